Context: an optimization exercise on an open-source flow, tuned for small area and a short achievable clock period. The choices shown serve that exercise and are no tape-out recipe. Where RTL was checked, it was by simulation tests only, not by an equivalence proof against the original. Runs are listed by start time; runs that overlapped did not see each other's results, and the first one shown may already differ from the original design. Not every run is shown, and edits may drop behaviour that the tests do not exercise. Only the layout flow was run in runs 4 to 7 and 14 to 17; the RTL was not checked for function there. The clock port is modelled as an ideal driver; clocking choices that lean on that would not hold on a real chip. Power is estimated from default activity; no workload was simulated.

## flow/design.v

```verilog
`timescale 1ns / 1ps
module basic_pe_array_ws (clk, reset, a_vec, b_vec, c_vec);
parameter size=8, row=8, col=8;
input wire clk,reset;                                                
input wire [row*size-1:0] a_vec;                             
input wire [row*col*size-1:0] b_vec;                 
output wire [col*(row)*(2*size+1)-1:0] c_vec;                      
wire [size-1:0] wa [1:row*col];        
wire [2*size:0] wc [1:col*row];
wire [size-1:0] b [1:row*col];
genvar j;
generate
    for (j =1; j <= row; j=j+1) begin                 
        assign wa[col*(j-1)+1] = a_vec[size*(row-j+1)-1:size*(row-j)];
    end
endgenerate
genvar k;
generate
    for (k =1; k <= (row)*col; k=k+1) begin      
        if(k%col != 0) begin                        
            assign c_vec[(2*size+1)*(col*(row)-k+1)-1:(2*size+1)*(col*(row)-k)] = wc[k];
        end
        else if (k%col == 0) begin
            assign c_vec[(2*size+1)*(col*(row)-k+1)-1:(2*size+1)*(col*(row)-k)] = wc[k];
        end
    end
endgenerate
genvar n;
generate
    for (n =1; n <= row*col; n=n+1) begin
        assign b[n] = b_vec[size*(row*col-n+1)-1:size*(row*col-n)];
    end
endgenerate
genvar i;
generate 
    for (i=1; i<=row*col; i=i+1) begin: sa
        if (i < col) begin
            pe_ws pe (.clk(clk), .reset(reset), .in_a(wa[i]), .in_b(b[i]), .in_c(0), .out_a(wa[i+1]), .out_c(wc[i]));
        end    
        else if (i == col) begin
            pe_ws pe (.clk(clk), .reset(reset), .in_a(wa[i]), .in_b(b[i]), .in_c(0), .out_a(), .out_c(wc[i]));
        end        
        else if (i > col && (i)%col != 0) begin
            pe_ws pe (.clk(clk), .reset(reset), .in_a(wa[i]), .in_b(b[i]), .in_c(wc[i-row]), .out_a(wa[i+1]), .out_c(wc[i]));
        end
        else if(i%col ==0)begin
            pe_ws pe (.clk(clk), .reset(reset), .in_a(wa[i]), .in_b(b[i]), .in_c(wc[i-row]), .out_a(), .out_c(wc[i]));
        end
    end
endgenerate
endmodule
module pe_ws(clk,reset,in_a,in_b,in_c,out_a,out_c);  
parameter size=8;                  
input wire reset,clk;                    
input wire [size-1:0] in_a,in_b;    
input wire [2*size:0] in_c;  
output wire [2*size:0] out_c;        
output wire [size-1:0] out_a;  
reg [2*size:0] reg_c;
reg [size-1:0] reg_a, reg_b;
 always @(posedge clk)begin           
    if(reset) begin                      
      reg_a <= 0;
      reg_b <= 0;
      reg_c <= 0;
    end
    else begin                           
      reg_a <= in_a;
      reg_b <= in_b;
      reg_c <= in_c;
    end
 end
    assign out_a = reg_a;
    assign out_c = reg_a*reg_b + reg_c;
endmodule
```

## flow/run.sh

```bash
#!/bin/bash
# synth_recipe.tcl (not shown) runs the flow's synth.tcl, then flattens the netlist and writes it again
# the make line also repeats each setting of config.mk as NAME=value (left out here)
make -C /OpenROAD-flow-scripts/flow DESIGN_CONFIG=/design/flow/config.mk WORK_HOME=/design/flow/orfs CLKGATE_MAP_FILE= SYNTH_SCRIPT=/design/flow/synth_recipe.tcl finish
```

## flow/config.mk

```make
export PLATFORM = sky130hd
export DESIGN_NAME = basic_pe_array_ws
export DESIGN_NICKNAME = basic_pe_array_ws
export VERILOG_FILES = /design/flow/design.v
export SDC_FILE = /design/flow/constraint.sdc
export NUM_CORES = 4
export LEC_CHECK = 0
export CAP_MARGIN = 20
export CORE_MARGIN = 2
export CORE_UTILIZATION = 40
export SLEW_MARGIN = 20
```

## flow/constraint.sdc

```tcl
create_clock -name core_clock -period 9.0 [get_ports {clk}]
set_input_delay 1.8000 -clock core_clock [delete_from_list [all_inputs] [get_ports {clk}]]
set_output_delay 1.8000 -clock core_clock [all_outputs]
set_load 0.01 [all_outputs]
```

==> results.py, run 1 <==
metrics = {
    "timing": {
        "finClkSkew_ns": 0.04660,
        "hold_viol_final": 0,
        "period_minus_slack_ns": 8.764,
        "setup_viol": 0,
        "worst-slew-pin-transition_ns": 1.346,
        "grt_setup_unrepaired": "yes",
        "slew_headroom": 0.1030,
        "report.final.slew_viol_count": 0,
        "post-route-period-util": 0.9737,
        "timing.fmax_mhz": 114.1,
        "setup_slack_ns": 0.2363,
    },
    "detailed_routing": {
        "wl_met1_um": 322100,
        "num_vias": 170888,
        "drt-pass1-iter-count": 6,
        "routedWlPerCell_um": 21.91,
        "drc": 0,
        "wl_met3_um": 47980,
        "dr_wl_met2_um": 327700,
        "top_layer": "met5",
        "finalWirelength_um": 743600,
        "ant_nets": 0,
        "drt_iter0_drc": 9700,
        "post_drt_via_cell_ratio": 5.035,
    },
    "place": {
        "dp_cells": 33042,
        "globalplace.congestion": 0.9655,
        "dp_slack_ns": 0.7639,
        "portBuffers": 1657,
        "place.detailed.hpwl_um": 631800,
    },
    "yosys": {
        "syn_inst": 24261,
        "ys_ff_latch": 1968,
        "synth.top_cell.area_share": 0.2135,
        "yosysSeqAreaShare": 0.1780,
        "synth_area_um2": 221300,
        "synth_edf_count": 0,
        "syn_avg_cell_area_um2": 9.121,
        "yosys-top-cells-count": "and2_1, inv_1, ha_1",
        "yosys_warnings": 2,
        "synth_cell_types": 83,
        "synth_area_leader_cell": "fa_1",
        "async_flop_share": 0,
        "yosysMostFrequentCell": "and2_1",
        "synth_ff_type": "dfxtp_1",
        "synth_area_leaders": "fa_1, ha_1, dfxtp_1",
    },
    "hold_path": {
        "hold_class": "flop to flop",
        "whs_path_depth": 2,
    },
    "global_route": {
        "grtUsageTotal": 0.2608,
        "grt_pass1_wl_um": 1102000,
        "grt_pass1_vias": 171660,
        "grt_antenna_before_repair": 206,
        "overflow": 0,
        "grt_max_degree": 190,
    },
    "layout": {
        "drive_above_1_share": 0.04870,
        "instances_no_fill": 33941,
        "fin_nets": 32254,
        "area_growth_pct": 17.31,
    },
    "worst_setup_path": {
        "end_kind": "primary output",
        "ff2ff_path_depth": 24,
        "crit_arrival_ns": 6.96,
        "path_max_fanout": 8,
        "crit_type": "flop to primary output",
        "worst_ep_required_time_ns": 7.20,
        "start_kind": "flop",
    },
    "clocking": {
        "root_buffer": "clkbuf_16",
        "cts_made_buffers": 273,
        "clk_pin_slew_worst_paths_ns": 0.06,
        "cts_tree": "built",
        "cts.sinks": 1968,
        "clock_latency_ns": 0.97,
        "clockBufferDepth": 4,
        "cts-htree-levels": 5,
        "cts_hold_buf": 0,
    },
    "pwr": {
        "p_leak_nw": 136.5,
        "seq_power_share": 0.357,
        "p_switching_w": 0.008545,
        "switching_share": 0.3146,
        "pwr-share-clk": 0.431,
        "comb_power_share": 0.212,
        "internal_power_w": 0.01862,
        "power.density_nw_per_um2": 104.6,
        "vdd_drop_max_v": 0.0001406,
    },
    "floorplan": {
        "die_h_um": 747.8,
        "die_w_um": 747.8,
        "ioPinCount": 1666,
        "initial_utilization": 0.4009,
        "rows": 273,
        "die_area_um2": 559200,
        "core_um2": 552000,
    },
    "run_status": {
        "status": "timing/DRC/antenna clean",
    },
    "flow_run": {
        "maxCapViolCount": 0,
    },
}
## worst paths after layout
kind	from	end	slack [ns]
max	flop	c_vec[692]	0.24
min	sa[47].genblk1.genblk1.genblk1.pe.reg_c[16]	sa[55].genblk1.genblk1.genblk1.pe.reg_c[16]	0.52
min reg2reg	sa[47].genblk1.genblk1.genblk1.pe.reg_c[16]	sa[55].genblk1.genblk1.genblk1.pe.reg_c[16]	0.52
max reg2reg	sa[10].genblk1.genblk1.genblk1.pe.reg_a[5]	sa[18].genblk1.genblk1.genblk1.pe.reg_c[14]	2.49
## cells by family (layout without fill, tap and decap cells)
group / count (synthesis) / after routing / synth area share
xor+xnor: 1526 / 1526 / 0.06040
mux: 37 / 37 / 0.001809
compound gates: 3140 / 3140 / 0.09090
simple gates: 8135 / 8135 / 0.2064
other cells: 1 / 381 / 0.00001695
flops: 1968 / 1968 / 0.1780
buf+inv: 3848 / 5861 / 0.06541
fa+ha+maj: 5606 / 5606 / 0.3970
## state kept, by name, summed over array words and instances, names as in the netlist
register	cells
sa.genblk1.genblk1.genblk1.genblk1.pe.reg_c	118
sa.genblk1.genblk1.pe.reg_a	8
sa.genblk1.genblk1.genblk1.pe.reg_c	826
sa.genblk1.genblk1.genblk1.genblk1.pe.reg_a	56
sa.genblk1.pe.reg_a	56
sa.genblk1.genblk1.genblk1.pe.reg_b	392
sa.genblk1.pe.reg_b	56
sa.genblk1.genblk1.pe.reg_b	8
sa.genblk1.genblk1.genblk1.genblk1.pe.reg_b	56
sa.genblk1.genblk1.genblk1.pe.reg_a	392
## power groups by stage
stage	clock, W	sequential (W)	combinational, W
CTS	0.0120	0.00968	0.00573
finish	0.0117	0.00970	0.00577
floorplan	0	0.00953	0.00293
detailed placement	0	0.00986	0.00567
global placement	0	0.00986	0.00566
global route	0.0123	0.00974	0.00618
## critical path, stage by stage (launching register included)
cell and delay [ns]:
dfxtp_1 0.52, nand2_1 0.13, fa_1 0.51, fa_1 0.50, inv_1 0.05, fa_1 0.48
inv_1 0.06, fa_1 0.48, inv_1 0.04, ha_1 0.33, a21oi_1 0.10, o21ai_0 0.33
a21oi_1 0.14, xnor2_1 0.14, ha_1 0.36, inv_1 0.13, o41ai_4 0.48, xor2_1 0.54
clkdlybuf4s50_1 0.67
## cell type report
type | count | area (µm²)
clock inverter | 134 | 1785
tap | 7287 | 9117
sequential | 1968 | 39840
antenna | 373 | 933.4
inverter | 3589 | 13480
timing repair buffer | 1786 | 17800
multi-input combinational | 18452 | 168900
fill | 53086 | 292400
clock buffer | 352 | 7711
## what timing repair did
action / CTS / global route
resized for setup: 145 / 615
setup buffers: 1 / 38
endpoints found under the setup margin: 83 / 221
pin swaps: 6 / 64
## cell usage in the layout, fill, tap and decap left out, drive strengths merged, types with 24 or more instances in the layout
master / Yosys / routed
a211oi: 96 / 96
a21o: 590 / 590
a21oi: 1057 / 1057
a31o: 30 / 30
a31oi: 126 / 126
a41oi: 45 / 45
and2: 4078 / 4078
and3: 85 / 85
buf: 10 / 131
bufinv: 0 / 32
clkbuf: 249 / 363
clkdlybuf4s50: 0 / 1548
clkinv: 0 / 69
dfxtp: 1968 / 1968
diode: 0 / 373
dlymetal6s2s: 0 / 81
fa: 2360 / 2360
ha: 3246 / 3246
inv: 3589 / 3607
nand2: 1267 / 1267
nand2b: 80 / 80
nand3: 182 / 182
nand4: 43 / 43
nor2: 675 / 675
nor2b: 1420 / 1420
nor3: 184 / 184
o211ai: 26 / 26
o21a: 143 / 143
o21ai: 517 / 517
o21bai: 212 / 212
o31ai: 40 / 40
o41a: 24 / 24
or2: 32 / 32
or3: 26 / 26
xnor2: 1035 / 1035
xor2: 491 / 491
## layer usage
metal | GRT usage | up-vias
met2 | 0.4031 | 4388
met1 | 0.3426 | 83754
met3 | 0.05089 | 1081
met5 | 0 | -
met4 | 0.1435 | 56
li1 | - | 81609
## per-stage QoR
| step | setup TNS [ns] | hold WS [ns] | cell area, µm² | utilization | power, W |
|---|---|---|---|---|---|
| after global routing | -0.3099 | 0.5346 | 259400 | 0.4700 | 0.02826 |
| after detailed placement | 0 | 0.5046 | 246900 | 0.4473 | 0.01553 |
| after CTS | 0 | 0.5125 | 256900 | 0.4653 | 0.02742 |
| final | 0 | 0.5195 | 259600 | 0.4703 | 0.02717 |
| after global placement | 0 | 0.4938 | 246900 | 0.4473 | 0.01552 |
| after floorplan | 0 | 0.4802 | 221300 | - | 0.01246 |
==> run 2: changes to the inputs <==
==> flow/design.v (replaced) <==
module basic_pe_array_ws (clk, reset, a_vec, b_vec, c_vec);
parameter size=8, row=8, col=8;
input wire clk, reset;
input wire [row*size-1:0] a_vec;
input wire [row*col*size-1:0] b_vec;
output wire [col*row*(2*size+1)-1:0] c_vec;
wire [2*size:0] cw [0:row*col-1];
wire [size-1:0] aw [0:row*col-1];    
genvar r, c;
generate
  for (r = 0; r < row; r = r + 1) begin : gr
    reg [size-1:0] ah [0:col-2];
    always @(posedge clk) begin : sh
      integer i;
      for (i = 0; i < col-1; i = i + 1)
        if (reset) ah[i] <= 0;
        else ah[i] <= aw[row*r+i];
    end
    for (c = 0; c < col; c = c + 1) begin : gc
      wire [size-1:0] bw = b_vec[size*(row*col-1-(row*r+c)) +: size];
      if (c == 0) begin : ga
        assign aw[row*r+c] = a_vec[size*(row-1-r) +: size];
      end else begin : ga
        assign aw[row*r+c] = ah[c-1];
      end
      if (c == 0 && r == 0) begin : pe
        pe_ws_az u (.clk(clk), .reset(reset), .a(aw[row*r+c]), .b(bw), .s({(2*size+1){1'b0}}), .c(cw[row*r+c]));
      end else if (c == 0) begin : pe
        pe_ws_as u (.clk(clk), .reset(reset), .a(aw[row*r+c]), .b(bw), .s(cw[row*(r-1)+c]), .c(cw[row*r+c]));
      end else if (r == 0) begin : pe
        pe_ws_rz u (.clk(clk), .reset(reset), .a(aw[row*r+c]), .b(bw), .s({(2*size+1){1'b0}}), .c(cw[row*r+c]));
      end else begin : pe
        pe_ws_rs u (.clk(clk), .reset(reset), .a(aw[row*r+c]), .b(bw), .s(cw[row*(r-1)+c]), .c(cw[row*r+c]));
      end
      assign c_vec[(2*size+1)*(row*col-1-(row*r+c)) +: 2*size+1] = cw[row*r+c];
    end
  end
endgenerate
endmodule
module pe_ws_rz (clk, reset, a, b, s, c);
input wire clk, reset;
input wire [7:0] a, b;
input wire [16:0] s;
output wire [16:0] c;
  wire pp0_0 = a[0] & b[0];
  wire pp0_1 = a[0] & b[1];
  wire pp0_2 = a[0] & b[2];
  wire pp0_3 = a[0] & b[3];
  wire pp0_4 = a[0] & b[4];
  wire pp0_5 = a[0] & b[5];
  wire pp0_6 = a[0] & b[6];
  wire pp0_7 = a[0] & b[7];
  wire pp1_0 = a[1] & b[0];
  wire pp1_1 = a[1] & b[1];
  wire pp1_2 = a[1] & b[2];
  wire pp1_3 = a[1] & b[3];
  wire pp1_4 = a[1] & b[4];
  wire pp1_5 = a[1] & b[5];
  wire pp1_6 = a[1] & b[6];
  wire pp1_7 = a[1] & b[7];
  wire pp2_0 = a[2] & b[0];
  wire pp2_1 = a[2] & b[1];
  wire pp2_2 = a[2] & b[2];
  wire pp2_3 = a[2] & b[3];
  wire pp2_4 = a[2] & b[4];
  wire pp2_5 = a[2] & b[5];
  wire pp2_6 = a[2] & b[6];
  wire pp2_7 = a[2] & b[7];
  wire pp3_0 = a[3] & b[0];
  wire pp3_1 = a[3] & b[1];
  wire pp3_2 = a[3] & b[2];
  wire pp3_3 = a[3] & b[3];
  wire pp3_4 = a[3] & b[4];
  wire pp3_5 = a[3] & b[5];
  wire pp3_6 = a[3] & b[6];
  wire pp3_7 = a[3] & b[7];
  wire pp4_0 = a[4] & b[0];
  wire pp4_1 = a[4] & b[1];
  wire pp4_2 = a[4] & b[2];
  wire pp4_3 = a[4] & b[3];
  wire pp4_4 = a[4] & b[4];
  wire pp4_5 = a[4] & b[5];
  wire pp4_6 = a[4] & b[6];
  wire pp4_7 = a[4] & b[7];
  wire pp5_0 = a[5] & b[0];
  wire pp5_1 = a[5] & b[1];
  wire pp5_2 = a[5] & b[2];
  wire pp5_3 = a[5] & b[3];
  wire pp5_4 = a[5] & b[4];
  wire pp5_5 = a[5] & b[5];
  wire pp5_6 = a[5] & b[6];
  wire pp5_7 = a[5] & b[7];
  wire pp6_0 = a[6] & b[0];
  wire pp6_1 = a[6] & b[1];
  wire pp6_2 = a[6] & b[2];
  wire pp6_3 = a[6] & b[3];
  wire pp6_4 = a[6] & b[4];
  wire pp6_5 = a[6] & b[5];
  wire pp6_6 = a[6] & b[6];
  wire pp6_7 = a[6] & b[7];
  wire pp7_0 = a[7] & b[0];
  wire pp7_1 = a[7] & b[1];
  wire pp7_2 = a[7] & b[2];
  wire pp7_3 = a[7] & b[3];
  wire pp7_4 = a[7] & b[4];
  wire pp7_5 = a[7] & b[5];
  wire pp7_6 = a[7] & b[6];
  wire pp7_7 = a[7] & b[7];
  wire w1, w2;
  ha_ws h3 (.a(pp0_6), .b(pp1_5), .s(w1), .co(w2));
  wire w4, w5;
  fa_ws f6 (.a(pp0_7), .b(pp1_6), .ci(pp2_5), .s(w4), .co(w5));
  wire w7, w8;
  ha_ws h9 (.a(pp3_4), .b(pp4_3), .s(w7), .co(w8));
  wire w10, w11;
  fa_ws f12 (.a(pp1_7), .b(pp2_6), .ci(pp3_5), .s(w10), .co(w11));
  wire w13, w14;
  ha_ws h15 (.a(pp4_4), .b(pp5_3), .s(w13), .co(w14));
  wire w16, w17;
  fa_ws f18 (.a(pp2_7), .b(pp3_6), .ci(pp4_5), .s(w16), .co(w17));
  wire w19, w20;
  ha_ws h21 (.a(pp0_4), .b(pp1_3), .s(w19), .co(w20));
  wire w22, w23;
  fa_ws f24 (.a(pp0_5), .b(pp1_4), .ci(pp2_3), .s(w22), .co(w23));
  wire w25, w26;
  ha_ws h27 (.a(pp3_2), .b(pp4_1), .s(w25), .co(w26));
  wire w28, w29;
  fa_ws f30 (.a(pp2_4), .b(pp3_3), .ci(pp4_2), .s(w28), .co(w29));
  wire w31, w32;
  fa_ws f33 (.a(pp5_1), .b(pp6_0), .ci(w1), .s(w31), .co(w32));
  wire w34, w35;
  fa_ws f36 (.a(pp5_2), .b(pp6_1), .ci(pp7_0), .s(w34), .co(w35));
  wire w37, w38;
  fa_ws f39 (.a(w2), .b(w7), .ci(w34), .s(w37), .co(w38));
  wire w40, w41;
  fa_ws f42 (.a(pp6_2), .b(pp7_1), .ci(w8), .s(w40), .co(w41));
  wire w43, w44;
  fa_ws f45 (.a(w13), .b(w5), .ci(w10), .s(w43), .co(w44));
  wire w46, w47;
  fa_ws f48 (.a(pp5_4), .b(pp6_3), .ci(pp7_2), .s(w46), .co(w47));
  wire w49, w50;
  fa_ws f51 (.a(w14), .b(w11), .ci(w16), .s(w49), .co(w50));
  wire w52, w53;
  fa_ws f54 (.a(pp3_7), .b(pp4_6), .ci(pp5_5), .s(w52), .co(w53));
  wire w55, w56;
  fa_ws f57 (.a(pp6_4), .b(pp7_3), .ci(w17), .s(w55), .co(w56));
  wire w58, w59;
  fa_ws f60 (.a(pp4_7), .b(pp5_6), .ci(pp6_5), .s(w58), .co(w59));
  wire w61, w62;
  ha_ws h63 (.a(pp0_3), .b(pp1_2), .s(w61), .co(w62));
  wire w64, w65;
  fa_ws f66 (.a(pp2_2), .b(pp3_1), .ci(pp4_0), .s(w64), .co(w65));
  wire w67, w68;
  fa_ws f69 (.a(pp5_0), .b(w20), .ci(w25), .s(w67), .co(w68));
  wire w70, w71;
  fa_ws f72 (.a(w26), .b(w23), .ci(w28), .s(w70), .co(w71));
  wire w73, w74;
  fa_ws f75 (.a(w29), .b(w4), .ci(w32), .s(w73), .co(w74));
  wire w76, w77;
  fa_ws f78 (.a(w35), .b(w40), .ci(w38), .s(w76), .co(w77));
  wire w79, w80;
  fa_ws f81 (.a(w46), .b(w41), .ci(w44), .s(w79), .co(w80));
  wire w82, w83;
  fa_ws f84 (.a(w47), .b(w52), .ci(w50), .s(w82), .co(w83));
  wire w85, w86;
  fa_ws f87 (.a(pp7_4), .b(w53), .ci(w58), .s(w85), .co(w86));
  wire w88, w89;
  fa_ws f90 (.a(pp5_7), .b(pp6_6), .ci(pp7_5), .s(w88), .co(w89));
  wire w91, w92;
  ha_ws h93 (.a(pp0_2), .b(pp1_1), .s(w91), .co(w92));
  wire w94, w95;
  fa_ws f96 (.a(pp2_1), .b(pp3_0), .ci(w61), .s(w94), .co(w95));
  wire w97, w98;
  fa_ws f99 (.a(w62), .b(w19), .ci(w64), .s(w97), .co(w98));
  wire w100, w101;
  fa_ws f102 (.a(w65), .b(w22), .ci(w67), .s(w100), .co(w101));
  wire w103, w104;
  fa_ws f105 (.a(w68), .b(w31), .ci(w70), .s(w103), .co(w104));
  wire w106, w107;
  fa_ws f108 (.a(w71), .b(w37), .ci(w73), .s(w106), .co(w107));
  wire w109, w110;
  fa_ws f111 (.a(w43), .b(w74), .ci(w76), .s(w109), .co(w110));
  wire w112, w113;
  fa_ws f114 (.a(w49), .b(w77), .ci(w79), .s(w112), .co(w113));
  wire w115, w116;
  fa_ws f117 (.a(w55), .b(w80), .ci(w82), .s(w115), .co(w116));
  wire w118, w119;
  fa_ws f120 (.a(w56), .b(w85), .ci(w83), .s(w118), .co(w119));
  wire w121, w122;
  fa_ws f123 (.a(w59), .b(w88), .ci(w86), .s(w121), .co(w122));
  wire w124, w125;
  fa_ws f126 (.a(pp6_7), .b(pp7_6), .ci(w89), .s(w124), .co(w125));
  wire w127, w128;
  ha_ws h129 (.a(pp0_1), .b(pp1_0), .s(w127), .co(w128));
  wire w130, w131;
  fa_ws f132 (.a(pp2_0), .b(w128), .ci(w91), .s(w130), .co(w131));
  wire w133, w134;
  fa_ws f135 (.a(w92), .b(w131), .ci(w94), .s(w133), .co(w134));
  wire w136, w137;
  fa_ws f138 (.a(w95), .b(w97), .ci(w134), .s(w136), .co(w137));
  wire w139, w140;
  ha_ws h141 (.a(w101), .b(w103), .s(w139), .co(w140));
  wire w142, w143;
  ha_ws h144 (.a(w124), .b(w122), .s(w142), .co(w143));
  reg [14:0] r0;
  wire [14:0] d0 = {pp7_7, w142, w121, w116, w113, w110, w107, w104, w139, w98, w136, w133, w130, w127, pp0_0};
  always @(posedge clk) begin
    if (reset) r0 <= 0;
    else r0 <= d0;
  end
  wire [16:0] q0 = {2'b0, r0};
  reg [14:5] r1;
  wire [14:5] d1 = {w125, 1'b0, w119, w118, w115, w112, w109, w106, 1'b0, w100};
  always @(posedge clk) begin
    if (reset) r1 <= 0;
    else r1 <= d1;
  end
  wire [16:0] q1 = {2'b0, r1, 5'b0};
  reg [14:5] r2;
  wire [14:5] d2 = {w143, 1'b0, 1'b0, 1'b0, 1'b0, 1'b0, 1'b0, w140, 1'b0, w137};
  always @(posedge clk) begin
    if (reset) r2 <= 0;
    else r2 <= d2;
  end
  wire [16:0] q2 = {2'b0, r2, 5'b0};
  assign c = q0 + q1 + q2;
endmodule
module pe_ws_rs (clk, reset, a, b, s, c);
input wire clk, reset;
input wire [7:0] a, b;
input wire [16:0] s;
output wire [16:0] c;
  wire pp0_0 = a[0] & b[0];
  wire pp0_1 = a[0] & b[1];
  wire pp0_2 = a[0] & b[2];
  wire pp0_3 = a[0] & b[3];
  wire pp0_4 = a[0] & b[4];
  wire pp0_5 = a[0] & b[5];
  wire pp0_6 = a[0] & b[6];
  wire pp0_7 = a[0] & b[7];
  wire pp1_0 = a[1] & b[0];
  wire pp1_1 = a[1] & b[1];
  wire pp1_2 = a[1] & b[2];
  wire pp1_3 = a[1] & b[3];
  wire pp1_4 = a[1] & b[4];
  wire pp1_5 = a[1] & b[5];
  wire pp1_6 = a[1] & b[6];
  wire pp1_7 = a[1] & b[7];
  wire pp2_0 = a[2] & b[0];
  wire pp2_1 = a[2] & b[1];
  wire pp2_2 = a[2] & b[2];
  wire pp2_3 = a[2] & b[3];
  wire pp2_4 = a[2] & b[4];
  wire pp2_5 = a[2] & b[5];
  wire pp2_6 = a[2] & b[6];
  wire pp2_7 = a[2] & b[7];
  wire pp3_0 = a[3] & b[0];
  wire pp3_1 = a[3] & b[1];
  wire pp3_2 = a[3] & b[2];
  wire pp3_3 = a[3] & b[3];
  wire pp3_4 = a[3] & b[4];
  wire pp3_5 = a[3] & b[5];
  wire pp3_6 = a[3] & b[6];
  wire pp3_7 = a[3] & b[7];
  wire pp4_0 = a[4] & b[0];
  wire pp4_1 = a[4] & b[1];
  wire pp4_2 = a[4] & b[2];
  wire pp4_3 = a[4] & b[3];
  wire pp4_4 = a[4] & b[4];
  wire pp4_5 = a[4] & b[5];
  wire pp4_6 = a[4] & b[6];
  wire pp4_7 = a[4] & b[7];
  wire pp5_0 = a[5] & b[0];
  wire pp5_1 = a[5] & b[1];
  wire pp5_2 = a[5] & b[2];
  wire pp5_3 = a[5] & b[3];
  wire pp5_4 = a[5] & b[4];
  wire pp5_5 = a[5] & b[5];
  wire pp5_6 = a[5] & b[6];
  wire pp5_7 = a[5] & b[7];
  wire pp6_0 = a[6] & b[0];
  wire pp6_1 = a[6] & b[1];
  wire pp6_2 = a[6] & b[2];
  wire pp6_3 = a[6] & b[3];
  wire pp6_4 = a[6] & b[4];
  wire pp6_5 = a[6] & b[5];
  wire pp6_6 = a[6] & b[6];
  wire pp6_7 = a[6] & b[7];
  wire pp7_0 = a[7] & b[0];
  wire pp7_1 = a[7] & b[1];
  wire pp7_2 = a[7] & b[2];
  wire pp7_3 = a[7] & b[3];
  wire pp7_4 = a[7] & b[4];
  wire pp7_5 = a[7] & b[5];
  wire pp7_6 = a[7] & b[6];
  wire pp7_7 = a[7] & b[7];
  wire w1, w2;
  ha_ws h3 (.a(s[5]), .b(pp0_5), .s(w1), .co(w2));
  wire w4, w5;
  fa_ws f6 (.a(s[6]), .b(pp0_6), .ci(pp1_5), .s(w4), .co(w5));
  wire w7, w8;
  ha_ws h9 (.a(pp2_4), .b(pp3_3), .s(w7), .co(w8));
  wire w10, w11;
  fa_ws f12 (.a(s[7]), .b(pp0_7), .ci(pp1_6), .s(w10), .co(w11));
  wire w13, w14;
  fa_ws f15 (.a(pp2_5), .b(pp3_4), .ci(pp4_3), .s(w13), .co(w14));
  wire w16, w17;
  ha_ws h18 (.a(pp5_2), .b(pp6_1), .s(w16), .co(w17));
  wire w19, w20;
  fa_ws f21 (.a(s[8]), .b(pp1_7), .ci(pp2_6), .s(w19), .co(w20));
  wire w22, w23;
  fa_ws f24 (.a(pp3_5), .b(pp4_4), .ci(pp5_3), .s(w22), .co(w23));
  wire w25, w26;
  ha_ws h27 (.a(pp6_2), .b(pp7_1), .s(w25), .co(w26));
  wire w28, w29;
  fa_ws f30 (.a(s[9]), .b(pp2_7), .ci(pp3_6), .s(w28), .co(w29));
  wire w31, w32;
  fa_ws f33 (.a(pp4_5), .b(pp5_4), .ci(pp6_3), .s(w31), .co(w32));
  wire w34, w35;
  fa_ws f36 (.a(s[10]), .b(pp3_7), .ci(pp4_6), .s(w34), .co(w35));
  wire w37, w38;
  ha_ws h39 (.a(s[3]), .b(pp0_3), .s(w37), .co(w38));
  wire w40, w41;
  fa_ws f42 (.a(s[4]), .b(pp0_4), .ci(pp1_3), .s(w40), .co(w41));
  wire w43, w44;
  ha_ws h45 (.a(pp2_2), .b(pp3_1), .s(w43), .co(w44));
  wire w46, w47;
  fa_ws f48 (.a(pp1_4), .b(pp2_3), .ci(pp3_2), .s(w46), .co(w47));
  wire w49, w50;
  fa_ws f51 (.a(pp4_1), .b(pp5_0), .ci(w1), .s(w49), .co(w50));
  wire w52, w53;
  fa_ws f54 (.a(pp4_2), .b(pp5_1), .ci(pp6_0), .s(w52), .co(w53));
  wire w55, w56;
  fa_ws f57 (.a(w2), .b(w7), .ci(w4), .s(w55), .co(w56));
  wire w58, w59;
  fa_ws f60 (.a(pp7_0), .b(w8), .ci(w16), .s(w58), .co(w59));
  wire w61, w62;
  fa_ws f63 (.a(w5), .b(w10), .ci(w13), .s(w61), .co(w62));
  wire w64, w65;
  fa_ws f66 (.a(w17), .b(w25), .ci(w11), .s(w64), .co(w65));
  wire w67, w68;
  fa_ws f69 (.a(w14), .b(w19), .ci(w22), .s(w67), .co(w68));
  wire w70, w71;
  fa_ws f72 (.a(pp7_2), .b(w26), .ci(w20), .s(w70), .co(w71));
  wire w73, w74;
  fa_ws f75 (.a(w23), .b(w28), .ci(w31), .s(w73), .co(w74));
  wire w76, w77;
  fa_ws f78 (.a(pp5_5), .b(pp6_4), .ci(pp7_3), .s(w76), .co(w77));
  wire w79, w80;
  fa_ws f81 (.a(w29), .b(w32), .ci(w34), .s(w79), .co(w80));
  wire w82, w83;
  fa_ws f84 (.a(s[11]), .b(pp4_7), .ci(pp5_6), .s(w82), .co(w83));
  wire w85, w86;
  fa_ws f87 (.a(pp6_5), .b(pp7_4), .ci(w35), .s(w85), .co(w86));
  wire w88, w89;
  fa_ws f90 (.a(s[12]), .b(pp5_7), .ci(pp6_6), .s(w88), .co(w89));
  wire w91, w92;
  ha_ws h93 (.a(s[2]), .b(pp0_2), .s(w91), .co(w92));
  wire w94, w95;
  fa_ws f96 (.a(pp1_2), .b(pp2_1), .ci(pp3_0), .s(w94), .co(w95));
  wire w97, w98;
  fa_ws f99 (.a(pp4_0), .b(w38), .ci(w43), .s(w97), .co(w98));
  wire w100, w101;
  fa_ws f102 (.a(w44), .b(w41), .ci(w46), .s(w100), .co(w101));
  wire w103, w104;
  fa_ws f105 (.a(w47), .b(w52), .ci(w50), .s(w103), .co(w104));
  wire w106, w107;
  fa_ws f108 (.a(w53), .b(w58), .ci(w56), .s(w106), .co(w107));
  wire w109, w110;
  fa_ws f111 (.a(w59), .b(w62), .ci(w64), .s(w109), .co(w110));
  wire w112, w113;
  fa_ws f114 (.a(w65), .b(w68), .ci(w70), .s(w112), .co(w113));
  wire w115, w116;
  fa_ws f117 (.a(w76), .b(w71), .ci(w74), .s(w115), .co(w116));
  wire w118, w119;
  fa_ws f120 (.a(w77), .b(w82), .ci(w80), .s(w118), .co(w119));
  wire w121, w122;
  fa_ws f123 (.a(pp7_5), .b(w83), .ci(w88), .s(w121), .co(w122));
  wire w124, w125;
  fa_ws f126 (.a(s[13]), .b(pp6_7), .ci(pp7_6), .s(w124), .co(w125));
  wire w127, w128;
  ha_ws h129 (.a(s[1]), .b(pp0_1), .s(w127), .co(w128));
  wire w130, w131;
  fa_ws f132 (.a(pp1_1), .b(pp2_0), .ci(w91), .s(w130), .co(w131));
  wire w133, w134;
  fa_ws f135 (.a(w92), .b(w37), .ci(w94), .s(w133), .co(w134));
  wire w136, w137;
  fa_ws f138 (.a(w95), .b(w40), .ci(w97), .s(w136), .co(w137));
  wire w139, w140;
  fa_ws f141 (.a(w98), .b(w49), .ci(w100), .s(w139), .co(w140));
  wire w142, w143;
  fa_ws f144 (.a(w101), .b(w55), .ci(w103), .s(w142), .co(w143));
  wire w145, w146;
  fa_ws f147 (.a(w61), .b(w104), .ci(w106), .s(w145), .co(w146));
  wire w148, w149;
  fa_ws f150 (.a(w67), .b(w107), .ci(w109), .s(w148), .co(w149));
  wire w151, w152;
  fa_ws f153 (.a(w73), .b(w110), .ci(w112), .s(w151), .co(w152));
  wire w154, w155;
  fa_ws f156 (.a(w79), .b(w113), .ci(w115), .s(w154), .co(w155));
  wire w157, w158;
  fa_ws f159 (.a(w85), .b(w116), .ci(w118), .s(w157), .co(w158));
  wire w160, w161;
  fa_ws f162 (.a(w86), .b(w121), .ci(w119), .s(w160), .co(w161));
  wire w163, w164;
  fa_ws f165 (.a(w89), .b(w124), .ci(w122), .s(w163), .co(w164));
  wire w166, w167;
  fa_ws f168 (.a(s[14]), .b(pp7_7), .ci(w125), .s(w166), .co(w167));
  wire w169, w170;
  ha_ws h171 (.a(s[0]), .b(pp0_0), .s(w169), .co(w170));
  wire w172, w173;
  fa_ws f174 (.a(pp1_0), .b(w170), .ci(w127), .s(w172), .co(w173));
  wire w175, w176;
  fa_ws f177 (.a(w128), .b(w173), .ci(w130), .s(w175), .co(w176));
  wire w178, w179;
  fa_ws f180 (.a(w131), .b(w133), .ci(w176), .s(w178), .co(w179));
  wire w181, w182;
  ha_ws h183 (.a(w137), .b(w139), .s(w181), .co(w182));
  wire w184, w185;
  ha_ws h186 (.a(w166), .b(w164), .s(w184), .co(w185));
  reg [16:0] r0;
  wire [16:0] d0 = {s[16], s[15], w184, w163, w158, w155, w152, w149, w146, w143, w140, w181, w134, w178, w175, w172, w169};
  always @(posedge clk) begin
    if (reset) r0 <= 0;
    else r0 <= d0;
  end
  wire [16:0] q0 = {r0};
  reg [15:4] r1;
  wire [15:4] d1 = {w167, 1'b0, w161, w160, w157, w154, w151, w148, w145, w142, 1'b0, w136};
  always @(posedge clk) begin
    if (reset) r1 <= 0;
    else r1 <= d1;
  end
  wire [16:0] q1 = {1'b0, r1, 4'b0};
  reg [15:4] r2;
  wire [15:4] d2 = {w185, 1'b0, 1'b0, 1'b0, 1'b0, 1'b0, 1'b0, 1'b0, 1'b0, w182, 1'b0, w179};
  always @(posedge clk) begin
    if (reset) r2 <= 0;
    else r2 <= d2;
  end
  wire [16:0] q2 = {1'b0, r2, 4'b0};
  assign c = q0 + q1 + q2;
endmodule
module pe_ws_az (clk, reset, a, b, s, c);
input wire clk, reset;
input wire [7:0] a, b;
input wire [16:0] s;
output wire [16:0] c;
  wire pp0_0 = a[0] & b[0];
  wire pp0_1 = a[0] & b[1];
  wire pp0_2 = a[0] & b[2];
  wire pp0_3 = a[0] & b[3];
  wire pp0_4 = a[0] & b[4];
  wire pp0_5 = a[0] & b[5];
  wire pp0_6 = a[0] & b[6];
  wire pp0_7 = a[0] & b[7];
  wire pp1_0 = a[1] & b[0];
  wire pp1_1 = a[1] & b[1];
  wire pp1_2 = a[1] & b[2];
  wire pp1_3 = a[1] & b[3];
  wire pp1_4 = a[1] & b[4];
  wire pp1_5 = a[1] & b[5];
  wire pp1_6 = a[1] & b[6];
  wire pp1_7 = a[1] & b[7];
  wire pp2_0 = a[2] & b[0];
  wire pp2_1 = a[2] & b[1];
  wire pp2_2 = a[2] & b[2];
  wire pp2_3 = a[2] & b[3];
  wire pp2_4 = a[2] & b[4];
  wire pp2_5 = a[2] & b[5];
  wire pp2_6 = a[2] & b[6];
  wire pp2_7 = a[2] & b[7];
  wire pp3_0 = a[3] & b[0];
  wire pp3_1 = a[3] & b[1];
  wire pp3_2 = a[3] & b[2];
  wire pp3_3 = a[3] & b[3];
  wire pp3_4 = a[3] & b[4];
  wire pp3_5 = a[3] & b[5];
  wire pp3_6 = a[3] & b[6];
  wire pp3_7 = a[3] & b[7];
  wire pp4_0 = a[4] & b[0];
  wire pp4_1 = a[4] & b[1];
  wire pp4_2 = a[4] & b[2];
  wire pp4_3 = a[4] & b[3];
  wire pp4_4 = a[4] & b[4];
  wire pp4_5 = a[4] & b[5];
  wire pp4_6 = a[4] & b[6];
  wire pp4_7 = a[4] & b[7];
  wire pp5_0 = a[5] & b[0];
  wire pp5_1 = a[5] & b[1];
  wire pp5_2 = a[5] & b[2];
  wire pp5_3 = a[5] & b[3];
  wire pp5_4 = a[5] & b[4];
  wire pp5_5 = a[5] & b[5];
  wire pp5_6 = a[5] & b[6];
  wire pp5_7 = a[5] & b[7];
  wire pp6_0 = a[6] & b[0];
  wire pp6_1 = a[6] & b[1];
  wire pp6_2 = a[6] & b[2];
  wire pp6_3 = a[6] & b[3];
  wire pp6_4 = a[6] & b[4];
  wire pp6_5 = a[6] & b[5];
  wire pp6_6 = a[6] & b[6];
  wire pp6_7 = a[6] & b[7];
  wire pp7_0 = a[7] & b[0];
  wire pp7_1 = a[7] & b[1];
  wire pp7_2 = a[7] & b[2];
  wire pp7_3 = a[7] & b[3];
  wire pp7_4 = a[7] & b[4];
  wire pp7_5 = a[7] & b[5];
  wire pp7_6 = a[7] & b[6];
  wire pp7_7 = a[7] & b[7];
  wire w1, w2;
  ha_ws h3 (.a(pp0_6), .b(pp1_5), .s(w1), .co(w2));
  wire w4, w5;
  fa_ws f6 (.a(pp0_7), .b(pp1_6), .ci(pp2_5), .s(w4), .co(w5));
  wire w7, w8;
  ha_ws h9 (.a(pp3_4), .b(pp4_3), .s(w7), .co(w8));
  wire w10, w11;
  fa_ws f12 (.a(pp1_7), .b(pp2_6), .ci(pp3_5), .s(w10), .co(w11));
  wire w13, w14;
  ha_ws h15 (.a(pp4_4), .b(pp5_3), .s(w13), .co(w14));
  wire w16, w17;
  fa_ws f18 (.a(pp2_7), .b(pp3_6), .ci(pp4_5), .s(w16), .co(w17));
  wire w19, w20;
  ha_ws h21 (.a(pp0_4), .b(pp1_3), .s(w19), .co(w20));
  wire w22, w23;
  fa_ws f24 (.a(pp0_5), .b(pp1_4), .ci(pp2_3), .s(w22), .co(w23));
  wire w25, w26;
  ha_ws h27 (.a(pp3_2), .b(pp4_1), .s(w25), .co(w26));
  wire w28, w29;
  fa_ws f30 (.a(pp2_4), .b(pp3_3), .ci(pp4_2), .s(w28), .co(w29));
  wire w31, w32;
  fa_ws f33 (.a(pp5_1), .b(pp6_0), .ci(w1), .s(w31), .co(w32));
  wire w34, w35;
  fa_ws f36 (.a(pp5_2), .b(pp6_1), .ci(pp7_0), .s(w34), .co(w35));
  wire w37, w38;
  fa_ws f39 (.a(w2), .b(w7), .ci(w34), .s(w37), .co(w38));
  wire w40, w41;
  fa_ws f42 (.a(pp6_2), .b(pp7_1), .ci(w8), .s(w40), .co(w41));
  wire w43, w44;
  fa_ws f45 (.a(w13), .b(w5), .ci(w10), .s(w43), .co(w44));
  wire w46, w47;
  fa_ws f48 (.a(pp5_4), .b(pp6_3), .ci(pp7_2), .s(w46), .co(w47));
  wire w49, w50;
  fa_ws f51 (.a(w14), .b(w11), .ci(w16), .s(w49), .co(w50));
  wire w52, w53;
  fa_ws f54 (.a(pp3_7), .b(pp4_6), .ci(pp5_5), .s(w52), .co(w53));
  wire w55, w56;
  fa_ws f57 (.a(pp6_4), .b(pp7_3), .ci(w17), .s(w55), .co(w56));
  wire w58, w59;
  fa_ws f60 (.a(pp4_7), .b(pp5_6), .ci(pp6_5), .s(w58), .co(w59));
  wire w61, w62;
  ha_ws h63 (.a(pp0_3), .b(pp1_2), .s(w61), .co(w62));
  wire w64, w65;
  fa_ws f66 (.a(pp2_2), .b(pp3_1), .ci(pp4_0), .s(w64), .co(w65));
  wire w67, w68;
  fa_ws f69 (.a(pp5_0), .b(w20), .ci(w25), .s(w67), .co(w68));
  wire w70, w71;
  fa_ws f72 (.a(w26), .b(w23), .ci(w28), .s(w70), .co(w71));
  wire w73, w74;
  fa_ws f75 (.a(w29), .b(w4), .ci(w32), .s(w73), .co(w74));
  wire w76, w77;
  fa_ws f78 (.a(w35), .b(w40), .ci(w38), .s(w76), .co(w77));
  wire w79, w80;
  fa_ws f81 (.a(w46), .b(w41), .ci(w44), .s(w79), .co(w80));
  wire w82, w83;
  fa_ws f84 (.a(w47), .b(w52), .ci(w50), .s(w82), .co(w83));
  wire w85, w86;
  fa_ws f87 (.a(pp7_4), .b(w53), .ci(w58), .s(w85), .co(w86));
  wire w88, w89;
  fa_ws f90 (.a(pp5_7), .b(pp6_6), .ci(pp7_5), .s(w88), .co(w89));
  wire w91, w92;
  ha_ws h93 (.a(pp0_2), .b(pp1_1), .s(w91), .co(w92));
  wire w94, w95;
  fa_ws f96 (.a(pp2_1), .b(pp3_0), .ci(w61), .s(w94), .co(w95));
  wire w97, w98;
  fa_ws f99 (.a(w62), .b(w19), .ci(w64), .s(w97), .co(w98));
  wire w100, w101;
  fa_ws f102 (.a(w65), .b(w22), .ci(w67), .s(w100), .co(w101));
  wire w103, w104;
  fa_ws f105 (.a(w68), .b(w31), .ci(w70), .s(w103), .co(w104));
  wire w106, w107;
  fa_ws f108 (.a(w71), .b(w37), .ci(w73), .s(w106), .co(w107));
  wire w109, w110;
  fa_ws f111 (.a(w43), .b(w74), .ci(w76), .s(w109), .co(w110));
  wire w112, w113;
  fa_ws f114 (.a(w49), .b(w77), .ci(w79), .s(w112), .co(w113));
  wire w115, w116;
  fa_ws f117 (.a(w55), .b(w80), .ci(w82), .s(w115), .co(w116));
  wire w118, w119;
  fa_ws f120 (.a(w56), .b(w85), .ci(w83), .s(w118), .co(w119));
  wire w121, w122;
  fa_ws f123 (.a(w59), .b(w88), .ci(w86), .s(w121), .co(w122));
  wire w124, w125;
  fa_ws f126 (.a(pp6_7), .b(pp7_6), .ci(w89), .s(w124), .co(w125));
  wire w127, w128;
  ha_ws h129 (.a(pp0_1), .b(pp1_0), .s(w127), .co(w128));
  wire w130, w131;
  fa_ws f132 (.a(pp2_0), .b(w128), .ci(w91), .s(w130), .co(w131));
  wire w133, w134;
  fa_ws f135 (.a(w92), .b(w131), .ci(w94), .s(w133), .co(w134));
  wire w136, w137;
  fa_ws f138 (.a(w95), .b(w97), .ci(w134), .s(w136), .co(w137));
  wire w139, w140;
  ha_ws h141 (.a(w101), .b(w103), .s(w139), .co(w140));
  wire w142, w143;
  ha_ws h144 (.a(w124), .b(w122), .s(w142), .co(w143));
  reg [14:0] r0;
  wire [14:0] d0 = {pp7_7, w142, w121, w116, w113, w110, w107, w104, w139, w98, w136, w133, w130, w127, pp0_0};
  always @(posedge clk) begin
    if (reset) r0 <= 0;
    else r0 <= d0;
  end
  wire [16:0] q0 = {2'b0, r0};
  reg [14:5] r1;
  wire [14:5] d1 = {w125, 1'b0, w119, w118, w115, w112, w109, w106, 1'b0, w100};
  always @(posedge clk) begin
    if (reset) r1 <= 0;
    else r1 <= d1;
  end
  wire [16:0] q1 = {2'b0, r1, 5'b0};
  reg [14:5] r2;
  wire [14:5] d2 = {w143, 1'b0, 1'b0, 1'b0, 1'b0, 1'b0, 1'b0, w140, 1'b0, w137};
  always @(posedge clk) begin
    if (reset) r2 <= 0;
    else r2 <= d2;
  end
  wire [16:0] q2 = {2'b0, r2, 5'b0};
  assign c = q0 + q1 + q2;
endmodule
module pe_ws_as (clk, reset, a, b, s, c);
input wire clk, reset;
input wire [7:0] a, b;
input wire [16:0] s;
output wire [16:0] c;
  wire pp0_0 = a[0] & b[0];
  wire pp0_1 = a[0] & b[1];
  wire pp0_2 = a[0] & b[2];
  wire pp0_3 = a[0] & b[3];
  wire pp0_4 = a[0] & b[4];
  wire pp0_5 = a[0] & b[5];
  wire pp0_6 = a[0] & b[6];
  wire pp0_7 = a[0] & b[7];
  wire pp1_0 = a[1] & b[0];
  wire pp1_1 = a[1] & b[1];
  wire pp1_2 = a[1] & b[2];
  wire pp1_3 = a[1] & b[3];
  wire pp1_4 = a[1] & b[4];
  wire pp1_5 = a[1] & b[5];
  wire pp1_6 = a[1] & b[6];
  wire pp1_7 = a[1] & b[7];
  wire pp2_0 = a[2] & b[0];
  wire pp2_1 = a[2] & b[1];
  wire pp2_2 = a[2] & b[2];
  wire pp2_3 = a[2] & b[3];
  wire pp2_4 = a[2] & b[4];
  wire pp2_5 = a[2] & b[5];
  wire pp2_6 = a[2] & b[6];
  wire pp2_7 = a[2] & b[7];
  wire pp3_0 = a[3] & b[0];
  wire pp3_1 = a[3] & b[1];
  wire pp3_2 = a[3] & b[2];
  wire pp3_3 = a[3] & b[3];
  wire pp3_4 = a[3] & b[4];
  wire pp3_5 = a[3] & b[5];
  wire pp3_6 = a[3] & b[6];
  wire pp3_7 = a[3] & b[7];
  wire pp4_0 = a[4] & b[0];
  wire pp4_1 = a[4] & b[1];
  wire pp4_2 = a[4] & b[2];
  wire pp4_3 = a[4] & b[3];
  wire pp4_4 = a[4] & b[4];
  wire pp4_5 = a[4] & b[5];
  wire pp4_6 = a[4] & b[6];
  wire pp4_7 = a[4] & b[7];
  wire pp5_0 = a[5] & b[0];
  wire pp5_1 = a[5] & b[1];
  wire pp5_2 = a[5] & b[2];
  wire pp5_3 = a[5] & b[3];
  wire pp5_4 = a[5] & b[4];
  wire pp5_5 = a[5] & b[5];
  wire pp5_6 = a[5] & b[6];
  wire pp5_7 = a[5] & b[7];
  wire pp6_0 = a[6] & b[0];
  wire pp6_1 = a[6] & b[1];
  wire pp6_2 = a[6] & b[2];
  wire pp6_3 = a[6] & b[3];
  wire pp6_4 = a[6] & b[4];
  wire pp6_5 = a[6] & b[5];
  wire pp6_6 = a[6] & b[6];
  wire pp6_7 = a[6] & b[7];
  wire pp7_0 = a[7] & b[0];
  wire pp7_1 = a[7] & b[1];
  wire pp7_2 = a[7] & b[2];
  wire pp7_3 = a[7] & b[3];
  wire pp7_4 = a[7] & b[4];
  wire pp7_5 = a[7] & b[5];
  wire pp7_6 = a[7] & b[6];
  wire pp7_7 = a[7] & b[7];
  wire w1, w2;
  ha_ws h3 (.a(s[5]), .b(pp0_5), .s(w1), .co(w2));
  wire w4, w5;
  fa_ws f6 (.a(s[6]), .b(pp0_6), .ci(pp1_5), .s(w4), .co(w5));
  wire w7, w8;
  ha_ws h9 (.a(pp2_4), .b(pp3_3), .s(w7), .co(w8));
  wire w10, w11;
  fa_ws f12 (.a(s[7]), .b(pp0_7), .ci(pp1_6), .s(w10), .co(w11));
  wire w13, w14;
  fa_ws f15 (.a(pp2_5), .b(pp3_4), .ci(pp4_3), .s(w13), .co(w14));
  wire w16, w17;
  ha_ws h18 (.a(pp5_2), .b(pp6_1), .s(w16), .co(w17));
  wire w19, w20;
  fa_ws f21 (.a(s[8]), .b(pp1_7), .ci(pp2_6), .s(w19), .co(w20));
  wire w22, w23;
  fa_ws f24 (.a(pp3_5), .b(pp4_4), .ci(pp5_3), .s(w22), .co(w23));
  wire w25, w26;
  ha_ws h27 (.a(pp6_2), .b(pp7_1), .s(w25), .co(w26));
  wire w28, w29;
  fa_ws f30 (.a(s[9]), .b(pp2_7), .ci(pp3_6), .s(w28), .co(w29));
  wire w31, w32;
  fa_ws f33 (.a(pp4_5), .b(pp5_4), .ci(pp6_3), .s(w31), .co(w32));
  wire w34, w35;
  fa_ws f36 (.a(s[10]), .b(pp3_7), .ci(pp4_6), .s(w34), .co(w35));
  wire w37, w38;
  ha_ws h39 (.a(s[3]), .b(pp0_3), .s(w37), .co(w38));
  wire w40, w41;
  fa_ws f42 (.a(s[4]), .b(pp0_4), .ci(pp1_3), .s(w40), .co(w41));
  wire w43, w44;
  ha_ws h45 (.a(pp2_2), .b(pp3_1), .s(w43), .co(w44));
  wire w46, w47;
  fa_ws f48 (.a(pp1_4), .b(pp2_3), .ci(pp3_2), .s(w46), .co(w47));
  wire w49, w50;
  fa_ws f51 (.a(pp4_1), .b(pp5_0), .ci(w1), .s(w49), .co(w50));
  wire w52, w53;
  fa_ws f54 (.a(pp4_2), .b(pp5_1), .ci(pp6_0), .s(w52), .co(w53));
  wire w55, w56;
  fa_ws f57 (.a(w2), .b(w7), .ci(w4), .s(w55), .co(w56));
  wire w58, w59;
  fa_ws f60 (.a(pp7_0), .b(w8), .ci(w16), .s(w58), .co(w59));
  wire w61, w62;
  fa_ws f63 (.a(w5), .b(w10), .ci(w13), .s(w61), .co(w62));
  wire w64, w65;
  fa_ws f66 (.a(w17), .b(w25), .ci(w11), .s(w64), .co(w65));
  wire w67, w68;
  fa_ws f69 (.a(w14), .b(w19), .ci(w22), .s(w67), .co(w68));
  wire w70, w71;
  fa_ws f72 (.a(pp7_2), .b(w26), .ci(w20), .s(w70), .co(w71));
  wire w73, w74;
  fa_ws f75 (.a(w23), .b(w28), .ci(w31), .s(w73), .co(w74));
  wire w76, w77;
  fa_ws f78 (.a(pp5_5), .b(pp6_4), .ci(pp7_3), .s(w76), .co(w77));
  wire w79, w80;
  fa_ws f81 (.a(w29), .b(w32), .ci(w34), .s(w79), .co(w80));
  wire w82, w83;
  fa_ws f84 (.a(s[11]), .b(pp4_7), .ci(pp5_6), .s(w82), .co(w83));
  wire w85, w86;
  fa_ws f87 (.a(pp6_5), .b(pp7_4), .ci(w35), .s(w85), .co(w86));
  wire w88, w89;
  fa_ws f90 (.a(s[12]), .b(pp5_7), .ci(pp6_6), .s(w88), .co(w89));
  wire w91, w92;
  ha_ws h93 (.a(s[2]), .b(pp0_2), .s(w91), .co(w92));
  wire w94, w95;
  fa_ws f96 (.a(pp1_2), .b(pp2_1), .ci(pp3_0), .s(w94), .co(w95));
  wire w97, w98;
  fa_ws f99 (.a(pp4_0), .b(w38), .ci(w43), .s(w97), .co(w98));
  wire w100, w101;
  fa_ws f102 (.a(w44), .b(w41), .ci(w46), .s(w100), .co(w101));
  wire w103, w104;
  fa_ws f105 (.a(w47), .b(w52), .ci(w50), .s(w103), .co(w104));
  wire w106, w107;
  fa_ws f108 (.a(w53), .b(w58), .ci(w56), .s(w106), .co(w107));
  wire w109, w110;
  fa_ws f111 (.a(w59), .b(w62), .ci(w64), .s(w109), .co(w110));
  wire w112, w113;
  fa_ws f114 (.a(w65), .b(w68), .ci(w70), .s(w112), .co(w113));
  wire w115, w116;
  fa_ws f117 (.a(w76), .b(w71), .ci(w74), .s(w115), .co(w116));
  wire w118, w119;
  fa_ws f120 (.a(w77), .b(w82), .ci(w80), .s(w118), .co(w119));
  wire w121, w122;
  fa_ws f123 (.a(pp7_5), .b(w83), .ci(w88), .s(w121), .co(w122));
  wire w124, w125;
  fa_ws f126 (.a(s[13]), .b(pp6_7), .ci(pp7_6), .s(w124), .co(w125));
  wire w127, w128;
  ha_ws h129 (.a(s[1]), .b(pp0_1), .s(w127), .co(w128));
  wire w130, w131;
  fa_ws f132 (.a(pp1_1), .b(pp2_0), .ci(w91), .s(w130), .co(w131));
  wire w133, w134;
  fa_ws f135 (.a(w92), .b(w37), .ci(w94), .s(w133), .co(w134));
  wire w136, w137;
  fa_ws f138 (.a(w95), .b(w40), .ci(w97), .s(w136), .co(w137));
  wire w139, w140;
  fa_ws f141 (.a(w98), .b(w49), .ci(w100), .s(w139), .co(w140));
  wire w142, w143;
  fa_ws f144 (.a(w101), .b(w55), .ci(w103), .s(w142), .co(w143));
  wire w145, w146;
  fa_ws f147 (.a(w61), .b(w104), .ci(w106), .s(w145), .co(w146));
  wire w148, w149;
  fa_ws f150 (.a(w67), .b(w107), .ci(w109), .s(w148), .co(w149));
  wire w151, w152;
  fa_ws f153 (.a(w73), .b(w110), .ci(w112), .s(w151), .co(w152));
  wire w154, w155;
  fa_ws f156 (.a(w79), .b(w113), .ci(w115), .s(w154), .co(w155));
  wire w157, w158;
  fa_ws f159 (.a(w85), .b(w116), .ci(w118), .s(w157), .co(w158));
  wire w160, w161;
  fa_ws f162 (.a(w86), .b(w121), .ci(w119), .s(w160), .co(w161));
  wire w163, w164;
  fa_ws f165 (.a(w89), .b(w124), .ci(w122), .s(w163), .co(w164));
  wire w166, w167;
  fa_ws f168 (.a(s[14]), .b(pp7_7), .ci(w125), .s(w166), .co(w167));
  wire w169, w170;
  ha_ws h171 (.a(s[0]), .b(pp0_0), .s(w169), .co(w170));
  wire w172, w173;
  fa_ws f174 (.a(pp1_0), .b(w170), .ci(w127), .s(w172), .co(w173));
  wire w175, w176;
  fa_ws f177 (.a(w128), .b(w173), .ci(w130), .s(w175), .co(w176));
  wire w178, w179;
  fa_ws f180 (.a(w131), .b(w133), .ci(w176), .s(w178), .co(w179));
  wire w181, w182;
  ha_ws h183 (.a(w137), .b(w139), .s(w181), .co(w182));
  wire w184, w185;
  ha_ws h186 (.a(w166), .b(w164), .s(w184), .co(w185));
  reg [16:0] r0;
  wire [16:0] d0 = {s[16], s[15], w184, w163, w158, w155, w152, w149, w146, w143, w140, w181, w134, w178, w175, w172, w169};
  always @(posedge clk) begin
    if (reset) r0 <= 0;
    else r0 <= d0;
  end
  wire [16:0] q0 = {r0};
  reg [15:4] r1;
  wire [15:4] d1 = {w167, 1'b0, w161, w160, w157, w154, w151, w148, w145, w142, 1'b0, w136};
  always @(posedge clk) begin
    if (reset) r1 <= 0;
    else r1 <= d1;
  end
  wire [16:0] q1 = {1'b0, r1, 4'b0};
  reg [15:4] r2;
  wire [15:4] d2 = {w185, 1'b0, 1'b0, 1'b0, 1'b0, 1'b0, 1'b0, 1'b0, 1'b0, w182, 1'b0, w179};
  always @(posedge clk) begin
    if (reset) r2 <= 0;
    else r2 <= d2;
  end
  wire [16:0] q2 = {1'b0, r2, 4'b0};
  assign c = q0 + q1 + q2;
endmodule
module fa_ws (a, b, ci, s, co);
input wire a, b, ci;
output wire s, co;
assign s = a ^ b ^ ci;
assign co = (a & b) | (ci & (a ^ b));
endmodule
module ha_ws (a, b, s, co);
input wire a, b;
output wire s, co;
assign s = a ^ b;
assign co = a & b;
endmodule
--- a/flow/config.mk
+++ b/flow/config.mk
@@ -10,2 +10,4 @@
 export CORE_UTILIZATION = 40
 export SLEW_MARGIN = 20
+export SYNTH_HIERARCHICAL = 1
+export SYNTH_MINIMUM_KEEP_SIZE = 0
==> results.py, run 2 <==
metrics = {
    "clocking": {
        "clock_latency_ns": 0.98,
        "cts_tree": "built",
        "cts_hold_buf": 0,
        "cts.sinks": 2336,
        "cts-htree-levels": 5,
        "root_buffer": "clkbuf_16",
        "cts.repair.resized": 0,
        "cts_made_buffers": 302,
        "clk_pin_slew_worst_paths_ns": 0.05,
        "cts_setup_buffers": 0,
        "clockBufferDepth": 4,
    },
    "place": {
        "portBuffers": 1665,
        "globalplace.congestion": 0.9169,
        "place.detailed.hpwl_um": 532500,
    },
    "timing": {
        "period_minus_slack_ns": 6.066,
        "post-route-period-util": 0.6740,
        "holdWs_ns": 0.5547,
        "report.final.slew_viol_count": 0,
        "fin_setup_tns_ns": 0,
        "worst-slew-pin-transition_ns": 1.225,
        "setup_viol": 0,
        "hold_viol_final": 0,
        "slew_headroom": 0.1822,
        "grt_setup_unrepaired": "no",
        "timing.fmax_mhz": 164.9,
        "finClkSkew_ns": 0.06207,
    },
    "flow_run": {
        "maxCapViolCount": 0,
    },
    "detailed_routing": {
        "drt_iter0_drc": 6496,
        "wl_met1_um": 260500,
        "drt-pass1-iter-count": 5,
        "num_vias": 131872,
        "top_layer": "met5",
        "routedWlPerCell_um": 23.91,
        "post_drt_via_cell_ratio": 4.985,
        "finalWirelength_um": 632600,
        "dr_wl_met2_um": 286700,
        "ant_nets": 0,
        "wl_met3_um": 38920,
        "drc": 0,
    },
    "worst_setup_path": {
        "path_max_fanout": 4,
        "cp_top_family": "compound AO/OA/AOI/OAI gates",
        "worstSetupEndpoint": "c_vec[607]",
        "crit_type": "flop to primary output",
        "crit_arrival_ns": 4.27,
        "cpPeakStageDelay_ns": 1.02,
        "cpMaxStageDelayCell": "o311ai_2",
        "end_kind": "primary output",
        "worst_ep_required_time_ns": 7.20,
        "crit_buf_inv": 1,
        "r2r_end": "gr[4].gc[4].genblk2.genblk1.pe.u.r0[14]",
        "ff2ff_path_depth": 11,
        "r2r_setup_slack_ns": 4.51,
        "crit_path_start": "gr[3].gc[4].genblk2.genblk1.pe.u.r0[6]",
        "start_kind": "flop",
        "rr_startpoint": "gr[3].gc[4].genblk2.genblk1.pe.u.r0[6]",
        "crit_path_cell_trace": "fa_1, ha_1, nand4_1, a21boi_0, o21a_1, o311ai_2, clkdlybuf4s50_1",
        "worst-path-stages": 7,
    },
    "layout": {
        "largest_register_ffs": 938,
        "final_cell_mix": "and2_1, fa_1, dfxtp_1, nor2b_1, ha_1",
        "area_growth_pct": 16.21,
        "fin_nets": 25133,
        "regMostFlops": "gr.gc.genblk2.genblk1.pe.u.r0",
        "top_regs": "gr.gc.genblk2.genblk1.pe.u.r0 x938, gr.gc.genblk2.genblk1.pe.u.r1 x546, gr.ah x448",
        "final_common_cell": "and2_1",
        "drive_above_1_share": 0.05300,
        "fillCellCount": 46760,
    },
    "floorplan": {
        "die_h_um": 715.4,
        "die_w_um": 715.4,
        "core_um2": 504500,
        "rows": 261,
        "initial_utilization": 0.4012,
        "ioPinCount": 1666,
        "die_area_um2": 511800,
    },
    "pwr": {
        "power.density_nw_per_um2": 166.0,
        "total_power_w": 0.03904,
        "p_leak_nw": 112.5,
        "vdd_drop_max_v": 0.0002144,
    },
    "yosys": {
        "syn_avg_cell_area_um2": 11.25,
        "synth_area_um2": 202400,
        "yosys_warnings": 27,
        "syn_inst": 17987,
    },
    "global_route": {
        "grt_antenna_before_repair": 178,
        "overflow": 0,
        "grtUsageTotal": 0.2465,
        "grt_max_degree": 193,
        "grt_pass1_vias": 142435,
        "grt_pass1_wl_um": 940700,
    },
    "hold_path": {
        "hold_class": "flop to flop",
    },
    "run_status": {
        "status": "timing/DRC/antenna clean",
    },
}
-- run 2: cell types whose count changed in the layout (fill, tap and decap cells not counted), moves of 304 or more --
cell,before,now
dfxtp_2,327,0
a21oi_1,1003,436
o21ai_0,471,56
dfxtp_1,1631,2336
nor2b_1,1417,2189
inv_1,3588,453
fa_1,2360,3352
a21o_1,590,29
ha_1,3234,1752
xnor2_1,971,373
nor2_1,669,342
nand2_1,1263,190
diode_2,373,69
xor2_1,463,156
-- run 2: area by class of cell --
class	instances	area, µm²	share of cell area
antenna	69	172.7	0.0007340
timing repair buffer	1707	17170	0.07300
multi-input combinational	14651	150500	0.6399
tap	6706	8391	0.03567
sequential	2336	46760	0.1988
inverter	453	1700	0.007228
clock inverter	148	2110	0.008967
clock buffer	386	8399	0.03570
-- run 2: where the power goes --
| part | internal, W | switching (W) | leakage (nW) |
|---|---|---|---|
| clock network | 0.00779 | 0.00513 | 5.11 |
| registers | 0.0113 | 0.000509 | 19.0 |
| logic | 0.00650 | 0.00782 | 88.4 |
-- run 2: routing by layer --
layer  vias up  global-route usage
met2      2953              0.3943
met5         -                   0
met3      1070             0.05511
met1     66808              0.3047
li1      60943                   -
met4        98              0.1484
-- run 2: tightest hold or removal path: cells and delay by family (launching register included) --
family / cells / cell delay (ns)
flip-flops: 1 / 0.38
AND/OR/NAND/NOR: 2 / 0.14
-- run 2: metrics by stage --
step / instances / util / setup WS [ns] / instance area [µm²]
floorplan: 17987 / - / 4.977 / 202400
global placement: 25853 / 0.4451 / 3.536 / 224600
detailed placement: 25853 / 0.4451 / 3.503 / 224600
CTS: 26387 / 0.4659 / 2.429 / 235100
global route: 26434 / 0.4662 / 2.681 / 235200
finish: 26456 / 0.4663 / 2.934 / 235200
-- run 2: worst min path at each step --
stage / startpoint / endpoint / slack, ns / cells after the start
2_1_floorplan: gr[0].ah[6][0] / gr[0].gc[7].genblk2.genblk1.pe.u.r0[0] / 0.46 / 2
3_3_place_gp: gr[0].ah[6][7] / gr[0].gc[7].genblk2.genblk1.pe.u.r0[14] / 0.56 / 2
3_5_place_dp: gr[0].ah[6][7] / gr[0].gc[7].genblk2.genblk1.pe.u.r0[14] / 0.55 / 2
4_1_cts: gr[0].ah[6][7] / gr[0].gc[7].genblk2.genblk1.pe.u.r0[14] / 0.56 / 2
5_1_grt: gr[0].ah[6][7] / gr[0].gc[7].genblk2.genblk1.pe.u.r0[14] / 0.58 / 2
6_report: gr[0].ah[6][7] / gr[0].gc[7].genblk2.genblk1.pe.u.r0[14] / 0.55 / 2
==> run 3: changes to the inputs <==
==> flow/design.v (replaced) <==
module basic_pe_array_ws (clk, reset, a_vec, b_vec, c_vec);
parameter size=8, row=8, col=8;
input wire clk, reset;
input wire [row*size-1:0] a_vec;
input wire [row*col*size-1:0] b_vec;
output wire [col*row*(2*size+1)-1:0] c_vec;
wire [2*size:0] cw [0:row*col-1];
wire [2*size:0] cnw [0:row*col-1];
wire [size-1:0] aw [0:row*col-1];    
genvar r, c;
generate
  for (r = 0; r < row; r = r + 1) begin : gr
    reg [size-1:0] ah [0:col-2];
    always @(posedge clk) begin : sh
      integer i;
      for (i = 0; i < col-1; i = i + 1)
        if (reset) ah[i] <= 0;
        else ah[i] <= aw[row*r+i];
    end
    for (c = 0; c < col; c = c + 1) begin : gc
      wire [size-1:0] bw = b_vec[size*(row*col-1-(row*r+c)) +: size];
      if (c == 0) begin : ga
        assign aw[row*r+c] = a_vec[size*(row-1-r) +: size];
      end else begin : ga
        assign aw[row*r+c] = ah[c-1];
      end
      if (c == 0 && r == 0) begin : pe
        pe_ws_az u (.clk(clk), .reset(reset), .a(aw[row*r+c]), .b(bw), .s({(2*size+1){1'b0}}), .sn({(2*size+1){1'b1}}), .c(cw[row*r+c]), .cn(cnw[row*r+c]));
      end else if (c == 0) begin : pe
        pe_ws_as u (.clk(clk), .reset(reset), .a(aw[row*r+c]), .b(bw), .s(cw[row*(r-1)+c]), .sn(cnw[row*(r-1)+c]), .c(cw[row*r+c]), .cn(cnw[row*r+c]));
      end else if (r == 0) begin : pe
        pe_ws_rz u (.clk(clk), .reset(reset), .a(aw[row*r+c]), .b(bw), .s({(2*size+1){1'b0}}), .sn({(2*size+1){1'b1}}), .c(cw[row*r+c]), .cn(cnw[row*r+c]));
      end else begin : pe
        pe_ws_rs u (.clk(clk), .reset(reset), .a(aw[row*r+c]), .b(bw), .s(cw[row*(r-1)+c]), .sn(cnw[row*(r-1)+c]), .c(cw[row*r+c]), .cn(cnw[row*r+c]));
      end
      assign c_vec[(2*size+1)*(row*col-1-(row*r+c)) +: 2*size+1] = cw[row*r+c];
    end
  end
endgenerate
endmodule
module pe_ws_rz (clk, reset, a, b, s, sn, c, cn);
input wire clk, reset;
input wire [7:0] a, b;
input wire [16:0] s, sn;    
output wire [16:0] c, cn;
  wire pp0_0 = ~(a[0] & b[0]);
  wire pp0_1 = ~(a[0] & b[1]);
  wire pp0_2 = ~(a[0] & b[2]);
  wire pp0_3 = ~(a[0] & b[3]);
  wire pp0_4 = ~(a[0] & b[4]);
  wire pp0_5 = ~(a[0] & b[5]);
  wire pp0_6 = ~(a[0] & b[6]);
  wire pp0_7 = ~(a[0] & b[7]);
  wire pp1_0 = ~(a[1] & b[0]);
  wire pp1_1 = ~(a[1] & b[1]);
  wire pp1_2 = ~(a[1] & b[2]);
  wire pp1_3 = ~(a[1] & b[3]);
  wire pp1_4 = ~(a[1] & b[4]);
  wire pp1_5 = ~(a[1] & b[5]);
  wire pp1_6 = ~(a[1] & b[6]);
  wire pp1_7 = ~(a[1] & b[7]);
  wire pp2_0 = ~(a[2] & b[0]);
  wire pp2_1 = ~(a[2] & b[1]);
  wire pp2_2 = ~(a[2] & b[2]);
  wire pp2_3 = ~(a[2] & b[3]);
  wire pp2_4 = ~(a[2] & b[4]);
  wire pp2_5 = ~(a[2] & b[5]);
  wire pp2_6 = ~(a[2] & b[6]);
  wire pp2_7 = ~(a[2] & b[7]);
  wire pp3_0 = ~(a[3] & b[0]);
  wire pp3_1 = ~(a[3] & b[1]);
  wire pp3_2 = ~(a[3] & b[2]);
  wire pp3_3 = ~(a[3] & b[3]);
  wire pp3_4 = ~(a[3] & b[4]);
  wire pp3_5 = ~(a[3] & b[5]);
  wire pp3_6 = ~(a[3] & b[6]);
  wire pp3_7 = ~(a[3] & b[7]);
  wire pp4_0 = ~(a[4] & b[0]);
  wire pp4_1 = ~(a[4] & b[1]);
  wire pp4_2 = ~(a[4] & b[2]);
  wire pp4_3 = ~(a[4] & b[3]);
  wire pp4_4 = ~(a[4] & b[4]);
  wire pp4_5 = ~(a[4] & b[5]);
  wire pp4_6 = ~(a[4] & b[6]);
  wire pp4_7 = ~(a[4] & b[7]);
  wire pp5_0 = ~(a[5] & b[0]);
  wire pp5_1 = ~(a[5] & b[1]);
  wire pp5_2 = ~(a[5] & b[2]);
  wire pp5_3 = ~(a[5] & b[3]);
  wire pp5_4 = ~(a[5] & b[4]);
  wire pp5_5 = ~(a[5] & b[5]);
  wire pp5_6 = ~(a[5] & b[6]);
  wire pp5_7 = ~(a[5] & b[7]);
  wire pp6_0 = ~(a[6] & b[0]);
  wire pp6_1 = ~(a[6] & b[1]);
  wire pp6_2 = ~(a[6] & b[2]);
  wire pp6_3 = ~(a[6] & b[3]);
  wire pp6_4 = ~(a[6] & b[4]);
  wire pp6_5 = ~(a[6] & b[5]);
  wire pp6_6 = ~(a[6] & b[6]);
  wire pp6_7 = ~(a[6] & b[7]);
  wire pp7_0 = ~(a[7] & b[0]);
  wire pp7_1 = ~(a[7] & b[1]);
  wire pp7_2 = ~(a[7] & b[2]);
  wire pp7_3 = ~(a[7] & b[3]);
  wire pp7_4 = ~(a[7] & b[4]);
  wire pp7_5 = ~(a[7] & b[5]);
  wire pp7_6 = ~(a[7] & b[6]);
  wire pp7_7 = ~(a[7] & b[7]);
  wire w1, w2;
  fa_ws h3 (.a(pp0_6), .b(pp1_5), .ci(1'b1), .s(w1), .co(w2));
  wire w4, w5;
  fa_ws f6 (.a(pp0_7), .b(pp1_6), .ci(pp2_5), .s(w4), .co(w5));
  wire w7, w8;
  fa_ws h9 (.a(pp3_4), .b(pp4_3), .ci(1'b1), .s(w7), .co(w8));
  wire w10, w11;
  fa_ws f12 (.a(pp1_7), .b(pp2_6), .ci(pp3_5), .s(w10), .co(w11));
  wire w13, w14;
  fa_ws h15 (.a(pp4_4), .b(pp5_3), .ci(1'b1), .s(w13), .co(w14));
  wire w16, w17;
  fa_ws f18 (.a(pp2_7), .b(pp3_6), .ci(pp4_5), .s(w16), .co(w17));
  wire w19, w20;
  fa_ws h21 (.a(pp0_4), .b(pp1_3), .ci(1'b1), .s(w19), .co(w20));
  wire w22, w23;
  fa_ws f24 (.a(pp0_5), .b(pp1_4), .ci(pp2_3), .s(w22), .co(w23));
  wire w25, w26;
  fa_ws h27 (.a(pp3_2), .b(pp4_1), .ci(1'b1), .s(w25), .co(w26));
  wire w28, w29;
  fa_ws f30 (.a(pp2_4), .b(pp3_3), .ci(pp4_2), .s(w28), .co(w29));
  wire w31, w32;
  fa_ws f33 (.a(pp5_1), .b(pp6_0), .ci(w1), .s(w31), .co(w32));
  wire w34, w35;
  fa_ws f36 (.a(pp5_2), .b(pp6_1), .ci(pp7_0), .s(w34), .co(w35));
  wire w37, w38;
  fa_ws f39 (.a(w2), .b(w7), .ci(w34), .s(w37), .co(w38));
  wire w40, w41;
  fa_ws f42 (.a(pp6_2), .b(pp7_1), .ci(w8), .s(w40), .co(w41));
  wire w43, w44;
  fa_ws f45 (.a(w13), .b(w5), .ci(w10), .s(w43), .co(w44));
  wire w46, w47;
  fa_ws f48 (.a(pp5_4), .b(pp6_3), .ci(pp7_2), .s(w46), .co(w47));
  wire w49, w50;
  fa_ws f51 (.a(w14), .b(w11), .ci(w16), .s(w49), .co(w50));
  wire w52, w53;
  fa_ws f54 (.a(pp3_7), .b(pp4_6), .ci(pp5_5), .s(w52), .co(w53));
  wire w55, w56;
  fa_ws f57 (.a(pp6_4), .b(pp7_3), .ci(w17), .s(w55), .co(w56));
  wire w58, w59;
  fa_ws f60 (.a(pp4_7), .b(pp5_6), .ci(pp6_5), .s(w58), .co(w59));
  wire w61, w62;
  fa_ws h63 (.a(pp0_3), .b(pp1_2), .ci(1'b1), .s(w61), .co(w62));
  wire w64, w65;
  fa_ws f66 (.a(pp2_2), .b(pp3_1), .ci(pp4_0), .s(w64), .co(w65));
  wire w67, w68;
  fa_ws f69 (.a(pp5_0), .b(w20), .ci(w25), .s(w67), .co(w68));
  wire w70, w71;
  fa_ws f72 (.a(w26), .b(w23), .ci(w28), .s(w70), .co(w71));
  wire w73, w74;
  fa_ws f75 (.a(w29), .b(w4), .ci(w32), .s(w73), .co(w74));
  wire w76, w77;
  fa_ws f78 (.a(w35), .b(w40), .ci(w38), .s(w76), .co(w77));
  wire w79, w80;
  fa_ws f81 (.a(w46), .b(w41), .ci(w44), .s(w79), .co(w80));
  wire w82, w83;
  fa_ws f84 (.a(w47), .b(w52), .ci(w50), .s(w82), .co(w83));
  wire w85, w86;
  fa_ws f87 (.a(pp7_4), .b(w53), .ci(w58), .s(w85), .co(w86));
  wire w88, w89;
  fa_ws f90 (.a(pp5_7), .b(pp6_6), .ci(pp7_5), .s(w88), .co(w89));
  wire w91, w92;
  fa_ws h93 (.a(pp0_2), .b(pp1_1), .ci(1'b1), .s(w91), .co(w92));
  wire w94, w95;
  fa_ws f96 (.a(pp2_1), .b(pp3_0), .ci(w61), .s(w94), .co(w95));
  wire w97, w98;
  fa_ws f99 (.a(w62), .b(w19), .ci(w64), .s(w97), .co(w98));
  wire w100, w101;
  fa_ws f102 (.a(w65), .b(w22), .ci(w67), .s(w100), .co(w101));
  wire w103, w104;
  fa_ws f105 (.a(w68), .b(w31), .ci(w70), .s(w103), .co(w104));
  wire w106, w107;
  fa_ws f108 (.a(w71), .b(w37), .ci(w73), .s(w106), .co(w107));
  wire w109, w110;
  fa_ws f111 (.a(w43), .b(w74), .ci(w76), .s(w109), .co(w110));
  wire w112, w113;
  fa_ws f114 (.a(w49), .b(w77), .ci(w79), .s(w112), .co(w113));
  wire w115, w116;
  fa_ws f117 (.a(w55), .b(w80), .ci(w82), .s(w115), .co(w116));
  wire w118, w119;
  fa_ws f120 (.a(w56), .b(w85), .ci(w83), .s(w118), .co(w119));
  wire w121, w122;
  fa_ws f123 (.a(w59), .b(w88), .ci(w86), .s(w121), .co(w122));
  wire w124, w125;
  fa_ws f126 (.a(pp6_7), .b(pp7_6), .ci(w89), .s(w124), .co(w125));
  wire [16:0] x0 = {1'b0, 1'b0, ~pp7_7, ~w124, ~w121, ~w116, ~w113, ~w110, ~w107, ~w104, ~w101, ~w98, ~w95, ~w92, ~pp2_0, ~pp0_1, ~pp0_0};
  wire [16:0] x1 = {1'b0, 1'b0, ~w125, ~w122, ~w119, ~w118, ~w115, ~w112, ~w109, ~w106, ~w103, ~w100, ~w97, ~w94, ~w91, ~pp1_0, 1'b0};
  wire [16:0] x2 = {1'b0, 1'b0, 1'b0, 1'b0, 1'b0, 1'b0, 1'b0, 1'b0, 1'b0, 1'b0, 1'b0, 1'b0, 1'b0, 1'b0, 1'b0, 1'b0, 1'b0};
  wire [16:0] sum = x0 + x1 + x2;
  reg [16:0] cr;
  always @(posedge clk) begin
    if (reset) cr <= 0;
    else cr <= sum;
  end
  assign c = cr;
  assign cn = ~cr;
endmodule
module pe_ws_rs (clk, reset, a, b, s, sn, c, cn);
input wire clk, reset;
input wire [7:0] a, b;
input wire [16:0] s, sn;    
output wire [16:0] c, cn;
  wire pp0_0 = ~(a[0] & b[0]);
  wire pp0_1 = ~(a[0] & b[1]);
  wire pp0_2 = ~(a[0] & b[2]);
  wire pp0_3 = ~(a[0] & b[3]);
  wire pp0_4 = ~(a[0] & b[4]);
  wire pp0_5 = ~(a[0] & b[5]);
  wire pp0_6 = ~(a[0] & b[6]);
  wire pp0_7 = ~(a[0] & b[7]);
  wire pp1_0 = ~(a[1] & b[0]);
  wire pp1_1 = ~(a[1] & b[1]);
  wire pp1_2 = ~(a[1] & b[2]);
  wire pp1_3 = ~(a[1] & b[3]);
  wire pp1_4 = ~(a[1] & b[4]);
  wire pp1_5 = ~(a[1] & b[5]);
  wire pp1_6 = ~(a[1] & b[6]);
  wire pp1_7 = ~(a[1] & b[7]);
  wire pp2_0 = ~(a[2] & b[0]);
  wire pp2_1 = ~(a[2] & b[1]);
  wire pp2_2 = ~(a[2] & b[2]);
  wire pp2_3 = ~(a[2] & b[3]);
  wire pp2_4 = ~(a[2] & b[4]);
  wire pp2_5 = ~(a[2] & b[5]);
  wire pp2_6 = ~(a[2] & b[6]);
  wire pp2_7 = ~(a[2] & b[7]);
  wire pp3_0 = ~(a[3] & b[0]);
  wire pp3_1 = ~(a[3] & b[1]);
  wire pp3_2 = ~(a[3] & b[2]);
  wire pp3_3 = ~(a[3] & b[3]);
  wire pp3_4 = ~(a[3] & b[4]);
  wire pp3_5 = ~(a[3] & b[5]);
  wire pp3_6 = ~(a[3] & b[6]);
  wire pp3_7 = ~(a[3] & b[7]);
  wire pp4_0 = ~(a[4] & b[0]);
  wire pp4_1 = ~(a[4] & b[1]);
  wire pp4_2 = ~(a[4] & b[2]);
  wire pp4_3 = ~(a[4] & b[3]);
  wire pp4_4 = ~(a[4] & b[4]);
  wire pp4_5 = ~(a[4] & b[5]);
  wire pp4_6 = ~(a[4] & b[6]);
  wire pp4_7 = ~(a[4] & b[7]);
  wire pp5_0 = ~(a[5] & b[0]);
  wire pp5_1 = ~(a[5] & b[1]);
  wire pp5_2 = ~(a[5] & b[2]);
  wire pp5_3 = ~(a[5] & b[3]);
  wire pp5_4 = ~(a[5] & b[4]);
  wire pp5_5 = ~(a[5] & b[5]);
  wire pp5_6 = ~(a[5] & b[6]);
  wire pp5_7 = ~(a[5] & b[7]);
  wire pp6_0 = ~(a[6] & b[0]);
  wire pp6_1 = ~(a[6] & b[1]);
  wire pp6_2 = ~(a[6] & b[2]);
  wire pp6_3 = ~(a[6] & b[3]);
  wire pp6_4 = ~(a[6] & b[4]);
  wire pp6_5 = ~(a[6] & b[5]);
  wire pp6_6 = ~(a[6] & b[6]);
  wire pp6_7 = ~(a[6] & b[7]);
  wire pp7_0 = ~(a[7] & b[0]);
  wire pp7_1 = ~(a[7] & b[1]);
  wire pp7_2 = ~(a[7] & b[2]);
  wire pp7_3 = ~(a[7] & b[3]);
  wire pp7_4 = ~(a[7] & b[4]);
  wire pp7_5 = ~(a[7] & b[5]);
  wire pp7_6 = ~(a[7] & b[6]);
  wire pp7_7 = ~(a[7] & b[7]);
  wire w1, w2;
  fa_ws h3 (.a(sn[5]), .b(pp0_5), .ci(1'b1), .s(w1), .co(w2));
  wire w4, w5;
  fa_ws f6 (.a(sn[6]), .b(pp0_6), .ci(pp1_5), .s(w4), .co(w5));
  wire w7, w8;
  fa_ws h9 (.a(pp2_4), .b(pp3_3), .ci(1'b1), .s(w7), .co(w8));
  wire w10, w11;
  fa_ws f12 (.a(sn[7]), .b(pp0_7), .ci(pp1_6), .s(w10), .co(w11));
  wire w13, w14;
  fa_ws f15 (.a(pp2_5), .b(pp3_4), .ci(pp4_3), .s(w13), .co(w14));
  wire w16, w17;
  fa_ws h18 (.a(pp5_2), .b(pp6_1), .ci(1'b1), .s(w16), .co(w17));
  wire w19, w20;
  fa_ws f21 (.a(sn[8]), .b(pp1_7), .ci(pp2_6), .s(w19), .co(w20));
  wire w22, w23;
  fa_ws f24 (.a(pp3_5), .b(pp4_4), .ci(pp5_3), .s(w22), .co(w23));
  wire w25, w26;
  fa_ws h27 (.a(pp6_2), .b(pp7_1), .ci(1'b1), .s(w25), .co(w26));
  wire w28, w29;
  fa_ws f30 (.a(sn[9]), .b(pp2_7), .ci(pp3_6), .s(w28), .co(w29));
  wire w31, w32;
  fa_ws f33 (.a(pp4_5), .b(pp5_4), .ci(pp6_3), .s(w31), .co(w32));
  wire w34, w35;
  fa_ws f36 (.a(sn[10]), .b(pp3_7), .ci(pp4_6), .s(w34), .co(w35));
  wire w37, w38;
  fa_ws h39 (.a(sn[3]), .b(pp0_3), .ci(1'b1), .s(w37), .co(w38));
  wire w40, w41;
  fa_ws f42 (.a(sn[4]), .b(pp0_4), .ci(pp1_3), .s(w40), .co(w41));
  wire w43, w44;
  fa_ws h45 (.a(pp2_2), .b(pp3_1), .ci(1'b1), .s(w43), .co(w44));
  wire w46, w47;
  fa_ws f48 (.a(pp1_4), .b(pp2_3), .ci(pp3_2), .s(w46), .co(w47));
  wire w49, w50;
  fa_ws f51 (.a(pp4_1), .b(pp5_0), .ci(w1), .s(w49), .co(w50));
  wire w52, w53;
  fa_ws f54 (.a(pp4_2), .b(pp5_1), .ci(pp6_0), .s(w52), .co(w53));
  wire w55, w56;
  fa_ws f57 (.a(w2), .b(w7), .ci(w4), .s(w55), .co(w56));
  wire w58, w59;
  fa_ws f60 (.a(pp7_0), .b(w8), .ci(w16), .s(w58), .co(w59));
  wire w61, w62;
  fa_ws f63 (.a(w5), .b(w10), .ci(w13), .s(w61), .co(w62));
  wire w64, w65;
  fa_ws f66 (.a(w17), .b(w25), .ci(w11), .s(w64), .co(w65));
  wire w67, w68;
  fa_ws f69 (.a(w14), .b(w19), .ci(w22), .s(w67), .co(w68));
  wire w70, w71;
  fa_ws f72 (.a(pp7_2), .b(w26), .ci(w20), .s(w70), .co(w71));
  wire w73, w74;
  fa_ws f75 (.a(w23), .b(w28), .ci(w31), .s(w73), .co(w74));
  wire w76, w77;
  fa_ws f78 (.a(pp5_5), .b(pp6_4), .ci(pp7_3), .s(w76), .co(w77));
  wire w79, w80;
  fa_ws f81 (.a(w29), .b(w32), .ci(w34), .s(w79), .co(w80));
  wire w82, w83;
  fa_ws f84 (.a(sn[11]), .b(pp4_7), .ci(pp5_6), .s(w82), .co(w83));
  wire w85, w86;
  fa_ws f87 (.a(pp6_5), .b(pp7_4), .ci(w35), .s(w85), .co(w86));
  wire w88, w89;
  fa_ws f90 (.a(sn[12]), .b(pp5_7), .ci(pp6_6), .s(w88), .co(w89));
  wire w91, w92;
  fa_ws h93 (.a(sn[2]), .b(pp0_2), .ci(1'b1), .s(w91), .co(w92));
  wire w94, w95;
  fa_ws f96 (.a(pp1_2), .b(pp2_1), .ci(pp3_0), .s(w94), .co(w95));
  wire w97, w98;
  fa_ws f99 (.a(pp4_0), .b(w38), .ci(w43), .s(w97), .co(w98));
  wire w100, w101;
  fa_ws f102 (.a(w44), .b(w41), .ci(w46), .s(w100), .co(w101));
  wire w103, w104;
  fa_ws f105 (.a(w47), .b(w52), .ci(w50), .s(w103), .co(w104));
  wire w106, w107;
  fa_ws f108 (.a(w53), .b(w58), .ci(w56), .s(w106), .co(w107));
  wire w109, w110;
  fa_ws f111 (.a(w59), .b(w62), .ci(w64), .s(w109), .co(w110));
  wire w112, w113;
  fa_ws f114 (.a(w65), .b(w68), .ci(w70), .s(w112), .co(w113));
  wire w115, w116;
  fa_ws f117 (.a(w76), .b(w71), .ci(w74), .s(w115), .co(w116));
  wire w118, w119;
  fa_ws f120 (.a(w77), .b(w82), .ci(w80), .s(w118), .co(w119));
  wire w121, w122;
  fa_ws f123 (.a(pp7_5), .b(w83), .ci(w88), .s(w121), .co(w122));
  wire w124, w125;
  fa_ws f126 (.a(sn[13]), .b(pp6_7), .ci(pp7_6), .s(w124), .co(w125));
  wire w127, w128;
  fa_ws h129 (.a(sn[1]), .b(pp0_1), .ci(1'b1), .s(w127), .co(w128));
  wire w130, w131;
  fa_ws f132 (.a(pp1_1), .b(pp2_0), .ci(w91), .s(w130), .co(w131));
  wire w133, w134;
  fa_ws f135 (.a(w92), .b(w37), .ci(w94), .s(w133), .co(w134));
  wire w136, w137;
  fa_ws f138 (.a(w95), .b(w40), .ci(w97), .s(w136), .co(w137));
  wire w139, w140;
  fa_ws f141 (.a(w98), .b(w49), .ci(w100), .s(w139), .co(w140));
  wire w142, w143;
  fa_ws f144 (.a(w101), .b(w55), .ci(w103), .s(w142), .co(w143));
  wire w145, w146;
  fa_ws f147 (.a(w61), .b(w104), .ci(w106), .s(w145), .co(w146));
  wire w148, w149;
  fa_ws f150 (.a(w67), .b(w107), .ci(w109), .s(w148), .co(w149));
  wire w151, w152;
  fa_ws f153 (.a(w73), .b(w110), .ci(w112), .s(w151), .co(w152));
  wire w154, w155;
  fa_ws f156 (.a(w79), .b(w113), .ci(w115), .s(w154), .co(w155));
  wire w157, w158;
  fa_ws f159 (.a(w85), .b(w116), .ci(w118), .s(w157), .co(w158));
  wire w160, w161;
  fa_ws f162 (.a(w86), .b(w121), .ci(w119), .s(w160), .co(w161));
  wire w163, w164;
  fa_ws f165 (.a(w89), .b(w124), .ci(w122), .s(w163), .co(w164));
  wire w166, w167;
  fa_ws f168 (.a(sn[14]), .b(pp7_7), .ci(w125), .s(w166), .co(w167));
  wire [16:0] x0 = {~sn[16], ~sn[15], ~w166, ~w163, ~w158, ~w155, ~w152, ~w149, ~w146, ~w143, ~w140, ~w137, ~w134, ~w131, ~w128, ~pp1_0, ~sn[0]};
  wire [16:0] x1 = {1'b0, ~w167, ~w164, ~w161, ~w160, ~w157, ~w154, ~w151, ~w148, ~w145, ~w142, ~w139, ~w136, ~w133, ~w130, ~w127, ~pp0_0};
  wire [16:0] x2 = {1'b0, 1'b0, 1'b0, 1'b0, 1'b0, 1'b0, 1'b0, 1'b0, 1'b0, 1'b0, 1'b0, 1'b0, 1'b0, 1'b0, 1'b0, 1'b0, 1'b0};
  wire [16:0] sum = x0 + x1 + x2;
  reg [16:0] cr;
  always @(posedge clk) begin
    if (reset) cr <= 0;
    else cr <= sum;
  end
  assign c = cr;
  assign cn = ~cr;
endmodule
module pe_ws_az (clk, reset, a, b, s, sn, c, cn);
input wire clk, reset;
input wire [7:0] a, b;
input wire [16:0] s, sn;    
output wire [16:0] c, cn;
  wire pp0_0 = ~(a[0] & b[0]);
  wire pp0_1 = ~(a[0] & b[1]);
  wire pp0_2 = ~(a[0] & b[2]);
  wire pp0_3 = ~(a[0] & b[3]);
  wire pp0_4 = ~(a[0] & b[4]);
  wire pp0_5 = ~(a[0] & b[5]);
  wire pp0_6 = ~(a[0] & b[6]);
  wire pp0_7 = ~(a[0] & b[7]);
  wire pp1_0 = ~(a[1] & b[0]);
  wire pp1_1 = ~(a[1] & b[1]);
  wire pp1_2 = ~(a[1] & b[2]);
  wire pp1_3 = ~(a[1] & b[3]);
  wire pp1_4 = ~(a[1] & b[4]);
  wire pp1_5 = ~(a[1] & b[5]);
  wire pp1_6 = ~(a[1] & b[6]);
  wire pp1_7 = ~(a[1] & b[7]);
  wire pp2_0 = ~(a[2] & b[0]);
  wire pp2_1 = ~(a[2] & b[1]);
  wire pp2_2 = ~(a[2] & b[2]);
  wire pp2_3 = ~(a[2] & b[3]);
  wire pp2_4 = ~(a[2] & b[4]);
  wire pp2_5 = ~(a[2] & b[5]);
  wire pp2_6 = ~(a[2] & b[6]);
  wire pp2_7 = ~(a[2] & b[7]);
  wire pp3_0 = ~(a[3] & b[0]);
  wire pp3_1 = ~(a[3] & b[1]);
  wire pp3_2 = ~(a[3] & b[2]);
  wire pp3_3 = ~(a[3] & b[3]);
  wire pp3_4 = ~(a[3] & b[4]);
  wire pp3_5 = ~(a[3] & b[5]);
  wire pp3_6 = ~(a[3] & b[6]);
  wire pp3_7 = ~(a[3] & b[7]);
  wire pp4_0 = ~(a[4] & b[0]);
  wire pp4_1 = ~(a[4] & b[1]);
  wire pp4_2 = ~(a[4] & b[2]);
  wire pp4_3 = ~(a[4] & b[3]);
  wire pp4_4 = ~(a[4] & b[4]);
  wire pp4_5 = ~(a[4] & b[5]);
  wire pp4_6 = ~(a[4] & b[6]);
  wire pp4_7 = ~(a[4] & b[7]);
  wire pp5_0 = ~(a[5] & b[0]);
  wire pp5_1 = ~(a[5] & b[1]);
  wire pp5_2 = ~(a[5] & b[2]);
  wire pp5_3 = ~(a[5] & b[3]);
  wire pp5_4 = ~(a[5] & b[4]);
  wire pp5_5 = ~(a[5] & b[5]);
  wire pp5_6 = ~(a[5] & b[6]);
  wire pp5_7 = ~(a[5] & b[7]);
  wire pp6_0 = ~(a[6] & b[0]);
  wire pp6_1 = ~(a[6] & b[1]);
  wire pp6_2 = ~(a[6] & b[2]);
  wire pp6_3 = ~(a[6] & b[3]);
  wire pp6_4 = ~(a[6] & b[4]);
  wire pp6_5 = ~(a[6] & b[5]);
  wire pp6_6 = ~(a[6] & b[6]);
  wire pp6_7 = ~(a[6] & b[7]);
  wire pp7_0 = ~(a[7] & b[0]);
  wire pp7_1 = ~(a[7] & b[1]);
  wire pp7_2 = ~(a[7] & b[2]);
  wire pp7_3 = ~(a[7] & b[3]);
  wire pp7_4 = ~(a[7] & b[4]);
  wire pp7_5 = ~(a[7] & b[5]);
  wire pp7_6 = ~(a[7] & b[6]);
  wire pp7_7 = ~(a[7] & b[7]);
  wire w1, w2;
  fa_ws h3 (.a(pp0_6), .b(pp1_5), .ci(1'b1), .s(w1), .co(w2));
  wire w4, w5;
  fa_ws f6 (.a(pp0_7), .b(pp1_6), .ci(pp2_5), .s(w4), .co(w5));
  wire w7, w8;
  fa_ws h9 (.a(pp3_4), .b(pp4_3), .ci(1'b1), .s(w7), .co(w8));
  wire w10, w11;
  fa_ws f12 (.a(pp1_7), .b(pp2_6), .ci(pp3_5), .s(w10), .co(w11));
  wire w13, w14;
  fa_ws h15 (.a(pp4_4), .b(pp5_3), .ci(1'b1), .s(w13), .co(w14));
  wire w16, w17;
  fa_ws f18 (.a(pp2_7), .b(pp3_6), .ci(pp4_5), .s(w16), .co(w17));
  wire w19, w20;
  fa_ws h21 (.a(pp0_4), .b(pp1_3), .ci(1'b1), .s(w19), .co(w20));
  wire w22, w23;
  fa_ws f24 (.a(pp0_5), .b(pp1_4), .ci(pp2_3), .s(w22), .co(w23));
  wire w25, w26;
  fa_ws h27 (.a(pp3_2), .b(pp4_1), .ci(1'b1), .s(w25), .co(w26));
  wire w28, w29;
  fa_ws f30 (.a(pp2_4), .b(pp3_3), .ci(pp4_2), .s(w28), .co(w29));
  wire w31, w32;
  fa_ws f33 (.a(pp5_1), .b(pp6_0), .ci(w1), .s(w31), .co(w32));
  wire w34, w35;
  fa_ws f36 (.a(pp5_2), .b(pp6_1), .ci(pp7_0), .s(w34), .co(w35));
  wire w37, w38;
  fa_ws f39 (.a(w2), .b(w7), .ci(w34), .s(w37), .co(w38));
  wire w40, w41;
  fa_ws f42 (.a(pp6_2), .b(pp7_1), .ci(w8), .s(w40), .co(w41));
  wire w43, w44;
  fa_ws f45 (.a(w13), .b(w5), .ci(w10), .s(w43), .co(w44));
  wire w46, w47;
  fa_ws f48 (.a(pp5_4), .b(pp6_3), .ci(pp7_2), .s(w46), .co(w47));
  wire w49, w50;
  fa_ws f51 (.a(w14), .b(w11), .ci(w16), .s(w49), .co(w50));
  wire w52, w53;
  fa_ws f54 (.a(pp3_7), .b(pp4_6), .ci(pp5_5), .s(w52), .co(w53));
  wire w55, w56;
  fa_ws f57 (.a(pp6_4), .b(pp7_3), .ci(w17), .s(w55), .co(w56));
  wire w58, w59;
  fa_ws f60 (.a(pp4_7), .b(pp5_6), .ci(pp6_5), .s(w58), .co(w59));
  wire w61, w62;
  fa_ws h63 (.a(pp0_3), .b(pp1_2), .ci(1'b1), .s(w61), .co(w62));
  wire w64, w65;
  fa_ws f66 (.a(pp2_2), .b(pp3_1), .ci(pp4_0), .s(w64), .co(w65));
  wire w67, w68;
  fa_ws f69 (.a(pp5_0), .b(w20), .ci(w25), .s(w67), .co(w68));
  wire w70, w71;
  fa_ws f72 (.a(w26), .b(w23), .ci(w28), .s(w70), .co(w71));
  wire w73, w74;
  fa_ws f75 (.a(w29), .b(w4), .ci(w32), .s(w73), .co(w74));
  wire w76, w77;
  fa_ws f78 (.a(w35), .b(w40), .ci(w38), .s(w76), .co(w77));
  wire w79, w80;
  fa_ws f81 (.a(w46), .b(w41), .ci(w44), .s(w79), .co(w80));
  wire w82, w83;
  fa_ws f84 (.a(w47), .b(w52), .ci(w50), .s(w82), .co(w83));
  wire w85, w86;
  fa_ws f87 (.a(pp7_4), .b(w53), .ci(w58), .s(w85), .co(w86));
  wire w88, w89;
  fa_ws f90 (.a(pp5_7), .b(pp6_6), .ci(pp7_5), .s(w88), .co(w89));
  wire w91, w92;
  fa_ws h93 (.a(pp0_2), .b(pp1_1), .ci(1'b1), .s(w91), .co(w92));
  wire w94, w95;
  fa_ws f96 (.a(pp2_1), .b(pp3_0), .ci(w61), .s(w94), .co(w95));
  wire w97, w98;
  fa_ws f99 (.a(w62), .b(w19), .ci(w64), .s(w97), .co(w98));
  wire w100, w101;
  fa_ws f102 (.a(w65), .b(w22), .ci(w67), .s(w100), .co(w101));
  wire w103, w104;
  fa_ws f105 (.a(w68), .b(w31), .ci(w70), .s(w103), .co(w104));
  wire w106, w107;
  fa_ws f108 (.a(w71), .b(w37), .ci(w73), .s(w106), .co(w107));
  wire w109, w110;
  fa_ws f111 (.a(w43), .b(w74), .ci(w76), .s(w109), .co(w110));
  wire w112, w113;
  fa_ws f114 (.a(w49), .b(w77), .ci(w79), .s(w112), .co(w113));
  wire w115, w116;
  fa_ws f117 (.a(w55), .b(w80), .ci(w82), .s(w115), .co(w116));
  wire w118, w119;
  fa_ws f120 (.a(w56), .b(w85), .ci(w83), .s(w118), .co(w119));
  wire w121, w122;
  fa_ws f123 (.a(w59), .b(w88), .ci(w86), .s(w121), .co(w122));
  wire w124, w125;
  fa_ws f126 (.a(pp6_7), .b(pp7_6), .ci(w89), .s(w124), .co(w125));
  wire [16:0] x0 = {1'b0, 1'b0, ~pp7_7, ~w124, ~w121, ~w116, ~w113, ~w110, ~w107, ~w104, ~w101, ~w98, ~w95, ~w92, ~pp2_0, ~pp0_1, ~pp0_0};
  wire [16:0] x1 = {1'b0, 1'b0, ~w125, ~w122, ~w119, ~w118, ~w115, ~w112, ~w109, ~w106, ~w103, ~w100, ~w97, ~w94, ~w91, ~pp1_0, 1'b0};
  wire [16:0] x2 = {1'b0, 1'b0, 1'b0, 1'b0, 1'b0, 1'b0, 1'b0, 1'b0, 1'b0, 1'b0, 1'b0, 1'b0, 1'b0, 1'b0, 1'b0, 1'b0, 1'b0};
  wire [16:0] sum = x0 + x1 + x2;
  reg [16:0] cr;
  always @(posedge clk) begin
    if (reset) cr <= 0;
    else cr <= sum;
  end
  assign c = cr;
  assign cn = ~cr;
endmodule
module pe_ws_as (clk, reset, a, b, s, sn, c, cn);
input wire clk, reset;
input wire [7:0] a, b;
input wire [16:0] s, sn;    
output wire [16:0] c, cn;
  wire pp0_0 = ~(a[0] & b[0]);
  wire pp0_1 = ~(a[0] & b[1]);
  wire pp0_2 = ~(a[0] & b[2]);
  wire pp0_3 = ~(a[0] & b[3]);
  wire pp0_4 = ~(a[0] & b[4]);
  wire pp0_5 = ~(a[0] & b[5]);
  wire pp0_6 = ~(a[0] & b[6]);
  wire pp0_7 = ~(a[0] & b[7]);
  wire pp1_0 = ~(a[1] & b[0]);
  wire pp1_1 = ~(a[1] & b[1]);
  wire pp1_2 = ~(a[1] & b[2]);
  wire pp1_3 = ~(a[1] & b[3]);
  wire pp1_4 = ~(a[1] & b[4]);
  wire pp1_5 = ~(a[1] & b[5]);
  wire pp1_6 = ~(a[1] & b[6]);
  wire pp1_7 = ~(a[1] & b[7]);
  wire pp2_0 = ~(a[2] & b[0]);
  wire pp2_1 = ~(a[2] & b[1]);
  wire pp2_2 = ~(a[2] & b[2]);
  wire pp2_3 = ~(a[2] & b[3]);
  wire pp2_4 = ~(a[2] & b[4]);
  wire pp2_5 = ~(a[2] & b[5]);
  wire pp2_6 = ~(a[2] & b[6]);
  wire pp2_7 = ~(a[2] & b[7]);
  wire pp3_0 = ~(a[3] & b[0]);
  wire pp3_1 = ~(a[3] & b[1]);
  wire pp3_2 = ~(a[3] & b[2]);
  wire pp3_3 = ~(a[3] & b[3]);
  wire pp3_4 = ~(a[3] & b[4]);
  wire pp3_5 = ~(a[3] & b[5]);
  wire pp3_6 = ~(a[3] & b[6]);
  wire pp3_7 = ~(a[3] & b[7]);
  wire pp4_0 = ~(a[4] & b[0]);
  wire pp4_1 = ~(a[4] & b[1]);
  wire pp4_2 = ~(a[4] & b[2]);
  wire pp4_3 = ~(a[4] & b[3]);
  wire pp4_4 = ~(a[4] & b[4]);
  wire pp4_5 = ~(a[4] & b[5]);
  wire pp4_6 = ~(a[4] & b[6]);
  wire pp4_7 = ~(a[4] & b[7]);
  wire pp5_0 = ~(a[5] & b[0]);
  wire pp5_1 = ~(a[5] & b[1]);
  wire pp5_2 = ~(a[5] & b[2]);
  wire pp5_3 = ~(a[5] & b[3]);
  wire pp5_4 = ~(a[5] & b[4]);
  wire pp5_5 = ~(a[5] & b[5]);
  wire pp5_6 = ~(a[5] & b[6]);
  wire pp5_7 = ~(a[5] & b[7]);
  wire pp6_0 = ~(a[6] & b[0]);
  wire pp6_1 = ~(a[6] & b[1]);
  wire pp6_2 = ~(a[6] & b[2]);
  wire pp6_3 = ~(a[6] & b[3]);
  wire pp6_4 = ~(a[6] & b[4]);
  wire pp6_5 = ~(a[6] & b[5]);
  wire pp6_6 = ~(a[6] & b[6]);
  wire pp6_7 = ~(a[6] & b[7]);
  wire pp7_0 = ~(a[7] & b[0]);
  wire pp7_1 = ~(a[7] & b[1]);
  wire pp7_2 = ~(a[7] & b[2]);
  wire pp7_3 = ~(a[7] & b[3]);
  wire pp7_4 = ~(a[7] & b[4]);
  wire pp7_5 = ~(a[7] & b[5]);
  wire pp7_6 = ~(a[7] & b[6]);
  wire pp7_7 = ~(a[7] & b[7]);
  wire w1, w2;
  fa_ws h3 (.a(sn[5]), .b(pp0_5), .ci(1'b1), .s(w1), .co(w2));
  wire w4, w5;
  fa_ws f6 (.a(sn[6]), .b(pp0_6), .ci(pp1_5), .s(w4), .co(w5));
  wire w7, w8;
  fa_ws h9 (.a(pp2_4), .b(pp3_3), .ci(1'b1), .s(w7), .co(w8));
  wire w10, w11;
  fa_ws f12 (.a(sn[7]), .b(pp0_7), .ci(pp1_6), .s(w10), .co(w11));
  wire w13, w14;
  fa_ws f15 (.a(pp2_5), .b(pp3_4), .ci(pp4_3), .s(w13), .co(w14));
  wire w16, w17;
  fa_ws h18 (.a(pp5_2), .b(pp6_1), .ci(1'b1), .s(w16), .co(w17));
  wire w19, w20;
  fa_ws f21 (.a(sn[8]), .b(pp1_7), .ci(pp2_6), .s(w19), .co(w20));
  wire w22, w23;
  fa_ws f24 (.a(pp3_5), .b(pp4_4), .ci(pp5_3), .s(w22), .co(w23));
  wire w25, w26;
  fa_ws h27 (.a(pp6_2), .b(pp7_1), .ci(1'b1), .s(w25), .co(w26));
  wire w28, w29;
  fa_ws f30 (.a(sn[9]), .b(pp2_7), .ci(pp3_6), .s(w28), .co(w29));
  wire w31, w32;
  fa_ws f33 (.a(pp4_5), .b(pp5_4), .ci(pp6_3), .s(w31), .co(w32));
  wire w34, w35;
  fa_ws f36 (.a(sn[10]), .b(pp3_7), .ci(pp4_6), .s(w34), .co(w35));
  wire w37, w38;
  fa_ws h39 (.a(sn[3]), .b(pp0_3), .ci(1'b1), .s(w37), .co(w38));
  wire w40, w41;
  fa_ws f42 (.a(sn[4]), .b(pp0_4), .ci(pp1_3), .s(w40), .co(w41));
  wire w43, w44;
  fa_ws h45 (.a(pp2_2), .b(pp3_1), .ci(1'b1), .s(w43), .co(w44));
  wire w46, w47;
  fa_ws f48 (.a(pp1_4), .b(pp2_3), .ci(pp3_2), .s(w46), .co(w47));
  wire w49, w50;
  fa_ws f51 (.a(pp4_1), .b(pp5_0), .ci(w1), .s(w49), .co(w50));
  wire w52, w53;
  fa_ws f54 (.a(pp4_2), .b(pp5_1), .ci(pp6_0), .s(w52), .co(w53));
  wire w55, w56;
  fa_ws f57 (.a(w2), .b(w7), .ci(w4), .s(w55), .co(w56));
  wire w58, w59;
  fa_ws f60 (.a(pp7_0), .b(w8), .ci(w16), .s(w58), .co(w59));
  wire w61, w62;
  fa_ws f63 (.a(w5), .b(w10), .ci(w13), .s(w61), .co(w62));
  wire w64, w65;
  fa_ws f66 (.a(w17), .b(w25), .ci(w11), .s(w64), .co(w65));
  wire w67, w68;
  fa_ws f69 (.a(w14), .b(w19), .ci(w22), .s(w67), .co(w68));
  wire w70, w71;
  fa_ws f72 (.a(pp7_2), .b(w26), .ci(w20), .s(w70), .co(w71));
  wire w73, w74;
  fa_ws f75 (.a(w23), .b(w28), .ci(w31), .s(w73), .co(w74));
  wire w76, w77;
  fa_ws f78 (.a(pp5_5), .b(pp6_4), .ci(pp7_3), .s(w76), .co(w77));
  wire w79, w80;
  fa_ws f81 (.a(w29), .b(w32), .ci(w34), .s(w79), .co(w80));
  wire w82, w83;
  fa_ws f84 (.a(sn[11]), .b(pp4_7), .ci(pp5_6), .s(w82), .co(w83));
  wire w85, w86;
  fa_ws f87 (.a(pp6_5), .b(pp7_4), .ci(w35), .s(w85), .co(w86));
  wire w88, w89;
  fa_ws f90 (.a(sn[12]), .b(pp5_7), .ci(pp6_6), .s(w88), .co(w89));
  wire w91, w92;
  fa_ws h93 (.a(sn[2]), .b(pp0_2), .ci(1'b1), .s(w91), .co(w92));
  wire w94, w95;
  fa_ws f96 (.a(pp1_2), .b(pp2_1), .ci(pp3_0), .s(w94), .co(w95));
  wire w97, w98;
  fa_ws f99 (.a(pp4_0), .b(w38), .ci(w43), .s(w97), .co(w98));
  wire w100, w101;
  fa_ws f102 (.a(w44), .b(w41), .ci(w46), .s(w100), .co(w101));
  wire w103, w104;
  fa_ws f105 (.a(w47), .b(w52), .ci(w50), .s(w103), .co(w104));
  wire w106, w107;
  fa_ws f108 (.a(w53), .b(w58), .ci(w56), .s(w106), .co(w107));
  wire w109, w110;
  fa_ws f111 (.a(w59), .b(w62), .ci(w64), .s(w109), .co(w110));
  wire w112, w113;
  fa_ws f114 (.a(w65), .b(w68), .ci(w70), .s(w112), .co(w113));
  wire w115, w116;
  fa_ws f117 (.a(w76), .b(w71), .ci(w74), .s(w115), .co(w116));
  wire w118, w119;
  fa_ws f120 (.a(w77), .b(w82), .ci(w80), .s(w118), .co(w119));
  wire w121, w122;
  fa_ws f123 (.a(pp7_5), .b(w83), .ci(w88), .s(w121), .co(w122));
  wire w124, w125;
  fa_ws f126 (.a(sn[13]), .b(pp6_7), .ci(pp7_6), .s(w124), .co(w125));
  wire w127, w128;
  fa_ws h129 (.a(sn[1]), .b(pp0_1), .ci(1'b1), .s(w127), .co(w128));
  wire w130, w131;
  fa_ws f132 (.a(pp1_1), .b(pp2_0), .ci(w91), .s(w130), .co(w131));
  wire w133, w134;
  fa_ws f135 (.a(w92), .b(w37), .ci(w94), .s(w133), .co(w134));
  wire w136, w137;
  fa_ws f138 (.a(w95), .b(w40), .ci(w97), .s(w136), .co(w137));
  wire w139, w140;
  fa_ws f141 (.a(w98), .b(w49), .ci(w100), .s(w139), .co(w140));
  wire w142, w143;
  fa_ws f144 (.a(w101), .b(w55), .ci(w103), .s(w142), .co(w143));
  wire w145, w146;
  fa_ws f147 (.a(w61), .b(w104), .ci(w106), .s(w145), .co(w146));
  wire w148, w149;
  fa_ws f150 (.a(w67), .b(w107), .ci(w109), .s(w148), .co(w149));
  wire w151, w152;
  fa_ws f153 (.a(w73), .b(w110), .ci(w112), .s(w151), .co(w152));
  wire w154, w155;
  fa_ws f156 (.a(w79), .b(w113), .ci(w115), .s(w154), .co(w155));
  wire w157, w158;
  fa_ws f159 (.a(w85), .b(w116), .ci(w118), .s(w157), .co(w158));
  wire w160, w161;
  fa_ws f162 (.a(w86), .b(w121), .ci(w119), .s(w160), .co(w161));
  wire w163, w164;
  fa_ws f165 (.a(w89), .b(w124), .ci(w122), .s(w163), .co(w164));
  wire w166, w167;
  fa_ws f168 (.a(sn[14]), .b(pp7_7), .ci(w125), .s(w166), .co(w167));
  wire [16:0] x0 = {~sn[16], ~sn[15], ~w166, ~w163, ~w158, ~w155, ~w152, ~w149, ~w146, ~w143, ~w140, ~w137, ~w134, ~w131, ~w128, ~pp1_0, ~sn[0]};
  wire [16:0] x1 = {1'b0, ~w167, ~w164, ~w161, ~w160, ~w157, ~w154, ~w151, ~w148, ~w145, ~w142, ~w139, ~w136, ~w133, ~w130, ~w127, ~pp0_0};
  wire [16:0] x2 = {1'b0, 1'b0, 1'b0, 1'b0, 1'b0, 1'b0, 1'b0, 1'b0, 1'b0, 1'b0, 1'b0, 1'b0, 1'b0, 1'b0, 1'b0, 1'b0, 1'b0};
  wire [16:0] sum = x0 + x1 + x2;
  reg [16:0] cr;
  always @(posedge clk) begin
    if (reset) cr <= 0;
    else cr <= sum;
  end
  assign c = cr;
  assign cn = ~cr;
endmodule
module fa_ws (a, b, ci, s, co);
input wire a, b, ci;
output wire s, co;
assign s = a ^ b ^ ci;
assign co = (a & b) | (ci & (a ^ b));
endmodule
module ha_ws (a, b, s, co);
input wire a, b;
output wire s, co;
assign s = a ^ b;
assign co = a & b;
endmodule
module han_ws (a, b, s, co);
input wire a, b;
output wire s, co;
assign s = ~(a ^ b);
assign co = a | b;
endmodule
--- a/flow/config.mk
+++ b/flow/config.mk
@@ -8,5 +8,6 @@
 export CAP_MARGIN = 20
 export CORE_MARGIN = 2
-export CORE_UTILIZATION = 40
+export CORE_UTILIZATION = 60
+export SETUP_SLACK_MARGIN = 4.5
 export SLEW_MARGIN = 20
 export SYNTH_HIERARCHICAL = 1
==> results.py, run 3 <==
metrics = {
    "run_status": {
        "status": "timing/DRC/antenna clean",
    },
    "clocking": {
        "clk_pin_slew_worst_paths_ns": 0.06,
        "cts_tree": "built",
        "cts_made_buffers": 195,
        "root_buffer": "clkbuf_16",
        "cts.sinks": 1528,
        "clockBufferDepth": 4,
        "clock_latency_ns": 0.95,
        "cts-htree-levels": 4,
    },
    "worst_setup_path": {
        "start_kind": "input pin",
        "ff2ff_path_depth": 12,
        "cpPeakStageDelay_ns": 0.56,
        "r2r_end": "gr[6].gc[6].genblk2.genblk1.pe.u.cr[13]",
        "crit_top_cell": "fa_1",
        "crit_path_start": "b_vec[77]",
        "cpMaxStageDelayCell": "fa_1",
        "crit_path_cell_trace": "buf_12, nand2_4, fa_1, fa_2, fa_1, fa_1, inv_2, ha_4, a21oi_4, o21ai_2, a221o_1, a21oi_2, mux2_4",
        "crit_arrival_ns": 5.43,
        "rr_startpoint": "gr[6].ah[5][0]",
        "r2r_setup_slack_ns": 4.67,
        "worst_ep_required_time_ns": 9.80,
        "crit_type": "input pin to flop",
        "path_max_fanout": 5,
        "end_kind": "flop",
        "worstSetupEndpoint": "gr[6].gc[6].genblk2.genblk1.pe.u.cr[13]",
    },
    "global_route": {
        "grt_pass1_vias": 162281,
        "grt_max_degree": 215,
        "overflow": 0,
        "grt_pass1_wl_um": 970500,
        "grtUsageTotal": 0.3959,
        "grt_antenna_before_repair": 182,
    },
    "detailed_routing": {
        "drt-pass1-iter-count": 8,
        "drt_iter0_drc": 11644,
        "finalWirelength_um": 643300,
        "drc": 0,
        "num_vias": 156438,
        "routedWlPerCell_um": 23.35,
        "ant_nets": 0,
        "post_drt_via_cell_ratio": 5.679,
    },
    "timing": {
        "post-route-period-util": 0.5145,
        "finClkSkew_ns": 0.03940,
        "holdWs_ns": 0.6038,
        "grt_setup_unrepaired": "yes",
        "setup_viol": 0,
        "worst-slew-pin-transition_ns": 1.156,
        "report.final.slew_viol_count": 0,
        "period_minus_slack_ns": 4.630,
        "hold_viol_final": 0,
        "fin_setup_tns_ns": 0,
        "slew_headroom": 0.2295,
        "timing.fmax_mhz": 216.0,
    },
    "floorplan": {
        "die_h_um": 567.5,
        "core_um2": 315500,
        "ioPinCount": 1666,
        "rows": 206,
        "die_area_um2": 322100,
        "die_w_um": 567.5,
        "initial_utilization": 0.6039,
    },
    "pwr": {
        "p_switching_w": 0.02837,
        "seq_power_share": 0.155,
        "vdd_drop_max_v": 0.0004244,
        "total_power_w": 0.06056,
        "p_leak_nw": 88.74,
        "internal_power_w": 0.03219,
        "power.density_nw_per_um2": 258.1,
        "switching_share": 0.4684,
        "pwr-share-clk": 0.144,
        "comb_power_share": 0.700,
    },
    "layout": {
        "area_growth_pct": 23.14,
        "drive_above_1_share": 0.1995,
        "instances_no_fill": 27547,
        "final_cell_mix": "nand2_1, inv_1, fa_1, dfxtp_1, nor2_1",
        "final_common_cell": "nand2_1",
        "regMostFlops": "gr.gc.genblk2.genblk1.pe.u.cr",
        "largest_register_ffs": 945,
        "fin_nets": 28236,
        "top_regs": "gr.gc.genblk2.genblk1.pe.u.cr x945, gr.ah x448, gr.gc.genblk2.pe.u.cr x119",
        "final_util": 0.7437,
    },
    "yosys": {
        "synth_area_um2": 190500,
        "syn_inst": 21702,
        "syn_avg_cell_area_um2": 8.779,
        "yosys_warnings": 27,
    },
    "place": {
        "place.detailed.hpwl_um": 533900,
        "globalplace.congestion": 1.015,
        "dp_cells": 26842,
        "portBuffers": 1657,
    },
    "hold_path": {
        "hold_class": "flop to flop",
    },
    "flow_run": {
        "maxCapViolCount": 0,
    },
}
-- run 3: per-stage QoR --
step / instance area [µm²] / worst slack (ns)
after global routing: 234500 / 4.322
final: 234600 / 4.370
after CTS: 226500 / 4.449
after detailed placement: 220100 / 2.718
after global placement: 220100 / 2.736
after floorplan: 207700 / 3.685
-- run 3: layer usage --
metal | vias to the layer above | GRT usage | share of wire
met5 | - | 0 | 0.00095
met2 | 6784 | 0.6054 | 0.44
met3 | 1810 | 0.1331 | 0.11
li1 | 69496 | - | -
met1 | 78254 | 0.4627 | 0.36
met4 | 94 | 0.2964 | 0.091
-- run 3: power groups by stage --
stage	Combinational, W	Sequential, W	Clock [W]
2_1_floorplan	0.0281	0.00932	0
3_3_place_gp	0.0370	0.00949	0
3_5_place_dp	0.0375	0.00950	0
4_1_cts	0.0385	0.00937	0.00886
5_1_grt	0.0460	0.00946	0.00910
6_report	0.0424	0.00941	0.00875
-- run 3: repair_timing --
item | 4_1_cts | 5_1_grt
cloned | 0 | 0
pin swaps | 60 | 697
gates resized for setup | 3054 | 1825
hold buffers | 0 | 0
buffers inserted | 21 | 214
setup endpoints to repair | 620 | 333
-- run 3: worst min path at each step --
stage / startpoint / end / slack, ns / cells after the start
6_report: gr[0].ah[2][6] / gr[0].ah[3][6] / 0.60 / 1
5_1_grt: gr[0].ah[2][6] / gr[0].ah[3][6] / 0.62 / 1
4_1_cts: gr[0].ah[5][0] / gr[0].gc[6].genblk2.genblk1.pe.u.cr[0] / 0.58 / 2
3_5_place_dp: gr[0].ah[5][0] / gr[0].gc[6].genblk2.genblk1.pe.u.cr[0] / 0.58 / 2
3_3_place_gp: gr[0].ah[5][0] / gr[0].gc[6].genblk2.genblk1.pe.u.cr[0] / 0.58 / 2
2_1_floorplan: gr[0].ah[0][2] / gr[0].ah[1][2] / 0.44 / 1
-- run 3: final cells by class --
cell class	instances	area [µm²]
timing repair buffer	1911	18410
antenna	114	285.3
multi-input combinational	16433	161700
inverter	3045	11430
tap	4160	5205
fill	23332	80870
clock buffer	244	5421
clock inverter	112	1593
sequential	1528	30590
-- run 3: worst max-delay path: cells and delay by family --
family                   cells  cell delay (ns)
adder cells (fa/ha/maj)      5             2.25
AO/OA/AOI/OAI                4             0.86
multiplexers                 1             0.30
buffers and inverters        2             0.14
AND/OR/NAND/NOR              1             0.06
==> run 4: changes to the inputs <==
--- a/flow/design.v
+++ b/flow/design.v
@@ -194,13 +194,24 @@
   wire [16:0] x0 = {1'b0, 1'b0, ~pp7_7, ~w124, ~w121, ~w116, ~w113, ~w110, ~w107, ~w104, ~w101, ~w98, ~w95, ~w92, ~pp2_0, ~pp0_1, ~pp0_0};
   wire [16:0] x1 = {1'b0, 1'b0, ~w125, ~w122, ~w119, ~w118, ~w115, ~w112, ~w109, ~w106, ~w103, ~w100, ~w97, ~w94, ~w91, ~pp1_0, 1'b0};
-  wire [16:0] x2 = {1'b0, 1'b0, 1'b0, 1'b0, 1'b0, 1'b0, 1'b0, 1'b0, 1'b0, 1'b0, 1'b0, 1'b0, 1'b0, 1'b0, 1'b0, 1'b0, 1'b0};
-  wire [16:0] sum = x0 + x1 + x2;
-  reg [16:0] cr;
+  wire [9:0] lo = x0[8:0] + x1[8:0];
+  reg [9:0] lr;
   always @(posedge clk) begin
-    if (reset) cr <= 0;
-    else cr <= sum;
+    if (reset) lr <= 0;
+    else lr <= lo;
   end
-  assign c = cr;
-  assign cn = ~cr;
+  reg [14:9] hr0;
+  always @(posedge clk) begin
+    if (reset) hr0 <= 0;
+    else hr0 <= x0[14:9];
+  end
+  wire [16:9] h0 = {2'b0, hr0};
+  reg [14:9] hr1;
+  always @(posedge clk) begin
+    if (reset) hr1 <= 0;
+    else hr1 <= x1[14:9];
+  end
+  wire [16:9] h1 = {2'b0, hr1};
+  assign c = {h0 + h1 + lr[9], lr[8:0]};
+  assign cn = ~c;
 endmodule
 module pe_ws_rs (clk, reset, a, b, s, sn, c, cn);
@@ -387,13 +398,24 @@
   wire [16:0] x0 = {~sn[16], ~sn[15], ~w166, ~w163, ~w158, ~w155, ~w152, ~w149, ~w146, ~w143, ~w140, ~w137, ~w134, ~w131, ~w128, ~pp1_0, ~sn[0]};
   wire [16:0] x1 = {1'b0, ~w167, ~w164, ~w161, ~w160, ~w157, ~w154, ~w151, ~w148, ~w145, ~w142, ~w139, ~w136, ~w133, ~w130, ~w127, ~pp0_0};
-  wire [16:0] x2 = {1'b0, 1'b0, 1'b0, 1'b0, 1'b0, 1'b0, 1'b0, 1'b0, 1'b0, 1'b0, 1'b0, 1'b0, 1'b0, 1'b0, 1'b0, 1'b0, 1'b0};
-  wire [16:0] sum = x0 + x1 + x2;
-  reg [16:0] cr;
+  wire [9:0] lo = x0[8:0] + x1[8:0];
+  reg [9:0] lr;
+  always @(posedge clk) begin
+    if (reset) lr <= 0;
+    else lr <= lo;
+  end
+  reg [16:9] hr0;
+  always @(posedge clk) begin
+    if (reset) hr0 <= 0;
+    else hr0 <= x0[16:9];
+  end
+  wire [16:9] h0 = {hr0};
+  reg [15:9] hr1;
   always @(posedge clk) begin
-    if (reset) cr <= 0;
-    else cr <= sum;
+    if (reset) hr1 <= 0;
+    else hr1 <= x1[15:9];
   end
-  assign c = cr;
-  assign cn = ~cr;
+  wire [16:9] h1 = {1'b0, hr1};
+  assign c = {h0 + h1 + lr[9], lr[8:0]};
+  assign cn = ~c;
 endmodule
 module pe_ws_az (clk, reset, a, b, s, sn, c, cn);
@@ -552,13 +574,24 @@
   wire [16:0] x0 = {1'b0, 1'b0, ~pp7_7, ~w124, ~w121, ~w116, ~w113, ~w110, ~w107, ~w104, ~w101, ~w98, ~w95, ~w92, ~pp2_0, ~pp0_1, ~pp0_0};
   wire [16:0] x1 = {1'b0, 1'b0, ~w125, ~w122, ~w119, ~w118, ~w115, ~w112, ~w109, ~w106, ~w103, ~w100, ~w97, ~w94, ~w91, ~pp1_0, 1'b0};
-  wire [16:0] x2 = {1'b0, 1'b0, 1'b0, 1'b0, 1'b0, 1'b0, 1'b0, 1'b0, 1'b0, 1'b0, 1'b0, 1'b0, 1'b0, 1'b0, 1'b0, 1'b0, 1'b0};
-  wire [16:0] sum = x0 + x1 + x2;
-  reg [16:0] cr;
+  wire [9:0] lo = x0[8:0] + x1[8:0];
+  reg [9:0] lr;
   always @(posedge clk) begin
-    if (reset) cr <= 0;
-    else cr <= sum;
+    if (reset) lr <= 0;
+    else lr <= lo;
   end
-  assign c = cr;
-  assign cn = ~cr;
+  reg [14:9] hr0;
+  always @(posedge clk) begin
+    if (reset) hr0 <= 0;
+    else hr0 <= x0[14:9];
+  end
+  wire [16:9] h0 = {2'b0, hr0};
+  reg [14:9] hr1;
+  always @(posedge clk) begin
+    if (reset) hr1 <= 0;
+    else hr1 <= x1[14:9];
+  end
+  wire [16:9] h1 = {2'b0, hr1};
+  assign c = {h0 + h1 + lr[9], lr[8:0]};
+  assign cn = ~c;
 endmodule
 module pe_ws_as (clk, reset, a, b, s, sn, c, cn);
@@ -745,13 +778,24 @@
   wire [16:0] x0 = {~sn[16], ~sn[15], ~w166, ~w163, ~w158, ~w155, ~w152, ~w149, ~w146, ~w143, ~w140, ~w137, ~w134, ~w131, ~w128, ~pp1_0, ~sn[0]};
   wire [16:0] x1 = {1'b0, ~w167, ~w164, ~w161, ~w160, ~w157, ~w154, ~w151, ~w148, ~w145, ~w142, ~w139, ~w136, ~w133, ~w130, ~w127, ~pp0_0};
-  wire [16:0] x2 = {1'b0, 1'b0, 1'b0, 1'b0, 1'b0, 1'b0, 1'b0, 1'b0, 1'b0, 1'b0, 1'b0, 1'b0, 1'b0, 1'b0, 1'b0, 1'b0, 1'b0};
-  wire [16:0] sum = x0 + x1 + x2;
-  reg [16:0] cr;
+  wire [9:0] lo = x0[8:0] + x1[8:0];
+  reg [9:0] lr;
+  always @(posedge clk) begin
+    if (reset) lr <= 0;
+    else lr <= lo;
+  end
+  reg [16:9] hr0;
+  always @(posedge clk) begin
+    if (reset) hr0 <= 0;
+    else hr0 <= x0[16:9];
+  end
+  wire [16:9] h0 = {hr0};
+  reg [15:9] hr1;
   always @(posedge clk) begin
-    if (reset) cr <= 0;
-    else cr <= sum;
+    if (reset) hr1 <= 0;
+    else hr1 <= x1[15:9];
   end
-  assign c = cr;
-  assign cn = ~cr;
+  wire [16:9] h1 = {1'b0, hr1};
+  assign c = {h0 + h1 + lr[9], lr[8:0]};
+  assign cn = ~c;
 endmodule
 module fa_ws (a, b, ci, s, co);
==> results.py, run 4 <==
metrics = {
    "run_status": {
        "status": "timing/DRC/antenna clean",
    },
    "pwr": {
        "internal_power_w": 0.02984,
        "power.density_nw_per_um2": 219.7,
        "p_switching_w": 0.02060,
        "p_leak_nw": 86.06,
        "seq_power_share": 0.235,
        "pwr-share-clk": 0.211,
        "vdd_drop_max_v": 0.0002337,
        "switching_share": 0.4084,
        "comb_power_share": 0.554,
    },
    "worst_setup_path": {
        "end_kind": "flop",
        "cpMaxStageDelayCell": "fa_2",
        "crit_top_cell": "buf_4",
        "crit_buf_inv": 27,
        "r2r_setup_slack_ns": 4.14,
        "rr_startpoint": "gr[5].gc[7].genblk2.genblk1.pe.u.lr[9]",
        "path_max_fanout": 2,
        "start_kind": "flop",
        "worst_ep_required_time_ns": 9.82,
        "r2r_end": "gr[6].gc[7].genblk2.genblk1.pe.u.hr0[15]",
        "cp_top_family": "buffers and inverters",
        "cpPeakStageDelay_ns": 0.36,
        "ff2ff_path_depth": 35,
        "crit_arrival_ns": 5.68,
        "crit_type": "flop to flop",
    },
    "timing": {
        "fin_setup_tns_ns": 0,
        "hold_viol_final": 0,
        "worst-slew-pin-transition_ns": 1.073,
        "period_minus_slack_ns": 4.857,
        "grt_setup_unrepaired": "yes",
        "holdWs_ns": 0.5503,
        "report.final.slew_viol_count": 0,
        "post-route-period-util": 0.5397,
        "slew_headroom": 0.2846,
        "setup_viol": 0,
        "finClkSkew_ns": 0.04330,
        "timing.fmax_mhz": 205.9,
    },
    "floorplan": {
        "die_area_um2": 327300,
        "rows": 208,
        "die_w_um": 572.1,
        "initial_utilization": 0.6030,
        "ioPinCount": 1666,
        "die_h_um": 572.1,
        "core_um2": 321100,
    },
    "detailed_routing": {
        "finalWirelength_um": 597100,
        "drt-pass1-iter-count": 6,
        "drc": 0,
        "num_vias": 142565,
        "drt_iter0_drc": 9632,
        "ant_nets": 0,
        "post_drt_via_cell_ratio": 5.381,
        "routedWlPerCell_um": 22.54,
    },
    "clocking": {
        "clk_pin_slew_worst_paths_ns": 0.06,
        "cts_tree": "built",
        "cts.sinks": 2024,
        "clock_latency_ns": 0.96,
        "cts_made_buffers": 241,
        "cts-htree-levels": 4,
        "clockBufferDepth": 4,
        "root_buffer": "clkbuf_16",
    },
    "layout": {
        "fin_nets": 27000,
        "final_common_cell": "nand2_1",
        "drive_above_1_share": 0.1432,
        "regMostFlops": "gr.gc.genblk2.genblk1.pe.u.lr",
        "fillCellCount": 24779,
        "final_cell_mix": "nand2_1, fa_1, inv_1, dfxtp_1, nor2_1",
        "largest_register_ffs": 560,
        "area_growth_pct": 18.54,
        "top_regs": "gr.gc.genblk2.genblk1.pe.u.lr x560, gr.ah x448, gr.gc.genblk2.genblk1.pe.u.hr0 x434",
    },
    "global_route": {
        "grt_pass1_wl_um": 889300,
        "grt_pass1_vias": 147393,
        "grt_max_degree": 168,
        "overflow": 0,
        "grtUsageTotal": 0.3639,
        "grt_antenna_before_repair": 291,
    },
    "place": {
        "place.detailed.hpwl_um": 487800,
        "globalplace.congestion": 0.9779,
        "portBuffers": 1657,
    },
    "hold_path": {
        "whs_path_depth": 2,
        "hold_class": "flop to flop",
        "hold_path.startpoint": "gr[0].ah[6][0]",
        "hold-path-endpoint": "gr[0].gc[7].genblk2.genblk1.pe.u.lr[0]",
    },
    "yosys": {
        "yosys_warnings": 27,
        "syn_avg_cell_area_um2": 9.344,
        "synth_area_um2": 193700,
        "syn_inst": 20727,
    },
    "flow_run": {
        "maxCapViolCount": 0,
    },
}
==> run 4: final cells by class <==
cell class	count	area [µm²]	area share
multi-input combinational	15006	144700	0.6302
sequential	2024	40720	0.1774
timing repair buffer	2088	20600	0.08975
inverter	2453	9214	0.04014
clock buffer	326	6970	0.03036
tap	4305	5386	0.02346
clock inverter	114	1549	0.006747
antenna	179	447.9	0.001951
==> run 4: worst max-delay path by stage <==
stage / from / endpoint / slack [ns] / cells past startpoint
finish: gr[5].gc[7].genblk2.genblk1.pe.u.lr[9] / gr[6].gc[7].genblk2.genblk1.pe.u.hr0[15] / 4.14 / 35
global route: gr[5].gc[7].genblk2.genblk1.pe.u.lr[9] / gr[6].gc[7].genblk2.genblk1.pe.u.hr0[15] / 4.04 / 35
CTS: gr[2].gc[3].genblk2.genblk1.pe.u.lr[9] / c_vec[763] / 4.16 / 9
detailed placement: a_vec[48] / gr[1].gc[0].genblk2.pe.u.lr[8] / 3.35 / 12
global placement: a_vec[24] / gr[4].gc[0].genblk2.pe.u.lr[8] / 3.40 / 12
floorplan: b_vec[509] / gr[0].gc[0].pe.u.lr[8] / 4.22 / 12
==> run 4: per-layer routing <==
layer,global-route usage,vias up,routed length (µm)
li1,-,64221,-
met1,0.4327,71467,220200
met2,0.5509,5270,263700
met3,0.1336,1463,65380
met4,0.2495,144,46900
met5,0,-,923
==> run 4: what timing repair did <==
action / CTS / global route
pin swaps: 397 / 373
setup endpoints to repair: 482 / 474
buffers inserted: 266 / 140
gates resized for setup: 2302 / 991
hold buffers: 0 / 0
==> run 4: per-stage QoR <==
step / utilization / cell area [µm²] / worst slack [ns] / std cells / power [W]
2_1_floorplan: - / 202700 / 4.220 / 21175 / 0.03100
3_5_place_dp: 0.6630 / 212900 / 3.354 / 25470 / 0.03911
3_3_place_gp: 0.6630 / 212900 / 3.404 / 25470 / 0.03859
6_report: 0.7148 / 229600 / 4.143 / 26495 / 0.05045
4_1_cts: 0.7018 / 225400 / 4.163 / 26176 / 0.05012
5_1_grt: 0.7145 / 229500 / 4.037 / 26449 / 0.05420
==> run 4: power groups by stage <==
stage	Combinational (W)	Clock, W	Sequential (W)
global placement	0.0267	0	0.0119
CTS	0.0276	0.0108	0.0118
floorplan	0.0199	0	0.0111
detailed placement	0.0272	0	0.0119
finish	0.0280	0.0106	0.0119
global route	0.0311	0.0111	0.0119
==> run 4: worst min-delay path, delay by kind of cell (launching register included) <==
| kind | cells | cell delay [ns] |
|---|---|---|
| flops | 1 | 0.38 |
| simple gates | 2 | 0.14 |
==> run 5: changes to the inputs <==
--- a/flow/design.v
+++ b/flow/design.v
@@ -109,21 +109,26 @@
   wire pp7_7 = ~(a[7] & b[7]);
   wire w1, w2;
-  fa_ws h3 (.a(pp0_6), .b(pp1_5), .ci(1'b1), .s(w1), .co(w2));
+  xnor_ws h3 (.a(pp0_6), .b(pp1_5), .y(w1));
+  or_ws o3 (.a(pp0_6), .b(pp1_5), .y(w2));
   wire w4, w5;
   fa_ws f6 (.a(pp0_7), .b(pp1_6), .ci(pp2_5), .s(w4), .co(w5));
   wire w7, w8;
-  fa_ws h9 (.a(pp3_4), .b(pp4_3), .ci(1'b1), .s(w7), .co(w8));
+  xnor_ws h9 (.a(pp3_4), .b(pp4_3), .y(w7));
+  or_ws o9 (.a(pp3_4), .b(pp4_3), .y(w8));
   wire w10, w11;
   fa_ws f12 (.a(pp1_7), .b(pp2_6), .ci(pp3_5), .s(w10), .co(w11));
   wire w13, w14;
-  fa_ws h15 (.a(pp4_4), .b(pp5_3), .ci(1'b1), .s(w13), .co(w14));
+  xnor_ws h15 (.a(pp4_4), .b(pp5_3), .y(w13));
+  or_ws o15 (.a(pp4_4), .b(pp5_3), .y(w14));
   wire w16, w17;
   fa_ws f18 (.a(pp2_7), .b(pp3_6), .ci(pp4_5), .s(w16), .co(w17));
   wire w19, w20;
-  fa_ws h21 (.a(pp0_4), .b(pp1_3), .ci(1'b1), .s(w19), .co(w20));
+  xnor_ws h21 (.a(pp0_4), .b(pp1_3), .y(w19));
+  or_ws o21 (.a(pp0_4), .b(pp1_3), .y(w20));
   wire w22, w23;
   fa_ws f24 (.a(pp0_5), .b(pp1_4), .ci(pp2_3), .s(w22), .co(w23));
   wire w25, w26;
-  fa_ws h27 (.a(pp3_2), .b(pp4_1), .ci(1'b1), .s(w25), .co(w26));
+  xnor_ws h27 (.a(pp3_2), .b(pp4_1), .y(w25));
+  or_ws o27 (.a(pp3_2), .b(pp4_1), .y(w26));
   wire w28, w29;
   fa_ws f30 (.a(pp2_4), .b(pp3_3), .ci(pp4_2), .s(w28), .co(w29));
@@ -149,5 +154,6 @@
   fa_ws f60 (.a(pp4_7), .b(pp5_6), .ci(pp6_5), .s(w58), .co(w59));
   wire w61, w62;
-  fa_ws h63 (.a(pp0_3), .b(pp1_2), .ci(1'b1), .s(w61), .co(w62));
+  xnor_ws h63 (.a(pp0_3), .b(pp1_2), .y(w61));
+  or_ws o63 (.a(pp0_3), .b(pp1_2), .y(w62));
   wire w64, w65;
   fa_ws f66 (.a(pp2_2), .b(pp3_1), .ci(pp4_0), .s(w64), .co(w65));
@@ -169,5 +175,6 @@
   fa_ws f90 (.a(pp5_7), .b(pp6_6), .ci(pp7_5), .s(w88), .co(w89));
   wire w91, w92;
-  fa_ws h93 (.a(pp0_2), .b(pp1_1), .ci(1'b1), .s(w91), .co(w92));
+  xnor_ws h93 (.a(pp0_2), .b(pp1_1), .y(w91));
+  or_ws o93 (.a(pp0_2), .b(pp1_1), .y(w92));
   wire w94, w95;
   fa_ws f96 (.a(pp2_1), .b(pp3_0), .ci(w61), .s(w94), .co(w95));
@@ -192,26 +199,15 @@
   wire w124, w125;
   fa_ws f126 (.a(pp6_7), .b(pp7_6), .ci(w89), .s(w124), .co(w125));
-  wire [16:0] x0 = {1'b0, 1'b0, ~pp7_7, ~w124, ~w121, ~w116, ~w113, ~w110, ~w107, ~w104, ~w101, ~w98, ~w95, ~w92, ~pp2_0, ~pp0_1, ~pp0_0};
-  wire [16:0] x1 = {1'b0, 1'b0, ~w125, ~w122, ~w119, ~w118, ~w115, ~w112, ~w109, ~w106, ~w103, ~w100, ~w97, ~w94, ~w91, ~pp1_0, 1'b0};
-  wire [9:0] lo = x0[8:0] + x1[8:0];
-  reg [9:0] lr;
+  wire [16:0] n0 = {1'b1, 1'b1, pp7_7, w124, w121, w116, w113, w110, w107, w104, w101, w98, w95, w92, pp2_0, pp0_1, pp0_0};
+  wire [16:0] n1 = {1'b1, 1'b1, w125, w122, w119, w118, w115, w112, w109, w106, w103, w100, w97, w94, w91, pp1_0, 1'b1};
+  wire [16:0] sumn = n0 + n1 + 1'b1;
+  wire [16:0] sum = ~sumn;
+  reg [16:0] cr;
   always @(posedge clk) begin
-    if (reset) lr <= 0;
-    else lr <= lo;
+    if (reset) cr <= 0;
+    else cr <= sum;
   end
-  reg [14:9] hr0;
-  always @(posedge clk) begin
-    if (reset) hr0 <= 0;
-    else hr0 <= x0[14:9];
-  end
-  wire [16:9] h0 = {2'b0, hr0};
-  reg [14:9] hr1;
-  always @(posedge clk) begin
-    if (reset) hr1 <= 0;
-    else hr1 <= x1[14:9];
-  end
-  wire [16:9] h1 = {2'b0, hr1};
-  assign c = {h0 + h1 + lr[9], lr[8:0]};
-  assign cn = ~c;
+  assign c = cr;
+  assign cn = ~cr;
 endmodule
 module pe_ws_rs (clk, reset, a, b, s, sn, c, cn);
@@ -285,9 +281,11 @@
   wire pp7_7 = ~(a[7] & b[7]);
   wire w1, w2;
-  fa_ws h3 (.a(sn[5]), .b(pp0_5), .ci(1'b1), .s(w1), .co(w2));
+  xnor_ws h3 (.a(sn[5]), .b(pp0_5), .y(w1));
+  or_ws o3 (.a(sn[5]), .b(pp0_5), .y(w2));
   wire w4, w5;
   fa_ws f6 (.a(sn[6]), .b(pp0_6), .ci(pp1_5), .s(w4), .co(w5));
   wire w7, w8;
-  fa_ws h9 (.a(pp2_4), .b(pp3_3), .ci(1'b1), .s(w7), .co(w8));
+  xnor_ws h9 (.a(pp2_4), .b(pp3_3), .y(w7));
+  or_ws o9 (.a(pp2_4), .b(pp3_3), .y(w8));
   wire w10, w11;
   fa_ws f12 (.a(sn[7]), .b(pp0_7), .ci(pp1_6), .s(w10), .co(w11));
@@ -295,5 +293,6 @@
   fa_ws f15 (.a(pp2_5), .b(pp3_4), .ci(pp4_3), .s(w13), .co(w14));
   wire w16, w17;
-  fa_ws h18 (.a(pp5_2), .b(pp6_1), .ci(1'b1), .s(w16), .co(w17));
+  xnor_ws h18 (.a(pp5_2), .b(pp6_1), .y(w16));
+  or_ws o18 (.a(pp5_2), .b(pp6_1), .y(w17));
   wire w19, w20;
   fa_ws f21 (.a(sn[8]), .b(pp1_7), .ci(pp2_6), .s(w19), .co(w20));
@@ -301,5 +300,6 @@
   fa_ws f24 (.a(pp3_5), .b(pp4_4), .ci(pp5_3), .s(w22), .co(w23));
   wire w25, w26;
-  fa_ws h27 (.a(pp6_2), .b(pp7_1), .ci(1'b1), .s(w25), .co(w26));
+  xnor_ws h27 (.a(pp6_2), .b(pp7_1), .y(w25));
+  or_ws o27 (.a(pp6_2), .b(pp7_1), .y(w26));
   wire w28, w29;
   fa_ws f30 (.a(sn[9]), .b(pp2_7), .ci(pp3_6), .s(w28), .co(w29));
@@ -309,9 +309,11 @@
   fa_ws f36 (.a(sn[10]), .b(pp3_7), .ci(pp4_6), .s(w34), .co(w35));
   wire w37, w38;
-  fa_ws h39 (.a(sn[3]), .b(pp0_3), .ci(1'b1), .s(w37), .co(w38));
+  xnor_ws h39 (.a(sn[3]), .b(pp0_3), .y(w37));
+  or_ws o39 (.a(sn[3]), .b(pp0_3), .y(w38));
   wire w40, w41;
   fa_ws f42 (.a(sn[4]), .b(pp0_4), .ci(pp1_3), .s(w40), .co(w41));
   wire w43, w44;
-  fa_ws h45 (.a(pp2_2), .b(pp3_1), .ci(1'b1), .s(w43), .co(w44));
+  xnor_ws h45 (.a(pp2_2), .b(pp3_1), .y(w43));
+  or_ws o45 (.a(pp2_2), .b(pp3_1), .y(w44));
   wire w46, w47;
   fa_ws f48 (.a(pp1_4), .b(pp2_3), .ci(pp3_2), .s(w46), .co(w47));
@@ -345,5 +347,6 @@
   fa_ws f90 (.a(sn[12]), .b(pp5_7), .ci(pp6_6), .s(w88), .co(w89));
   wire w91, w92;
-  fa_ws h93 (.a(sn[2]), .b(pp0_2), .ci(1'b1), .s(w91), .co(w92));
+  xnor_ws h93 (.a(sn[2]), .b(pp0_2), .y(w91));
+  or_ws o93 (.a(sn[2]), .b(pp0_2), .y(w92));
   wire w94, w95;
   fa_ws f96 (.a(pp1_2), .b(pp2_1), .ci(pp3_0), .s(w94), .co(w95));
@@ -369,5 +372,6 @@
   fa_ws f126 (.a(sn[13]), .b(pp6_7), .ci(pp7_6), .s(w124), .co(w125));
   wire w127, w128;
-  fa_ws h129 (.a(sn[1]), .b(pp0_1), .ci(1'b1), .s(w127), .co(w128));
+  xnor_ws h129 (.a(sn[1]), .b(pp0_1), .y(w127));
+  or_ws o129 (.a(sn[1]), .b(pp0_1), .y(w128));
   wire w130, w131;
   fa_ws f132 (.a(pp1_1), .b(pp2_0), .ci(w91), .s(w130), .co(w131));
@@ -396,26 +400,15 @@
   wire w166, w167;
   fa_ws f168 (.a(sn[14]), .b(pp7_7), .ci(w125), .s(w166), .co(w167));
-  wire [16:0] x0 = {~sn[16], ~sn[15], ~w166, ~w163, ~w158, ~w155, ~w152, ~w149, ~w146, ~w143, ~w140, ~w137, ~w134, ~w131, ~w128, ~pp1_0, ~sn[0]};
-  wire [16:0] x1 = {1'b0, ~w167, ~w164, ~w161, ~w160, ~w157, ~w154, ~w151, ~w148, ~w145, ~w142, ~w139, ~w136, ~w133, ~w130, ~w127, ~pp0_0};
-  wire [9:0] lo = x0[8:0] + x1[8:0];
-  reg [9:0] lr;
-  always @(posedge clk) begin
-    if (reset) lr <= 0;
-    else lr <= lo;
-  end
-  reg [16:9] hr0;
-  always @(posedge clk) begin
-    if (reset) hr0 <= 0;
-    else hr0 <= x0[16:9];
-  end
-  wire [16:9] h0 = {hr0};
-  reg [15:9] hr1;
+  wire [16:0] n0 = {sn[16], sn[15], w166, w163, w158, w155, w152, w149, w146, w143, w140, w137, w134, w131, w128, pp1_0, sn[0]};
+  wire [16:0] n1 = {1'b1, w167, w164, w161, w160, w157, w154, w151, w148, w145, w142, w139, w136, w133, w130, w127, pp0_0};
+  wire [16:0] sumn = n0 + n1 + 1'b1;
+  wire [16:0] sum = ~sumn;
+  reg [16:0] cr;
   always @(posedge clk) begin
-    if (reset) hr1 <= 0;
-    else hr1 <= x1[15:9];
+    if (reset) cr <= 0;
+    else cr <= sum;
   end
-  wire [16:9] h1 = {1'b0, hr1};
-  assign c = {h0 + h1 + lr[9], lr[8:0]};
-  assign cn = ~c;
+  assign c = cr;
+  assign cn = ~cr;
 endmodule
 module pe_ws_az (clk, reset, a, b, s, sn, c, cn);
@@ -489,21 +482,26 @@
   wire pp7_7 = ~(a[7] & b[7]);
   wire w1, w2;
-  fa_ws h3 (.a(pp0_6), .b(pp1_5), .ci(1'b1), .s(w1), .co(w2));
+  xnor_ws h3 (.a(pp0_6), .b(pp1_5), .y(w1));
+  or_ws o3 (.a(pp0_6), .b(pp1_5), .y(w2));
   wire w4, w5;
   fa_ws f6 (.a(pp0_7), .b(pp1_6), .ci(pp2_5), .s(w4), .co(w5));
   wire w7, w8;
-  fa_ws h9 (.a(pp3_4), .b(pp4_3), .ci(1'b1), .s(w7), .co(w8));
+  xnor_ws h9 (.a(pp3_4), .b(pp4_3), .y(w7));
+  or_ws o9 (.a(pp3_4), .b(pp4_3), .y(w8));
   wire w10, w11;
   fa_ws f12 (.a(pp1_7), .b(pp2_6), .ci(pp3_5), .s(w10), .co(w11));
   wire w13, w14;
-  fa_ws h15 (.a(pp4_4), .b(pp5_3), .ci(1'b1), .s(w13), .co(w14));
+  xnor_ws h15 (.a(pp4_4), .b(pp5_3), .y(w13));
+  or_ws o15 (.a(pp4_4), .b(pp5_3), .y(w14));
   wire w16, w17;
   fa_ws f18 (.a(pp2_7), .b(pp3_6), .ci(pp4_5), .s(w16), .co(w17));
   wire w19, w20;
-  fa_ws h21 (.a(pp0_4), .b(pp1_3), .ci(1'b1), .s(w19), .co(w20));
+  xnor_ws h21 (.a(pp0_4), .b(pp1_3), .y(w19));
+  or_ws o21 (.a(pp0_4), .b(pp1_3), .y(w20));
   wire w22, w23;
   fa_ws f24 (.a(pp0_5), .b(pp1_4), .ci(pp2_3), .s(w22), .co(w23));
   wire w25, w26;
-  fa_ws h27 (.a(pp3_2), .b(pp4_1), .ci(1'b1), .s(w25), .co(w26));
+  xnor_ws h27 (.a(pp3_2), .b(pp4_1), .y(w25));
+  or_ws o27 (.a(pp3_2), .b(pp4_1), .y(w26));
   wire w28, w29;
   fa_ws f30 (.a(pp2_4), .b(pp3_3), .ci(pp4_2), .s(w28), .co(w29));
@@ -529,5 +527,6 @@
   fa_ws f60 (.a(pp4_7), .b(pp5_6), .ci(pp6_5), .s(w58), .co(w59));
   wire w61, w62;
-  fa_ws h63 (.a(pp0_3), .b(pp1_2), .ci(1'b1), .s(w61), .co(w62));
+  xnor_ws h63 (.a(pp0_3), .b(pp1_2), .y(w61));
+  or_ws o63 (.a(pp0_3), .b(pp1_2), .y(w62));
   wire w64, w65;
   fa_ws f66 (.a(pp2_2), .b(pp3_1), .ci(pp4_0), .s(w64), .co(w65));
@@ -549,5 +548,6 @@
   fa_ws f90 (.a(pp5_7), .b(pp6_6), .ci(pp7_5), .s(w88), .co(w89));
   wire w91, w92;
-  fa_ws h93 (.a(pp0_2), .b(pp1_1), .ci(1'b1), .s(w91), .co(w92));
+  xnor_ws h93 (.a(pp0_2), .b(pp1_1), .y(w91));
+  or_ws o93 (.a(pp0_2), .b(pp1_1), .y(w92));
   wire w94, w95;
   fa_ws f96 (.a(pp2_1), .b(pp3_0), .ci(w61), .s(w94), .co(w95));
@@ -572,26 +572,15 @@
   wire w124, w125;
   fa_ws f126 (.a(pp6_7), .b(pp7_6), .ci(w89), .s(w124), .co(w125));
-  wire [16:0] x0 = {1'b0, 1'b0, ~pp7_7, ~w124, ~w121, ~w116, ~w113, ~w110, ~w107, ~w104, ~w101, ~w98, ~w95, ~w92, ~pp2_0, ~pp0_1, ~pp0_0};
-  wire [16:0] x1 = {1'b0, 1'b0, ~w125, ~w122, ~w119, ~w118, ~w115, ~w112, ~w109, ~w106, ~w103, ~w100, ~w97, ~w94, ~w91, ~pp1_0, 1'b0};
-  wire [9:0] lo = x0[8:0] + x1[8:0];
-  reg [9:0] lr;
-  always @(posedge clk) begin
-    if (reset) lr <= 0;
-    else lr <= lo;
-  end
-  reg [14:9] hr0;
+  wire [16:0] n0 = {1'b1, 1'b1, pp7_7, w124, w121, w116, w113, w110, w107, w104, w101, w98, w95, w92, pp2_0, pp0_1, pp0_0};
+  wire [16:0] n1 = {1'b1, 1'b1, w125, w122, w119, w118, w115, w112, w109, w106, w103, w100, w97, w94, w91, pp1_0, 1'b1};
+  wire [16:0] sumn = n0 + n1 + 1'b1;
+  wire [16:0] sum = ~sumn;
+  reg [16:0] cr;
   always @(posedge clk) begin
-    if (reset) hr0 <= 0;
-    else hr0 <= x0[14:9];
+    if (reset) cr <= 0;
+    else cr <= sum;
   end
-  wire [16:9] h0 = {2'b0, hr0};
-  reg [14:9] hr1;
-  always @(posedge clk) begin
-    if (reset) hr1 <= 0;
-    else hr1 <= x1[14:9];
-  end
-  wire [16:9] h1 = {2'b0, hr1};
-  assign c = {h0 + h1 + lr[9], lr[8:0]};
-  assign cn = ~c;
+  assign c = cr;
+  assign cn = ~cr;
 endmodule
 module pe_ws_as (clk, reset, a, b, s, sn, c, cn);
@@ -665,9 +654,11 @@
   wire pp7_7 = ~(a[7] & b[7]);
   wire w1, w2;
-  fa_ws h3 (.a(sn[5]), .b(pp0_5), .ci(1'b1), .s(w1), .co(w2));
+  xnor_ws h3 (.a(sn[5]), .b(pp0_5), .y(w1));
+  or_ws o3 (.a(sn[5]), .b(pp0_5), .y(w2));
   wire w4, w5;
   fa_ws f6 (.a(sn[6]), .b(pp0_6), .ci(pp1_5), .s(w4), .co(w5));
   wire w7, w8;
-  fa_ws h9 (.a(pp2_4), .b(pp3_3), .ci(1'b1), .s(w7), .co(w8));
+  xnor_ws h9 (.a(pp2_4), .b(pp3_3), .y(w7));
+  or_ws o9 (.a(pp2_4), .b(pp3_3), .y(w8));
   wire w10, w11;
   fa_ws f12 (.a(sn[7]), .b(pp0_7), .ci(pp1_6), .s(w10), .co(w11));
@@ -675,5 +666,6 @@
   fa_ws f15 (.a(pp2_5), .b(pp3_4), .ci(pp4_3), .s(w13), .co(w14));
   wire w16, w17;
-  fa_ws h18 (.a(pp5_2), .b(pp6_1), .ci(1'b1), .s(w16), .co(w17));
+  xnor_ws h18 (.a(pp5_2), .b(pp6_1), .y(w16));
+  or_ws o18 (.a(pp5_2), .b(pp6_1), .y(w17));
   wire w19, w20;
   fa_ws f21 (.a(sn[8]), .b(pp1_7), .ci(pp2_6), .s(w19), .co(w20));
@@ -681,5 +673,6 @@
   fa_ws f24 (.a(pp3_5), .b(pp4_4), .ci(pp5_3), .s(w22), .co(w23));
   wire w25, w26;
-  fa_ws h27 (.a(pp6_2), .b(pp7_1), .ci(1'b1), .s(w25), .co(w26));
+  xnor_ws h27 (.a(pp6_2), .b(pp7_1), .y(w25));
+  or_ws o27 (.a(pp6_2), .b(pp7_1), .y(w26));
   wire w28, w29;
   fa_ws f30 (.a(sn[9]), .b(pp2_7), .ci(pp3_6), .s(w28), .co(w29));
@@ -689,9 +682,11 @@
   fa_ws f36 (.a(sn[10]), .b(pp3_7), .ci(pp4_6), .s(w34), .co(w35));
   wire w37, w38;
-  fa_ws h39 (.a(sn[3]), .b(pp0_3), .ci(1'b1), .s(w37), .co(w38));
+  xnor_ws h39 (.a(sn[3]), .b(pp0_3), .y(w37));
+  or_ws o39 (.a(sn[3]), .b(pp0_3), .y(w38));
   wire w40, w41;
   fa_ws f42 (.a(sn[4]), .b(pp0_4), .ci(pp1_3), .s(w40), .co(w41));
   wire w43, w44;
-  fa_ws h45 (.a(pp2_2), .b(pp3_1), .ci(1'b1), .s(w43), .co(w44));
+  xnor_ws h45 (.a(pp2_2), .b(pp3_1), .y(w43));
+  or_ws o45 (.a(pp2_2), .b(pp3_1), .y(w44));
   wire w46, w47;
   fa_ws f48 (.a(pp1_4), .b(pp2_3), .ci(pp3_2), .s(w46), .co(w47));
@@ -725,5 +720,6 @@
   fa_ws f90 (.a(sn[12]), .b(pp5_7), .ci(pp6_6), .s(w88), .co(w89));
   wire w91, w92;
-  fa_ws h93 (.a(sn[2]), .b(pp0_2), .ci(1'b1), .s(w91), .co(w92));
+  xnor_ws h93 (.a(sn[2]), .b(pp0_2), .y(w91));
+  or_ws o93 (.a(sn[2]), .b(pp0_2), .y(w92));
   wire w94, w95;
   fa_ws f96 (.a(pp1_2), .b(pp2_1), .ci(pp3_0), .s(w94), .co(w95));
@@ -749,5 +745,6 @@
   fa_ws f126 (.a(sn[13]), .b(pp6_7), .ci(pp7_6), .s(w124), .co(w125));
   wire w127, w128;
-  fa_ws h129 (.a(sn[1]), .b(pp0_1), .ci(1'b1), .s(w127), .co(w128));
+  xnor_ws h129 (.a(sn[1]), .b(pp0_1), .y(w127));
+  or_ws o129 (.a(sn[1]), .b(pp0_1), .y(w128));
   wire w130, w131;
   fa_ws f132 (.a(pp1_1), .b(pp2_0), .ci(w91), .s(w130), .co(w131));
@@ -776,26 +773,15 @@
   wire w166, w167;
   fa_ws f168 (.a(sn[14]), .b(pp7_7), .ci(w125), .s(w166), .co(w167));
-  wire [16:0] x0 = {~sn[16], ~sn[15], ~w166, ~w163, ~w158, ~w155, ~w152, ~w149, ~w146, ~w143, ~w140, ~w137, ~w134, ~w131, ~w128, ~pp1_0, ~sn[0]};
-  wire [16:0] x1 = {1'b0, ~w167, ~w164, ~w161, ~w160, ~w157, ~w154, ~w151, ~w148, ~w145, ~w142, ~w139, ~w136, ~w133, ~w130, ~w127, ~pp0_0};
-  wire [9:0] lo = x0[8:0] + x1[8:0];
-  reg [9:0] lr;
+  wire [16:0] n0 = {sn[16], sn[15], w166, w163, w158, w155, w152, w149, w146, w143, w140, w137, w134, w131, w128, pp1_0, sn[0]};
+  wire [16:0] n1 = {1'b1, w167, w164, w161, w160, w157, w154, w151, w148, w145, w142, w139, w136, w133, w130, w127, pp0_0};
+  wire [16:0] sumn = n0 + n1 + 1'b1;
+  wire [16:0] sum = ~sumn;
+  reg [16:0] cr;
   always @(posedge clk) begin
-    if (reset) lr <= 0;
-    else lr <= lo;
+    if (reset) cr <= 0;
+    else cr <= sum;
   end
-  reg [16:9] hr0;
-  always @(posedge clk) begin
-    if (reset) hr0 <= 0;
-    else hr0 <= x0[16:9];
-  end
-  wire [16:9] h0 = {hr0};
-  reg [15:9] hr1;
-  always @(posedge clk) begin
-    if (reset) hr1 <= 0;
-    else hr1 <= x1[15:9];
-  end
-  wire [16:9] h1 = {1'b0, hr1};
-  assign c = {h0 + h1 + lr[9], lr[8:0]};
-  assign cn = ~c;
+  assign c = cr;
+  assign cn = ~cr;
 endmodule
 module fa_ws (a, b, ci, s, co);
@@ -811,8 +797,12 @@
 assign co = a & b;
 endmodule
-module han_ws (a, b, s, co);
+module xnor_ws (a, b, y);
 input wire a, b;
-output wire s, co;
-assign s = ~(a ^ b);
-assign co = a | b;
+output wire y;
+assign y = ~(a ^ b);
+endmodule
+module or_ws (a, b, y);
+input wire a, b;
+output wire y;
+assign y = a | b;
 endmodule
==> flow/flow/run.sh (new file) <==
#!/bin/bash
set -euo pipefail
export REMOVE_ABC_BUFFERS=1
bash standard.sh > flow.log 2>&1
==> flow/standard.sh (new file) <==
#!/bin/bash
# synth_recipe.tcl (not shown) runs the flow's synth.tcl, then flattens the netlist and writes it again
# the make line also repeats each setting of config.mk as NAME=value (left out here)
make -C /OpenROAD-flow-scripts/flow DESIGN_CONFIG=/design/flow/config.mk WORK_HOME=/design/flow/orfs CLKGATE_MAP_FILE= SYNTH_SCRIPT=/design/flow/synth_recipe.tcl "${@:-finish}"
removed: flow/run.sh
==> results.py, run 5 <==
metrics = {
    "worst_setup_path": {
        "r2r_setup_slack_ns": 4.75,
        "cp_top_family": "adder cells",
        "crit_buf_inv": 1,
        "crit_path_cell_trace": "buf_4, nand2_1, fa_1, fa_1, fa_1, fa_1, ha_2, nand2_1, nor2_1, nand3_1, o31ai_1, mux2_2",
        "cpPeakStageDelay_ns": 0.51,
        "crit_type": "input pin to flop",
        "crit_arrival_ns": 5.35,
        "crit_top_cell": "fa_1",
        "cpMaxStageDelayCell": "fa_1",
        "r2r_end": "gr[3].gc[2].genblk2.genblk1.pe.u.cr[16]",
        "ff2ff_path_depth": 11,
        "end_kind": "flop",
        "start_kind": "input pin",
        "rr_startpoint": "gr[2].gc[2].genblk2.genblk1.pe.u.cr[6]",
        "path_max_fanout": 8,
        "worst_ep_required_time_ns": 9.76,
    },
    "clocking": {
        "root_buffer": "clkbuf_16",
        "cts_tree": "built",
        "cts.sinks": 1528,
        "cts_hold_buf": 0,
        "cts_made_buffers": 195,
        "clk_pin_slew_worst_paths_ns": 0.06,
        "cts-htree-levels": 4,
        "clock_latency_ns": 0.90,
        "clockBufferDepth": 4,
    },
    "global_route": {
        "grt_use_met1": 0.4487,
        "grt_antenna_before_repair": 189,
        "grt_use_met3": 0.1589,
        "overflow": 0,
        "grt_max_degree": 200,
        "grt_pass1_vias": 145423,
        "use_met2": 0.5698,
        "grt_pass1_wl_um": 878600,
        "busiest_layer": "met2",
        "grtUsageTotal": 0.3815,
    },
    "layout": {
        "multi_input_area_um2": 148300,
        "drive_above_1_share": 0.1694,
        "area_growth_pct": 19.47,
        "regMostFlops": "gr.gc.genblk2.genblk1.pe.u.cr",
        "final_common_cell": "nand2_1",
        "fin_nets": 25631,
        "largest_register_ffs": 945,
        "final_cell_mix": "nand2_1, fa_1, dfxtp_1, nor2_1, inv_1",
        "fillCellCount": 23106,
        "top_regs": "gr.gc.genblk2.genblk1.pe.u.cr x945, gr.ah x448, gr.gc.genblk2.pe.u.cr x119",
        "regArea_um2": 30590,
    },
    "timing": {
        "slew_headroom": 0.2551,
        "post-route-period-util": 0.5091,
        "setup_slack_ns": 4.418,
        "fin_setup_tns_ns": 0,
        "worst-slew-pin-transition_ns": 1.113,
        "period_minus_slack_ns": 4.582,
        "grt_setup_unrepaired": "yes",
        "report.final.slew_viol_count": 0,
        "hold_viol_final": 0,
        "timing.fmax_mhz": 218.3,
        "setup_viol": 0,
        "finClkSkew_ns": 0.04387,
    },
    "yosys": {
        "syn_inst": 20019,
        "synth_area_um2": 178800,
        "yosys_warnings": 27,
        "syn_avg_cell_area_um2": 8.934,
    },
    "detailed_routing": {
        "ant_nets": 0,
        "drc": 0,
        "post_drt_via_cell_ratio": 5.748,
        "drt-pass1-iter-count": 8,
        "routedWlPerCell_um": 23.63,
        "drt_iter0_drc": 10754,
        "finalWirelength_um": 596100,
        "num_vias": 144997,
    },
    "place": {
        "dp_slack_ns": 2.693,
        "portBuffers": 1657,
        "place.detailed.hpwl_um": 484500,
        "globalplace.congestion": 1.028,
    },
    "floorplan": {
        "die_w_um": 550.0,
        "die_area_um2": 302500,
        "initial_utilization": 0.6026,
        "core_um2": 296800,
        "die_h_um": 550.0,
        "ioPinCount": 1666,
        "rows": 200,
    },
    "pwr": {
        "power.density_nw_per_um2": 236.1,
        "vdd_drop_max_v": 0.0002836,
        "seq_power_share": 0.179,
        "p_leak_nw": 62.88,
        "pwr-share-clk": 0.169,
        "total_power_w": 0.05044,
        "p_switching_w": 0.02208,
        "internal_power_w": 0.02835,
        "switching_share": 0.4378,
        "comb_power_share": 0.652,
    },
    "flow_run": {
        "maxCapViolCount": 0,
    },
    "hold_path": {
        "hold_class": "flop to flop",
        "whs_path_depth": 2,
        "hold_path.startpoint": "gr[0].ah[4][0]",
        "hold-path-endpoint": "gr[0].gc[5].genblk2.genblk1.pe.u.cr[0]",
    },
    "run_status": {
        "status": "timing/DRC/antenna clean",
    },
}
[run 5: cell type report]
class	count	area share
Clock buffer	263	0.02570
Inverter	1212	0.02129
Antenna cell	112	0.001312
Tap cell	3939	0.02307
Multi-Input combinational cell	16135	0.6942
Sequential cell	1528	0.1432
Clock inverter	96	0.006477
Timing Repair Buffer	1941	0.08480
[run 5: tightest hold or removal path, stage by stage (launching register included)]
cell	delay, ns
dfxtp_1	0.41
nand2_1	0.11
nor2_1	0.03
[run 5: per-stage QoR]
stage / utilization / cell area [µm²] / hold slack, ns / std cells
final: 0.7199 / 213700 / 0.5729 / 25226
after global placement: 0.6601 / 195900 / 0.5822 / 24494
after floorplan: - / 174100 / 0.4865 / 18875
after global routing: 0.7198 / 213600 / 0.5933 / 25205
after detailed placement: 0.6601 / 195900 / 0.5872 / 24494
after CTS: 0.6891 / 204500 / 0.5580 / 24886
[run 5: power by group through the flow]
| stage | sequential [W] | combinational, W | clock (W) |
|---|---|---|---|
| floorplan | 0.00911 | 0.0176 | 0 |
| detailed placement | 0.00913 | 0.0262 | 0 |
| finish | 0.00904 | 0.0329 | 0.00851 |
| CTS | 0.00899 | 0.0281 | 0.00863 |
| global placement | 0.00911 | 0.0260 | 0 |
| global route | 0.00910 | 0.0358 | 0.00889 |
[run 5: how the worst max path moves through the flow]
stage / from / to / slack, ns / depth (start not counted)
2_1_floorplan: b_vec[511] / gr[0].gc[0].pe.u.cr[14] / 3.77 / 11
3_3_place_gp: b_vec[115] / gr[6].gc[1].genblk2.genblk1.pe.u.cr[16] / 2.77 / 12
3_5_place_dp: b_vec[111] / gr[6].gc[2].genblk2.genblk1.pe.u.cr[16] / 2.69 / 12
4_1_cts: b_vec[118] / gr[6].gc[1].genblk2.genblk1.pe.u.cr[16] / 4.48 / 12
5_1_grt: b_vec[227] / gr[4].gc[3].genblk2.genblk1.pe.u.cr[16] / 4.34 / 12
6_report: b_vec[39] / gr[7].gc[3].genblk2.genblk1.pe.u.cr[13] / 4.42 / 12
[run 5: timing repair]
item | 4_1_cts | 5_1_grt
buffers inserted | 33 | 228
gates resized for setup | 3261 | 2354
pin swaps | 219 | 906
endpoints found under the setup margin | 590 | 435
[run 5: per-layer routing]
layer	share of wire	wire, µm
met1	0.37	219000
met2	0.43	259300
met3	0.12	71150
met4	0.077	46130
met5	0.00097	580
==> run 6: changes to the inputs <==
--- a/flow/design.v
+++ b/flow/design.v
@@ -201,5 +201,61 @@
   wire [16:0] n0 = {1'b1, 1'b1, pp7_7, w124, w121, w116, w113, w110, w107, w104, w101, w98, w95, w92, pp2_0, pp0_1, pp0_0};
   wire [16:0] n1 = {1'b1, 1'b1, w125, w122, w119, w118, w115, w112, w109, w106, w103, w100, w97, w94, w91, pp1_0, 1'b1};
-  wire [16:0] sumn = n0 + n1 + 1'b1;
+  wire [16:0] sumn_g = n0 & n1;
+  wire [16:0] sumn_p = n0 ^ n1;
+  wire sumn_G1 = sumn_g[0] | (sumn_p[0] & 1'b1);
+  wire sumn_P1 = sumn_p[0] & 1'b0;
+  wire sumn_G2 = sumn_g[2] | (sumn_p[2] & sumn_g[1]);
+  wire sumn_P2 = sumn_p[2] & sumn_p[1];
+  wire sumn_G3 = sumn_g[4] | (sumn_p[4] & sumn_g[3]);
+  wire sumn_P3 = sumn_p[4] & sumn_p[3];
+  wire sumn_G4 = sumn_g[6] | (sumn_p[6] & sumn_g[5]);
+  wire sumn_P4 = sumn_p[6] & sumn_p[5];
+  wire sumn_G5 = sumn_g[8] | (sumn_p[8] & sumn_g[7]);
+  wire sumn_P5 = sumn_p[8] & sumn_p[7];
+  wire sumn_G6 = sumn_g[10] | (sumn_p[10] & sumn_g[9]);
+  wire sumn_P6 = sumn_p[10] & sumn_p[9];
+  wire sumn_G7 = sumn_g[12] | (sumn_p[12] & sumn_g[11]);
+  wire sumn_P7 = sumn_p[12] & sumn_p[11];
+  wire sumn_G8 = sumn_g[14] | (sumn_p[14] & sumn_g[13]);
+  wire sumn_P8 = sumn_p[14] & sumn_p[13];
+  wire sumn_G9 = sumn_G2 | (sumn_P2 & sumn_G1);
+  wire sumn_P9 = sumn_P2 & sumn_P1;
+  wire sumn_G10 = sumn_G4 | (sumn_P4 & sumn_G3);
+  wire sumn_P10 = sumn_P4 & sumn_P3;
+  wire sumn_G11 = sumn_G6 | (sumn_P6 & sumn_G5);
+  wire sumn_P11 = sumn_P6 & sumn_P5;
+  wire sumn_G12 = sumn_G8 | (sumn_P8 & sumn_G7);
+  wire sumn_P12 = sumn_P8 & sumn_P7;
+  wire sumn_G13 = sumn_G10 | (sumn_P10 & sumn_G9);
+  wire sumn_P13 = sumn_P10 & sumn_P9;
+  wire sumn_G14 = sumn_G12 | (sumn_P12 & sumn_G11);
+  wire sumn_P14 = sumn_P12 & sumn_P11;
+  wire sumn_G15 = sumn_G14 | (sumn_P14 & sumn_G13);
+  wire sumn_P15 = sumn_P14 & sumn_P13;
+  wire sumn_G16 = sumn_G11 | (sumn_P11 & sumn_G13);
+  wire sumn_P16 = sumn_P11 & sumn_P13;
+  wire sumn_G17 = sumn_G3 | (sumn_P3 & sumn_G9);
+  wire sumn_P17 = sumn_P3 & sumn_P9;
+  wire sumn_G18 = sumn_G5 | (sumn_P5 & sumn_G13);
+  wire sumn_P18 = sumn_P5 & sumn_P13;
+  wire sumn_G19 = sumn_G7 | (sumn_P7 & sumn_G16);
+  wire sumn_P19 = sumn_P7 & sumn_P16;
+  wire sumn_G20 = sumn_g[1] | (sumn_p[1] & sumn_G1);
+  wire sumn_P20 = sumn_p[1] & sumn_P1;
+  wire sumn_G21 = sumn_g[3] | (sumn_p[3] & sumn_G9);
+  wire sumn_P21 = sumn_p[3] & sumn_P9;
+  wire sumn_G22 = sumn_g[5] | (sumn_p[5] & sumn_G17);
+  wire sumn_P22 = sumn_p[5] & sumn_P17;
+  wire sumn_G23 = sumn_g[7] | (sumn_p[7] & sumn_G13);
+  wire sumn_P23 = sumn_p[7] & sumn_P13;
+  wire sumn_G24 = sumn_g[9] | (sumn_p[9] & sumn_G18);
+  wire sumn_P24 = sumn_p[9] & sumn_P18;
+  wire sumn_G25 = sumn_g[11] | (sumn_p[11] & sumn_G16);
+  wire sumn_P25 = sumn_p[11] & sumn_P16;
+  wire sumn_G26 = sumn_g[13] | (sumn_p[13] & sumn_G19);
+  wire sumn_P26 = sumn_p[13] & sumn_P19;
+  wire sumn_G27 = sumn_g[15] | (sumn_p[15] & sumn_G15);
+  wire sumn_P27 = sumn_p[15] & sumn_P15;
+  wire [16:0] sumn = {sumn_p[16] ^ sumn_G27, sumn_p[15] ^ sumn_G15, sumn_p[14] ^ sumn_G26, sumn_p[13] ^ sumn_G19, sumn_p[12] ^ sumn_G25, sumn_p[11] ^ sumn_G16, sumn_p[10] ^ sumn_G24, sumn_p[9] ^ sumn_G18, sumn_p[8] ^ sumn_G23, sumn_p[7] ^ sumn_G13, sumn_p[6] ^ sumn_G22, sumn_p[5] ^ sumn_G17, sumn_p[4] ^ sumn_G21, sumn_p[3] ^ sumn_G9, sumn_p[2] ^ sumn_G20, sumn_p[1] ^ sumn_G1, sumn_p[0] ^ 1'b1};
   wire [16:0] sum = ~sumn;
   reg [16:0] cr;
@@ -402,5 +458,61 @@
   wire [16:0] n0 = {sn[16], sn[15], w166, w163, w158, w155, w152, w149, w146, w143, w140, w137, w134, w131, w128, pp1_0, sn[0]};
   wire [16:0] n1 = {1'b1, w167, w164, w161, w160, w157, w154, w151, w148, w145, w142, w139, w136, w133, w130, w127, pp0_0};
-  wire [16:0] sumn = n0 + n1 + 1'b1;
+  wire [16:0] sumn_g = n0 & n1;
+  wire [16:0] sumn_p = n0 ^ n1;
+  wire sumn_G1 = sumn_g[0] | (sumn_p[0] & 1'b1);
+  wire sumn_P1 = sumn_p[0] & 1'b0;
+  wire sumn_G2 = sumn_g[2] | (sumn_p[2] & sumn_g[1]);
+  wire sumn_P2 = sumn_p[2] & sumn_p[1];
+  wire sumn_G3 = sumn_g[4] | (sumn_p[4] & sumn_g[3]);
+  wire sumn_P3 = sumn_p[4] & sumn_p[3];
+  wire sumn_G4 = sumn_g[6] | (sumn_p[6] & sumn_g[5]);
+  wire sumn_P4 = sumn_p[6] & sumn_p[5];
+  wire sumn_G5 = sumn_g[8] | (sumn_p[8] & sumn_g[7]);
+  wire sumn_P5 = sumn_p[8] & sumn_p[7];
+  wire sumn_G6 = sumn_g[10] | (sumn_p[10] & sumn_g[9]);
+  wire sumn_P6 = sumn_p[10] & sumn_p[9];
+  wire sumn_G7 = sumn_g[12] | (sumn_p[12] & sumn_g[11]);
+  wire sumn_P7 = sumn_p[12] & sumn_p[11];
+  wire sumn_G8 = sumn_g[14] | (sumn_p[14] & sumn_g[13]);
+  wire sumn_P8 = sumn_p[14] & sumn_p[13];
+  wire sumn_G9 = sumn_G2 | (sumn_P2 & sumn_G1);
+  wire sumn_P9 = sumn_P2 & sumn_P1;
+  wire sumn_G10 = sumn_G4 | (sumn_P4 & sumn_G3);
+  wire sumn_P10 = sumn_P4 & sumn_P3;
+  wire sumn_G11 = sumn_G6 | (sumn_P6 & sumn_G5);
+  wire sumn_P11 = sumn_P6 & sumn_P5;
+  wire sumn_G12 = sumn_G8 | (sumn_P8 & sumn_G7);
+  wire sumn_P12 = sumn_P8 & sumn_P7;
+  wire sumn_G13 = sumn_G10 | (sumn_P10 & sumn_G9);
+  wire sumn_P13 = sumn_P10 & sumn_P9;
+  wire sumn_G14 = sumn_G12 | (sumn_P12 & sumn_G11);
+  wire sumn_P14 = sumn_P12 & sumn_P11;
+  wire sumn_G15 = sumn_G14 | (sumn_P14 & sumn_G13);
+  wire sumn_P15 = sumn_P14 & sumn_P13;
+  wire sumn_G16 = sumn_G11 | (sumn_P11 & sumn_G13);
+  wire sumn_P16 = sumn_P11 & sumn_P13;
+  wire sumn_G17 = sumn_G3 | (sumn_P3 & sumn_G9);
+  wire sumn_P17 = sumn_P3 & sumn_P9;
+  wire sumn_G18 = sumn_G5 | (sumn_P5 & sumn_G13);
+  wire sumn_P18 = sumn_P5 & sumn_P13;
+  wire sumn_G19 = sumn_G7 | (sumn_P7 & sumn_G16);
+  wire sumn_P19 = sumn_P7 & sumn_P16;
+  wire sumn_G20 = sumn_g[1] | (sumn_p[1] & sumn_G1);
+  wire sumn_P20 = sumn_p[1] & sumn_P1;
+  wire sumn_G21 = sumn_g[3] | (sumn_p[3] & sumn_G9);
+  wire sumn_P21 = sumn_p[3] & sumn_P9;
+  wire sumn_G22 = sumn_g[5] | (sumn_p[5] & sumn_G17);
+  wire sumn_P22 = sumn_p[5] & sumn_P17;
+  wire sumn_G23 = sumn_g[7] | (sumn_p[7] & sumn_G13);
+  wire sumn_P23 = sumn_p[7] & sumn_P13;
+  wire sumn_G24 = sumn_g[9] | (sumn_p[9] & sumn_G18);
+  wire sumn_P24 = sumn_p[9] & sumn_P18;
+  wire sumn_G25 = sumn_g[11] | (sumn_p[11] & sumn_G16);
+  wire sumn_P25 = sumn_p[11] & sumn_P16;
+  wire sumn_G26 = sumn_g[13] | (sumn_p[13] & sumn_G19);
+  wire sumn_P26 = sumn_p[13] & sumn_P19;
+  wire sumn_G27 = sumn_g[15] | (sumn_p[15] & sumn_G15);
+  wire sumn_P27 = sumn_p[15] & sumn_P15;
+  wire [16:0] sumn = {sumn_p[16] ^ sumn_G27, sumn_p[15] ^ sumn_G15, sumn_p[14] ^ sumn_G26, sumn_p[13] ^ sumn_G19, sumn_p[12] ^ sumn_G25, sumn_p[11] ^ sumn_G16, sumn_p[10] ^ sumn_G24, sumn_p[9] ^ sumn_G18, sumn_p[8] ^ sumn_G23, sumn_p[7] ^ sumn_G13, sumn_p[6] ^ sumn_G22, sumn_p[5] ^ sumn_G17, sumn_p[4] ^ sumn_G21, sumn_p[3] ^ sumn_G9, sumn_p[2] ^ sumn_G20, sumn_p[1] ^ sumn_G1, sumn_p[0] ^ 1'b1};
   wire [16:0] sum = ~sumn;
   reg [16:0] cr;
@@ -574,5 +686,61 @@
   wire [16:0] n0 = {1'b1, 1'b1, pp7_7, w124, w121, w116, w113, w110, w107, w104, w101, w98, w95, w92, pp2_0, pp0_1, pp0_0};
   wire [16:0] n1 = {1'b1, 1'b1, w125, w122, w119, w118, w115, w112, w109, w106, w103, w100, w97, w94, w91, pp1_0, 1'b1};
-  wire [16:0] sumn = n0 + n1 + 1'b1;
+  wire [16:0] sumn_g = n0 & n1;
+  wire [16:0] sumn_p = n0 ^ n1;
+  wire sumn_G1 = sumn_g[0] | (sumn_p[0] & 1'b1);
+  wire sumn_P1 = sumn_p[0] & 1'b0;
+  wire sumn_G2 = sumn_g[2] | (sumn_p[2] & sumn_g[1]);
+  wire sumn_P2 = sumn_p[2] & sumn_p[1];
+  wire sumn_G3 = sumn_g[4] | (sumn_p[4] & sumn_g[3]);
+  wire sumn_P3 = sumn_p[4] & sumn_p[3];
+  wire sumn_G4 = sumn_g[6] | (sumn_p[6] & sumn_g[5]);
+  wire sumn_P4 = sumn_p[6] & sumn_p[5];
+  wire sumn_G5 = sumn_g[8] | (sumn_p[8] & sumn_g[7]);
+  wire sumn_P5 = sumn_p[8] & sumn_p[7];
+  wire sumn_G6 = sumn_g[10] | (sumn_p[10] & sumn_g[9]);
+  wire sumn_P6 = sumn_p[10] & sumn_p[9];
+  wire sumn_G7 = sumn_g[12] | (sumn_p[12] & sumn_g[11]);
+  wire sumn_P7 = sumn_p[12] & sumn_p[11];
+  wire sumn_G8 = sumn_g[14] | (sumn_p[14] & sumn_g[13]);
+  wire sumn_P8 = sumn_p[14] & sumn_p[13];
+  wire sumn_G9 = sumn_G2 | (sumn_P2 & sumn_G1);
+  wire sumn_P9 = sumn_P2 & sumn_P1;
+  wire sumn_G10 = sumn_G4 | (sumn_P4 & sumn_G3);
+  wire sumn_P10 = sumn_P4 & sumn_P3;
+  wire sumn_G11 = sumn_G6 | (sumn_P6 & sumn_G5);
+  wire sumn_P11 = sumn_P6 & sumn_P5;
+  wire sumn_G12 = sumn_G8 | (sumn_P8 & sumn_G7);
+  wire sumn_P12 = sumn_P8 & sumn_P7;
+  wire sumn_G13 = sumn_G10 | (sumn_P10 & sumn_G9);
+  wire sumn_P13 = sumn_P10 & sumn_P9;
+  wire sumn_G14 = sumn_G12 | (sumn_P12 & sumn_G11);
+  wire sumn_P14 = sumn_P12 & sumn_P11;
+  wire sumn_G15 = sumn_G14 | (sumn_P14 & sumn_G13);
+  wire sumn_P15 = sumn_P14 & sumn_P13;
+  wire sumn_G16 = sumn_G11 | (sumn_P11 & sumn_G13);
+  wire sumn_P16 = sumn_P11 & sumn_P13;
+  wire sumn_G17 = sumn_G3 | (sumn_P3 & sumn_G9);
+  wire sumn_P17 = sumn_P3 & sumn_P9;
+  wire sumn_G18 = sumn_G5 | (sumn_P5 & sumn_G13);
+  wire sumn_P18 = sumn_P5 & sumn_P13;
+  wire sumn_G19 = sumn_G7 | (sumn_P7 & sumn_G16);
+  wire sumn_P19 = sumn_P7 & sumn_P16;
+  wire sumn_G20 = sumn_g[1] | (sumn_p[1] & sumn_G1);
+  wire sumn_P20 = sumn_p[1] & sumn_P1;
+  wire sumn_G21 = sumn_g[3] | (sumn_p[3] & sumn_G9);
+  wire sumn_P21 = sumn_p[3] & sumn_P9;
+  wire sumn_G22 = sumn_g[5] | (sumn_p[5] & sumn_G17);
+  wire sumn_P22 = sumn_p[5] & sumn_P17;
+  wire sumn_G23 = sumn_g[7] | (sumn_p[7] & sumn_G13);
+  wire sumn_P23 = sumn_p[7] & sumn_P13;
+  wire sumn_G24 = sumn_g[9] | (sumn_p[9] & sumn_G18);
+  wire sumn_P24 = sumn_p[9] & sumn_P18;
+  wire sumn_G25 = sumn_g[11] | (sumn_p[11] & sumn_G16);
+  wire sumn_P25 = sumn_p[11] & sumn_P16;
+  wire sumn_G26 = sumn_g[13] | (sumn_p[13] & sumn_G19);
+  wire sumn_P26 = sumn_p[13] & sumn_P19;
+  wire sumn_G27 = sumn_g[15] | (sumn_p[15] & sumn_G15);
+  wire sumn_P27 = sumn_p[15] & sumn_P15;
+  wire [16:0] sumn = {sumn_p[16] ^ sumn_G27, sumn_p[15] ^ sumn_G15, sumn_p[14] ^ sumn_G26, sumn_p[13] ^ sumn_G19, sumn_p[12] ^ sumn_G25, sumn_p[11] ^ sumn_G16, sumn_p[10] ^ sumn_G24, sumn_p[9] ^ sumn_G18, sumn_p[8] ^ sumn_G23, sumn_p[7] ^ sumn_G13, sumn_p[6] ^ sumn_G22, sumn_p[5] ^ sumn_G17, sumn_p[4] ^ sumn_G21, sumn_p[3] ^ sumn_G9, sumn_p[2] ^ sumn_G20, sumn_p[1] ^ sumn_G1, sumn_p[0] ^ 1'b1};
   wire [16:0] sum = ~sumn;
   reg [16:0] cr;
@@ -775,5 +943,61 @@
   wire [16:0] n0 = {sn[16], sn[15], w166, w163, w158, w155, w152, w149, w146, w143, w140, w137, w134, w131, w128, pp1_0, sn[0]};
   wire [16:0] n1 = {1'b1, w167, w164, w161, w160, w157, w154, w151, w148, w145, w142, w139, w136, w133, w130, w127, pp0_0};
-  wire [16:0] sumn = n0 + n1 + 1'b1;
+  wire [16:0] sumn_g = n0 & n1;
+  wire [16:0] sumn_p = n0 ^ n1;
+  wire sumn_G1 = sumn_g[0] | (sumn_p[0] & 1'b1);
+  wire sumn_P1 = sumn_p[0] & 1'b0;
+  wire sumn_G2 = sumn_g[2] | (sumn_p[2] & sumn_g[1]);
+  wire sumn_P2 = sumn_p[2] & sumn_p[1];
+  wire sumn_G3 = sumn_g[4] | (sumn_p[4] & sumn_g[3]);
+  wire sumn_P3 = sumn_p[4] & sumn_p[3];
+  wire sumn_G4 = sumn_g[6] | (sumn_p[6] & sumn_g[5]);
+  wire sumn_P4 = sumn_p[6] & sumn_p[5];
+  wire sumn_G5 = sumn_g[8] | (sumn_p[8] & sumn_g[7]);
+  wire sumn_P5 = sumn_p[8] & sumn_p[7];
+  wire sumn_G6 = sumn_g[10] | (sumn_p[10] & sumn_g[9]);
+  wire sumn_P6 = sumn_p[10] & sumn_p[9];
+  wire sumn_G7 = sumn_g[12] | (sumn_p[12] & sumn_g[11]);
+  wire sumn_P7 = sumn_p[12] & sumn_p[11];
+  wire sumn_G8 = sumn_g[14] | (sumn_p[14] & sumn_g[13]);
+  wire sumn_P8 = sumn_p[14] & sumn_p[13];
+  wire sumn_G9 = sumn_G2 | (sumn_P2 & sumn_G1);
+  wire sumn_P9 = sumn_P2 & sumn_P1;
+  wire sumn_G10 = sumn_G4 | (sumn_P4 & sumn_G3);
+  wire sumn_P10 = sumn_P4 & sumn_P3;
+  wire sumn_G11 = sumn_G6 | (sumn_P6 & sumn_G5);
+  wire sumn_P11 = sumn_P6 & sumn_P5;
+  wire sumn_G12 = sumn_G8 | (sumn_P8 & sumn_G7);
+  wire sumn_P12 = sumn_P8 & sumn_P7;
+  wire sumn_G13 = sumn_G10 | (sumn_P10 & sumn_G9);
+  wire sumn_P13 = sumn_P10 & sumn_P9;
+  wire sumn_G14 = sumn_G12 | (sumn_P12 & sumn_G11);
+  wire sumn_P14 = sumn_P12 & sumn_P11;
+  wire sumn_G15 = sumn_G14 | (sumn_P14 & sumn_G13);
+  wire sumn_P15 = sumn_P14 & sumn_P13;
+  wire sumn_G16 = sumn_G11 | (sumn_P11 & sumn_G13);
+  wire sumn_P16 = sumn_P11 & sumn_P13;
+  wire sumn_G17 = sumn_G3 | (sumn_P3 & sumn_G9);
+  wire sumn_P17 = sumn_P3 & sumn_P9;
+  wire sumn_G18 = sumn_G5 | (sumn_P5 & sumn_G13);
+  wire sumn_P18 = sumn_P5 & sumn_P13;
+  wire sumn_G19 = sumn_G7 | (sumn_P7 & sumn_G16);
+  wire sumn_P19 = sumn_P7 & sumn_P16;
+  wire sumn_G20 = sumn_g[1] | (sumn_p[1] & sumn_G1);
+  wire sumn_P20 = sumn_p[1] & sumn_P1;
+  wire sumn_G21 = sumn_g[3] | (sumn_p[3] & sumn_G9);
+  wire sumn_P21 = sumn_p[3] & sumn_P9;
+  wire sumn_G22 = sumn_g[5] | (sumn_p[5] & sumn_G17);
+  wire sumn_P22 = sumn_p[5] & sumn_P17;
+  wire sumn_G23 = sumn_g[7] | (sumn_p[7] & sumn_G13);
+  wire sumn_P23 = sumn_p[7] & sumn_P13;
+  wire sumn_G24 = sumn_g[9] | (sumn_p[9] & sumn_G18);
+  wire sumn_P24 = sumn_p[9] & sumn_P18;
+  wire sumn_G25 = sumn_g[11] | (sumn_p[11] & sumn_G16);
+  wire sumn_P25 = sumn_p[11] & sumn_P16;
+  wire sumn_G26 = sumn_g[13] | (sumn_p[13] & sumn_G19);
+  wire sumn_P26 = sumn_p[13] & sumn_P19;
+  wire sumn_G27 = sumn_g[15] | (sumn_p[15] & sumn_G15);
+  wire sumn_P27 = sumn_p[15] & sumn_P15;
+  wire [16:0] sumn = {sumn_p[16] ^ sumn_G27, sumn_p[15] ^ sumn_G15, sumn_p[14] ^ sumn_G26, sumn_p[13] ^ sumn_G19, sumn_p[12] ^ sumn_G25, sumn_p[11] ^ sumn_G16, sumn_p[10] ^ sumn_G24, sumn_p[9] ^ sumn_G18, sumn_p[8] ^ sumn_G23, sumn_p[7] ^ sumn_G13, sumn_p[6] ^ sumn_G22, sumn_p[5] ^ sumn_G17, sumn_p[4] ^ sumn_G21, sumn_p[3] ^ sumn_G9, sumn_p[2] ^ sumn_G20, sumn_p[1] ^ sumn_G1, sumn_p[0] ^ 1'b1};
   wire [16:0] sum = ~sumn;
   reg [16:0] cr;
==> flow/flow/run.sh (replaced) <==
#!/bin/bash
set -euo pipefail
export REMOVE_ABC_BUFFERS=1
export BUFFER_PORTS_ARGS="-buffer_cell sky130_fd_sc_hd__buf_1"
bash standard.sh > flow.log 2>&1
==> results.py, run 6 <==
metrics = {
    "pwr": {
        "pwr-share-clk": 0.196,
        "vdd_drop_max_v": 0.0002751,
        "power.density_nw_per_um2": 203.6,
        "seq_power_share": 0.207,
        "p_leak_nw": 69.37,
        "comb_power_share": 0.598,
        "internal_power_w": 0.02506,
        "p_switching_w": 0.01746,
        "switching_share": 0.4107,
    },
    "global_route": {
        "grt_max_degree": 161,
        "grt_pass1_wl_um": 813500,
        "grt_antenna_before_repair": 88,
        "grtUsageTotal": 0.3709,
        "grt_pass1_vias": 131419,
        "overflow": 0,
    },
    "layout": {
        "final_util": 0.7268,
        "multi_input_area_um2": 142800,
        "regMostFlops": "gr.gc.genblk2.genblk1.pe.u.cr",
        "largest_register_ffs": 945,
        "fillCellCount": 21361,
        "fin_nets": 24475,
        "top_regs": "gr.gc.genblk2.genblk1.pe.u.cr x945, gr.ah x448, gr.gc.genblk2.pe.u.cr x119",
        "drive_above_1_share": 0.2278,
        "final_cell_mix": "nand2_1, fa_1, inv_1, dfxtp_1, fa_2",
        "instances_no_fill": 23463,
        "regArea_um2": 30590,
        "area_growth_pct": 20.81,
        "final_common_cell": "nand2_1",
    },
    "hold_path": {
        "hold_class": "flop to flop",
        "hold_path.startpoint": "gr[6].gc[1].genblk2.genblk1.pe.u.cr[16]",
        "whs_path_depth": 3,
        "hold-path-endpoint": "gr[7].gc[1].genblk2.genblk1.pe.u.cr[16]",
    },
    "timing": {
        "slew_headroom": 0.3537,
        "worst-slew-pin-transition_ns": 0.9695,
        "finClkSkew_ns": 0.04060,
        "report.final.slew_viol_count": 0,
        "setup_slack_ns": 4.274,
        "hold_viol_final": 0,
        "post-route-period-util": 0.5251,
        "timing.fmax_mhz": 211.6,
        "period_minus_slack_ns": 4.726,
        "setup_viol": 0,
        "fin_setup_tns_ns": 0,
        "grt_setup_unrepaired": "yes",
    },
    "detailed_routing": {
        "drt_iter0_drc": 8767,
        "finalWirelength_um": 552500,
        "routedWlPerCell_um": 23.55,
        "drc": 0,
        "ant_nets": 0,
        "post_drt_via_cell_ratio": 5.439,
        "drt-pass1-iter-count": 6,
        "num_vias": 127610,
    },
    "clocking": {
        "cts_hold_buf": 0,
        "cts_made_buffers": 191,
        "cts-htree-levels": 4,
        "cts.sinks": 1528,
        "clock_latency_ns": 0.89,
        "cts_tree": "built",
        "clockBufferDepth": 4,
        "root_buffer": "clkbuf_16",
        "clk_pin_slew_worst_paths_ns": 0.06,
    },
    "worst_setup_path": {
        "worst_ep_required_time_ns": 9.72,
        "r2r_end": "gr[4].gc[3].genblk2.genblk1.pe.u.cr[16]",
        "path_max_fanout": 6,
        "cp_top_family": "adder cells",
        "r2r_setup_slack_ns": 4.57,
        "crit_path_cell_trace": "buf_12, buf_8, nand2_4, fa_1, fa_2, fa_1, fa_2, ha_4, a21o_1, a211o_1, o32a_1, fa_2, xnor2_2, nor2_1",
        "ff2ff_path_depth": 13,
        "start_kind": "input pin",
        "cpMaxStageDelayCell": "fa_1",
        "crit_top_cell": "fa_2",
        "cpPeakStageDelay_ns": 0.54,
        "crit_buf_inv": 2,
        "end_kind": "flop",
        "rr_startpoint": "gr[4].ah[2][3]",
        "crit_arrival_ns": 5.45,
        "crit_type": "input pin to flop",
    },
    "place": {
        "dp_cells": 22492,
        "portBuffers": 1657,
        "place.detailed.hpwl_um": 450800,
        "dp_slack_ns": 2.898,
        "globalplace.congestion": 0.9771,
    },
    "floorplan": {
        "ioPinCount": 1666,
        "die_area_um2": 292500,
        "die_h_um": 540.8,
        "die_w_um": 540.8,
        "rows": 197,
        "initial_utilization": 0.6016,
        "core_um2": 287400,
    },
    "flow_run": {
        "maxCapViolCount": 0,
    },
    "yosys": {
        "yosys_warnings": 27,
        "syn_avg_cell_area_um2": 9.566,
        "syn_inst": 18075,
        "synth_area_um2": 172900,
    },
    "run_status": {
        "status": "timing/DRC/antenna clean",
    },
}
run 6: area by class of cell:
class / count / area share
clock buffer: 241 / 0.02572
antenna: 56 / 0.0006709
timing repair buffer: 2247 / 0.08094
inverter: 1865 / 0.03351
tap: 3781 / 0.02265
sequential: 1528 / 0.1464
multi-input combinational: 13640 / 0.6836
clock inverter: 105 / 0.006505
run 6: what timing repair did:
item / 4_1_cts / 5_1_grt
setup endpoints to repair: 497 / 463
cloned: 0 / 1
setup buffers: 297 / 271
pin swaps: 1377 / 1253
gates resized for setup: 3336 / 1723
run 6: worst max-delay path by stage:
stage / from / end / slack (ns) / cells after the start
6_report: a_vec[20] / gr[5].gc[0].genblk2.pe.u.cr[16] / 4.27 / 14
5_1_grt: a_vec[20] / gr[5].gc[0].genblk2.pe.u.cr[16] / 4.22 / 14
4_1_cts: b_vec[187] / gr[5].gc[0].genblk2.pe.u.cr[13] / 4.34 / 13
3_5_place_dp: a_vec[40] / gr[2].gc[0].genblk2.pe.u.cr[13] / 2.90 / 12
3_3_place_gp: a_vec[27] / gr[4].gc[0].genblk2.pe.u.cr[13] / 2.97 / 12
2_1_floorplan: b_vec[407] / gr[1].gc[5].genblk2.genblk1.pe.u.cr[13] / 3.64 / 12
run 6: stage by stage:
step                total power (W)  cell area, µm²  hold WS, ns
floorplan                   0.02270          168600       0.4847
global placement            0.02791          179800       0.5054
detailed placement          0.02832          179800       0.5158
CTS                         0.03948          200000       0.5323
global route                0.04565          208800       0.5677
finish                      0.04252          208900       0.5250
run 6: routing by layer:
layer | GRT usage | vias up | part of all wire
li1 | - | 57598 | -
met1 | 0.4487 | 63903 | 0.37
met2 | 0.5385 | 4848 | 0.43
met3 | 0.1495 | 1217 | 0.12
met4 | 0.2630 | 44 | 0.082
met5 | 0.001151 | - | 0.00058
run 6: tightest hold or removal path, cell delays in order, from the launching register on:
cell,delay [ns]
dfxtp_1,0.31
inv_1,0.06
xnor2_1,0.06
nor2_1,0.07
run 6: power groups by stage:
| stage | logic, W | clock network [W] | registers, W |
|---|---|---|---|
| after global routing | 0.0281 | 0.00871 | 0.00884 |
| final | 0.0254 | 0.00832 | 0.00879 |
| after floorplan | 0.0139 | 0 | 0.00883 |
| after CTS | 0.0223 | 0.00844 | 0.00872 |
| after detailed placement | 0.0195 | 0 | 0.00886 |
| after global placement | 0.0191 | 0 | 0.00884 |
==> run 7: changes to the inputs <==
--- a/flow/design.v
+++ b/flow/design.v
@@ -219,43 +219,55 @@
   wire sumn_G8 = sumn_g[14] | (sumn_p[14] & sumn_g[13]);
   wire sumn_P8 = sumn_p[14] & sumn_p[13];
-  wire sumn_G9 = sumn_G2 | (sumn_P2 & sumn_G1);
-  wire sumn_P9 = sumn_P2 & sumn_P1;
-  wire sumn_G10 = sumn_G4 | (sumn_P4 & sumn_G3);
-  wire sumn_P10 = sumn_P4 & sumn_P3;
-  wire sumn_G11 = sumn_G6 | (sumn_P6 & sumn_G5);
-  wire sumn_P11 = sumn_P6 & sumn_P5;
-  wire sumn_G12 = sumn_G8 | (sumn_P8 & sumn_G7);
-  wire sumn_P12 = sumn_P8 & sumn_P7;
-  wire sumn_G13 = sumn_G10 | (sumn_P10 & sumn_G9);
-  wire sumn_P13 = sumn_P10 & sumn_P9;
-  wire sumn_G14 = sumn_G12 | (sumn_P12 & sumn_G11);
-  wire sumn_P14 = sumn_P12 & sumn_P11;
-  wire sumn_G15 = sumn_G14 | (sumn_P14 & sumn_G13);
-  wire sumn_P15 = sumn_P14 & sumn_P13;
-  wire sumn_G16 = sumn_G11 | (sumn_P11 & sumn_G13);
-  wire sumn_P16 = sumn_P11 & sumn_P13;
-  wire sumn_G17 = sumn_G3 | (sumn_P3 & sumn_G9);
-  wire sumn_P17 = sumn_P3 & sumn_P9;
-  wire sumn_G18 = sumn_G5 | (sumn_P5 & sumn_G13);
-  wire sumn_P18 = sumn_P5 & sumn_P13;
-  wire sumn_G19 = sumn_G7 | (sumn_P7 & sumn_G16);
-  wire sumn_P19 = sumn_P7 & sumn_P16;
-  wire sumn_G20 = sumn_g[1] | (sumn_p[1] & sumn_G1);
-  wire sumn_P20 = sumn_p[1] & sumn_P1;
-  wire sumn_G21 = sumn_g[3] | (sumn_p[3] & sumn_G9);
-  wire sumn_P21 = sumn_p[3] & sumn_P9;
-  wire sumn_G22 = sumn_g[5] | (sumn_p[5] & sumn_G17);
-  wire sumn_P22 = sumn_p[5] & sumn_P17;
-  wire sumn_G23 = sumn_g[7] | (sumn_p[7] & sumn_G13);
-  wire sumn_P23 = sumn_p[7] & sumn_P13;
-  wire sumn_G24 = sumn_g[9] | (sumn_p[9] & sumn_G18);
-  wire sumn_P24 = sumn_p[9] & sumn_P18;
-  wire sumn_G25 = sumn_g[11] | (sumn_p[11] & sumn_G16);
-  wire sumn_P25 = sumn_p[11] & sumn_P16;
-  wire sumn_G26 = sumn_g[13] | (sumn_p[13] & sumn_G19);
-  wire sumn_P26 = sumn_p[13] & sumn_P19;
-  wire sumn_G27 = sumn_g[15] | (sumn_p[15] & sumn_G15);
-  wire sumn_P27 = sumn_p[15] & sumn_P15;
-  wire [16:0] sumn = {sumn_p[16] ^ sumn_G27, sumn_p[15] ^ sumn_G15, sumn_p[14] ^ sumn_G26, sumn_p[13] ^ sumn_G19, sumn_p[12] ^ sumn_G25, sumn_p[11] ^ sumn_G16, sumn_p[10] ^ sumn_G24, sumn_p[9] ^ sumn_G18, sumn_p[8] ^ sumn_G23, sumn_p[7] ^ sumn_G13, sumn_p[6] ^ sumn_G22, sumn_p[5] ^ sumn_G17, sumn_p[4] ^ sumn_G21, sumn_p[3] ^ sumn_G9, sumn_p[2] ^ sumn_G20, sumn_p[1] ^ sumn_G1, sumn_p[0] ^ 1'b1};
+  wire sumn_G9 = sumn_g[1] | (sumn_p[1] & sumn_G1);
+  wire sumn_P9 = sumn_p[1] & sumn_P1;
+  wire sumn_G10 = sumn_G2 | (sumn_P2 & sumn_G1);
+  wire sumn_P10 = sumn_P2 & sumn_P1;
+  wire sumn_G11 = sumn_g[5] | (sumn_p[5] & sumn_G3);
+  wire sumn_P11 = sumn_p[5] & sumn_P3;
+  wire sumn_G12 = sumn_G4 | (sumn_P4 & sumn_G3);
+  wire sumn_P12 = sumn_P4 & sumn_P3;
+  wire sumn_G13 = sumn_g[9] | (sumn_p[9] & sumn_G5);
+  wire sumn_P13 = sumn_p[9] & sumn_P5;
+  wire sumn_G14 = sumn_G6 | (sumn_P6 & sumn_G5);
+  wire sumn_P14 = sumn_P6 & sumn_P5;
+  wire sumn_G15 = sumn_g[13] | (sumn_p[13] & sumn_G7);
+  wire sumn_P15 = sumn_p[13] & sumn_P7;
+  wire sumn_G16 = sumn_G8 | (sumn_P8 & sumn_G7);
+  wire sumn_P16 = sumn_P8 & sumn_P7;
+  wire sumn_G17 = sumn_g[3] | (sumn_p[3] & sumn_G10);
+  wire sumn_P17 = sumn_p[3] & sumn_P10;
+  wire sumn_G18 = sumn_G3 | (sumn_P3 & sumn_G10);
+  wire sumn_P18 = sumn_P3 & sumn_P10;
+  wire sumn_G19 = sumn_G11 | (sumn_P11 & sumn_G10);
+  wire sumn_P19 = sumn_P11 & sumn_P10;
+  wire sumn_G20 = sumn_G12 | (sumn_P12 & sumn_G10);
+  wire sumn_P20 = sumn_P12 & sumn_P10;
+  wire sumn_G21 = sumn_g[11] | (sumn_p[11] & sumn_G14);
+  wire sumn_P21 = sumn_p[11] & sumn_P14;
+  wire sumn_G22 = sumn_G7 | (sumn_P7 & sumn_G14);
+  wire sumn_P22 = sumn_P7 & sumn_P14;
+  wire sumn_G23 = sumn_G15 | (sumn_P15 & sumn_G14);
+  wire sumn_P23 = sumn_P15 & sumn_P14;
+  wire sumn_G24 = sumn_G16 | (sumn_P16 & sumn_G14);
+  wire sumn_P24 = sumn_P16 & sumn_P14;
+  wire sumn_G25 = sumn_g[7] | (sumn_p[7] & sumn_G20);
+  wire sumn_P25 = sumn_p[7] & sumn_P20;
+  wire sumn_G26 = sumn_G5 | (sumn_P5 & sumn_G20);
+  wire sumn_P26 = sumn_P5 & sumn_P20;
+  wire sumn_G27 = sumn_G13 | (sumn_P13 & sumn_G20);
+  wire sumn_P27 = sumn_P13 & sumn_P20;
+  wire sumn_G28 = sumn_G14 | (sumn_P14 & sumn_G20);
+  wire sumn_P28 = sumn_P14 & sumn_P20;
+  wire sumn_G29 = sumn_G21 | (sumn_P21 & sumn_G20);
+  wire sumn_P29 = sumn_P21 & sumn_P20;
+  wire sumn_G30 = sumn_G22 | (sumn_P22 & sumn_G20);
+  wire sumn_P30 = sumn_P22 & sumn_P20;
+  wire sumn_G31 = sumn_G23 | (sumn_P23 & sumn_G20);
+  wire sumn_P31 = sumn_P23 & sumn_P20;
+  wire sumn_G32 = sumn_G24 | (sumn_P24 & sumn_G20);
+  wire sumn_P32 = sumn_P24 & sumn_P20;
+  wire sumn_G33 = sumn_g[15] | (sumn_p[15] & sumn_G32);
+  wire sumn_P33 = sumn_p[15] & sumn_P32;
+  wire [16:0] sumn = {sumn_p[16] ^ sumn_G33, sumn_p[15] ^ sumn_G32, sumn_p[14] ^ sumn_G31, sumn_p[13] ^ sumn_G30, sumn_p[12] ^ sumn_G29, sumn_p[11] ^ sumn_G28, sumn_p[10] ^ sumn_G27, sumn_p[9] ^ sumn_G26, sumn_p[8] ^ sumn_G25, sumn_p[7] ^ sumn_G20, sumn_p[6] ^ sumn_G19, sumn_p[5] ^ sumn_G18, sumn_p[4] ^ sumn_G17, sumn_p[3] ^ sumn_G10, sumn_p[2] ^ sumn_G9, sumn_p[1] ^ sumn_G1, sumn_p[0] ^ 1'b1};
   wire [16:0] sum = ~sumn;
   reg [16:0] cr;
@@ -476,43 +488,55 @@
   wire sumn_G8 = sumn_g[14] | (sumn_p[14] & sumn_g[13]);
   wire sumn_P8 = sumn_p[14] & sumn_p[13];
-  wire sumn_G9 = sumn_G2 | (sumn_P2 & sumn_G1);
-  wire sumn_P9 = sumn_P2 & sumn_P1;
-  wire sumn_G10 = sumn_G4 | (sumn_P4 & sumn_G3);
-  wire sumn_P10 = sumn_P4 & sumn_P3;
-  wire sumn_G11 = sumn_G6 | (sumn_P6 & sumn_G5);
-  wire sumn_P11 = sumn_P6 & sumn_P5;
-  wire sumn_G12 = sumn_G8 | (sumn_P8 & sumn_G7);
-  wire sumn_P12 = sumn_P8 & sumn_P7;
-  wire sumn_G13 = sumn_G10 | (sumn_P10 & sumn_G9);
-  wire sumn_P13 = sumn_P10 & sumn_P9;
-  wire sumn_G14 = sumn_G12 | (sumn_P12 & sumn_G11);
-  wire sumn_P14 = sumn_P12 & sumn_P11;
-  wire sumn_G15 = sumn_G14 | (sumn_P14 & sumn_G13);
-  wire sumn_P15 = sumn_P14 & sumn_P13;
-  wire sumn_G16 = sumn_G11 | (sumn_P11 & sumn_G13);
-  wire sumn_P16 = sumn_P11 & sumn_P13;
-  wire sumn_G17 = sumn_G3 | (sumn_P3 & sumn_G9);
-  wire sumn_P17 = sumn_P3 & sumn_P9;
-  wire sumn_G18 = sumn_G5 | (sumn_P5 & sumn_G13);
-  wire sumn_P18 = sumn_P5 & sumn_P13;
-  wire sumn_G19 = sumn_G7 | (sumn_P7 & sumn_G16);
-  wire sumn_P19 = sumn_P7 & sumn_P16;
-  wire sumn_G20 = sumn_g[1] | (sumn_p[1] & sumn_G1);
-  wire sumn_P20 = sumn_p[1] & sumn_P1;
-  wire sumn_G21 = sumn_g[3] | (sumn_p[3] & sumn_G9);
-  wire sumn_P21 = sumn_p[3] & sumn_P9;
-  wire sumn_G22 = sumn_g[5] | (sumn_p[5] & sumn_G17);
-  wire sumn_P22 = sumn_p[5] & sumn_P17;
-  wire sumn_G23 = sumn_g[7] | (sumn_p[7] & sumn_G13);
-  wire sumn_P23 = sumn_p[7] & sumn_P13;
-  wire sumn_G24 = sumn_g[9] | (sumn_p[9] & sumn_G18);
-  wire sumn_P24 = sumn_p[9] & sumn_P18;
-  wire sumn_G25 = sumn_g[11] | (sumn_p[11] & sumn_G16);
-  wire sumn_P25 = sumn_p[11] & sumn_P16;
-  wire sumn_G26 = sumn_g[13] | (sumn_p[13] & sumn_G19);
-  wire sumn_P26 = sumn_p[13] & sumn_P19;
-  wire sumn_G27 = sumn_g[15] | (sumn_p[15] & sumn_G15);
-  wire sumn_P27 = sumn_p[15] & sumn_P15;
-  wire [16:0] sumn = {sumn_p[16] ^ sumn_G27, sumn_p[15] ^ sumn_G15, sumn_p[14] ^ sumn_G26, sumn_p[13] ^ sumn_G19, sumn_p[12] ^ sumn_G25, sumn_p[11] ^ sumn_G16, sumn_p[10] ^ sumn_G24, sumn_p[9] ^ sumn_G18, sumn_p[8] ^ sumn_G23, sumn_p[7] ^ sumn_G13, sumn_p[6] ^ sumn_G22, sumn_p[5] ^ sumn_G17, sumn_p[4] ^ sumn_G21, sumn_p[3] ^ sumn_G9, sumn_p[2] ^ sumn_G20, sumn_p[1] ^ sumn_G1, sumn_p[0] ^ 1'b1};
+  wire sumn_G9 = sumn_g[1] | (sumn_p[1] & sumn_G1);
+  wire sumn_P9 = sumn_p[1] & sumn_P1;
+  wire sumn_G10 = sumn_G2 | (sumn_P2 & sumn_G1);
+  wire sumn_P10 = sumn_P2 & sumn_P1;
+  wire sumn_G11 = sumn_g[5] | (sumn_p[5] & sumn_G3);
+  wire sumn_P11 = sumn_p[5] & sumn_P3;
+  wire sumn_G12 = sumn_G4 | (sumn_P4 & sumn_G3);
+  wire sumn_P12 = sumn_P4 & sumn_P3;
+  wire sumn_G13 = sumn_g[9] | (sumn_p[9] & sumn_G5);
+  wire sumn_P13 = sumn_p[9] & sumn_P5;
+  wire sumn_G14 = sumn_G6 | (sumn_P6 & sumn_G5);
+  wire sumn_P14 = sumn_P6 & sumn_P5;
+  wire sumn_G15 = sumn_g[13] | (sumn_p[13] & sumn_G7);
+  wire sumn_P15 = sumn_p[13] & sumn_P7;
+  wire sumn_G16 = sumn_G8 | (sumn_P8 & sumn_G7);
+  wire sumn_P16 = sumn_P8 & sumn_P7;
+  wire sumn_G17 = sumn_g[3] | (sumn_p[3] & sumn_G10);
+  wire sumn_P17 = sumn_p[3] & sumn_P10;
+  wire sumn_G18 = sumn_G3 | (sumn_P3 & sumn_G10);
+  wire sumn_P18 = sumn_P3 & sumn_P10;
+  wire sumn_G19 = sumn_G11 | (sumn_P11 & sumn_G10);
+  wire sumn_P19 = sumn_P11 & sumn_P10;
+  wire sumn_G20 = sumn_G12 | (sumn_P12 & sumn_G10);
+  wire sumn_P20 = sumn_P12 & sumn_P10;
+  wire sumn_G21 = sumn_g[11] | (sumn_p[11] & sumn_G14);
+  wire sumn_P21 = sumn_p[11] & sumn_P14;
+  wire sumn_G22 = sumn_G7 | (sumn_P7 & sumn_G14);
+  wire sumn_P22 = sumn_P7 & sumn_P14;
+  wire sumn_G23 = sumn_G15 | (sumn_P15 & sumn_G14);
+  wire sumn_P23 = sumn_P15 & sumn_P14;
+  wire sumn_G24 = sumn_G16 | (sumn_P16 & sumn_G14);
+  wire sumn_P24 = sumn_P16 & sumn_P14;
+  wire sumn_G25 = sumn_g[7] | (sumn_p[7] & sumn_G20);
+  wire sumn_P25 = sumn_p[7] & sumn_P20;
+  wire sumn_G26 = sumn_G5 | (sumn_P5 & sumn_G20);
+  wire sumn_P26 = sumn_P5 & sumn_P20;
+  wire sumn_G27 = sumn_G13 | (sumn_P13 & sumn_G20);
+  wire sumn_P27 = sumn_P13 & sumn_P20;
+  wire sumn_G28 = sumn_G14 | (sumn_P14 & sumn_G20);
+  wire sumn_P28 = sumn_P14 & sumn_P20;
+  wire sumn_G29 = sumn_G21 | (sumn_P21 & sumn_G20);
+  wire sumn_P29 = sumn_P21 & sumn_P20;
+  wire sumn_G30 = sumn_G22 | (sumn_P22 & sumn_G20);
+  wire sumn_P30 = sumn_P22 & sumn_P20;
+  wire sumn_G31 = sumn_G23 | (sumn_P23 & sumn_G20);
+  wire sumn_P31 = sumn_P23 & sumn_P20;
+  wire sumn_G32 = sumn_G24 | (sumn_P24 & sumn_G20);
+  wire sumn_P32 = sumn_P24 & sumn_P20;
+  wire sumn_G33 = sumn_g[15] | (sumn_p[15] & sumn_G32);
+  wire sumn_P33 = sumn_p[15] & sumn_P32;
+  wire [16:0] sumn = {sumn_p[16] ^ sumn_G33, sumn_p[15] ^ sumn_G32, sumn_p[14] ^ sumn_G31, sumn_p[13] ^ sumn_G30, sumn_p[12] ^ sumn_G29, sumn_p[11] ^ sumn_G28, sumn_p[10] ^ sumn_G27, sumn_p[9] ^ sumn_G26, sumn_p[8] ^ sumn_G25, sumn_p[7] ^ sumn_G20, sumn_p[6] ^ sumn_G19, sumn_p[5] ^ sumn_G18, sumn_p[4] ^ sumn_G17, sumn_p[3] ^ sumn_G10, sumn_p[2] ^ sumn_G9, sumn_p[1] ^ sumn_G1, sumn_p[0] ^ 1'b1};
   wire [16:0] sum = ~sumn;
   reg [16:0] cr;
@@ -704,43 +728,55 @@
   wire sumn_G8 = sumn_g[14] | (sumn_p[14] & sumn_g[13]);
   wire sumn_P8 = sumn_p[14] & sumn_p[13];
-  wire sumn_G9 = sumn_G2 | (sumn_P2 & sumn_G1);
-  wire sumn_P9 = sumn_P2 & sumn_P1;
-  wire sumn_G10 = sumn_G4 | (sumn_P4 & sumn_G3);
-  wire sumn_P10 = sumn_P4 & sumn_P3;
-  wire sumn_G11 = sumn_G6 | (sumn_P6 & sumn_G5);
-  wire sumn_P11 = sumn_P6 & sumn_P5;
-  wire sumn_G12 = sumn_G8 | (sumn_P8 & sumn_G7);
-  wire sumn_P12 = sumn_P8 & sumn_P7;
-  wire sumn_G13 = sumn_G10 | (sumn_P10 & sumn_G9);
-  wire sumn_P13 = sumn_P10 & sumn_P9;
-  wire sumn_G14 = sumn_G12 | (sumn_P12 & sumn_G11);
-  wire sumn_P14 = sumn_P12 & sumn_P11;
-  wire sumn_G15 = sumn_G14 | (sumn_P14 & sumn_G13);
-  wire sumn_P15 = sumn_P14 & sumn_P13;
-  wire sumn_G16 = sumn_G11 | (sumn_P11 & sumn_G13);
-  wire sumn_P16 = sumn_P11 & sumn_P13;
-  wire sumn_G17 = sumn_G3 | (sumn_P3 & sumn_G9);
-  wire sumn_P17 = sumn_P3 & sumn_P9;
-  wire sumn_G18 = sumn_G5 | (sumn_P5 & sumn_G13);
-  wire sumn_P18 = sumn_P5 & sumn_P13;
-  wire sumn_G19 = sumn_G7 | (sumn_P7 & sumn_G16);
-  wire sumn_P19 = sumn_P7 & sumn_P16;
-  wire sumn_G20 = sumn_g[1] | (sumn_p[1] & sumn_G1);
-  wire sumn_P20 = sumn_p[1] & sumn_P1;
-  wire sumn_G21 = sumn_g[3] | (sumn_p[3] & sumn_G9);
-  wire sumn_P21 = sumn_p[3] & sumn_P9;
-  wire sumn_G22 = sumn_g[5] | (sumn_p[5] & sumn_G17);
-  wire sumn_P22 = sumn_p[5] & sumn_P17;
-  wire sumn_G23 = sumn_g[7] | (sumn_p[7] & sumn_G13);
-  wire sumn_P23 = sumn_p[7] & sumn_P13;
-  wire sumn_G24 = sumn_g[9] | (sumn_p[9] & sumn_G18);
-  wire sumn_P24 = sumn_p[9] & sumn_P18;
-  wire sumn_G25 = sumn_g[11] | (sumn_p[11] & sumn_G16);
-  wire sumn_P25 = sumn_p[11] & sumn_P16;
-  wire sumn_G26 = sumn_g[13] | (sumn_p[13] & sumn_G19);
-  wire sumn_P26 = sumn_p[13] & sumn_P19;
-  wire sumn_G27 = sumn_g[15] | (sumn_p[15] & sumn_G15);
-  wire sumn_P27 = sumn_p[15] & sumn_P15;
-  wire [16:0] sumn = {sumn_p[16] ^ sumn_G27, sumn_p[15] ^ sumn_G15, sumn_p[14] ^ sumn_G26, sumn_p[13] ^ sumn_G19, sumn_p[12] ^ sumn_G25, sumn_p[11] ^ sumn_G16, sumn_p[10] ^ sumn_G24, sumn_p[9] ^ sumn_G18, sumn_p[8] ^ sumn_G23, sumn_p[7] ^ sumn_G13, sumn_p[6] ^ sumn_G22, sumn_p[5] ^ sumn_G17, sumn_p[4] ^ sumn_G21, sumn_p[3] ^ sumn_G9, sumn_p[2] ^ sumn_G20, sumn_p[1] ^ sumn_G1, sumn_p[0] ^ 1'b1};
+  wire sumn_G9 = sumn_g[1] | (sumn_p[1] & sumn_G1);
+  wire sumn_P9 = sumn_p[1] & sumn_P1;
+  wire sumn_G10 = sumn_G2 | (sumn_P2 & sumn_G1);
+  wire sumn_P10 = sumn_P2 & sumn_P1;
+  wire sumn_G11 = sumn_g[5] | (sumn_p[5] & sumn_G3);
+  wire sumn_P11 = sumn_p[5] & sumn_P3;
+  wire sumn_G12 = sumn_G4 | (sumn_P4 & sumn_G3);
+  wire sumn_P12 = sumn_P4 & sumn_P3;
+  wire sumn_G13 = sumn_g[9] | (sumn_p[9] & sumn_G5);
+  wire sumn_P13 = sumn_p[9] & sumn_P5;
+  wire sumn_G14 = sumn_G6 | (sumn_P6 & sumn_G5);
+  wire sumn_P14 = sumn_P6 & sumn_P5;
+  wire sumn_G15 = sumn_g[13] | (sumn_p[13] & sumn_G7);
+  wire sumn_P15 = sumn_p[13] & sumn_P7;
+  wire sumn_G16 = sumn_G8 | (sumn_P8 & sumn_G7);
+  wire sumn_P16 = sumn_P8 & sumn_P7;
+  wire sumn_G17 = sumn_g[3] | (sumn_p[3] & sumn_G10);
+  wire sumn_P17 = sumn_p[3] & sumn_P10;
+  wire sumn_G18 = sumn_G3 | (sumn_P3 & sumn_G10);
+  wire sumn_P18 = sumn_P3 & sumn_P10;
+  wire sumn_G19 = sumn_G11 | (sumn_P11 & sumn_G10);
+  wire sumn_P19 = sumn_P11 & sumn_P10;
+  wire sumn_G20 = sumn_G12 | (sumn_P12 & sumn_G10);
+  wire sumn_P20 = sumn_P12 & sumn_P10;
+  wire sumn_G21 = sumn_g[11] | (sumn_p[11] & sumn_G14);
+  wire sumn_P21 = sumn_p[11] & sumn_P14;
+  wire sumn_G22 = sumn_G7 | (sumn_P7 & sumn_G14);
+  wire sumn_P22 = sumn_P7 & sumn_P14;
+  wire sumn_G23 = sumn_G15 | (sumn_P15 & sumn_G14);
+  wire sumn_P23 = sumn_P15 & sumn_P14;
+  wire sumn_G24 = sumn_G16 | (sumn_P16 & sumn_G14);
+  wire sumn_P24 = sumn_P16 & sumn_P14;
+  wire sumn_G25 = sumn_g[7] | (sumn_p[7] & sumn_G20);
+  wire sumn_P25 = sumn_p[7] & sumn_P20;
+  wire sumn_G26 = sumn_G5 | (sumn_P5 & sumn_G20);
+  wire sumn_P26 = sumn_P5 & sumn_P20;
+  wire sumn_G27 = sumn_G13 | (sumn_P13 & sumn_G20);
+  wire sumn_P27 = sumn_P13 & sumn_P20;
+  wire sumn_G28 = sumn_G14 | (sumn_P14 & sumn_G20);
+  wire sumn_P28 = sumn_P14 & sumn_P20;
+  wire sumn_G29 = sumn_G21 | (sumn_P21 & sumn_G20);
+  wire sumn_P29 = sumn_P21 & sumn_P20;
+  wire sumn_G30 = sumn_G22 | (sumn_P22 & sumn_G20);
+  wire sumn_P30 = sumn_P22 & sumn_P20;
+  wire sumn_G31 = sumn_G23 | (sumn_P23 & sumn_G20);
+  wire sumn_P31 = sumn_P23 & sumn_P20;
+  wire sumn_G32 = sumn_G24 | (sumn_P24 & sumn_G20);
+  wire sumn_P32 = sumn_P24 & sumn_P20;
+  wire sumn_G33 = sumn_g[15] | (sumn_p[15] & sumn_G32);
+  wire sumn_P33 = sumn_p[15] & sumn_P32;
+  wire [16:0] sumn = {sumn_p[16] ^ sumn_G33, sumn_p[15] ^ sumn_G32, sumn_p[14] ^ sumn_G31, sumn_p[13] ^ sumn_G30, sumn_p[12] ^ sumn_G29, sumn_p[11] ^ sumn_G28, sumn_p[10] ^ sumn_G27, sumn_p[9] ^ sumn_G26, sumn_p[8] ^ sumn_G25, sumn_p[7] ^ sumn_G20, sumn_p[6] ^ sumn_G19, sumn_p[5] ^ sumn_G18, sumn_p[4] ^ sumn_G17, sumn_p[3] ^ sumn_G10, sumn_p[2] ^ sumn_G9, sumn_p[1] ^ sumn_G1, sumn_p[0] ^ 1'b1};
   wire [16:0] sum = ~sumn;
   reg [16:0] cr;
@@ -961,43 +997,55 @@
   wire sumn_G8 = sumn_g[14] | (sumn_p[14] & sumn_g[13]);
   wire sumn_P8 = sumn_p[14] & sumn_p[13];
-  wire sumn_G9 = sumn_G2 | (sumn_P2 & sumn_G1);
-  wire sumn_P9 = sumn_P2 & sumn_P1;
-  wire sumn_G10 = sumn_G4 | (sumn_P4 & sumn_G3);
-  wire sumn_P10 = sumn_P4 & sumn_P3;
-  wire sumn_G11 = sumn_G6 | (sumn_P6 & sumn_G5);
-  wire sumn_P11 = sumn_P6 & sumn_P5;
-  wire sumn_G12 = sumn_G8 | (sumn_P8 & sumn_G7);
-  wire sumn_P12 = sumn_P8 & sumn_P7;
-  wire sumn_G13 = sumn_G10 | (sumn_P10 & sumn_G9);
-  wire sumn_P13 = sumn_P10 & sumn_P9;
-  wire sumn_G14 = sumn_G12 | (sumn_P12 & sumn_G11);
-  wire sumn_P14 = sumn_P12 & sumn_P11;
-  wire sumn_G15 = sumn_G14 | (sumn_P14 & sumn_G13);
-  wire sumn_P15 = sumn_P14 & sumn_P13;
-  wire sumn_G16 = sumn_G11 | (sumn_P11 & sumn_G13);
-  wire sumn_P16 = sumn_P11 & sumn_P13;
-  wire sumn_G17 = sumn_G3 | (sumn_P3 & sumn_G9);
-  wire sumn_P17 = sumn_P3 & sumn_P9;
-  wire sumn_G18 = sumn_G5 | (sumn_P5 & sumn_G13);
-  wire sumn_P18 = sumn_P5 & sumn_P13;
-  wire sumn_G19 = sumn_G7 | (sumn_P7 & sumn_G16);
-  wire sumn_P19 = sumn_P7 & sumn_P16;
-  wire sumn_G20 = sumn_g[1] | (sumn_p[1] & sumn_G1);
-  wire sumn_P20 = sumn_p[1] & sumn_P1;
-  wire sumn_G21 = sumn_g[3] | (sumn_p[3] & sumn_G9);
-  wire sumn_P21 = sumn_p[3] & sumn_P9;
-  wire sumn_G22 = sumn_g[5] | (sumn_p[5] & sumn_G17);
-  wire sumn_P22 = sumn_p[5] & sumn_P17;
-  wire sumn_G23 = sumn_g[7] | (sumn_p[7] & sumn_G13);
-  wire sumn_P23 = sumn_p[7] & sumn_P13;
-  wire sumn_G24 = sumn_g[9] | (sumn_p[9] & sumn_G18);
-  wire sumn_P24 = sumn_p[9] & sumn_P18;
-  wire sumn_G25 = sumn_g[11] | (sumn_p[11] & sumn_G16);
-  wire sumn_P25 = sumn_p[11] & sumn_P16;
-  wire sumn_G26 = sumn_g[13] | (sumn_p[13] & sumn_G19);
-  wire sumn_P26 = sumn_p[13] & sumn_P19;
-  wire sumn_G27 = sumn_g[15] | (sumn_p[15] & sumn_G15);
-  wire sumn_P27 = sumn_p[15] & sumn_P15;
-  wire [16:0] sumn = {sumn_p[16] ^ sumn_G27, sumn_p[15] ^ sumn_G15, sumn_p[14] ^ sumn_G26, sumn_p[13] ^ sumn_G19, sumn_p[12] ^ sumn_G25, sumn_p[11] ^ sumn_G16, sumn_p[10] ^ sumn_G24, sumn_p[9] ^ sumn_G18, sumn_p[8] ^ sumn_G23, sumn_p[7] ^ sumn_G13, sumn_p[6] ^ sumn_G22, sumn_p[5] ^ sumn_G17, sumn_p[4] ^ sumn_G21, sumn_p[3] ^ sumn_G9, sumn_p[2] ^ sumn_G20, sumn_p[1] ^ sumn_G1, sumn_p[0] ^ 1'b1};
+  wire sumn_G9 = sumn_g[1] | (sumn_p[1] & sumn_G1);
+  wire sumn_P9 = sumn_p[1] & sumn_P1;
+  wire sumn_G10 = sumn_G2 | (sumn_P2 & sumn_G1);
+  wire sumn_P10 = sumn_P2 & sumn_P1;
+  wire sumn_G11 = sumn_g[5] | (sumn_p[5] & sumn_G3);
+  wire sumn_P11 = sumn_p[5] & sumn_P3;
+  wire sumn_G12 = sumn_G4 | (sumn_P4 & sumn_G3);
+  wire sumn_P12 = sumn_P4 & sumn_P3;
+  wire sumn_G13 = sumn_g[9] | (sumn_p[9] & sumn_G5);
+  wire sumn_P13 = sumn_p[9] & sumn_P5;
+  wire sumn_G14 = sumn_G6 | (sumn_P6 & sumn_G5);
+  wire sumn_P14 = sumn_P6 & sumn_P5;
+  wire sumn_G15 = sumn_g[13] | (sumn_p[13] & sumn_G7);
+  wire sumn_P15 = sumn_p[13] & sumn_P7;
+  wire sumn_G16 = sumn_G8 | (sumn_P8 & sumn_G7);
+  wire sumn_P16 = sumn_P8 & sumn_P7;
+  wire sumn_G17 = sumn_g[3] | (sumn_p[3] & sumn_G10);
+  wire sumn_P17 = sumn_p[3] & sumn_P10;
+  wire sumn_G18 = sumn_G3 | (sumn_P3 & sumn_G10);
+  wire sumn_P18 = sumn_P3 & sumn_P10;
+  wire sumn_G19 = sumn_G11 | (sumn_P11 & sumn_G10);
+  wire sumn_P19 = sumn_P11 & sumn_P10;
+  wire sumn_G20 = sumn_G12 | (sumn_P12 & sumn_G10);
+  wire sumn_P20 = sumn_P12 & sumn_P10;
+  wire sumn_G21 = sumn_g[11] | (sumn_p[11] & sumn_G14);
+  wire sumn_P21 = sumn_p[11] & sumn_P14;
+  wire sumn_G22 = sumn_G7 | (sumn_P7 & sumn_G14);
+  wire sumn_P22 = sumn_P7 & sumn_P14;
+  wire sumn_G23 = sumn_G15 | (sumn_P15 & sumn_G14);
+  wire sumn_P23 = sumn_P15 & sumn_P14;
+  wire sumn_G24 = sumn_G16 | (sumn_P16 & sumn_G14);
+  wire sumn_P24 = sumn_P16 & sumn_P14;
+  wire sumn_G25 = sumn_g[7] | (sumn_p[7] & sumn_G20);
+  wire sumn_P25 = sumn_p[7] & sumn_P20;
+  wire sumn_G26 = sumn_G5 | (sumn_P5 & sumn_G20);
+  wire sumn_P26 = sumn_P5 & sumn_P20;
+  wire sumn_G27 = sumn_G13 | (sumn_P13 & sumn_G20);
+  wire sumn_P27 = sumn_P13 & sumn_P20;
+  wire sumn_G28 = sumn_G14 | (sumn_P14 & sumn_G20);
+  wire sumn_P28 = sumn_P14 & sumn_P20;
+  wire sumn_G29 = sumn_G21 | (sumn_P21 & sumn_G20);
+  wire sumn_P29 = sumn_P21 & sumn_P20;
+  wire sumn_G30 = sumn_G22 | (sumn_P22 & sumn_G20);
+  wire sumn_P30 = sumn_P22 & sumn_P20;
+  wire sumn_G31 = sumn_G23 | (sumn_P23 & sumn_G20);
+  wire sumn_P31 = sumn_P23 & sumn_P20;
+  wire sumn_G32 = sumn_G24 | (sumn_P24 & sumn_G20);
+  wire sumn_P32 = sumn_P24 & sumn_P20;
+  wire sumn_G33 = sumn_g[15] | (sumn_p[15] & sumn_G32);
+  wire sumn_P33 = sumn_p[15] & sumn_P32;
+  wire [16:0] sumn = {sumn_p[16] ^ sumn_G33, sumn_p[15] ^ sumn_G32, sumn_p[14] ^ sumn_G31, sumn_p[13] ^ sumn_G30, sumn_p[12] ^ sumn_G29, sumn_p[11] ^ sumn_G28, sumn_p[10] ^ sumn_G27, sumn_p[9] ^ sumn_G26, sumn_p[8] ^ sumn_G25, sumn_p[7] ^ sumn_G20, sumn_p[6] ^ sumn_G19, sumn_p[5] ^ sumn_G18, sumn_p[4] ^ sumn_G17, sumn_p[3] ^ sumn_G10, sumn_p[2] ^ sumn_G9, sumn_p[1] ^ sumn_G1, sumn_p[0] ^ 1'b1};
   wire [16:0] sum = ~sumn;
   reg [16:0] cr;
==> results.py, run 7 <==
metrics = {
    "pwr": {
        "p_leak_nw": 63.56,
        "seq_power_share": 0.218,
        "vdd_drop_max_v": 0.0002098,
        "p_switching_w": 0.01732,
        "power.density_nw_per_um2": 209.5,
        "comb_power_share": 0.584,
        "total_power_w": 0.04180,
        "switching_share": 0.4143,
        "pwr-share-clk": 0.198,
        "internal_power_w": 0.02448,
    },
    "detailed_routing": {
        "drc": 0,
        "finalWirelength_um": 546000,
        "drt-pass1-iter-count": 6,
        "post_drt_via_cell_ratio": 5.499,
        "num_vias": 126922,
        "drt_iter0_drc": 8191,
        "ant_nets": 0,
        "routedWlPerCell_um": 23.66,
    },
    "clocking": {
        "clockBufferDepth": 4,
        "cts_made_buffers": 194,
        "clock_latency_ns": 0.90,
        "cts.sinks": 1528,
        "cts_hold_buf": 0,
        "root_buffer": "clkbuf_16",
        "cts_tree": "built",
        "cts-htree-levels": 4,
        "clk_pin_slew_worst_paths_ns": 0.06,
    },
    "floorplan": {
        "die_h_um": 534.2,
        "core_um2": 279600,
        "rows": 194,
        "die_area_um2": 285400,
        "initial_utilization": 0.6033,
        "ioPinCount": 1666,
        "die_w_um": 534.2,
    },
    "global_route": {
        "grt_pass1_vias": 129529,
        "grt_max_degree": 193,
        "grt_antenna_before_repair": 97,
        "overflow": 0,
        "grt_pass1_wl_um": 804900,
        "grtUsageTotal": 0.3757,
    },
    "worst_setup_path": {
        "ff2ff_path_depth": 14,
        "worst_ep_required_time_ns": 9.80,
        "crit_type": "input pin to flop",
        "start_kind": "input pin",
        "path_max_fanout": 8,
        "end_kind": "flop",
        "crit_arrival_ns": 5.91,
    },
    "yosys": {
        "synth_area_um2": 168700,
        "syn_avg_cell_area_um2": 9.519,
        "syn_inst": 17722,
        "yosys_warnings": 27,
    },
    "run_status": {
        "status": "timing/DRC/antenna clean",
    },
    "timing": {
        "post-route-period-util": 0.5679,
        "worst-slew-pin-transition_ns": 1.198,
        "fin_setup_tns_ns": 0,
        "slew_headroom": 0.2014,
        "period_minus_slack_ns": 5.111,
        "hold_viol_final": 0,
        "finClkSkew_ns": 0.04607,
        "setup_viol": 0,
        "timing.fmax_mhz": 195.7,
        "grt_setup_unrepaired": "yes",
        "report.final.slew_viol_count": 0,
    },
    "layout": {
        "final_util": 0.7135,
        "fillCellCount": 21737,
        "final_cell_mix": "nand2_1, fa_1, dfxtp_1, inv_1, buf_1",
        "drive_above_1_share": 0.1734,
        "regMostFlops": "gr.gc.genblk2.genblk1.pe.u.cr",
        "largest_register_ffs": 945,
        "area_growth_pct": 18.27,
        "top_regs": "gr.gc.genblk2.genblk1.pe.u.cr x945, gr.ah x448, gr.gc.genblk2.pe.u.cr x119",
        "final_common_cell": "nand2_1",
        "fin_nets": 23885,
    },
    "place": {
        "globalplace.congestion": 1.005,
        "portBuffers": 1657,
        "place.detailed.hpwl_um": 444500,
    },
    "hold_path": {
        "whs_path_depth": 3,
        "hold_class": "flop to flop",
    },
    "flow_run": {
        "maxCapViolCount": 0,
    },
}
-- run 7: layout make-up --
cell class,count,area [µm²],area share
timing repair buffer,2319,17060,0.08549
tap,3724,4659,0.02335
clock buffer,261,5494,0.02754
multi-input combinational,13696,135100,0.6773
inverter,1400,5255,0.02634
clock inverter,90,1166,0.005845
antenna,61,152.6,0.0007651
sequential,1528,30590,0.1533
-- run 7: path summary, 6_finish.rpt --
check	slack [ns]	from	end
worst max-delay path	3.89	b_vec[116]	gr[6].gc[1].genblk2.genblk1.pe.u.cr[15]
worst min-delay path	0.54	gr[6].gc[7].genblk2.genblk1.pe.u.cr[16]	gr[7].gc[7].genblk2.genblk1.pe.u.cr[16]
worst max register to register	4.11	gr[2].gc[2].genblk2.genblk1.pe.u.cr[6]	gr[3].gc[2].genblk2.genblk1.pe.u.cr[15]
worst min register to register	0.54	gr[6].gc[7].genblk2.genblk1.pe.u.cr[16]	gr[7].gc[7].genblk2.genblk1.pe.u.cr[16]
-- run 7: per-stage QoR --
step           area [µm²]  hold slack (ns)  instances  worst slack [ns]
2_1_floorplan      164100           0.5270      16624             3.288
3_3_place_gp       175300           0.5042      22032             2.561
3_5_place_dp       175300           0.5064      22032             2.517
4_1_cts            191500           0.5281      22735             4.002
5_1_grt            199500           0.5711      23069             3.791
6_report           199500           0.5438      23079             3.889
-- run 7: metal layers --
metal	up-vias	global-route usage	share of wire
li1	57457	-	-
met1	63220	0.4593	0.38
met2	5036	0.5463	0.42
met3	1163	0.1503	0.12
met4	46	0.2551	0.082
met5	-	0	0.00053
-- run 7: repair_timing --
item	4_1_cts	5_1_grt
setup endpoints to repair	488	388
setup buffers	352	283
pin swaps	1034	900
gates resized for setup	2096	1470
-- run 7: power by group through the flow --
stage	Sequential, W	Combinational, W	Clock (W)
final	0.00911	0.0244	0.00829
after global routing	0.00917	0.0269	0.00868
after CTS	0.00903	0.0220	0.00841
after detailed placement	0.00917	0.0197	0
after global placement	0.00916	0.0194	0
after floorplan	0.00900	0.0140	0
-- run 7: worst max-delay path: stages --
cell	delay, ns
buf_8	0.11
nand2_1	0.07
fa_1	0.47
fa_2	0.38
fa_1	0.52
fa_1	0.46
ha_4	0.30
nand4_1	0.14
a211oi_2	0.36
o211ai_2	0.13
a21boi_2	0.25
a31o_1	0.22
a21o_1	0.13
fa_1	0.44
nor2_1	0.12
==> run 8: changes to the inputs <==
--- a/flow/design.v
+++ b/flow/design.v
@@ -199,9 +199,18 @@
   wire w124, w125;
   fa_ws f126 (.a(pp6_7), .b(pp7_6), .ci(w89), .s(w124), .co(w125));
-  wire [16:0] n0 = {1'b1, 1'b1, pp7_7, w124, w121, w116, w113, w110, w107, w104, w101, w98, w95, w92, pp2_0, pp0_1, pp0_0};
-  wire [16:0] n1 = {1'b1, 1'b1, w125, w122, w119, w118, w115, w112, w109, w106, w103, w100, w97, w94, w91, pp1_0, 1'b1};
-  wire [16:0] sumn_g = n0 & n1;
-  wire [16:0] sumn_p = n0 ^ n1;
-  wire sumn_G1 = sumn_g[0] | (sumn_p[0] & 1'b1);
+  wire w127, w128;
+  xnor_ws h129 (.a(pp0_1), .b(pp1_0), .y(w127));
+  or_ws o129 (.a(pp0_1), .b(pp1_0), .y(w128));
+  wire w130, w131;
+  fa_ws f132 (.a(pp2_0), .b(w128), .ci(w91), .s(w130), .co(w131));
+  wire w133, w134;
+  fa_ws f135 (.a(w92), .b(w131), .ci(w94), .s(w133), .co(w134));
+  wire w136, w137;
+  fa_ws f138 (.a(w95), .b(w97), .ci(w134), .s(w136), .co(w137));
+  wire [11:0] n0 = {1'b1, 1'b1, pp7_7, w124, w121, w116, w113, w110, w107, w104, w101, w98};
+  wire [11:0] n1 = {1'b1, 1'b1, w125, w122, w119, w118, w115, w112, w109, w106, w103, w100};
+  wire [11:0] sumn_g = n0 & n1;
+  wire [11:0] sumn_p = n0 ^ n1;
+  wire sumn_G1 = sumn_g[0] | (sumn_p[0] & w137);
   wire sumn_P1 = sumn_p[0] & 1'b0;
   wire sumn_G2 = sumn_g[2] | (sumn_p[2] & sumn_g[1]);
@@ -215,60 +224,30 @@
   wire sumn_G6 = sumn_g[10] | (sumn_p[10] & sumn_g[9]);
   wire sumn_P6 = sumn_p[10] & sumn_p[9];
-  wire sumn_G7 = sumn_g[12] | (sumn_p[12] & sumn_g[11]);
-  wire sumn_P7 = sumn_p[12] & sumn_p[11];
-  wire sumn_G8 = sumn_g[14] | (sumn_p[14] & sumn_g[13]);
-  wire sumn_P8 = sumn_p[14] & sumn_p[13];
-  wire sumn_G9 = sumn_g[1] | (sumn_p[1] & sumn_G1);
-  wire sumn_P9 = sumn_p[1] & sumn_P1;
-  wire sumn_G10 = sumn_G2 | (sumn_P2 & sumn_G1);
-  wire sumn_P10 = sumn_P2 & sumn_P1;
-  wire sumn_G11 = sumn_g[5] | (sumn_p[5] & sumn_G3);
-  wire sumn_P11 = sumn_p[5] & sumn_P3;
-  wire sumn_G12 = sumn_G4 | (sumn_P4 & sumn_G3);
-  wire sumn_P12 = sumn_P4 & sumn_P3;
-  wire sumn_G13 = sumn_g[9] | (sumn_p[9] & sumn_G5);
-  wire sumn_P13 = sumn_p[9] & sumn_P5;
-  wire sumn_G14 = sumn_G6 | (sumn_P6 & sumn_G5);
-  wire sumn_P14 = sumn_P6 & sumn_P5;
-  wire sumn_G15 = sumn_g[13] | (sumn_p[13] & sumn_G7);
-  wire sumn_P15 = sumn_p[13] & sumn_P7;
-  wire sumn_G16 = sumn_G8 | (sumn_P8 & sumn_G7);
-  wire sumn_P16 = sumn_P8 & sumn_P7;
-  wire sumn_G17 = sumn_g[3] | (sumn_p[3] & sumn_G10);
-  wire sumn_P17 = sumn_p[3] & sumn_P10;
-  wire sumn_G18 = sumn_G3 | (sumn_P3 & sumn_G10);
-  wire sumn_P18 = sumn_P3 & sumn_P10;
-  wire sumn_G19 = sumn_G11 | (sumn_P11 & sumn_G10);
-  wire sumn_P19 = sumn_P11 & sumn_P10;
-  wire sumn_G20 = sumn_G12 | (sumn_P12 & sumn_G10);
-  wire sumn_P20 = sumn_P12 & sumn_P10;
-  wire sumn_G21 = sumn_g[11] | (sumn_p[11] & sumn_G14);
-  wire sumn_P21 = sumn_p[11] & sumn_P14;
-  wire sumn_G22 = sumn_G7 | (sumn_P7 & sumn_G14);
-  wire sumn_P22 = sumn_P7 & sumn_P14;
-  wire sumn_G23 = sumn_G15 | (sumn_P15 & sumn_G14);
-  wire sumn_P23 = sumn_P15 & sumn_P14;
-  wire sumn_G24 = sumn_G16 | (sumn_P16 & sumn_G14);
-  wire sumn_P24 = sumn_P16 & sumn_P14;
-  wire sumn_G25 = sumn_g[7] | (sumn_p[7] & sumn_G20);
-  wire sumn_P25 = sumn_p[7] & sumn_P20;
-  wire sumn_G26 = sumn_G5 | (sumn_P5 & sumn_G20);
-  wire sumn_P26 = sumn_P5 & sumn_P20;
-  wire sumn_G27 = sumn_G13 | (sumn_P13 & sumn_G20);
-  wire sumn_P27 = sumn_P13 & sumn_P20;
-  wire sumn_G28 = sumn_G14 | (sumn_P14 & sumn_G20);
-  wire sumn_P28 = sumn_P14 & sumn_P20;
-  wire sumn_G29 = sumn_G21 | (sumn_P21 & sumn_G20);
-  wire sumn_P29 = sumn_P21 & sumn_P20;
-  wire sumn_G30 = sumn_G22 | (sumn_P22 & sumn_G20);
-  wire sumn_P30 = sumn_P22 & sumn_P20;
-  wire sumn_G31 = sumn_G23 | (sumn_P23 & sumn_G20);
-  wire sumn_P31 = sumn_P23 & sumn_P20;
-  wire sumn_G32 = sumn_G24 | (sumn_P24 & sumn_G20);
-  wire sumn_P32 = sumn_P24 & sumn_P20;
-  wire sumn_G33 = sumn_g[15] | (sumn_p[15] & sumn_G32);
-  wire sumn_P33 = sumn_p[15] & sumn_P32;
-  wire [16:0] sumn = {sumn_p[16] ^ sumn_G33, sumn_p[15] ^ sumn_G32, sumn_p[14] ^ sumn_G31, sumn_p[13] ^ sumn_G30, sumn_p[12] ^ sumn_G29, sumn_p[11] ^ sumn_G28, sumn_p[10] ^ sumn_G27, sumn_p[9] ^ sumn_G26, sumn_p[8] ^ sumn_G25, sumn_p[7] ^ sumn_G20, sumn_p[6] ^ sumn_G19, sumn_p[5] ^ sumn_G18, sumn_p[4] ^ sumn_G17, sumn_p[3] ^ sumn_G10, sumn_p[2] ^ sumn_G9, sumn_p[1] ^ sumn_G1, sumn_p[0] ^ 1'b1};
-  wire [16:0] sum = ~sumn;
+  wire sumn_G7 = sumn_G2 | (sumn_P2 & sumn_G1);
+  wire sumn_P7 = sumn_P2 & sumn_P1;
+  wire sumn_G8 = sumn_G4 | (sumn_P4 & sumn_G3);
+  wire sumn_P8 = sumn_P4 & sumn_P3;
+  wire sumn_G9 = sumn_G6 | (sumn_P6 & sumn_G5);
+  wire sumn_P9 = sumn_P6 & sumn_P5;
+  wire sumn_G10 = sumn_G8 | (sumn_P8 & sumn_G7);
+  wire sumn_P10 = sumn_P8 & sumn_P7;
+  wire sumn_G11 = sumn_G9 | (sumn_P9 & sumn_G10);
+  wire sumn_P11 = sumn_P9 & sumn_P10;
+  wire sumn_G12 = sumn_G3 | (sumn_P3 & sumn_G7);
+  wire sumn_P12 = sumn_P3 & sumn_P7;
+  wire sumn_G13 = sumn_G5 | (sumn_P5 & sumn_G10);
+  wire sumn_P13 = sumn_P5 & sumn_P10;
+  wire sumn_G14 = sumn_g[1] | (sumn_p[1] & sumn_G1);
+  wire sumn_P14 = sumn_p[1] & sumn_P1;
+  wire sumn_G15 = sumn_g[3] | (sumn_p[3] & sumn_G7);
+  wire sumn_P15 = sumn_p[3] & sumn_P7;
+  wire sumn_G16 = sumn_g[5] | (sumn_p[5] & sumn_G12);
+  wire sumn_P16 = sumn_p[5] & sumn_P12;
+  wire sumn_G17 = sumn_g[7] | (sumn_p[7] & sumn_G10);
+  wire sumn_P17 = sumn_p[7] & sumn_P10;
+  wire sumn_G18 = sumn_g[9] | (sumn_p[9] & sumn_G13);
+  wire sumn_P18 = sumn_p[9] & sumn_P13;
+  wire [11:0] sumn = {sumn_p[11] ^ sumn_G11, sumn_p[10] ^ sumn_G18, sumn_p[9] ^ sumn_G13, sumn_p[8] ^ sumn_G17, sumn_p[7] ^ sumn_G10, sumn_p[6] ^ sumn_G16, sumn_p[5] ^ sumn_G12, sumn_p[4] ^ sumn_G15, sumn_p[3] ^ sumn_G7, sumn_p[2] ^ sumn_G14, sumn_p[1] ^ sumn_G1, sumn_p[0] ^ w137};
+  wire [16:0] sum = {~sumn, ~w136, ~w133, ~w130, ~w127, ~pp0_0};
   reg [16:0] cr;
   always @(posedge clk) begin
@@ -468,9 +447,18 @@
   wire w166, w167;
   fa_ws f168 (.a(sn[14]), .b(pp7_7), .ci(w125), .s(w166), .co(w167));
-  wire [16:0] n0 = {sn[16], sn[15], w166, w163, w158, w155, w152, w149, w146, w143, w140, w137, w134, w131, w128, pp1_0, sn[0]};
-  wire [16:0] n1 = {1'b1, w167, w164, w161, w160, w157, w154, w151, w148, w145, w142, w139, w136, w133, w130, w127, pp0_0};
-  wire [16:0] sumn_g = n0 & n1;
-  wire [16:0] sumn_p = n0 ^ n1;
-  wire sumn_G1 = sumn_g[0] | (sumn_p[0] & 1'b1);
+  wire w169, w170;
+  xnor_ws h171 (.a(sn[0]), .b(pp0_0), .y(w169));
+  or_ws o171 (.a(sn[0]), .b(pp0_0), .y(w170));
+  wire w172, w173;
+  fa_ws f174 (.a(pp1_0), .b(w170), .ci(w127), .s(w172), .co(w173));
+  wire w175, w176;
+  fa_ws f177 (.a(w128), .b(w173), .ci(w130), .s(w175), .co(w176));
+  wire w178, w179;
+  fa_ws f180 (.a(w131), .b(w133), .ci(w176), .s(w178), .co(w179));
+  wire [12:0] n0 = {sn[16], sn[15], w166, w163, w158, w155, w152, w149, w146, w143, w140, w137, w134};
+  wire [12:0] n1 = {1'b1, w167, w164, w161, w160, w157, w154, w151, w148, w145, w142, w139, w136};
+  wire [12:0] sumn_g = n0 & n1;
+  wire [12:0] sumn_p = n0 ^ n1;
+  wire sumn_G1 = sumn_g[0] | (sumn_p[0] & w179);
   wire sumn_P1 = sumn_p[0] & 1'b0;
   wire sumn_G2 = sumn_g[2] | (sumn_p[2] & sumn_g[1]);
@@ -484,60 +472,32 @@
   wire sumn_G6 = sumn_g[10] | (sumn_p[10] & sumn_g[9]);
   wire sumn_P6 = sumn_p[10] & sumn_p[9];
-  wire sumn_G7 = sumn_g[12] | (sumn_p[12] & sumn_g[11]);
-  wire sumn_P7 = sumn_p[12] & sumn_p[11];
-  wire sumn_G8 = sumn_g[14] | (sumn_p[14] & sumn_g[13]);
-  wire sumn_P8 = sumn_p[14] & sumn_p[13];
-  wire sumn_G9 = sumn_g[1] | (sumn_p[1] & sumn_G1);
-  wire sumn_P9 = sumn_p[1] & sumn_P1;
-  wire sumn_G10 = sumn_G2 | (sumn_P2 & sumn_G1);
-  wire sumn_P10 = sumn_P2 & sumn_P1;
-  wire sumn_G11 = sumn_g[5] | (sumn_p[5] & sumn_G3);
-  wire sumn_P11 = sumn_p[5] & sumn_P3;
-  wire sumn_G12 = sumn_G4 | (sumn_P4 & sumn_G3);
-  wire sumn_P12 = sumn_P4 & sumn_P3;
-  wire sumn_G13 = sumn_g[9] | (sumn_p[9] & sumn_G5);
-  wire sumn_P13 = sumn_p[9] & sumn_P5;
-  wire sumn_G14 = sumn_G6 | (sumn_P6 & sumn_G5);
-  wire sumn_P14 = sumn_P6 & sumn_P5;
-  wire sumn_G15 = sumn_g[13] | (sumn_p[13] & sumn_G7);
-  wire sumn_P15 = sumn_p[13] & sumn_P7;
-  wire sumn_G16 = sumn_G8 | (sumn_P8 & sumn_G7);
-  wire sumn_P16 = sumn_P8 & sumn_P7;
-  wire sumn_G17 = sumn_g[3] | (sumn_p[3] & sumn_G10);
-  wire sumn_P17 = sumn_p[3] & sumn_P10;
-  wire sumn_G18 = sumn_G3 | (sumn_P3 & sumn_G10);
-  wire sumn_P18 = sumn_P3 & sumn_P10;
-  wire sumn_G19 = sumn_G11 | (sumn_P11 & sumn_G10);
-  wire sumn_P19 = sumn_P11 & sumn_P10;
-  wire sumn_G20 = sumn_G12 | (sumn_P12 & sumn_G10);
-  wire sumn_P20 = sumn_P12 & sumn_P10;
-  wire sumn_G21 = sumn_g[11] | (sumn_p[11] & sumn_G14);
-  wire sumn_P21 = sumn_p[11] & sumn_P14;
-  wire sumn_G22 = sumn_G7 | (sumn_P7 & sumn_G14);
-  wire sumn_P22 = sumn_P7 & sumn_P14;
-  wire sumn_G23 = sumn_G15 | (sumn_P15 & sumn_G14);
-  wire sumn_P23 = sumn_P15 & sumn_P14;
-  wire sumn_G24 = sumn_G16 | (sumn_P16 & sumn_G14);
-  wire sumn_P24 = sumn_P16 & sumn_P14;
-  wire sumn_G25 = sumn_g[7] | (sumn_p[7] & sumn_G20);
-  wire sumn_P25 = sumn_p[7] & sumn_P20;
-  wire sumn_G26 = sumn_G5 | (sumn_P5 & sumn_G20);
-  wire sumn_P26 = sumn_P5 & sumn_P20;
-  wire sumn_G27 = sumn_G13 | (sumn_P13 & sumn_G20);
-  wire sumn_P27 = sumn_P13 & sumn_P20;
-  wire sumn_G28 = sumn_G14 | (sumn_P14 & sumn_G20);
-  wire sumn_P28 = sumn_P14 & sumn_P20;
-  wire sumn_G29 = sumn_G21 | (sumn_P21 & sumn_G20);
-  wire sumn_P29 = sumn_P21 & sumn_P20;
-  wire sumn_G30 = sumn_G22 | (sumn_P22 & sumn_G20);
-  wire sumn_P30 = sumn_P22 & sumn_P20;
-  wire sumn_G31 = sumn_G23 | (sumn_P23 & sumn_G20);
-  wire sumn_P31 = sumn_P23 & sumn_P20;
-  wire sumn_G32 = sumn_G24 | (sumn_P24 & sumn_G20);
-  wire sumn_P32 = sumn_P24 & sumn_P20;
-  wire sumn_G33 = sumn_g[15] | (sumn_p[15] & sumn_G32);
-  wire sumn_P33 = sumn_p[15] & sumn_P32;
-  wire [16:0] sumn = {sumn_p[16] ^ sumn_G33, sumn_p[15] ^ sumn_G32, sumn_p[14] ^ sumn_G31, sumn_p[13] ^ sumn_G30, sumn_p[12] ^ sumn_G29, sumn_p[11] ^ sumn_G28, sumn_p[10] ^ sumn_G27, sumn_p[9] ^ sumn_G26, sumn_p[8] ^ sumn_G25, sumn_p[7] ^ sumn_G20, sumn_p[6] ^ sumn_G19, sumn_p[5] ^ sumn_G18, sumn_p[4] ^ sumn_G17, sumn_p[3] ^ sumn_G10, sumn_p[2] ^ sumn_G9, sumn_p[1] ^ sumn_G1, sumn_p[0] ^ 1'b1};
-  wire [16:0] sum = ~sumn;
+  wire sumn_G7 = sumn_G2 | (sumn_P2 & sumn_G1);
+  wire sumn_P7 = sumn_P2 & sumn_P1;
+  wire sumn_G8 = sumn_G4 | (sumn_P4 & sumn_G3);
+  wire sumn_P8 = sumn_P4 & sumn_P3;
+  wire sumn_G9 = sumn_G6 | (sumn_P6 & sumn_G5);
+  wire sumn_P9 = sumn_P6 & sumn_P5;
+  wire sumn_G10 = sumn_G8 | (sumn_P8 & sumn_G7);
+  wire sumn_P10 = sumn_P8 & sumn_P7;
+  wire sumn_G11 = sumn_G9 | (sumn_P9 & sumn_G10);
+  wire sumn_P11 = sumn_P9 & sumn_P10;
+  wire sumn_G12 = sumn_G3 | (sumn_P3 & sumn_G7);
+  wire sumn_P12 = sumn_P3 & sumn_P7;
+  wire sumn_G13 = sumn_G5 | (sumn_P5 & sumn_G10);
+  wire sumn_P13 = sumn_P5 & sumn_P10;
+  wire sumn_G14 = sumn_g[1] | (sumn_p[1] & sumn_G1);
+  wire sumn_P14 = sumn_p[1] & sumn_P1;
+  wire sumn_G15 = sumn_g[3] | (sumn_p[3] & sumn_G7);
+  wire sumn_P15 = sumn_p[3] & sumn_P7;
+  wire sumn_G16 = sumn_g[5] | (sumn_p[5] & sumn_G12);
+  wire sumn_P16 = sumn_p[5] & sumn_P12;
+  wire sumn_G17 = sumn_g[7] | (sumn_p[7] & sumn_G10);
+  wire sumn_P17 = sumn_p[7] & sumn_P10;
+  wire sumn_G18 = sumn_g[9] | (sumn_p[9] & sumn_G13);
+  wire sumn_P18 = sumn_p[9] & sumn_P13;
+  wire sumn_G19 = sumn_g[11] | (sumn_p[11] & sumn_G11);
+  wire sumn_P19 = sumn_p[11] & sumn_P11;
+  wire [12:0] sumn = {sumn_p[12] ^ sumn_G19, sumn_p[11] ^ sumn_G11, sumn_p[10] ^ sumn_G18, sumn_p[9] ^ sumn_G13, sumn_p[8] ^ sumn_G17, sumn_p[7] ^ sumn_G10, sumn_p[6] ^ sumn_G16, sumn_p[5] ^ sumn_G12, sumn_p[4] ^ sumn_G15, sumn_p[3] ^ sumn_G7, sumn_p[2] ^ sumn_G14, sumn_p[1] ^ sumn_G1, sumn_p[0] ^ w179};
+  wire [16:0] sum = {~sumn, ~w178, ~w175, ~w172, ~w169};
   reg [16:0] cr;
   always @(posedge clk) begin
@@ -708,9 +668,18 @@
   wire w124, w125;
   fa_ws f126 (.a(pp6_7), .b(pp7_6), .ci(w89), .s(w124), .co(w125));
-  wire [16:0] n0 = {1'b1, 1'b1, pp7_7, w124, w121, w116, w113, w110, w107, w104, w101, w98, w95, w92, pp2_0, pp0_1, pp0_0};
-  wire [16:0] n1 = {1'b1, 1'b1, w125, w122, w119, w118, w115, w112, w109, w106, w103, w100, w97, w94, w91, pp1_0, 1'b1};
-  wire [16:0] sumn_g = n0 & n1;
-  wire [16:0] sumn_p = n0 ^ n1;
-  wire sumn_G1 = sumn_g[0] | (sumn_p[0] & 1'b1);
+  wire w127, w128;
+  xnor_ws h129 (.a(pp0_1), .b(pp1_0), .y(w127));
+  or_ws o129 (.a(pp0_1), .b(pp1_0), .y(w128));
+  wire w130, w131;
+  fa_ws f132 (.a(pp2_0), .b(w128), .ci(w91), .s(w130), .co(w131));
+  wire w133, w134;
+  fa_ws f135 (.a(w92), .b(w131), .ci(w94), .s(w133), .co(w134));
+  wire w136, w137;
+  fa_ws f138 (.a(w95), .b(w97), .ci(w134), .s(w136), .co(w137));
+  wire [11:0] n0 = {1'b1, 1'b1, pp7_7, w124, w121, w116, w113, w110, w107, w104, w101, w98};
+  wire [11:0] n1 = {1'b1, 1'b1, w125, w122, w119, w118, w115, w112, w109, w106, w103, w100};
+  wire [11:0] sumn_g = n0 & n1;
+  wire [11:0] sumn_p = n0 ^ n1;
+  wire sumn_G1 = sumn_g[0] | (sumn_p[0] & w137);
   wire sumn_P1 = sumn_p[0] & 1'b0;
   wire sumn_G2 = sumn_g[2] | (sumn_p[2] & sumn_g[1]);
@@ -724,60 +693,30 @@
   wire sumn_G6 = sumn_g[10] | (sumn_p[10] & sumn_g[9]);
   wire sumn_P6 = sumn_p[10] & sumn_p[9];
-  wire sumn_G7 = sumn_g[12] | (sumn_p[12] & sumn_g[11]);
-  wire sumn_P7 = sumn_p[12] & sumn_p[11];
-  wire sumn_G8 = sumn_g[14] | (sumn_p[14] & sumn_g[13]);
-  wire sumn_P8 = sumn_p[14] & sumn_p[13];
-  wire sumn_G9 = sumn_g[1] | (sumn_p[1] & sumn_G1);
-  wire sumn_P9 = sumn_p[1] & sumn_P1;
-  wire sumn_G10 = sumn_G2 | (sumn_P2 & sumn_G1);
-  wire sumn_P10 = sumn_P2 & sumn_P1;
-  wire sumn_G11 = sumn_g[5] | (sumn_p[5] & sumn_G3);
-  wire sumn_P11 = sumn_p[5] & sumn_P3;
-  wire sumn_G12 = sumn_G4 | (sumn_P4 & sumn_G3);
-  wire sumn_P12 = sumn_P4 & sumn_P3;
-  wire sumn_G13 = sumn_g[9] | (sumn_p[9] & sumn_G5);
-  wire sumn_P13 = sumn_p[9] & sumn_P5;
-  wire sumn_G14 = sumn_G6 | (sumn_P6 & sumn_G5);
-  wire sumn_P14 = sumn_P6 & sumn_P5;
-  wire sumn_G15 = sumn_g[13] | (sumn_p[13] & sumn_G7);
-  wire sumn_P15 = sumn_p[13] & sumn_P7;
-  wire sumn_G16 = sumn_G8 | (sumn_P8 & sumn_G7);
-  wire sumn_P16 = sumn_P8 & sumn_P7;
-  wire sumn_G17 = sumn_g[3] | (sumn_p[3] & sumn_G10);
-  wire sumn_P17 = sumn_p[3] & sumn_P10;
-  wire sumn_G18 = sumn_G3 | (sumn_P3 & sumn_G10);
-  wire sumn_P18 = sumn_P3 & sumn_P10;
-  wire sumn_G19 = sumn_G11 | (sumn_P11 & sumn_G10);
-  wire sumn_P19 = sumn_P11 & sumn_P10;
-  wire sumn_G20 = sumn_G12 | (sumn_P12 & sumn_G10);
-  wire sumn_P20 = sumn_P12 & sumn_P10;
-  wire sumn_G21 = sumn_g[11] | (sumn_p[11] & sumn_G14);
-  wire sumn_P21 = sumn_p[11] & sumn_P14;
-  wire sumn_G22 = sumn_G7 | (sumn_P7 & sumn_G14);
-  wire sumn_P22 = sumn_P7 & sumn_P14;
-  wire sumn_G23 = sumn_G15 | (sumn_P15 & sumn_G14);
-  wire sumn_P23 = sumn_P15 & sumn_P14;
-  wire sumn_G24 = sumn_G16 | (sumn_P16 & sumn_G14);
-  wire sumn_P24 = sumn_P16 & sumn_P14;
-  wire sumn_G25 = sumn_g[7] | (sumn_p[7] & sumn_G20);
-  wire sumn_P25 = sumn_p[7] & sumn_P20;
-  wire sumn_G26 = sumn_G5 | (sumn_P5 & sumn_G20);
-  wire sumn_P26 = sumn_P5 & sumn_P20;
-  wire sumn_G27 = sumn_G13 | (sumn_P13 & sumn_G20);
-  wire sumn_P27 = sumn_P13 & sumn_P20;
-  wire sumn_G28 = sumn_G14 | (sumn_P14 & sumn_G20);
-  wire sumn_P28 = sumn_P14 & sumn_P20;
-  wire sumn_G29 = sumn_G21 | (sumn_P21 & sumn_G20);
-  wire sumn_P29 = sumn_P21 & sumn_P20;
-  wire sumn_G30 = sumn_G22 | (sumn_P22 & sumn_G20);
-  wire sumn_P30 = sumn_P22 & sumn_P20;
-  wire sumn_G31 = sumn_G23 | (sumn_P23 & sumn_G20);
-  wire sumn_P31 = sumn_P23 & sumn_P20;
-  wire sumn_G32 = sumn_G24 | (sumn_P24 & sumn_G20);
-  wire sumn_P32 = sumn_P24 & sumn_P20;
-  wire sumn_G33 = sumn_g[15] | (sumn_p[15] & sumn_G32);
-  wire sumn_P33 = sumn_p[15] & sumn_P32;
-  wire [16:0] sumn = {sumn_p[16] ^ sumn_G33, sumn_p[15] ^ sumn_G32, sumn_p[14] ^ sumn_G31, sumn_p[13] ^ sumn_G30, sumn_p[12] ^ sumn_G29, sumn_p[11] ^ sumn_G28, sumn_p[10] ^ sumn_G27, sumn_p[9] ^ sumn_G26, sumn_p[8] ^ sumn_G25, sumn_p[7] ^ sumn_G20, sumn_p[6] ^ sumn_G19, sumn_p[5] ^ sumn_G18, sumn_p[4] ^ sumn_G17, sumn_p[3] ^ sumn_G10, sumn_p[2] ^ sumn_G9, sumn_p[1] ^ sumn_G1, sumn_p[0] ^ 1'b1};
-  wire [16:0] sum = ~sumn;
+  wire sumn_G7 = sumn_G2 | (sumn_P2 & sumn_G1);
+  wire sumn_P7 = sumn_P2 & sumn_P1;
+  wire sumn_G8 = sumn_G4 | (sumn_P4 & sumn_G3);
+  wire sumn_P8 = sumn_P4 & sumn_P3;
+  wire sumn_G9 = sumn_G6 | (sumn_P6 & sumn_G5);
+  wire sumn_P9 = sumn_P6 & sumn_P5;
+  wire sumn_G10 = sumn_G8 | (sumn_P8 & sumn_G7);
+  wire sumn_P10 = sumn_P8 & sumn_P7;
+  wire sumn_G11 = sumn_G9 | (sumn_P9 & sumn_G10);
+  wire sumn_P11 = sumn_P9 & sumn_P10;
+  wire sumn_G12 = sumn_G3 | (sumn_P3 & sumn_G7);
+  wire sumn_P12 = sumn_P3 & sumn_P7;
+  wire sumn_G13 = sumn_G5 | (sumn_P5 & sumn_G10);
+  wire sumn_P13 = sumn_P5 & sumn_P10;
+  wire sumn_G14 = sumn_g[1] | (sumn_p[1] & sumn_G1);
+  wire sumn_P14 = sumn_p[1] & sumn_P1;
+  wire sumn_G15 = sumn_g[3] | (sumn_p[3] & sumn_G7);
+  wire sumn_P15 = sumn_p[3] & sumn_P7;
+  wire sumn_G16 = sumn_g[5] | (sumn_p[5] & sumn_G12);
+  wire sumn_P16 = sumn_p[5] & sumn_P12;
+  wire sumn_G17 = sumn_g[7] | (sumn_p[7] & sumn_G10);
+  wire sumn_P17 = sumn_p[7] & sumn_P10;
+  wire sumn_G18 = sumn_g[9] | (sumn_p[9] & sumn_G13);
+  wire sumn_P18 = sumn_p[9] & sumn_P13;
+  wire [11:0] sumn = {sumn_p[11] ^ sumn_G11, sumn_p[10] ^ sumn_G18, sumn_p[9] ^ sumn_G13, sumn_p[8] ^ sumn_G17, sumn_p[7] ^ sumn_G10, sumn_p[6] ^ sumn_G16, sumn_p[5] ^ sumn_G12, sumn_p[4] ^ sumn_G15, sumn_p[3] ^ sumn_G7, sumn_p[2] ^ sumn_G14, sumn_p[1] ^ sumn_G1, sumn_p[0] ^ w137};
+  wire [16:0] sum = {~sumn, ~w136, ~w133, ~w130, ~w127, ~pp0_0};
   reg [16:0] cr;
   always @(posedge clk) begin
@@ -977,9 +916,18 @@
   wire w166, w167;
   fa_ws f168 (.a(sn[14]), .b(pp7_7), .ci(w125), .s(w166), .co(w167));
-  wire [16:0] n0 = {sn[16], sn[15], w166, w163, w158, w155, w152, w149, w146, w143, w140, w137, w134, w131, w128, pp1_0, sn[0]};
-  wire [16:0] n1 = {1'b1, w167, w164, w161, w160, w157, w154, w151, w148, w145, w142, w139, w136, w133, w130, w127, pp0_0};
-  wire [16:0] sumn_g = n0 & n1;
-  wire [16:0] sumn_p = n0 ^ n1;
-  wire sumn_G1 = sumn_g[0] | (sumn_p[0] & 1'b1);
+  wire w169, w170;
+  xnor_ws h171 (.a(sn[0]), .b(pp0_0), .y(w169));
+  or_ws o171 (.a(sn[0]), .b(pp0_0), .y(w170));
+  wire w172, w173;
+  fa_ws f174 (.a(pp1_0), .b(w170), .ci(w127), .s(w172), .co(w173));
+  wire w175, w176;
+  fa_ws f177 (.a(w128), .b(w173), .ci(w130), .s(w175), .co(w176));
+  wire w178, w179;
+  fa_ws f180 (.a(w131), .b(w133), .ci(w176), .s(w178), .co(w179));
+  wire [12:0] n0 = {sn[16], sn[15], w166, w163, w158, w155, w152, w149, w146, w143, w140, w137, w134};
+  wire [12:0] n1 = {1'b1, w167, w164, w161, w160, w157, w154, w151, w148, w145, w142, w139, w136};
+  wire [12:0] sumn_g = n0 & n1;
+  wire [12:0] sumn_p = n0 ^ n1;
+  wire sumn_G1 = sumn_g[0] | (sumn_p[0] & w179);
   wire sumn_P1 = sumn_p[0] & 1'b0;
   wire sumn_G2 = sumn_g[2] | (sumn_p[2] & sumn_g[1]);
@@ -993,60 +941,32 @@
   wire sumn_G6 = sumn_g[10] | (sumn_p[10] & sumn_g[9]);
   wire sumn_P6 = sumn_p[10] & sumn_p[9];
-  wire sumn_G7 = sumn_g[12] | (sumn_p[12] & sumn_g[11]);
-  wire sumn_P7 = sumn_p[12] & sumn_p[11];
-  wire sumn_G8 = sumn_g[14] | (sumn_p[14] & sumn_g[13]);
-  wire sumn_P8 = sumn_p[14] & sumn_p[13];
-  wire sumn_G9 = sumn_g[1] | (sumn_p[1] & sumn_G1);
-  wire sumn_P9 = sumn_p[1] & sumn_P1;
-  wire sumn_G10 = sumn_G2 | (sumn_P2 & sumn_G1);
-  wire sumn_P10 = sumn_P2 & sumn_P1;
-  wire sumn_G11 = sumn_g[5] | (sumn_p[5] & sumn_G3);
-  wire sumn_P11 = sumn_p[5] & sumn_P3;
-  wire sumn_G12 = sumn_G4 | (sumn_P4 & sumn_G3);
-  wire sumn_P12 = sumn_P4 & sumn_P3;
-  wire sumn_G13 = sumn_g[9] | (sumn_p[9] & sumn_G5);
-  wire sumn_P13 = sumn_p[9] & sumn_P5;
-  wire sumn_G14 = sumn_G6 | (sumn_P6 & sumn_G5);
-  wire sumn_P14 = sumn_P6 & sumn_P5;
-  wire sumn_G15 = sumn_g[13] | (sumn_p[13] & sumn_G7);
-  wire sumn_P15 = sumn_p[13] & sumn_P7;
-  wire sumn_G16 = sumn_G8 | (sumn_P8 & sumn_G7);
-  wire sumn_P16 = sumn_P8 & sumn_P7;
-  wire sumn_G17 = sumn_g[3] | (sumn_p[3] & sumn_G10);
-  wire sumn_P17 = sumn_p[3] & sumn_P10;
-  wire sumn_G18 = sumn_G3 | (sumn_P3 & sumn_G10);
-  wire sumn_P18 = sumn_P3 & sumn_P10;
-  wire sumn_G19 = sumn_G11 | (sumn_P11 & sumn_G10);
-  wire sumn_P19 = sumn_P11 & sumn_P10;
-  wire sumn_G20 = sumn_G12 | (sumn_P12 & sumn_G10);
-  wire sumn_P20 = sumn_P12 & sumn_P10;
-  wire sumn_G21 = sumn_g[11] | (sumn_p[11] & sumn_G14);
-  wire sumn_P21 = sumn_p[11] & sumn_P14;
-  wire sumn_G22 = sumn_G7 | (sumn_P7 & sumn_G14);
-  wire sumn_P22 = sumn_P7 & sumn_P14;
-  wire sumn_G23 = sumn_G15 | (sumn_P15 & sumn_G14);
-  wire sumn_P23 = sumn_P15 & sumn_P14;
-  wire sumn_G24 = sumn_G16 | (sumn_P16 & sumn_G14);
-  wire sumn_P24 = sumn_P16 & sumn_P14;
-  wire sumn_G25 = sumn_g[7] | (sumn_p[7] & sumn_G20);
-  wire sumn_P25 = sumn_p[7] & sumn_P20;
-  wire sumn_G26 = sumn_G5 | (sumn_P5 & sumn_G20);
-  wire sumn_P26 = sumn_P5 & sumn_P20;
-  wire sumn_G27 = sumn_G13 | (sumn_P13 & sumn_G20);
-  wire sumn_P27 = sumn_P13 & sumn_P20;
-  wire sumn_G28 = sumn_G14 | (sumn_P14 & sumn_G20);
-  wire sumn_P28 = sumn_P14 & sumn_P20;
-  wire sumn_G29 = sumn_G21 | (sumn_P21 & sumn_G20);
-  wire sumn_P29 = sumn_P21 & sumn_P20;
-  wire sumn_G30 = sumn_G22 | (sumn_P22 & sumn_G20);
-  wire sumn_P30 = sumn_P22 & sumn_P20;
-  wire sumn_G31 = sumn_G23 | (sumn_P23 & sumn_G20);
-  wire sumn_P31 = sumn_P23 & sumn_P20;
-  wire sumn_G32 = sumn_G24 | (sumn_P24 & sumn_G20);
-  wire sumn_P32 = sumn_P24 & sumn_P20;
-  wire sumn_G33 = sumn_g[15] | (sumn_p[15] & sumn_G32);
-  wire sumn_P33 = sumn_p[15] & sumn_P32;
-  wire [16:0] sumn = {sumn_p[16] ^ sumn_G33, sumn_p[15] ^ sumn_G32, sumn_p[14] ^ sumn_G31, sumn_p[13] ^ sumn_G30, sumn_p[12] ^ sumn_G29, sumn_p[11] ^ sumn_G28, sumn_p[10] ^ sumn_G27, sumn_p[9] ^ sumn_G26, sumn_p[8] ^ sumn_G25, sumn_p[7] ^ sumn_G20, sumn_p[6] ^ sumn_G19, sumn_p[5] ^ sumn_G18, sumn_p[4] ^ sumn_G17, sumn_p[3] ^ sumn_G10, sumn_p[2] ^ sumn_G9, sumn_p[1] ^ sumn_G1, sumn_p[0] ^ 1'b1};
-  wire [16:0] sum = ~sumn;
+  wire sumn_G7 = sumn_G2 | (sumn_P2 & sumn_G1);
+  wire sumn_P7 = sumn_P2 & sumn_P1;
+  wire sumn_G8 = sumn_G4 | (sumn_P4 & sumn_G3);
+  wire sumn_P8 = sumn_P4 & sumn_P3;
+  wire sumn_G9 = sumn_G6 | (sumn_P6 & sumn_G5);
+  wire sumn_P9 = sumn_P6 & sumn_P5;
+  wire sumn_G10 = sumn_G8 | (sumn_P8 & sumn_G7);
+  wire sumn_P10 = sumn_P8 & sumn_P7;
+  wire sumn_G11 = sumn_G9 | (sumn_P9 & sumn_G10);
+  wire sumn_P11 = sumn_P9 & sumn_P10;
+  wire sumn_G12 = sumn_G3 | (sumn_P3 & sumn_G7);
+  wire sumn_P12 = sumn_P3 & sumn_P7;
+  wire sumn_G13 = sumn_G5 | (sumn_P5 & sumn_G10);
+  wire sumn_P13 = sumn_P5 & sumn_P10;
+  wire sumn_G14 = sumn_g[1] | (sumn_p[1] & sumn_G1);
+  wire sumn_P14 = sumn_p[1] & sumn_P1;
+  wire sumn_G15 = sumn_g[3] | (sumn_p[3] & sumn_G7);
+  wire sumn_P15 = sumn_p[3] & sumn_P7;
+  wire sumn_G16 = sumn_g[5] | (sumn_p[5] & sumn_G12);
+  wire sumn_P16 = sumn_p[5] & sumn_P12;
+  wire sumn_G17 = sumn_g[7] | (sumn_p[7] & sumn_G10);
+  wire sumn_P17 = sumn_p[7] & sumn_P10;
+  wire sumn_G18 = sumn_g[9] | (sumn_p[9] & sumn_G13);
+  wire sumn_P18 = sumn_p[9] & sumn_P13;
+  wire sumn_G19 = sumn_g[11] | (sumn_p[11] & sumn_G11);
+  wire sumn_P19 = sumn_p[11] & sumn_P11;
+  wire [12:0] sumn = {sumn_p[12] ^ sumn_G19, sumn_p[11] ^ sumn_G11, sumn_p[10] ^ sumn_G18, sumn_p[9] ^ sumn_G13, sumn_p[8] ^ sumn_G17, sumn_p[7] ^ sumn_G10, sumn_p[6] ^ sumn_G16, sumn_p[5] ^ sumn_G12, sumn_p[4] ^ sumn_G15, sumn_p[3] ^ sumn_G7, sumn_p[2] ^ sumn_G14, sumn_p[1] ^ sumn_G1, sumn_p[0] ^ w179};
+  wire [16:0] sum = {~sumn, ~w178, ~w175, ~w172, ~w169};
   reg [16:0] cr;
   always @(posedge clk) begin
==> results.py, run 8 <==
metrics = {
    "detailed_routing": {
        "num_vias": 119226,
        "finalWirelength_um": 528600,
        "wl_met1_um": 195400,
        "ant_nets": 0,
        "drc": 0,
        "routedWlPerCell_um": 24.13,
        "top_layer": "met5",
        "dr_wl_met2_um": 226700,
        "post_drt_via_cell_ratio": 5.444,
        "drt-pass1-iter-count": 6,
        "drt_iter0_drc": 8023,
        "wl_met3_um": 59730,
    },
    "place": {
        "portBuffers": 1657,
        "globalplace.congestion": 1.001,
        "dp_cells": 20988,
        "place.detailed.hpwl_um": 429500,
    },
    "global_route": {
        "overflow": 0,
        "grt_pass1_vias": 123649,
        "grtUsageTotal": 0.3763,
        "grt_antenna_before_repair": 94,
        "grt_pass1_wl_um": 779800,
        "grt_max_degree": 177,
    },
    "floorplan": {
        "die_area_um2": 278600,
        "die_h_um": 527.8,
        "ioPinCount": 1666,
        "rows": 192,
        "die_w_um": 527.8,
        "initial_utilization": 0.6022,
        "core_um2": 273400,
    },
    "worst_setup_path": {
        "r2r_end": "gr[5].gc[3].genblk2.genblk1.pe.u.cr[13]",
        "path_max_fanout": 8,
        "rr_startpoint": "gr[4].gc[3].genblk2.genblk1.pe.u.cr[7]",
        "ff2ff_path_depth": 12,
        "start_kind": "input pin",
        "end_kind": "flop",
        "crit_type": "input pin to flop",
        "r2r_setup_slack_ns": 4.51,
        "crit_arrival_ns": 5.61,
        "worst_ep_required_time_ns": 9.82,
    },
    "layout": {
        "regArea_um2": 30590,
        "multi_input_area_um2": 134600,
        "drive_above_1_share": 0.2248,
        "final_cell_mix": "nand2_1, fa_1, inv_1, dfxtp_1, buf_1",
        "fin_nets": 22901,
        "fillCellCount": 20141,
        "top_regs": "gr.gc.genblk2.genblk1.pe.u.cr x945, gr.ah x448, gr.gc.genblk2.pe.u.cr x119",
        "instances_no_fill": 21901,
        "largest_register_ffs": 945,
        "regMostFlops": "gr.gc.genblk2.genblk1.pe.u.cr",
        "final_common_cell": "nand2_1",
        "area_growth_pct": 21.02,
    },
    "clocking": {
        "cts_tree": "built",
        "cts_made_buffers": 192,
        "clock_latency_ns": 0.90,
        "cts_hold_buf": 0,
        "cts.sinks": 1528,
        "clk_pin_slew_worst_paths_ns": 0.06,
        "clockBufferDepth": 4,
        "root_buffer": "clkbuf_16",
        "cts-htree-levels": 4,
    },
    "hold_path": {
        "whs_path_depth": 3,
        "hold_class": "flop to flop",
        "hold_path.startpoint": "gr[4].gc[4].genblk2.genblk1.pe.u.cr[16]",
        "hold-path-endpoint": "gr[5].gc[4].genblk2.genblk1.pe.u.cr[16]",
    },
    "flow_run": {
        "maxCapViolCount": 0,
    },
    "timing": {
        "report.final.slew_viol_count": 0,
        "grt_setup_unrepaired": "yes",
        "setup_viol": 0,
        "slew_headroom": 0.3445,
        "hold_viol_final": 0,
        "finClkSkew_ns": 0.04185,
        "fin_setup_tns_ns": 0,
        "post-route-period-util": 0.5328,
        "period_minus_slack_ns": 4.796,
        "worst-slew-pin-transition_ns": 0.9832,
        "timing.fmax_mhz": 208.5,
    },
    "pwr": {
        "p_leak_nw": 62.01,
        "power.density_nw_per_um2": 204.3,
        "vdd_drop_max_v": 0.0002491,
    },
    "yosys": {
        "syn_avg_cell_area_um2": 9.757,
        "syn_inst": 16874,
        "synth_area_um2": 164600,
        "yosys_warnings": 27,
    },
    "run_status": {
        "status": "timing/DRC/antenna clean",
    },
}
run 8: cell count changes in the layout (fill, tap and decap cells not counted), sizes merged, moves of 96 or more:
cell	before	now
mux2	112	0
xnor2	816	928
nor3	16	112
a21oi	568	304
nand2b	112	0
or3	128	0
xor2	240	8
buf	2240	2135
fa	3208	3600
a21o	288	72
inv	1407	1622
ha	960	624
run 8: per-stage QoR:
stage	hold WS, ns	setup WS, ns	power (W)	util	instance area [µm²]
after floorplan	0.4845	3.756	0.02071	-	159900
after global placement	0.5051	3.014	0.02543	0.6249	170800
after detailed placement	0.5139	2.963	0.02583	0.6249	170800
after CTS	0.5365	4.270	0.03761	0.6984	190900
after global routing	0.5803	4.087	0.04346	0.7287	199200
final	0.5464	4.204	0.04072	0.7289	199300
run 8: how the worst max path moves through the flow:
stage / depth (start not counted) / end / slack, ns / start
CTS: 13 / gr[3].gc[5].genblk2.genblk1.pe.u.cr[15] / 4.27 / b_vec[275]
floorplan: 13 / gr[1].gc[5].genblk2.genblk1.pe.u.cr[14] / 3.76 / b_vec[407]
global route: 13 / gr[2].gc[1].genblk2.genblk1.pe.u.cr[15] / 4.09 / b_vec[375]
global placement: 14 / gr[5].gc[5].genblk2.genblk1.pe.u.cr[16] / 3.01 / b_vec[148]
detailed placement: 14 / gr[5].gc[5].genblk2.genblk1.pe.u.cr[16] / 2.96 / b_vec[149]
finish: 13 / gr[2].gc[1].genblk2.genblk1.pe.u.cr[15] / 4.20 / b_vec[375]
run 8: routing by layer:
metal | track usage | vias to the layer above
met2 | 0.5424 | 4824
met4 | 0.2815 | 42
met1 | 0.4606 | 60482
met5 | 0.003810 | -
li1 | - | 52634
met3 | 0.1411 | 1244
run 8: cell type report:
type | instances | share of cell area
Antenna cell | 59 | 0.0007410
Clock buffer | 244 | 0.02718
Inverter | 1616 | 0.03044
Multi-Input combinational cell | 12576 | 0.6754
Timing Repair Buffer | 2185 | 0.08316
Sequential cell | 1528 | 0.1535
Tap cell | 3589 | 0.02254
Clock inverter | 104 | 0.007064
run 8: worst max-delay path: stages:
cell	delay, ns
buf_12	0.10
nand2_1	0.08
fa_1	0.52
fa_2	0.40
fa_1	0.58
fa_1	0.48
ha_4	0.35
nand3_4	0.08
nor3_4	0.21
o211ai_4	0.13
a311oi_2	0.30
fa_2	0.48
nor2_1	0.09
run 8: power breakdown:
group          switching (W)  internal (W)
sequential          0.000943       0.00775
clock                0.00333       0.00511
combinational         0.0123        0.0113
total                 0.0166        0.0241
run 8: what timing repair did:
item | CTS | global route
buffers inserted | 306 | 197
endpoints found under the setup margin | 465 | 420
cloned | 0 | 3
gates resized for setup | 3150 | 1659
pin swaps | 1151 | 1344
==> run 9: changes to the inputs <==
--- a/flow/design.v
+++ b/flow/design.v
@@ -211,5 +211,17 @@
   wire [11:0] n1 = {1'b1, 1'b1, w125, w122, w119, w118, w115, w112, w109, w106, w103, w100};
   wire [11:0] sumn_g = n0 & n1;
-  wire [11:0] sumn_p = n0 ^ n1;
+  wire [11:0] sumn_p;
+  xor_ws sumn_px0 (.a(n0[0]), .b(n1[0]), .y(sumn_p[0]));
+  xor_ws sumn_px1 (.a(n0[1]), .b(n1[1]), .y(sumn_p[1]));
+  xor_ws sumn_px2 (.a(n0[2]), .b(n1[2]), .y(sumn_p[2]));
+  xor_ws sumn_px3 (.a(n0[3]), .b(n1[3]), .y(sumn_p[3]));
+  xor_ws sumn_px4 (.a(n0[4]), .b(n1[4]), .y(sumn_p[4]));
+  xor_ws sumn_px5 (.a(n0[5]), .b(n1[5]), .y(sumn_p[5]));
+  xor_ws sumn_px6 (.a(n0[6]), .b(n1[6]), .y(sumn_p[6]));
+  xor_ws sumn_px7 (.a(n0[7]), .b(n1[7]), .y(sumn_p[7]));
+  xor_ws sumn_px8 (.a(n0[8]), .b(n1[8]), .y(sumn_p[8]));
+  xor_ws sumn_px9 (.a(n0[9]), .b(n1[9]), .y(sumn_p[9]));
+  xor_ws sumn_px10 (.a(n0[10]), .b(n1[10]), .y(sumn_p[10]));
+  xor_ws sumn_px11 (.a(n0[11]), .b(n1[11]), .y(sumn_p[11]));
   wire sumn_G1 = sumn_g[0] | (sumn_p[0] & w137);
   wire sumn_P1 = sumn_p[0] & 1'b0;
@@ -248,5 +260,17 @@
   wire sumn_G18 = sumn_g[9] | (sumn_p[9] & sumn_G13);
   wire sumn_P18 = sumn_p[9] & sumn_P13;
-  wire [11:0] sumn = {sumn_p[11] ^ sumn_G11, sumn_p[10] ^ sumn_G18, sumn_p[9] ^ sumn_G13, sumn_p[8] ^ sumn_G17, sumn_p[7] ^ sumn_G10, sumn_p[6] ^ sumn_G16, sumn_p[5] ^ sumn_G12, sumn_p[4] ^ sumn_G15, sumn_p[3] ^ sumn_G7, sumn_p[2] ^ sumn_G14, sumn_p[1] ^ sumn_G1, sumn_p[0] ^ w137};
+  wire [11:0] sumn;
+  xor_ws sumn_sx0 (.a(sumn_p[0]), .b(w137), .y(sumn[0]));
+  xor_ws sumn_sx1 (.a(sumn_p[1]), .b(sumn_G1), .y(sumn[1]));
+  xor_ws sumn_sx2 (.a(sumn_p[2]), .b(sumn_G14), .y(sumn[2]));
+  xor_ws sumn_sx3 (.a(sumn_p[3]), .b(sumn_G7), .y(sumn[3]));
+  xor_ws sumn_sx4 (.a(sumn_p[4]), .b(sumn_G15), .y(sumn[4]));
+  xor_ws sumn_sx5 (.a(sumn_p[5]), .b(sumn_G12), .y(sumn[5]));
+  xor_ws sumn_sx6 (.a(sumn_p[6]), .b(sumn_G16), .y(sumn[6]));
+  xor_ws sumn_sx7 (.a(sumn_p[7]), .b(sumn_G10), .y(sumn[7]));
+  xor_ws sumn_sx8 (.a(sumn_p[8]), .b(sumn_G17), .y(sumn[8]));
+  xor_ws sumn_sx9 (.a(sumn_p[9]), .b(sumn_G13), .y(sumn[9]));
+  xor_ws sumn_sx10 (.a(sumn_p[10]), .b(sumn_G18), .y(sumn[10]));
+  xor_ws sumn_sx11 (.a(sumn_p[11]), .b(sumn_G11), .y(sumn[11]));
   wire [16:0] sum = {~sumn, ~w136, ~w133, ~w130, ~w127, ~pp0_0};
   reg [16:0] cr;
@@ -459,5 +483,18 @@
   wire [12:0] n1 = {1'b1, w167, w164, w161, w160, w157, w154, w151, w148, w145, w142, w139, w136};
   wire [12:0] sumn_g = n0 & n1;
-  wire [12:0] sumn_p = n0 ^ n1;
+  wire [12:0] sumn_p;
+  xor_ws sumn_px0 (.a(n0[0]), .b(n1[0]), .y(sumn_p[0]));
+  xor_ws sumn_px1 (.a(n0[1]), .b(n1[1]), .y(sumn_p[1]));
+  xor_ws sumn_px2 (.a(n0[2]), .b(n1[2]), .y(sumn_p[2]));
+  xor_ws sumn_px3 (.a(n0[3]), .b(n1[3]), .y(sumn_p[3]));
+  xor_ws sumn_px4 (.a(n0[4]), .b(n1[4]), .y(sumn_p[4]));
+  xor_ws sumn_px5 (.a(n0[5]), .b(n1[5]), .y(sumn_p[5]));
+  xor_ws sumn_px6 (.a(n0[6]), .b(n1[6]), .y(sumn_p[6]));
+  xor_ws sumn_px7 (.a(n0[7]), .b(n1[7]), .y(sumn_p[7]));
+  xor_ws sumn_px8 (.a(n0[8]), .b(n1[8]), .y(sumn_p[8]));
+  xor_ws sumn_px9 (.a(n0[9]), .b(n1[9]), .y(sumn_p[9]));
+  xor_ws sumn_px10 (.a(n0[10]), .b(n1[10]), .y(sumn_p[10]));
+  xor_ws sumn_px11 (.a(n0[11]), .b(n1[11]), .y(sumn_p[11]));
+  xor_ws sumn_px12 (.a(n0[12]), .b(n1[12]), .y(sumn_p[12]));
   wire sumn_G1 = sumn_g[0] | (sumn_p[0] & w179);
   wire sumn_P1 = sumn_p[0] & 1'b0;
@@ -498,5 +535,18 @@
   wire sumn_G19 = sumn_g[11] | (sumn_p[11] & sumn_G11);
   wire sumn_P19 = sumn_p[11] & sumn_P11;
-  wire [12:0] sumn = {sumn_p[12] ^ sumn_G19, sumn_p[11] ^ sumn_G11, sumn_p[10] ^ sumn_G18, sumn_p[9] ^ sumn_G13, sumn_p[8] ^ sumn_G17, sumn_p[7] ^ sumn_G10, sumn_p[6] ^ sumn_G16, sumn_p[5] ^ sumn_G12, sumn_p[4] ^ sumn_G15, sumn_p[3] ^ sumn_G7, sumn_p[2] ^ sumn_G14, sumn_p[1] ^ sumn_G1, sumn_p[0] ^ w179};
+  wire [12:0] sumn;
+  xor_ws sumn_sx0 (.a(sumn_p[0]), .b(w179), .y(sumn[0]));
+  xor_ws sumn_sx1 (.a(sumn_p[1]), .b(sumn_G1), .y(sumn[1]));
+  xor_ws sumn_sx2 (.a(sumn_p[2]), .b(sumn_G14), .y(sumn[2]));
+  xor_ws sumn_sx3 (.a(sumn_p[3]), .b(sumn_G7), .y(sumn[3]));
+  xor_ws sumn_sx4 (.a(sumn_p[4]), .b(sumn_G15), .y(sumn[4]));
+  xor_ws sumn_sx5 (.a(sumn_p[5]), .b(sumn_G12), .y(sumn[5]));
+  xor_ws sumn_sx6 (.a(sumn_p[6]), .b(sumn_G16), .y(sumn[6]));
+  xor_ws sumn_sx7 (.a(sumn_p[7]), .b(sumn_G10), .y(sumn[7]));
+  xor_ws sumn_sx8 (.a(sumn_p[8]), .b(sumn_G17), .y(sumn[8]));
+  xor_ws sumn_sx9 (.a(sumn_p[9]), .b(sumn_G13), .y(sumn[9]));
+  xor_ws sumn_sx10 (.a(sumn_p[10]), .b(sumn_G18), .y(sumn[10]));
+  xor_ws sumn_sx11 (.a(sumn_p[11]), .b(sumn_G11), .y(sumn[11]));
+  xor_ws sumn_sx12 (.a(sumn_p[12]), .b(sumn_G19), .y(sumn[12]));
   wire [16:0] sum = {~sumn, ~w178, ~w175, ~w172, ~w169};
   reg [16:0] cr;
@@ -680,5 +730,17 @@
   wire [11:0] n1 = {1'b1, 1'b1, w125, w122, w119, w118, w115, w112, w109, w106, w103, w100};
   wire [11:0] sumn_g = n0 & n1;
-  wire [11:0] sumn_p = n0 ^ n1;
+  wire [11:0] sumn_p;
+  xor_ws sumn_px0 (.a(n0[0]), .b(n1[0]), .y(sumn_p[0]));
+  xor_ws sumn_px1 (.a(n0[1]), .b(n1[1]), .y(sumn_p[1]));
+  xor_ws sumn_px2 (.a(n0[2]), .b(n1[2]), .y(sumn_p[2]));
+  xor_ws sumn_px3 (.a(n0[3]), .b(n1[3]), .y(sumn_p[3]));
+  xor_ws sumn_px4 (.a(n0[4]), .b(n1[4]), .y(sumn_p[4]));
+  xor_ws sumn_px5 (.a(n0[5]), .b(n1[5]), .y(sumn_p[5]));
+  xor_ws sumn_px6 (.a(n0[6]), .b(n1[6]), .y(sumn_p[6]));
+  xor_ws sumn_px7 (.a(n0[7]), .b(n1[7]), .y(sumn_p[7]));
+  xor_ws sumn_px8 (.a(n0[8]), .b(n1[8]), .y(sumn_p[8]));
+  xor_ws sumn_px9 (.a(n0[9]), .b(n1[9]), .y(sumn_p[9]));
+  xor_ws sumn_px10 (.a(n0[10]), .b(n1[10]), .y(sumn_p[10]));
+  xor_ws sumn_px11 (.a(n0[11]), .b(n1[11]), .y(sumn_p[11]));
   wire sumn_G1 = sumn_g[0] | (sumn_p[0] & w137);
   wire sumn_P1 = sumn_p[0] & 1'b0;
@@ -717,5 +779,17 @@
   wire sumn_G18 = sumn_g[9] | (sumn_p[9] & sumn_G13);
   wire sumn_P18 = sumn_p[9] & sumn_P13;
-  wire [11:0] sumn = {sumn_p[11] ^ sumn_G11, sumn_p[10] ^ sumn_G18, sumn_p[9] ^ sumn_G13, sumn_p[8] ^ sumn_G17, sumn_p[7] ^ sumn_G10, sumn_p[6] ^ sumn_G16, sumn_p[5] ^ sumn_G12, sumn_p[4] ^ sumn_G15, sumn_p[3] ^ sumn_G7, sumn_p[2] ^ sumn_G14, sumn_p[1] ^ sumn_G1, sumn_p[0] ^ w137};
+  wire [11:0] sumn;
+  xor_ws sumn_sx0 (.a(sumn_p[0]), .b(w137), .y(sumn[0]));
+  xor_ws sumn_sx1 (.a(sumn_p[1]), .b(sumn_G1), .y(sumn[1]));
+  xor_ws sumn_sx2 (.a(sumn_p[2]), .b(sumn_G14), .y(sumn[2]));
+  xor_ws sumn_sx3 (.a(sumn_p[3]), .b(sumn_G7), .y(sumn[3]));
+  xor_ws sumn_sx4 (.a(sumn_p[4]), .b(sumn_G15), .y(sumn[4]));
+  xor_ws sumn_sx5 (.a(sumn_p[5]), .b(sumn_G12), .y(sumn[5]));
+  xor_ws sumn_sx6 (.a(sumn_p[6]), .b(sumn_G16), .y(sumn[6]));
+  xor_ws sumn_sx7 (.a(sumn_p[7]), .b(sumn_G10), .y(sumn[7]));
+  xor_ws sumn_sx8 (.a(sumn_p[8]), .b(sumn_G17), .y(sumn[8]));
+  xor_ws sumn_sx9 (.a(sumn_p[9]), .b(sumn_G13), .y(sumn[9]));
+  xor_ws sumn_sx10 (.a(sumn_p[10]), .b(sumn_G18), .y(sumn[10]));
+  xor_ws sumn_sx11 (.a(sumn_p[11]), .b(sumn_G11), .y(sumn[11]));
   wire [16:0] sum = {~sumn, ~w136, ~w133, ~w130, ~w127, ~pp0_0};
   reg [16:0] cr;
@@ -928,5 +1002,18 @@
   wire [12:0] n1 = {1'b1, w167, w164, w161, w160, w157, w154, w151, w148, w145, w142, w139, w136};
   wire [12:0] sumn_g = n0 & n1;
-  wire [12:0] sumn_p = n0 ^ n1;
+  wire [12:0] sumn_p;
+  xor_ws sumn_px0 (.a(n0[0]), .b(n1[0]), .y(sumn_p[0]));
+  xor_ws sumn_px1 (.a(n0[1]), .b(n1[1]), .y(sumn_p[1]));
+  xor_ws sumn_px2 (.a(n0[2]), .b(n1[2]), .y(sumn_p[2]));
+  xor_ws sumn_px3 (.a(n0[3]), .b(n1[3]), .y(sumn_p[3]));
+  xor_ws sumn_px4 (.a(n0[4]), .b(n1[4]), .y(sumn_p[4]));
+  xor_ws sumn_px5 (.a(n0[5]), .b(n1[5]), .y(sumn_p[5]));
+  xor_ws sumn_px6 (.a(n0[6]), .b(n1[6]), .y(sumn_p[6]));
+  xor_ws sumn_px7 (.a(n0[7]), .b(n1[7]), .y(sumn_p[7]));
+  xor_ws sumn_px8 (.a(n0[8]), .b(n1[8]), .y(sumn_p[8]));
+  xor_ws sumn_px9 (.a(n0[9]), .b(n1[9]), .y(sumn_p[9]));
+  xor_ws sumn_px10 (.a(n0[10]), .b(n1[10]), .y(sumn_p[10]));
+  xor_ws sumn_px11 (.a(n0[11]), .b(n1[11]), .y(sumn_p[11]));
+  xor_ws sumn_px12 (.a(n0[12]), .b(n1[12]), .y(sumn_p[12]));
   wire sumn_G1 = sumn_g[0] | (sumn_p[0] & w179);
   wire sumn_P1 = sumn_p[0] & 1'b0;
@@ -967,5 +1054,18 @@
   wire sumn_G19 = sumn_g[11] | (sumn_p[11] & sumn_G11);
   wire sumn_P19 = sumn_p[11] & sumn_P11;
-  wire [12:0] sumn = {sumn_p[12] ^ sumn_G19, sumn_p[11] ^ sumn_G11, sumn_p[10] ^ sumn_G18, sumn_p[9] ^ sumn_G13, sumn_p[8] ^ sumn_G17, sumn_p[7] ^ sumn_G10, sumn_p[6] ^ sumn_G16, sumn_p[5] ^ sumn_G12, sumn_p[4] ^ sumn_G15, sumn_p[3] ^ sumn_G7, sumn_p[2] ^ sumn_G14, sumn_p[1] ^ sumn_G1, sumn_p[0] ^ w179};
+  wire [12:0] sumn;
+  xor_ws sumn_sx0 (.a(sumn_p[0]), .b(w179), .y(sumn[0]));
+  xor_ws sumn_sx1 (.a(sumn_p[1]), .b(sumn_G1), .y(sumn[1]));
+  xor_ws sumn_sx2 (.a(sumn_p[2]), .b(sumn_G14), .y(sumn[2]));
+  xor_ws sumn_sx3 (.a(sumn_p[3]), .b(sumn_G7), .y(sumn[3]));
+  xor_ws sumn_sx4 (.a(sumn_p[4]), .b(sumn_G15), .y(sumn[4]));
+  xor_ws sumn_sx5 (.a(sumn_p[5]), .b(sumn_G12), .y(sumn[5]));
+  xor_ws sumn_sx6 (.a(sumn_p[6]), .b(sumn_G16), .y(sumn[6]));
+  xor_ws sumn_sx7 (.a(sumn_p[7]), .b(sumn_G10), .y(sumn[7]));
+  xor_ws sumn_sx8 (.a(sumn_p[8]), .b(sumn_G17), .y(sumn[8]));
+  xor_ws sumn_sx9 (.a(sumn_p[9]), .b(sumn_G13), .y(sumn[9]));
+  xor_ws sumn_sx10 (.a(sumn_p[10]), .b(sumn_G18), .y(sumn[10]));
+  xor_ws sumn_sx11 (.a(sumn_p[11]), .b(sumn_G11), .y(sumn[11]));
+  xor_ws sumn_sx12 (.a(sumn_p[12]), .b(sumn_G19), .y(sumn[12]));
   wire [16:0] sum = {~sumn, ~w178, ~w175, ~w172, ~w169};
   reg [16:0] cr;
@@ -994,4 +1094,9 @@
 assign y = ~(a ^ b);
 endmodule
+module xor_ws (a, b, y);
+input wire a, b;
+output wire y;
+assign y = a ^ b;
+endmodule
 module or_ws (a, b, y);
 input wire a, b;
==> flow/flow/run.sh (replaced) <==
#!/bin/bash
set -euo pipefail
export REMOVE_ABC_BUFFERS=1
export BUFFER_PORTS_ARGS="-buffer_cell sky130_fd_sc_hd__buf_1"
SETUP_SLACK_MARGIN=4.5 bash standard.sh cts > flow_cts.log 2>&1
SETUP_SLACK_MARGIN=-2 bash standard.sh > flow_rest.log 2>&1
--- a/flow/config.mk
+++ b/flow/config.mk
@@ -9,5 +9,4 @@
 export CORE_MARGIN = 2
 export CORE_UTILIZATION = 60
-export SETUP_SLACK_MARGIN = 4.5
 export SLEW_MARGIN = 20
 export SYNTH_HIERARCHICAL = 1
==> results.py, run 9 <==
metrics = {
    "worst_setup_path": {
        "cpPeakStageDelay_ns": 0.58,
        "cp_top_family": "adder cells",
        "cpMaxStageDelayCell": "xor2_1",
        "start_kind": "input pin",
        "crit_arrival_ns": 5.48,
        "path_max_fanout": 8,
        "crit_buf_inv": 2,
        "crit_top_cell": "fa_1",
        "crit_type": "input pin to flop",
        "worst_ep_required_time_ns": 9.74,
        "end_kind": "flop",
        "crit_path_cell_trace": "buf_1, nand2_1, fa_1, fa_1, fa_1, xor2_1, a32o_1, a31o_4, a31oi_4, inv_2, xor2_1, nor2_1",
    },
    "timing": {
        "finClkSkew_ns": 0.04645,
        "grt_setup_unrepaired": "no",
        "setup_viol": 0,
        "slew_headroom": 0.2369,
        "worst-slew-pin-transition_ns": 1.140,
        "hold_viol_final": 0,
        "period_minus_slack_ns": 4.743,
        "timing.fmax_mhz": 210.9,
        "fin_setup_tns_ns": 0,
        "holdWs_ns": 0.5671,
        "post-route-period-util": 0.5270,
        "report.final.slew_viol_count": 0,
    },
    "detailed_routing": {
        "ant_nets": 0,
        "post_drt_via_cell_ratio": 5.528,
        "finalWirelength_um": 515000,
        "drt-pass1-iter-count": 6,
        "drt_iter0_drc": 9384,
        "routedWlPerCell_um": 23.41,
        "wl_met1_um": 197600,
        "num_vias": 121591,
        "dr_wl_met2_um": 213900,
        "drc": 0,
        "top_layer": "met5",
        "wl_met3_um": 59650,
    },
    "layout": {
        "area_growth_pct": 10.01,
        "drive_above_1_share": 0.1010,
        "fin_nets": 21860,
        "regMostFlops": "gr.gc.genblk2.genblk1.pe.u.cr",
        "final_cell_mix": "nand2_1, fa_1, dfxtp_1, xor2_1, buf_1",
        "final_common_cell": "nand2_1",
        "fillCellCount": 22934,
        "largest_register_ffs": 952,
        "final_util": 0.6619,
        "top_regs": "gr.gc.genblk2.genblk1.pe.u.cr x952, gr.ah x448, gr.gc.genblk2.pe.u.cr x119",
    },
    "flow_run": {
        "maxCapViolCount": 0,
    },
    "floorplan": {
        "die_w_um": 527.4,
        "initial_utilization": 0.6017,
        "die_h_um": 527.4,
        "ioPinCount": 1666,
        "core_um2": 273100,
        "die_area_um2": 278100,
        "rows": 192,
    },
    "yosys": {
        "synth_area_um2": 164300,
        "syn_avg_cell_area_um2": 9.496,
        "yosys_warnings": 27,
        "syn_inst": 17306,
    },
    "clocking": {
        "clock_latency_ns": 0.91,
        "cts_hold_buf": 0,
        "root_buffer": "clkbuf_16",
        "cts_tree": "built",
        "clockBufferDepth": 4,
        "cts_made_buffers": 192,
        "clk_pin_slew_worst_paths_ns": 0.06,
        "cts.sinks": 1536,
        "cts-htree-levels": 4,
    },
    "pwr": {
        "internal_power_w": 0.02250,
        "switching_share": 0.4436,
        "pwr-share-clk": 0.200,
        "p_leak_nw": 48.52,
        "seq_power_share": 0.229,
        "comb_power_share": 0.571,
        "power.density_nw_per_um2": 223.7,
        "p_switching_w": 0.01794,
        "vdd_drop_max_v": 0.0001974,
    },
    "run_status": {
        "status": "timing/DRC/antenna clean",
    },
    "global_route": {
        "grtUsageTotal": 0.3698,
        "overflow": 0,
        "grt_antenna_before_repair": 220,
        "grt_pass1_vias": 122408,
        "grt_max_degree": 195,
        "grt_pass1_wl_um": 770800,
    },
    "hold_path": {
        "hold_class": "flop to flop",
    },
    "place": {
        "globalplace.congestion": 1.094,
        "place.detailed.hpwl_um": 428400,
        "portBuffers": 1665,
    },
}
## run 9: timing repair
item,4_1_cts,5_1_grt
setup buffers,112,0
endpoints found under the setup margin,456,0
gates resized for setup,973,0
## run 9: cell type report
cell class | instances | area [µm²] | share of cell area
Antenna cell | 134 | 335.3 | 0.001855
Clock buffer | 248 | 5330 | 0.02948
Clock inverter | 98 | 1182 | 0.006540
Inverter | 1080 | 4054 | 0.02242
Multi-Input combinational cell | 13520 | 126300 | 0.6987
Sequential cell | 1536 | 30750 | 0.1701
Tap cell | 3589 | 4491 | 0.02484
Timing Repair Buffer | 1792 | 8339 | 0.04613
## run 9: final timing paths
kind	slack, ns	cells past startpoint	from	to
setup reg to reg	4.73	12	gr[2].gc[3].genblk2.genblk1.pe.u.cr[10]	gr[3].gc[3].genblk2.genblk1.pe.u.cr[16]
hold / removal	0.57	3	gr[6].gc[7].genblk2.genblk1.pe.u.cr[0]	gr[7].gc[7].genblk2.genblk1.pe.u.cr[0]
hold reg to reg	0.57	3	gr[6].gc[7].genblk2.genblk1.pe.u.cr[0]	gr[7].gc[7].genblk2.genblk1.pe.u.cr[0]
setup / recovery	4.26	12	b_vec[40]	gr[7].gc[2].genblk2.genblk1.pe.u.cr[9]
## run 9: per-layer routing
metal | global-route usage | vias to the layer above
li1 | - | 54664
met1 | 0.4642 | 60724
met2 | 0.5212 | 4963
met3 | 0.1394 | 1138
met4 | 0.2708 | 102
met5 | 0 | -
## run 9: power by group through the flow
stage	Clock, W	Sequential, W	Combinational (W)
6_report	0.00809	0.00926	0.0231
5_1_grt	0.00850	0.00932	0.0254
3_5_place_dp	0	0.00934	0.0215
3_3_place_gp	0	0.00933	0.0212
4_1_cts	0.00823	0.00919	0.0228
2_1_floorplan	0	0.00916	0.0160
## run 9: worst reg2reg max path, stage by stage (launching register included)
cell and delay, ns:
dfxtp_1 0.73, inv_1 0.16, fa_1 0.53, fa_1 0.43
fa_1 0.41, fa_1 0.59, xor2_1 0.43, a32o_1 0.23
a22o_1 0.16, a31oi_1 0.09, o21ai_1 0.13, xor2_1 0.15
nor2_1 0.06
## run 9: per-stage QoR
step | instances | power (W) | worst slack [ns] | area [µm²]
after floorplan | 16136 | 0.02514 | 3.824 | 159600
after global placement | 21405 | 0.03056 | 3.045 | 170500
after detailed placement | 21405 | 0.03083 | 2.996 | 170500
after CTS | 21863 | 0.04024 | 4.479 | 180500
after global routing | 21957 | 0.04319 | 4.189 | 180700
final | 21997 | 0.04044 | 4.257 | 180800
==> run 10: changes to the inputs <==
--- a/flow/config.mk
+++ b/flow/config.mk
@@ -8,5 +8,5 @@
 export CAP_MARGIN = 20
 export CORE_MARGIN = 2
-export CORE_UTILIZATION = 60
+export CORE_UTILIZATION = 70
 export SLEW_MARGIN = 20
 export SYNTH_HIERARCHICAL = 1
==> results.py, run 10 <==
metrics = {
    "floorplan": {
        "die_h_um": 488.5,
        "ioPinCount": 1666,
        "rows": 177,
        "initial_utilization": 0.7054,
        "core_um2": 233000,
        "die_area_um2": 238700,
        "die_w_um": 488.5,
    },
    "layout": {
        "area_growth_pct": 10.15,
        "drive_above_1_share": 0.1086,
        "regMostFlops": "gr.gc.genblk2.genblk1.pe.u.cr",
        "regArea_um2": 30750,
        "fillCellCount": 16135,
        "largest_register_ffs": 952,
        "final_cell_mix": "nand2_1, fa_1, dfxtp_1, xor2_1, buf_1",
        "final_common_cell": "nand2_1",
        "multi_input_area_um2": 126900,
        "fin_nets": 21878,
        "top_regs": "gr.gc.genblk2.genblk1.pe.u.cr x952, gr.ah x448, gr.gc.genblk2.pe.u.cr x119",
    },
    "timing": {
        "grt_setup_unrepaired": "no",
        "finClkSkew_ns": 0.03349,
        "worst-slew-pin-transition_ns": 1.222,
        "holdWs_ns": 0.5799,
        "fin_setup_tns_ns": 0,
        "period_minus_slack_ns": 4.685,
        "report.final.slew_viol_count": 0,
        "post-route-period-util": 0.5205,
        "setup_viol": 0,
        "timing.fmax_mhz": 213.5,
        "hold_viol_final": 0,
        "slew_headroom": 0.1851,
    },
    "clocking": {
        "clock_latency_ns": 0.88,
        "cts.sinks": 1536,
        "cts_made_buffers": 180,
        "cts-htree-levels": 4,
        "cts_tree": "built",
        "root_buffer": "clkbuf_16",
        "clockBufferDepth": 3,
        "clk_pin_slew_worst_paths_ns": 0.07,
    },
    "place": {
        "globalplace.congestion": 1.066,
        "place.detailed.hpwl_um": 427300,
        "portBuffers": 1665,
    },
    "yosys": {
        "syn_inst": 17306,
        "yosys_warnings": 27,
        "synth_area_um2": 164300,
        "syn_avg_cell_area_um2": 9.496,
    },
    "global_route": {
        "overflow": 0,
        "grt_antenna_before_repair": 237,
        "grt_pass1_vias": 127318,
        "grtUsageTotal": 0.4395,
        "grt_max_degree": 200,
        "grt_pass1_wl_um": 781800,
    },
    "detailed_routing": {
        "ant_nets": 0,
        "num_vias": 125348,
        "drt-pass1-iter-count": 8,
        "finalWirelength_um": 522800,
        "drt_iter0_drc": 10768,
        "routedWlPerCell_um": 24.25,
        "drc": 0,
        "post_drt_via_cell_ratio": 5.814,
    },
    "worst_setup_path": {
        "crit_arrival_ns": 5.40,
        "start_kind": "input pin",
        "worst_ep_required_time_ns": 9.72,
        "crit_buf_inv": 2,
        "end_kind": "flop",
        "cpPeakStageDelay_ns": 0.60,
        "cpMaxStageDelayCell": "fa_1",
        "path_max_fanout": 8,
        "crit_top_cell": "fa_1",
        "crit_type": "input pin to flop",
        "crit_path_cell_trace": "buf_1, nand2_1, or2_1, fa_1, fa_1, fa_1, xor2_2, and3_1, o2bb2ai_1, a41oi_2, buf_4, a31oi_1, xor2_1, nor2_1",
        "cp_top_family": "adder cells",
    },
    "pwr": {
        "power.density_nw_per_um2": 224.9,
        "p_leak_nw": 48.80,
        "vdd_drop_max_v": 0.0002665,
    },
    "flow_run": {
        "maxCapViolCount": 0,
    },
    "run_status": {
        "status": "timing/DRC/antenna clean",
    },
    "hold_path": {
        "hold_class": "flop to flop",
    },
}
run 10: cell type report:
type                    instances  area share
clock buffers                 239     0.02828
inverters                    1080     0.02239
repair buffers               1822     0.04873
well taps                    3132     0.02165
flip-flops and latches       1536      0.1699
multi-input cells           13520      0.7009
diodes                        138    0.001908
clock inverters                91    0.006227
run 10: path summary, 6_finish.rpt:
path	from	endpoint	slack, ns	cells past startpoint
hold reg to reg	gr[6].gc[7].genblk2.genblk1.pe.u.cr[0]	gr[7].gc[7].genblk2.genblk1.pe.u.cr[0]	0.58	3
setup reg to reg	gr[0].ah[3][3]	gr[0].gc[4].genblk2.genblk1.pe.u.cr[12]	4.77	13
hold / removal	gr[6].gc[7].genblk2.genblk1.pe.u.cr[0]	gr[7].gc[7].genblk2.genblk1.pe.u.cr[0]	0.58	3
setup / recovery	b_vec[314]	gr[3].gc[0].genblk2.pe.u.cr[13]	4.32	14
run 10: per-layer routing:
metal,vias up,track usage,part of all wire
li1,54701,-,-
met1,62185,0.5181,0.34
met2,6707,0.6084,0.41
met3,1595,0.1925,0.14
met4,160,0.3885,0.11
met5,-,0.0006124,0.0019
run 10: repair_timing:
action / 4_1_cts / 5_1_grt
hold buffers: 0 / 0
buffers inserted: 142 / 0
setup endpoints to repair: 485 / 0
resized for setup: 1200 / 0
run 10: metrics by stage:
stage | setup slack [ns] | cells | utilization | power, W | cell area [µm²]
2_1_floorplan | 3.824 | 16136 | - | 0.02514 | 159600
6_report | 4.315 | 21558 | 0.7770 | 0.04071 | 181000
3_5_place_dp | 3.039 | 20948 | 0.7295 | 0.03080 | 170000
4_1_cts | 4.471 | 21420 | 0.7755 | 0.04006 | 180700
3_3_place_gp | 3.114 | 20948 | 0.7295 | 0.03029 | 170000
5_1_grt | 4.107 | 21527 | 0.7767 | 0.04322 | 180900
run 10: worst register-to-register path: stages (launching register included):
cell,delay [ns]
dfxtp_1,0.60
nand2_2,0.12
fa_1,0.51
fa_2,0.38
fa_1,0.49
fa_1,0.54
xor2_2,0.18
a32o_1,0.28
a22o_1,0.20
a22o_1,0.23
a31oi_4,0.20
inv_1,0.09
xor2_1,0.18
nor2_1,0.09
run 10: where the power goes:
part	total (W)	internal (W)	switching (W)
Clock	0.00776	0.00456	0.00319
Combinational	0.0237	0.00984	0.0139
Sequential	0.00926	0.00801	0.00125
Total	0.0407	0.0224	0.0183
==> run 11: changes to the inputs <==
==> flow/flow/run.sh (replaced) <==
#!/bin/bash
set -euo pipefail
export REMOVE_ABC_BUFFERS=1
export BUFFER_PORTS_ARGS="-buffer_cell sky130_fd_sc_hd__buf_1"
SETUP_SLACK_MARGIN=4.5 bash standard.sh cts > flow_cts.log 2>&1
SETUP_SLACK_MARGIN=4.3 bash standard.sh > flow_rest.log 2>&1
--- a/flow/config.mk
+++ b/flow/config.mk
@@ -8,5 +8,5 @@
 export CAP_MARGIN = 20
 export CORE_MARGIN = 2
-export CORE_UTILIZATION = 70
+export CORE_UTILIZATION = 60
 export SLEW_MARGIN = 20
 export SYNTH_HIERARCHICAL = 1
==> results.py, run 11 <==
metrics = {
    "clocking": {
        "cts-htree-levels": 4,
        "clockBufferDepth": 4,
        "root_buffer": "clkbuf_16",
        "cts.sinks": 1536,
        "cts_hold_buf": 0,
        "clk_pin_slew_worst_paths_ns": 0.05,
        "clock_latency_ns": 0.91,
        "cts_made_buffers": 192,
        "cts_tree": "built",
    },
    "timing": {
        "fin_setup_tns_ns": 0,
        "slew_headroom": 0.2370,
        "finClkSkew_ns": 0.04933,
        "setup_slack_ns": 4.369,
        "worst-slew-pin-transition_ns": 1.140,
        "timing.fmax_mhz": 215.9,
        "grt_setup_unrepaired": "yes",
        "post-route-period-util": 0.5146,
        "period_minus_slack_ns": 4.631,
        "report.final.slew_viol_count": 0,
        "setup_viol": 0,
        "hold_viol_final": 0,
    },
    "worst_setup_path": {
        "rr_startpoint": "gr[0].ah[5][3]",
        "crit_type": "input pin to flop",
        "path_max_fanout": 8,
        "end_kind": "flop",
        "r2r_setup_slack_ns": 4.75,
        "start_kind": "input pin",
        "crit_arrival_ns": 5.38,
        "worst_ep_required_time_ns": 9.75,
        "ff2ff_path_depth": 13,
        "r2r_end": "gr[0].gc[6].genblk2.genblk1.pe.u.cr[13]",
    },
    "layout": {
        "drive_above_1_share": 0.1085,
        "final_cell_mix": "nand2_1, fa_1, dfxtp_1, xor2_1, buf_1",
        "fin_nets": 21884,
        "top_regs": "gr.gc.genblk2.genblk1.pe.u.cr x952, gr.ah x448, gr.gc.genblk2.pe.u.cr x119",
        "regMostFlops": "gr.gc.genblk2.genblk1.pe.u.cr",
        "area_growth_pct": 10.57,
        "largest_register_ffs": 952,
        "final_util": 0.6653,
        "final_common_cell": "nand2_1",
    },
    "yosys": {
        "synth_area_um2": 164300,
        "syn_inst": 17306,
        "yosys_warnings": 27,
        "syn_avg_cell_area_um2": 9.496,
    },
    "floorplan": {
        "die_w_um": 527.4,
        "rows": 192,
        "initial_utilization": 0.6017,
        "core_um2": 273100,
        "ioPinCount": 1666,
        "die_area_um2": 278100,
        "die_h_um": 527.4,
    },
    "place": {
        "portBuffers": 1665,
        "dp_slack_ns": 2.996,
        "place.detailed.hpwl_um": 428400,
        "globalplace.congestion": 1.094,
    },
    "hold_path": {
        "hold_class": "flop to flop",
        "whs_path_depth": 3,
        "hold-path-endpoint": "gr[7].gc[7].genblk2.genblk1.pe.u.cr[0]",
        "hold_path.startpoint": "gr[6].gc[7].genblk2.genblk1.pe.u.cr[0]",
    },
    "global_route": {
        "grt_pass1_wl_um": 770800,
        "use_met2": 0.5212,
        "grt_pass1_vias": 122408,
        "grt_max_degree": 195,
        "grt_antenna_before_repair": 220,
        "grt_use_met3": 0.1394,
        "busiest_layer": "met2",
        "overflow": 0,
        "grtUsageTotal": 0.3698,
        "grt_use_met1": 0.4642,
    },
    "detailed_routing": {
        "drt_iter0_drc": 9187,
        "finalWirelength_um": 515700,
        "num_vias": 121777,
        "post_drt_via_cell_ratio": 5.530,
        "routedWlPerCell_um": 23.42,
        "drt-pass1-iter-count": 6,
        "drc": 0,
        "ant_nets": 0,
    },
    "pwr": {
        "power.density_nw_per_um2": 224.6,
        "p_leak_nw": 48.82,
        "vdd_drop_max_v": 0.0002019,
    },
    "flow_run": {
        "maxCapViolCount": 0,
    },
    "run_status": {
        "status": "timing/DRC/antenna clean",
    },
}
## run 11: per-layer routing
layer | routed length, µm | vias to the layer above | part of all wire
met1 | 197300 | 60800 | 0.38
met4 | 43580 | 102 | 0.085
met2 | 214600 | 5010 | 0.42
li1 | - | 54701 | -
met5 | 663 | - | 0.0013
met3 | 59630 | 1164 | 0.12
## run 11: how the worst max path moves through the flow
stage / start / end / depth (start not counted)
5_1_grt: b_vec[77] / gr[6].gc[6].genblk2.genblk1.pe.u.cr[13] / 14
6_report: b_vec[375] / gr[2].gc[1].genblk2.genblk1.pe.u.cr[13] / 14
3_3_place_gp: b_vec[157] / gr[5].gc[4].genblk2.genblk1.pe.u.cr[13] / 13
3_5_place_dp: b_vec[157] / gr[5].gc[4].genblk2.genblk1.pe.u.cr[13] / 13
4_1_cts: a_vec[51] / gr[1].gc[0].genblk2.pe.u.cr[13] / 14
2_1_floorplan: b_vec[407] / gr[1].gc[5].genblk2.genblk1.pe.u.cr[13] / 12
## run 11: report_power, final
part / leakage [nW] / internal (W) / switching [W]
clock: 3.17 / 0.00483 / 0.00325
combinational: 33.1 / 0.00989 / 0.0136
sequential: 12.6 / 0.00801 / 0.00125
## run 11: area by class of cell
type / instances / area, µm²
Clock inverter: 98 / 1182
Sequential cell: 1536 / 30750
Tap cell: 3589 / 4491
Fill cell: 22791 / 91430
Antenna cell: 133 / 332.8
Clock buffer: 248 / 5330
Inverter: 1080 / 4054
Multi-Input combinational cell: 13520 / 127000
Timing Repair Buffer: 1816 / 8612
## run 11: worst max-delay path, stage by stage
cell       delay (ns)
buf_2            0.18
nand2_1          0.10
fa_1             0.51
fa_1             0.44
fa_1             0.48
fa_1             0.57
xor2_2           0.18
a32o_1           0.26
o2bb2ai_1        0.15
a41oi_2          0.05
buf_4            0.19
a31oi_1          0.19
xor2_1           0.20
nor2_1           0.08
## run 11: metrics by stage
step                std cells  cell area [µm²]  total power, W  hold WS (ns)
global placement        21405           170500         0.03056        0.5352
detailed placement      21405           170500         0.03083        0.5453
global route            21981           181600         0.04355        0.6058
CTS                     21863           180500         0.04024        0.5615
finish                  22020           181700         0.04081        0.5664
floorplan               16136           159600         0.02514        0.4909
## run 11: timing repair
action | 4_1_cts | 5_1_grt
endpoints found under the setup margin | 456 | 147
hold endpoints to repair | 0 | 0
setup buffers | 112 | 24
pin swaps | 201 | 86
resized for setup | 973 | 159
==> run 12: changes to the inputs <==
==> flow/flow/run.sh (replaced) <==
#!/bin/bash
set -euo pipefail
export REMOVE_ABC_BUFFERS=1
export BUFFER_PORTS_ARGS="-buffer_cell sky130_fd_sc_hd__buf_1"
SETUP_SLACK_MARGIN=4.5 bash standard.sh cts > flow_cts.log 2>&1
SETUP_SLACK_MARGIN=4.5 bash standard.sh > flow_rest.log 2>&1
==> results.py, run 12 <==
metrics = {
    "detailed_routing": {
        "num_vias": 123481,
        "ant_nets": 0,
        "drc": 0,
        "finalWirelength_um": 526100,
        "routedWlPerCell_um": 23.67,
        "post_drt_via_cell_ratio": 5.555,
        "drt_iter0_drc": 9045,
        "drt-pass1-iter-count": 6,
    },
    "timing": {
        "fin_setup_tns_ns": 0,
        "hold_viol_final": 0,
        "post-route-period-util": 0.5156,
        "grt_setup_unrepaired": "yes",
        "report.final.slew_viol_count": 0,
        "slew_headroom": 0.2386,
        "setup_viol": 0,
        "timing.fmax_mhz": 215.5,
        "finClkSkew_ns": 0.04657,
        "period_minus_slack_ns": 4.640,
        "worst-slew-pin-transition_ns": 1.138,
    },
    "global_route": {
        "grt_pass1_wl_um": 770800,
        "grt_antenna_before_repair": 186,
        "overflow": 0,
        "grtUsageTotal": 0.3698,
        "grt_max_degree": 195,
        "grt_pass1_vias": 122408,
    },
    "layout": {
        "drive_above_1_share": 0.1816,
        "area_growth_pct": 15.93,
        "regMostFlops": "gr.gc.genblk2.genblk1.pe.u.cr",
        "final_common_cell": "nand2_1",
        "top_regs": "gr.gc.genblk2.genblk1.pe.u.cr x952, gr.ah x448, gr.gc.genblk2.pe.u.cr x119",
        "stdcell_area_um2": 190500,
        "largest_register_ffs": 952,
        "fillCellCount": 21573,
        "regArea_um2": 30750,
        "final_cell_mix": "nand2_1, fa_1, dfxtp_1, xor2_1, buf_1",
        "multi_input_area_um2": 132300,
        "fin_nets": 22112,
    },
    "place": {
        "globalplace.congestion": 1.094,
        "placed_cell_area_um2": 170500,
        "place.detailed.hpwl_um": 428400,
        "portBuffers": 1665,
    },
    "hold_path": {
        "hold_class": "flop to flop",
    },
    "worst_setup_path": {
        "crit_arrival_ns": 5.38,
        "end_kind": "flop",
        "worst_ep_required_time_ns": 9.74,
        "path_max_fanout": 5,
        "crit_type": "input pin to flop",
        "start_kind": "input pin",
    },
    "yosys": {
        "syn_avg_cell_area_um2": 9.496,
        "syn_inst": 17306,
        "yosys_warnings": 27,
        "synth_area_um2": 164300,
    },
    "run_status": {
        "status": "timing/DRC/antenna clean",
    },
    "pwr": {
        "vdd_drop_max_v": 0.0002200,
        "p_leak_nw": 51.93,
        "power.density_nw_per_um2": 230.0,
    },
    "clocking": {
        "clock_latency_ns": 0.90,
        "cts_tree": "built",
        "cts_made_buffers": 192,
        "clockBufferDepth": 4,
        "cts.sinks": 1536,
        "root_buffer": "clkbuf_16",
        "cts-htree-levels": 4,
        "clk_pin_slew_worst_paths_ns": 0.06,
    },
    "floorplan": {
        "die_w_um": 527.4,
        "die_area_um2": 278100,
        "ioPinCount": 1666,
        "initial_utilization": 0.6017,
        "rows": 192,
        "die_h_um": 527.4,
        "core_um2": 273100,
    },
    "flow_run": {
        "maxCapViolCount": 0,
    },
}
==> run 12: per-layer routing <==
| metal | routed length, µm | vias to the layer above | GRT usage |
|---|---|---|---|
| met4 | 45070 | 88 | 0.2708 |
| met1 | 198300 | 61959 | 0.4642 |
| met3 | 60520 | 1214 | 0.1394 |
| met5 | 563 | - | 0 |
| met2 | 221600 | 5182 | 0.5212 |
| li1 | - | 55038 | - |
==> run 12: area by class of cell <==
cell class | count | share of cell area
clock inverters | 98 | 0.006206
inverters | 1080 | 0.02128
multi-input cells | 13520 | 0.6945
flip-flops and latches | 1536 | 0.1614
well taps | 3589 | 0.02357
clock buffers | 248 | 0.02798
diodes | 114 | 0.001497
repair buffers | 2044 | 0.06363
==> run 12: final timing paths <==
path                                     startpoint                                 endpoint  slack, ns  depth (start not counted)
max reg2reg                          gr[7].ah[0][0]  gr[7].gc[1].genblk2.genblk1.pe.u.cr[14]       4.64                         10
min reg2reg  gr[6].gc[7].genblk2.genblk1.pe.u.cr[0]   gr[7].gc[7].genblk2.genblk1.pe.u.cr[0]       0.57                          3
min          gr[6].gc[7].genblk2.genblk1.pe.u.cr[0]   gr[7].gc[7].genblk2.genblk1.pe.u.cr[0]       0.57                          3
max                                       b_vec[54]  gr[7].gc[1].genblk2.genblk1.pe.u.cr[14]       4.36                         11
==> run 12: report_power, final <==
group	switching, W	internal (W)	total, W	leakage (nW)
sequential	0.00126	0.00801	0.00927	12.6
combinational	0.0148	0.0116	0.0265	36.2
clock	0.00327	0.00483	0.00810	3.16
==> run 12: repair_timing <==
action	4_1_cts	5_1_grt
buffers inserted	112	252
pin swaps	201	1029
hold buffers	0	0
gates resized for setup	973	2130
endpoints found under the setup margin	456	379
==> run 12: through the flow <==
step	total power [W]	setup WS, ns	cells	hold WS, ns	utilization
2_1_floorplan	0.02514	3.824	16136	0.4909	-
3_3_place_gp	0.03056	3.045	21405	0.5352	0.6244
3_5_place_dp	0.03083	2.996	21405	0.5453	0.6244
4_1_cts	0.04024	4.479	21863	0.5615	0.6607
5_1_grt	0.04659	4.314	22203	0.6033	0.6973
6_report	0.04383	4.360	22229	0.5672	0.6975
==> run 12: critical path, cell delays in order <==
cell	delay (ns)
buf_12	0.09
nand2_1	0.08
fa_1	0.64
fa_1	0.44
fa_1	0.47
fa_1	0.58
xor2_1	0.49
a41oi_2	0.31
o21bai_1	0.22
xor2_1	0.18
nor2_1	0.07
==> run 13: changes to the inputs <==
==> flow/flow/run.sh (replaced) <==
#!/bin/bash
set -euo pipefail
export REMOVE_ABC_BUFFERS=1
export BUFFER_PORTS_ARGS="-buffer_cell sky130_fd_sc_hd__buf_1"
SETUP_SLACK_MARGIN=4.5 bash standard.sh cts > flow_cts.log 2>&1
SETUP_SLACK_MARGIN=4.3 bash standard.sh > flow_rest.log 2>&1
--- a/flow/config.mk
+++ b/flow/config.mk
@@ -8,5 +8,5 @@
 export CAP_MARGIN = 20
 export CORE_MARGIN = 2
-export CORE_UTILIZATION = 60
+export CORE_UTILIZATION = 70
 export SLEW_MARGIN = 20
 export SYNTH_HIERARCHICAL = 1
==> results.py, run 13 <==
metrics = {
    "run_status": {
        "status": "timing/DRC/antenna clean",
    },
    "clocking": {
        "cts_tree": "built",
        "clockBufferDepth": 3,
        "cts.sinks": 1536,
        "clk_pin_slew_worst_paths_ns": 0.06,
        "root_buffer": "clkbuf_16",
        "cts_made_buffers": 180,
        "cts-htree-levels": 4,
        "clock_latency_ns": 0.88,
    },
    "layout": {
        "fin_nets": 21936,
        "largest_register_ffs": 952,
        "regMostFlops": "gr.gc.genblk2.genblk1.pe.u.cr",
        "final_common_cell": "nand2_1",
        "stdcell_area_um2": 182800,
        "drive_above_1_share": 0.1228,
        "final_cell_mix": "nand2_1, fa_1, dfxtp_1, xor2_1, buf_1",
        "area_growth_pct": 11.22,
        "fillCellCount": 15792,
        "top_regs": "gr.gc.genblk2.genblk1.pe.u.cr x952, gr.ah x448, gr.gc.genblk2.pe.u.cr x119",
    },
    "detailed_routing": {
        "ant_nets": 0,
        "drt_iter0_drc": 10657,
        "post_drt_via_cell_ratio": 5.821,
        "drc": 0,
        "num_vias": 125805,
        "routedWlPerCell_um": 24.34,
        "finalWirelength_um": 526200,
        "drt-pass1-iter-count": 7,
    },
    "place": {
        "portBuffers": 1665,
        "placed_cell_area_um2": 170000,
        "dp_slack_ns": 3.039,
        "place.detailed.hpwl_um": 427300,
        "globalplace.congestion": 1.066,
    },
    "worst_setup_path": {
        "rr_startpoint": "gr[3].ah[2][4]",
        "cp_top_family": "adder cells",
        "cpPeakStageDelay_ns": 0.64,
        "cpMaxStageDelayCell": "fa_1",
        "crit_arrival_ns": 5.43,
        "crit_buf_inv": 1,
        "path_max_fanout": 8,
        "start_kind": "input pin",
        "crit_path_start": "b_vec[291]",
        "worst_ep_required_time_ns": 9.71,
        "crit_path_cell_trace": "buf_4, nand2_1, fa_1, fa_1, fa_1, fa_1, xor2_2, and3_4, o2bb2ai_1, a41oi_2, a31oi_1, xor2_1, nor2_1",
        "end_kind": "flop",
        "crit_type": "input pin to flop",
        "crit_top_cell": "fa_1",
    },
    "timing": {
        "post-route-period-util": 0.5247,
        "grt_setup_unrepaired": "yes",
        "period_minus_slack_ns": 4.723,
        "worst-slew-pin-transition_ns": 1.221,
        "slew_headroom": 0.1830,
        "fin_setup_tns_ns": 0,
        "setup_viol": 0,
        "timing.fmax_mhz": 211.7,
        "finClkSkew_ns": 0.03103,
        "report.final.slew_viol_count": 0,
        "hold_viol_final": 0,
        "setup_slack_ns": 4.277,
    },
    "global_route": {
        "grt_pass1_wl_um": 781800,
        "overflow": 0,
        "grt_antenna_before_repair": 231,
        "grt_pass1_vias": 127318,
        "grtUsageTotal": 0.4395,
        "grt_max_degree": 200,
    },
    "floorplan": {
        "die_area_um2": 238700,
        "initial_utilization": 0.7054,
        "rows": 177,
        "core_um2": 233000,
        "ioPinCount": 1666,
        "die_w_um": 488.5,
        "die_h_um": 488.5,
    },
    "yosys": {
        "synth_area_um2": 164300,
        "syn_avg_cell_area_um2": 9.496,
        "yosys_warnings": 27,
        "syn_inst": 17306,
    },
    "hold_path": {
        "hold_path.startpoint": "gr[0].gc[0].pe.u.cr[0]",
        "hold_class": "flop to flop",
    },
    "pwr": {
        "vdd_drop_max_v": 0.0002566,
        "total_power_w": 0.04154,
        "p_leak_nw": 49.35,
        "power.density_nw_per_um2": 227.3,
    },
    "flow_run": {
        "maxCapViolCount": 0,
    },
}
## run 13: worst paths after layout
check / slack [ns] / cells past startpoint / endpoint
setup / recovery: 4.28 / 13 / gr[3].gc[3].genblk2.genblk1.pe.u.cr[13]
hold / removal: 0.58 / 3 / gr[1].gc[0].genblk2.pe.u.cr[0]
setup reg to reg: 4.74 / 12 / gr[3].gc[3].genblk2.genblk1.pe.u.cr[13]
hold reg to reg: 0.58 / 3 / gr[1].gc[0].genblk2.pe.u.cr[0]
## run 13: repair_timing
item | in CTS | in global routing
hold endpoints to repair | 0 | 0
setup endpoints to repair | 485 | 185
resized for setup | 1200 | 287
pin swaps | 338 | 178
setup buffers | 142 | 58
hold buffers | 0 | 0
## run 13: area by class of cell
cell class	instances	area (µm²)	share of cell area
Clock inverter	91	1127	0.006167
Timing Repair Buffer	1880	9420	0.05154
Inverter	1080	4054	0.02218
Tap cell	3132	3919	0.02144
Multi-Input combinational cell	13520	128100	0.7006
Sequential cell	1536	30750	0.1682
Clock buffer	239	5120	0.02801
Antenna cell	135	337.8	0.001848
## run 13: stage by stage
stage,utilization,hold WS [ns],std cells
after floorplan,-,0.4909,16136
final,0.7846,0.5799,21613
after CTS,0.7755,0.5774,21420
after detailed placement,0.7295,0.5537,20948
after global routing,0.7842,0.6325,21582
after global placement,0.7295,0.5359,20948
## run 13: per-layer routing
layer,GRT usage,part of all wire
met1,0.5181,0.34
met2,0.6084,0.41
met3,0.1925,0.14
met4,0.3885,0.11
met5,0.0006124,0.0018
## run 13: power by group
group          switching, W  internal, W  leakage, nW
combinational        0.0142       0.0103         33.7
clock               0.00320      0.00456         3.05
sequential          0.00125      0.00801         12.6
## run 13: worst reg2reg max path, stage by stage, from the launching register on
cell	delay, ns
dfxtp_1	0.57
nand2_1	0.16
fa_1	0.48
fa_1	0.45
fa_1	0.44
fa_1	0.64
xor2_2	0.30
and3_4	0.26
o2bb2ai_1	0.14
a41oi_2	0.10
a31oi_1	0.29
xor2_1	0.21
nor2_1	0.07
==> run 14: changes to the inputs <==
--- a/flow/design.v
+++ b/flow/design.v
@@ -274,11 +274,11 @@
   xor_ws sumn_sx11 (.a(sumn_p[11]), .b(sumn_G11), .y(sumn[11]));
   wire [16:0] sum = {~sumn, ~w136, ~w133, ~w130, ~w127, ~pp0_0};
-  reg [16:0] cr;
+  reg [15:0] cr;
   always @(posedge clk) begin
     if (reset) cr <= 0;
-    else cr <= sum;
+    else cr <= sum[15:0];
   end
-  assign c = cr;
-  assign cn = ~cr;
+  assign c = {1'b0, cr};
+  assign cn = ~c;
 endmodule
 module pe_ws_rs (clk, reset, a, b, s, sn, c, cn);
@@ -793,11 +793,11 @@
   xor_ws sumn_sx11 (.a(sumn_p[11]), .b(sumn_G11), .y(sumn[11]));
   wire [16:0] sum = {~sumn, ~w136, ~w133, ~w130, ~w127, ~pp0_0};
-  reg [16:0] cr;
+  reg [15:0] cr;
   always @(posedge clk) begin
     if (reset) cr <= 0;
-    else cr <= sum;
+    else cr <= sum[15:0];
   end
-  assign c = cr;
-  assign cn = ~cr;
+  assign c = {1'b0, cr};
+  assign cn = ~c;
 endmodule
 module pe_ws_as (clk, reset, a, b, s, sn, c, cn);
==> flow/flow/run.sh (replaced) <==
#!/bin/bash
set -euo pipefail
export REMOVE_ABC_BUFFERS=1
export BUFFER_PORTS_ARGS="-buffer_cell sky130_fd_sc_hd__buf_1"
SETUP_SLACK_MARGIN=4.7 bash standard.sh cts > flow_cts.log 2>&1
SETUP_SLACK_MARGIN=4.3 bash standard.sh > flow_rest.log 2>&1
--- a/flow/config.mk
+++ b/flow/config.mk
@@ -8,5 +8,5 @@
 export CAP_MARGIN = 20
 export CORE_MARGIN = 2
-export CORE_UTILIZATION = 70
+export CORE_UTILIZATION = 60
 export SLEW_MARGIN = 20
 export SYNTH_HIERARCHICAL = 1
==> results.py, run 14 <==
metrics = {
    "run_status": {
        "status": "timing/DRC/antenna clean",
    },
    "clocking": {
        "cts_tree": "built",
        "cts_hold_buf": 0,
        "clk_pin_slew_worst_paths_ns": 0.06,
        "clock_latency_ns": 0.90,
        "root_buffer": "clkbuf_16",
        "cts.sinks": 1528,
        "clockBufferDepth": 4,
        "cts-htree-levels": 4,
        "cts_made_buffers": 190,
    },
    "floorplan": {
        "ioPinCount": 1666,
        "initial_utilization": 0.6014,
        "die_w_um": 527.0,
        "die_area_um2": 277800,
        "core_um2": 272900,
        "die_h_um": 527.0,
        "rows": 192,
    },
    "timing": {
        "setup_viol": 0,
        "slew_headroom": 0.3216,
        "fin_setup_tns_ns": 0,
        "post-route-period-util": 0.5157,
        "timing.fmax_mhz": 215.4,
        "finClkSkew_ns": 0.02819,
        "worst-slew-pin-transition_ns": 1.014,
        "grt_setup_unrepaired": "no",
        "setup_slack_ns": 4.359,
        "report.final.slew_viol_count": 0,
        "hold_viol_final": 0,
        "period_minus_slack_ns": 4.641,
    },
    "layout": {
        "final_common_cell": "nand2_1",
        "fillCellCount": 21836,
        "drive_above_1_share": 0.1690,
        "regMostFlops": "gr.gc.genblk2.genblk1.pe.u.cr",
        "final_cell_mix": "nand2_1, fa_1, dfxtp_1, xor2_1, buf_1",
        "top_regs": "gr.gc.genblk2.genblk1.pe.u.cr x945, gr.ah x448, gr.gc.genblk2.pe.u.cr x119",
        "area_growth_pct": 15.20,
        "largest_register_ffs": 945,
        "regArea_um2": 30590,
        "multi_input_area_um2": 130100,
        "fin_nets": 22093,
    },
    "worst_setup_path": {
        "path_max_fanout": 8,
        "worst_ep_required_time_ns": 9.73,
        "crit_arrival_ns": 5.37,
        "start_kind": "input pin",
        "end_kind": "flop",
        "crit_type": "input pin to flop",
    },
    "global_route": {
        "overflow": 0,
        "grt_max_degree": 178,
        "grtUsageTotal": 0.3817,
        "grt_pass1_wl_um": 794200,
        "grt_pass1_vias": 125971,
        "grt_antenna_before_repair": 176,
    },
    "detailed_routing": {
        "drc": 0,
        "routedWlPerCell_um": 23.90,
        "post_drt_via_cell_ratio": 5.539,
        "drt_iter0_drc": 9227,
        "drt-pass1-iter-count": 6,
        "ant_nets": 0,
        "finalWirelength_um": 530300,
        "num_vias": 122880,
    },
    "pwr": {
        "switching_share": 0.4398,
        "p_leak_nw": 52.03,
        "pwr-share-clk": 0.189,
        "vdd_drop_max_v": 0.0002688,
        "power.density_nw_per_um2": 228.0,
        "total_power_w": 0.04310,
        "internal_power_w": 0.02415,
        "comb_power_share": 0.598,
        "p_switching_w": 0.01895,
        "seq_power_share": 0.213,
    },
    "yosys": {
        "synth_area_um2": 164100,
        "syn_avg_cell_area_um2": 9.493,
        "syn_inst": 17290,
        "yosys_warnings": 27,
    },
    "place": {
        "globalplace.congestion": 1.067,
        "dp_slack_ns": 2.989,
        "place.detailed.hpwl_um": 433100,
        "portBuffers": 1657,
    },
    "hold_path": {
        "hold_class": "flop to flop",
    },
    "flow_run": {
        "maxCapViolCount": 0,
    },
}
## run 14: power groups by stage
| stage | Combinational [W] | Sequential (W) | Clock, W |
|---|---|---|---|
| after floorplan | 0.0160 | 0.00911 | 0 |
| after global placement | 0.0213 | 0.00924 | 0 |
| after detailed placement | 0.0215 | 0.00925 | 0 |
| after CTS | 0.0252 | 0.00911 | 0.00828 |
| after global routing | 0.0281 | 0.00923 | 0.00854 |
| final | 0.0258 | 0.00918 | 0.00816 |
## run 14: path summary, 6_finish.rpt
kind / start / end / slack (ns) / depth (start not counted)
min: gr[0].ah[6][0] / gr[0].gc[7].genblk2.genblk1.pe.u.cr[0] / 0.55 / 2
min reg2reg: gr[0].ah[6][0] / gr[0].gc[7].genblk2.genblk1.pe.u.cr[0] / 0.55 / 2
max reg2reg: gr[2].gc[2].genblk2.genblk1.pe.u.cr[7] / gr[3].gc[2].genblk2.genblk1.pe.u.cr[13] / 4.76 / 12
max: b_vec[46] / gr[7].gc[2].genblk2.genblk1.pe.u.cr[7] / 4.36 / 9
## run 14: critical path, stage by stage
cell and delay, ns:
buf_6 0.12, nand2_1 0.08, fa_1 0.49, fa_1 0.40, fa_1 0.48, fa_1 0.57
xor2_1 0.47, xor2_1 0.85, nor2_1 0.10
## run 14: metal layers
metal / up-vias / track usage / share of wire
li1: 54973 / - / -
met1: 61627 / 0.4718 / 0.38
met5: - / 0 / 0.0011
met3: 1196 / 0.1516 / 0.12
met2: 4994 / 0.5375 / 0.42
met4: 90 / 0.2867 / 0.086
## run 14: area by class of cell
cell class / instances / area share
diodes: 97 / 0.001284
clock inverters: 77 / 0.005499
clock buffers: 260 / 0.02927
inverters: 1072 / 0.02128
repair buffers: 2075 / 0.06880
flip-flops and latches: 1528 / 0.1618
multi-input cells: 13488 / 0.6883
well taps: 3589 / 0.02375
## run 14: through the flow
stage,hold slack (ns),std cells,cell area [µm²],utilization
after detailed placement,0.5406,21353,170100,0.6234
after CTS,0.5463,22088,188800,0.6919
after global routing,0.5711,22161,189000,0.6926
after floorplan,0.4845,16088,159200,-
after global placement,0.5375,21353,170100,0.6234
final,0.5466,22186,189100,0.6928
## run 14: timing repair
| item | in CTS | in global routing |
|---|---|---|
| hold endpoints to repair | 0 | 0 |
| setup endpoints to repair | 500 | 1 |
| resized for setup | 2745 | 0 |
| pin swaps | 1154 | 1 |
| setup buffers | 398 | 1 |
==> run 15: changes to the inputs <==
==> flow/flow/run.sh (replaced) <==
#!/bin/bash
set -euo pipefail
export REMOVE_ABC_BUFFERS=1
export BUFFER_PORTS_ARGS="-buffer_cell sky130_fd_sc_hd__buf_1"
SETUP_SLACK_MARGIN=4.5 bash standard.sh cts > flow_cts.log 2>&1
SETUP_SLACK_MARGIN=4.3 bash standard.sh > flow_rest.log 2>&1
==> results.py, run 15 <==
metrics = {
    "run_status": {
        "status": "timing/DRC/antenna clean",
    },
    "flow_run": {
        "maxCapViolCount": 0,
    },
    "layout": {
        "fillCellCount": 22902,
        "drive_above_1_share": 0.1114,
        "final_cell_mix": "nand2_1, fa_1, dfxtp_1, xor2_1, buf_1",
        "area_growth_pct": 10.70,
        "stdcell_area_um2": 181700,
        "fin_nets": 21826,
        "final_common_cell": "nand2_1",
        "largest_register_ffs": 945,
        "top_regs": "gr.gc.genblk2.genblk1.pe.u.cr x945, gr.ah x448, gr.gc.genblk2.pe.u.cr x119",
        "regMostFlops": "gr.gc.genblk2.genblk1.pe.u.cr",
    },
    "place": {
        "portBuffers": 1657,
        "globalplace.congestion": 1.067,
        "placed_cell_area_um2": 170100,
        "place.detailed.hpwl_um": 433100,
    },
    "floorplan": {
        "core_um2": 272900,
        "die_area_um2": 277800,
        "rows": 192,
        "die_w_um": 527.0,
        "initial_utilization": 0.6014,
        "die_h_um": 527.0,
        "ioPinCount": 1666,
    },
    "clocking": {
        "cts_tree": "built",
        "root_buffer": "clkbuf_16",
        "cts.sinks": 1528,
        "clk_pin_slew_worst_paths_ns": 0.06,
        "clock_latency_ns": 0.91,
        "clockBufferDepth": 4,
        "cts-htree-levels": 4,
        "cts_made_buffers": 190,
    },
    "detailed_routing": {
        "finalWirelength_um": 520700,
        "post_drt_via_cell_ratio": 5.533,
        "drt_iter0_drc": 9515,
        "num_vias": 121439,
        "drc": 0,
        "routedWlPerCell_um": 23.72,
        "drt-pass1-iter-count": 6,
        "ant_nets": 0,
    },
    "yosys": {
        "syn_inst": 17290,
        "syn_avg_cell_area_um2": 9.493,
        "synth_area_um2": 164100,
        "yosys_warnings": 27,
    },
    "worst_setup_path": {
        "worst_ep_required_time_ns": 9.74,
        "end_kind": "flop",
        "crit_type": "input pin to flop",
        "path_max_fanout": 8,
        "start_kind": "input pin",
        "crit_arrival_ns": 5.36,
    },
    "timing": {
        "period_minus_slack_ns": 4.620,
        "hold_viol_final": 0,
        "report.final.slew_viol_count": 0,
        "setup_viol": 0,
        "fin_setup_tns_ns": 0,
        "finClkSkew_ns": 0.03289,
        "worst-slew-pin-transition_ns": 1.034,
        "slew_headroom": 0.3085,
        "post-route-period-util": 0.5133,
        "timing.fmax_mhz": 216.5,
        "grt_setup_unrepaired": "yes",
    },
    "global_route": {
        "grt_antenna_before_repair": 230,
        "grt_max_degree": 178,
        "grt_pass1_vias": 122307,
        "grt_pass1_wl_um": 777900,
        "overflow": 0,
        "grtUsageTotal": 0.3737,
    },
    "pwr": {
        "vdd_drop_max_v": 0.0002332,
        "power.density_nw_per_um2": 225.5,
        "p_leak_nw": 48.76,
    },
    "hold_path": {
        "hold_class": "flop to flop",
    },
}
-- run 15: routing by layer --
| layer | wire length (µm) | vias up | track usage |
|---|---|---|---|
| li1 | - | 54529 | - |
| met1 | 198900 | 60498 | 0.4687 |
| met2 | 215700 | 5086 | 0.5233 |
| met3 | 62510 | 1188 | 0.1499 |
| met4 | 42780 | 138 | 0.2675 |
| met5 | 864 | - | 0 |
-- run 15: area by class of cell --
cell class / instances / area, µm² / share of cell area
multi-input combinational: 13488 / 127100 / 0.6996
clock buffer: 260 / 5534 / 0.03046
sequential: 1528 / 30590 / 0.1683
timing repair buffer: 1808 / 8597 / 0.04731
tap: 3589 / 4491 / 0.02471
antenna: 125 / 312.8 / 0.001722
inverter: 1072 / 4024 / 0.02215
clock inverter: 77 / 1040 / 0.005722
-- run 15: final timing paths --
path / startpoint / to / slack (ns) / cells after the start
worst max-delay path: b_vec[197] / gr[4].gc[7].genblk2.genblk1.pe.u.cr[13] / 4.38 / 15
worst min-delay path: gr[0].ah[6][0] / gr[0].gc[7].genblk2.genblk1.pe.u.cr[0] / 0.55 / 2
worst max register to register: gr[2].gc[2].genblk2.genblk1.pe.u.cr[8] / gr[3].gc[2].genblk2.genblk1.pe.u.cr[14] / 4.73 / 12
worst min register to register: gr[0].ah[6][0] / gr[0].gc[7].genblk2.genblk1.pe.u.cr[0] / 0.55 / 2
-- run 15: where the power goes --
group / switching (W) / internal (W) / total [W]
logic: 0.0137 / 0.00997 / 0.0236
clock network: 0.00324 / 0.00492 / 0.00815
registers: 0.00120 / 0.00797 / 0.00917
-- run 15: metrics by stage --
step / power (W) / worst slack (ns) / util / cells / hold WS (ns)
finish: 0.04097 / 4.380 / 0.6658 / 21947 / 0.5516
global route: 0.04374 / 4.269 / 0.6654 / 21903 / 0.5711
CTS: 0.04020 / 4.488 / 0.6599 / 21793 / 0.5463
detailed placement: 0.03078 / 2.989 / 0.6234 / 21353 / 0.5406
floorplan: 0.02507 / 3.824 / - / 16088 / 0.4845
global placement: 0.03050 / 3.087 / 0.6234 / 21353 / 0.5375
-- run 15: what timing repair did --
item	CTS	global route
setup buffers	103	29
gates resized for setup	976	225
cloned	0	0
endpoints found under the setup margin	467	162
pin swaps	207	108
hold buffers	0	0
-- run 15: critical path: stages --
cell       delay (ns)
buf_2            0.18
nand2_1          0.12
fa_1             0.48
fa_1             0.45
fa_1             0.44
fa_2             0.61
xor2_2           0.23
buf_4            0.16
inv_1            0.05
o2bb2ai_2        0.17
a41oi_2          0.06
buf_4            0.19
a31oi_1          0.19
xor2_1           0.16
nor2_1           0.06
==> run 16: changes to the inputs <==
==> flow/flow/run.sh (replaced) <==
#!/bin/bash
set -euo pipefail
export REMOVE_ABC_BUFFERS=1
export BUFFER_PORTS_ARGS="-buffer_cell sky130_fd_sc_hd__buf_1"
SETUP_SLACK_MARGIN=4.5 bash standard.sh cts > flow_cts.log 2>&1
SETUP_SLACK_MARGIN=4.1 bash standard.sh > flow_rest.log 2>&1
==> results.py, run 16 <==
metrics = {
    "timing": {
        "worst-slew-pin-transition_ns": 1.020,
        "holdWs_ns": 0.5533,
        "timing.fmax_mhz": 213.5,
        "grt_setup_unrepaired": "no",
        "slew_headroom": 0.3202,
        "report.final.slew_viol_count": 0,
        "fin_setup_tns_ns": 0,
        "setup_viol": 0,
        "finClkSkew_ns": 0.02962,
        "setup_slack_ns": 4.316,
        "period_minus_slack_ns": 4.684,
        "hold_viol_final": 0,
        "post-route-period-util": 0.5204,
    },
    "worst_setup_path": {
        "crit_path_cell_trace": "buf_2, nand2_1, fa_1, fa_1, fa_1, fa_1, xor2_2, and3_1, o2bb2ai_1, a41oi_2, buf_4, a31oi_1, xor2_1, nor2_1",
        "crit_top_cell": "fa_1",
        "crit_arrival_ns": 5.42,
        "start_kind": "input pin",
        "worst_ep_required_time_ns": 9.74,
        "crit_type": "input pin to flop",
        "path_max_fanout": 8,
        "end_kind": "flop",
        "cpPeakStageDelay_ns": 0.59,
        "cpMaxStageDelayCell": "fa_1",
    },
    "detailed_routing": {
        "num_vias": 121251,
        "post_drt_via_cell_ratio": 5.532,
        "ant_nets": 0,
        "finalWirelength_um": 519800,
        "drt-pass1-iter-count": 6,
        "routedWlPerCell_um": 23.71,
        "drc": 0,
        "drt_iter0_drc": 9441,
    },
    "clocking": {
        "clockBufferDepth": 4,
        "clock_latency_ns": 0.90,
        "root_buffer": "clkbuf_16",
        "cts.sinks": 1528,
        "clk_pin_slew_worst_paths_ns": 0.06,
        "cts_tree": "built",
        "cts_hold_buf": 0,
        "cts-htree-levels": 4,
        "cts_made_buffers": 190,
    },
    "flow_run": {
        "maxCapViolCount": 0,
    },
    "place": {
        "dp_slack_ns": 2.989,
        "place.detailed.hpwl_um": 433100,
        "placed_cell_area_um2": 170100,
        "globalplace.congestion": 1.067,
        "portBuffers": 1657,
    },
    "layout": {
        "drive_above_1_share": 0.1008,
        "area_growth_pct": 9.908,
        "fillCellCount": 23074,
        "regArea_um2": 30590,
        "final_common_cell": "nand2_1",
        "largest_register_ffs": 945,
        "fin_nets": 21797,
        "stdcell_area_um2": 180400,
        "top_regs": "gr.gc.genblk2.genblk1.pe.u.cr x945, gr.ah x448, gr.gc.genblk2.pe.u.cr x119",
        "regMostFlops": "gr.gc.genblk2.genblk1.pe.u.cr",
        "final_cell_mix": "nand2_1, fa_1, dfxtp_1, xor2_1, buf_1",
        "multi_input_area_um2": 126100,
    },
    "run_status": {
        "status": "timing/DRC/antenna clean",
    },
    "pwr": {
        "p_leak_nw": 48.37,
        "total_power_w": 0.04040,
        "power.density_nw_per_um2": 224.0,
        "vdd_drop_max_v": 0.0002278,
    },
    "hold_path": {
        "hold_class": "flop to flop",
    },
    "global_route": {
        "grt_max_degree": 178,
        "grt_pass1_vias": 122307,
        "grt_pass1_wl_um": 777900,
        "overflow": 0,
        "grt_antenna_before_repair": 232,
        "grtUsageTotal": 0.3737,
    },
    "floorplan": {
        "die_w_um": 527.0,
        "die_h_um": 527.0,
        "initial_utilization": 0.6014,
        "ioPinCount": 1666,
        "rows": 192,
        "die_area_um2": 277800,
        "core_um2": 272900,
    },
    "yosys": {
        "syn_inst": 17290,
        "syn_avg_cell_area_um2": 9.493,
        "synth_area_um2": 164100,
        "yosys_warnings": 27,
    },
}
==> run 16: cell types whose count changed in the layout (fill, tap and decap cells not counted), moves of 10 or more <==
cell / previous run / this run
buf_2: 312 / 350
clkbuf_4: 39 / 1
xor2_4: 20 / 4
and3_1: 40 / 51
a32o_2: 49 / 39
xor2_2: 188 / 143
fa_1: 3050 / 3099
buf_4: 295 / 266
and3_4: 24 / 13
fa_2: 110 / 61
xor2_1: 1424 / 1485
a32o_1: 191 / 201
==> run 16: layer usage <==
metal | share of wire | global-route usage | vias to the layer above
li1 | - | - | 54517
met1 | 0.38 | 0.4687 | 60520
met3 | 0.12 | 0.1499 | 1143
met4 | 0.081 | 0.2675 | 136
met5 | 0.0016 | 0 | -
met2 | 0.41 | 0.5233 | 4935
==> run 16: layout make-up <==
| type | instances | share of cell area |
|---|---|---|
| multi-input combinational | 13488 | 0.6992 |
| sequential | 1528 | 0.1696 |
| timing repair buffer | 1779 | 0.04586 |
| clock buffer | 260 | 0.03068 |
| tap | 3589 | 0.02489 |
| inverter | 1072 | 0.02231 |
| clock inverter | 77 | 0.005764 |
| antenna | 126 | 0.001748 |
==> run 16: report_power, final <==
part	total, W	switching (W)	internal [W]
clock	0.00815	0.00323	0.00492
combinational	0.0231	0.0134	0.00963
sequential	0.00917	0.00120	0.00797
==> run 16: worst paths after layout <==
check | cells past startpoint | start | end | slack [ns]
max | 14 | b_vec[5] | gr[7].gc[7].genblk2.genblk1.pe.u.cr[13] | 4.32
min | 2 | gr[0].ah[6][0] | gr[0].gc[7].genblk2.genblk1.pe.u.cr[0] | 0.55
max reg2reg | 12 | gr[2].gc[2].genblk2.genblk1.pe.u.cr[8] | gr[3].gc[2].genblk2.genblk1.pe.u.cr[13] | 4.70
min reg2reg | 2 | gr[0].ah[6][0] | gr[0].gc[7].genblk2.genblk1.pe.u.cr[0] | 0.55
==> run 16: timing repair <==
item | in CTS | in global routing
buffers inserted | 103 | 0
gates resized for setup | 976 | 0
endpoints found under the setup margin | 467 | 0
endpoints found under the hold margin | 0 | 0
==> run 16: critical path, delay by kind of cell <==
| family | cells | cell delay, ns |
|---|---|---|
| buf+inv | 2 | 0.41 |
| simple gates | 3 | 0.42 |
| xor+xnor | 2 | 0.42 |
| fa+ha+maj | 4 | 1.94 |
| compound gates | 3 | 0.42 |
==> run 16: through the flow <==
stage	util	instances
6_report	0.6610	21919
5_1_grt	0.6606	21874
4_1_cts	0.6599	21793
3_5_place_dp	0.6234	21353
3_3_place_gp	0.6234	21353
2_1_floorplan	-	16088
==> run 17: changes to the inputs <==
==> flow/flow/run.sh (replaced) <==
#!/bin/bash
set -euo pipefail
export REMOVE_ABC_BUFFERS=1
export BUFFER_PORTS_ARGS="-buffer_cell sky130_fd_sc_hd__buf_1"
SETUP_SLACK_MARGIN=4.3 bash standard.sh cts > flow_cts.log 2>&1
SETUP_SLACK_MARGIN=4.3 bash standard.sh > flow_rest.log 2>&1
==> results.py, run 17 <==
metrics = {
    "detailed_routing": {
        "num_vias": 121437,
        "drc": 0,
        "drt-pass1-iter-count": 6,
        "finalWirelength_um": 521000,
        "routedWlPerCell_um": 23.78,
        "ant_nets": 0,
        "drt_iter0_drc": 8966,
        "post_drt_via_cell_ratio": 5.543,
    },
    "timing": {
        "setup_slack_ns": 4.320,
        "finClkSkew_ns": 0.02604,
        "hold_viol_final": 0,
        "report.final.slew_viol_count": 0,
        "fin_setup_tns_ns": 0,
        "slew_headroom": 0.3077,
        "period_minus_slack_ns": 4.680,
        "grt_setup_unrepaired": "yes",
        "worst-slew-pin-transition_ns": 1.038,
        "setup_viol": 0,
        "timing.fmax_mhz": 213.7,
        "post-route-period-util": 0.5200,
    },
    "worst_setup_path": {
        "path_max_fanout": 8,
        "r2r_end": "gr[0].gc[3].genblk2.genblk1.pe.u.cr[13]",
        "cpMaxStageDelayCell": "fa_1",
        "crit_path_cell_trace": "buf_2, nand2_1, fa_1, fa_1, fa_1, fa_2, xor2_4, a32o_2, o2bb2ai_1, a41oi_2, o21bai_1, xor2_1, nor2_1",
        "cp_top_family": "adder cells",
        "crit_buf_inv": 1,
        "r2r_setup_slack_ns": 4.72,
        "end_kind": "flop",
        "worst_ep_required_time_ns": 9.75,
        "crit_type": "input pin to flop",
        "rr_startpoint": "gr[0].ah[2][3]",
        "ff2ff_path_depth": 13,
        "crit_arrival_ns": 5.43,
        "start_kind": "input pin",
        "crit_top_cell": "fa_1",
        "cpPeakStageDelay_ns": 0.57,
    },
    "global_route": {
        "overflow": 0,
        "grt_pass1_vias": 121271,
        "grt_max_degree": 178,
        "grtUsageTotal": 0.3714,
        "use_met2": 0.5174,
        "grt_use_met3": 0.1509,
        "grt_use_met1": 0.4665,
        "grt_pass1_wl_um": 773100,
        "grt_antenna_before_repair": 231,
        "busiest_layer": "met2",
    },
    "floorplan": {
        "die_area_um2": 277800,
        "initial_utilization": 0.6014,
        "die_w_um": 527.0,
        "ioPinCount": 1666,
        "rows": 192,
        "die_h_um": 527.0,
        "core_um2": 272900,
    },
    "clocking": {
        "cts.sinks": 1528,
        "cts-htree-levels": 4,
        "clk_pin_slew_worst_paths_ns": 0.06,
        "cts_hold_buf": 0,
        "clock_latency_ns": 0.90,
        "clockBufferDepth": 4,
        "cts_tree": "built",
        "cts_made_buffers": 190,
        "root_buffer": "clkbuf_16",
    },
    "flow_run": {
        "maxCapViolCount": 0,
    },
    "hold_path": {
        "hold-path-endpoint": "gr[0].gc[7].genblk2.genblk1.pe.u.cr[0]",
        "whs_path_depth": 2,
        "hold_path.startpoint": "gr[0].ah[6][0]",
        "hold_class": "flop to flop",
    },
    "layout": {
        "largest_register_ffs": 945,
        "top_regs": "gr.gc.genblk2.genblk1.pe.u.cr x945, gr.ah x448, gr.gc.genblk2.pe.u.cr x119",
        "final_cell_mix": "nand2_1, fa_1, dfxtp_1, xor2_1, buf_1",
        "drive_above_1_share": 0.1159,
        "instances_no_fill": 21907,
        "fin_nets": 21788,
        "final_common_cell": "nand2_1",
        "final_util": 0.6681,
        "area_growth_pct": 11.08,
        "regMostFlops": "gr.gc.genblk2.genblk1.pe.u.cr",
    },
    "run_status": {
        "status": "timing/DRC/antenna clean",
    },
    "yosys": {
        "yosys_warnings": 27,
        "synth_area_um2": 164100,
        "syn_inst": 17290,
        "syn_avg_cell_area_um2": 9.493,
    },
    "place": {
        "dp_slack_ns": 2.989,
        "portBuffers": 1657,
        "place.detailed.hpwl_um": 433100,
        "dp_cells": 21353,
        "globalplace.congestion": 1.067,
    },
    "pwr": {
        "vdd_drop_max_v": 0.0002410,
        "power.density_nw_per_um2": 224.9,
        "p_leak_nw": 48.72,
    },
}
==> run 17: cell types whose count changed in the layout (fill, tap and decap cells not counted), sizes merged <==
cell / delta
buf: -308
diode: -3
clkbuf: +299
==> run 17: through the flow <==
stage	total power [W]	cell area, µm²	hold slack, ns
6_report	0.04101	182300	0.5506
3_3_place_gp	0.03050	170100	0.5375
2_1_floorplan	0.02507	159200	0.4845
4_1_cts	0.03929	177700	0.5463
3_5_place_dp	0.03078	170100	0.5406
5_1_grt	0.04375	182200	0.5709
==> run 17: layout make-up <==
type,instances,area [µm²]
inverters,1072,4024
flip-flops and latches,1528,30590
multi-input cells,13488,128000
well taps,3589,4491
clock buffers,260,5534
diodes,123,307.8
repair buffers,1770,8372
clock inverters,77,1040
fillers,22820,90590
==> run 17: worst min-delay path: cells and delay by family (launching register included) <==
kind          cells  cell delay, ns
flops             1            0.39
simple gates      2            0.12
==> run 17: how the worst max path moves through the flow <==
stage | from | endpoint | slack [ns] | cells after the start
3_5_place_dp | a_vec[48] | gr[1].gc[0].genblk2.pe.u.cr[16] | 2.99 | 13
4_1_cts | a_vec[54] | gr[1].gc[0].genblk2.pe.u.cr[16] | 4.30 | 13
3_3_place_gp | b_vec[31] | gr[7].gc[4].genblk2.genblk1.pe.u.cr[15] | 3.09 | 13
5_1_grt | b_vec[350] | gr[2].gc[4].genblk2.genblk1.pe.u.cr[13] | 4.23 | 13
6_report | b_vec[221] | gr[4].gc[4].genblk2.genblk1.pe.u.cr[14] | 4.32 | 13
2_1_floorplan | b_vec[407] | gr[1].gc[5].genblk2.genblk1.pe.u.cr[13] | 3.82 | 12
==> run 17: metal layers <==
layer | vias up | share of wire
li1 | 54479 | -
met1 | 60796 | 0.38
met2 | 4864 | 0.42
met3 | 1168 | 0.12
met4 | 130 | 0.081
met5 | - | 0.0016
==> run 17: power breakdown <==
part | total, W | switching [W] | internal, W
clock network | 0.00816 | 0.00324 | 0.00492
logic | 0.0237 | 0.0138 | 0.00992
registers | 0.00917 | 0.00120 | 0.00797
total | 0.0410 | 0.0182 | 0.0228
==> run 17: repair_timing <==
| item | CTS | global route |
|---|---|---|
| gates resized for setup | 433 | 1002 |
| buffers inserted | 8 | 86 |
| pin swaps | 6 | 339 |
| endpoints found under the setup margin | 336 | 358 |
==> run 18: changes to the inputs <==
--- a/flow/design.v
+++ b/flow/design.v
@@ -208,8 +208,10 @@
   wire w136, w137;
   fa_ws f138 (.a(w95), .b(w97), .ci(w134), .s(w136), .co(w137));
-  wire [11:0] n0 = {1'b1, 1'b1, pp7_7, w124, w121, w116, w113, w110, w107, w104, w101, w98};
-  wire [11:0] n1 = {1'b1, 1'b1, w125, w122, w119, w118, w115, w112, w109, w106, w103, w100};
-  wire [11:0] sumn_g = n0 & n1;
-  wire [11:0] sumn_p;
+  wire w139, w140;
+  fa_ws f141 (.a(w98), .b(w100), .ci(w137), .s(w139), .co(w140));
+  wire [10:0] n0 = {1'b1, 1'b1, pp7_7, w124, w121, w116, w113, w110, w107, w104, w101};
+  wire [10:0] n1 = {1'b1, 1'b1, w125, w122, w119, w118, w115, w112, w109, w106, w103};
+  wire [10:0] sumn_g = n0 & n1;
+  wire [10:0] sumn_p;
   xor_ws sumn_px0 (.a(n0[0]), .b(n1[0]), .y(sumn_p[0]));
   xor_ws sumn_px1 (.a(n0[1]), .b(n1[1]), .y(sumn_p[1]));
@@ -223,6 +225,5 @@
   xor_ws sumn_px9 (.a(n0[9]), .b(n1[9]), .y(sumn_p[9]));
   xor_ws sumn_px10 (.a(n0[10]), .b(n1[10]), .y(sumn_p[10]));
-  xor_ws sumn_px11 (.a(n0[11]), .b(n1[11]), .y(sumn_p[11]));
-  wire sumn_G1 = sumn_g[0] | (sumn_p[0] & w137);
+  wire sumn_G1 = sumn_g[0] | (sumn_p[0] & w140);
   wire sumn_P1 = sumn_p[0] & 1'b0;
   wire sumn_G2 = sumn_g[2] | (sumn_p[2] & sumn_g[1]);
@@ -234,44 +235,37 @@
   wire sumn_G5 = sumn_g[8] | (sumn_p[8] & sumn_g[7]);
   wire sumn_P5 = sumn_p[8] & sumn_p[7];
-  wire sumn_G6 = sumn_g[10] | (sumn_p[10] & sumn_g[9]);
-  wire sumn_P6 = sumn_p[10] & sumn_p[9];
-  wire sumn_G7 = sumn_G2 | (sumn_P2 & sumn_G1);
-  wire sumn_P7 = sumn_P2 & sumn_P1;
-  wire sumn_G8 = sumn_G4 | (sumn_P4 & sumn_G3);
-  wire sumn_P8 = sumn_P4 & sumn_P3;
-  wire sumn_G9 = sumn_G6 | (sumn_P6 & sumn_G5);
-  wire sumn_P9 = sumn_P6 & sumn_P5;
-  wire sumn_G10 = sumn_G8 | (sumn_P8 & sumn_G7);
-  wire sumn_P10 = sumn_P8 & sumn_P7;
-  wire sumn_G11 = sumn_G9 | (sumn_P9 & sumn_G10);
-  wire sumn_P11 = sumn_P9 & sumn_P10;
-  wire sumn_G12 = sumn_G3 | (sumn_P3 & sumn_G7);
-  wire sumn_P12 = sumn_P3 & sumn_P7;
-  wire sumn_G13 = sumn_G5 | (sumn_P5 & sumn_G10);
-  wire sumn_P13 = sumn_P5 & sumn_P10;
-  wire sumn_G14 = sumn_g[1] | (sumn_p[1] & sumn_G1);
-  wire sumn_P14 = sumn_p[1] & sumn_P1;
-  wire sumn_G15 = sumn_g[3] | (sumn_p[3] & sumn_G7);
-  wire sumn_P15 = sumn_p[3] & sumn_P7;
-  wire sumn_G16 = sumn_g[5] | (sumn_p[5] & sumn_G12);
-  wire sumn_P16 = sumn_p[5] & sumn_P12;
-  wire sumn_G17 = sumn_g[7] | (sumn_p[7] & sumn_G10);
-  wire sumn_P17 = sumn_p[7] & sumn_P10;
-  wire sumn_G18 = sumn_g[9] | (sumn_p[9] & sumn_G13);
-  wire sumn_P18 = sumn_p[9] & sumn_P13;
-  wire [11:0] sumn;
-  xor_ws sumn_sx0 (.a(sumn_p[0]), .b(w137), .y(sumn[0]));
+  wire sumn_G6 = sumn_G2 | (sumn_P2 & sumn_G1);
+  wire sumn_P6 = sumn_P2 & sumn_P1;
+  wire sumn_G7 = sumn_G4 | (sumn_P4 & sumn_G3);
+  wire sumn_P7 = sumn_P4 & sumn_P3;
+  wire sumn_G8 = sumn_G7 | (sumn_P7 & sumn_G6);
+  wire sumn_P8 = sumn_P7 & sumn_P6;
+  wire sumn_G9 = sumn_G3 | (sumn_P3 & sumn_G6);
+  wire sumn_P9 = sumn_P3 & sumn_P6;
+  wire sumn_G10 = sumn_G5 | (sumn_P5 & sumn_G8);
+  wire sumn_P10 = sumn_P5 & sumn_P8;
+  wire sumn_G11 = sumn_g[1] | (sumn_p[1] & sumn_G1);
+  wire sumn_P11 = sumn_p[1] & sumn_P1;
+  wire sumn_G12 = sumn_g[3] | (sumn_p[3] & sumn_G6);
+  wire sumn_P12 = sumn_p[3] & sumn_P6;
+  wire sumn_G13 = sumn_g[5] | (sumn_p[5] & sumn_G9);
+  wire sumn_P13 = sumn_p[5] & sumn_P9;
+  wire sumn_G14 = sumn_g[7] | (sumn_p[7] & sumn_G8);
+  wire sumn_P14 = sumn_p[7] & sumn_P8;
+  wire sumn_G15 = sumn_g[9] | (sumn_p[9] & sumn_G10);
+  wire sumn_P15 = sumn_p[9] & sumn_P10;
+  wire [10:0] sumn;
+  xor_ws sumn_sx0 (.a(sumn_p[0]), .b(w140), .y(sumn[0]));
   xor_ws sumn_sx1 (.a(sumn_p[1]), .b(sumn_G1), .y(sumn[1]));
-  xor_ws sumn_sx2 (.a(sumn_p[2]), .b(sumn_G14), .y(sumn[2]));
-  xor_ws sumn_sx3 (.a(sumn_p[3]), .b(sumn_G7), .y(sumn[3]));
-  xor_ws sumn_sx4 (.a(sumn_p[4]), .b(sumn_G15), .y(sumn[4]));
-  xor_ws sumn_sx5 (.a(sumn_p[5]), .b(sumn_G12), .y(sumn[5]));
-  xor_ws sumn_sx6 (.a(sumn_p[6]), .b(sumn_G16), .y(sumn[6]));
-  xor_ws sumn_sx7 (.a(sumn_p[7]), .b(sumn_G10), .y(sumn[7]));
-  xor_ws sumn_sx8 (.a(sumn_p[8]), .b(sumn_G17), .y(sumn[8]));
-  xor_ws sumn_sx9 (.a(sumn_p[9]), .b(sumn_G13), .y(sumn[9]));
-  xor_ws sumn_sx10 (.a(sumn_p[10]), .b(sumn_G18), .y(sumn[10]));
-  xor_ws sumn_sx11 (.a(sumn_p[11]), .b(sumn_G11), .y(sumn[11]));
-  wire [16:0] sum = {~sumn, ~w136, ~w133, ~w130, ~w127, ~pp0_0};
+  xor_ws sumn_sx2 (.a(sumn_p[2]), .b(sumn_G11), .y(sumn[2]));
+  xor_ws sumn_sx3 (.a(sumn_p[3]), .b(sumn_G6), .y(sumn[3]));
+  xor_ws sumn_sx4 (.a(sumn_p[4]), .b(sumn_G12), .y(sumn[4]));
+  xor_ws sumn_sx5 (.a(sumn_p[5]), .b(sumn_G9), .y(sumn[5]));
+  xor_ws sumn_sx6 (.a(sumn_p[6]), .b(sumn_G13), .y(sumn[6]));
+  xor_ws sumn_sx7 (.a(sumn_p[7]), .b(sumn_G8), .y(sumn[7]));
+  xor_ws sumn_sx8 (.a(sumn_p[8]), .b(sumn_G14), .y(sumn[8]));
+  xor_ws sumn_sx9 (.a(sumn_p[9]), .b(sumn_G10), .y(sumn[9]));
+  xor_ws sumn_sx10 (.a(sumn_p[10]), .b(sumn_G15), .y(sumn[10]));
+  wire [16:0] sum = {~sumn, ~w139, ~w136, ~w133, ~w130, ~w127, ~pp0_0};
   reg [15:0] cr;
   always @(posedge clk) begin
@@ -480,8 +474,10 @@
   wire w178, w179;
   fa_ws f180 (.a(w131), .b(w133), .ci(w176), .s(w178), .co(w179));
-  wire [12:0] n0 = {sn[16], sn[15], w166, w163, w158, w155, w152, w149, w146, w143, w140, w137, w134};
-  wire [12:0] n1 = {1'b1, w167, w164, w161, w160, w157, w154, w151, w148, w145, w142, w139, w136};
-  wire [12:0] sumn_g = n0 & n1;
-  wire [12:0] sumn_p;
+  wire w181, w182;
+  fa_ws f183 (.a(w134), .b(w136), .ci(w179), .s(w181), .co(w182));
+  wire [11:0] n0 = {sn[16], sn[15], w166, w163, w158, w155, w152, w149, w146, w143, w140, w137};
+  wire [11:0] n1 = {1'b1, w167, w164, w161, w160, w157, w154, w151, w148, w145, w142, w139};
+  wire [11:0] sumn_g = n0 & n1;
+  wire [11:0] sumn_p;
   xor_ws sumn_px0 (.a(n0[0]), .b(n1[0]), .y(sumn_p[0]));
   xor_ws sumn_px1 (.a(n0[1]), .b(n1[1]), .y(sumn_p[1]));
@@ -496,6 +492,5 @@
   xor_ws sumn_px10 (.a(n0[10]), .b(n1[10]), .y(sumn_p[10]));
   xor_ws sumn_px11 (.a(n0[11]), .b(n1[11]), .y(sumn_p[11]));
-  xor_ws sumn_px12 (.a(n0[12]), .b(n1[12]), .y(sumn_p[12]));
-  wire sumn_G1 = sumn_g[0] | (sumn_p[0] & w179);
+  wire sumn_G1 = sumn_g[0] | (sumn_p[0] & w182);
   wire sumn_P1 = sumn_p[0] & 1'b0;
   wire sumn_G2 = sumn_g[2] | (sumn_p[2] & sumn_g[1]);
@@ -533,8 +528,6 @@
   wire sumn_G18 = sumn_g[9] | (sumn_p[9] & sumn_G13);
   wire sumn_P18 = sumn_p[9] & sumn_P13;
-  wire sumn_G19 = sumn_g[11] | (sumn_p[11] & sumn_G11);
-  wire sumn_P19 = sumn_p[11] & sumn_P11;
-  wire [12:0] sumn;
-  xor_ws sumn_sx0 (.a(sumn_p[0]), .b(w179), .y(sumn[0]));
+  wire [11:0] sumn;
+  xor_ws sumn_sx0 (.a(sumn_p[0]), .b(w182), .y(sumn[0]));
   xor_ws sumn_sx1 (.a(sumn_p[1]), .b(sumn_G1), .y(sumn[1]));
   xor_ws sumn_sx2 (.a(sumn_p[2]), .b(sumn_G14), .y(sumn[2]));
@@ -548,6 +541,5 @@
   xor_ws sumn_sx10 (.a(sumn_p[10]), .b(sumn_G18), .y(sumn[10]));
   xor_ws sumn_sx11 (.a(sumn_p[11]), .b(sumn_G11), .y(sumn[11]));
-  xor_ws sumn_sx12 (.a(sumn_p[12]), .b(sumn_G19), .y(sumn[12]));
-  wire [16:0] sum = {~sumn, ~w178, ~w175, ~w172, ~w169};
+  wire [16:0] sum = {~sumn, ~w181, ~w178, ~w175, ~w172, ~w169};
   reg [16:0] cr;
   always @(posedge clk) begin
@@ -727,8 +719,10 @@
   wire w136, w137;
   fa_ws f138 (.a(w95), .b(w97), .ci(w134), .s(w136), .co(w137));
-  wire [11:0] n0 = {1'b1, 1'b1, pp7_7, w124, w121, w116, w113, w110, w107, w104, w101, w98};
-  wire [11:0] n1 = {1'b1, 1'b1, w125, w122, w119, w118, w115, w112, w109, w106, w103, w100};
-  wire [11:0] sumn_g = n0 & n1;
-  wire [11:0] sumn_p;
+  wire w139, w140;
+  fa_ws f141 (.a(w98), .b(w100), .ci(w137), .s(w139), .co(w140));
+  wire [10:0] n0 = {1'b1, 1'b1, pp7_7, w124, w121, w116, w113, w110, w107, w104, w101};
+  wire [10:0] n1 = {1'b1, 1'b1, w125, w122, w119, w118, w115, w112, w109, w106, w103};
+  wire [10:0] sumn_g = n0 & n1;
+  wire [10:0] sumn_p;
   xor_ws sumn_px0 (.a(n0[0]), .b(n1[0]), .y(sumn_p[0]));
   xor_ws sumn_px1 (.a(n0[1]), .b(n1[1]), .y(sumn_p[1]));
@@ -742,6 +736,5 @@
   xor_ws sumn_px9 (.a(n0[9]), .b(n1[9]), .y(sumn_p[9]));
   xor_ws sumn_px10 (.a(n0[10]), .b(n1[10]), .y(sumn_p[10]));
-  xor_ws sumn_px11 (.a(n0[11]), .b(n1[11]), .y(sumn_p[11]));
-  wire sumn_G1 = sumn_g[0] | (sumn_p[0] & w137);
+  wire sumn_G1 = sumn_g[0] | (sumn_p[0] & w140);
   wire sumn_P1 = sumn_p[0] & 1'b0;
   wire sumn_G2 = sumn_g[2] | (sumn_p[2] & sumn_g[1]);
@@ -753,44 +746,37 @@
   wire sumn_G5 = sumn_g[8] | (sumn_p[8] & sumn_g[7]);
   wire sumn_P5 = sumn_p[8] & sumn_p[7];
-  wire sumn_G6 = sumn_g[10] | (sumn_p[10] & sumn_g[9]);
-  wire sumn_P6 = sumn_p[10] & sumn_p[9];
-  wire sumn_G7 = sumn_G2 | (sumn_P2 & sumn_G1);
-  wire sumn_P7 = sumn_P2 & sumn_P1;
-  wire sumn_G8 = sumn_G4 | (sumn_P4 & sumn_G3);
-  wire sumn_P8 = sumn_P4 & sumn_P3;
-  wire sumn_G9 = sumn_G6 | (sumn_P6 & sumn_G5);
-  wire sumn_P9 = sumn_P6 & sumn_P5;
-  wire sumn_G10 = sumn_G8 | (sumn_P8 & sumn_G7);
-  wire sumn_P10 = sumn_P8 & sumn_P7;
-  wire sumn_G11 = sumn_G9 | (sumn_P9 & sumn_G10);
-  wire sumn_P11 = sumn_P9 & sumn_P10;
-  wire sumn_G12 = sumn_G3 | (sumn_P3 & sumn_G7);
-  wire sumn_P12 = sumn_P3 & sumn_P7;
-  wire sumn_G13 = sumn_G5 | (sumn_P5 & sumn_G10);
-  wire sumn_P13 = sumn_P5 & sumn_P10;
-  wire sumn_G14 = sumn_g[1] | (sumn_p[1] & sumn_G1);
-  wire sumn_P14 = sumn_p[1] & sumn_P1;
-  wire sumn_G15 = sumn_g[3] | (sumn_p[3] & sumn_G7);
-  wire sumn_P15 = sumn_p[3] & sumn_P7;
-  wire sumn_G16 = sumn_g[5] | (sumn_p[5] & sumn_G12);
-  wire sumn_P16 = sumn_p[5] & sumn_P12;
-  wire sumn_G17 = sumn_g[7] | (sumn_p[7] & sumn_G10);
-  wire sumn_P17 = sumn_p[7] & sumn_P10;
-  wire sumn_G18 = sumn_g[9] | (sumn_p[9] & sumn_G13);
-  wire sumn_P18 = sumn_p[9] & sumn_P13;
-  wire [11:0] sumn;
-  xor_ws sumn_sx0 (.a(sumn_p[0]), .b(w137), .y(sumn[0]));
+  wire sumn_G6 = sumn_G2 | (sumn_P2 & sumn_G1);
+  wire sumn_P6 = sumn_P2 & sumn_P1;
+  wire sumn_G7 = sumn_G4 | (sumn_P4 & sumn_G3);
+  wire sumn_P7 = sumn_P4 & sumn_P3;
+  wire sumn_G8 = sumn_G7 | (sumn_P7 & sumn_G6);
+  wire sumn_P8 = sumn_P7 & sumn_P6;
+  wire sumn_G9 = sumn_G3 | (sumn_P3 & sumn_G6);
+  wire sumn_P9 = sumn_P3 & sumn_P6;
+  wire sumn_G10 = sumn_G5 | (sumn_P5 & sumn_G8);
+  wire sumn_P10 = sumn_P5 & sumn_P8;
+  wire sumn_G11 = sumn_g[1] | (sumn_p[1] & sumn_G1);
+  wire sumn_P11 = sumn_p[1] & sumn_P1;
+  wire sumn_G12 = sumn_g[3] | (sumn_p[3] & sumn_G6);
+  wire sumn_P12 = sumn_p[3] & sumn_P6;
+  wire sumn_G13 = sumn_g[5] | (sumn_p[5] & sumn_G9);
+  wire sumn_P13 = sumn_p[5] & sumn_P9;
+  wire sumn_G14 = sumn_g[7] | (sumn_p[7] & sumn_G8);
+  wire sumn_P14 = sumn_p[7] & sumn_P8;
+  wire sumn_G15 = sumn_g[9] | (sumn_p[9] & sumn_G10);
+  wire sumn_P15 = sumn_p[9] & sumn_P10;
+  wire [10:0] sumn;
+  xor_ws sumn_sx0 (.a(sumn_p[0]), .b(w140), .y(sumn[0]));
   xor_ws sumn_sx1 (.a(sumn_p[1]), .b(sumn_G1), .y(sumn[1]));
-  xor_ws sumn_sx2 (.a(sumn_p[2]), .b(sumn_G14), .y(sumn[2]));
-  xor_ws sumn_sx3 (.a(sumn_p[3]), .b(sumn_G7), .y(sumn[3]));
-  xor_ws sumn_sx4 (.a(sumn_p[4]), .b(sumn_G15), .y(sumn[4]));
-  xor_ws sumn_sx5 (.a(sumn_p[5]), .b(sumn_G12), .y(sumn[5]));
-  xor_ws sumn_sx6 (.a(sumn_p[6]), .b(sumn_G16), .y(sumn[6]));
-  xor_ws sumn_sx7 (.a(sumn_p[7]), .b(sumn_G10), .y(sumn[7]));
-  xor_ws sumn_sx8 (.a(sumn_p[8]), .b(sumn_G17), .y(sumn[8]));
-  xor_ws sumn_sx9 (.a(sumn_p[9]), .b(sumn_G13), .y(sumn[9]));
-  xor_ws sumn_sx10 (.a(sumn_p[10]), .b(sumn_G18), .y(sumn[10]));
-  xor_ws sumn_sx11 (.a(sumn_p[11]), .b(sumn_G11), .y(sumn[11]));
-  wire [16:0] sum = {~sumn, ~w136, ~w133, ~w130, ~w127, ~pp0_0};
+  xor_ws sumn_sx2 (.a(sumn_p[2]), .b(sumn_G11), .y(sumn[2]));
+  xor_ws sumn_sx3 (.a(sumn_p[3]), .b(sumn_G6), .y(sumn[3]));
+  xor_ws sumn_sx4 (.a(sumn_p[4]), .b(sumn_G12), .y(sumn[4]));
+  xor_ws sumn_sx5 (.a(sumn_p[5]), .b(sumn_G9), .y(sumn[5]));
+  xor_ws sumn_sx6 (.a(sumn_p[6]), .b(sumn_G13), .y(sumn[6]));
+  xor_ws sumn_sx7 (.a(sumn_p[7]), .b(sumn_G8), .y(sumn[7]));
+  xor_ws sumn_sx8 (.a(sumn_p[8]), .b(sumn_G14), .y(sumn[8]));
+  xor_ws sumn_sx9 (.a(sumn_p[9]), .b(sumn_G10), .y(sumn[9]));
+  xor_ws sumn_sx10 (.a(sumn_p[10]), .b(sumn_G15), .y(sumn[10]));
+  wire [16:0] sum = {~sumn, ~w139, ~w136, ~w133, ~w130, ~w127, ~pp0_0};
   reg [15:0] cr;
   always @(posedge clk) begin
@@ -999,8 +985,10 @@
   wire w178, w179;
   fa_ws f180 (.a(w131), .b(w133), .ci(w176), .s(w178), .co(w179));
-  wire [12:0] n0 = {sn[16], sn[15], w166, w163, w158, w155, w152, w149, w146, w143, w140, w137, w134};
-  wire [12:0] n1 = {1'b1, w167, w164, w161, w160, w157, w154, w151, w148, w145, w142, w139, w136};
-  wire [12:0] sumn_g = n0 & n1;
-  wire [12:0] sumn_p;
+  wire w181, w182;
+  fa_ws f183 (.a(w134), .b(w136), .ci(w179), .s(w181), .co(w182));
+  wire [11:0] n0 = {sn[16], sn[15], w166, w163, w158, w155, w152, w149, w146, w143, w140, w137};
+  wire [11:0] n1 = {1'b1, w167, w164, w161, w160, w157, w154, w151, w148, w145, w142, w139};
+  wire [11:0] sumn_g = n0 & n1;
+  wire [11:0] sumn_p;
   xor_ws sumn_px0 (.a(n0[0]), .b(n1[0]), .y(sumn_p[0]));
   xor_ws sumn_px1 (.a(n0[1]), .b(n1[1]), .y(sumn_p[1]));
@@ -1015,6 +1003,5 @@
   xor_ws sumn_px10 (.a(n0[10]), .b(n1[10]), .y(sumn_p[10]));
   xor_ws sumn_px11 (.a(n0[11]), .b(n1[11]), .y(sumn_p[11]));
-  xor_ws sumn_px12 (.a(n0[12]), .b(n1[12]), .y(sumn_p[12]));
-  wire sumn_G1 = sumn_g[0] | (sumn_p[0] & w179);
+  wire sumn_G1 = sumn_g[0] | (sumn_p[0] & w182);
   wire sumn_P1 = sumn_p[0] & 1'b0;
   wire sumn_G2 = sumn_g[2] | (sumn_p[2] & sumn_g[1]);
@@ -1052,8 +1039,6 @@
   wire sumn_G18 = sumn_g[9] | (sumn_p[9] & sumn_G13);
   wire sumn_P18 = sumn_p[9] & sumn_P13;
-  wire sumn_G19 = sumn_g[11] | (sumn_p[11] & sumn_G11);
-  wire sumn_P19 = sumn_p[11] & sumn_P11;
-  wire [12:0] sumn;
-  xor_ws sumn_sx0 (.a(sumn_p[0]), .b(w179), .y(sumn[0]));
+  wire [11:0] sumn;
+  xor_ws sumn_sx0 (.a(sumn_p[0]), .b(w182), .y(sumn[0]));
   xor_ws sumn_sx1 (.a(sumn_p[1]), .b(sumn_G1), .y(sumn[1]));
   xor_ws sumn_sx2 (.a(sumn_p[2]), .b(sumn_G14), .y(sumn[2]));
@@ -1067,6 +1052,5 @@
   xor_ws sumn_sx10 (.a(sumn_p[10]), .b(sumn_G18), .y(sumn[10]));
   xor_ws sumn_sx11 (.a(sumn_p[11]), .b(sumn_G11), .y(sumn[11]));
-  xor_ws sumn_sx12 (.a(sumn_p[12]), .b(sumn_G19), .y(sumn[12]));
-  wire [16:0] sum = {~sumn, ~w178, ~w175, ~w172, ~w169};
+  wire [16:0] sum = {~sumn, ~w181, ~w178, ~w175, ~w172, ~w169};
   reg [16:0] cr;
   always @(posedge clk) begin
==> flow/flow/run.sh (replaced) <==
#!/bin/bash
set -euo pipefail
export REMOVE_ABC_BUFFERS=1
export BUFFER_PORTS_ARGS="-buffer_cell sky130_fd_sc_hd__buf_1"
SETUP_SLACK_MARGIN=4.5 bash standard.sh cts > flow_cts.log 2>&1
SETUP_SLACK_MARGIN=4.3 bash standard.sh > flow_rest.log 2>&1
==> results.py, run 18 <==
metrics = {
    "clocking": {
        "cts_hold_buf": 0,
        "clockBufferDepth": 4,
        "cts_made_buffers": 192,
        "root_buffer": "clkbuf_16",
        "clock_latency_ns": 0.91,
        "clk_pin_slew_worst_paths_ns": 0.06,
        "cts-htree-levels": 4,
        "cts.sinks": 1528,
        "cts_tree": "built",
    },
    "floorplan": {
        "die_area_um2": 272500,
        "initial_utilization": 0.6020,
        "rows": 190,
        "ioPinCount": 1666,
        "core_um2": 267400,
        "die_w_um": 522.0,
        "die_h_um": 522.0,
    },
    "pwr": {
        "total_power_w": 0.03818,
        "seq_power_share": 0.239,
        "vdd_drop_max_v": 0.0002008,
        "power.density_nw_per_um2": 214.5,
        "internal_power_w": 0.02154,
        "p_switching_w": 0.01664,
        "pwr-share-clk": 0.213,
        "switching_share": 0.4358,
        "comb_power_share": 0.548,
        "p_leak_nw": 47.29,
    },
    "timing": {
        "post-route-period-util": 0.5170,
        "timing.fmax_mhz": 214.9,
        "period_minus_slack_ns": 4.653,
        "fin_setup_tns_ns": 0,
        "hold_viol_final": 0,
        "report.final.slew_viol_count": 0,
        "grt_setup_unrepaired": "yes",
        "slew_headroom": 0.2906,
        "setup_viol": 0,
        "finClkSkew_ns": 0.03657,
        "worst-slew-pin-transition_ns": 1.064,
    },
    "yosys": {
        "syn_avg_cell_area_um2": 9.545,
        "syn_inst": 16866,
        "yosys_warnings": 27,
        "synth_area_um2": 161000,
    },
    "hold_path": {
        "hold_class": "flop to flop",
        "whs_path_depth": 3,
    },
    "layout": {
        "final_cell_mix": "nand2_1, fa_1, dfxtp_1, xor2_1, nor2_1",
        "top_regs": "gr.gc.genblk2.genblk1.pe.u.cr x945, gr.ah x448, gr.gc.genblk2.pe.u.cr x119",
        "drive_above_1_share": 0.1050,
        "final_common_cell": "nand2_1",
        "largest_register_ffs": 945,
        "regMostFlops": "gr.gc.genblk2.genblk1.pe.u.cr",
        "fin_nets": 21467,
        "area_growth_pct": 10.56,
    },
    "worst_setup_path": {
        "worst_ep_required_time_ns": 9.74,
        "r2r_setup_slack_ns": 4.71,
        "start_kind": "input pin",
        "crit_type": "input pin to flop",
        "crit_top_cell": "fa_1",
        "path_max_fanout": 8,
        "cpMaxStageDelayCell": "fa_1",
        "cpPeakStageDelay_ns": 0.67,
        "end_kind": "flop",
        "crit_path_cell_trace": "buf_2, nand2_1, fa_1, fa_1, fa_1, fa_1, xor2_2, a32oi_2, o21a_1, o211ai_2, a22o_1, xor2_1, nor2_1",
        "ff2ff_path_depth": 13,
        "crit_arrival_ns": 5.40,
    },
    "global_route": {
        "grt_antenna_before_repair": 224,
        "grtUsageTotal": 0.3740,
        "grt_max_degree": 174,
        "grt_pass1_vias": 118746,
        "overflow": 0,
        "grt_pass1_wl_um": 757600,
    },
    "detailed_routing": {
        "finalWirelength_um": 510700,
        "drt_iter0_drc": 8811,
        "post_drt_via_cell_ratio": 5.476,
        "drt-pass1-iter-count": 6,
        "num_vias": 117642,
        "ant_nets": 0,
        "routedWlPerCell_um": 23.77,
        "drc": 0,
    },
    "flow_run": {
        "maxCapViolCount": 0,
    },
    "place": {
        "globalplace.congestion": 1.003,
        "portBuffers": 1657,
        "place.detailed.hpwl_um": 425500,
    },
    "run_status": {
        "status": "timing/DRC/antenna clean",
    },
}
## run 18: area by class of cell
cell class	instances	area (µm²)
fillers	22303	89460
clock buffers	247	5335
clock inverters	94	1179
well taps	3552	4444
multi-input cells	13112	123700
inverters	1024	3844
flip-flops and latches	1528	30590
diodes	119	297.8
repair buffers	1807	8569
## run 18: final timing paths
check                                         start                                      end
max                                      b_vec[295]  gr[3].gc[3].genblk2.genblk1.pe.u.cr[15]
min          gr[5].gc[3].genblk2.genblk1.pe.u.cr[0]   gr[6].gc[3].genblk2.genblk1.pe.u.cr[0]
max reg2reg  gr[2].gc[5].genblk2.genblk1.pe.u.cr[6]  gr[3].gc[5].genblk2.genblk1.pe.u.cr[15]
min reg2reg  gr[5].gc[3].genblk2.genblk1.pe.u.cr[0]   gr[6].gc[3].genblk2.genblk1.pe.u.cr[0]
## run 18: routing by layer
layer	global-route usage	up-vias	routed length, µm
li1	-	52529	-
met1	0.4731	58986	195100
met2	0.5267	4896	214300
met3	0.1442	1113	60440
met4	0.2625	118	40200
met5	0	-	726
## run 18: through the flow
step | cell area (µm²) | hold slack [ns] | util | worst slack, ns | std cells
floorplan | 156100 | 0.4845 | - | 3.949 | 15664
global placement | 167000 | 0.5378 | 0.6243 | 3.175 | 20892
detailed placement | 167000 | 0.5488 | 0.6243 | 3.134 | 20892
CTS | 176000 | 0.5631 | 0.6581 | 4.489 | 21306
global route | 177900 | 0.6075 | 0.6651 | 4.205 | 21442
finish | 178000 | 0.5614 | 0.6655 | 4.347 | 21483
## run 18: repair_timing
item | CTS | global route
endpoints found under the setup margin | 397 | 172
resized for setup | 806 | 277
setup buffers | 73 | 58
pin swaps | 108 | 139
## run 18: power by group through the flow
stage / Sequential [W] / Combinational (W) / Clock (W)
finish: 0.00912 / 0.0209 / 0.00813
global route: 0.00918 / 0.0230 / 0.00850
CTS: 0.00905 / 0.0201 / 0.00825
detailed placement: 0.00920 / 0.0193 / 0
global placement: 0.00919 / 0.0190 / 0
floorplan: 0.00905 / 0.0140 / 0
## run 18: worst max-delay path, delay by kind of cell
kind            cells  cell delay [ns]
fa+ha+maj           4             2.07
compound gates      4             0.82
xor+xnor            2             0.38
buf+inv             1             0.17
simple gates        2             0.14

==> port drivers added, routing unchanged <==
Ports are ideal in the flow. The routed layouts listed here were re-timed in OpenROAD. Step 1 assumes that a clkbuf_16 drives the clock port and a buf_2 every other input. Step 2 times the ports against the registers' clock, not the clock port: input delays grow and output delays shrink by t, the midpoint of the rising clock arrivals with the driver on. Three values: ideal ports, drivers, drivers and shift; two values: the first two.
run | t (ns) | setup slack, ns | hold WS [ns]
run 1 | 1.072 | 0.236 / 0.111 / 1.183 | 0.519 / 0.519 / 0.519
run 2 | 1.078 | 2.934 / 2.802 / 3.880 | 0.555 / 0.555 / 0.555
run 3 | 1.046 | 4.370 / 4.225 / 3.180 | 0.604 / 0.604 / 0.604
run 4 | 1.060 | 4.143 / 4.082 / 3.384 | 0.550 / 0.550 / 0.550
run 5 | 1.008 | 4.418 / 4.253 / 3.244 | 0.573 / 0.573 / 0.573
run 6 | 0.995 | 4.274 / 4.147 / 3.151 | 0.525 / 0.525 / 0.525
run 7 | 0.998 | 3.889 / 3.800 / 2.802 | 0.544 / 0.544 / 0.544
run 8 | 0.996 | 4.204 / 4.130 / 3.135 | 0.546 / 0.546 / 0.546
run 9 | 0.992 | 4.257 / 4.230 / 3.238 | 0.567 / 0.567 / 0.567
run 10 | 0.967 | 4.315 / 4.241 / 3.274 | 0.580 / 0.580 / 0.580
run 11 | 0.987 | 4.369 / 4.239 / 3.252 | 0.566 / 0.566 / 0.566
run 12 | 0.989 | 4.360 / 4.358 / 3.369 | 0.567 / 0.567 / 0.567
run 13 | 0.972 | 4.277 / 4.197 / 3.225 | 0.580 / 0.580 / 0.580
run 14 | 0.995 | 4.359 / 4.372 / 3.377 | 0.547 / 0.547 / 0.547
run 15 | 0.996 | 4.380 / 4.244 / 3.248 | 0.552 / 0.552 / 0.552
run 16 | 0.998 | 4.316 / 4.248 / 3.250 | 0.553 / 0.553 / 0.553
run 17 | 0.990 | 4.320 / 4.165 / 3.174 | 0.551 / 0.551 / 0.551
run 18 | 0.990 | 4.347 / 4.260 / 3.270 | 0.561 / 0.561 / 0.561
After both steps setup and hold are still met in every run listed. For run 3, which loses most, drivers alone change the setup slack by -0.145 ns; drivers and shift together by -1.190 ns.
